Background: an optimization exercise with open tools, aiming at small area, a short achievable clock period and few clock cycles. Do not read the settings as production practice. Only simulation tests tie the RTL to the original design; equivalence was not proved. Runs are listed by start time; runs that overlapped did not see each other's results, and the first one shown may already differ from the original design. The series may have gaps, and a smaller design here may also do less where the tests do not look. Power is estimated from default activity; no workload was simulated.

### run.sh
#!/bin/bash
# synth_recipe.tcl (not shown) runs the flow's synth.tcl, then flattens the netlist and writes it again
# the make line also repeats each setting of config.mk as NAME=value (left out here)
make -C /OpenROAD-flow-scripts/flow DESIGN_CONFIG=/design/flow/config.mk WORK_HOME=/design/flow/orfs CLKGATE_MAP_FILE= SYNTH_SCRIPT=/design/flow/synth_recipe.tcl finish
### config.mk
export PLATFORM = sky130hd
export DESIGN_NAME = riscv
export DESIGN_NICKNAME = riscv
export VERILOG_FILES = /design/flow/design.v
export SDC_FILE = /design/flow/constraint.sdc
export NUM_CORES = 8
export LEC_CHECK = 0
export CAP_MARGIN = 20
export CORE_MARGIN = 2
export CORE_UTILIZATION = 40
export SLEW_MARGIN = 20
### constraint.sdc
create_clock -name core_clock -period 12.0 [get_ports {clk}]
set_input_delay 2.4000 -clock core_clock [delete_from_list [all_inputs] [get_ports {clk}]]
set_output_delay 2.4000 -clock core_clock [all_outputs]
set_load 0.01 [all_outputs]
### design.v
module adder (input [31:0] a, b,
                output [31:0] y);
    assign y =  a + b;
endmodule  
module mux2 (input logic [31:0] d0, d1,
              input logic s,
              output logic [31:0] y);
    assign y = s ? d1: d0;
endmodule  
module mux3 (input logic [31:0] d0, d1, d2,
                 input logic [1:0] s,
                 output logic [31:0] y);
    assign y = s[1] ? d2 : (s[0] ? d1 : d0);
endmodule  
module mux4 (input logic [31:0] d0, d1, d2, d3,
             input logic [1:0] s,
             output logic [31:0] y);
    always_comb begin
        case (s)
            2'b00: y = d0;
            2'b01: y = d1;
            2'b10: y = d2;
            2'b11: y = d3;
            default: y = 32'b0;
        endcase
    end
endmodule  
module regfile (input logic clk, we3, clr,
                input logic [4:0] a1, a2, a3,
                input logic [31:0] wd3,
                output logic [31:0] rd1, rd2);
    logic [31:0] rf[31:0];
    always_ff @(posedge clk or posedge clr) begin
        if (clr) begin
            integer i;
            for (i = 0; i < 32; i=i+1)
                rf[i] <= 32'b0;
        end else if (we3) rf[a3] <= wd3;
    end
    always_comb begin
        if (we3 && (a3 == a1) && (a1 != 0)) rd1 = wd3;  
        else if (a1 == 0) rd1 = 32'b0;  
        else rd1 = rf[a1];  
        if (we3 && (a3 == a2) && (a2 != 0)) rd2 = wd3;
        else if (a2 == 0) rd2 = 32'b0;
        else rd2 = rf[a2];
    end
endmodule  
module alu (input logic [31:0] d0, d1,
            input logic [3:0] s,
            output logic [31:0] y);
    always_comb begin
        case (s)
            4'b0000: y = d0 + d1;  
            4'b0001: y = d0 - d1;  
            4'b0111: y = d0 << d1[4:0];  
            4'b0101: y = ($signed(d0) < $signed(d1)) ? 32'b1 : 32'b0;  
            4'b0110: y = (d0 < d1) ? 32'b1 : 32'b0;  
            4'b0100: y = d0 ^ d1;  
            4'b1001: y = $signed(d0) >>> d1[4:0];  
            4'b1000: y = d0 >> d1[4:0];  
            4'b0011: y = d0 | d1;  
            4'b0010: y = d0 & d1;  
            default: y = 32'b0;
        endcase
    end
endmodule  
module branch_unit (input logic [31:0] SrcAE, SrcBE,
                    input logic [2:0] funct3E,
                    output logic branchTakenE
);
    logic eqE, ltE, ltuE;
    assign eqE = (SrcAE == SrcBE);
    assign ltE = $signed(SrcAE) < $signed(SrcBE);
    assign ltuE = $unsigned(SrcAE) < $unsigned(SrcBE);
    always_comb begin
        case (funct3E)
            3'b000: branchTakenE = eqE;  
            3'b001: branchTakenE = !eqE;  
            3'b100: branchTakenE = ltE;  
            3'b101: branchTakenE = !ltE;  
            3'b110: branchTakenE = ltuE;  
            3'b111: branchTakenE = !ltuE;  
            default: branchTakenE =  1'b0;
        endcase
    end
endmodule  
module IFregister (input logic clk, en, clr,
                    input logic [31:0] d,
                    output logic [31:0] q);
    always_ff @(posedge clk or posedge clr)
        if (clr) begin
            q <= 32'b0;
        end
        else if (en) q <= d;
endmodule  
module IFIDregister (input logic clk, clr, flush, en,
                    input logic [31:0] RD_instr, PCF, PCPlus4F,
                    output logic [31:0] InstrD, PCD, PCPlus4D);
    always_ff @(posedge clk or posedge clr)
        if (clr) begin
            InstrD <= 32'b0;
            PCD <= 32'b0;
            PCPlus4D <= 32'b0;
        end
        else if (flush) begin
            InstrD <= 32'b0;
            PCD <= 32'b0;
            PCPlus4D <= 32'b0;
        end
        else if (en) begin
            InstrD <= RD_instr;
            PCD <= PCF;
            PCPlus4D <= PCPlus4F;
        end
endmodule  
module IDEXregister (input logic clk, clr, flush,
                    input logic RegWriteD,
                    input logic [2:0] ResultSrcD,
                    input logic MemWriteD,
                    input logic JumpD,
                    input logic BranchD,
                    input logic [3:0] ALUControlD,
                    input logic ALUSrcD,
                    input logic SrcAsrcD,
                    input logic [2:0] funct3D,
                    input logic jumpRegD,
                    input logic is_M,
                    output logic RegWriteE,
                    output logic [2:0] ResultSrcE,
                    output logic MemWriteE,
                    output logic JumpE,
                    output logic BranchE,
                    output logic [3:0] ALUControlE,
                    output logic ALUSrcE,
                    output logic SrcAsrcE,
                    output logic [2:0] funct3E,
                    output logic jumpRegE,
                    output logic is_ME,
                    input logic [31:0] RD1, RD2, PCD,
                    input logic [4:0] Rs1D, Rs2D, RdD,
                    input logic [31:0] ImmExtD,
                    input logic [31:0] PCPlus4D,
                    output logic [31:0] RD1E, RD2E, PCE,
                    output logic [4:0] Rs1E, Rs2E, RdE,
                    output logic [31:0] ImmExtE,
                    output logic [31:0] PCPlus4E
);
    always_ff @(posedge clk or posedge clr) begin
        if (clr) begin
            RegWriteE <= 1'b0;
            ResultSrcE <= 3'b0;
            MemWriteE <= 1'b0;
            JumpE <= 1'b0;
            BranchE <= 1'b0;
            ALUControlE <= 4'b0;
            ALUSrcE <= 1'b0;
            SrcAsrcE <= 1'b0;
            funct3E <= 3'b0;
            jumpRegE <= 1'b0;
            is_ME <= 1'b0;
            RD1E <= 32'b0; RD2E <= 32'b0; PCE <= 32'b0;
            Rs1E <= 5'b0; Rs2E <= 5'b0; RdE <= 5'b0;
            ImmExtE <= 32'b0;
            PCPlus4E <= 32'b0;
        end else if (flush) begin
            RegWriteE <= 1'b0;
            ResultSrcE <= 3'b0;
            MemWriteE <= 1'b0;
            JumpE <= 1'b0;
            BranchE <= 1'b0;
            ALUControlE <= 4'b0;
            ALUSrcE <= 1'b0;
            SrcAsrcE <= 1'b0;
            funct3E <= 3'b0;
            jumpRegE <= 1'b0;
            is_ME <= 1'b0;
            RD1E <= 32'b0; RD2E <= 32'b0; PCE <= 32'b0;
            Rs1E <= 5'b0; Rs2E <= 5'b0; RdE <= 5'b0;
            ImmExtE <= 32'b0;
            PCPlus4E <= 32'b0;
        end else begin
            RegWriteE <= RegWriteD;
            ResultSrcE <= ResultSrcD;
            MemWriteE <= MemWriteD;
            JumpE <= JumpD;
            BranchE <= BranchD;
            ALUControlE <= ALUControlD;
            ALUSrcE <= ALUSrcD;
            SrcAsrcE <= SrcAsrcD;
            funct3E <= funct3D;
            jumpRegE <= jumpRegD;
            is_ME <= is_M;
            RD1E <= RD1; RD2E <= RD2; PCE <= PCD;
            Rs1E <= Rs1D; Rs2E <= Rs2D; RdE <= RdD;
            ImmExtE <= ImmExtD;
            PCPlus4E <= PCPlus4D;
        end
    end   
endmodule
module Intemediate_register (input logic clk, clr,
                    input logic RegWriteE,
                    input logic [2:0] ResultSrcE,
                    input logic MemWriteE,
                    input logic [2:0] funct3E,
                    input logic is_ME,
                    output logic RegWrite_interm,
                    output logic [2:0] ResultSrc_interm,
                    output logic MemWrite_interm,
                    output logic [2:0] funct3_interm,
                    output logic is_M_interm,
                    input logic [31:0] ALUResultE,
                    input logic [31:0] WriteDataE,
                    input logic [4:0] RdE,
                    input logic [31:0] ImmExtE,
                    input logic [31:0] PCPlus4E,
                    input logic [31:0] SrcAE,
                    input logic [31:0] SrcBE,
                    output logic [31:0] ALUResult_interm,
                    output logic [31:0] WriteData_interm,
                    output logic [4:0] Rd_interm,
                    output logic [31:0] ImmExt_interm,
                    output logic [31:0] PCPlus4_interm,
                    output logic [31:0] SrcA_interm,
                    output logic [31:0] SrcB_interm
);
    always_ff @(posedge clk or posedge clr) begin
        if (clr) begin
            RegWrite_interm <= 1'b0;
            ResultSrc_interm <= 3'b0;
            MemWrite_interm <= 1'b0;
            funct3_interm <= 3'b0;
            is_M_interm <= 1'b0;
            ALUResult_interm <= 32'b0;
            WriteData_interm <= 32'b0;
            Rd_interm <= 5'b0;
            ImmExt_interm <= 32'b0;
            PCPlus4_interm <= 32'b0;
            SrcA_interm <= 32'b0;
            SrcB_interm <= 32'b0;
        end else begin
            RegWrite_interm <= RegWriteE;
            ResultSrc_interm <= ResultSrcE;
            MemWrite_interm <= MemWriteE;
            funct3_interm <= funct3E;
            is_M_interm <= is_ME;
            ALUResult_interm <= ALUResultE;
            WriteData_interm <= WriteDataE;
            Rd_interm <= RdE;
            ImmExt_interm <= ImmExtE;
            PCPlus4_interm <= PCPlus4E;
            SrcA_interm <= SrcAE;
            SrcB_interm <= SrcBE;
        end
    end  
endmodule
module IntermMEMregister (input logic clk, clr,  
                    input logic RegWrite_interm,
                    input logic [2:0] ResultSrc_interm,
                    input logic MemWrite_interm,
                    input logic [2:0] funct3_interm,
                    input logic is_M_interm,
                    output logic RegWriteM,
                    output logic [2:0] ResultSrcM,
                    output logic MemWriteM,
                    output logic [2:0] funct3M,
                    output logic is_MM,
                    input logic [31:0] ALUResult_interm,
                    input logic [31:0] WriteData_interm,
                    input logic [4:0] Rd_interm,
                    input logic [31:0] ImmExt_interm,
                    input logic [31:0] PCPlus4_interm,
                    input logic [63:0] mul_interm,
                    input logic [63:0] mul_s_interm,
                    input logic SrcA_b31_interm,
                    input logic [31:0] SrcB_interm,
                    output logic [31:0] ALUResultM,
                    output logic [31:0] WriteDataM,
                    output logic [4:0] RdM,
                    output logic [31:0] ImmExtM,
                    output logic [31:0] PCPlus4M,
                    output logic [63:0] mulM,
                    output logic [63:0] mul_sM,
                    output logic SrcA_b31M,
                    output logic [31:0] SrcBM
);
    always_ff @(posedge clk or posedge clr) begin
        if (clr) begin
            RegWriteM <= 1'b0;
            ResultSrcM <= 3'b0;
            MemWriteM <= 1'b0;
            funct3M <= 3'b0;
            is_MM <= 1'b0;
            ALUResultM <= 32'b0;
            WriteDataM <= 32'b0;
            RdM <= 5'b0;
            ImmExtM <= 32'b0;
            PCPlus4M <= 32'b0;
            mulM <= 64'b0;
            mul_sM <= 64'b0;
            SrcA_b31M <= 1'b0;
            SrcBM <= 32'b0;
        end else begin
            RegWriteM <= RegWrite_interm;
            ResultSrcM <= ResultSrc_interm;
            MemWriteM <= MemWrite_interm;
            funct3M <= funct3_interm;
            is_MM <= is_M_interm;
            ALUResultM <= ALUResult_interm;
            WriteDataM <= WriteData_interm;
            RdM <= Rd_interm;
            ImmExtM <= ImmExt_interm;
            PCPlus4M <= PCPlus4_interm;
            mulM <= mul_interm;
            mul_sM <= mul_s_interm;
            SrcA_b31M <= SrcA_b31_interm;
            SrcBM <= SrcB_interm;
        end
    end  
endmodule
module MEMWBregister (input logic clk, clr,  
                    input logic RegWriteM,
                    input logic [2:0] ResultSrcM,
                    output logic RegWriteW,
                    output logic [2:0] ResultSrcW,
                    input logic [31:0] ALUResultM,
                    input logic [31:0] load_data,
                    input logic [4:0] RdM,
                    input logic [31:0] ImmExtM,
                    input logic [31:0] PCPlus4M,
                    input logic [31:0] mul_resultM,
                    output logic [31:0] ALUResultW,
                    output logic [31:0] ReadDataW,
                    output logic [4:0] RdW,
                    output logic [31:0] ImmExtW,
                    output logic [31:0] PCPlus4W,
                    output logic [31:0] mul_resultW
);
    always_ff @(posedge clk or posedge clr) begin
        if (clr) begin
            RegWriteW <= 1'b0;
            ResultSrcW <= 3'b0;
            ALUResultW <= 32'b0;
            ReadDataW <= 32'b0;
            RdW <= 5'b0;
            ImmExtW <= 32'b0;
            PCPlus4W <= 32'b0;
            mul_resultW <= 32'b0;
        end else begin
            RegWriteW <= RegWriteM;
            ResultSrcW <= ResultSrcM;
            ALUResultW <= ALUResultM;
            ReadDataW <= load_data;
            RdW <= RdM;
            ImmExtW <= ImmExtM;
            PCPlus4W <= PCPlus4M;
            mul_resultW <= mul_resultM;
        end
    end   
endmodule
module extend (input logic [31:0] instr,
               input logic [2:0] immsrc,
               output logic [31:0] immext);
    always_comb
        case (immsrc)
            3'b000: immext = { {20{ instr[31] }}, instr[31:20] };
            3'b001: immext = { {20{instr[31]} }, instr[31:25], instr[11:7] };
            3'b010: immext = { {20{instr[31]} }, instr[7], instr[30:25], instr[11:8], 1'b0 };
            3'b011: immext = { {12{instr[31]}}, instr[19:12], instr[20], instr[30:21], 1'b0 };
            3'b100: immext = {instr[31:12], 12'b0};
            default: immext = 32'b0;  
        endcase
endmodule
module loadext (
    input logic [2:0] LoadTypeM,  
    input logic [31:0] RD_data,
    input logic [1:0] byteAddrM,
    output logic [31:0] load_data
);
    always_comb begin
        case (LoadTypeM)
            3'b000: case (byteAddrM)  
                2'b00: load_data = {{24{RD_data[7]}}, RD_data[7:0]};
                2'b01: load_data = {{24{RD_data[15]}}, RD_data[15:8]};
                2'b10: load_data = {{24{RD_data[23]}}, RD_data[23:16]};
                2'b11: load_data = {{24{RD_data[31]}}, RD_data[31:24]};
                default: load_data = 31'b0;
            endcase
            3'b100: case (byteAddrM)  
                2'b00: load_data = {24'b0, RD_data[7:0]};
                2'b01: load_data = {24'b0, RD_data[15:8]};
                2'b10: load_data = {24'b0, RD_data[23:16]};
                2'b11: load_data = {24'b0, RD_data[31:24]};
                default: load_data = 31'b0;
            endcase
            3'b001: if (byteAddrM[1] == 1'b0)  
                        load_data = {{16{RD_data[15]}}, RD_data[15:0]};
                    else
                        load_data = {{16{RD_data[31]}}, RD_data[31:16]};
            3'b101: if (byteAddrM[1] == 1'b0)  
                        load_data = {16'b0, RD_data[15:0]};
                    else
                        load_data = {16'b0, RD_data[31:16]};
            3'b010: load_data = RD_data;  
            default: load_data = 32'b0;  
        endcase
    end
endmodule
module multiplier (
	dataa,
	datab,
	result);
	input	[31:0]  dataa;
	input	[31:0]  datab;
	output	[63:0]  result;
	assign result = dataa * datab;
endmodule
module multiplier_s (
	dataa,
	datab,
	result);
	input	[31:0]  dataa;
	input	[31:0]  datab;
	output	[63:0]  result;
	assign result = $signed(dataa) * $signed(datab);
endmodule
module maindec (input logic [6:0] op,
                input logic [2:0] funct3,
                input logic [6:0] funct7,
                output logic [2:0] ResultSrcD,
                output logic MemWriteD,
                output logic BranchD, ALUSrcD,
                output logic RegWriteD, JumpD,
                output logic [2:0] ImmSrcD,
                output logic [1:0] ALUOp,
                output logic SrcAsrcD,
                output logic jumpRegD,
                output logic is_M);
    logic [14:0] controls;
    assign {RegWriteD, ImmSrcD, ALUSrcD, MemWriteD,
            ResultSrcD, BranchD, ALUOp, JumpD, SrcAsrcD, jumpRegD} = controls;
    always_comb begin
        is_M = 1'b0;
        case (op)
            7'b0110011: begin
                if (funct7 == 7'b0000001) begin
                    controls = 15'b1_000_0_0_100_0_00_0_1_0;  
                    is_M = 1'b1;
                end else controls = 15'b1_000_0_0_000_0_10_0_1_0;  
            end
            7'b0000011: controls = 15'b1_000_1_0_001_0_00_0_1_0;  
            7'b0100011: controls = 15'b0_001_1_1_000_0_00_0_1_0;  
            7'b0010011: controls = 15'b1_000_1_0_000_0_10_0_1_0;  
            7'b1100011: controls = 15'b0_010_0_0_000_1_01_0_1_0;  
            7'b0110111: controls = 15'b1_100_1_0_011_0_00_0_0_0;  
            7'b0010111: controls = 15'b1_100_1_0_000_0_00_0_0_0;  
            7'b1101111: controls = 15'b1_011_0_0_010_0_00_1_1_0;  
            7'b1100111: controls = 15'b1_000_0_0_010_0_00_1_1_1;  
            default: controls = 15'b0;  
        endcase
    end
endmodule
module aludec (input logic opb5,  
                input logic [2:0] funct3,  
                input logic funct7b5,  
                input logic [1:0] ALUOp,
                output logic [3:0] ALUControl
);
    logic RtypeSub;
    assign RtypeSub = funct7b5 & opb5;  
    localparam [3:0]
        ADD = 4'b0000,
        SUB = 4'b0001,
        AND = 4'b0010,
        OR = 4'b0011,
        XOR = 4'b0100,
        SLT = 4'b0101,
        SLTU = 4'b0110,
        SLL = 4'b0111,
        SRL = 4'b1000,
        SRA = 4'b1001;
    always_comb begin
            case (ALUOp)
                2'b00: ALUControl = ADD;  
                2'b01: ALUControl = SUB;  
                default: begin
                    case (funct3)
                        3'b000: ALUControl = RtypeSub ? SUB : ADD;
                        3'b001: ALUControl = SLL;
                        3'b010: ALUControl = SLT;  
                        3'b011: ALUControl = SLTU;  
                        3'b100: ALUControl = XOR;
                        3'b101: ALUControl = funct7b5
                                            ? SRA  
                                            : SRL;  
                        3'b110: ALUControl = OR;  
                        3'b111: ALUControl = AND;  
                        default: ALUControl = 4'b0;
                    endcase
                end
            endcase
        end
endmodule
module controller (input logic [6:0] op,
                   input logic [2:0] funct3,
                   input logic [6:0] funct7,
                   output logic RegWriteD,
                   output logic [2:0] ResultSrcD,
                   output logic MemWriteD,
                   output logic JumpD,
                   output logic BranchD,
                   output logic [3:0] ALUControlD,
                   output logic ALUSrcD,
                   output logic [2:0] ImmSrcD,
                   output logic SrcAsrcD,
                   output logic [2:0] funct3D,
                   output logic jumpRegD,
                   output logic is_M);
    logic [1:0] ALUOp;
    assign funct3D = funct3;
    maindec md(
        .op(op),
        .funct3(funct3),
        .funct7(funct7),
        .ResultSrcD(ResultSrcD),
        .MemWriteD(MemWriteD),
        .BranchD(BranchD),
        .ALUSrcD(ALUSrcD),
        .RegWriteD(RegWriteD),
        .JumpD(JumpD),
        .ImmSrcD(ImmSrcD),
        .ALUOp(ALUOp),
        .SrcAsrcD(SrcAsrcD),
        .jumpRegD(jumpRegD),
        .is_M(is_M)
    );
    aludec ad(
        .opb5(op[5]),
        .funct3(funct3),
        .funct7b5(funct7[5]),
        .ALUOp(ALUOp),
        .ALUControl(ALUControlD)
    );
endmodule
module hazard (input logic [4:0] Rs1D, Rs2D,
                input logic [4:0] Rs1E, Rs2E, RdE,
                input logic PCSrcE, 
                input logic LoadMulE,  
                input logic [4:0] Rd_interm,
                input logic RegWrite_interm,
                input logic Load_interm,  
                input logic [4:0] RdM,
                input logic RegWriteM,
                input logic [4:0] RdW,
                input logic RegWriteW,
                output logic StallF,
                output logic StallD, FlushD,
                output logic FlushE,
                output logic [1:0] ForwardAE, ForwardBE
);
    logic lwStall;
    always_comb begin
        if ( ( (Rs1E == Rd_interm) && RegWrite_interm ) && (Rs1E != 0) ) begin
            ForwardAE = 2'b11;
        end else if ( ( (Rs1E == RdM) && RegWriteM ) && (Rs1E != 0) ) begin
            ForwardAE = 2'b10;
        end else if ( ((Rs1E == RdW) && RegWriteW) && (Rs1E != 0) ) begin
            ForwardAE = 2'b01;
        end else begin
            ForwardAE = 2'b00;
        end
        if ( ( (Rs2E == Rd_interm) && RegWrite_interm ) && (Rs2E != 0) ) begin
            ForwardBE = 2'b11;
        end else if ( ( (Rs2E == RdM) && RegWriteM ) && (Rs2E != 0) ) begin
            ForwardBE = 2'b10;
        end else if ( ((Rs2E == RdW) && RegWriteW) && (Rs2E != 0) ) begin
            ForwardBE = 2'b01;
        end else ForwardBE = 2'b00;
    end
    assign lwStall = ~PCSrcE & (
                       ( LoadMulE & ( (Rs1D == RdE) | (Rs2D == RdE) ) ) |
                       ( Load_interm & ( (Rs1D == Rd_interm) | (Rs2D == Rd_interm) ) ) );
    assign StallF = lwStall;
    assign StallD = lwStall;
    assign FlushD = PCSrcE ? 1'b1 : 1'b0;
    assign FlushE = (lwStall | PCSrcE) ? 1'b1 : 1'b0;
endmodule
module datapath (input logic clk, clr,
                input logic RegWriteD,
                input logic [2:0] ResultSrcD,
                input logic MemWriteD,
                input logic JumpD,
                input logic BranchD,
                input logic [3:0] ALUControlD,
                input logic ALUSrcD,
                input logic [2:0] ImmSrcD,
                input logic SrcAsrcD,
                input logic [2:0] funct3D,
                input logic jumpRegD,
                input logic is_M,
                input logic StallF, StallD, FlushD, FlushE,
                input logic [1:0] ForwardAE, ForwardBE,
                input logic [31:0] RD_instr, RD_data,
                output logic [31:0] PCF,  
                output logic [31:0] ALUResultM, WriteDataM,  
                output logic MemWriteM,  
                output logic [31:0] InstrD,  
                output logic [3:0] byteEnable,  
                output logic [4:0] Rs1D, Rs2D,  
                output logic [4:0] Rs1E, Rs2E,
                output logic [4:0] RdE,  
                output logic PCSrcE, LoadMulE, RegWriteM, RegWriteW,
                output logic [4:0] Rd_interm,  
                output logic RegWrite_interm, Load_interm,
                output logic [4:0] RdM,  
                output logic [4:0] RdW  
);  
    logic [31:0] PCPlus4F, PCTargetE, PCF_new;
    logic PCSrcE_int;
    logic [31:0] PCF_int;
    assign PCSrcE = PCSrcE_int;
    assign PCF = PCF_int;
    mux2 pcmux(
        .d0(PCPlus4F),
        .d1(PCTargetE),
        .s(PCSrcE_int),
        .y(PCF_new)
    );
    IFregister ifreg(
        .clk(clk),
        .en(~StallF),
        .clr(clr),
        .d(PCF_new),
        .q(PCF_int)
    );
    adder pcplus4(
        .a(PCF_int),
        .b(32'd4),
        .y(PCPlus4F)
    );
    logic [31:0] PCD, PCPlus4D;
    logic [31:0] RD1, RD2;
    logic [31:0] ResultW;
    logic [31:0] ImmExtD;
    logic [4:0] RdD;
    logic [31:0] InstrD_int;
    assign InstrD = InstrD_int;
    logic [4:0] Rs1D_int, Rs2D_int;
    assign Rs1D = Rs1D_int;
    assign Rs2D = Rs2D_int;
    assign Rs1D_int = InstrD_int[19:15];
    assign Rs2D_int = InstrD_int[24:20];
    assign RdD = InstrD_int[11:7];
    IFIDregister ifidreg(
        .clk(clk),
        .clr(clr),
        .flush(FlushD),
        .en(~StallD),
        .RD_instr(RD_instr), .PCF(PCF_int), .PCPlus4F(PCPlus4F),
        .InstrD(InstrD_int), .PCD(PCD), .PCPlus4D(PCPlus4D)
    );
	logic RegWriteW_int;
    assign RegWriteW = RegWriteW_int;
    regfile rf(
        .clk(clk), .we3(RegWriteW_int), .clr(clr),
        .a1(Rs1D_int), .a2(Rs2D_int), .a3(RdW),
        .wd3(ResultW), .rd1(RD1), .rd2(RD2)
    );
    extend ext(
        .instr(InstrD_int),
        .immsrc(ImmSrcD),
        .immext(ImmExtD)
    );
    logic [31:0] RD1E, RD2E, PCE;
    logic [31:0] ImmExtE;
    logic [31:0] PCPlus4E;
    logic [31:0] SrcAE, SrcBE;
    logic [31:0] WriteDataE;
    logic [31:0] SrcAE_input1;
    logic [31:0] ALUResultE;
    logic RegWriteE;
    logic [2:0] ResultSrcE;
    logic MemWriteE, JumpE, BranchE;
    logic [3:0] ALUControlE;
    logic ALUSrcE;
    logic SrcAsrcE;
    logic [2:0] funct3E;
    logic branchTakenE;
    logic jumpRegE;
    logic is_ME;
    IDEXregister idexreg(
        .clk(clk), .clr(clr), .flush(FlushE),
        .RegWriteD(RegWriteD),
        .ResultSrcD(ResultSrcD),
        .MemWriteD(MemWriteD),
        .JumpD(JumpD),
        .BranchD(BranchD),
        .ALUControlD(ALUControlD),
        .ALUSrcD(ALUSrcD),
        .SrcAsrcD(SrcAsrcD),
        .funct3D(funct3D),
        .jumpRegD(jumpRegD),
        .is_M(is_M),
        .RegWriteE(RegWriteE),
        .ResultSrcE(ResultSrcE),
        .MemWriteE(MemWriteE),
        .JumpE(JumpE),
        .BranchE(BranchE),
        .ALUControlE(ALUControlE),
        .ALUSrcE(ALUSrcE),
        .SrcAsrcE(SrcAsrcE),
        .funct3E(funct3E),
        .jumpRegE(jumpRegE),
        .is_ME(is_ME),
        .RD1(RD1), .RD2(RD2), .PCD(PCD),
        .Rs1D(Rs1D_int), .Rs2D(Rs2D_int), .RdD(RdD),
        .ImmExtD(ImmExtD),
        .PCPlus4D(PCPlus4D),
        .RD1E(RD1E), .RD2E(RD2E), .PCE(PCE),
        .Rs1E(Rs1E), .Rs2E(Rs2E), .RdE(RdE),
        .ImmExtE(ImmExtE),
        .PCPlus4E(PCPlus4E)
    );
    assign PCSrcE_int = (BranchE & branchTakenE) | JumpE;
    assign LoadMulE = (ResultSrcE == 3'b001) | (ResultSrcE == 3'b100);
	logic [31:0] ALUResultM_int;
    assign ALUResultM_int = ALUResultM;
    logic [31:0] Result_interm_fwd, ResultM_fwd;
    mux4 SrcAE_input1mux(
        .d0(RD1E), .d1(ResultW), .d2(ResultM_fwd), .d3(Result_interm_fwd),  
        .s(ForwardAE),  
        .y(SrcAE_input1)  
    );
    mux2 SrcAEmux(
        .d0(PCE), .d1(SrcAE_input1),
        .s(SrcAsrcE),  
        .y(SrcAE)
    );
    mux4 WriteDataEmux(
        .d0(RD2E), .d1(ResultW), .d2(ResultM_fwd), .d3(Result_interm_fwd),
        .s(ForwardBE),
        .y(WriteDataE)
    );
    mux2 SrcBEmux(
        .d0(WriteDataE), .d1(ImmExtE),  
        .s(ALUSrcE),  
        .y(SrcBE)  
    );
    branch_unit bu(
        .SrcAE(SrcAE), .SrcBE(SrcBE),
        .funct3E(funct3E),
        .branchTakenE(branchTakenE)
    );
    logic [31:0] adder_base;
    assign adder_base = jumpRegE ? SrcAE_input1 : PCE;
    logic [31:0] PCTargetE_sum;
    adder add(
        .a(adder_base), .b(ImmExtE),  
        .y(PCTargetE_sum)  
    );
    assign PCTargetE = {PCTargetE_sum[31:1], 1'b0};  
    alu alu(
        .d0(SrcAE), .d1(SrcBE),  
        .s(ALUControlE),  
        .y(ALUResultE)  
    );
    logic [2:0] ResultSrc_interm;
    logic MemWrite_interm;
    logic [2:0] funct3_interm;
    logic is_M_interm;
    logic [31:0] ALUResult_interm;
    logic [31:0] WriteData_interm;
    logic [31:0] ImmExt_interm;
    logic [31:0] PCPlus4_interm;
    logic [31:0] SrcA_interm, SrcB_interm;
    Intemediate_register interm_reg (
        .clk(clk), .clr(clr),
        .RegWriteE(RegWriteE),
        .ResultSrcE(ResultSrcE),
        .MemWriteE(MemWriteE),
        .funct3E(funct3E),
        .is_ME(is_ME),
        .RegWrite_interm(RegWrite_interm),
        .ResultSrc_interm(ResultSrc_interm),
        .MemWrite_interm(MemWrite_interm),
        .funct3_interm(funct3_interm),
        .is_M_interm(is_M_interm),
        .ALUResultE(ALUResultE),
        .WriteDataE(WriteDataE),
        .RdE(RdE),
        .ImmExtE(ImmExtE),
        .PCPlus4E(PCPlus4E),
        .SrcAE(SrcAE),
        .SrcBE(SrcBE),
        .ALUResult_interm(ALUResult_interm),
        .WriteData_interm(WriteData_interm),
        .Rd_interm(Rd_interm),
        .ImmExt_interm(ImmExt_interm),
        .PCPlus4_interm(PCPlus4_interm),
        .SrcA_interm(SrcA_interm),
        .SrcB_interm(SrcB_interm)
    );
    assign Load_interm = (ResultSrc_interm == 3'b001);
    always_comb begin
        case (ResultSrc_interm)
            3'b010: Result_interm_fwd = PCPlus4_interm;
            3'b011: Result_interm_fwd = ImmExt_interm;
            default: Result_interm_fwd = ALUResult_interm;
        endcase
    end
    logic [31:0] WriteData_interm_lanes;
    assign WriteData_interm_lanes = WriteData_interm << {ALUResult_interm[1:0], 3'b000};
    logic [63:0] mul_interm, mul_s_interm;
    multiplier multiplier (
        .dataa(SrcA_interm),
        .datab(SrcB_interm),
        .result(mul_interm)
    );
    multiplier_s multiplier_s (
        .dataa(SrcA_interm),
        .datab(SrcB_interm),
        .result(mul_s_interm)
    );
    logic [31:0] PCPlus4M;
    logic [2:0] funct3M;
    logic RegWriteM_int;
    assign RegWriteM = RegWriteM_int;
    logic [2:0] ResultSrcM;
    logic [1:0] byteAddrM;
    assign byteAddrM = ALUResultM_int[1:0];
    logic [31:0] load_data;
    logic [31:0] ImmExtM;
    logic is_MM;
    logic [63:0] mulM, mul_sM;
    logic [31:0] mul_resultM;
    logic SrcA_b31M;
    logic [31:0] SrcBM;
    IntermMEMregister interm_memreg(
        .clk(clk), .clr(clr),
        .RegWrite_interm(RegWrite_interm),
        .ResultSrc_interm(ResultSrc_interm),
        .MemWrite_interm(MemWrite_interm),
        .funct3_interm(funct3_interm),
        .is_M_interm(is_M_interm),
        .RegWriteM(RegWriteM_int),
        .ResultSrcM(ResultSrcM),
        .MemWriteM(MemWriteM),
        .funct3M(funct3M),
        .is_MM(is_MM),
        .ALUResult_interm(ALUResult_interm),
        .WriteData_interm(WriteData_interm_lanes),
        .Rd_interm(Rd_interm),
        .ImmExt_interm(ImmExt_interm),
        .PCPlus4_interm(PCPlus4_interm),
        .mul_interm(mul_interm),
        .mul_s_interm(mul_s_interm),
        .SrcA_b31_interm(SrcA_interm[31]),
        .SrcB_interm(SrcB_interm),
        .ALUResultM(ALUResultM),  
        .WriteDataM(WriteDataM),
        .RdM(RdM),
        .ImmExtM(ImmExtM),
        .PCPlus4M(PCPlus4M),
        .mulM(mulM),
        .mul_sM(mul_sM),
        .SrcA_b31M(SrcA_b31M),
        .SrcBM(SrcBM)
    );
    always_comb begin
        byteEnable = 4'b0000;
        case (funct3M)  
            3'b000: case (byteAddrM)
                2'b00: byteEnable = 4'b0001;  
                2'b01: byteEnable = 4'b0010;  
                2'b10: byteEnable = 4'b0100;  
                2'b11: byteEnable = 4'b1000;  
                default: byteEnable = 4'b0000;
            endcase
            3'b001: byteEnable = (byteAddrM[1] == 0)  
                                    ? 4'b0011  
                                    : 4'b1100;  
            3'b010: byteEnable = 4'b1111;
            default: byteEnable = 4'b0000;
        endcase
    end
    loadext loadext(
        .LoadTypeM(funct3M),
        .RD_data(RD_data),
        .byteAddrM(byteAddrM),
        .load_data(load_data)
    );
    always_comb begin
        if (is_MM) begin
            case (funct3M)
                3'b000: mul_resultM = mulM[31:0];  
                3'b001: mul_resultM = mul_sM[63:32];  
                3'b010: mul_resultM = mulM[63:32] - (SrcA_b31M ? SrcBM : 32'b0);  
                3'b011: mul_resultM = mulM[63:32];  
                default: mul_resultM = 32'b0;
            endcase
        end else mul_resultM = 32'b0;
    end  
    logic [31:0] ALUResultW;
    logic [31:0] ReadDataW;
    logic [31:0] PCPlus4W;
    logic [31:0] ImmExtW;
    logic [2:0] ResultSrcW;
    logic [31:0] mul_resultW;
    MEMWBregister wbreg(
        .clk(clk), .clr(clr),
        .RegWriteM(RegWriteM_int),
        .ResultSrcM(ResultSrcM),
        .RegWriteW(RegWriteW_int),
        .ResultSrcW(ResultSrcW),
        .ALUResultM(ALUResultM_int),
        .load_data(load_data),
        .RdM(RdM),
        .ImmExtM(ImmExtM),
        .PCPlus4M(PCPlus4M),
        .mul_resultM(mul_resultM),
        .ALUResultW(ALUResultW),
        .ReadDataW(ReadDataW),
        .RdW(RdW),
        .ImmExtW(ImmExtW),
        .PCPlus4W(PCPlus4W),
        .mul_resultW(mul_resultW)
    );
    always_comb begin
        case (ResultSrcM)
            3'b010: ResultM_fwd = PCPlus4M;
            3'b011: ResultM_fwd = ImmExtM;
            3'b100: ResultM_fwd = mul_resultM;
            default: ResultM_fwd = ALUResultM_int;
        endcase
    end
    always_comb begin
        case (ResultSrcW)
            3'b001: ResultW = ReadDataW;
            3'b010: ResultW = PCPlus4W;
            3'b011: ResultW = ImmExtW;
            3'b100: ResultW = mul_resultW;
            default: ResultW = ALUResultW;
        endcase
    end
endmodule
module riscv (input logic clk, clr,
                        input logic [31:0] RD_instr, RD_data,
                        output logic [31:0] PCF,
                        output logic [31:0] ALUResultM, WriteDataM,
                        output logic MemWriteM,
                        output logic [3:0] byteEnable);
    logic RegWriteD;
    logic [2:0] ResultSrcD;
    logic MemWriteD;
    logic JumpD;
    logic BranchD;
    logic [3:0] ALUControlD;
    logic ALUSrcD;
    logic [2:0] ImmSrcD;
    logic SrcAsrcD;
    logic is_M;
    logic [31:0] InstrD;
    logic LoadMulE;
    logic [4:0] Rd_interm;
    logic RegWrite_interm, Load_interm;
    logic StallF;
    logic StallD, FlushD;
    logic FlushE;
    logic [1:0] ForwardAE, ForwardBE;
    logic PCSrcE;
    logic [4:0] Rs1D, Rs2D;
    logic [4:0] Rs1E, Rs2E, RdE;
    logic [4:0] RdM, RdW;
    logic RegWriteM, RegWriteW;
    logic [2:0] funct3;
    logic jumpRegD;
    logic [1:0] src1;
    controller c(
        .op(InstrD[6:0]),
        .funct3(InstrD[14:12]),
        .funct7(InstrD[31:25]),
        .RegWriteD(RegWriteD),
        .ResultSrcD(ResultSrcD),
        .MemWriteD(MemWriteD),
        .JumpD(JumpD),
        .BranchD(BranchD),
        .ALUControlD(ALUControlD),
        .ALUSrcD(ALUSrcD),
        .ImmSrcD(ImmSrcD),
        .SrcAsrcD(SrcAsrcD),
        .funct3D(funct3),
        .jumpRegD(jumpRegD),
        .is_M(is_M)
    );
    datapath dp(.clk(clk), .clr(clr),
                .RegWriteD(RegWriteD),
                .ResultSrcD(ResultSrcD),
                .MemWriteD(MemWriteD),
                .JumpD(JumpD),
                .BranchD(BranchD),
                .ALUControlD(ALUControlD),
                .ALUSrcD(ALUSrcD),
                .ImmSrcD(ImmSrcD),
                .SrcAsrcD(SrcAsrcD),
                .funct3D(funct3),
                .jumpRegD(jumpRegD),
                .is_M(is_M),
                .StallF(StallF), .StallD(StallD), .FlushD(FlushD), .FlushE(FlushE),
                .ForwardAE(ForwardAE), .ForwardBE(ForwardBE),
                .RD_instr(RD_instr), .RD_data(RD_data),
                .PCF(PCF),
                .ALUResultM(ALUResultM), .WriteDataM(WriteDataM),
				.MemWriteM(MemWriteM),
                .InstrD(InstrD),
                .byteEnable(byteEnable),
                .Rs1D(Rs1D), .Rs2D(Rs2D),
                .Rs1E(Rs1E), .Rs2E(Rs2E),
                .PCSrcE(PCSrcE), .LoadMulE(LoadMulE),
                .Rd_interm(Rd_interm), .RegWrite_interm(RegWrite_interm), .Load_interm(Load_interm),
                .RegWriteM(RegWriteM), .RegWriteW(RegWriteW),
                .RdE(RdE),
                .RdM(RdM),
                .RdW(RdW));
    hazard hu(
        .Rs1D(Rs1D), .Rs2D(Rs2D),
        .Rs1E(Rs1E), .Rs2E(Rs2E), .RdE(RdE),
        .PCSrcE(PCSrcE),
        .LoadMulE(LoadMulE),
        .Rd_interm(Rd_interm),
        .RegWrite_interm(RegWrite_interm),
        .Load_interm(Load_interm),
        .RdM(RdM),
        .RegWriteM(RegWriteM),
        .RdW(RdW),
        .RegWriteW(RegWriteW),
        .StallF(StallF),
        .StallD(StallD), .FlushD(FlushD),
        .FlushE(FlushE),
        .ForwardAE(ForwardAE), .ForwardBE(ForwardBE)
    );
endmodule
==> results of run 1 <==
## through the flow
stage / hold slack (ps) / util
2_1_floorplan: 331 / -
3_3_place_gp: 332 / 0.423
3_5_place_dp: 335 / 0.423
4_1_cts: 325 / 0.443
5_1_grt: 336 / 0.444
6_report: 314 / 0.444
## worst paths after layout
| check | from | end | slack [ps] | depth (start not counted) |
|---|---|---|---|---|
| setup / recovery | dp.interm_reg.SrcB_interm[2]$_DFF_PP0_ | dp.interm_memreg.mul_sM[59]$_DFF_PP0_ | 2450 | 28 |
| hold / removal | dp.interm_reg.funct3_interm[2]$_DFF_PP0_ | dp.interm_memreg.funct3M[2]$_DFF_PP0_ | 310 | 0 |
| setup reg to reg | dp.interm_reg.SrcB_interm[2]$_DFF_PP0_ | dp.interm_memreg.mul_sM[59]$_DFF_PP0_ | 2450 | 28 |
| hold reg to reg | dp.interm_reg.funct3_interm[2]$_DFF_PP0_ | dp.interm_memreg.funct3M[2]$_DFF_PP0_ | 310 | 0 |
| max in group asynchronous | clr | dp.rf.rf[7][18]$_DFFE_PP0P_ | 7380 | 5 |
| min in group asynchronous | clr | dp.rf.rf[12][15]$_DFFE_PP0P_ | 2190 | 3 |
## synthesized netlist by cell type (all sizes together) (123+ instances only)
| cell type | n |
|---|---|
| buf | 123 |
| mux2i | 281 |
| and2 | 412 |
| nand3 | 126 |
| a21oi | 519 |
| xnor2 | 184 |
| a21o | 132 |
| nand2 | 2379 |
| dfrtp | 1954 |
| o21ai | 1349 |
| fa | 1475 |
| nor2 | 651 |
| a221oi | 492 |
| inv | 1865 |
| a211oi | 135 |
| ha | 544 |
| clkbuf | 970 |
| a22o | 398 |
| nand4 | 192 |
## where the power goes
group	internal, W	switching, W	leakage [nW]
registers	0.00774	0.00134	26.0
logic	0.00772	0.0145	44.4
clock network	0.00416	0.00306	3.71
## kinds of logic (layout without fill, tap and decap cells)
kind of cell | after synthesis | count (layout) | share of synthesized area
xor+xnor | 289 | 289 | 0.0172
buf+inv | 2961 | 2840 | 0.0767
flops | 1954 | 1954 | 0.332
fa+ha+maj | 2019 | 2019 | 0.246
mux | 327 | 327 | 0.0238
simple gates | 4319 | 4319 | 0.131
other cells | 1 | 52 | 0.0000254
compound gates | 3792 | 3792 | 0.173
## cell usage in the layout, fill, tap and decap left out, types with 105 or more instances in the layout
cell type        instances
dfrtp_1               1937
a211oi_1               133
inv_1                 1860
ha_1                   544
nor2_1                 581
a21o_1                 131
nand3_1                116
buf_4                  384
fa_1                  1475
clkbuf_16              224
mux2i_1                279
clkdlybuf4s50_1        165
xnor2_1                183
o21ai_0               1327
xor2_1                 105
a221oi_1               490
and2_1                 411
a22o_1                 398
nand4_1                192
nand2_1               2354
a21oi_1                513
## layer usage
metal	wire (um)	up-vias	global-route usage
li1	-	52200	-
met1	264000	64300	0.481
met2	271000	8781	0.498
met3	87700	2235	0.118
met4	47600	26	0.200
met5	253	-	0
## final cells by class
type / count / area, um^2 / area share
flip-flops and latches: 1954 / 48900 / 0.301
diodes: 51 / 128 / 0.000784
clock buffers: 321 / 6490 / 0.0399
multi-input cells: 10700 / 88200 / 0.542
repair buffers: 567 / 4850 / 0.0298
inverters: 1868 / 7020 / 0.0431
well taps: 4816 / 6030 / 0.0370
clock inverters: 84 / 1100 / 0.00678
## worst max-delay path, delay by kind of cell (launching register included)
kind / cells / cell delay (ps)
adders and majority gates: 9 / 4330
AOI/OAI and AO/OA: 8 / 2300
and+or+nand+nor: 4 / 1210
xor gates and xnor gates: 1 / 130
buffers and inverters: 6 / 680
DFF: 1 / 800
==> flow_metrics.tcl, run 1 <==
set metrics [dict create \
    status "finished clean" \
    reg_top3 "dp.rf.rf (992), dp.interm_memreg.mulM (64)" \
    area_growth_pct 10.3 \
    nFillCells 35300 \
    placed_cell_area_mm2 0.155 \
    powerDensity_mw_per_mm2 236 \
    fin_setup_tns_ps 0 \
    wl_mm 670 \
    syn_area_mm2 0.147 \
    start_util 0.403 \
    ys_types 112 \
    tightest_slew_ps 1330 \
    htree_levels 4 \
    core_area_mm2 0.366 \
    port_buffers 165 \
    dieArea_mm2 0.374 \
    cts_hold_buf 0 \
    drc 0 \
    power_w 0.0385 \
    cp.required_ps 12840 \
    rsz0062_at_grt "false" \
    track_usage 0.356 \
    die_h_um 611 \
    synth_warnings 17 \
    worst_ir_drop_vdd_uv 236 \
    rows 222 \
    hpwl_mm 472 \
    largest_reg_flops 992 \
    synth_edf_count 0 \
    vias_per_cell 6.25 \
    clock_skew_ps 123 \
    synth_top_area_cell "dfrtp_1" \
    antenna_found_initial 53 \
    clockRootBuffer "clkbuf_16" \
    instances_no_fill 20400 \
    async_flop_share 1.00 \
    cts_setup_buffers 0 \
    dr_total_vias 128000 \
    place.gp.congestion 1.06 \
    die_x_um 611 \
    synthCells 15700 \
    ys_ff_latch 1954 \
    grt_pass1_vias 124000 \
    post-place-cells 19900 \
    clk_path_buf_depth 4 \
    report.final.slew_viol_count 0 \
    firstDrtPassIters 9 \
    synth_seq_area_share 0.332 \
    crit_type "flip-flop to flip-flop" \
    grt_start_max_net_pins 162 \
    drive_above_1_share 0.0685 \
    cts_tree "yes" \
    drtAntennaViolNets 0 \
    timing.final.ws_setup_ps 2450 \
    slowest_delay_ps 800 \
    avgSynthCellArea_um2 9.42 \
    cp.arrival_ps 10390 \
    hold_class "flip-flop to flip-flop" \
    max_freq_mhz 105 \
    hold_violations 0 \
    path_clk_slew_ps 60 \
    post_drt_wl_per_cell_um 32.8 \
    leakage_nw 74.0 \
    fin_crit_sh 0.796 \
    clock_latency_ps 980 \
    cap_violations 0 \
    slew_headroom 0.0883 \
    worstSetupStartpointType "flip-flop" \
    regMostFlops "dp.rf.rf" \
    cp-end-kind "flip-flop" \
    cts_buffers 222 \
    slowest_stage "dfrtp_1" \
    ys.flop_type "dfrtp_1" \
    finish.instance_area_mm2 0.163 \
    nets 17400 \
    synth_area_leaders "dfrtp_1 (33%), fa_1 (20%), nand2_1 (6.1%), inv_1 (4.7%), ha_1 (4.6%)" \
    worstPathMaxFanout 20 \
    fin_crit_ps 9550 \
    synth.top_cell.area_share 0.332 \
    postCtsResizedCells 0 \
    io_pins 167 \
    grt_pass1_wl_mm 951 \
    critPathMostFrequentCell "fa_1" \
    setup-violations-final 0 \
    drt_iter0_drc 17900 \
    dpl_worst_slack_ps 2380 \
    grt_remaining_overflow 0 \
    clock_sinks 1954 \
]
Testbench counts, summed over its fixed seeds: cycles 20,150.
==> run 2, diff against run 1 <==
==> design.v (replaced) <==
module mul_booth (input logic clk,
                  input logic [31:0] a, b,
                  input logic sa, sb,
                  output logic [63:0] p);
  wire [33:0] ax = {{2{sa & a[31]}}, a};
  wire [34:0] bx = {{3{sb & b[31]}}, b};
  wire s1;
  wire c2;
  wire s3;
  wire c4;
  wire s5;
  wire c6;
  wire s7;
  wire c8;
  wire s9;
  wire c10;
  wire s11;
  wire c12;
  wire s13;
  wire c14;
  wire s15;
  wire c16;
  wire s17;
  wire c18;
  wire s19;
  wire c20;
  wire s21;
  wire c22;
  wire s23;
  wire c24;
  wire s25;
  wire c26;
  wire s27;
  wire c28;
  wire s29;
  wire c30;
  wire s31;
  wire c32;
  wire s33;
  wire c34;
  wire s35;
  wire c36;
  wire s37;
  wire c38;
  wire s39;
  wire c40;
  wire s41;
  wire c42;
  wire s43;
  wire c44;
  wire s45;
  wire c46;
  wire s47;
  wire c48;
  wire s49;
  wire c50;
  wire s51;
  wire c52;
  wire s53;
  wire c54;
  wire s55;
  wire c56;
  wire s57;
  wire c58;
  wire s59;
  wire c60;
  wire s61;
  wire c62;
  wire s63;
  wire c64;
  wire s65;
  wire c66;
  wire s67;
  wire c68;
  wire s69;
  wire c70;
  wire s71;
  wire c72;
  wire s73;
  wire c74;
  wire s75;
  wire c76;
  wire s77;
  wire c78;
  wire s79;
  wire c80;
  wire s81;
  wire c82;
  wire s83;
  wire c84;
  wire s85;
  wire c86;
  wire s87;
  wire c88;
  wire s89;
  wire c90;
  wire s91;
  wire c92;
  wire s93;
  wire c94;
  wire s95;
  wire c96;
  wire s97;
  wire c98;
  wire s99;
  wire c100;
  wire s101;
  wire c102;
  wire s103;
  wire c104;
  wire s105;
  wire c106;
  wire s107;
  wire c108;
  wire s109;
  wire c110;
  wire s111;
  wire c112;
  wire s113;
  wire c114;
  wire s115;
  wire c116;
  wire s117;
  wire c118;
  wire s119;
  wire c120;
  wire s121;
  wire c122;
  wire s123;
  wire c124;
  wire s125;
  wire c126;
  wire s127;
  wire c128;
  wire s129;
  wire c130;
  wire s131;
  wire c132;
  wire s133;
  wire c134;
  wire s135;
  wire c136;
  wire s137;
  wire c138;
  wire s139;
  wire c140;
  wire s141;
  wire c142;
  wire s143;
  wire c144;
  wire s145;
  wire c146;
  wire s147;
  wire c148;
  wire s149;
  wire c150;
  wire s151;
  wire c152;
  wire s153;
  wire c154;
  wire s155;
  wire c156;
  wire s157;
  wire c158;
  wire s159;
  wire c160;
  wire s161;
  wire c162;
  wire s163;
  wire c164;
  wire s165;
  wire c166;
  wire s167;
  wire c168;
  wire s169;
  wire c170;
  wire s171;
  wire c172;
  wire s173;
  wire c174;
  wire s175;
  wire c176;
  wire s177;
  wire c178;
  wire s179;
  wire c180;
  wire s181;
  wire c182;
  wire s183;
  wire c184;
  wire s185;
  wire c186;
  wire s187;
  wire c188;
  wire s189;
  wire c190;
  wire s191;
  wire c192;
  wire s193;
  wire c194;
  wire s195;
  wire c196;
  wire s197;
  wire c198;
  wire s199;
  wire c200;
  wire s201;
  wire c202;
  wire s203;
  wire c204;
  wire s205;
  wire c206;
  wire s207;
  wire c208;
  wire s209;
  wire c210;
  wire s211;
  wire c212;
  wire s213;
  wire c214;
  wire s215;
  wire c216;
  wire s217;
  wire c218;
  wire s219;
  wire c220;
  wire s221;
  wire c222;
  wire s223;
  wire c224;
  wire s225;
  wire c226;
  wire s227;
  wire c228;
  wire s229;
  wire c230;
  wire s231;
  wire c232;
  wire s233;
  wire c234;
  wire s235;
  wire c236;
  wire s237;
  wire c238;
  wire s239;
  wire c240;
  wire s241;
  wire c242;
  wire s243;
  wire c244;
  wire s245;
  wire c246;
  wire s247;
  wire c248;
  wire s249;
  wire c250;
  wire s251;
  wire c252;
  wire s253;
  wire c254;
  wire s255;
  wire c256;
  wire s257;
  wire c258;
  wire s259;
  wire c260;
  wire s261;
  wire c262;
  wire s263;
  wire c264;
  wire s265;
  wire c266;
  wire s267;
  wire c268;
  wire s269;
  wire c270;
  wire s271;
  wire c272;
  wire s273;
  wire c274;
  wire s275;
  wire c276;
  wire s277;
  wire c278;
  wire s279;
  wire c280;
  wire s281;
  wire c282;
  wire s283;
  wire c284;
  wire s285;
  wire c286;
  wire s287;
  wire c288;
  wire s289;
  wire c290;
  wire s291;
  wire c292;
  wire s293;
  wire c294;
  wire s295;
  wire c296;
  wire s297;
  wire c298;
  wire s299;
  wire c300;
  wire s301;
  wire c302;
  wire s303;
  wire c304;
  wire s305;
  wire c306;
  wire s307;
  wire c308;
  wire s309;
  wire c310;
  wire s311;
  wire c312;
  wire s313;
  wire c314;
  wire s315;
  wire c316;
  wire s317;
  wire c318;
  wire s319;
  wire c320;
  wire s321;
  wire c322;
  wire s323;
  wire c324;
  wire s325;
  wire c326;
  wire s327;
  wire c328;
  wire s329;
  wire c330;
  wire s331;
  wire c332;
  wire s333;
  wire c334;
  wire s335;
  wire c336;
  wire s337;
  wire c338;
  wire s339;
  wire c340;
  wire s341;
  wire c342;
  wire s343;
  wire c344;
  wire s345;
  wire c346;
  wire s347;
  wire c348;
  wire s349;
  wire c350;
  wire s351;
  wire c352;
  wire s353;
  wire c354;
  wire s355;
  wire c356;
  wire s357;
  wire c358;
  wire s359;
  wire c360;
  wire s361;
  wire c362;
  wire s363;
  wire c364;
  wire s365;
  wire c366;
  wire s367;
  wire c368;
  wire s369;
  wire c370;
  wire s371;
  wire c372;
  wire s373;
  wire c374;
  wire s375;
  wire c376;
  wire s377;
  wire c378;
  wire s379;
  wire c380;
  wire s381;
  wire c382;
  wire s383;
  wire c384;
  wire s385;
  wire c386;
  wire s387;
  wire c388;
  wire s389;
  wire c390;
  wire s391;
  wire c392;
  wire s393;
  wire c394;
  wire s395;
  wire c396;
  wire s397;
  wire c398;
  wire s399;
  wire c400;
  wire s401;
  wire c402;
  wire s403;
  wire c404;
  wire s405;
  wire c406;
  wire s407;
  wire c408;
  wire s409;
  wire c410;
  wire s411;
  wire c412;
  wire s413;
  wire c414;
  wire s415;
  wire c416;
  wire s417;
  wire c418;
  wire s419;
  wire c420;
  wire s421;
  wire c422;
  wire s423;
  wire c424;
  wire s425;
  wire c426;
  wire s427;
  wire c428;
  wire s429;
  wire c430;
  wire s431;
  wire c432;
  wire s433;
  wire c434;
  wire s435;
  wire c436;
  wire s437;
  wire c438;
  wire s439;
  wire c440;
  wire s441;
  wire c442;
  wire s443;
  wire c444;
  wire s445;
  wire c446;
  wire s447;
  wire c448;
  wire s449;
  wire c450;
  wire s451;
  wire c452;
  wire s453;
  wire c454;
  wire s455;
  wire c456;
  wire s457;
  wire c458;
  wire s459;
  wire c460;
  wire s461;
  wire c462;
  wire s463;
  wire c464;
  wire s465;
  wire c466;
  wire s467;
  wire c468;
  wire s469;
  wire c470;
  wire s471;
  wire c472;
  wire s473;
  wire c474;
  wire s475;
  wire c476;
  wire s477;
  wire c478;
  wire s479;
  wire c480;
  wire s481;
  wire c482;
  wire s483;
  wire c484;
  wire s485;
  wire c486;
  wire s487;
  wire c488;
  wire s489;
  wire c490;
  wire s491;
  wire c492;
  wire s493;
  wire c494;
  wire s495;
  wire c496;
  wire s497;
  wire c498;
  wire s499;
  wire c500;
  wire s501;
  wire c502;
  wire s503;
  wire c504;
  wire s505;
  wire c506;
  wire s507;
  wire c508;
  wire s509;
  wire c510;
  wire s511;
  wire c512;
  wire s513;
  wire c514;
  wire s515;
  wire c516;
  wire s517;
  wire c518;
  wire s519;
  wire c520;
  wire s521;
  wire c522;
  wire s523;
  wire c524;
  wire s525;
  wire c526;
  wire s527;
  wire c528;
  wire s529;
  wire c530;
  wire s531;
  wire c532;
  wire s533;
  wire c534;
  wire s535;
  wire c536;
  wire s537;
  wire c538;
  wire s539;
  wire c540;
  wire s541;
  wire c542;
  wire s543;
  wire c544;
  wire s545;
  wire c546;
  wire s547;
  wire c548;
  wire s549;
  wire c550;
  wire s551;
  wire c552;
  wire s553;
  wire c554;
  wire s555;
  wire c556;
  wire s557;
  wire c558;
  wire s559;
  wire c560;
  wire s561;
  wire c562;
  wire s563;
  wire c564;
  wire s565;
  wire c566;
  wire s567;
  wire c568;
  wire s569;
  wire c570;
  wire s571;
  wire c572;
  wire s573;
  wire c574;
  wire s575;
  wire c576;
  wire s577;
  wire c578;
  wire s579;
  wire c580;
  wire s581;
  wire c582;
  wire s583;
  wire c584;
  wire s585;
  wire c586;
  wire s587;
  wire c588;
  wire s589;
  wire c590;
  wire s591;
  wire c592;
  wire s593;
  wire c594;
  wire s595;
  wire c596;
  wire s597;
  wire c598;
  wire s599;
  wire c600;
  wire s601;
  wire c602;
  wire s603;
  wire c604;
  wire s605;
  wire c606;
  wire s607;
  wire c608;
  wire s609;
  wire c610;
  wire s611;
  wire c612;
  wire s613;
  wire c614;
  wire s615;
  wire c616;
  wire s617;
  wire c618;
  wire s619;
  wire c620;
  wire s621;
  wire c622;
  wire s623;
  wire c624;
  wire s625;
  wire c626;
  wire s627;
  wire c628;
  wire s629;
  wire c630;
  wire s631;
  wire c632;
  wire s633;
  wire c634;
  wire s635;
  wire c636;
  wire s637;
  wire c638;
  wire s639;
  wire c640;
  wire s641;
  wire c642;
  wire s643;
  wire c644;
  wire s645;
  wire c646;
  wire s647;
  wire c648;
  wire s649;
  wire c650;
  wire s651;
  wire c652;
  wire s653;
  wire c654;
  wire s655;
  wire c656;
  wire s657;
  wire c658;
  wire s659;
  wire c660;
  wire s661;
  wire c662;
  wire s663;
  wire c664;
  wire s665;
  wire c666;
  wire s667;
  wire c668;
  wire s669;
  wire c670;
  wire s671;
  wire c672;
  wire s673;
  wire c674;
  wire s675;
  wire c676;
  wire s677;
  wire c678;
  wire s679;
  wire c680;
  wire s681;
  wire c682;
  wire s683;
  wire c684;
  wire s685;
  wire c686;
  wire s687;
  wire c688;
  wire s689;
  wire c690;
  wire s691;
  wire c692;
  wire s693;
  wire c694;
  wire s695;
  wire c696;
  wire s697;
  wire c698;
  wire s699;
  wire c700;
  wire s701;
  wire c702;
  wire s703;
  wire c704;
  wire s705;
  wire c706;
  wire s707;
  wire c708;
  wire s709;
  wire c710;
  wire s711;
  wire c712;
  wire s713;
  wire c714;
  wire s715;
  wire c716;
  wire s717;
  wire c718;
  wire s719;
  wire c720;
  wire s721;
  wire c722;
  wire s723;
  wire c724;
  wire s725;
  wire c726;
  wire s727;
  wire c728;
  wire s729;
  wire c730;
  wire s731;
  wire c732;
  wire s733;
  wire c734;
  wire s735;
  wire c736;
  wire s737;
  wire c738;
  wire s739;
  wire c740;
  wire s741;
  wire c742;
  wire s743;
  wire c744;
  wire s745;
  wire c746;
  wire s747;
  wire c748;
  wire s749;
  wire c750;
  wire s751;
  wire c752;
  wire s753;
  wire c754;
  wire s755;
  wire c756;
  wire s757;
  wire c758;
  wire s759;
  wire c760;
  wire s761;
  wire c762;
  wire s763;
  wire c764;
  wire s765;
  wire c766;
  wire s767;
  wire c768;
  wire s769;
  wire c770;
  wire s771;
  wire c772;
  wire s773;
  wire c774;
  wire s775;
  wire c776;
  wire s777;
  wire c778;
  wire s779;
  wire c780;
  wire s781;
  wire c782;
  wire s783;
  wire c784;
  wire s785;
  wire c786;
  wire s787;
  wire c788;
  wire s789;
  wire c790;
  wire s791;
  wire c792;
  wire s793;
  wire c794;
  wire s795;
  wire c796;
  wire s797;
  wire c798;
  wire s799;
  wire c800;
  wire s801;
  wire c802;
  wire s803;
  wire c804;
  wire s805;
  wire c806;
  wire s807;
  wire c808;
  wire s809;
  wire c810;
  wire s811;
  wire c812;
  wire s813;
  wire c814;
  wire s815;
  wire c816;
  wire s817;
  wire c818;
  wire s819;
  wire c820;
  wire s821;
  wire c822;
  wire s823;
  wire c824;
  wire s825;
  wire c826;
  wire s827;
  wire c828;
  wire s829;
  wire c830;
  wire s831;
  wire c832;
  wire s833;
  wire c834;
  wire s835;
  wire c836;
  wire s837;
  wire c838;
  wire s839;
  wire c840;
  wire s841;
  wire c842;
  wire s843;
  wire c844;
  wire s845;
  wire c846;
  wire s847;
  wire c848;
  wire s849;
  wire c850;
  wire s851;
  wire c852;
  wire s853;
  wire c854;
  wire s855;
  wire c856;
  wire s857;
  wire c858;
  wire s859;
  wire c860;
  wire s861;
  wire c862;
  wire s863;
  wire c864;
  wire s865;
  wire c866;
  wire s867;
  wire c868;
  wire s869;
  wire c870;
  wire s871;
  wire c872;
  wire s873;
  wire c874;
  wire s875;
  wire c876;
  wire s877;
  wire c878;
  wire s879;
  wire c880;
  wire s881;
  wire c882;
  wire s883;
  wire c884;
  wire s885;
  wire c886;
  wire s887;
  wire c888;
  wire s889;
  wire c890;
  wire s891;
  wire c892;
  wire s893;
  wire c894;
  wire s895;
  wire c896;
  wire s897;
  wire c898;
  wire s899;
  wire c900;
  wire s901;
  wire c902;
  wire s903;
  wire c904;
  wire s905;
  wire c906;
  wire s907;
  wire c908;
  wire s909;
  wire c910;
  wire s911;
  wire c912;
  wire s913;
  wire c914;
  wire s915;
  wire c916;
  wire s917;
  wire c918;
  wire s919;
  wire c920;
  wire s921;
  wire c922;
  wire s923;
  wire c924;
  wire s925;
  wire c926;
  wire s927;
  wire c928;
  wire s929;
  wire c930;
  wire s931;
  wire c932;
  wire s933;
  wire c934;
  wire s935;
  wire c936;
  wire s937;
  wire c938;
  wire s939;
  wire c940;
  wire s941;
  wire c942;
  wire s943;
  wire c944;
  wire s945;
  wire c946;
  wire s947;
  wire c948;
  wire s949;
  wire c950;
  wire s951;
  wire c952;
  wire s953;
  wire c954;
  wire s955;
  wire c956;
  wire s957;
  wire c958;
  wire s959;
  wire c960;
  wire s961;
  wire c962;
  wire s963;
  wire c964;
  wire s965;
  wire c966;
  wire s967;
  wire c968;
  wire s969;
  wire c970;
  wire s971;
  wire c972;
  wire s973;
  wire c974;
  wire s975;
  wire c976;
  wire s977;
  wire c978;
  wire s979;
  wire c980;
  wire s981;
  wire c982;
  wire s983;
  wire c984;
  wire s985;
  wire c986;
  wire s987;
  wire c988;
  wire s989;
  wire c990;
  wire s991;
  wire c992;
  wire s993;
  wire c994;
  wire s995;
  wire c996;
  wire s997;
  wire c998;
  wire s999;
  wire c1000;
  wire s1001;
  wire c1002;
  wire s1003;
  wire c1004;
  wire s1005;
  wire c1006;
  wire s1007;
  wire c1008;
  wire s1009;
  wire c1010;
  wire s1011;
  wire c1012;
  wire s1013;
  wire c1014;
  wire s1015;
  wire c1016;
  wire s1017;
  wire c1018;
  wire s1019;
  wire c1020;
  wire s1021;
  wire c1022;
  wire s1023;
  wire c1024;
  wire s1025;
  wire c1026;
  wire s1027;
  wire c1028;
  wire s1029;
  wire c1030;
  wire s1031;
  wire c1032;
  wire s1033;
  wire c1034;
  wire s1035;
  wire c1036;
  wire s1037;
  wire c1038;
  wire s1039;
  wire c1040;
  wire s1041;
  wire c1042;
  wire s1043;
  wire c1044;
  wire s1045;
  wire c1046;
  wire s1047;
  wire c1048;
  wire s1049;
  wire c1050;
  wire s1051;
  wire c1052;
  wire s1053;
  wire c1054;
  reg [241:0] q;
  wire q0 = q[0];
  wire q1 = q[1];
  wire q2 = q[2];
  wire q3 = q[3];
  wire q4 = q[4];
  wire q5 = q[5];
  wire q6 = q[6];
  wire q7 = q[7];
  wire q8 = q[8];
  wire q9 = q[9];
  wire q10 = q[10];
  wire q11 = q[11];
  wire q12 = q[12];
  wire q13 = q[13];
  wire q14 = q[14];
  wire q15 = q[15];
  wire q16 = q[16];
  wire q17 = q[17];
  wire q18 = q[18];
  wire q19 = q[19];
  wire q20 = q[20];
  wire q21 = q[21];
  wire q22 = q[22];
  wire q23 = q[23];
  wire q24 = q[24];
  wire q25 = q[25];
  wire q26 = q[26];
  wire q27 = q[27];
  wire q28 = q[28];
  wire q29 = q[29];
  wire q30 = q[30];
  wire q31 = q[31];
  wire q32 = q[32];
  wire q33 = q[33];
  wire q34 = q[34];
  wire q35 = q[35];
  wire q36 = q[36];
  wire q37 = q[37];
  wire q38 = q[38];
  wire q39 = q[39];
  wire q40 = q[40];
  wire q41 = q[41];
  wire q42 = q[42];
  wire q43 = q[43];
  wire q44 = q[44];
  wire q45 = q[45];
  wire q46 = q[46];
  wire q47 = q[47];
  wire q48 = q[48];
  wire q49 = q[49];
  wire q50 = q[50];
  wire q51 = q[51];
  wire q52 = q[52];
  wire q53 = q[53];
  wire q54 = q[54];
  wire q55 = q[55];
  wire q56 = q[56];
  wire q57 = q[57];
  wire q58 = q[58];
  wire q59 = q[59];
  wire q60 = q[60];
  wire q61 = q[61];
  wire q62 = q[62];
  wire q63 = q[63];
  wire q64 = q[64];
  wire q65 = q[65];
  wire q66 = q[66];
  wire q67 = q[67];
  wire q68 = q[68];
  wire q69 = q[69];
  wire q70 = q[70];
  wire q71 = q[71];
  wire q72 = q[72];
  wire q73 = q[73];
  wire q74 = q[74];
  wire q75 = q[75];
  wire q76 = q[76];
  wire q77 = q[77];
  wire q78 = q[78];
  wire q79 = q[79];
  wire q80 = q[80];
  wire q81 = q[81];
  wire q82 = q[82];
  wire q83 = q[83];
  wire q84 = q[84];
  wire q85 = q[85];
  wire q86 = q[86];
  wire q87 = q[87];
  wire q88 = q[88];
  wire q89 = q[89];
  wire q90 = q[90];
  wire q91 = q[91];
  wire q92 = q[92];
  wire q93 = q[93];
  wire q94 = q[94];
  wire q95 = q[95];
  wire q96 = q[96];
  wire q97 = q[97];
  wire q98 = q[98];
  wire q99 = q[99];
  wire q100 = q[100];
  wire q101 = q[101];
  wire q102 = q[102];
  wire q103 = q[103];
  wire q104 = q[104];
  wire q105 = q[105];
  wire q106 = q[106];
  wire q107 = q[107];
  wire q108 = q[108];
  wire q109 = q[109];
  wire q110 = q[110];
  wire q111 = q[111];
  wire q112 = q[112];
  wire q113 = q[113];
  wire q114 = q[114];
  wire q115 = q[115];
  wire q116 = q[116];
  wire q117 = q[117];
  wire q118 = q[118];
  wire q119 = q[119];
  wire q120 = q[120];
  wire q121 = q[121];
  wire q122 = q[122];
  wire q123 = q[123];
  wire q124 = q[124];
  wire q125 = q[125];
  wire q126 = q[126];
  wire q127 = q[127];
  wire q128 = q[128];
  wire q129 = q[129];
  wire q130 = q[130];
  wire q131 = q[131];
  wire q132 = q[132];
  wire q133 = q[133];
  wire q134 = q[134];
  wire q135 = q[135];
  wire q136 = q[136];
  wire q137 = q[137];
  wire q138 = q[138];
  wire q139 = q[139];
  wire q140 = q[140];
  wire q141 = q[141];
  wire q142 = q[142];
  wire q143 = q[143];
  wire q144 = q[144];
  wire q145 = q[145];
  wire q146 = q[146];
  wire q147 = q[147];
  wire q148 = q[148];
  wire q149 = q[149];
  wire q150 = q[150];
  wire q151 = q[151];
  wire q152 = q[152];
  wire q153 = q[153];
  wire q154 = q[154];
  wire q155 = q[155];
  wire q156 = q[156];
  wire q157 = q[157];
  wire q158 = q[158];
  wire q159 = q[159];
  wire q160 = q[160];
  wire q161 = q[161];
  wire q162 = q[162];
  wire q163 = q[163];
  wire q164 = q[164];
  wire q165 = q[165];
  wire q166 = q[166];
  wire q167 = q[167];
  wire q168 = q[168];
  wire q169 = q[169];
  wire q170 = q[170];
  wire q171 = q[171];
  wire q172 = q[172];
  wire q173 = q[173];
  wire q174 = q[174];
  wire q175 = q[175];
  wire q176 = q[176];
  wire q177 = q[177];
  wire q178 = q[178];
  wire q179 = q[179];
  wire q180 = q[180];
  wire q181 = q[181];
  wire q182 = q[182];
  wire q183 = q[183];
  wire q184 = q[184];
  wire q185 = q[185];
  wire q186 = q[186];
  wire q187 = q[187];
  wire q188 = q[188];
  wire q189 = q[189];
  wire q190 = q[190];
  wire q191 = q[191];
  wire q192 = q[192];
  wire q193 = q[193];
  wire q194 = q[194];
  wire q195 = q[195];
  wire q196 = q[196];
  wire q197 = q[197];
  wire q198 = q[198];
  wire q199 = q[199];
  wire q200 = q[200];
  wire q201 = q[201];
  wire q202 = q[202];
  wire q203 = q[203];
  wire q204 = q[204];
  wire q205 = q[205];
  wire q206 = q[206];
  wire q207 = q[207];
  wire q208 = q[208];
  wire q209 = q[209];
  wire q210 = q[210];
  wire q211 = q[211];
  wire q212 = q[212];
  wire q213 = q[213];
  wire q214 = q[214];
  wire q215 = q[215];
  wire q216 = q[216];
  wire q217 = q[217];
  wire q218 = q[218];
  wire q219 = q[219];
  wire q220 = q[220];
  wire q221 = q[221];
  wire q222 = q[222];
  wire q223 = q[223];
  wire q224 = q[224];
  wire q225 = q[225];
  wire q226 = q[226];
  wire q227 = q[227];
  wire q228 = q[228];
  wire q229 = q[229];
  wire q230 = q[230];
  wire q231 = q[231];
  wire q232 = q[232];
  wire q233 = q[233];
  wire q234 = q[234];
  wire q235 = q[235];
  wire q236 = q[236];
  wire q237 = q[237];
  wire q238 = q[238];
  wire q239 = q[239];
  wire q240 = q[240];
  wire q241 = q[241];
  wire neg0 = bx[1];
  wire one0 = bx[0] ^ 1'b0;
  wire two0 = (bx[1] & ~bx[0] & ~1'b0) | (~bx[1] & bx[0] & 1'b0);
  wire [33:0] pp0;
  assign pp0 = ({34{one0}} & ax[33:0] | {34{two0}} & {ax[32:0],1'b0}) ^ {34{neg0}};
  wire ns0 = ~pp0[33];
  wire neg1 = bx[3];
  wire one1 = bx[2] ^ bx[1];
  wire two1 = (bx[3] & ~bx[2] & ~bx[1]) | (~bx[3] & bx[2] & bx[1]);
  wire [33:0] pp1;
  assign pp1 = ({34{one1}} & ax[33:0] | {34{two1}} & {ax[32:0],1'b0}) ^ {34{neg1}};
  wire ns1 = ~pp1[33];
  wire neg2 = bx[5];
  wire one2 = bx[4] ^ bx[3];
  wire two2 = (bx[5] & ~bx[4] & ~bx[3]) | (~bx[5] & bx[4] & bx[3]);
  wire [33:0] pp2;
  assign pp2 = ({34{one2}} & ax[33:0] | {34{two2}} & {ax[32:0],1'b0}) ^ {34{neg2}};
  wire ns2 = ~pp2[33];
  wire neg3 = bx[7];
  wire one3 = bx[6] ^ bx[5];
  wire two3 = (bx[7] & ~bx[6] & ~bx[5]) | (~bx[7] & bx[6] & bx[5]);
  wire [33:0] pp3;
  assign pp3 = ({34{one3}} & ax[33:0] | {34{two3}} & {ax[32:0],1'b0}) ^ {34{neg3}};
  wire ns3 = ~pp3[33];
  wire neg4 = bx[9];
  wire one4 = bx[8] ^ bx[7];
  wire two4 = (bx[9] & ~bx[8] & ~bx[7]) | (~bx[9] & bx[8] & bx[7]);
  wire [33:0] pp4;
  assign pp4 = ({34{one4}} & ax[33:0] | {34{two4}} & {ax[32:0],1'b0}) ^ {34{neg4}};
  wire ns4 = ~pp4[33];
  wire neg5 = bx[11];
  wire one5 = bx[10] ^ bx[9];
  wire two5 = (bx[11] & ~bx[10] & ~bx[9]) | (~bx[11] & bx[10] & bx[9]);
  wire [33:0] pp5;
  assign pp5 = ({34{one5}} & ax[33:0] | {34{two5}} & {ax[32:0],1'b0}) ^ {34{neg5}};
  wire ns5 = ~pp5[33];
  wire neg6 = bx[13];
  wire one6 = bx[12] ^ bx[11];
  wire two6 = (bx[13] & ~bx[12] & ~bx[11]) | (~bx[13] & bx[12] & bx[11]);
  wire [33:0] pp6;
  assign pp6 = ({34{one6}} & ax[33:0] | {34{two6}} & {ax[32:0],1'b0}) ^ {34{neg6}};
  wire ns6 = ~pp6[33];
  wire neg7 = bx[15];
  wire one7 = bx[14] ^ bx[13];
  wire two7 = (bx[15] & ~bx[14] & ~bx[13]) | (~bx[15] & bx[14] & bx[13]);
  wire [33:0] pp7;
  assign pp7 = ({34{one7}} & ax[33:0] | {34{two7}} & {ax[32:0],1'b0}) ^ {34{neg7}};
  wire ns7 = ~pp7[33];
  wire neg8 = bx[17];
  wire one8 = bx[16] ^ bx[15];
  wire two8 = (bx[17] & ~bx[16] & ~bx[15]) | (~bx[17] & bx[16] & bx[15]);
  wire [33:0] pp8;
  assign pp8 = ({34{one8}} & ax[33:0] | {34{two8}} & {ax[32:0],1'b0}) ^ {34{neg8}};
  wire ns8 = ~pp8[33];
  wire neg9 = bx[19];
  wire one9 = bx[18] ^ bx[17];
  wire two9 = (bx[19] & ~bx[18] & ~bx[17]) | (~bx[19] & bx[18] & bx[17]);
  wire [33:0] pp9;
  assign pp9 = ({34{one9}} & ax[33:0] | {34{two9}} & {ax[32:0],1'b0}) ^ {34{neg9}};
  wire ns9 = ~pp9[33];
  wire neg10 = bx[21];
  wire one10 = bx[20] ^ bx[19];
  wire two10 = (bx[21] & ~bx[20] & ~bx[19]) | (~bx[21] & bx[20] & bx[19]);
  wire [33:0] pp10;
  assign pp10 = ({34{one10}} & ax[33:0] | {34{two10}} & {ax[32:0],1'b0}) ^ {34{neg10}};
  wire ns10 = ~pp10[33];
  wire neg11 = bx[23];
  wire one11 = bx[22] ^ bx[21];
  wire two11 = (bx[23] & ~bx[22] & ~bx[21]) | (~bx[23] & bx[22] & bx[21]);
  wire [33:0] pp11;
  assign pp11 = ({34{one11}} & ax[33:0] | {34{two11}} & {ax[32:0],1'b0}) ^ {34{neg11}};
  wire ns11 = ~pp11[33];
  wire neg12 = bx[25];
  wire one12 = bx[24] ^ bx[23];
  wire two12 = (bx[25] & ~bx[24] & ~bx[23]) | (~bx[25] & bx[24] & bx[23]);
  wire [33:0] pp12;
  assign pp12 = ({34{one12}} & ax[33:0] | {34{two12}} & {ax[32:0],1'b0}) ^ {34{neg12}};
  wire ns12 = ~pp12[33];
  wire neg13 = bx[27];
  wire one13 = bx[26] ^ bx[25];
  wire two13 = (bx[27] & ~bx[26] & ~bx[25]) | (~bx[27] & bx[26] & bx[25]);
  wire [33:0] pp13;
  assign pp13 = ({34{one13}} & ax[33:0] | {34{two13}} & {ax[32:0],1'b0}) ^ {34{neg13}};
  wire ns13 = ~pp13[33];
  wire neg14 = bx[29];
  wire one14 = bx[28] ^ bx[27];
  wire two14 = (bx[29] & ~bx[28] & ~bx[27]) | (~bx[29] & bx[28] & bx[27]);
  wire [33:0] pp14;
  assign pp14 = ({34{one14}} & ax[33:0] | {34{two14}} & {ax[32:0],1'b0}) ^ {34{neg14}};
  wire ns14 = ~pp14[33];
  wire neg15 = bx[31];
  wire one15 = bx[30] ^ bx[29];
  wire two15 = (bx[31] & ~bx[30] & ~bx[29]) | (~bx[31] & bx[30] & bx[29]);
  wire [33:0] pp15;
  assign pp15 = ({34{one15}} & ax[33:0] | {34{two15}} & {ax[32:0],1'b0}) ^ {34{neg15}};
  wire ns15 = ~pp15[33];
  wire neg16 = bx[33];
  wire one16 = bx[32] ^ bx[31];
  wire two16 = (bx[33] & ~bx[32] & ~bx[31]) | (~bx[33] & bx[32] & bx[31]);
  wire [33:0] pp16;
  assign pp16 = ({34{one16}} & ax[33:0] | {34{two16}} & {ax[32:0],1'b0}) ^ {34{neg16}};
  assign {c2,s1} = pp0[24] + pp1[22];
  assign {c4,s3} = pp0[25] + pp1[23];
  assign {c6,s5} = pp0[26] + pp1[24] + pp2[22];
  assign {c8,s7} = pp3[20] + pp4[18];
  assign {c10,s9} = pp0[27] + pp1[25] + pp2[23];
  assign {c12,s11} = pp3[21] + pp4[19];
  assign {c14,s13} = pp0[28] + pp1[26] + pp2[24];
  assign {c16,s15} = pp3[22] + pp4[20] + pp5[18];
  assign {c18,s17} = pp6[16] + pp7[14];
  assign {c20,s19} = pp0[29] + pp1[27] + pp2[25];
  assign {c22,s21} = pp3[23] + pp4[21] + pp5[19];
  assign {c24,s23} = pp6[17] + pp7[15];
  assign {c26,s25} = pp0[30] + pp1[28] + pp2[26];
  assign {c28,s27} = pp3[24] + pp4[22] + pp5[20];
  assign {c30,s29} = pp6[18] + pp7[16] + pp8[14];
  assign {c32,s31} = pp9[12] + pp10[10];
  assign {c34,s33} = pp0[31] + pp1[29] + pp2[27];
  assign {c36,s35} = pp3[25] + pp4[23] + pp5[21];
  assign {c38,s37} = pp6[19] + pp7[17] + pp8[15];
  assign {c40,s39} = pp9[13] + pp10[11];
  assign {c42,s41} = pp0[32] + pp1[30] + pp2[28];
  assign {c44,s43} = pp3[26] + pp4[24] + pp5[22];
  assign {c46,s45} = pp6[20] + pp7[18] + pp8[16];
  assign {c48,s47} = pp9[14] + pp10[12] + pp11[10];
  assign {c50,s49} = pp12[8] + pp13[6];
  assign {c52,s51} = ns0 + pp1[31] + pp2[29];
  assign {c54,s53} = pp3[27] + pp4[25] + pp5[23];
  assign {c56,s55} = pp6[21] + pp7[19] + pp8[17];
  assign {c58,s57} = pp9[15] + pp10[13] + pp11[11];
  assign {c60,s59} = pp12[9] + pp13[7] + pp14[5];
  assign {c62,s61} = pp1[32] + pp2[30] + pp3[28];
  assign {c64,s63} = pp4[26] + pp5[24] + pp6[22];
  assign {c66,s65} = pp7[20] + pp8[18] + pp9[16];
  assign {c68,s67} = pp10[14] + pp11[12] + pp12[10];
  assign {c70,s69} = pp13[8] + pp14[6];
  assign {c72,s71} = ns1 + pp2[31] + pp3[29];
  assign {c74,s73} = pp4[27] + pp5[25] + pp6[23];
  assign {c76,s75} = pp7[21] + pp8[19] + pp9[17];
  assign {c78,s77} = pp10[15] + pp11[13] + pp12[11];
  assign {c80,s79} = pp2[32] + pp3[30] + pp4[28];
  assign {c82,s81} = pp5[26] + pp6[24] + pp7[22];
  assign {c84,s83} = pp8[20] + pp9[18] + pp10[16];
  assign {c86,s85} = pp11[14] + pp12[12];
  assign {c88,s87} = ns2 + pp3[31] + pp4[29];
  assign {c90,s89} = pp5[27] + pp6[25] + pp7[23];
  assign {c92,s91} = pp8[21] + pp9[19] + pp10[17];
  assign {c94,s93} = pp3[32] + pp4[30] + pp5[28];
  assign {c96,s95} = pp6[26] + pp7[24] + pp8[22];
  assign {c98,s97} = pp9[20] + pp10[18];
  assign {c100,s99} = ns3 + pp4[31] + pp5[29];
  assign {c102,s101} = pp6[27] + pp7[25] + pp8[23];
  assign {c104,s103} = pp4[32] + pp5[30] + pp6[28];
  assign {c106,s105} = pp7[26] + pp8[24];
  assign {c108,s107} = ns4 + pp5[31] + pp6[29];
  assign {c110,s109} = pp5[32] + pp6[30];
  assign {c112,s111} = pp0[16] + pp1[14];
  assign {c114,s113} = pp0[17] + pp1[15];
  assign {c116,s115} = pp0[18] + pp1[16] + pp2[14];
  assign {c118,s117} = pp3[12] + pp4[10];
  assign {c120,s119} = pp0[19] + pp1[17] + pp2[15];
  assign {c122,s121} = pp3[13] + pp4[11];
  assign {c124,s123} = pp0[20] + pp1[18] + pp2[16];
  assign {c126,s125} = pp3[14] + pp4[12] + pp5[10];
  assign {c128,s127} = pp6[8] + pp7[6];
  assign {c130,s129} = pp0[21] + pp1[19] + pp2[17];
  assign {c132,s131} = pp3[15] + pp4[13] + pp5[11];
  assign {c134,s133} = pp6[9] + pp7[7];
  assign {c136,s135} = pp0[22] + pp1[20] + pp2[18];
  assign {c138,s137} = pp3[16] + pp4[14] + pp5[12];
  assign {c140,s139} = pp6[10] + pp7[8] + pp8[6];
  assign {c142,s141} = pp9[4] + pp10[2];
  assign {c144,s143} = pp0[23] + pp1[21] + pp2[19];
  assign {c146,s145} = pp3[17] + pp4[15] + pp5[13];
  assign {c148,s147} = pp6[11] + pp7[9] + pp8[7];
  assign {c150,s149} = pp9[5] + pp10[3];
  assign {c152,s151} = pp2[20] + pp3[18] + pp4[16];
  assign {c154,s153} = pp5[14] + pp6[12] + pp7[10];
  assign {c156,s155} = pp8[8] + pp9[6] + pp10[4];
  assign {c158,s157} = pp11[2] + pp12[0] + neg12;
  assign {c160,s159} = pp2[21] + pp3[19] + pp4[17];
  assign {c162,s161} = pp5[15] + pp6[13] + pp7[11];
  assign {c164,s163} = pp8[9] + pp9[7] + pp10[5];
  assign {c166,s165} = pp11[3] + pp12[1] + s3;
  assign {c168,s167} = pp5[16] + pp6[14] + pp7[12];
  assign {c170,s169} = pp8[10] + pp9[8] + pp10[6];
  assign {c172,s171} = pp11[4] + pp12[2] + pp13[0];
  assign {c174,s173} = neg13 + s5 + s7;
  assign {c176,s175} = pp5[17] + pp6[15] + pp7[13];
  assign {c178,s177} = pp8[11] + pp9[9] + pp10[7];
  assign {c180,s179} = pp11[5] + pp12[3] + pp13[1];
  assign {c182,s181} = s9 + s11 + c6;
  assign {c184,s183} = pp8[12] + pp9[10] + pp10[8];
  assign {c186,s185} = pp11[6] + pp12[4] + pp13[2];
  assign {c188,s187} = pp14[0] + neg14 + s13;
  assign {c190,s189} = s15 + s17 + c10;
  assign {c192,s191} = pp8[13] + pp9[11] + pp10[9];
  assign {c194,s193} = pp11[7] + pp12[5] + pp13[3];
  assign {c196,s195} = pp14[1] + s19 + s21;
  assign {c198,s197} = s23 + c14 + c16;
  assign {c200,s199} = pp11[8] + pp12[6] + pp13[4];
  assign {c202,s201} = pp14[2] + pp15[0] + neg15;
  assign {c204,s203} = s25 + s27 + s29;
  assign {c206,s205} = s31 + c20 + c22;
  assign {c208,s207} = pp11[9] + pp12[7] + pp13[5];
  assign {c210,s209} = pp14[3] + pp15[1] + s33;
  assign {c212,s211} = s35 + s37 + s39;
  assign {c214,s213} = c26 + c28 + c30;
  assign {c216,s215} = pp14[4] + pp15[2] + pp16[0];
  assign {c218,s217} = neg16 + s41 + s43;
  assign {c220,s219} = s45 + s47 + s49;
  assign {c222,s221} = c34 + c36 + c38;
  assign {c224,s223} = pp15[3] + pp16[1] + 1'b1;
  assign {c226,s225} = s51 + s53 + s55;
  assign {c228,s227} = s57 + s59 + c42;
  assign {c230,s229} = c44 + c46 + c48;
  assign {c232,s231} = pp15[4] + pp16[2] + 1'b1;
  assign {c234,s233} = s61 + s63 + s65;
  assign {c236,s235} = s67 + s69 + c52;
  assign {c238,s237} = c54 + c56 + c58;
  assign {c240,s239} = pp13[9] + pp14[7] + pp15[5];
  assign {c242,s241} = pp16[3] + s71 + s73;
  assign {c244,s243} = s75 + s77 + c62;
  assign {c246,s245} = c64 + c66 + c68;
  assign {c248,s247} = pp13[10] + pp14[8] + pp15[6];
  assign {c250,s249} = pp16[4] + 1'b1 + s79;
  assign {c252,s251} = s81 + s83 + s85;
  assign {c254,s253} = c72 + c74 + c76;
  assign {c256,s255} = pp11[15] + pp12[13] + pp13[11];
  assign {c258,s257} = pp14[9] + pp15[7] + pp16[5];
  assign {c260,s259} = s87 + s89 + s91;
  assign {c262,s261} = c80 + c82 + c84;
  assign {c264,s263} = pp11[16] + pp12[14] + pp13[12];
  assign {c266,s265} = pp14[10] + pp15[8] + pp16[6];
  assign {c268,s267} = 1'b1 + s93 + s95;
  assign {c270,s269} = s97 + c88 + c90;
  assign {c272,s271} = pp9[21] + pp10[19] + pp11[17];
  assign {c274,s273} = pp12[15] + pp13[13] + pp14[11];
  assign {c276,s275} = pp15[9] + pp16[7] + s99;
  assign {c278,s277} = s101 + c94 + c96;
  assign {c280,s279} = pp9[22] + pp10[20] + pp11[18];
  assign {c282,s281} = pp12[16] + pp13[14] + pp14[12];
  assign {c284,s283} = pp15[10] + pp16[8] + 1'b1;
  assign {c286,s285} = s103 + s105 + c100;
  assign {c288,s287} = pp7[27] + pp8[25] + pp9[23];
  assign {c290,s289} = pp10[21] + pp11[19] + pp12[17];
  assign {c292,s291} = pp13[15] + pp14[13] + pp15[11];
  assign {c294,s293} = pp16[9] + s107 + c104;
  assign {c296,s295} = pp7[28] + pp8[26] + pp9[24];
  assign {c298,s297} = pp10[22] + pp11[20] + pp12[18];
  assign {c300,s299} = pp13[16] + pp14[14] + pp15[12];
  assign {c302,s301} = pp16[10] + 1'b1 + s109;
  assign {c304,s303} = ns5 + pp6[31] + pp7[29];
  assign {c306,s305} = pp8[27] + pp9[25] + pp10[23];
  assign {c308,s307} = pp11[21] + pp12[19] + pp13[17];
  assign {c310,s309} = pp14[15] + pp15[13] + pp16[11];
  assign {c312,s311} = pp6[32] + pp7[30] + pp8[28];
  assign {c314,s313} = pp9[26] + pp10[24] + pp11[22];
  assign {c316,s315} = pp12[20] + pp13[18] + pp14[16];
  assign {c318,s317} = pp15[14] + pp16[12];
  assign {c320,s319} = ns6 + pp7[31] + pp8[29];
  assign {c322,s321} = pp9[27] + pp10[25] + pp11[23];
  assign {c324,s323} = pp12[21] + pp13[19] + pp14[17];
  assign {c326,s325} = pp7[32] + pp8[30] + pp9[28];
  assign {c328,s327} = pp10[26] + pp11[24] + pp12[22];
  assign {c330,s329} = pp13[20] + pp14[18];
  assign {c332,s331} = ns7 + pp8[31] + pp9[29];
  assign {c334,s333} = pp10[27] + pp11[25] + pp12[23];
  assign {c336,s335} = pp8[32] + pp9[30] + pp10[28];
  assign {c338,s337} = pp11[26] + pp12[24];
  assign {c340,s339} = ns8 + pp9[31] + pp10[29];
  assign {c342,s341} = pp9[32] + pp10[30];
  assign {c344,s343} = pp0[10] + pp1[8];
  assign {c346,s345} = pp0[11] + pp1[9];
  assign {c348,s347} = pp0[12] + pp1[10] + pp2[8];
  assign {c350,s349} = pp3[6] + pp4[4];
  assign {c352,s351} = pp0[13] + pp1[11] + pp2[9];
  assign {c354,s353} = pp3[7] + pp4[5];
  assign {c356,s355} = pp0[14] + pp1[12] + pp2[10];
  assign {c358,s357} = pp3[8] + pp4[6] + pp5[4];
  assign {c360,s359} = pp6[2] + pp7[0];
  assign {c362,s361} = pp0[15] + pp1[13] + pp2[11];
  assign {c364,s363} = pp3[9] + pp4[7] + pp5[5];
  assign {c366,s365} = pp6[3] + pp7[1];
  assign {c368,s367} = pp2[12] + pp3[10] + pp4[8];
  assign {c370,s369} = pp5[6] + pp6[4] + pp7[2];
  assign {c372,s371} = pp8[0] + neg8 + s111;
  assign {c374,s373} = pp2[13] + pp3[11] + pp4[9];
  assign {c376,s375} = pp5[7] + pp6[5] + pp7[3];
  assign {c378,s377} = pp8[1] + s113 + c112;
  assign {c380,s379} = pp5[8] + pp6[6] + pp7[4];
  assign {c382,s381} = pp8[2] + pp9[0] + neg9;
  assign {c384,s383} = s115 + s117 + c114;
  assign {c386,s385} = pp5[9] + pp6[7] + pp7[5];
  assign {c388,s387} = pp8[3] + pp9[1] + s119;
  assign {c390,s389} = s121 + c116 + c118;
  assign {c392,s391} = pp8[4] + pp9[2] + pp10[0];
  assign {c394,s393} = neg10 + s123 + s125;
  assign {c396,s395} = s127 + c120 + c122;
  assign {c398,s397} = pp8[5] + pp9[3] + pp10[1];
  assign {c400,s399} = s129 + s131 + s133;
  assign {c402,s401} = c124 + c126 + c128;
  assign {c404,s403} = pp11[0] + neg11 + s135;
  assign {c406,s405} = s137 + s139 + s141;
  assign {c408,s407} = c130 + c132 + c134;
  assign {c410,s409} = pp11[1] + s143 + s145;
  assign {c412,s411} = s147 + s149 + c136;
  assign {c414,s413} = c138 + c140 + c142;
  assign {c416,s415} = s1 + s151 + s153;
  assign {c418,s417} = s155 + s157 + c144;
  assign {c420,s419} = c146 + c148 + c150;
  assign {c422,s421} = c2 + s159 + s161;
  assign {c424,s423} = s163 + s165 + c152;
  assign {c426,s425} = c154 + c156 + c158;
  assign {c428,s427} = c4 + s167 + s169;
  assign {c430,s429} = s171 + s173 + c160;
  assign {c432,s431} = c162 + c164 + c166;
  assign {c434,s433} = c8 + s175 + s177;
  assign {c436,s435} = s179 + s181 + c168;
  assign {c438,s437} = c170 + c172 + c174;
  assign {c440,s439} = c12 + s183 + s185;
  assign {c442,s441} = s187 + s189 + c176;
  assign {c444,s443} = c178 + c180 + c182;
  assign {c446,s445} = c18 + s191 + s193;
  assign {c448,s447} = s195 + s197 + c184;
  assign {c450,s449} = c186 + c188 + c190;
  assign {c452,s451} = c24 + s199 + s201;
  assign {c454,s453} = s203 + s205 + c192;
  assign {c456,s455} = c194 + c196 + c198;
  assign {c458,s457} = c32 + s207 + s209;
  assign {c460,s459} = s211 + s213 + c200;
  assign {c462,s461} = c202 + c204 + c206;
  assign {c464,s463} = c40 + s215 + s217;
  assign {c466,s465} = s219 + s221 + c208;
  assign {c468,s467} = c210 + c212 + c214;
  assign {c470,s469} = c50 + s223 + s225;
  assign {c472,s471} = s227 + s229 + c216;
  assign {c474,s473} = c218 + c220 + c222;
  assign {c476,s475} = c60 + s231 + s233;
  assign {c478,s477} = s235 + s237 + c224;
  assign {c480,s479} = c226 + c228 + c230;
  assign {c482,s481} = c70 + s239 + s241;
  assign {c484,s483} = s243 + s245 + c232;
  assign {c486,s485} = c234 + c236 + c238;
  assign {c488,s487} = c78 + s247 + s249;
  assign {c490,s489} = s251 + s253 + c240;
  assign {c492,s491} = c242 + c244 + c246;
  assign {c494,s493} = c86 + s255 + s257;
  assign {c496,s495} = s259 + s261 + c248;
  assign {c498,s497} = c250 + c252 + c254;
  assign {c500,s499} = c92 + s263 + s265;
  assign {c502,s501} = s267 + s269 + c256;
  assign {c504,s503} = c258 + c260 + c262;
  assign {c506,s505} = c98 + s271 + s273;
  assign {c508,s507} = s275 + s277 + c264;
  assign {c510,s509} = c266 + c268 + c270;
  assign {c512,s511} = c102 + s279 + s281;
  assign {c514,s513} = s283 + s285 + c272;
  assign {c516,s515} = c274 + c276 + c278;
  assign {c518,s517} = c106 + s287 + s289;
  assign {c520,s519} = s291 + s293 + c280;
  assign {c522,s521} = c282 + c284 + c286;
  assign {c524,s523} = c108 + s295 + s297;
  assign {c526,s525} = s299 + s301 + c288;
  assign {c528,s527} = c290 + c292 + c294;
  assign {c530,s529} = c110 + s303 + s305;
  assign {c532,s531} = s307 + s309 + c296;
  assign {c534,s533} = c298 + c300 + c302;
  assign {c536,s535} = 1'b1 + s311 + s313;
  assign {c538,s537} = s315 + s317 + c304;
  assign {c540,s539} = c306 + c308 + c310;
  assign {c542,s541} = pp15[15] + pp16[13] + s319;
  assign {c544,s543} = s321 + s323 + c312;
  assign {c546,s545} = c314 + c316 + c318;
  assign {c548,s547} = pp15[16] + pp16[14] + 1'b1;
  assign {c550,s549} = s325 + s327 + s329;
  assign {c552,s551} = c320 + c322 + c324;
  assign {c554,s553} = pp13[21] + pp14[19] + pp15[17];
  assign {c556,s555} = pp16[15] + s331 + s333;
  assign {c558,s557} = c326 + c328 + c330;
  assign {c560,s559} = pp13[22] + pp14[20] + pp15[18];
  assign {c562,s561} = pp16[16] + 1'b1 + s335;
  assign {c564,s563} = s337 + c332 + c334;
  assign {c566,s565} = pp11[27] + pp12[25] + pp13[23];
  assign {c568,s567} = pp14[21] + pp15[19] + pp16[17];
  assign {c570,s569} = s339 + c336 + c338;
  assign {c572,s571} = pp11[28] + pp12[26] + pp13[24];
  assign {c574,s573} = pp14[22] + pp15[20] + pp16[18];
  assign {c576,s575} = 1'b1 + s341 + c340;
  assign {c578,s577} = ns9 + pp10[31] + pp11[29];
  assign {c580,s579} = pp12[27] + pp13[25] + pp14[23];
  assign {c582,s581} = pp15[21] + pp16[19] + c342;
  assign {c584,s583} = pp10[32] + pp11[30] + pp12[28];
  assign {c586,s585} = pp13[26] + pp14[24] + pp15[22];
  assign {c588,s587} = pp16[20] + 1'b1;
  assign {c590,s589} = ns10 + pp11[31] + pp12[29];
  assign {c592,s591} = pp13[27] + pp14[25] + pp15[23];
  assign {c594,s593} = pp11[32] + pp12[30] + pp13[28];
  assign {c596,s595} = pp14[26] + pp15[24];
  assign {c598,s597} = ns11 + pp12[31] + pp13[29];
  assign {c600,s599} = pp12[32] + pp13[30];
  assign {c602,s601} = pp0[6] + pp1[4];
  assign {c604,s603} = pp0[7] + pp1[5];
  assign {c606,s605} = pp0[8] + pp1[6] + pp2[4];
  assign {c608,s607} = pp3[2] + pp4[0];
  assign {c610,s609} = pp0[9] + pp1[7] + pp2[5];
  assign {c612,s611} = pp3[3] + pp4[1];
  assign {c614,s613} = pp2[6] + pp3[4] + pp4[2];
  assign {c616,s615} = pp5[0] + neg5 + s343;
  assign {c618,s617} = pp2[7] + pp3[5] + pp4[3];
  assign {c620,s619} = pp5[1] + s345 + c344;
  assign {c622,s621} = pp5[2] + pp6[0] + neg6;
  assign {c624,s623} = s347 + s349 + c346;
  assign {c626,s625} = pp5[3] + pp6[1] + s351;
  assign {c628,s627} = s353 + c348 + c350;
  assign {c630,s629} = neg7 + s355 + s357;
  assign {c632,s631} = s359 + c352 + c354;
  assign {c634,s633} = s361 + s363 + s365;
  assign {c636,s635} = c356 + c358 + c360;
  assign {c638,s637} = s367 + s369 + s371;
  assign {c640,s639} = c362 + c364 + c366;
  assign {c642,s641} = s373 + s375 + s377;
  assign {c644,s643} = c368 + c370 + c372;
  assign {c646,s645} = s379 + s381 + s383;
  assign {c648,s647} = c374 + c376 + c378;
  assign {c650,s649} = s385 + s387 + s389;
  assign {c652,s651} = c380 + c382 + c384;
  assign {c654,s653} = s391 + s393 + s395;
  assign {c656,s655} = c386 + c388 + c390;
  assign {c658,s657} = s397 + s399 + s401;
  assign {c660,s659} = c392 + c394 + c396;
  assign {c662,s661} = s403 + s405 + s407;
  assign {c664,s663} = c398 + c400 + c402;
  assign {c666,s665} = s409 + s411 + s413;
  assign {c668,s667} = c404 + c406 + c408;
  assign {c670,s669} = s415 + s417 + s419;
  assign {c672,s671} = c410 + c412 + c414;
  assign {c674,s673} = s421 + s423 + s425;
  assign {c676,s675} = c416 + c418 + c420;
  assign {c678,s677} = s427 + s429 + s431;
  assign {c680,s679} = c422 + c424 + c426;
  assign {c682,s681} = s433 + s435 + s437;
  assign {c684,s683} = c428 + c430 + c432;
  assign {c686,s685} = s439 + s441 + s443;
  assign {c688,s687} = c434 + c436 + c438;
  assign {c690,s689} = s445 + s447 + s449;
  assign {c692,s691} = c440 + c442 + c444;
  assign {c694,s693} = s451 + s453 + s455;
  assign {c696,s695} = c446 + c448 + c450;
  assign {c698,s697} = s457 + s459 + s461;
  assign {c700,s699} = c452 + c454 + c456;
  assign {c702,s701} = s463 + s465 + s467;
  assign {c704,s703} = c458 + c460 + c462;
  assign {c706,s705} = s469 + s471 + s473;
  assign {c708,s707} = c464 + c466 + c468;
  assign {c710,s709} = s475 + s477 + s479;
  assign {c712,s711} = c470 + c472 + c474;
  assign {c714,s713} = s481 + s483 + s485;
  assign {c716,s715} = c476 + c478 + c480;
  assign {c718,s717} = s487 + s489 + s491;
  assign {c720,s719} = c482 + c484 + c486;
  assign {c722,s721} = s493 + s495 + s497;
  assign {c724,s723} = c488 + c490 + c492;
  assign {c726,s725} = s499 + s501 + s503;
  assign {c728,s727} = c494 + c496 + c498;
  assign {c730,s729} = s505 + s507 + s509;
  assign {c732,s731} = c500 + c502 + c504;
  assign {c734,s733} = s511 + s513 + s515;
  assign {c736,s735} = c506 + c508 + c510;
  assign {c738,s737} = s517 + s519 + s521;
  assign {c740,s739} = c512 + c514 + c516;
  assign {c742,s741} = s523 + s525 + s527;
  assign {c744,s743} = c518 + c520 + c522;
  assign {c746,s745} = s529 + s531 + s533;
  assign {c748,s747} = c524 + c526 + c528;
  assign {c750,s749} = s535 + s537 + s539;
  assign {c752,s751} = c530 + c532 + c534;
  assign {c754,s753} = s541 + s543 + s545;
  assign {c756,s755} = c536 + c538 + c540;
  assign {c758,s757} = s547 + s549 + s551;
  assign {c760,s759} = c542 + c544 + c546;
  assign {c762,s761} = s553 + s555 + s557;
  assign {c764,s763} = c548 + c550 + c552;
  assign {c766,s765} = s559 + s561 + s563;
  assign {c768,s767} = c554 + c556 + c558;
  assign {c770,s769} = s565 + s567 + s569;
  assign {c772,s771} = c560 + c562 + c564;
  assign {c774,s773} = s571 + s573 + s575;
  assign {c776,s775} = c566 + c568 + c570;
  assign {c778,s777} = s577 + s579 + s581;
  assign {c780,s779} = c572 + c574 + c576;
  assign {c782,s781} = s583 + s585 + s587;
  assign {c784,s783} = c578 + c580 + c582;
  assign {c786,s785} = pp16[21] + s589 + s591;
  assign {c788,s787} = c584 + c586 + c588;
  assign {c790,s789} = pp16[22] + 1'b1 + s593;
  assign {c792,s791} = s595 + c590 + c592;
  assign {c794,s793} = pp14[27] + pp15[25] + pp16[23];
  assign {c796,s795} = s597 + c594 + c596;
  assign {c798,s797} = pp14[28] + pp15[26] + pp16[24];
  assign {c800,s799} = 1'b1 + s599 + c598;
  assign {c802,s801} = ns12 + pp13[31] + pp14[29];
  assign {c804,s803} = pp15[27] + pp16[25] + c600;
  assign {c806,s805} = pp13[32] + pp14[30] + pp15[28];
  assign {c808,s807} = pp16[26] + 1'b1;
  assign {c810,s809} = ns13 + pp14[31] + pp15[29];
  assign {c812,s811} = pp14[32] + pp15[30];
  assign {c814,s813} = q8 + q9;
  assign {c816,s815} = q12 + q13;
  assign {c818,s817} = q15 + q16 + q17;
  assign {c820,s819} = q19 + q20 + q21;
  assign {c822,s821} = q23 + q24 + q25;
  assign {c824,s823} = q27 + q28 + q29;
  assign {c826,s825} = q31 + q32 + q33;
  assign {c828,s827} = q35 + q36 + q37;
  assign {c830,s829} = q39 + q40 + q41;
  assign {c832,s831} = q43 + q44 + q45;
  assign {c834,s833} = q47 + q48 + q49;
  assign {c836,s835} = q51 + q52 + q53;
  assign {c838,s837} = q55 + q56 + q57;
  assign {c840,s839} = q59 + q60 + q61;
  assign {c842,s841} = q63 + q64 + q65;
  assign {c844,s843} = q67 + q68 + q69;
  assign {c846,s845} = q71 + q72 + q73;
  assign {c848,s847} = q75 + q76 + q77;
  assign {c850,s849} = q79 + q80 + q81;
  assign {c852,s851} = q83 + q84 + q85;
  assign {c854,s853} = q87 + q88 + q89;
  assign {c856,s855} = q91 + q92 + q93;
  assign {c858,s857} = q95 + q96 + q97;
  assign {c860,s859} = q99 + q100 + q101;
  assign {c862,s861} = q103 + q104 + q105;
  assign {c864,s863} = q107 + q108 + q109;
  assign {c866,s865} = q111 + q112 + q113;
  assign {c868,s867} = q115 + q116 + q117;
  assign {c870,s869} = q119 + q120 + q121;
  assign {c872,s871} = q123 + q124 + q125;
  assign {c874,s873} = q127 + q128 + q129;
  assign {c876,s875} = q131 + q132 + q133;
  assign {c878,s877} = q135 + q136 + q137;
  assign {c880,s879} = q139 + q140 + q141;
  assign {c882,s881} = q143 + q144 + q145;
  assign {c884,s883} = q147 + q148 + q149;
  assign {c886,s885} = q151 + q152 + q153;
  assign {c888,s887} = q155 + q156 + q157;
  assign {c890,s889} = q159 + q160 + q161;
  assign {c892,s891} = q163 + q164 + q165;
  assign {c894,s893} = q167 + q168 + q169;
  assign {c896,s895} = q171 + q172 + q173;
  assign {c898,s897} = q175 + q176 + q177;
  assign {c900,s899} = q179 + q180 + q181;
  assign {c902,s901} = q183 + q184 + q185;
  assign {c904,s903} = q187 + q188 + q189;
  assign {c906,s905} = q191 + q192 + q193;
  assign {c908,s907} = q195 + q196 + q197;
  assign {c910,s909} = q199 + q200 + q201;
  assign {c912,s911} = q203 + q204 + q205;
  assign {c914,s913} = q207 + q208 + q209;
  assign {c916,s915} = q211 + q212 + q213;
  assign {c918,s917} = q215 + q216 + q217;
  assign {c920,s919} = q219 + q220 + q221;
  assign {c922,s921} = q223 + q224 + q225;
  assign {c924,s923} = q227 + q228 + q229;
  assign {c926,s925} = q231 + 1'b1 + q232;
  assign {c928,s927} = q234 + q235 + q236;
  assign {c930,s929} = q238 + q239;
  assign {c932,s931} = q3 + q4;
  assign {c934,s933} = q6 + q7;
  assign {c936,s935} = q10 + q11 + s813;
  assign {c938,s937} = q14 + s815 + c814;
  assign {c940,s939} = q18 + s817 + c816;
  assign {c942,s941} = q22 + s819 + c818;
  assign {c944,s943} = q26 + s821 + c820;
  assign {c946,s945} = q30 + s823 + c822;
  assign {c948,s947} = q34 + s825 + c824;
  assign {c950,s949} = q38 + s827 + c826;
  assign {c952,s951} = q42 + s829 + c828;
  assign {c954,s953} = q46 + s831 + c830;
  assign {c956,s955} = q50 + s833 + c832;
  assign {c958,s957} = q54 + s835 + c834;
  assign {c960,s959} = q58 + s837 + c836;
  assign {c962,s961} = q62 + s839 + c838;
  assign {c964,s963} = q66 + s841 + c840;
  assign {c966,s965} = q70 + s843 + c842;
  assign {c968,s967} = q74 + s845 + c844;
  assign {c970,s969} = q78 + s847 + c846;
  assign {c972,s971} = q82 + s849 + c848;
  assign {c974,s973} = q86 + s851 + c850;
  assign {c976,s975} = q90 + s853 + c852;
  assign {c978,s977} = q94 + s855 + c854;
  assign {c980,s979} = q98 + s857 + c856;
  assign {c982,s981} = q102 + s859 + c858;
  assign {c984,s983} = q106 + s861 + c860;
  assign {c986,s985} = q110 + s863 + c862;
  assign {c988,s987} = q114 + s865 + c864;
  assign {c990,s989} = q118 + s867 + c866;
  assign {c992,s991} = q122 + s869 + c868;
  assign {c994,s993} = q126 + s871 + c870;
  assign {c996,s995} = q130 + s873 + c872;
  assign {c998,s997} = q134 + s875 + c874;
  assign {c1000,s999} = q138 + s877 + c876;
  assign {c1002,s1001} = q142 + s879 + c878;
  assign {c1004,s1003} = q146 + s881 + c880;
  assign {c1006,s1005} = q150 + s883 + c882;
  assign {c1008,s1007} = q154 + s885 + c884;
  assign {c1010,s1009} = q158 + s887 + c886;
  assign {c1012,s1011} = q162 + s889 + c888;
  assign {c1014,s1013} = q166 + s891 + c890;
  assign {c1016,s1015} = q170 + s893 + c892;
  assign {c1018,s1017} = q174 + s895 + c894;
  assign {c1020,s1019} = q178 + s897 + c896;
  assign {c1022,s1021} = q182 + s899 + c898;
  assign {c1024,s1023} = q186 + s901 + c900;
  assign {c1026,s1025} = q190 + s903 + c902;
  assign {c1028,s1027} = q194 + s905 + c904;
  assign {c1030,s1029} = q198 + s907 + c906;
  assign {c1032,s1031} = q202 + s909 + c908;
  assign {c1034,s1033} = q206 + s911 + c910;
  assign {c1036,s1035} = q210 + s913 + c912;
  assign {c1038,s1037} = q214 + s915 + c914;
  assign {c1040,s1039} = q218 + s917 + c916;
  assign {c1042,s1041} = q222 + s919 + c918;
  assign {c1044,s1043} = q226 + s921 + c920;
  assign {c1046,s1045} = q230 + s923 + c922;
  assign {c1048,s1047} = q233 + s925 + c924;
  assign {c1050,s1049} = q237 + s927 + c926;
  assign {c1052,s1051} = 1'b1 + s929 + c928;
  assign {c1054,s1053} = q240 + q241 + c930;
  always_ff @(posedge clk) begin
    q <= {pp16[31], ns15, pp16[30], pp15[32], c812, pp16[29], pp15[31], ns14, c810, s811, pp16[28], c808, c806, s809, pp16[27], c804, c802, s807, s805, c800, c798, s803, s801, c796, c794, s799, s797, c792, c790, s795, s793, c788, c786, s791, s789, c784, c782, s787, s785, c780, c778, s783, s781, c776, c774, s779, s777, c772, c770, s775, s773, c768, c766, s771, s769, c764, c762, s767, s765, c760, c758, s763, s761, c756, c754, s759, s757, c752, c750, s755, s753, c748, c746, s751, s749, c744, c742, s747, s745, c740, c738, s743, s741, c736, c734, s739, s737, c732, c730, s735, s733, c728, c726, s731, s729, c724, c722, s727, s725, c720, c718, s723, s721, c716, c714, s719, s717, c712, c710, s715, s713, c708, c706, s711, s709, c704, c702, s707, s705, c700, c698, s703, s701, c696, c694, s699, s697, c692, c690, s695, s693, c688, c686, s691, s689, c684, c682, s687, s685, c680, c678, s683, s681, c676, c674, s679, s677, c672, c670, s675, s673, c668, c666, s671, s669, c664, c662, s667, s665, c660, c658, s663, s661, c656, c654, s659, s657, c652, c650, s655, s653, c648, c646, s651, s649, c644, c642, s647, s645, c640, c638, s643, s641, c636, c634, s639, s637, c632, c630, s635, s633, c628, c626, s631, s629, c624, c622, s627, s625, c620, c618, s623, s621, c616, c614, s619, s617, c612, c610, s615, s613, c608, c606, s611, s609, c604, s607, s605, neg4, c602, s603, pp3[1], pp2[3], s601, neg3, pp3[0], pp2[2], pp2[1], pp1[3], pp0[5], neg2, pp2[0], pp1[2], pp0[4], pp1[1], pp0[3], neg1, pp1[0], pp0[2], pp0[1], neg0, pp0[0]};
  end
  wire [63:0] ra = {s1053, s1051, s1049, s1047, s1045, s1043, s1041, s1039, s1037, s1035, s1033, s1031, s1029, s1027, s1025, s1023, s1021, s1019, s1017, s1015, s1013, s1011, s1009, s1007, s1005, s1003, s1001, s999, s997, s995, s993, s991, s989, s987, s985, s983, s981, s979, s977, s975, s973, s971, s969, s967, s965, s963, s961, s959, s957, s955, s953, s951, s949, s947, s945, s943, s941, s939, s937, s935, s933, q5, q2, q0};
  wire [63:0] rb = {c1052, c1050, c1048, c1046, c1044, c1042, c1040, c1038, c1036, c1034, c1032, c1030, c1028, c1026, c1024, c1022, c1020, c1018, c1016, c1014, c1012, c1010, c1008, c1006, c1004, c1002, c1000, c998, c996, c994, c992, c990, c988, c986, c984, c982, c980, c978, c976, c974, c972, c970, c968, c966, c964, c962, c960, c958, c956, c954, c952, c950, c948, c946, c944, c942, c940, c938, c936, c934, c932, s931, 1'b0, q1};
  assign p = ra + rb;
endmodule
module riscv (input  logic        clk, clr,
              input  logic [31:0] RD_instr, RD_data,
              output logic [31:0] PCF,
              output logic [31:0] ALUResultM, WriteDataM,
              output logic        MemWriteM,
              output logic [3:0]  byteEnable);
    logic        stallD, redirD, redirE;
    logic [31:0] targetE, pcImmD;
    logic [31:1] pcF;
    assign PCF = {pcF, 1'b0};
    wire  [31:1] pcPlus4F = pcF + 31'd2;
    always_ff @(posedge clk or posedge clr)
        if (clr)          pcF <= '0;
        else if (redirE)  pcF <= targetE[31:1];
        else if (redirD)  pcF <= pcImmD[31:1];
        else if (!stallD) pcF <= pcPlus4F;
    logic        validD;
    logic [31:0] instrD;
    logic [31:1] pcD;
    always_ff @(posedge clk or posedge clr)
        if (clr)                   validD <= 1'b0;
        else if (redirE | redirD)  validD <= 1'b0;
        else if (!stallD)          validD <= 1'b1;
    always_ff @(posedge clk)
        if (!stallD) begin
            instrD <= RD_instr;
            pcD    <= pcF;
        end
    wire [4:0] op  = instrD[6:2];
    wire [2:0] f3  = instrD[14:12];
    wire [4:0] rdD = instrD[11:7];
    wire [4:0] rs1D = instrD[19:15];
    wire [4:0] rs2D = instrD[24:20];
    wire isLUI   = op == 5'b01101;
    wire isAUIPC = op == 5'b00101;
    wire isJAL   = op == 5'b11011;
    wire isJALR  = op == 5'b11001;
    wire isBr    = op == 5'b11000;
    wire isLd    = op == 5'b00000;
    wire isSt    = op == 5'b01000;
    wire isOpI   = op == 5'b00100;
    wire isOp    = op == 5'b01100;
    wire isMul   = isOp & instrD[25];
    wire isAlu   = isOpI | isOp & ~instrD[25];
    wire writesRd = isLUI | isAUIPC | isJAL | isJALR | isLd | isOpI | isOp;
    wire useRs1   = isJALR | isBr | isLd | isSt | isOpI | isOp;
    wire useRs2   = isBr | isSt | isOp;
    wire regwD    = validD & writesRd & (rdD != 5'd0);
    wire [31:0] immI = {{20{instrD[31]}}, instrD[31:20]};
    wire [31:0] immS = {{20{instrD[31]}}, instrD[31:25], instrD[11:7]};
    wire [31:0] immB = {{20{instrD[31]}}, instrD[7], instrD[30:25], instrD[11:8], 1'b0};
    wire [31:0] immJ = {{12{instrD[31]}}, instrD[19:12], instrD[20], instrD[30:21], 1'b0};
    wire [31:0] immU = {instrD[31:12], 12'b0};
    wire [31:0] immPC = isJAL ? immJ : isBr ? immB : immU;
    assign pcImmD = {pcD, 1'b0} + immPC;
    wire [31:0] cD = isLUI ? immU : (isJAL | isJALR) ? {pcF, 1'b0} : pcImmD;
    assign redirD = validD & isJAL;
    wire subD  = isOp & instrD[30] & (f3 == 3'b000) | (isAlu & f3[2:1] == 2'b01) | isBr;
    wire selAdd = isAlu & (f3 == 3'b000) | isLd | isSt;
    wire selSlt = isAlu & (f3[2:1] == 2'b01);
    wire selSh  = isAlu & (f3[1:0] == 2'b01);
    wire selXor = isAlu & (f3 == 3'b100);
    wire selOr  = isAlu & (f3 == 3'b110);
    wire selAnd = isAlu & (f3 == 3'b111);
    wire selC   = isLUI | isAUIPC | isJAL | isJALR;
    wire bImm   = isOpI | isLd | isSt | isJALR;
    logic [31:0] regs [31:1];
    logic        regwW;
    logic [4:0]  rdW;
    logic [31:0] resW;
    genvar gi;
    generate
        for (gi = 1; gi < 32; gi = gi + 1) begin : g_rf
            always_ff @(posedge clk)
                if (regwW && rdW == gi) regs[gi] <= resW;
        end
    endgenerate
    logic [31:0] rf1, rf2;
    always_comb begin
        rf1 = '0;
        rf2 = '0;
        for (int k = 1; k < 32; k++) begin
            rf1 = rf1 | ({32{rs1D == k}} & regs[k]);
            rf2 = rf2 | ({32{rs2D == k}} & regs[k]);
        end
    end
    wire [31:0] r1D = (regwW && rdW == rs1D) ? resW : rf1;
    wire [31:0] r2D = (regwW && rdW == rs2D) ? resW : rf2;
    logic        regwE, isLdE, isMulE, isStE, isBrE, isJALRE;
    logic [4:0]  rdE;
    logic [31:0] aE, bE, immE, cE;
    logic [2:0]  f3E;
    logic        fAME, fAWE, fBME, fBWE;
    logic        subE, selAddE, selSltE, selShE, selXorE, selOrE, selAndE, selCE, bImmE;
    logic        shLeftE, shArithE, saE, sbE, mulHiE;
    logic        regwM, isLdM, isMulM, mulHiM;
    logic [4:0]  rdM;
    logic [2:0]  f3M;
    wire fAM = regwE & (rdE == rs1D);
    wire fAW = regwM & (rdM == rs1D);
    wire fBM = regwE & (rdE == rs2D);
    wire fBW = regwM & (rdM == rs2D);
    assign stallD = validD & (isLdE | isMulE) & regwE &
                    ((useRs1 & (rdE == rs1D)) | (useRs2 & (rdE == rs2D)));
    wire bubble = stallD | redirE;
    always_ff @(posedge clk or posedge clr)
        if (clr) begin
            regwE <= 1'b0; isLdE <= 1'b0; isMulE <= 1'b0; isStE <= 1'b0; isBrE <= 1'b0; isJALRE <= 1'b0;
        end else if (bubble) begin
            regwE <= 1'b0; isLdE <= 1'b0; isMulE <= 1'b0; isStE <= 1'b0; isBrE <= 1'b0; isJALRE <= 1'b0;
        end else begin
            regwE   <= regwD;
            isLdE   <= validD & isLd;
            isMulE  <= validD & isMul;
            isStE   <= validD & isSt;
            isBrE   <= validD & isBr;
            isJALRE <= validD & isJALR;
        end
    always_ff @(posedge clk) begin
        rdE  <= rdD;
        aE   <= r1D;
        bE   <= r2D;
        immE <= isSt ? immS : immI;
        cE   <= cD;
        f3E  <= f3;
        fAME <= fAM; fAWE <= fAW & ~fAM;
        fBME <= fBM; fBWE <= fBW & ~fBM;
        subE <= subD;
        selAddE <= selAdd; selSltE <= selSlt; selShE <= selSh; selXorE <= selXor;
        selOrE <= selOr; selAndE <= selAnd; selCE <= selC; bImmE <= bImm;
        shLeftE  <= ~f3[2];
        shArithE <= instrD[30] & f3[2];
        saE    <= f3[1] ^ f3[0];
        sbE    <= ~f3[1] & f3[0];
        mulHiE <= f3[1] | f3[0];
    end
    wire [31:0] A   = fAME ? ALUResultM : fAWE ? resW : aE;
    wire [31:0] B   = fBME ? ALUResultM : fBWE ? resW : bE;
    wire [31:0] opB = bImmE ? immE : B;
    wire [32:0] sum = {1'b0, A} + {1'b0, opB ^ {32{subE}}} + {32'b0, subE};
    wire ltU = ~sum[32];
    wire ltS = (A[31] ^ opB[31]) ? A[31] : sum[31];
    wire eq  = A == opB;
    logic [31:0] shIn, shOut, shRes;
    always_comb
        for (int k = 0; k < 32; k++) shIn[k] = shLeftE ? A[31-k] : A[k];
    assign shOut = 32'($signed({shArithE & A[31], shIn}) >>> opB[4:0]);
    always_comb
        for (int k = 0; k < 32; k++) shRes[k] = shLeftE ? shOut[31-k] : shOut[k];
    wire slt = f3E[0] ? ltU : ltS;
    wire [31:0] resE = ({32{selAddE}} & sum[31:0])
                     | ({32{selSltE}} & {31'b0, slt})
                     | ({32{selShE}}  & shRes)
                     | ({32{selXorE}} & (A ^ opB))
                     | ({32{selOrE}}  & (A | opB))
                     | ({32{selAndE}} & (A & opB))
                     | ({32{selCE}}   & cE);
    logic taken;
    always_comb
        case (f3E[2:1])
            2'b00:   taken = eq ^ f3E[0];
            2'b10:   taken = ltS ^ f3E[0];
            2'b11:   taken = ltU ^ f3E[0];
            default: taken = 1'b0;
        endcase
    assign redirE  = isBrE & taken | isJALRE;
    assign targetE = isJALRE ? {sum[31:1], 1'b0} : cE;
    wire [63:0] prodM;
    mul_booth mul (.clk(clk), .a(A), .b(B), .sa(saE), .sb(sbE), .p(prodM));
    always_ff @(posedge clk or posedge clr)
        if (clr) begin
            MemWriteM <= 1'b0; regwM <= 1'b0; isLdM <= 1'b0; isMulM <= 1'b0;
        end else begin
            MemWriteM <= isStE; regwM <= regwE; isLdM <= isLdE; isMulM <= isMulE;
        end
    always_ff @(posedge clk) begin
        ALUResultM <= resE;
        WriteDataM <= f3E[1] ? B : f3E[0] ? {2{B[15:0]}} : {4{B[7:0]}};
        byteEnable <= f3E[1] ? 4'b1111 :
                      f3E[0] ? (sum[1] ? 4'b1100 : 4'b0011) :
                      (4'b0001 << sum[1:0]);
        rdM    <= rdE;
        f3M    <= f3E;
        mulHiM <= mulHiE;
    end
    wire [7:0]  ldByte = ALUResultM[1] ? (ALUResultM[0] ? RD_data[31:24] : RD_data[23:16])
                                       : (ALUResultM[0] ? RD_data[15:8]  : RD_data[7:0]);
    wire [15:0] ldHalf = ALUResultM[1] ? RD_data[31:16] : RD_data[15:0];
    wire [31:0] ldData = f3M[1] ? RD_data :
                         f3M[0] ? {{16{~f3M[2] & ldHalf[15]}}, ldHalf} :
                                  {{24{~f3M[2] & ldByte[7]}}, ldByte};
    wire [31:0] mulRes = mulHiM ? prodM[63:32] : prodM[31:0];
    wire [31:0] resM   = isLdM ? ldData : isMulM ? mulRes : ALUResultM;
    always_ff @(posedge clk or posedge clr)
        if (clr) regwW <= 1'b0;
        else     regwW <= regwM;
    always_ff @(posedge clk) begin
        resW <= resM;
        rdW  <= rdM;
    end
endmodule
==> run 2 against run 1 <==
Effect of this change:
- setup slack better by 2300 ps
- critical path type unchanged
- die area down 32%
- clock power down 23%
- register-to-register slack better by 2300 ps
- global-route usage up 4.5 points
- still clean
- hold slack better by 67 ps
- wire length down 20%
==> flow_metrics.tcl, run 2 <==
set metrics [dict create \
    yosysMostFrequentCell "edfxtp_1" \
    final_cell_mix "edfxtp_1 (1053), o21ai_0 (973), a21oi_1 (735)" \
    worst_ir_drop_vdd_uv 421 \
    drtAntennaViolNets 0 \
    synth.top_cell.area_share 0.315 \
    clock_skew_ps 120 \
    clock_latency_ps 960 \
    htree_levels 4 \
    dr_total_vias 99800 \
    grt_start_max_net_pins 108 \
    reg_top3 "regs (992), mul.q (242)" \
    port_buffers 163 \
    path_clk_slew_ps 60 \
    start_util 0.401 \
    worstPathMaxFanout 33 \
    cp.required_ps 12750 \
    cap_violations 0 \
    cts_setup_buffers 0 \
    ys.flop_type "edfxtp_1" \
    synth_top_area_cell "edfxtp_1" \
    largest_reg_flops 992 \
    tightest_slew_ps 1410 \
    worst-r2r-setup-slack_ps 4770 \
    synthTopCellsByCount "edfxtp_1 (1053), o21ai_0 (998), clkbuf_1 (958)" \
    nets 10600 \
    drt_iter0_drc 22500 \
    clock_sinks 1581 \
    rsz0062_at_grt "false" \
    r2r-end "mul.q[119]$_DFF_P_" \
    synth_seq_area_share 0.422 \
    postCtsResizedCells 0 \
    powerDensity_mw_per_mm2 322 \
    synth_area_leaders "edfxtp_1 (31%), dfxtp_1 (9.7%), fa_1 (9.2%), o21ai_0 (5.0%), a21oi_1 (3.7%)" \
    grt_pass1_wl_mm 729 \
    drive_above_1_share 0.0982 \
    synth_edf_count 1053 \
    worstRegToRegCells 14 \
    cts_tree "yes" \
    synth_warnings 3 \
    rows 184 \
    die_x_um 505 \
    firstDrtPassIters 22 \
    synthCells 10100 \
    async_flop_share 0.0272 \
    hold_violations 0 \
    clockRootBuffer "clkbuf_16" \
    antenna_found_initial 38 \
    holdPathStages 0 \
    place.gp.congestion 1.08 \
    utilization 0.449 \
    wl_mm 533 \
    ys_ff_latch 1581 \
    avgSynthCellArea_um2 9.91 \
    status "finished clean" \
    hold_class "flip-flop to flip-flop" \
    worstSetupStartpointType "flip-flop" \
    cp-end-kind "flip-flop" \
    cts_hold_buf 0 \
    syn_area_mm2 0.101 \
    slew_headroom 0.0536 \
    ys_types 97 \
    clk_path_buf_depth 3 \
    track_usage 0.401 \
    cts_buffers 174 \
    vias_per_cell 7.47 \
    fin_crit_sh 0.602 \
    leakage_nw 40.2 \
    max_freq_mhz 138 \
    crit_type "flip-flop to flip-flop" \
    core_area_mm2 0.251 \
    final_common_cell "edfxtp_1" \
    post_drt_wl_per_cell_um 40.0 \
    fin_setup_tns_ps 0 \
    hp-start "isStE$_DFF_PP0_" \
    report.final.slew_viol_count 0 \
    hpwl_mm 328 \
    regMostFlops "regs" \
    dieArea_mm2 0.255 \
    setup-violations-final 0 \
    cp.arrival_ps 7980 \
    area_growth_pct 12.0 \
    die_h_um 505 \
    grt_pass1_vias 93200 \
    drc 0 \
    io_pins 167 \
    fin_crit_ps 7230 \
    grt_remaining_overflow 0 \
    reg2reg_from "fBWE$_DFF_P_" \
    min_to "MemWriteM$_DFF_PP0_" \
]
run 2: changes by cell type after synthesis, sizes merged, moves of 324 or more:
| cell | delta |
|---|---|
| o21ai | -324 |
| dfrtp | -1911 |
| and2 | -382 |
| edfxtp | +1053 |
| fa | -1015 |
| nand2 | -1899 |
| inv | -1361 |
| dfxtp | +485 |
| a22oi | +420 |
run 2: worst max-delay path, cell delays in order (launching register included):
cell and delay [ps]:
dfxtp_2 310, buf_4 480, mux2i_1 410, o21a_2 640, buf_4 500, clkinv_1 710
nand2_1 1170, o21ai_0 170, o21ai_0 220, o221ai_1 200, fa_1 660, fa_1 470
fa_1 510, fa_1 500, inv_1 40
run 2: per-stage QoR:
step,cells,hold WS (ps),power (W),setup slack (ps),area [um^2]
6_report,13300,380,0.0362,4770,113000
4_1_cts,13300,386,0.0349,4800,112000
3_3_place_gp,13000,371,0.0291,4830,106000
3_5_place_dp,13000,354,0.0292,4800,106000
5_1_grt,13300,395,0.0377,4740,113000
2_1_floorplan,10100,310,0.0209,6590,101000
run 2: cell families after synthesis:
kind of cell | count (synthesis) | share of synthesized area
compound gates | 4094 | 0.273
xor+xnor | 219 | 0.0191
fa+ha+maj | 711 | 0.123
buf+inv | 1583 | 0.0598
flops | 1581 | 0.422
mux | 194 | 0.0239
other cells | 1 | 0.0000373
simple gates | 1758 | 0.0798
run 2: how the worst max path moves through the flow:
stage / slack, ps / end / depth (start not counted) / from
after detailed placement: 4800 / pcF[15]$_DFFE_PP0P_ / 18 / resW[0]$_DFF_P_
after floorplan: 6590 / pcF[15]$_DFFE_PP0P_ / 21 / fBME$_DFF_P_
after global routing: 4740 / pcF[15]$_DFFE_PP0P_ / 22 / fBWE$_DFF_P_
after CTS: 4800 / pcF[15]$_DFFE_PP0P_ / 18 / resW[0]$_DFF_P_
final: 4770 / mul.q[119]$_DFF_P_ / 14 / fBWE$_DFF_P_
after global placement: 4830 / pcF[15]$_DFFE_PP0P_ / 18 / resW[0]$_DFF_P_
run 2: report_power, final:
part	total [W]	leakage [nW]	internal, W	switching, W
clock	0.00554	2.83	0.00307	0.00247
combinational	0.0230	23.0	0.00776	0.0153
sequential	0.00764	14.4	0.00691	0.000730
run 2: cell type report:
class | count | area [um^2]
repair buffers | 554 | 4600
fillers | 23200 | 138000
clock buffers | 219 | 4680
diodes | 42 | 105
inverters | 520 | 1960
well taps | 3348 | 4190
clock inverters | 106 | 1230
multi-input cells | 6977 | 53400
flip-flops and latches | 1581 | 42400
run 2: layer usage:
metal	global-route usage	routed length, um	vias up
met5	0.00694	512	-
li1	-	-	38100
met2	0.535	204000	10600
met3	0.197	94000	3163
met1	0.488	180000	47900
met4	0.310	54500	38
Testbench counts for the RTL of run 2, summed over its fixed seeds: cycles 19,604.
==> run 3, diff against run 2 <==
--- a/design.v
+++ b/design.v
@@ -1944,7 +1944,6 @@
               output logic [3:0]  byteEnable);
-    logic        stallD, redirD, redirE;
-    logic [31:0] targetE, pcImmD;
+    logic        stallF, redirE;
+    logic [31:0] targetE;
     logic [31:1] pcF;
     assign PCF = {pcF, 1'b0};
-    wire  [31:1] pcPlus4F = pcF + 31'd2;
     always_ff @(posedge clk or posedge clr)
@@ -1952,21 +1951,9 @@
         else if (redirE)  pcF <= targetE[31:1];
-        else if (redirD)  pcF <= pcImmD[31:1];
-        else if (!stallD) pcF <= pcPlus4F;
-    logic        validD;
-    logic [31:0] instrD;
-    logic [31:1] pcD;
-    always_ff @(posedge clk or posedge clr)
-        if (clr)                   validD <= 1'b0;
-        else if (redirE | redirD)  validD <= 1'b0;
-        else if (!stallD)          validD <= 1'b1;
-    always_ff @(posedge clk)
-        if (!stallD) begin
-            instrD <= RD_instr;
-            pcD    <= pcF;
-        end
-    wire [4:0] op  = instrD[6:2];
-    wire [2:0] f3  = instrD[14:12];
-    wire [4:0] rdD = instrD[11:7];
-    wire [4:0] rs1D = instrD[19:15];
-    wire [4:0] rs2D = instrD[24:20];
+        else if (!stallF) pcF <= pcF + 31'd1 + 31'd1;
+    wire [31:0] iF   = RD_instr;
+    wire [4:0]  op   = iF[6:2];
+    wire [2:0]  f3   = iF[14:12];
+    wire [4:0]  rdF  = iF[11:7];
+    wire [4:0]  rs1F = iF[19:15];
+    wire [4:0]  rs2F = iF[24:20];
     wire isLUI   = op == 5'b01101;
@@ -1980,4 +1967,4 @@
     wire isOp    = op == 5'b01100;
-    wire isMul   = isOp & instrD[25];
-    wire isAlu   = isOpI | isOp & ~instrD[25];
+    wire isMul   = isOp & iF[25];
+    wire isAlu   = isOpI | isOp & ~iF[25];
     wire writesRd = isLUI | isAUIPC | isJAL | isJALR | isLd | isOpI | isOp;
@@ -1985,13 +1972,9 @@
     wire useRs2   = isBr | isSt | isOp;
-    wire regwD    = validD & writesRd & (rdD != 5'd0);
-    wire [31:0] immI = {{20{instrD[31]}}, instrD[31:20]};
-    wire [31:0] immS = {{20{instrD[31]}}, instrD[31:25], instrD[11:7]};
-    wire [31:0] immB = {{20{instrD[31]}}, instrD[7], instrD[30:25], instrD[11:8], 1'b0};
-    wire [31:0] immJ = {{12{instrD[31]}}, instrD[19:12], instrD[20], instrD[30:21], 1'b0};
-    wire [31:0] immU = {instrD[31:12], 12'b0};
-    wire [31:0] immPC = isJAL ? immJ : isBr ? immB : immU;
-    assign pcImmD = {pcD, 1'b0} + immPC;
-    wire [31:0] cD = isLUI ? immU : (isJAL | isJALR) ? {pcF, 1'b0} : pcImmD;
-    assign redirD = validD & isJAL;
-    wire subD  = isOp & instrD[30] & (f3 == 3'b000) | (isAlu & f3[2:1] == 2'b01) | isBr;
+    wire [31:0] immI = {{20{iF[31]}}, iF[31:20]};
+    wire [31:0] immS = {{20{iF[31]}}, iF[31:25], iF[11:7]};
+    wire [31:0] immB = {{20{iF[31]}}, iF[7], iF[30:25], iF[11:8], 1'b0};
+    wire [31:0] immJ = {{12{iF[31]}}, iF[19:12], iF[20], iF[30:21], 1'b0};
+    wire [31:0] immU = {iF[31:12], 12'b0};
+    wire [31:0] immF = (isLUI | isAUIPC) ? immU : isJAL ? immJ : isBr ? immB : isSt ? immS : immI;
+    wire subF   = isOp & iF[30] & (f3 == 3'b000) | (isAlu & f3[2:1] == 2'b01) | isBr;
     wire selAdd = isAlu & (f3 == 3'b000) | isLd | isSt;
@@ -2002,3 +1985,2 @@
     wire selAnd = isAlu & (f3 == 3'b111);
-    wire selC   = isLUI | isAUIPC | isJAL | isJALR;
     wire bImm   = isOpI | isLd | isSt | isJALR;
@@ -2007,3 +1989,6 @@
     logic [4:0]  rdW;
-    logic [31:0] resW;
+    logic [31:0] resW, resWr;
+    logic [31:1] wdec;
+    always_comb
+        for (int k = 1; k < 32; k++) wdec[k] = regwW & (rdW == k);
     genvar gi;
@@ -2012,22 +1997,22 @@
             always_ff @(posedge clk)
-                if (regwW && rdW == gi) regs[gi] <= resW;
+                if (wdec[gi]) regs[gi] <= resWr;
         end
     endgenerate
-    logic [31:0] rf1, rf2;
+    logic [31:0] r1F, r2F;
     always_comb begin
-        rf1 = '0;
-        rf2 = '0;
+        r1F = {32{regwW & (rdW == rs1F) & (rs1F != 5'd0)}} & resWr;
+        r2F = {32{regwW & (rdW == rs2F) & (rs2F != 5'd0)}} & resWr;
         for (int k = 1; k < 32; k++) begin
-            rf1 = rf1 | ({32{rs1D == k}} & regs[k]);
-            rf2 = rf2 | ({32{rs2D == k}} & regs[k]);
+            r1F = r1F | ({32{(rs1F == k) & ~wdec[k]}} & regs[k]);
+            r2F = r2F | ({32{(rs2F == k) & ~wdec[k]}} & regs[k]);
         end
     end
-    wire [31:0] r1D = (regwW && rdW == rs1D) ? resW : rf1;
-    wire [31:0] r2D = (regwW && rdW == rs2D) ? resW : rf2;
-    logic        regwE, isLdE, isMulE, isStE, isBrE, isJALRE;
+    logic        regwE, isLdE, isMulE, isStE, isBrE, isJALE, isJALRE;
     logic [4:0]  rdE;
-    logic [31:0] aE, bE, immE, cE;
+    logic [31:0] aE, bE, immE;
+    logic [31:1] pcE;
     logic [2:0]  f3E;
     logic        fAME, fAWE, fBME, fBWE;
-    logic        subE, selAddE, selSltE, selShE, selXorE, selOrE, selAndE, selCE, bImmE;
+    logic        subE, selAddE, selSltE, selShE, selXorE, selOrE, selAndE, bImmE;
+    logic        selLuiE, selAuipcE, selLinkE;
     logic        shLeftE, shArithE, saE, sbE, mulHiE;
@@ -2036,36 +2021,38 @@
     logic [2:0]  f3M;
-    wire fAM = regwE & (rdE == rs1D);
-    wire fAW = regwM & (rdM == rs1D);
-    wire fBM = regwE & (rdE == rs2D);
-    wire fBW = regwM & (rdM == rs2D);
-    assign stallD = validD & (isLdE | isMulE) & regwE &
-                    ((useRs1 & (rdE == rs1D)) | (useRs2 & (rdE == rs2D)));
-    wire bubble = stallD | redirE;
+    assign stallF = (isLdE | isMulE) & regwE &
+                    ((useRs1 & (rdE == rs1F)) | (useRs2 & (rdE == rs2F)));
+    wire bubble = stallF | redirE;
     always_ff @(posedge clk or posedge clr)
         if (clr) begin
-            regwE <= 1'b0; isLdE <= 1'b0; isMulE <= 1'b0; isStE <= 1'b0; isBrE <= 1'b0; isJALRE <= 1'b0;
+            regwE <= 1'b0; isLdE <= 1'b0; isMulE <= 1'b0; isStE <= 1'b0;
+            isBrE <= 1'b0; isJALE <= 1'b0; isJALRE <= 1'b0;
         end else if (bubble) begin
-            regwE <= 1'b0; isLdE <= 1'b0; isMulE <= 1'b0; isStE <= 1'b0; isBrE <= 1'b0; isJALRE <= 1'b0;
+            regwE <= 1'b0; isLdE <= 1'b0; isMulE <= 1'b0; isStE <= 1'b0;
+            isBrE <= 1'b0; isJALE <= 1'b0; isJALRE <= 1'b0;
         end else begin
-            regwE   <= regwD;
-            isLdE   <= validD & isLd;
-            isMulE  <= validD & isMul;
-            isStE   <= validD & isSt;
-            isBrE   <= validD & isBr;
-            isJALRE <= validD & isJALR;
+            regwE   <= writesRd & (rdF != 5'd0);
+            isLdE   <= isLd;
+            isMulE  <= isMul;
+            isStE   <= isSt;
+            isBrE   <= isBr;
+            isJALE  <= isJAL;
+            isJALRE <= isJALR;
         end
     always_ff @(posedge clk) begin
-        rdE  <= rdD;
-        aE   <= r1D;
-        bE   <= r2D;
-        immE <= isSt ? immS : immI;
-        cE   <= cD;
+        rdE  <= rdF;
+        aE   <= r1F;
+        bE   <= r2F;
+        immE <= immF;
+        pcE  <= pcF;
         f3E  <= f3;
-        fAME <= fAM; fAWE <= fAW & ~fAM;
-        fBME <= fBM; fBWE <= fBW & ~fBM;
-        subE <= subD;
+        fAME <= regwE & (rdE == rs1F);
+        fAWE <= regwM & (rdM == rs1F) & ~(regwE & (rdE == rs1F));
+        fBME <= regwE & (rdE == rs2F);
+        fBWE <= regwM & (rdM == rs2F) & ~(regwE & (rdE == rs2F));
+        subE <= subF;
         selAddE <= selAdd; selSltE <= selSlt; selShE <= selSh; selXorE <= selXor;
-        selOrE <= selOr; selAndE <= selAnd; selCE <= selC; bImmE <= bImm;
+        selOrE <= selOr; selAndE <= selAnd; bImmE <= bImm;
+        selLuiE <= isLUI; selAuipcE <= isAUIPC; selLinkE <= isJAL | isJALR;
         shLeftE  <= ~f3[2];
-        shArithE <= instrD[30] & f3[2];
+        shArithE <= iF[30] & f3[2];
         saE    <= f3[1] ^ f3[0];
@@ -2081,2 +2068,3 @@
     wire eq  = A == opB;
+    wire [31:0] pcImmE = {pcE, 1'b0} + immE;
     logic [31:0] shIn, shOut, shRes;
@@ -2088,9 +2076,11 @@
     wire slt = f3E[0] ? ltU : ltS;
-    wire [31:0] resE = ({32{selAddE}} & sum[31:0])
-                     | ({32{selSltE}} & {31'b0, slt})
-                     | ({32{selShE}}  & shRes)
-                     | ({32{selXorE}} & (A ^ opB))
-                     | ({32{selOrE}}  & (A | opB))
-                     | ({32{selAndE}} & (A & opB))
-                     | ({32{selCE}}   & cE);
+    wire [31:0] resE = ({32{selAddE}}   & sum[31:0])
+                     | ({32{selSltE}}   & {31'b0, slt})
+                     | ({32{selShE}}    & shRes)
+                     | ({32{selXorE}}   & (A ^ opB))
+                     | ({32{selOrE}}    & (A | opB))
+                     | ({32{selAndE}}   & (A & opB))
+                     | ({32{selLuiE}}   & immE)
+                     | ({32{selAuipcE}} & pcImmE)
+                     | ({32{selLinkE}}  & {pcF, 1'b0});
     logic taken;
@@ -2103,4 +2093,4 @@
         endcase
-    assign redirE  = isBrE & taken | isJALRE;
-    assign targetE = isJALRE ? {sum[31:1], 1'b0} : cE;
+    assign redirE  = isBrE & taken | isJALE | isJALRE;
+    assign targetE = isJALRE ? {sum[31:1], 1'b0} : pcImmE;
     wire [63:0] prodM;
@@ -2137,2 +2127,3 @@
         rdW  <= rdM;
+        if (regwM) resWr <= resM;
     end
==> flow/run.sh (new file) <==
#!/bin/bash
set -euo pipefail
bash standard.sh SETUP_SLACK_MARGIN=7.5 finish > standard_flow.log 2>&1
==> standard.sh (new file) <==
#!/bin/bash
# synth_recipe.tcl (not shown) runs the flow's synth.tcl, then flattens the netlist and writes it again
# the make line also repeats each setting of config.mk as NAME=value (left out here)
make -C /OpenROAD-flow-scripts/flow DESIGN_CONFIG=/design/flow/config.mk WORK_HOME=/design/flow/orfs CLKGATE_MAP_FILE= SYNTH_SCRIPT=/design/flow/synth_recipe.tcl "${@:-finish}"
--- a/config.mk
+++ b/config.mk
@@ -7,2 +7,3 @@
 export LEC_CHECK = 0
+export ABC_AREA = 1
 export CAP_MARGIN = 20
removed: run.sh
==> run 3 against run 2 <==
Effect of this change:
- still clean on timing, DRC and antenna
- final area is 2.9% higher
- core utilization is 3.9 points higher
- hold slack worse by 65 ps
- critical path type unchanged
- critical endpoint unchanged
==> flow_metrics.tcl, run 3 <==
set metrics [dict create \
    status "finished clean" \
    place.gp.congestion 1.02 \
    synthCells 10000 \
    htree_levels 4 \
    yosysMostFrequentCell "nand2_1" \
    clock_sinks 1574 \
    crit_type "flip-flop to flip-flop" \
    clk_path_buf_depth 3 \
    grt_use_met3 0.139 \
    track_usage 0.378 \
    use_met2 0.539 \
    use_met1 0.466 \
    synth_seq_area_share 0.441 \
    reg_top3 "regs (992), mul.q (242)" \
    hold_class "flip-flop to flip-flop" \
    start_util 0.401 \
    clockRootBuffer "clkbuf_16" \
    dieArea_mm2 0.242 \
    avgSynthCellArea_um2 9.48 \
    fin_crit_ps 5040 \
    ys.flop_type "edfxtp_1" \
    cp.arrival_ps 5810 \
    placed_cell_area_mm2 0.102 \
    drt_iter0_drc 14800 \
    tightest_slew_ps 1280 \
    async_flop_share 0.0273 \
    ys_ff_latch 1574 \
    grt.busiest_layer "met2" \
    antenna_found_initial 46 \
    area_growth_pct 21.8 \
    port_buffers 163 \
    report.final.slew_viol_count 0 \
    clock_latency_ps 900 \
    ys_types 71 \
    rows 179 \
    io_pins 167 \
    synth_area_leaders "edfxtp_1 (32%), dfxtp_1 (11%), fa_1 (9.7%), nand2_1 (6.1%), xor2_1 (5.7%)" \
    cts_tree "yes" \
    fin_crit_sh 0.420 \
    clock_skew_ps 108 \
    grt_start_max_net_pins 52 \
    grt_pass1_vias 84200 \
    firstDrtPassIters 13 \
    regMostFlops "regs" \
    fin_setup_tns_ps 0 \
    drc 0 \
    post_drt_wl_per_cell_um 34.5 \
    syn_area_mm2 0.0952 \
    final_cell_mix "nand2_1 (1441), inv_1 (1244), edfxtp_1 (1024)" \
    drive_above_1_share 0.156 \
    final_common_cell "nand2_1" \
    max_freq_mhz 198 \
    cts_buffers 174 \
    worstSetupStartpointType "flip-flop" \
    cap_violations 0 \
    synth_edf_count 1024 \
    cts_hold_buf 0 \
    drtAntennaViolNets 0 \
    vias_per_cell 6.43 \
    die_h_um 492 \
    synth.top_cell.area_share 0.323 \
    wl_mm 477 \
    post-place-cells 13100 \
    slew_headroom 0.139 \
    nets 11200 \
    finish.instance_area_mm2 0.116 \
    synthTopCellsByCount "nand2_1 (1538), inv_1 (1310), edfxtp_1 (1024)" \
    synth_warnings 3 \
    cp.required_ps 12770 \
    hold_violations 0 \
    hpwl_mm 302 \
    grt_pass1_wl_mm 648 \
    largest_reg_flops 992 \
    die_x_um 492 \
    instances_no_fill 13800 \
    rsz0062_at_grt "true" \
    setup-violations-final 0 \
    grt_remaining_overflow 0 \
    worstPathMaxFanout 8 \
    synth_top_area_cell "edfxtp_1" \
    dr_total_vias 88800 \
    core_area_mm2 0.237 \
    cp-end-kind "flip-flop" \
    path_clk_slew_ps 70 \
]
run 3: changes by cell type after synthesis, moves of 450 or more:
cell      previous run  this run
xor2_1              94       622
o21ai_0            998       548
nand2_1            480      1538
clkbuf_1           958       410
o22ai_1            335       812
inv_1              494      1310
run 3: worst paths after layout:
kind	slack, ps	to	depth (start not counted)	from
min in group asynchronous	1990	pcF[26]$_DFFE_PP0P_	2	clr
hold reg to reg	320	MemWriteM$_DFF_PP0_	0	isStE$_DFF_PP0_
setup reg to reg	6960	mul.q[119]$_DFF_P_	18	fBWE$_DFF_P_
hold / removal	320	MemWriteM$_DFF_PP0_	0	isStE$_DFF_PP0_
setup / recovery	6960	mul.q[119]$_DFF_P_	18	fBWE$_DFF_P_
max in group asynchronous	9310	pcF[4]$_DFFE_PP0P_	2	clr
run 3: kinds of logic after synthesis:
family	after synthesis	synth area share
AND/OR/NAND/NOR	2554	0.115
multiplexers	22	0.00231
adder cells (fa/ha/maj)	711	0.130
XOR/XNOR	663	0.0610
flip-flops	1574	0.441
AO/OA/AOI/OAI	2545	0.171
other	1	0.0000394
buffers and inverters	1963	0.0797
run 3: worst max-delay path: stages (launching register included):
cell and delay [ps]:
dfxtp_4 400, buf_12 170, clkinv_16 70, o211ai_1 900, o21ai_2 270, inv_2 160
buf_6 120, nand2_4 60, nand2_4 70, nand2_4 50, buf_12 150, buf_12 130
o22ai_4 90, xor2_1 200, fa_1 470, fa_1 550, fa_2 450, fa_2 540
inv_1 40
run 3: layer usage:
metal	wire, um	vias to the layer above	part of all wire
met5	473	-	0.00099
met4	45400	34	0.095
met3	68600	2203	0.14
met2	196000	7547	0.41
met1	167000	43000	0.35
li1	-	36000	-
run 3: what timing repair did:
item	in CTS	in global routing
cloned	53	13
setup buffers	170	110
gates resized for setup	741	348
pin swaps	87	130
setup endpoints to repair	366	248
run 3: through the flow:
stage	hold slack (ps)	utilization	setup WS, ps
global route	317	0.488	7010
finish	315	0.488	6960
CTS	306	0.477	7290
global placement	341	0.428	4940
floorplan	310	-	7550
detailed placement	341	0.428	4920
run 3: cell type report:
type / instances / area (um^2)
repair inverters: 4 / 28.8
diodes: 29 / 72.6
repair buffers: 832 / 9750
clock inverters: 114 / 1200
well taps: 3167 / 3960
inverters: 1368 / 5400
flip-flops and latches: 1574 / 42100
clock buffers: 212 / 4650
multi-input cells: 6507 / 48700
fillers: 21600 / 121000
Testbench counts for the RTL of run 3, summed over its fixed seeds: cycles 18,062.
Power of run 3 is not shown: the default activity estimate is doubtful for this run.
==> run 4, diff against run 3 <==
--- a/design.v
+++ b/design.v
@@ -1944,3 +1944,4 @@
               output logic [3:0]  byteEnable);
-    logic        stallF, redirE;
+    logic        stallF, redirE, predF;
+    logic [31:0] pcTgtF;
     logic [31:0] targetE;
@@ -1951,3 +1952,5 @@
         else if (redirE)  pcF <= targetE[31:1];
-        else if (!stallF) pcF <= pcF + 31'd1 + 31'd1;
+        else if (stallF)  pcF <= pcF;
+        else if (predF)   pcF <= pcTgtF[31:1];
+        else              pcF <= pcF + 31'd1 + 31'd1;
     wire [31:0] iF   = RD_instr;
@@ -1977,3 +1980,5 @@
     wire [31:0] immU = {iF[31:12], 12'b0};
-    wire [31:0] immF = (isLUI | isAUIPC) ? immU : isJAL ? immJ : isBr ? immB : isSt ? immS : immI;
+    assign predF  = isJAL | isBr & iF[31];
+    assign pcTgtF = {pcF, 1'b0} + (iF[3] ? immJ : immB);
+    wire [31:0] immF = (isLUI | isAUIPC) ? immU : predF ? 32'd4 : isBr ? immB : isSt ? immS : immI;
     wire subF   = isOp & iF[30] & (f3 == 3'b000) | (isAlu & f3[2:1] == 2'b01) | isBr;
@@ -2009,3 +2014,3 @@
     end
-    logic        regwE, isLdE, isMulE, isStE, isBrE, isJALE, isJALRE;
+    logic        regwE, isLdE, isMulE, isStE, isBrE, isJALRE, predE;
     logic [4:0]  rdE;
@@ -2016,3 +2021,3 @@
     logic        subE, selAddE, selSltE, selShE, selXorE, selOrE, selAndE, bImmE;
-    logic        selLuiE, selAuipcE, selLinkE;
+    logic        selLuiE, selAuipcE, selLinkE;    
     logic        shLeftE, shArithE, saE, sbE, mulHiE;
@@ -2027,6 +2032,6 @@
             regwE <= 1'b0; isLdE <= 1'b0; isMulE <= 1'b0; isStE <= 1'b0;
-            isBrE <= 1'b0; isJALE <= 1'b0; isJALRE <= 1'b0;
+            isBrE <= 1'b0; isJALRE <= 1'b0;
         end else if (bubble) begin
             regwE <= 1'b0; isLdE <= 1'b0; isMulE <= 1'b0; isStE <= 1'b0;
-            isBrE <= 1'b0; isJALE <= 1'b0; isJALRE <= 1'b0;
+            isBrE <= 1'b0; isJALRE <= 1'b0;
         end else begin
@@ -2037,3 +2042,2 @@
             isBrE   <= isBr;
-            isJALE  <= isJAL;
             isJALRE <= isJALR;
@@ -2054,3 +2058,4 @@
         selOrE <= selOr; selAndE <= selAnd; bImmE <= bImm;
-        selLuiE <= isLUI; selAuipcE <= isAUIPC; selLinkE <= isJAL | isJALR;
+        selLuiE <= isLUI; selAuipcE <= isAUIPC | isJAL; selLinkE <= isJALR;
+        predE <= iF[31];
         shLeftE  <= ~f3[2];
@@ -2093,3 +2098,3 @@
         endcase
-    assign redirE  = isBrE & taken | isJALE | isJALRE;
+    assign redirE  = isBrE & (taken ^ predE) | isJALRE;
     assign targetE = isJALRE ? {sum[31:1], 1'b0} : pcImmE;
--- a/config.mk
+++ b/config.mk
@@ -10,3 +10,3 @@
 export CORE_MARGIN = 2
-export CORE_UTILIZATION = 40
+export CORE_UTILIZATION = 65
 export SLEW_MARGIN = 20
==> run 4 against run 3 <==
Effect of this change:
- the flow now stops in 5_1_grt
- area after synthesis up 1.2%
- synthesized cell count up 2.3%
==> flow_metrics.tcl, run 4 <==
set metrics [dict create \
    synth_seq_area_share 0.436 \
    grt_start_max_net_pins 74 \
    synth_top_area_cell "edfxtp_1" \
    rows 141 \
    io_pins 167 \
    yosysMostFrequentCell "nand2_1" \
    synthTopCellsByCount "nand2_1 (1698), inv_1 (1247), edfxtp_1 (1024)" \
    status "stopped before the end" \
    stop_stage "5_1_grt" \
    post-place-cells 12000 \
    hpwl_mm 290 \
    synthCells 10300 \
    syn_area_mm2 0.0963 \
    synth_warnings 3 \
    port_buffers 163 \
    synth.top_cell.area_share 0.319 \
    clock_sinks 1574 \
    grt_remaining_overflow 11 \
    async_flop_share 0.0267 \
    firstError "[ERROR GRT-0232] Routing congestion too high. Check the congestion heatmap in the GUI." \
    synth_area_leaders "edfxtp_1 (32%), dfxtp_1 (11%), fa_1 (9.6%), nand2_1 (6.6%), xor2_1 (5.5%)" \
    die_h_um 389 \
    die_x_um 389 \
    ys.flop_type "edfxtp_1" \
    clockRootBuffer "clkbuf_16" \
    place.gp.congestion 1.07 \
    cts_buffers 165 \
    cts_hold_buf 0 \
    clk_path_buf_depth 3 \
    htree_levels 4 \
    track_usage 0.697 \
    ys_ff_latch 1574 \
    ys_types 72 \
    synth_edf_count 1024 \
    start_util 0.653 \
    avgSynthCellArea_um2 9.38 \
]
run 4: worst min path at each step:
stage,startpoint,end,slack (ps),cells after the start
after detailed placement,mulHiE$_DFF_P_,mulHiM$_DFF_P_,320,0
after floorplan,mulHiE$_DFF_P_,mulHiM$_DFF_P_,310,0
after global placement,mulHiE$_DFF_P_,mulHiM$_DFF_P_,310,0
after CTS,mulHiE$_DFF_P_,mulHiM$_DFF_P_,330,0
run 4: per-stage QoR:
step                setup WS [ps]   util  hold slack (ps)  instance area (um^2)
global placement             4920  0.685              314                101000
detailed placement           4840  0.685              316                101000
CTS                          7430  0.777              330                114000
floorplan                    7180      -              310                 96400
run 4: cell families after synthesis:
family / synth area share
other: 0.0000390
flip-flops: 0.436
multiplexers: 0.00252
buffers and inverters: 0.0754
adder cells (fa/ha/maj): 0.132
XOR/XNOR: 0.0604
AND/OR/NAND/NOR: 0.119
AO/OA/AOI/OAI: 0.175
run 4: routing by layer:
metal,overflow,GRT usage
met5,0,0.299
met4,8,0.617
met3,1,0.527
met2,2,0.861
met1,0,0.736
run 4: repair_timing:
action                                 4_1_cts
endpoints found under the hold margin        0
gates resized for setup                    892
setup endpoints to repair                  412
gates cloned                                73
pin swaps                                  154
buffers inserted                           301
Testbench counts for the RTL of run 4, summed over its fixed seeds: cycles 17,224.
## Run 5: large edit since run 4, in outline
design.v: 2135 -> 2170 lines; modules unchanged: 0
  aoi222: new, 3 lines
  aoi22: new, 3 lines
  rdmux32: new, 12 lines
  fa_cell: new, 3 lines
  ha_cell: new, 3 lines
  mul_booth: edited, 1938 -> 1938 lines, shown in part
  riscv: edited, 197 -> 208 lines
==> module aoi222 as of run 5 <==
module aoi222 (input logic a0, b0, a1, b1, a2, b2, output logic y);
    assign y = ~(a0 & b0 | a1 & b1 | a2 & b2);
endmodule
==> module aoi22 as of run 5 <==
module aoi22 (input logic a0, b0, a1, b1, output logic y);
    assign y = ~(a0 & b0 | a1 & b1);
endmodule
==> module rdmux32 as of run 5 <==
module rdmux32 (input logic [31:0] sel, d, output logic y);
    logic [10:0] n;
    genvar t;
    generate
        for (t = 0; t < 10; t = t + 1) begin : g_t
            aoi222 u (.a0(sel[3*t]), .b0(d[3*t]), .a1(sel[3*t+1]), .b1(d[3*t+1]),
                      .a2(sel[3*t+2]), .b2(d[3*t+2]), .y(n[t]));
        end
    endgenerate
    aoi22 u_last (.a0(sel[30]), .b0(d[30]), .a1(sel[31]), .b1(d[31]), .y(n[10]));
    assign y = ~(&n);
endmodule
==> module fa_cell as of run 5 <==
module fa_cell (input logic a, b, c, output logic s, co);
  assign {co, s} = a + b + c;
endmodule
==> module ha_cell as of run 5 <==
module ha_cell (input logic a, b, output logic s, co);
  assign {co, s} = a + b;
endmodule
==> module mul_booth as of run 5, first 134 of 1938 lines <==
module mul_booth (input logic clk,
                  input logic [31:0] a, b,
                  input logic sa, sb,
                  output logic [63:0] p);
  wire [33:0] ax = {{2{sa & a[31]}}, a};
  wire [34:0] bx = {{3{sb & b[31]}}, b};
  wire s1;
  wire c2;
  wire s3;
  wire c4;
  wire s5;
  wire c6;
  wire s7;
  wire c8;
  wire s9;
  wire c10;
  wire s11;
  wire c12;
  wire s13;
  wire c14;
  wire s15;
  wire c16;
  wire s17;
  wire c18;
  wire s19;
  wire c20;
  wire s21;
  wire c22;
  wire s23;
  wire c24;
  wire s25;
  wire c26;
  wire s27;
  wire c28;
  wire s29;
  wire c30;
  wire s31;
  wire c32;
  wire s33;
  wire c34;
  wire s35;
  wire c36;
  wire s37;
  wire c38;
  wire s39;
  wire c40;
  wire s41;
  wire c42;
  wire s43;
  wire c44;
  wire s45;
  wire c46;
  wire s47;
  wire c48;
  wire s49;
  wire c50;
  wire s51;
  wire c52;
  wire s53;
  wire c54;
  wire s55;
  wire c56;
  wire s57;
  wire c58;
  wire s59;
  wire c60;
  wire s61;
  wire c62;
  wire s63;
  wire c64;
  wire s65;
  wire c66;
  wire s67;
  wire c68;
  wire s69;
  wire c70;
  wire s71;
  wire c72;
  wire s73;
  wire c74;
  wire s75;
  wire c76;
  wire s77;
  wire c78;
  wire s79;
  wire c80;
  wire s81;
  wire c82;
  wire s83;
  wire c84;
  wire s85;
  wire c86;
  wire s87;
  wire c88;
  wire s89;
  wire c90;
  wire s91;
  wire c92;
  wire s93;
  wire c94;
  wire s95;
  wire c96;
  wire s97;
  wire c98;
  wire s99;
  wire c100;
  wire s101;
  wire c102;
  wire s103;
  wire c104;
  wire s105;
  wire c106;
  wire s107;
  wire c108;
  wire s109;
  wire c110;
  wire s111;
  wire c112;
  wire s113;
  wire c114;
  wire s115;
  wire c116;
  wire s117;
  wire c118;
  wire s119;
  wire c120;
  wire s121;
  wire c122;
  wire s123;
  wire c124;
  wire s125;
  wire c126;
  wire s127;
  wire c128;
==> module riscv, changes in run 5 <==
@@ -67,11 +67,22 @@
     endgenerate
-    logic [31:0] r1F, r2F;
-    always_comb begin
-        r1F = {32{regwW & (rdW == rs1F) & (rs1F != 5'd0)}} & resWr;
-        r2F = {32{regwW & (rdW == rs2F) & (rs2F != 5'd0)}} & resWr;
+    logic [31:0] sel1, sel2, r1F, r2F;
+    assign sel1[0] = regwW & (rdW == rs1F) & (rs1F != 5'd0);
+    assign sel2[0] = regwW & (rdW == rs2F) & (rs2F != 5'd0);
+    always_comb
         for (int k = 1; k < 32; k++) begin
-            r1F = r1F | ({32{(rs1F == k) & ~wdec[k]}} & regs[k]);
-            r2F = r2F | ({32{(rs2F == k) & ~wdec[k]}} & regs[k]);
-        end
-    end
+            sel1[k] = (rs1F == k) & ~wdec[k];
+            sel2[k] = (rs2F == k) & ~wdec[k];
+        end
+    genvar bi, ki;
+    generate
+        for (bi = 0; bi < 32; bi = bi + 1) begin : g_rd
+            wire [31:0] col;
+            assign col[0] = resWr[bi];
+            for (ki = 1; ki < 32; ki = ki + 1) begin : g_c
+                assign col[ki] = regs[ki][bi];
+            end
+            rdmux32 u1 (.sel(sel1), .d(col), .y(r1F[bi]));
+            rdmux32 u2 (.sel(sel2), .d(col), .y(r2F[bi]));
+        end
+    endgenerate
     logic        regwE, isLdE, isMulE, isStE, isBrE, isJALRE, predE;
==> flow/run.sh (replaced) <==
#!/bin/bash
set -euo pipefail
R=orfs/results/sky130hd/riscv/base
DU="sky130_fd_sc_hd__probe_p_8 sky130_fd_sc_hd__probec_p_8 sky130_fd_sc_hd__lpflow_bleeder_1 sky130_fd_sc_hd__lpflow_clkbufkapwr_1 sky130_fd_sc_hd__lpflow_clkbufkapwr_16 sky130_fd_sc_hd__lpflow_clkbufkapwr_2 sky130_fd_sc_hd__lpflow_clkbufkapwr_4 sky130_fd_sc_hd__lpflow_clkbufkapwr_8 sky130_fd_sc_hd__lpflow_clkinvkapwr_1 sky130_fd_sc_hd__lpflow_clkinvkapwr_16 sky130_fd_sc_hd__lpflow_clkinvkapwr_2 sky130_fd_sc_hd__lpflow_clkinvkapwr_4 sky130_fd_sc_hd__lpflow_clkinvkapwr_8 sky130_fd_sc_hd__lpflow_decapkapwr_12 sky130_fd_sc_hd__lpflow_decapkapwr_3 sky130_fd_sc_hd__lpflow_decapkapwr_4 sky130_fd_sc_hd__lpflow_decapkapwr_6 sky130_fd_sc_hd__lpflow_decapkapwr_8 sky130_fd_sc_hd__lpflow_inputiso0n_1 sky130_fd_sc_hd__lpflow_inputiso0p_1 sky130_fd_sc_hd__lpflow_inputiso1n_1 sky130_fd_sc_hd__lpflow_inputiso1p_1 sky130_fd_sc_hd__lpflow_inputisolatch_1 sky130_fd_sc_hd__lpflow_isobufsrc_1 sky130_fd_sc_hd__lpflow_isobufsrc_16 sky130_fd_sc_hd__lpflow_isobufsrc_2 sky130_fd_sc_hd__lpflow_isobufsrc_4 sky130_fd_sc_hd__lpflow_isobufsrc_8 sky130_fd_sc_hd__lpflow_isobufsrckapwr_16 sky130_fd_sc_hd__lpflow_lsbuf_lh_hl_isowell_tap_1 sky130_fd_sc_hd__lpflow_lsbuf_lh_hl_isowell_tap_2 sky130_fd_sc_hd__lpflow_lsbuf_lh_hl_isowell_tap_4 sky130_fd_sc_hd__lpflow_lsbuf_lh_isowell_4 sky130_fd_sc_hd__lpflow_lsbuf_lh_isowell_tap_1 sky130_fd_sc_hd__lpflow_lsbuf_lh_isowell_tap_2 sky130_fd_sc_hd__lpflow_lsbuf_lh_isowell_tap_4 sky130_fd_sc_hd__clkdlybuf4s* sky130_fd_sc_hd__dlygate4sd* sky130_fd_sc_hd__dlymetal6s*"

bash standard.sh synth > std_synth.log 2>&1
cp $R/1_2_yosys.v std_1_2_yosys.v
cp orfs/logs/sky130hd/riscv/base/1_2_yosys.log std_1_2_yosys.log

sed "s|SYNTH_SCRIPT=[^ ]*|SYNTH_SCRIPT=$PWD/flow/synth_split.tcl|" standard.sh > split.sh
rm -f $R/1_2_yosys.v $R/1_2_yosys.sdc $R/1_synth.odb $R/1_synth.sdc
bash split.sh synth > split_synth.log 2>&1
python3 flow/regcheck.py std_1_2_yosys.v $R/1_2_yosys.v > regcheck.log 2>&1

bash split.sh SETUP_SLACK_MARGIN=7.5 "DONT_USE_CELLS=$DU" finish > layout.log 2>&1
==> flow/regcheck.py (new file) <==
#!/usr/bin/env python3
"""regcheck.py STD.v NEW.v: exit 1 unless both netlists hold the same registers (instance names
and cell types, drive strength aside)."""
import re, sys

def regs(path):
    text = open(path).read()
    out = {}
    for typ, name in re.findall(r'^\s*(sky130_fd_sc_hd__\w+)\s+(\S+)\s*\(', text, re.M):
        base = re.sub(r'_\d+$', '', typ)
        if re.search(r'__(s?e?df|dl)', base):
            out[name] = base
    return out

a, b = regs(sys.argv[1]), regs(sys.argv[2])
bad = [n for n in set(a) | set(b) if a.get(n) != b.get(n)]
print(f"registers: standard {len(a)}, this synthesis {len(b)}, differing {len(bad)}")
for n in sorted(bad)[:20]:
    print(f"  {n}: {a.get(n)} vs {b.get(n)}")
sys.exit(1 if bad else 0)
==> flow/synth_split.tcl (new file) <==
# The standard synthesis script (synth_recipe.tcl), except that technology mapping with ABC
# runs per module: the small gate modules of blocks.sv (aoi222, aoi22, rdmux32) with ORFS's speed
# script, which maps each one to a single complex cell, and every other module with ORFS's area
# script.  Registers are mapped before ABC runs, so they are the standard synthesis's.
proc synth {args} { yosys synth -nofsm -noshare {*}$args }
proc abc {args} {
  set speed_mods {aoi222 aoi22 rdmux32}
  set base [list]
  set skip 0
  foreach a $args {
    if {$skip} { set skip 0; continue }
    if {$a eq "-script"} { set skip 1; continue }
    lappend base $a
  }
  set sd $::env(SCRIPTS_DIR)
  yosys abc -script $sd/abc_speed.script {*}$base {*}$speed_mods
  set rest [list *]
  foreach m $speed_mods { lappend rest $m %d }
  yosys abc -script $sd/abc_area.script {*}$base {*}$rest
}
source $::env(SCRIPTS_DIR)/synth.tcl
# left out here: clear keep_hierarchy, flatten, clean up, hide names made inside functions, write 1_2_yosys.v
--- a/config.mk
+++ b/config.mk
@@ -7,6 +7,6 @@
 export LEC_CHECK = 0
-export ABC_AREA = 1
 export CAP_MARGIN = 20
 export CORE_MARGIN = 2
-export CORE_UTILIZATION = 65
+export CORE_UTILIZATION = 55
 export SLEW_MARGIN = 20
+export SYNTH_HIERARCHICAL = 1
==> run 5 against run 4 <==
Effect of this change:
- now clean on timing, DRC and antenna
- area after synthesis fell by 2.5%
- synthesized cell count fell by 11%
==> flow_metrics.tcl, run 5 <==
set metrics [dict create \
    die_h_um 417 \
    drive_above_1_share 0.162 \
    vias_per_cell 7.23 \
    post_drt_wl_per_cell_um 36.8 \
    holdPathStages 0 \
    fin_setup_tns_ps 0 \
    synth_edf_count 1024 \
    start_util 0.554 \
    hpwl_mm 294 \
    place.gp.congestion 1.08 \
    regMostFlops "regs" \
    drtAntennaViolNets 0 \
    wl_mm 448 \
    clock_skew_ps 74.6 \
    clk_path_buf_depth 3 \
    synth_area_leaders "edfxtp_1 (33%), dfxtp_1 (11%), fa_1 (10%), a222oi_1 (6.8%), xor2_1 (6.0%)" \
    worstPathMaxFanout 7 \
    grt.busiest_layer "met2" \
    cp.required_ps 12680 \
    ys_types 66 \
    worst-r2r-setup-slack_ps 6950 \
    reg2reg_from "fBWE$_DFF_P_" \
    crit_type "flip-flop to flip-flop" \
    htree_levels 4 \
    area_growth_pct 17.6 \
    hold_slack_ps 350 \
    port_buffers 163 \
    cts_hold_buf 0 \
    rows 151 \
    dr_total_vias 88100 \
    synthTopCellsByCount "nand2_1 (1490), edfxtp_1 (1024), inv_1 (681)" \
    antenna_found_initial 54 \
    worstSetupStartpointType "flip-flop" \
    track_usage 0.495 \
    path_clk_slew_ps 60 \
    nets 10600 \
    tightest_slew_ps 1320 \
    grt_start_max_net_pins 58 \
    largest_reg_flops 992 \
    regArea_mm2 0.0421 \
    fin_crit_ps 5050 \
    fin_crit_sh 0.421 \
    synth_seq_area_share 0.448 \
    avgSynthCellArea_um2 10.3 \
    io_pins 167 \
    firstDrtPassIters 14 \
    nFillCells 13700 \
    grt_remaining_overflow 0 \
    hold_violations 0 \
    grt_pass1_vias 82100 \
    cts_buffers 169 \
    cap_violations 0 \
    utilization 0.651 \
    dieArea_mm2 0.174 \
    final_common_cell "nand2_1" \
    clockRootBuffer "clkbuf_16" \
    report.final.slew_viol_count 0 \
    r2r-end "mul.q[123]$_DFF_P_" \
    grt_use_met3 0.207 \
    async_flop_share 0.0266 \
    ys.flop_type "edfxtp_1" \
    timing.final.ws_setup_ps 6950 \
    clock_sinks 1578 \
    max_freq_mhz 198 \
    cp.arrival_ps 5730 \
    use_met2 0.698 \
    syn_area_mm2 0.0939 \
    cp-endpoint "mul.q[123]$_DFF_P_" \
    clock_latency_ps 880 \
    dpl_worst_slack_ps 4660 \
    multi_input_area_mm2 0.0500 \
    drt_iter0_drc 16900 \
    setup-violations-final 0 \
    die_x_um 417 \
    yosysMostFrequentCell "nand2_1" \
    synthCells 9108 \
    synth_warnings 9 \
    synth_top_area_cell "edfxtp_1" \
    status "finished clean" \
    drc 0 \
    synth.top_cell.area_share 0.327 \
    worstRegToRegCells 16 \
    slew_headroom 0.110 \
    cp-end-kind "flip-flop" \
    core_area_mm2 0.169 \
    reg_top3 "regs (992), mul.q (242)" \
    final_cell_mix "nand2_1 (1425), edfxtp_1 (1024), a222oi_1 (640)" \
    grt_pass1_wl_mm 610 \
    ys_ff_latch 1578 \
    cts_tree "yes" \
    use_met1 0.588 \
    rsz0062_at_grt "true" \
    worstSetupStartpoint "fBWE$_DFF_P_" \
    hold_class "flip-flop to flip-flop" \
]
[run 5: routing by layer]
layer  share of wire  vias to the layer above
met5          0.0010                        -
met4            0.11                       36
met3            0.15                     2514
met2            0.41                     7995
met1            0.33                    42300
li1                -                    35300
[run 5: timing repair]
item,in CTS,in global routing
pin swaps,98,185
endpoints found under the setup margin,375,245
setup buffers,241,172
gates resized for setup,574,482
gates cloned,37,22
[run 5: layout make-up]
| cell class | count | share of cell area |
|---|---|---|
| timing repair inverter | 12 | 0.000850 |
| sequential | 1578 | 0.381 |
| tap | 2218 | 0.0251 |
| inverter | 725 | 0.0291 |
| timing repair buffer | 915 | 0.0578 |
| clock inverter | 81 | 0.00838 |
| antenna | 53 | 0.00120 |
| clock buffer | 232 | 0.0432 |
| multi-input combinational | 6378 | 0.453 |
[run 5: cell families after synthesis]
kind of cell               Yosys count  synth area share
other                                1         0.0000399
AOI/OAI and AO/OA                 2220             0.173
buffers and inverters             1175            0.0503
DFF                               1578             0.448
muxes                               23           0.00245
and+or+nand+nor                   2687             0.126
xor gates and xnor gates           673            0.0628
adders and majority gates          751             0.138
[run 5: how the worst min path moves through the flow]
stage                    start                  end  slack, ps
2_1_floorplan   mulHiE$_DFF_P_       mulHiM$_DFF_P_        310
3_3_place_gp   isStE$_DFF_PP0_  MemWriteM$_DFF_PP0_        330
3_5_place_dp   isStE$_DFF_PP0_  MemWriteM$_DFF_PP0_        340
4_1_cts        isStE$_DFF_PP0_  MemWriteM$_DFF_PP0_        350
5_1_grt        isStE$_DFF_PP0_  MemWriteM$_DFF_PP0_        370
6_report       isStE$_DFF_PP0_  MemWriteM$_DFF_PP0_        350
[run 5: Yosys stat by module (local to each module, per instance)]
module | cells | flip-flops and latches | times used | area [um^2]
fa_cell | 1 | 0 | 467 | 20.0
aoi22 | 1 | 0 | 64 | 12.5
ha_cell | 1 | 0 | 44 | 12.5
aoi222 | 1 | 0 | 640 | 10.0
riscv | 4517 | 1336 | 1 | 53900
rdmux32 | 4 | 0 | 64 | 23.8
mul_booth | 3120 | 242 | 1 | 21300
[run 5: critical path, cell delays in order (launching register included)]
cell       delay [ps]
dfxtp_4           430
clkinv_8          100
o211ai_1          910
o21ai_4           170
buf_2             200
buf_12            140
buf_16            130
nand2_2            80
inv_1              70
nor2_4            130
bufinv_16         200
o22ai_2           150
xor2_1            200
fa_1              470
fa_2              590
fa_2              440
fa_1              450
[run 5: per-stage QoR]
stage	area (um^2)	cells
after floorplan	94200	9108
after global placement	97600	11300
after detailed placement	97800	11300
after CTS	107000	11900
after global routing	110000	12200
final	110000	12200
Testbench counts for the RTL of run 5, summed over its fixed seeds: cycles 17,224.
Power of run 5 is not shown: the default activity estimate is doubtful for this run.
==> run 6, diff against run 5 <==
--- a/design.v
+++ b/design.v
@@ -25,3 +25,5 @@
 module mul_booth (input logic clk,
-                  input logic [31:0] a, b,
+                  input logic [31:0] a,
+                  input logic [31:0] bm, bw, br,   
+                  input logic fm, fw,
                   input logic sa, sb,
@@ -29,3 +31,5 @@
   wire [33:0] ax = {{2{sa & a[31]}}, a};
-  wire [34:0] bx = {{3{sb & b[31]}}, b};
+  wire [34:0] bxm = {{3{sb & bm[31]}}, bm};
+  wire [34:0] bxw = {{3{sb & bw[31]}}, bw};
+  wire [34:0] bxr = {{3{sb & br[31]}}, br};
   wire s1;
@@ -1327,5 +1331,14 @@
   wire q241 = q[241];
-  wire neg0 = bx[1];
-  wire one0 = bx[0] ^ 1'b0;
-  wire two0 = (bx[1] & ~bx[0] & ~1'b0) | (~bx[1] & bx[0] & 1'b0);
+  wire neg0m = bxm[1];
+  wire one0m = bxm[0] ^ 1'b0;
+  wire two0m = (bxm[1] & ~bxm[0] & ~1'b0) | (~bxm[1] & bxm[0] & 1'b0);
+  wire neg0w = bxw[1];
+  wire one0w = bxw[0] ^ 1'b0;
+  wire two0w = (bxw[1] & ~bxw[0] & ~1'b0) | (~bxw[1] & bxw[0] & 1'b0);
+  wire neg0r = bxr[1];
+  wire one0r = bxr[0] ^ 1'b0;
+  wire two0r = (bxr[1] & ~bxr[0] & ~1'b0) | (~bxr[1] & bxr[0] & 1'b0);
+  wire neg0 = fm ? neg0m : fw ? neg0w : neg0r;
+  wire one0 = fm ? one0m : fw ? one0w : one0r;
+  wire two0 = fm ? two0m : fw ? two0w : two0r;
   wire [33:0] pp0;
@@ -1333,5 +1346,14 @@
   wire ns0 = ~pp0[33];
-  wire neg1 = bx[3];
-  wire one1 = bx[2] ^ bx[1];
-  wire two1 = (bx[3] & ~bx[2] & ~bx[1]) | (~bx[3] & bx[2] & bx[1]);
+  wire neg1m = bxm[3];
+  wire one1m = bxm[2] ^ bxm[1];
+  wire two1m = (bxm[3] & ~bxm[2] & ~bxm[1]) | (~bxm[3] & bxm[2] & bxm[1]);
+  wire neg1w = bxw[3];
+  wire one1w = bxw[2] ^ bxw[1];
+  wire two1w = (bxw[3] & ~bxw[2] & ~bxw[1]) | (~bxw[3] & bxw[2] & bxw[1]);
+  wire neg1r = bxr[3];
+  wire one1r = bxr[2] ^ bxr[1];
+  wire two1r = (bxr[3] & ~bxr[2] & ~bxr[1]) | (~bxr[3] & bxr[2] & bxr[1]);
+  wire neg1 = fm ? neg1m : fw ? neg1w : neg1r;
+  wire one1 = fm ? one1m : fw ? one1w : one1r;
+  wire two1 = fm ? two1m : fw ? two1w : two1r;
   wire [33:0] pp1;
@@ -1339,5 +1361,14 @@
   wire ns1 = ~pp1[33];
-  wire neg2 = bx[5];
-  wire one2 = bx[4] ^ bx[3];
-  wire two2 = (bx[5] & ~bx[4] & ~bx[3]) | (~bx[5] & bx[4] & bx[3]);
+  wire neg2m = bxm[5];
+  wire one2m = bxm[4] ^ bxm[3];
+  wire two2m = (bxm[5] & ~bxm[4] & ~bxm[3]) | (~bxm[5] & bxm[4] & bxm[3]);
+  wire neg2w = bxw[5];
+  wire one2w = bxw[4] ^ bxw[3];
+  wire two2w = (bxw[5] & ~bxw[4] & ~bxw[3]) | (~bxw[5] & bxw[4] & bxw[3]);
+  wire neg2r = bxr[5];
+  wire one2r = bxr[4] ^ bxr[3];
+  wire two2r = (bxr[5] & ~bxr[4] & ~bxr[3]) | (~bxr[5] & bxr[4] & bxr[3]);
+  wire neg2 = fm ? neg2m : fw ? neg2w : neg2r;
+  wire one2 = fm ? one2m : fw ? one2w : one2r;
+  wire two2 = fm ? two2m : fw ? two2w : two2r;
   wire [33:0] pp2;
@@ -1345,5 +1376,14 @@
   wire ns2 = ~pp2[33];
-  wire neg3 = bx[7];
-  wire one3 = bx[6] ^ bx[5];
-  wire two3 = (bx[7] & ~bx[6] & ~bx[5]) | (~bx[7] & bx[6] & bx[5]);
+  wire neg3m = bxm[7];
+  wire one3m = bxm[6] ^ bxm[5];
+  wire two3m = (bxm[7] & ~bxm[6] & ~bxm[5]) | (~bxm[7] & bxm[6] & bxm[5]);
+  wire neg3w = bxw[7];
+  wire one3w = bxw[6] ^ bxw[5];
+  wire two3w = (bxw[7] & ~bxw[6] & ~bxw[5]) | (~bxw[7] & bxw[6] & bxw[5]);
+  wire neg3r = bxr[7];
+  wire one3r = bxr[6] ^ bxr[5];
+  wire two3r = (bxr[7] & ~bxr[6] & ~bxr[5]) | (~bxr[7] & bxr[6] & bxr[5]);
+  wire neg3 = fm ? neg3m : fw ? neg3w : neg3r;
+  wire one3 = fm ? one3m : fw ? one3w : one3r;
+  wire two3 = fm ? two3m : fw ? two3w : two3r;
   wire [33:0] pp3;
@@ -1351,5 +1391,14 @@
   wire ns3 = ~pp3[33];
-  wire neg4 = bx[9];
-  wire one4 = bx[8] ^ bx[7];
-  wire two4 = (bx[9] & ~bx[8] & ~bx[7]) | (~bx[9] & bx[8] & bx[7]);
+  wire neg4m = bxm[9];
+  wire one4m = bxm[8] ^ bxm[7];
+  wire two4m = (bxm[9] & ~bxm[8] & ~bxm[7]) | (~bxm[9] & bxm[8] & bxm[7]);
+  wire neg4w = bxw[9];
+  wire one4w = bxw[8] ^ bxw[7];
+  wire two4w = (bxw[9] & ~bxw[8] & ~bxw[7]) | (~bxw[9] & bxw[8] & bxw[7]);
+  wire neg4r = bxr[9];
+  wire one4r = bxr[8] ^ bxr[7];
+  wire two4r = (bxr[9] & ~bxr[8] & ~bxr[7]) | (~bxr[9] & bxr[8] & bxr[7]);
+  wire neg4 = fm ? neg4m : fw ? neg4w : neg4r;
+  wire one4 = fm ? one4m : fw ? one4w : one4r;
+  wire two4 = fm ? two4m : fw ? two4w : two4r;
   wire [33:0] pp4;
@@ -1357,5 +1406,14 @@
   wire ns4 = ~pp4[33];
-  wire neg5 = bx[11];
-  wire one5 = bx[10] ^ bx[9];
-  wire two5 = (bx[11] & ~bx[10] & ~bx[9]) | (~bx[11] & bx[10] & bx[9]);
+  wire neg5m = bxm[11];
+  wire one5m = bxm[10] ^ bxm[9];
+  wire two5m = (bxm[11] & ~bxm[10] & ~bxm[9]) | (~bxm[11] & bxm[10] & bxm[9]);
+  wire neg5w = bxw[11];
+  wire one5w = bxw[10] ^ bxw[9];
+  wire two5w = (bxw[11] & ~bxw[10] & ~bxw[9]) | (~bxw[11] & bxw[10] & bxw[9]);
+  wire neg5r = bxr[11];
+  wire one5r = bxr[10] ^ bxr[9];
+  wire two5r = (bxr[11] & ~bxr[10] & ~bxr[9]) | (~bxr[11] & bxr[10] & bxr[9]);
+  wire neg5 = fm ? neg5m : fw ? neg5w : neg5r;
+  wire one5 = fm ? one5m : fw ? one5w : one5r;
+  wire two5 = fm ? two5m : fw ? two5w : two5r;
   wire [33:0] pp5;
@@ -1363,5 +1421,14 @@
   wire ns5 = ~pp5[33];
-  wire neg6 = bx[13];
-  wire one6 = bx[12] ^ bx[11];
-  wire two6 = (bx[13] & ~bx[12] & ~bx[11]) | (~bx[13] & bx[12] & bx[11]);
+  wire neg6m = bxm[13];
+  wire one6m = bxm[12] ^ bxm[11];
+  wire two6m = (bxm[13] & ~bxm[12] & ~bxm[11]) | (~bxm[13] & bxm[12] & bxm[11]);
+  wire neg6w = bxw[13];
+  wire one6w = bxw[12] ^ bxw[11];
+  wire two6w = (bxw[13] & ~bxw[12] & ~bxw[11]) | (~bxw[13] & bxw[12] & bxw[11]);
+  wire neg6r = bxr[13];
+  wire one6r = bxr[12] ^ bxr[11];
+  wire two6r = (bxr[13] & ~bxr[12] & ~bxr[11]) | (~bxr[13] & bxr[12] & bxr[11]);
+  wire neg6 = fm ? neg6m : fw ? neg6w : neg6r;
+  wire one6 = fm ? one6m : fw ? one6w : one6r;
+  wire two6 = fm ? two6m : fw ? two6w : two6r;
   wire [33:0] pp6;
@@ -1369,5 +1436,14 @@
   wire ns6 = ~pp6[33];
-  wire neg7 = bx[15];
-  wire one7 = bx[14] ^ bx[13];
-  wire two7 = (bx[15] & ~bx[14] & ~bx[13]) | (~bx[15] & bx[14] & bx[13]);
+  wire neg7m = bxm[15];
+  wire one7m = bxm[14] ^ bxm[13];
+  wire two7m = (bxm[15] & ~bxm[14] & ~bxm[13]) | (~bxm[15] & bxm[14] & bxm[13]);
+  wire neg7w = bxw[15];
+  wire one7w = bxw[14] ^ bxw[13];
+  wire two7w = (bxw[15] & ~bxw[14] & ~bxw[13]) | (~bxw[15] & bxw[14] & bxw[13]);
+  wire neg7r = bxr[15];
+  wire one7r = bxr[14] ^ bxr[13];
+  wire two7r = (bxr[15] & ~bxr[14] & ~bxr[13]) | (~bxr[15] & bxr[14] & bxr[13]);
+  wire neg7 = fm ? neg7m : fw ? neg7w : neg7r;
+  wire one7 = fm ? one7m : fw ? one7w : one7r;
+  wire two7 = fm ? two7m : fw ? two7w : two7r;
   wire [33:0] pp7;
@@ -1375,5 +1451,14 @@
   wire ns7 = ~pp7[33];
-  wire neg8 = bx[17];
-  wire one8 = bx[16] ^ bx[15];
-  wire two8 = (bx[17] & ~bx[16] & ~bx[15]) | (~bx[17] & bx[16] & bx[15]);
+  wire neg8m = bxm[17];
+  wire one8m = bxm[16] ^ bxm[15];
+  wire two8m = (bxm[17] & ~bxm[16] & ~bxm[15]) | (~bxm[17] & bxm[16] & bxm[15]);
+  wire neg8w = bxw[17];
+  wire one8w = bxw[16] ^ bxw[15];
+  wire two8w = (bxw[17] & ~bxw[16] & ~bxw[15]) | (~bxw[17] & bxw[16] & bxw[15]);
+  wire neg8r = bxr[17];
+  wire one8r = bxr[16] ^ bxr[15];
+  wire two8r = (bxr[17] & ~bxr[16] & ~bxr[15]) | (~bxr[17] & bxr[16] & bxr[15]);
+  wire neg8 = fm ? neg8m : fw ? neg8w : neg8r;
+  wire one8 = fm ? one8m : fw ? one8w : one8r;
+  wire two8 = fm ? two8m : fw ? two8w : two8r;
   wire [33:0] pp8;
@@ -1381,5 +1466,14 @@
   wire ns8 = ~pp8[33];
-  wire neg9 = bx[19];
-  wire one9 = bx[18] ^ bx[17];
-  wire two9 = (bx[19] & ~bx[18] & ~bx[17]) | (~bx[19] & bx[18] & bx[17]);
+  wire neg9m = bxm[19];
+  wire one9m = bxm[18] ^ bxm[17];
+  wire two9m = (bxm[19] & ~bxm[18] & ~bxm[17]) | (~bxm[19] & bxm[18] & bxm[17]);
+  wire neg9w = bxw[19];
+  wire one9w = bxw[18] ^ bxw[17];
+  wire two9w = (bxw[19] & ~bxw[18] & ~bxw[17]) | (~bxw[19] & bxw[18] & bxw[17]);
+  wire neg9r = bxr[19];
+  wire one9r = bxr[18] ^ bxr[17];
+  wire two9r = (bxr[19] & ~bxr[18] & ~bxr[17]) | (~bxr[19] & bxr[18] & bxr[17]);
+  wire neg9 = fm ? neg9m : fw ? neg9w : neg9r;
+  wire one9 = fm ? one9m : fw ? one9w : one9r;
+  wire two9 = fm ? two9m : fw ? two9w : two9r;
   wire [33:0] pp9;
@@ -1387,5 +1481,14 @@
   wire ns9 = ~pp9[33];
-  wire neg10 = bx[21];
-  wire one10 = bx[20] ^ bx[19];
-  wire two10 = (bx[21] & ~bx[20] & ~bx[19]) | (~bx[21] & bx[20] & bx[19]);
+  wire neg10m = bxm[21];
+  wire one10m = bxm[20] ^ bxm[19];
+  wire two10m = (bxm[21] & ~bxm[20] & ~bxm[19]) | (~bxm[21] & bxm[20] & bxm[19]);
+  wire neg10w = bxw[21];
+  wire one10w = bxw[20] ^ bxw[19];
+  wire two10w = (bxw[21] & ~bxw[20] & ~bxw[19]) | (~bxw[21] & bxw[20] & bxw[19]);
+  wire neg10r = bxr[21];
+  wire one10r = bxr[20] ^ bxr[19];
+  wire two10r = (bxr[21] & ~bxr[20] & ~bxr[19]) | (~bxr[21] & bxr[20] & bxr[19]);
+  wire neg10 = fm ? neg10m : fw ? neg10w : neg10r;
+  wire one10 = fm ? one10m : fw ? one10w : one10r;
+  wire two10 = fm ? two10m : fw ? two10w : two10r;
   wire [33:0] pp10;
@@ -1393,5 +1496,14 @@
   wire ns10 = ~pp10[33];
-  wire neg11 = bx[23];
-  wire one11 = bx[22] ^ bx[21];
-  wire two11 = (bx[23] & ~bx[22] & ~bx[21]) | (~bx[23] & bx[22] & bx[21]);
+  wire neg11m = bxm[23];
+  wire one11m = bxm[22] ^ bxm[21];
+  wire two11m = (bxm[23] & ~bxm[22] & ~bxm[21]) | (~bxm[23] & bxm[22] & bxm[21]);
+  wire neg11w = bxw[23];
+  wire one11w = bxw[22] ^ bxw[21];
+  wire two11w = (bxw[23] & ~bxw[22] & ~bxw[21]) | (~bxw[23] & bxw[22] & bxw[21]);
+  wire neg11r = bxr[23];
+  wire one11r = bxr[22] ^ bxr[21];
+  wire two11r = (bxr[23] & ~bxr[22] & ~bxr[21]) | (~bxr[23] & bxr[22] & bxr[21]);
+  wire neg11 = fm ? neg11m : fw ? neg11w : neg11r;
+  wire one11 = fm ? one11m : fw ? one11w : one11r;
+  wire two11 = fm ? two11m : fw ? two11w : two11r;
   wire [33:0] pp11;
@@ -1399,5 +1511,14 @@
   wire ns11 = ~pp11[33];
-  wire neg12 = bx[25];
-  wire one12 = bx[24] ^ bx[23];
-  wire two12 = (bx[25] & ~bx[24] & ~bx[23]) | (~bx[25] & bx[24] & bx[23]);
+  wire neg12m = bxm[25];
+  wire one12m = bxm[24] ^ bxm[23];
+  wire two12m = (bxm[25] & ~bxm[24] & ~bxm[23]) | (~bxm[25] & bxm[24] & bxm[23]);
+  wire neg12w = bxw[25];
+  wire one12w = bxw[24] ^ bxw[23];
+  wire two12w = (bxw[25] & ~bxw[24] & ~bxw[23]) | (~bxw[25] & bxw[24] & bxw[23]);
+  wire neg12r = bxr[25];
+  wire one12r = bxr[24] ^ bxr[23];
+  wire two12r = (bxr[25] & ~bxr[24] & ~bxr[23]) | (~bxr[25] & bxr[24] & bxr[23]);
+  wire neg12 = fm ? neg12m : fw ? neg12w : neg12r;
+  wire one12 = fm ? one12m : fw ? one12w : one12r;
+  wire two12 = fm ? two12m : fw ? two12w : two12r;
   wire [33:0] pp12;
@@ -1405,5 +1526,14 @@
   wire ns12 = ~pp12[33];
-  wire neg13 = bx[27];
-  wire one13 = bx[26] ^ bx[25];
-  wire two13 = (bx[27] & ~bx[26] & ~bx[25]) | (~bx[27] & bx[26] & bx[25]);
+  wire neg13m = bxm[27];
+  wire one13m = bxm[26] ^ bxm[25];
+  wire two13m = (bxm[27] & ~bxm[26] & ~bxm[25]) | (~bxm[27] & bxm[26] & bxm[25]);
+  wire neg13w = bxw[27];
+  wire one13w = bxw[26] ^ bxw[25];
+  wire two13w = (bxw[27] & ~bxw[26] & ~bxw[25]) | (~bxw[27] & bxw[26] & bxw[25]);
+  wire neg13r = bxr[27];
+  wire one13r = bxr[26] ^ bxr[25];
+  wire two13r = (bxr[27] & ~bxr[26] & ~bxr[25]) | (~bxr[27] & bxr[26] & bxr[25]);
+  wire neg13 = fm ? neg13m : fw ? neg13w : neg13r;
+  wire one13 = fm ? one13m : fw ? one13w : one13r;
+  wire two13 = fm ? two13m : fw ? two13w : two13r;
   wire [33:0] pp13;
@@ -1411,5 +1541,14 @@
   wire ns13 = ~pp13[33];
-  wire neg14 = bx[29];
-  wire one14 = bx[28] ^ bx[27];
-  wire two14 = (bx[29] & ~bx[28] & ~bx[27]) | (~bx[29] & bx[28] & bx[27]);
+  wire neg14m = bxm[29];
+  wire one14m = bxm[28] ^ bxm[27];
+  wire two14m = (bxm[29] & ~bxm[28] & ~bxm[27]) | (~bxm[29] & bxm[28] & bxm[27]);
+  wire neg14w = bxw[29];
+  wire one14w = bxw[28] ^ bxw[27];
+  wire two14w = (bxw[29] & ~bxw[28] & ~bxw[27]) | (~bxw[29] & bxw[28] & bxw[27]);
+  wire neg14r = bxr[29];
+  wire one14r = bxr[28] ^ bxr[27];
+  wire two14r = (bxr[29] & ~bxr[28] & ~bxr[27]) | (~bxr[29] & bxr[28] & bxr[27]);
+  wire neg14 = fm ? neg14m : fw ? neg14w : neg14r;
+  wire one14 = fm ? one14m : fw ? one14w : one14r;
+  wire two14 = fm ? two14m : fw ? two14w : two14r;
   wire [33:0] pp14;
@@ -1417,5 +1556,14 @@
   wire ns14 = ~pp14[33];
-  wire neg15 = bx[31];
-  wire one15 = bx[30] ^ bx[29];
-  wire two15 = (bx[31] & ~bx[30] & ~bx[29]) | (~bx[31] & bx[30] & bx[29]);
+  wire neg15m = bxm[31];
+  wire one15m = bxm[30] ^ bxm[29];
+  wire two15m = (bxm[31] & ~bxm[30] & ~bxm[29]) | (~bxm[31] & bxm[30] & bxm[29]);
+  wire neg15w = bxw[31];
+  wire one15w = bxw[30] ^ bxw[29];
+  wire two15w = (bxw[31] & ~bxw[30] & ~bxw[29]) | (~bxw[31] & bxw[30] & bxw[29]);
+  wire neg15r = bxr[31];
+  wire one15r = bxr[30] ^ bxr[29];
+  wire two15r = (bxr[31] & ~bxr[30] & ~bxr[29]) | (~bxr[31] & bxr[30] & bxr[29]);
+  wire neg15 = fm ? neg15m : fw ? neg15w : neg15r;
+  wire one15 = fm ? one15m : fw ? one15w : one15r;
+  wire two15 = fm ? two15m : fw ? two15w : two15r;
   wire [33:0] pp15;
@@ -1423,5 +1571,14 @@
   wire ns15 = ~pp15[33];
-  wire neg16 = bx[33];
-  wire one16 = bx[32] ^ bx[31];
-  wire two16 = (bx[33] & ~bx[32] & ~bx[31]) | (~bx[33] & bx[32] & bx[31]);
+  wire neg16m = bxm[33];
+  wire one16m = bxm[32] ^ bxm[31];
+  wire two16m = (bxm[33] & ~bxm[32] & ~bxm[31]) | (~bxm[33] & bxm[32] & bxm[31]);
+  wire neg16w = bxw[33];
+  wire one16w = bxw[32] ^ bxw[31];
+  wire two16w = (bxw[33] & ~bxw[32] & ~bxw[31]) | (~bxw[33] & bxw[32] & bxw[31]);
+  wire neg16r = bxr[33];
+  wire one16r = bxr[32] ^ bxr[31];
+  wire two16r = (bxr[33] & ~bxr[32] & ~bxr[31]) | (~bxr[33] & bxr[32] & bxr[31]);
+  wire neg16 = fm ? neg16m : fw ? neg16w : neg16r;
+  wire one16 = fm ? one16m : fw ? one16w : one16r;
+  wire two16 = fm ? two16m : fw ? two16w : two16r;
   wire [33:0] pp16;
@@ -1968,3 +2125,3 @@
               output logic [3:0]  byteEnable);
-    logic        stallF, redirE, predF;
+    logic        stallF, redirE, predF, takeTgtF;
     logic [31:0] pcTgtF;
@@ -1974,7 +2131,6 @@
     always_ff @(posedge clk or posedge clr)
-        if (clr)          pcF <= '0;
-        else if (redirE)  pcF <= targetE[31:1];
-        else if (stallF)  pcF <= pcF;
-        else if (predF)   pcF <= pcTgtF[31:1];
-        else              pcF <= pcF + 31'd1 + 31'd1;
+        if (clr)           pcF <= '0;
+        else if (takeTgtF) pcF <= pcTgtF[31:1];
+        else if (redirE)   pcF <= targetE[31:1];
+        else if (!stallF)  pcF <= pcF + 31'd1 + 31'd1;
     wire [31:0] iF   = RD_instr;
@@ -1997,4 +2153,4 @@
     wire writesRd = isLUI | isAUIPC | isJAL | isJALR | isLd | isOpI | isOp;
-    wire useRs1   = isJALR | isBr | isLd | isSt | isOpI | isOp;
-    wire useRs2   = isBr | isSt | isOp;
+    wire useRs1   = ~op[0] | ~op[2] & ~op[1];
+    wire useRs2   = op[3] & ~op[0];
     wire [31:0] immI = {{20{iF[31]}}, iF[31:20]};
@@ -2006,4 +2162,5 @@
     assign pcTgtF = {pcF, 1'b0} + (iF[3] ? immJ : immB);
+    assign takeTgtF = predF & ~stallF & ~redirE;
     wire [31:0] immF = (isLUI | isAUIPC) ? immU : predF ? 32'd4 : isBr ? immB : isSt ? immS : immI;
-    wire subF   = isOp & iF[30] & (f3 == 3'b000) | (isAlu & f3[2:1] == 2'b01) | isBr;
+    wire subF   = isOp & iF[30] & (f3 == 3'b000) | (isAlu & f3[2:1] == 2'b01);
     wire selAdd = isAlu & (f3 == 3'b000) | isLd | isSt;
@@ -2050,2 +2207,3 @@
     logic        regwE, isLdE, isMulE, isStE, isBrE, isJALRE, predE;
+    logic        ldmulE;    
     logic [4:0]  rdE;
@@ -2061,4 +2219,3 @@
     logic [2:0]  f3M;
-    assign stallF = (isLdE | isMulE) & regwE &
-                    ((useRs1 & (rdE == rs1F)) | (useRs2 & (rdE == rs2F)));
+    assign stallF = ldmulE & ((useRs1 & (rdE == rs1F)) | (useRs2 & (rdE == rs2F)));
     wire bubble = stallF | redirE;
@@ -2066,6 +2223,6 @@
         if (clr) begin
-            regwE <= 1'b0; isLdE <= 1'b0; isMulE <= 1'b0; isStE <= 1'b0;
+            regwE <= 1'b0; isLdE <= 1'b0; isMulE <= 1'b0; isStE <= 1'b0; ldmulE <= 1'b0;
             isBrE <= 1'b0; isJALRE <= 1'b0;
         end else if (bubble) begin
-            regwE <= 1'b0; isLdE <= 1'b0; isMulE <= 1'b0; isStE <= 1'b0;
+            regwE <= 1'b0; isLdE <= 1'b0; isMulE <= 1'b0; isStE <= 1'b0; ldmulE <= 1'b0;
             isBrE <= 1'b0; isJALRE <= 1'b0;
@@ -2073,2 +2230,3 @@
             regwE   <= writesRd & (rdF != 5'd0);
+            ldmulE  <= (isLd | isMul) & (rdF != 5'd0);
             isLdE   <= isLd;
@@ -2107,3 +2265,5 @@
     wire ltS = (A[31] ^ opB[31]) ? A[31] : sum[31];
-    wire eq  = A == opB;
+    wire brEq  = A == B;
+    wire brLtU = A < B;
+    wire brLtS = (A[31] ^ B[31]) ? A[31] : brLtU;
     wire [31:0] pcImmE = {pcE, 1'b0} + immE;
@@ -2128,5 +2288,5 @@
         case (f3E[2:1])
-            2'b00:   taken = eq ^ f3E[0];
-            2'b10:   taken = ltS ^ f3E[0];
-            2'b11:   taken = ltU ^ f3E[0];
+            2'b00:   taken = brEq ^ f3E[0];
+            2'b10:   taken = brLtS ^ f3E[0];
+            2'b11:   taken = brLtU ^ f3E[0];
             default: taken = 1'b0;
@@ -2136,3 +2296,4 @@
     wire [63:0] prodM;
-    mul_booth mul (.clk(clk), .a(A), .b(B), .sa(saE), .sb(sbE), .p(prodM));
+    mul_booth mul (.clk(clk), .a(A), .bm(ALUResultM), .bw(resW), .br(bE), .fm(fBME), .fw(fBWE),
+                   .sa(saE), .sb(sbE), .p(prodM));
     always_ff @(posedge clk or posedge clr)
--- a/config.mk
+++ b/config.mk
@@ -9,3 +9,3 @@
 export CORE_MARGIN = 2
-export CORE_UTILIZATION = 55
+export CORE_UTILIZATION = 45
 export SLEW_MARGIN = 20
==> run 6 against run 5 <==
Effect of this change:
- global-route usage down 7.5 points
- core utilization shrank 13 points
- clock skew grew 23 ps
- clock-buffer cell count down 5
- still clean
- first-iteration DRC count grew 8.6%
- highest routed layer unchanged
- hold slack improved by 4.1 ps
- final cell count is 22% higher
- critical path type is now primary input to flip-flop
- critical path depth fell by 7
- setup slack better by 430 ps
==> flow_metrics.tcl, run 6 <==
set metrics [dict create \
    synth_edf_count 1024 \
    die_x_um 479 \
    antenna_found_initial 37 \
    nFillCells 20800 \
    ys_types 71 \
    async_flop_share 0.0272 \
    clock_latency_ps 900 \
    crit_type "primary input to flip-flop" \
    io_pins 167 \
    firstDrtPassIters 14 \
    setup-violations-final 0 \
    avgSynthCellArea_um2 8.94 \
    fin_crit_ps 4630 \
    path_clk_slew_ps 60 \
    hold_slack_ps 354 \
    hpwl_mm 338 \
    ys_ff_latch 1579 \
    drive_above_1_share 0.107 \
    synth.top_cell.area_share 0.303 \
    rsz0062_at_grt "true" \
    hold_violations 0 \
    cp.arrival_ps 5430 \
    worstSetupStartpointType "primary input" \
    grt_pass1_vias 93300 \
    synth_seq_area_share 0.414 \
    final_cell_mix "nand2_1 (3295), edfxtp_1 (1024), o21ai_0 (724)" \
    timing.final.ws_setup_ps 7370 \
    wl_mm 504 \
    nets 12600 \
    grt.busiest_layer "met2" \
    reg_top3 "regs (992), mul.q (242)" \
    port_buffers 163 \
    cts_buffers 175 \
    grt_start_max_net_pins 64 \
    syn_area_mm2 0.102 \
    cp-end-kind "flip-flop" \
    worst-r2r-setup-slack_ps 7390 \
    post-place-cells 14300 \
    grt_use_met3 0.148 \
    use_met1 0.521 \
    clockRootBuffer "clkbuf_16" \
    synth_warnings 9 \
    rows 174 \
    drt_iter0_drc 18400 \
    drc 0 \
    synth_area_leaders "edfxtp_1 (30%), nand2_1 (12%), dfxtp_1 (10%), fa_1 (9.3%), a222oi_1 (6.3%)" \
    tightest_slew_ps 1340 \
    die_h_um 479 \
    drtAntennaViolNets 0 \
    regMostFlops "regs" \
    report.final.slew_viol_count 0 \
    worstPathMaxFanout 27 \
    largest_reg_flops 992 \
    instances_no_fill 14900 \
    yosysMostFrequentCell "nand2_1" \
    area_growth_pct 14.5 \
    grt_remaining_overflow 0 \
    use_met2 0.607 \
    grt_pass1_wl_mm 691 \
    dpl_worst_slack_ps 4510 \
    htree_levels 4 \
    fin_setup_tns_ps 0 \
    synthCells 11400 \
    clk_path_buf_depth 3 \
    vias_per_cell 6.74 \
    start_util 0.452 \
    synthTopCellsByCount "nand2_1 (3321), edfxtp_1 (1024), inv_1 (774)" \
    clock_sinks 1579 \
    status "finished clean" \
    final_common_cell "nand2_1" \
    post_drt_wl_per_cell_um 33.9 \
    track_usage 0.421 \
    slew_headroom 0.104 \
    dieArea_mm2 0.230 \
    dr_total_vias 100000 \
    ys.flop_type "edfxtp_1" \
    cap_violations 0 \
    cts_tree "yes" \
    cp.required_ps 12810 \
    place.gp.congestion 1.04 \
    hold_class "flip-flop to flip-flop" \
    synth_top_area_cell "edfxtp_1" \
    core_area_mm2 0.225 \
    max_freq_mhz 216 \
    fin_crit_sh 0.386 \
    clock_skew_ps 97.4 \
]
## run 6: stage by stage
stage | utilization | area (um^2)
detailed placement | 0.471 | 106000
CTS | 0.510 | 115000
finish | 0.518 | 116000
global route | 0.518 | 116000
global placement | 0.471 | 106000
floorplan | - | 102000
## run 6: metal layers
layer,vias to the layer above,routed length (um)
li1,41700,-
met1,48100,176000
met2,8323,207000
met3,2205,75000
met4,28,46700
met5,-,188
## run 6: path summary, 6_finish.rpt
| check | depth (start not counted) | endpoint | start |
|---|---|---|---|
| max reg2reg | 14 | mul.q[105]$_DFF_P_ | fAME$_DFF_P_ |
| max | 9 | bE[16]$_DFF_P_ | RD_instr[21] |
| min reg2reg | 0 | regwM$_DFF_PP0_ | regwE$_DFF_PP0_ |
| min in group asynchronous | 2 | isStE$_DFF_PP0_ | clr |
| min | 0 | regwM$_DFF_PP0_ | regwE$_DFF_PP0_ |
| max in group asynchronous | 2 | pcF[20]$_DFFE_PP0P_ | clr |
## run 6: cell type report
class / count / area (um^2) / area share
Antenna cell: 16 / 40.0 / 0.000344
Clock buffer: 227 / 4820 / 0.0415
Clock inverter: 102 / 1410 / 0.0121
Inverter: 800 / 3340 / 0.0287
Multi-Input combinational cell: 8413 / 55800 / 0.480
Sequential cell: 1579 / 42100 / 0.362
Tap cell: 2992 / 3740 / 0.0322
Timing Repair Buffer: 762 / 4940 / 0.0425
Timing Repair inverter: 6 / 51.3 / 0.000441
## run 6: logic make-up (layout without fill, tap and decap cells)
logic type | after synthesis | in the layout | share of synthesized area
xor+xnor | 236 | 236 | 0.0203
buf+inv | 1398 | 1897 | 0.0553
flops | 1579 | 1579 | 0.414
compound gates | 2470 | 2475 | 0.178
simple gates | 4866 | 4892 | 0.199
other cells | 1 | 17 | 0.0000369
mux | 26 | 26 | 0.00256
fa+ha+maj | 783 | 783 | 0.131
## run 6: worst max-delay path, stage by stage
cell and delay (ps):
buf_2 150, clkbuf_4 230, nor2_2 330, nand2_1 170, nor3_2 560, buf_4 530, a222oi_1 200, nand4_1 610
or3_1 190
## run 6: per-module statistics from Yosys (local to each module, per instance), a selection
module / copies in the design / flops+latches / area [um^2] / cells inside
riscv: 1 / 1337 / 55200 / 4745
aoi22: 64 / 0 / 12.5 / 1
mul_booth: 1 / 242 / 27800 / 5143
fa_cell: 467 / 0 / 20.0 / 1
aoi222: 640 / 0 / 10.0 / 1
rdmux32: 64 / 0 / 23.8 / 4
## run 6: what timing repair did
item / CTS / global route
gates resized for setup: 479 / 285
pin swaps: 63 / 46
buffers inserted: 140 / 100
setup endpoints to repair: 379 / 211
gates cloned: 26 / 17
hold buffers: 0 / 0
Testbench counts for the RTL of run 6, summed over its fixed seeds: cycles 17,224.
Power of run 6 is not shown: the default activity estimate is doubtful for this run.
==> run 7, diff against run 6 <==
--- a/design.v
+++ b/design.v
@@ -24,2 +24,9 @@
 endmodule
+module booth_digit (input logic [2:0] m, w, r, input logic fm, fw,
+                    output logic neg, one, two);
+  wire [2:0] t = fm ? m : fw ? w : r;
+  assign neg = t[2];
+  assign one = t[1] ^ t[0];
+  assign two = (t[2] & ~t[1] & ~t[0]) | (~t[2] & t[1] & t[0]);
+endmodule
 module mul_booth (input logic clk,
@@ -1331,14 +1338,4 @@
   wire q241 = q[241];
-  wire neg0m = bxm[1];
-  wire one0m = bxm[0] ^ 1'b0;
-  wire two0m = (bxm[1] & ~bxm[0] & ~1'b0) | (~bxm[1] & bxm[0] & 1'b0);
-  wire neg0w = bxw[1];
-  wire one0w = bxw[0] ^ 1'b0;
-  wire two0w = (bxw[1] & ~bxw[0] & ~1'b0) | (~bxw[1] & bxw[0] & 1'b0);
-  wire neg0r = bxr[1];
-  wire one0r = bxr[0] ^ 1'b0;
-  wire two0r = (bxr[1] & ~bxr[0] & ~1'b0) | (~bxr[1] & bxr[0] & 1'b0);
-  wire neg0 = fm ? neg0m : fw ? neg0w : neg0r;
-  wire one0 = fm ? one0m : fw ? one0w : one0r;
-  wire two0 = fm ? two0m : fw ? two0w : two0r;
+  wire neg0, one0, two0;
+  booth_digit u_bd0 (.m({bxm[1], bxm[0], 1'b0}), .w({bxw[1], bxw[0], 1'b0}), .r({bxr[1], bxr[0], 1'b0}), .fm(fm), .fw(fw), .neg(neg0), .one(one0), .two(two0));
   wire [33:0] pp0;
@@ -1346,14 +1343,4 @@
   wire ns0 = ~pp0[33];
-  wire neg1m = bxm[3];
-  wire one1m = bxm[2] ^ bxm[1];
-  wire two1m = (bxm[3] & ~bxm[2] & ~bxm[1]) | (~bxm[3] & bxm[2] & bxm[1]);
-  wire neg1w = bxw[3];
-  wire one1w = bxw[2] ^ bxw[1];
-  wire two1w = (bxw[3] & ~bxw[2] & ~bxw[1]) | (~bxw[3] & bxw[2] & bxw[1]);
-  wire neg1r = bxr[3];
-  wire one1r = bxr[2] ^ bxr[1];
-  wire two1r = (bxr[3] & ~bxr[2] & ~bxr[1]) | (~bxr[3] & bxr[2] & bxr[1]);
-  wire neg1 = fm ? neg1m : fw ? neg1w : neg1r;
-  wire one1 = fm ? one1m : fw ? one1w : one1r;
-  wire two1 = fm ? two1m : fw ? two1w : two1r;
+  wire neg1, one1, two1;
+  booth_digit u_bd1 (.m({bxm[3], bxm[2], bxm[1]}), .w({bxw[3], bxw[2], bxw[1]}), .r({bxr[3], bxr[2], bxr[1]}), .fm(fm), .fw(fw), .neg(neg1), .one(one1), .two(two1));
   wire [33:0] pp1;
@@ -1361,14 +1348,4 @@
   wire ns1 = ~pp1[33];
-  wire neg2m = bxm[5];
-  wire one2m = bxm[4] ^ bxm[3];
-  wire two2m = (bxm[5] & ~bxm[4] & ~bxm[3]) | (~bxm[5] & bxm[4] & bxm[3]);
-  wire neg2w = bxw[5];
-  wire one2w = bxw[4] ^ bxw[3];
-  wire two2w = (bxw[5] & ~bxw[4] & ~bxw[3]) | (~bxw[5] & bxw[4] & bxw[3]);
-  wire neg2r = bxr[5];
-  wire one2r = bxr[4] ^ bxr[3];
-  wire two2r = (bxr[5] & ~bxr[4] & ~bxr[3]) | (~bxr[5] & bxr[4] & bxr[3]);
-  wire neg2 = fm ? neg2m : fw ? neg2w : neg2r;
-  wire one2 = fm ? one2m : fw ? one2w : one2r;
-  wire two2 = fm ? two2m : fw ? two2w : two2r;
+  wire neg2, one2, two2;
+  booth_digit u_bd2 (.m({bxm[5], bxm[4], bxm[3]}), .w({bxw[5], bxw[4], bxw[3]}), .r({bxr[5], bxr[4], bxr[3]}), .fm(fm), .fw(fw), .neg(neg2), .one(one2), .two(two2));
   wire [33:0] pp2;
@@ -1376,14 +1353,4 @@
   wire ns2 = ~pp2[33];
-  wire neg3m = bxm[7];
-  wire one3m = bxm[6] ^ bxm[5];
-  wire two3m = (bxm[7] & ~bxm[6] & ~bxm[5]) | (~bxm[7] & bxm[6] & bxm[5]);
-  wire neg3w = bxw[7];
-  wire one3w = bxw[6] ^ bxw[5];
-  wire two3w = (bxw[7] & ~bxw[6] & ~bxw[5]) | (~bxw[7] & bxw[6] & bxw[5]);
-  wire neg3r = bxr[7];
-  wire one3r = bxr[6] ^ bxr[5];
-  wire two3r = (bxr[7] & ~bxr[6] & ~bxr[5]) | (~bxr[7] & bxr[6] & bxr[5]);
-  wire neg3 = fm ? neg3m : fw ? neg3w : neg3r;
-  wire one3 = fm ? one3m : fw ? one3w : one3r;
-  wire two3 = fm ? two3m : fw ? two3w : two3r;
+  wire neg3, one3, two3;
+  booth_digit u_bd3 (.m({bxm[7], bxm[6], bxm[5]}), .w({bxw[7], bxw[6], bxw[5]}), .r({bxr[7], bxr[6], bxr[5]}), .fm(fm), .fw(fw), .neg(neg3), .one(one3), .two(two3));
   wire [33:0] pp3;
@@ -1391,14 +1358,4 @@
   wire ns3 = ~pp3[33];
-  wire neg4m = bxm[9];
-  wire one4m = bxm[8] ^ bxm[7];
-  wire two4m = (bxm[9] & ~bxm[8] & ~bxm[7]) | (~bxm[9] & bxm[8] & bxm[7]);
-  wire neg4w = bxw[9];
-  wire one4w = bxw[8] ^ bxw[7];
-  wire two4w = (bxw[9] & ~bxw[8] & ~bxw[7]) | (~bxw[9] & bxw[8] & bxw[7]);
-  wire neg4r = bxr[9];
-  wire one4r = bxr[8] ^ bxr[7];
-  wire two4r = (bxr[9] & ~bxr[8] & ~bxr[7]) | (~bxr[9] & bxr[8] & bxr[7]);
-  wire neg4 = fm ? neg4m : fw ? neg4w : neg4r;
-  wire one4 = fm ? one4m : fw ? one4w : one4r;
-  wire two4 = fm ? two4m : fw ? two4w : two4r;
+  wire neg4, one4, two4;
+  booth_digit u_bd4 (.m({bxm[9], bxm[8], bxm[7]}), .w({bxw[9], bxw[8], bxw[7]}), .r({bxr[9], bxr[8], bxr[7]}), .fm(fm), .fw(fw), .neg(neg4), .one(one4), .two(two4));
   wire [33:0] pp4;
@@ -1406,14 +1363,4 @@
   wire ns4 = ~pp4[33];
-  wire neg5m = bxm[11];
-  wire one5m = bxm[10] ^ bxm[9];
-  wire two5m = (bxm[11] & ~bxm[10] & ~bxm[9]) | (~bxm[11] & bxm[10] & bxm[9]);
-  wire neg5w = bxw[11];
-  wire one5w = bxw[10] ^ bxw[9];
-  wire two5w = (bxw[11] & ~bxw[10] & ~bxw[9]) | (~bxw[11] & bxw[10] & bxw[9]);
-  wire neg5r = bxr[11];
-  wire one5r = bxr[10] ^ bxr[9];
-  wire two5r = (bxr[11] & ~bxr[10] & ~bxr[9]) | (~bxr[11] & bxr[10] & bxr[9]);
-  wire neg5 = fm ? neg5m : fw ? neg5w : neg5r;
-  wire one5 = fm ? one5m : fw ? one5w : one5r;
-  wire two5 = fm ? two5m : fw ? two5w : two5r;
+  wire neg5, one5, two5;
+  booth_digit u_bd5 (.m({bxm[11], bxm[10], bxm[9]}), .w({bxw[11], bxw[10], bxw[9]}), .r({bxr[11], bxr[10], bxr[9]}), .fm(fm), .fw(fw), .neg(neg5), .one(one5), .two(two5));
   wire [33:0] pp5;
@@ -1421,14 +1368,4 @@
   wire ns5 = ~pp5[33];
-  wire neg6m = bxm[13];
-  wire one6m = bxm[12] ^ bxm[11];
-  wire two6m = (bxm[13] & ~bxm[12] & ~bxm[11]) | (~bxm[13] & bxm[12] & bxm[11]);
-  wire neg6w = bxw[13];
-  wire one6w = bxw[12] ^ bxw[11];
-  wire two6w = (bxw[13] & ~bxw[12] & ~bxw[11]) | (~bxw[13] & bxw[12] & bxw[11]);
-  wire neg6r = bxr[13];
-  wire one6r = bxr[12] ^ bxr[11];
-  wire two6r = (bxr[13] & ~bxr[12] & ~bxr[11]) | (~bxr[13] & bxr[12] & bxr[11]);
-  wire neg6 = fm ? neg6m : fw ? neg6w : neg6r;
-  wire one6 = fm ? one6m : fw ? one6w : one6r;
-  wire two6 = fm ? two6m : fw ? two6w : two6r;
+  wire neg6, one6, two6;
+  booth_digit u_bd6 (.m({bxm[13], bxm[12], bxm[11]}), .w({bxw[13], bxw[12], bxw[11]}), .r({bxr[13], bxr[12], bxr[11]}), .fm(fm), .fw(fw), .neg(neg6), .one(one6), .two(two6));
   wire [33:0] pp6;
@@ -1436,14 +1373,4 @@
   wire ns6 = ~pp6[33];
-  wire neg7m = bxm[15];
-  wire one7m = bxm[14] ^ bxm[13];
-  wire two7m = (bxm[15] & ~bxm[14] & ~bxm[13]) | (~bxm[15] & bxm[14] & bxm[13]);
-  wire neg7w = bxw[15];
-  wire one7w = bxw[14] ^ bxw[13];
-  wire two7w = (bxw[15] & ~bxw[14] & ~bxw[13]) | (~bxw[15] & bxw[14] & bxw[13]);
-  wire neg7r = bxr[15];
-  wire one7r = bxr[14] ^ bxr[13];
-  wire two7r = (bxr[15] & ~bxr[14] & ~bxr[13]) | (~bxr[15] & bxr[14] & bxr[13]);
-  wire neg7 = fm ? neg7m : fw ? neg7w : neg7r;
-  wire one7 = fm ? one7m : fw ? one7w : one7r;
-  wire two7 = fm ? two7m : fw ? two7w : two7r;
+  wire neg7, one7, two7;
+  booth_digit u_bd7 (.m({bxm[15], bxm[14], bxm[13]}), .w({bxw[15], bxw[14], bxw[13]}), .r({bxr[15], bxr[14], bxr[13]}), .fm(fm), .fw(fw), .neg(neg7), .one(one7), .two(two7));
   wire [33:0] pp7;
@@ -1451,14 +1378,4 @@
   wire ns7 = ~pp7[33];
-  wire neg8m = bxm[17];
-  wire one8m = bxm[16] ^ bxm[15];
-  wire two8m = (bxm[17] & ~bxm[16] & ~bxm[15]) | (~bxm[17] & bxm[16] & bxm[15]);
-  wire neg8w = bxw[17];
-  wire one8w = bxw[16] ^ bxw[15];
-  wire two8w = (bxw[17] & ~bxw[16] & ~bxw[15]) | (~bxw[17] & bxw[16] & bxw[15]);
-  wire neg8r = bxr[17];
-  wire one8r = bxr[16] ^ bxr[15];
-  wire two8r = (bxr[17] & ~bxr[16] & ~bxr[15]) | (~bxr[17] & bxr[16] & bxr[15]);
-  wire neg8 = fm ? neg8m : fw ? neg8w : neg8r;
-  wire one8 = fm ? one8m : fw ? one8w : one8r;
-  wire two8 = fm ? two8m : fw ? two8w : two8r;
+  wire neg8, one8, two8;
+  booth_digit u_bd8 (.m({bxm[17], bxm[16], bxm[15]}), .w({bxw[17], bxw[16], bxw[15]}), .r({bxr[17], bxr[16], bxr[15]}), .fm(fm), .fw(fw), .neg(neg8), .one(one8), .two(two8));
   wire [33:0] pp8;
@@ -1466,14 +1383,4 @@
   wire ns8 = ~pp8[33];
-  wire neg9m = bxm[19];
-  wire one9m = bxm[18] ^ bxm[17];
-  wire two9m = (bxm[19] & ~bxm[18] & ~bxm[17]) | (~bxm[19] & bxm[18] & bxm[17]);
-  wire neg9w = bxw[19];
-  wire one9w = bxw[18] ^ bxw[17];
-  wire two9w = (bxw[19] & ~bxw[18] & ~bxw[17]) | (~bxw[19] & bxw[18] & bxw[17]);
-  wire neg9r = bxr[19];
-  wire one9r = bxr[18] ^ bxr[17];
-  wire two9r = (bxr[19] & ~bxr[18] & ~bxr[17]) | (~bxr[19] & bxr[18] & bxr[17]);
-  wire neg9 = fm ? neg9m : fw ? neg9w : neg9r;
-  wire one9 = fm ? one9m : fw ? one9w : one9r;
-  wire two9 = fm ? two9m : fw ? two9w : two9r;
+  wire neg9, one9, two9;
+  booth_digit u_bd9 (.m({bxm[19], bxm[18], bxm[17]}), .w({bxw[19], bxw[18], bxw[17]}), .r({bxr[19], bxr[18], bxr[17]}), .fm(fm), .fw(fw), .neg(neg9), .one(one9), .two(two9));
   wire [33:0] pp9;
@@ -1481,14 +1388,4 @@
   wire ns9 = ~pp9[33];
-  wire neg10m = bxm[21];
-  wire one10m = bxm[20] ^ bxm[19];
-  wire two10m = (bxm[21] & ~bxm[20] & ~bxm[19]) | (~bxm[21] & bxm[20] & bxm[19]);
-  wire neg10w = bxw[21];
-  wire one10w = bxw[20] ^ bxw[19];
-  wire two10w = (bxw[21] & ~bxw[20] & ~bxw[19]) | (~bxw[21] & bxw[20] & bxw[19]);
-  wire neg10r = bxr[21];
-  wire one10r = bxr[20] ^ bxr[19];
-  wire two10r = (bxr[21] & ~bxr[20] & ~bxr[19]) | (~bxr[21] & bxr[20] & bxr[19]);
-  wire neg10 = fm ? neg10m : fw ? neg10w : neg10r;
-  wire one10 = fm ? one10m : fw ? one10w : one10r;
-  wire two10 = fm ? two10m : fw ? two10w : two10r;
+  wire neg10, one10, two10;
+  booth_digit u_bd10 (.m({bxm[21], bxm[20], bxm[19]}), .w({bxw[21], bxw[20], bxw[19]}), .r({bxr[21], bxr[20], bxr[19]}), .fm(fm), .fw(fw), .neg(neg10), .one(one10), .two(two10));
   wire [33:0] pp10;
@@ -1496,14 +1393,4 @@
   wire ns10 = ~pp10[33];
-  wire neg11m = bxm[23];
-  wire one11m = bxm[22] ^ bxm[21];
-  wire two11m = (bxm[23] & ~bxm[22] & ~bxm[21]) | (~bxm[23] & bxm[22] & bxm[21]);
-  wire neg11w = bxw[23];
-  wire one11w = bxw[22] ^ bxw[21];
-  wire two11w = (bxw[23] & ~bxw[22] & ~bxw[21]) | (~bxw[23] & bxw[22] & bxw[21]);
-  wire neg11r = bxr[23];
-  wire one11r = bxr[22] ^ bxr[21];
-  wire two11r = (bxr[23] & ~bxr[22] & ~bxr[21]) | (~bxr[23] & bxr[22] & bxr[21]);
-  wire neg11 = fm ? neg11m : fw ? neg11w : neg11r;
-  wire one11 = fm ? one11m : fw ? one11w : one11r;
-  wire two11 = fm ? two11m : fw ? two11w : two11r;
+  wire neg11, one11, two11;
+  booth_digit u_bd11 (.m({bxm[23], bxm[22], bxm[21]}), .w({bxw[23], bxw[22], bxw[21]}), .r({bxr[23], bxr[22], bxr[21]}), .fm(fm), .fw(fw), .neg(neg11), .one(one11), .two(two11));
   wire [33:0] pp11;
@@ -1511,14 +1398,4 @@
   wire ns11 = ~pp11[33];
-  wire neg12m = bxm[25];
-  wire one12m = bxm[24] ^ bxm[23];
-  wire two12m = (bxm[25] & ~bxm[24] & ~bxm[23]) | (~bxm[25] & bxm[24] & bxm[23]);
-  wire neg12w = bxw[25];
-  wire one12w = bxw[24] ^ bxw[23];
-  wire two12w = (bxw[25] & ~bxw[24] & ~bxw[23]) | (~bxw[25] & bxw[24] & bxw[23]);
-  wire neg12r = bxr[25];
-  wire one12r = bxr[24] ^ bxr[23];
-  wire two12r = (bxr[25] & ~bxr[24] & ~bxr[23]) | (~bxr[25] & bxr[24] & bxr[23]);
-  wire neg12 = fm ? neg12m : fw ? neg12w : neg12r;
-  wire one12 = fm ? one12m : fw ? one12w : one12r;
-  wire two12 = fm ? two12m : fw ? two12w : two12r;
+  wire neg12, one12, two12;
+  booth_digit u_bd12 (.m({bxm[25], bxm[24], bxm[23]}), .w({bxw[25], bxw[24], bxw[23]}), .r({bxr[25], bxr[24], bxr[23]}), .fm(fm), .fw(fw), .neg(neg12), .one(one12), .two(two12));
   wire [33:0] pp12;
@@ -1526,14 +1403,4 @@
   wire ns12 = ~pp12[33];
-  wire neg13m = bxm[27];
-  wire one13m = bxm[26] ^ bxm[25];
-  wire two13m = (bxm[27] & ~bxm[26] & ~bxm[25]) | (~bxm[27] & bxm[26] & bxm[25]);
-  wire neg13w = bxw[27];
-  wire one13w = bxw[26] ^ bxw[25];
-  wire two13w = (bxw[27] & ~bxw[26] & ~bxw[25]) | (~bxw[27] & bxw[26] & bxw[25]);
-  wire neg13r = bxr[27];
-  wire one13r = bxr[26] ^ bxr[25];
-  wire two13r = (bxr[27] & ~bxr[26] & ~bxr[25]) | (~bxr[27] & bxr[26] & bxr[25]);
-  wire neg13 = fm ? neg13m : fw ? neg13w : neg13r;
-  wire one13 = fm ? one13m : fw ? one13w : one13r;
-  wire two13 = fm ? two13m : fw ? two13w : two13r;
+  wire neg13, one13, two13;
+  booth_digit u_bd13 (.m({bxm[27], bxm[26], bxm[25]}), .w({bxw[27], bxw[26], bxw[25]}), .r({bxr[27], bxr[26], bxr[25]}), .fm(fm), .fw(fw), .neg(neg13), .one(one13), .two(two13));
   wire [33:0] pp13;
@@ -1541,14 +1408,4 @@
   wire ns13 = ~pp13[33];
-  wire neg14m = bxm[29];
-  wire one14m = bxm[28] ^ bxm[27];
-  wire two14m = (bxm[29] & ~bxm[28] & ~bxm[27]) | (~bxm[29] & bxm[28] & bxm[27]);
-  wire neg14w = bxw[29];
-  wire one14w = bxw[28] ^ bxw[27];
-  wire two14w = (bxw[29] & ~bxw[28] & ~bxw[27]) | (~bxw[29] & bxw[28] & bxw[27]);
-  wire neg14r = bxr[29];
-  wire one14r = bxr[28] ^ bxr[27];
-  wire two14r = (bxr[29] & ~bxr[28] & ~bxr[27]) | (~bxr[29] & bxr[28] & bxr[27]);
-  wire neg14 = fm ? neg14m : fw ? neg14w : neg14r;
-  wire one14 = fm ? one14m : fw ? one14w : one14r;
-  wire two14 = fm ? two14m : fw ? two14w : two14r;
+  wire neg14, one14, two14;
+  booth_digit u_bd14 (.m({bxm[29], bxm[28], bxm[27]}), .w({bxw[29], bxw[28], bxw[27]}), .r({bxr[29], bxr[28], bxr[27]}), .fm(fm), .fw(fw), .neg(neg14), .one(one14), .two(two14));
   wire [33:0] pp14;
@@ -1556,14 +1413,4 @@
   wire ns14 = ~pp14[33];
-  wire neg15m = bxm[31];
-  wire one15m = bxm[30] ^ bxm[29];
-  wire two15m = (bxm[31] & ~bxm[30] & ~bxm[29]) | (~bxm[31] & bxm[30] & bxm[29]);
-  wire neg15w = bxw[31];
-  wire one15w = bxw[30] ^ bxw[29];
-  wire two15w = (bxw[31] & ~bxw[30] & ~bxw[29]) | (~bxw[31] & bxw[30] & bxw[29]);
-  wire neg15r = bxr[31];
-  wire one15r = bxr[30] ^ bxr[29];
-  wire two15r = (bxr[31] & ~bxr[30] & ~bxr[29]) | (~bxr[31] & bxr[30] & bxr[29]);
-  wire neg15 = fm ? neg15m : fw ? neg15w : neg15r;
-  wire one15 = fm ? one15m : fw ? one15w : one15r;
-  wire two15 = fm ? two15m : fw ? two15w : two15r;
+  wire neg15, one15, two15;
+  booth_digit u_bd15 (.m({bxm[31], bxm[30], bxm[29]}), .w({bxw[31], bxw[30], bxw[29]}), .r({bxr[31], bxr[30], bxr[29]}), .fm(fm), .fw(fw), .neg(neg15), .one(one15), .two(two15));
   wire [33:0] pp15;
@@ -1571,14 +1418,4 @@
   wire ns15 = ~pp15[33];
-  wire neg16m = bxm[33];
-  wire one16m = bxm[32] ^ bxm[31];
-  wire two16m = (bxm[33] & ~bxm[32] & ~bxm[31]) | (~bxm[33] & bxm[32] & bxm[31]);
-  wire neg16w = bxw[33];
-  wire one16w = bxw[32] ^ bxw[31];
-  wire two16w = (bxw[33] & ~bxw[32] & ~bxw[31]) | (~bxw[33] & bxw[32] & bxw[31]);
-  wire neg16r = bxr[33];
-  wire one16r = bxr[32] ^ bxr[31];
-  wire two16r = (bxr[33] & ~bxr[32] & ~bxr[31]) | (~bxr[33] & bxr[32] & bxr[31]);
-  wire neg16 = fm ? neg16m : fw ? neg16w : neg16r;
-  wire one16 = fm ? one16m : fw ? one16w : one16r;
-  wire two16 = fm ? two16m : fw ? two16w : two16r;
+  wire neg16, one16, two16;
+  booth_digit u_bd16 (.m({bxm[33], bxm[32], bxm[31]}), .w({bxw[33], bxw[32], bxw[31]}), .r({bxr[33], bxr[32], bxr[31]}), .fm(fm), .fw(fw), .neg(neg16), .one(one16), .two(two16));
   wire [33:0] pp16;
@@ -2175,3 +2012,3 @@
     logic [4:0]  rdW;
-    logic [31:0] resW, resWr;
+    logic [31:0] resW;
     logic [31:1] wdec;
@@ -2183,3 +2020,3 @@
             always_ff @(posedge clk)
-                if (wdec[gi]) regs[gi] <= resWr;
+                if (wdec[gi]) regs[gi] <= resW;
         end
@@ -2198,3 +2035,3 @@
             wire [31:0] col;
-            assign col[0] = resWr[bi];
+            assign col[0] = resW[bi];
             for (ki = 1; ki < 32; ki = ki + 1) begin : g_c
@@ -2328,3 +2165,2 @@
         rdW  <= rdM;
-        if (regwM) resWr <= resM;
     end
--- a/flow/synth_split.tcl
+++ b/flow/synth_split.tcl
@@ -1,4 +1,4 @@
 # The standard synthesis script (synth_recipe.tcl), except that technology mapping with ABC
-# runs per module: the small gate modules of blocks.sv (aoi222, aoi22, rdmux32) with ORFS's speed
-# script, which maps each one to a single complex cell, and every other module with ORFS's area
+# runs per module: the small gate modules (aoi222, aoi22, rdmux32, booth_digit) with ORFS's speed
+# script, which maps each small module to few complex cells, and every other module with ORFS's area
 # script.  Registers are mapped before ABC runs, so they are the standard synthesis's.
@@ -6,3 +6,3 @@
 proc abc {args} {
-  set speed_mods {aoi222 aoi22 rdmux32}
+  set speed_mods {aoi222 aoi22 rdmux32 booth_digit}
   set base [list]
==> run 7 against run 6 <==
Effect of this change:
- still clean on timing, DRC and antenna
- core utilization is 0.93 points higher
- fmax down 0.27%
- global-route usage is 2.3 points lower
- critical path depth increased by 7
- final area is 4.0% lower
- non-clock buffer count rose by 22
- clock-buffer cell count fell by 24
- register-to-register slack got worse by 30 ps
- setup slack worse by 13 ps
- synthesized cell count shrank 16%
- highest routed layer unchanged
==> flow_metrics.tcl, run 7 <==
set metrics [dict create \
    status "finished clean" \
    area_growth_pct 16.4 \
    worstSetupStartpointType "flip-flop" \
    largest_reg_flops 992 \
    drc 0 \
    clock_skew_ps 57.6 \
    reg2reg_from "fBWE$_DFF_P_" \
    synth_compound_area_frac 0.162 \
    yosysMostFrequentCell "nand2_1" \
    cp.depth 16 \
    async_flop_share 0.0278 \
    hold_violations 0 \
    port_buffers 163 \
    synth_top_family_by_area "compound AO/OA/AOI/OAI gates" \
    grt_remaining_overflow 0 \
    yosys.area_share.simple 0.138 \
    path_buf_inv 6 \
    hpwl_mm 313 \
    cap_violations 0 \
    final_common_cell "nand2_1" \
    antenna_found_initial 38 \
    clock_latency_ps 860 \
    die_x_um 466 \
    slowest_stage "fa_2" \
    drt_iter0_drc 14600 \
    grt_pass1_vias 82300 \
    core_area_mm2 0.212 \
    path_clk_slew_ps 60 \
    start_util 0.453 \
    synth.top_cell.area_share 0.311 \
    die_h_um 466 \
    place.gp.congestion 1.04 \
    slowest_delay_ps 580 \
    synth_edf_count 992 \
    synth_seq_area_share 0.429 \
    worstRegToRegCells 16 \
    synth_fa_ha_area_frac 0.139 \
    report.final.slew_viol_count 0 \
    synth_area_leaders "edfxtp_1 (31%), dfxtp_1 (11%), fa_1 (9.8%), a222oi_1 (6.7%), nand2_1 (6.6%)" \
    worstSetupStartpoint "fBWE$_DFF_P_" \
    regMostFlops "regs" \
    synthTopCellsByCount "nand2_1 (1698), edfxtp_1 (992), xor2_1 (713)" \
    fin_crit_sh 0.387 \
    syn_area_mm2 0.0959 \
    worstPathMaxFanout 9 \
    track_usage 0.397 \
    hp-start "mulHiE$_DFF_P_" \
    cts_tree "yes" \
    ys_ff_latch 1547 \
    rows 169 \
    final_cell_mix "nand2_1 (1686), edfxtp_1 (992), xor2_1 (672)" \
    dr_total_vias 86200 \
    clockRootBuffer "clkbuf_16" \
    cp.arrival_ps 5330 \
    firstDrtPassIters 14 \
    dieArea_mm2 0.217 \
    drtAntennaViolNets 0 \
    io_pins 167 \
    cp-end-kind "flip-flop" \
    max_freq_mhz 215 \
    crit_type "flip-flop to flip-flop" \
    crit_path_cell_trace "buf_12 -> buf_16 -> buf_12 -> mux2i_4 -> nor2_2 -> a21oi_4 -> buf_6 -> mux2i_4 -> clkinvlp_4 -> buf_6 -> o22ai_2 -> xor2_2 -> fa_1 -> fa_1 -> fa_2 -> fa_2" \
    drive_above_1_share 0.139 \
    synthXorXnorAreaFrac 0.0698 \
    r2r-end "mul.q[139]$_DFF_P_" \
    synthCells 9529 \
    cts_buffers 167 \
    setup-violations-final 0 \
    fin_setup_tns_ps 0 \
    hold_class "flip-flop to flip-flop" \
    slew_headroom 0.163 \
    reg_top3 "regs (992), mul.q (242)" \
    synthMuxAreaShare 0.0135 \
    rsz0062_at_grt "true" \
    post_drt_wl_per_cell_um 34.2 \
    grt_start_max_net_pins 57 \
    synth_warnings 9 \
    clk_path_buf_depth 3 \
    avgSynthCellArea_um2 10.1 \
    vias_per_cell 6.62 \
    ys_types 71 \
    fin_crit_ps 4640 \
    grt_pass1_wl_mm 618 \
    synth_top_area_cell "edfxtp_1" \
    finish.instance_area_mm2 0.112 \
    cp.required_ps 12690 \
    nets 10900 \
    cp_top_family "adder cells" \
    cp-endpoint "mul.q[139]$_DFF_P_" \
    placed_cell_area_mm2 0.100 \
    ys.flop_type "edfxtp_1" \
    clock_sinks 1547 \
    tightest_slew_ps 1250 \
    htree_levels 4 \
    wl_mm 446 \
    worst-r2r-setup-slack_ps 7360 \
]
## run 7: cell types whose count changed after synthesis, sizes merged, moves of 32 or more
cell and delta:
buf -59, clkbuf -83, edfxtp -32, inv -127, mux2i +63, nand2 -1615, nand3 -137, nor2 -41
o211ai -404, o21ai -379, o22ai +488, xor2 +514
## run 7: cells by family (layout without fill, tap and decap cells)
family	after synthesis	count (layout)
and+or+nand+nor	3059	3067
AOI/OAI and AO/OA	2108	2114
DFF	1547	1547
buffers and inverters	1160	1804
adders and majority gates	783	783
xor gates and xnor gates	764	764
muxes	106	106
other	2	20
## run 7: worst min-delay path by stage
stage	endpoint	cells past startpoint
6_report	mulHiM$_DFF_P_	0
3_5_place_dp	mulHiM$_DFF_P_	0
5_1_grt	mulHiM$_DFF_P_	0
2_1_floorplan	mulHiM$_DFF_P_	0
4_1_cts	mulHiM$_DFF_P_	0
3_3_place_gp	mulHiM$_DFF_P_	0
## run 7: modules after synthesis (local to each module, per instance)
module,flip-flops and latches,area [um^2],cells inside,times used
aoi22,0,12.5,1,64
aoi222,0,10.0,1,640
booth_digit,0,100,12,17
fa_cell,0,20.0,1,467
ha_cell,0,12.5,1,44
mul_booth,242,20900,3071,1
rdmux32,0,23.8,4,64
riscv,1305,54600,4783,1
## run 7: cell type report
class | instances | area [um^2]
fillers | 19200 | 100000
multi-input cells | 6838 | 53100
flip-flops and latches | 1547 | 41200
repair buffers | 784 | 5060
clock buffers | 203 | 4400
well taps | 2821 | 3530
inverters | 704 | 3090
clock inverters | 104 | 1170
repair inverters | 9 | 67.6
diodes | 16 | 40.0
## run 7: timing repair
action                     CTS  global route
hold buffers                 0             0
setup endpoints to repair  367           203
pin swaps                   79            89
cloned                      23             8
buffers inserted           191           112
gates resized for setup    625           299
## run 7: metrics by stage
stage               cells  hold WS [ps]  setup WS (ps)  utilization
floorplan            9531           310           5870            -
CTS                 12900           328           7410        0.517
global route        13000           331           7310        0.527
global placement    12400           327           4760        0.473
finish              13000           319           7360        0.527
detailed placement  12400           331           4710        0.474
## run 7: routing by layer
layer,global-route usage,routed length [um]
met1,0.514,165000
met2,0.593,191000
met3,0.116,57800
met4,0.229,31400
met5,0,128
Testbench counts for the RTL of run 7, summed over its fixed seeds: cycles 17,224.
Power of run 7 is not shown: the default activity estimate is doubtful for this run.
==> run 8, diff against run 7 <==
--- a/design.v
+++ b/design.v
@@ -2050,2 +2050,3 @@
     logic        fAME, fAWE, fBME, fBWE;
+    logic        nfAME, nfAWE;    
     logic        subE, selAddE, selSltE, selShE, selXorE, selOrE, selAndE, bImmE;
@@ -2083,2 +2084,4 @@
         fAWE <= regwM & (rdM == rs1F) & ~(regwE & (rdE == rs1F));
+        nfAME <= ~(regwE & (rdE == rs1F));
+        nfAWE <= ~(regwM & (rdM == rs1F) & ~(regwE & (rdE == rs1F)));
         fBME <= regwE & (rdE == rs2F);
@@ -2097,2 +2100,3 @@
     wire [31:0] A   = fAME ? ALUResultM : fAWE ? resW : aE;
+    wire [31:0] mulA = ~nfAME ? ALUResultM : ~nfAWE ? resW : aE;
     wire [31:0] B   = fBME ? ALUResultM : fBWE ? resW : bE;
@@ -2133,3 +2137,3 @@
     wire [63:0] prodM;
-    mul_booth mul (.clk(clk), .a(A), .bm(ALUResultM), .bw(resW), .br(bE), .fm(fBME), .fw(fBWE),
+    mul_booth mul (.clk(clk), .a(mulA), .bm(ALUResultM), .bw(resW), .br(bE), .fm(fBME), .fw(fBWE),
                    .sa(saE), .sb(sbE), .p(prodM));
==> run 8 against run 7 <==
Effect of this change:
- die area grew 0.59%
- register-to-register slack lost 170 ps
- critical path depth shrank 6
- sequential share of layout area shrank 0.59 points
- sequential cell count grew 2
- critical endpoint is now mul.q[119]$_DFF_P_
==> flow_metrics.tcl, run 8 <==
set metrics [dict create \
    synth_warnings 9 \
    min_to "mulHiM$_DFF_P_" \
    reg_top3 "regs (992), mul.q (242)" \
    dpl_worst_slack_ps 4700 \
    worst-r2r-setup-slack_ps 7190 \
    hold_class "flip-flop to flip-flop" \
    cp.required_ps 12740 \
    place.gp.congestion 1.08 \
    wl_mm 482 \
    report.final.slew_viol_count 0 \
    synth.top_cell.area_share 0.309 \
    path_clk_slew_ps 70 \
    ys_ff_latch 1549 \
    cts_buffers 170 \
    reg2reg_from "ALUResultM[14]$_DFF_P_" \
    nFillCells 19000 \
    drive_above_1_share 0.155 \
    cap_violations 0 \
    clockRootBuffer "clkbuf_16" \
    regMostFlops "regs" \
    worstRegToRegCells 10 \
    core_area_mm2 0.213 \
    async_flop_share 0.0278 \
    grt_pass1_wl_mm 656 \
    dieArea_mm2 0.218 \
    dr_total_vias 90200 \
    cp-end-kind "flip-flop" \
    clk_path_buf_depth 3 \
    port_buffers 163 \
    tightest_slew_ps 1250 \
    max_freq_mhz 208 \
    holdPathStages 0 \
    hold_violations 0 \
    placed_cell_area_mm2 0.101 \
    nets 11000 \
    start_util 0.454 \
    die_h_um 467 \
    die_x_um 467 \
    regArea_mm2 0.0412 \
    hp-start "mulHiE$_DFF_P_" \
    ys_types 70 \
    timing.final.ws_setup_ps 7190 \
    drt_iter0_drc 16700 \
    vias_per_cell 6.87 \
    worstSetupStartpointType "flip-flop" \
    final_common_cell "nand2_1" \
    antenna_found_initial 46 \
    clock_sinks 1549 \
    track_usage 0.427 \
    final_cell_mix "nand2_1 (1643), edfxtp_1 (992), xor2_1 (654)" \
    avgSynthCellArea_um2 10.0 \
    cp.arrival_ps 5550 \
    hpwl_mm 329 \
    fin_setup_tns_ps 0 \
    grt_pass1_vias 84800 \
    firstDrtPassIters 12 \
    rows 169 \
    largest_reg_flops 992 \
    yosysMostFrequentCell "nand2_1" \
    crit_type "flip-flop to flip-flop" \
    synth_area_leaders "edfxtp_1 (31%), dfxtp_1 (11%), fa_1 (9.8%), a222oi_1 (6.6%), nand2_1 (6.5%)" \
    clock_latency_ps 880 \
    io_pins 167 \
    rsz0062_at_grt "true" \
    post_drt_wl_per_cell_um 36.7 \
    drc 0 \
    r2r-end "mul.q[119]$_DFF_P_" \
    area_growth_pct 17.8 \
    synthTopCellsByCount "nand2_1 (1661), edfxtp_1 (992), xor2_1 (707)" \
    setup-violations-final 0 \
    synth_top_area_cell "edfxtp_1" \
    syn_area_mm2 0.0965 \
    drtAntennaViolNets 0 \
    synth_edf_count 992 \
    multi_input_area_mm2 0.0543 \
    fin_crit_ps 4810 \
    ys.flop_type "edfxtp_1" \
    status "finished clean" \
    fin_crit_sh 0.401 \
    slew_headroom 0.167 \
    grt_start_max_net_pins 93 \
    htree_levels 4 \
    synthCells 9620 \
    grt_remaining_overflow 0 \
    synth_seq_area_share 0.427 \
    worstPathMaxFanout 22 \
    cts_tree "yes" \
    clock_skew_ps 58.3 \
    finish.instance_area_mm2 0.114 \
]
## run 8: how the worst max path moves through the flow
stage                                       from                  to  slack [ps]  cells after the start
final                     ALUResultM[14]$_DFF_P_  mul.q[119]$_DFF_P_        7190                     10
after global routing                fBWE$_DFF_P_  mul.q[123]$_DFF_P_        7210                     16
after CTS                          nfAME$_DFF_P_  mul.q[119]$_DFF_P_        7320                     11
after detailed placement            fBME$_DFF_P_  mul.q[131]$_DFF_P_        4700                     13
after global placement              fBME$_DFF_P_  mul.q[119]$_DFF_P_        4770                     14
after floorplan                     RD_instr[21]       bE[0]$_DFF_P_        5840                      8
## run 8: kinds of logic after synthesis
| kind of cell | synth area share |
|---|---|
| simple gates | 0.137 |
| fa+ha+maj | 0.138 |
| other cells | 0.0000779 |
| buf+inv | 0.0489 |
| flops | 0.427 |
| mux | 0.0136 |
| compound gates | 0.166 |
| xor+xnor | 0.0700 |
## run 8: metal layers
metal	global-route usage	wire (um)
met2	0.603	195000
met3	0.133	68200
met5	0	138
met4	0.265	39400
met1	0.569	179000
## run 8: cell type report
class	count	area share
diodes	23	0.000506
clock buffers	229	0.0411
clock inverters	87	0.00940
inverters	735	0.0277
multi-input cells	6885	0.478
flip-flops and latches	1549	0.363
well taps	2821	0.0311
repair buffers	795	0.0493
repair inverters	2	0.000132
## run 8: stage by stage
| step | std cells | hold slack [ps] | util |
|---|---|---|---|
| global route | 13100 | 350 | 0.535 |
| finish | 13100 | 341 | 0.535 |
| CTS | 13000 | 341 | 0.524 |
| floorplan | 9622 | 310 | - |
| global placement | 12500 | 321 | 0.476 |
| detailed placement | 12500 | 325 | 0.477 |
## run 8: repair_timing
| action | in CTS | in global routing |
|---|---|---|
| resized for setup | 751 | 375 |
| setup endpoints to repair | 361 | 221 |
| hold buffers | 0 | 0 |
| cloned | 26 | 8 |
| pin swaps | 113 | 117 |
| buffers inserted | 182 | 90 |
## run 8: modules after synthesis (local to each module, per instance), a selection
module	times used	cells inside	flip-flops and latches
riscv	1	4874	1307
mul_booth	1	3071	242
booth_digit	17	12	0
rdmux32	64	4	0
fa_cell	467	1	0
aoi22	64	1	0
ha_cell	44	1	0
## run 8: critical path: stages, from the launching register on
cell	delay, ps
dfxtp_1	790
nor2_1	160
a31oi_2	430
clkinv_2	370
buf_4	380
o22ai_4	250
xor2_2	100
fa_1	590
fa_1	470
fa_2	590
fa_2	470
Testbench counts for the RTL of run 8, summed over its fixed seeds: cycles 17,224.
Power of run 8 is not shown: the default activity estimate is doubtful for this run.
==> run 9, diff against run 8 <==
--- a/flow/run.sh
+++ b/flow/run.sh
@@ -14,2 +14,2 @@
 
-bash split.sh SETUP_SLACK_MARGIN=7.5 "DONT_USE_CELLS=$DU" finish > layout.log 2>&1
+bash split.sh SETUP_SLACK_MARGIN=7.8 "DONT_USE_CELLS=$DU" finish > layout.log 2>&1
==> run 9 against run 8 <==
Effect of this change:
- global-route usage is 0.71 points lower
- setup slack gained 56 ps
- sequential cell count stayed put
- clock skew increased by 12 ps
- register-to-register slack gained 60 ps
- synthesized cell count did not move
- fmax increased by 1.2%
- core utilization is 1.0 points higher
- wire length is 0.35% lower
- hold slack better by 5.3 ps
- first-iteration DRC count rose by 5.3%
- sequential share of layout area down 0.66 points
- critical path type unchanged
==> flow_metrics.tcl, run 9 <==
set metrics [dict create \
    rsz0062_at_grt "true" \
    report.final.slew_viol_count 0 \
    post-place-cells 12500 \
    critPathMostFrequentCell "fa_2" \
    grt_pass1_wl_mm 649 \
    cts_buffers 166 \
    area_growth_pct 20.1 \
    wl_met1_mm 171 \
    clk_path_buf_depth 3 \
    cts_hold_buf 0 \
    async_flop_share 0.0278 \
    tightest_slew_ps 1340 \
    drc 0 \
    grt_start_max_net_pins 64 \
    max_freq_mhz 210 \
    fin_crit_ps 4760 \
    die_x_um 467 \
    regMostFlops "regs" \
    start_util 0.454 \
    fin_crit_sh 0.396 \
    fin_setup_tns_ps 0 \
    crit_path_cell_trace "buf_12 -> buf_2 -> buf_6 -> buf_16 -> mux2_4 -> mux2i_4 -> buf_6 -> xor2_4 -> buf_8 -> clkinvlp_4 -> buf_12 -> buf_8 -> clkbuf_2 -> o22ai_4 -> xor2_2 -> fa_2 -> fa_2 -> fa_2 -> fa_2" \
    syn_area_mm2 0.0965 \
    slew_headroom 0.106 \
    wl_mm 480 \
    cp-end-kind "flip-flop" \
    nFillCells 18500 \
    post_drt_wl_per_cell_um 36.3 \
    wl_met3_mm 73.3 \
    regArea_mm2 0.0413 \
    synth_area_leaders "edfxtp_1 (31%), dfxtp_1 (11%), fa_1 (9.8%), a222oi_1 (6.6%), nand2_1 (6.5%)" \
    drtAntennaViolNets 0 \
    htree_levels 4 \
    ys_ff_latch 1549 \
    r2r-end "mul.q[107]$_DFF_P_" \
    dr_total_vias 91000 \
    multi_input_area_mm2 0.0557 \
    yosysMostFrequentCell "nand2_1" \
    status "finished clean" \
    maxUsedRoutingLayer "met5" \
    min_to "MemWriteM$_DFF_PP0_" \
    worstSetupStartpointType "flip-flop" \
    instances_no_fill 13200 \
    antenna_found_initial 58 \
    worstSetupStartpoint "fBWE$_DFF_P_" \
    avgSynthCellArea_um2 10.0 \
    synthTopCellsByCount "nand2_1 (1661), edfxtp_1 (992), xor2_1 (707)" \
    synth_edf_count 992 \
    cp.arrival_ps 5530 \
    final_common_cell "nand2_1" \
    ys_types 70 \
    largest_reg_flops 992 \
    cts_tree "yes" \
    path_clk_slew_ps 80 \
    clock_skew_ps 70.7 \
    rows 169 \
    hold_slack_ps 347 \
    setup-violations-final 0 \
    hpwl_mm 328 \
    hold_class "flip-flop to flip-flop" \
    clock_latency_ps 870 \
    ys.flop_type "edfxtp_1" \
    synth_warnings 9 \
    place.gp.congestion 1.15 \
    synth_seq_area_share 0.427 \
    met2_length_mm 194 \
    final_cell_mix "nand2_1 (1610), edfxtp_1 (992), a222oi_1 (640)" \
    cap_violations 0 \
    slowest_stage "fa_2" \
    reg_top3 "regs (992), mul.q (242)" \
    dieArea_mm2 0.218 \
    worstPathMaxFanout 8 \
    clockRootBuffer "clkbuf_16" \
    synth_top_area_cell "edfxtp_1" \
    worst-r2r-setup-slack_ps 7240 \
    port_buffers 163 \
    crit_type "flip-flop to flip-flop" \
    die_h_um 467 \
    clock_sinks 1549 \
    holdPathStages 0 \
    drt_iter0_drc 17600 \
    track_usage 0.420 \
    grt_remaining_overflow 0 \
    core_area_mm2 0.213 \
    firstDrtPassIters 13 \
    cp.required_ps 12770 \
    hold_violations 0 \
    drive_above_1_share 0.189 \
    synthCells 9620 \
    nets 11100 \
    worstRegToRegCells 19 \
    vias_per_cell 6.88 \
    io_pins 167 \
    slowest_delay_ps 550 \
    grt_pass1_vias 83900 \
    synth.top_cell.area_share 0.309 \
    hp-start "isStE$_DFF_PP0_" \
    reg2reg_from "fBWE$_DFF_P_" \
]
==> run 9: per-module statistics from Yosys, one instance, submodules excluded <==
module,flops+latches,times used
mul_booth,242,1
riscv,1307,1
ha_cell,0,44
rdmux32,0,64
booth_digit,0,17
fa_cell,0,467
aoi222,0,640
aoi22,0,64
==> run 9: timing repair <==
item,4_1_cts,5_1_grt
buffers inserted,201,150
resized for setup,867,665
pin swaps,117,182
endpoints found under the setup margin,397,252
gates cloned,30,22
==> run 9: metrics by stage <==
stage	cell area [um^2]	util	setup WS [ps]
4_1_cts	112000	0.527	7440
3_5_place_dp	102000	0.479	4180
3_3_place_gp	102000	0.479	4210
5_1_grt	116000	0.545	7180
6_report	116000	0.545	7240
2_1_floorplan	97800	-	5840
==> run 9: cell families after synthesis <==
logic type | synth area share
simple gates | 0.137
compound gates | 0.166
flops | 0.427
buf+inv | 0.0489
fa+ha+maj | 0.138
xor+xnor | 0.0700
mux | 0.0136
other cells | 0.0000779
==> run 9: area by class of cell <==
class,count,share of cell area
antenna,18,0.000389
clock buffer,239,0.0407
clock inverter,69,0.00895
inverter,735,0.0269
multi-input combinational,6899,0.481
sequential,1549,0.356
tap,2821,0.0305
timing repair buffer,881,0.0549
timing repair inverter,7,0.000572
==> run 9: worst max-delay path by stage <==
stage / end / slack, ps
2_1_floorplan: bE[0]$_DFF_P_ / 5840
3_3_place_gp: pcF[31]$_DFFE_PP0P_ / 4210
3_5_place_dp: pcF[18]$_DFFE_PP0P_ / 4180
4_1_cts: mul.q[103]$_DFF_P_ / 7440
5_1_grt: mul.q[219]$_DFF_P_ / 7180
6_report: mul.q[107]$_DFF_P_ / 7240
==> run 9: worst max-delay path, delay by kind of cell, from the launching register on <==
family	cells	cell delay (ps)
fa+ha+maj	4	1980
xor+xnor	2	320
mux	2	480
buf+inv	10	1330
compound gates	1	160
flops	1	360
==> run 9: per-layer routing <==
layer | vias up | track usage
met5 | - | 0
met4 | 46 | 0.269
met3 | 1818 | 0.141
met2 | 7951 | 0.595
met1 | 44400 | 0.549
li1 | 36800 | -
Power of run 9 is not shown: the default activity estimate is doubtful for this run.
==> run 10, diff against run 9 <==
--- a/design.v
+++ b/design.v
@@ -2050,3 +2050,2 @@
     logic        fAME, fAWE, fBME, fBWE;
-    logic        nfAME, nfAWE;    
     logic        subE, selAddE, selSltE, selShE, selXorE, selOrE, selAndE, bImmE;
@@ -2084,4 +2083,2 @@
         fAWE <= regwM & (rdM == rs1F) & ~(regwE & (rdE == rs1F));
-        nfAME <= ~(regwE & (rdE == rs1F));
-        nfAWE <= ~(regwM & (rdM == rs1F) & ~(regwE & (rdE == rs1F)));
         fBME <= regwE & (rdE == rs2F);
@@ -2100,3 +2097,2 @@
     wire [31:0] A   = fAME ? ALUResultM : fAWE ? resW : aE;
-    wire [31:0] mulA = ~nfAME ? ALUResultM : ~nfAWE ? resW : aE;
     wire [31:0] B   = fBME ? ALUResultM : fBWE ? resW : bE;
@@ -2137,3 +2133,3 @@
     wire [63:0] prodM;
-    mul_booth mul (.clk(clk), .a(mulA), .bm(ALUResultM), .bw(resW), .br(bE), .fm(fBME), .fw(fBWE),
+    mul_booth mul (.clk(clk), .a(A), .bm(ALUResultM), .bw(resW), .br(bE), .fm(fBME), .fw(fBWE),
                    .sa(saE), .sb(sbE), .p(prodM));
--- a/flow/run.sh
+++ b/flow/run.sh
@@ -14,2 +14,2 @@
 
-bash split.sh SETUP_SLACK_MARGIN=7.8 "DONT_USE_CELLS=$DU" finish > layout.log 2>&1
+bash split.sh SETUP_SLACK_MARGIN=7.2 "DONT_USE_CELLS=$DU" finish > layout.log 2>&1
==> run 10 against run 9 <==
Effect of this change:
- clock-buffer cell count shrank 29
- final cell count fell by 2.9%
- clock skew grew 9.6 ps
- sequential cell count shrank 2
- hold slack better by 7.0 ps
- highest routed layer unchanged
==> flow_metrics.tcl, run 10 <==
set metrics [dict create \
    area_growth_pct 13.3 \
    synth.top_cell.area_share 0.311 \
    port_buffers 163 \
    vias_per_cell 6.63 \
    final_cell_mix "nand2_1 (1689), edfxtp_1 (992), xor2_1 (690)" \
    regArea_mm2 0.0411 \
    r2r-end "mul.q[139]$_DFF_P_" \
    clockRootBuffer "clkbuf_16" \
    hpwl_mm 294 \
    reg2reg_from "ALUResultM[5]$_DFF_P_" \
    crit_type "primary input to flip-flop" \
    cp-end-kind "flip-flop" \
    die_x_um 466 \
    holdPathStages 0 \
    core_area_mm2 0.212 \
    rsz0062_at_grt "true" \
    fin_crit_ps 4920 \
    grt_pass1_vias 81000 \
    hold_class "flip-flop to flip-flop" \
    crit_path_cell_trace "buf_1 -> inv_1 -> nor2_1 -> nand2_1 -> nor3_4 -> buf_6 -> a222oi_1 -> nand4_1 -> or3_1" \
    async_flop_share 0.0278 \
    nets 10700 \
    clock_latency_ps 900 \
    ys_types 71 \
    synthTopCellsByCount "nand2_1 (1698), edfxtp_1 (992), xor2_1 (713)" \
    cts_tree "yes" \
    clock_sinks 1547 \
    start_util 0.453 \
    fin_setup_tns_ps 0 \
    final_common_cell "nand2_1" \
    fin_crit_sh 0.410 \
    syn_area_mm2 0.0959 \
    slew_headroom 0.0709 \
    clock_skew_ps 80.3 \
    cts_hold_buf 0 \
    max_freq_mhz 203 \
    regMostFlops "regs" \
    synth_edf_count 992 \
    cap_violations 0 \
    report.final.slew_viol_count 0 \
    slowest_stage "nor3_4" \
    worstSetupStartpointType "primary input" \
    drc 0 \
    tightest_slew_ps 1380 \
    drive_above_1_share 0.112 \
    setup-violations-final 0 \
    hold_violations 0 \
    antenna_found_initial 27 \
    worstPathMaxFanout 26 \
    avgSynthCellArea_um2 10.1 \
    yosysMostFrequentCell "nand2_1" \
    slowest_delay_ps 610 \
    synth_warnings 9 \
    place.gp.congestion 1.07 \
    hp-start "mulHiE$_DFF_P_" \
    dieArea_mm2 0.217 \
    status "finished clean" \
    synth_seq_area_share 0.429 \
    drtAntennaViolNets 0 \
    drt_iter0_drc 14800 \
    post_drt_wl_per_cell_um 32.7 \
    use_met1 0.466 \
    min_to "mulHiM$_DFF_P_" \
    synth_top_area_cell "edfxtp_1" \
    io_pins 167 \
    ys.flop_type "edfxtp_1" \
    htree_levels 4 \
    cp.arrival_ps 5700 \
    synthCells 9529 \
    grt_pass1_wl_mm 585 \
    wl_mm 419 \
    grt_remaining_overflow 0 \
    clk_path_buf_depth 3 \
    cts_buffers 165 \
    reg_top3 "regs (992), mul.q (242)" \
    path_clk_slew_ps 70 \
    grt_use_met3 0.134 \
    grt.busiest_layer "met2" \
    rows 169 \
    worst-r2r-setup-slack_ps 7090 \
    use_met2 0.553 \
    multi_input_area_mm2 0.0520 \
    firstDrtPassIters 13 \
    nFillCells 19200 \
    dr_total_vias 85100 \
    grt_start_max_net_pins 57 \
    die_h_um 466 \
    synth_area_leaders "edfxtp_1 (31%), dfxtp_1 (11%), fa_1 (9.8%), a222oi_1 (6.7%), nand2_1 (6.6%)" \
    track_usage 0.374 \
    worstRegToRegCells 11 \
    largest_reg_flops 992 \
    cp.required_ps 12780 \
    ys_ff_latch 1547 \
]
-- run 10: changes by cell type in the layout (fill, tap and decap cells not counted), moves of 55 or more --
cell / before / now
o22ai_1: 404 / 559
fa_1: 333 / 467
o22ai_2: 108 / 1
buf_6: 132 / 38
buf_1: 340 / 285
nand2_1: 1610 / 1689
buf_4: 130 / 64
fa_2: 137 / 3
-- run 10: repair_timing --
action / 4_1_cts / 5_1_grt
pin swaps: 20 / 27
buffers inserted: 83 / 74
resized for setup: 303 / 204
gates cloned: 10 / 5
endpoints found under the setup margin: 340 / 189
-- run 10: kinds of logic (layout without fill, tap and decap cells) --
logic type / after synthesis / count (layout) / synth area share
xor+xnor: 764 / 764 / 0.0698
flops: 1547 / 1547 / 0.429
other cells: 2 / 12 / 0.0000783
fa+ha+maj: 783 / 783 / 0.139
simple gates: 3059 / 3064 / 0.138
compound gates: 2108 / 2112 / 0.162
mux: 106 / 106 / 0.0135
buf+inv: 1160 / 1627 / 0.0487
-- run 10: area by class of cell --
class | instances | area share
multi-input combinational | 6833 | 0.479
inverter | 704 | 0.0274
antenna | 8 | 0.000184
clock inverter | 95 | 0.00954
tap | 2821 | 0.0325
clock buffer | 210 | 0.0410
sequential | 1547 | 0.379
timing repair buffer | 614 | 0.0316
timing repair inverter | 4 | 0.000253
-- run 10: worst max-delay path: cells and delay by family --
| family | cells | cell delay (ps) |
|---|---|---|
| compound gates | 1 | 180 |
| simple gates | 5 | 1990 |
| buf+inv | 3 | 1080 |
-- run 10: through the flow --
| step | instance area (um^2) | hold slack (ps) | utilization | setup slack (ps) | std cells |
|---|---|---|---|---|---|
| final | 109000 | 354 | 0.513 | 7080 | 12800 |
| after global routing | 109000 | 355 | 0.513 | 7160 | 12800 |
| after CTS | 107000 | 348 | 0.506 | 7090 | 12700 |
| after detailed placement | 100000 | 333 | 0.473 | 4790 | 12300 |
| after global placement | 100000 | 317 | 0.473 | 4810 | 12300 |
| after floorplan | 96000 | 310 | - | 5870 | 9531 |
-- run 10: per-module statistics from Yosys (local to each module, per instance) --
| module | times used | cell area [um^2] | flops+latches | cells inside |
|---|---|---|---|---|
| rdmux32 | 64 | 23.8 | 0 | 4 |
| booth_digit | 17 | 100 | 0 | 12 |
| aoi222 | 640 | 10.0 | 0 | 1 |
| fa_cell | 467 | 20.0 | 0 | 1 |
| mul_booth | 1 | 20900 | 242 | 3071 |
| riscv | 1 | 54600 | 1305 | 4783 |
| aoi22 | 64 | 12.5 | 0 | 1 |
| ha_cell | 44 | 12.5 | 0 | 1 |
-- run 10: worst max path at each step --
| stage | depth (start not counted) | endpoint | startpoint | slack [ps] |
|---|---|---|---|---|
| 2_1_floorplan | 8 | bE[0]$_DFF_P_ | RD_instr[21] | 5870 |
| 3_3_place_gp | 24 | pcF[18]$_DFFE_PP0P_ | fBME$_DFF_P_ | 4810 |
| 3_5_place_dp | 24 | pcF[12]$_DFFE_PP0P_ | fBME$_DFF_P_ | 4790 |
| 4_1_cts | 23 | pcF[18]$_DFFE_PP0P_ | fBWE$_DFF_P_ | 7090 |
| 5_1_grt | 16 | mul.q[131]$_DFF_P_ | fBWE$_DFF_P_ | 7160 |
| 6_report | 9 | aE[25]$_DFF_P_ | RD_instr[15] | 7080 |
-- run 10: layer usage --
metal,routed length [um],part of all wire
met2,177000,0.42
met3,59700,0.14
met4,32300,0.077
met5,147,0.00035
met1,150000,0.36
Testbench counts for the RTL of run 10, summed over its fixed seeds: cycles 17,224.
Power of run 10 is not shown: the default activity estimate is doubtful for this run.
==> run 11, diff against run 10 <==
--- a/flow/run.sh
+++ b/flow/run.sh
@@ -14,2 +14,2 @@
 
-bash split.sh SETUP_SLACK_MARGIN=7.2 "DONT_USE_CELLS=$DU" finish > layout.log 2>&1
+bash split.sh SETUP_SLACK_MARGIN=6.9 "DONT_USE_CELLS=$DU" finish > layout.log 2>&1
==> run 11 against run 10 <==
Effect of this change:
- still clean
- core utilization down 0.34 points
- non-clock buffer count down 62
- fmax shrank 5.3%
- area after synthesis is the same
- register-to-register slack got worse by 240 ps
- sequential cell count unchanged
- first-iteration DRC count increased by 4.7%
- setup slack worse by 270 ps
- clock-buffer cell count increased by 5
- sequential share of layout area grew 0.26 points
- wire length increased by 2.0%
- critical path type unchanged
- critical endpoint is now bE[31]$_DFF_P_
==> flow_metrics.tcl, run 11 <==
set metrics [dict create \
    port_buffers 163 \
    slew_headroom 0.144 \
    synth_compound_area_frac 0.162 \
    synth.top_cell.area_share 0.311 \
    ys_types 71 \
    area_growth_pct 12.5 \
    drc 0 \
    drt_iter0_drc 15500 \
    synth_fa_ha_area_frac 0.139 \
    met2_length_mm 182 \
    synthTopCellsByCount "nand2_1 (1698), edfxtp_1 (992), xor2_1 (713)" \
    die_x_um 466 \
    rows 169 \
    worstSetupStartpointType "primary input" \
    setup-violations-final 0 \
    max_freq_mhz 193 \
    grt_pass1_wl_mm 596 \
    path_clk_slew_ps 60 \
    clockRootBuffer "clkbuf_16" \
    nets 10700 \
    synth_area_leaders "edfxtp_1 (31%), dfxtp_1 (11%), fa_1 (9.8%), a222oi_1 (6.7%), nand2_1 (6.6%)" \
    async_flop_share 0.0278 \
    synthMuxAreaShare 0.0135 \
    crit_path_cell_trace "buf_1 -> inv_6 -> nor2_4 -> nand2_1 -> nor3_4 -> buf_2 -> a222oi_1 -> nand4_1 -> or3_1" \
    antenna_found_initial 45 \
    firstDrtPassIters 15 \
    utilization 0.509 \
    report.final.slew_viol_count 0 \
    hold_class "flip-flop to flip-flop" \
    hpwl_mm 300 \
    tightest_slew_ps 1280 \
    avgSynthCellArea_um2 10.1 \
    worstPathMaxFanout 21 \
    synthXorXnorAreaFrac 0.0698 \
    vias_per_cell 6.72 \
    dieArea_mm2 0.217 \
    slowest_stage "nor3_4" \
    synth_edf_count 992 \
    cts_buffers 167 \
    drive_above_1_share 0.102 \
    cts_hold_buf 0 \
    path_buf_inv 3 \
    place.gp.congestion 1.07 \
    drtAntennaViolNets 0 \
    reg_top3 "regs (992), mul.q (242)" \
    track_usage 0.382 \
    regMostFlops "regs" \
    fin_setup_tns_ps 0 \
    clk_path_buf_depth 3 \
    crit_type "primary input to flip-flop" \
    worst-r2r-setup-slack_ps 6850 \
    grt_remaining_overflow 0 \
    htree_levels 4 \
    synthCells 9529 \
    cp_top_family "simple AND/OR/NAND/NOR gates" \
    synth_top_area_cell "edfxtp_1" \
    cts_tree "yes" \
    ys.flop_type "edfxtp_1" \
    wl_met1_mm 155 \
    final_common_cell "nand2_1" \
    cp.required_ps 12720 \
    clock_skew_ps 103 \
    clock_sinks 1547 \
    maxUsedRoutingLayer "met5" \
    status "finished clean" \
    wl_met3_mm 59.5 \
    hold_violations 0 \
    final_cell_mix "nand2_1 (1692), edfxtp_1 (992), xor2_1 (700)" \
    instances_no_fill 12800 \
    core_area_mm2 0.212 \
    wl_mm 427 \
    post-place-cells 12300 \
    largest_reg_flops 992 \
    fin_crit_ps 5190 \
    cap_violations 0 \
    syn_area_mm2 0.0959 \
    start_util 0.453 \
    synth_seq_area_share 0.429 \
    die_h_um 466 \
    cp-end-kind "flip-flop" \
    yosys.area_share.simple 0.138 \
    dr_total_vias 86000 \
    synth_warnings 9 \
    rsz0062_at_grt "true" \
    grt_start_max_net_pins 61 \
    post_drt_wl_per_cell_um 33.4 \
    slowest_delay_ps 830 \
    yosysMostFrequentCell "nand2_1" \
    ys_ff_latch 1547 \
    fin_crit_sh 0.433 \
    clock_latency_ps 900 \
    hold_slack_ps 352 \
    synth_top_family_by_area "compound AO/OA/AOI/OAI gates" \
    io_pins 167 \
    grt_pass1_vias 81400 \
    cp.arrival_ps 5910 \
]
-- run 11: cell counts after synthesis --
Identical to the previous run, type by type.
-- run 11: area by class of cell --
type | count | area [um^2]
fill | 19200 | 104000
multi-input combinational | 6830 | 51600
tap | 2821 | 3530
timing repair inverter | 5 | 32.5
inverter | 704 | 2870
clock inverter | 96 | 1310
clock buffer | 215 | 4510
timing repair buffer | 552 | 2840
sequential | 1547 | 41200
antenna | 19 | 47.5
-- run 11: through the flow --
step | area (um^2) | setup WS, ps
2_1_floorplan | 96000 | 5870
3_3_place_gp | 100000 | 4550
6_report | 108000 | 6810
3_5_place_dp | 100000 | 4710
5_1_grt | 108000 | 6780
4_1_cts | 107000 | 6840
-- run 11: worst paths after layout --
kind | from | to | depth (start not counted)
worst max register to register | fAWE$_DFF_P_ | mul.q[147]$_DFF_P_ | 14
worst min register to register | isLdE$_DFF_PP0_ | isLdM$_DFF_PP0_ | 0
worst min-delay path | isLdE$_DFF_PP0_ | isLdM$_DFF_PP0_ | 0
min in group asynchronous | clr | isMulE$_DFF_PP0_ | 2
max in group asynchronous | clr | pcF[28]$_DFFE_PP0P_ | 3
worst max-delay path | RD_instr[21] | bE[31]$_DFF_P_ | 9
-- run 11: per-module statistics from Yosys (local to each module, per instance) --
module | cell area [um^2] | flip-flops and latches
riscv | 54600 | 1305
mul_booth | 20900 | 242
aoi22 | 12.5 | 0
fa_cell | 20.0 | 0
ha_cell | 12.5 | 0
aoi222 | 10.0 | 0
booth_digit | 100 | 0
rdmux32 | 23.8 | 0
-- run 11: worst reg2reg max path, delay by kind of cell, from the launching register on --
| kind | cells | cell delay [ps] |
|---|---|---|
| AOI/OAI and AO/OA | 2 | 500 |
| adders and majority gates | 4 | 2110 |
| DFF | 1 | 340 |
| buffers and inverters | 4 | 960 |
| xor gates and xnor gates | 1 | 480 |
| and+or+nand+nor | 3 | 550 |
-- run 11: timing repair --
item / 4_1_cts / 5_1_grt
gates resized for setup: 203 / 127
endpoints found under the hold margin: 0 / 0
buffers inserted: 43 / 52
setup endpoints to repair: 322 / 186
pin swaps: 13 / 6
gates cloned: 6 / 7
-- run 11: logic make-up (layout without fill, tap and decap cells) --
group                    count (synthesis)  after routing
AND/OR/NAND/NOR                       3059           3062
AO/OA/AOI/OAI                         2108           2111
flip-flops                            1547           1547
buffers and inverters                 1160           1572
adder cells (fa/ha/maj)                783            783
XOR/XNOR                               764            764
multiplexers                           106            106
other                                    2             23
-- run 11: layer usage --
layer,vias up,global-route usage
met1,42000,0.486
met3,1377,0.125
met2,6798,0.570
li1,35700,-
met5,-,0
met4,20,0.219
Power of run 11 is not shown: the default activity estimate is doubtful for this run.
==> run 12, diff against run 11 <==
--- a/flow/run.sh
+++ b/flow/run.sh
@@ -14,2 +14,2 @@
 
-bash split.sh SETUP_SLACK_MARGIN=6.9 "DONT_USE_CELLS=$DU" finish > layout.log 2>&1
+bash split.sh SETUP_SLACK_MARGIN=7.5 "DONT_USE_CELLS=$DU" finish > layout.log 2>&1
--- a/config.mk
+++ b/config.mk
@@ -12 +12,2 @@
 export SYNTH_HIERARCHICAL = 1
+export TNS_END_PERCENT = 20
==> run 12 against run 11 <==
Effect of this change:
- still clean
- wire length rose by 1.2%
- via count up 0.47%
- synthesized cell count did not move
- register-to-register slack better by 490 ps
- first-iteration DRC count is 4.4% lower
- core utilization up 0.87 points
- final cell count rose by 0.91%
- critical endpoint is now resW[24]$_DFF_P_
==> flow_metrics.tcl, run 12 <==
set metrics [dict create \
    worstPathMaxFanout 4 \
    tightest_slew_ps 1350 \
    synthXorXnorAreaFrac 0.0698 \
    cts_hold_buf 0 \
    synthMuxAreaShare 0.0135 \
    port_buffers 163 \
    core_area_mm2 0.212 \
    avgSynthCellArea_um2 10.1 \
    vias_per_cell 6.69 \
    ys_types 71 \
    fin_crit_sh 0.388 \
    cp.depth 15 \
    clk_path_buf_depth 3 \
    track_usage 0.386 \
    grt_start_max_net_pins 85 \
    nets 10800 \
    die_h_um 466 \
    dieArea_mm2 0.217 \
    synthTopCellsByCount "nand2_1 (1698), edfxtp_1 (992), xor2_1 (713)" \
    synthCells 9529 \
    post_drt_wl_per_cell_um 33.5 \
    cts_tree "yes" \
    async_flop_share 0.0278 \
    syn_area_mm2 0.0959 \
    clockRootBuffer "clkbuf_16" \
    clock_sinks 1547 \
    drive_above_1_share 0.124 \
    cts_buffers 162 \
    cp-endpoint "resW[24]$_DFF_P_" \
    final_cell_mix "nand2_1 (1688), edfxtp_1 (992), xor2_1 (690)" \
    fin_crit_ps 4660 \
    dr_total_vias 86400 \
    io_pins 167 \
    cp-end-kind "flip-flop" \
    r2r-end "resW[24]$_DFF_P_" \
    reg_top3 "regs (992), mul.q (242)" \
    area_growth_pct 14.4 \
    post-place-cells 12400 \
    start_util 0.453 \
    critPathMostFrequentCell "nand2_1" \
    synth_warnings 9 \
    final_common_cell "nand2_1" \
    ys_ff_latch 1547 \
    wl_mm 433 \
    path_clk_slew_ps 70 \
    grt_pass1_vias 81800 \
    ys.flop_type "edfxtp_1" \
    cp_top_family "compound AO/OA/AOI/OAI gates" \
    instances_no_fill 12900 \
    synth_compound_area_frac 0.162 \
    hpwl_mm 302 \
    hold_violations 0 \
    clock_skew_ps 84.5 \
    drtAntennaViolNets 0 \
    utilization 0.518 \
    worstRegToRegCells 15 \
    regMostFlops "regs" \
    hold_slack_ps 316 \
    firstDrtPassIters 17 \
    rsz0062_at_grt "true" \
    slowest_stage "o21ai_0" \
    place.gp.congestion 1.06 \
    drt_iter0_drc 14800 \
    synth_fa_ha_area_frac 0.139 \
    yosys.area_share.simple 0.138 \
    cp.required_ps 12660 \
    largest_reg_flops 992 \
    rows 169 \
    cp.arrival_ps 5330 \
    slew_headroom 0.0920 \
    synth_edf_count 992 \
    htree_levels 4 \
    synth_area_leaders "edfxtp_1 (31%), dfxtp_1 (11%), fa_1 (9.8%), a222oi_1 (6.7%), nand2_1 (6.6%)" \
    hold_class "flip-flop to flip-flop" \
    crit_type "flip-flop to flip-flop" \
    drc 0 \
    setup-violations-final 0 \
    worst-r2r-setup-slack_ps 7340 \
    slowest_delay_ps 1020 \
    status "finished clean" \
    synth.top_cell.area_share 0.311 \
    fin_setup_tns_ps 0 \
    synth_seq_area_share 0.429 \
    max_freq_mhz 215 \
    worstSetupStartpointType "flip-flop" \
    reg2reg_from "mul.q[59]$_DFF_P_" \
    cap_violations 0 \
    synth_top_family_by_area "compound AO/OA/AOI/OAI gates" \
    synth_top_area_cell "edfxtp_1" \
    crit_path_cell_trace "fa_1 -> fa_1 -> ha_1 -> nand2_1 -> nand2_1 -> nand2_1 -> nand2_1 -> a21oi_1 -> nand3_2 -> nand2_1 -> nand3_1 -> nand2_1 -> nand2_1 -> o21ai_0 -> a22oi_1" \
    report.final.slew_viol_count 0 \
    die_x_um 466 \
    antenna_found_initial 37 \
    clock_latency_ps 890 \
    path_buf_inv 0 \
    grt_remaining_overflow 0 \
    yosysMostFrequentCell "nand2_1" \
    worstSetupStartpoint "mul.q[59]$_DFF_P_" \
    grt_pass1_wl_mm 603 \
]
-- run 12: cell families (layout without fill, tap and decap cells) --
| family | after synthesis | after routing |
|---|---|---|
| muxes | 106 | 106 |
| adders and majority gates | 783 | 783 |
| buffers and inverters | 1160 | 1688 |
| AOI/OAI and AO/OA | 2108 | 2114 |
| xor gates and xnor gates | 764 | 764 |
| other | 2 | 14 |
| and+or+nand+nor | 3059 | 3069 |
| DFF | 1547 | 1547 |
-- run 12: metal layers --
layer | global-route usage | wire length [um] | vias to the layer above
li1 | - | - | 36000
met1 | 0.486 | 155000 | 42000
met2 | 0.575 | 185000 | 6871
met3 | 0.130 | 60000 | 1443
met4 | 0.230 | 31800 | 38
met5 | 0 | 429 | -
-- run 12: layout make-up --
type                    count  area (um^2)
inverters                 704         3020
well taps                2821         3530
diodes                     10         25.0
multi-input cells        6840        52300
flip-flops and latches   1547        41200
clock buffers             216         4410
repair buffers            686         4400
fillers                 19200       102000
clock inverters            80          852
repair inverters            2         15.0
-- run 12: worst min-delay path by stage --
stage                           startpoint             endpoint  slack, ps  cells after the start
after floorplan             mulHiE$_DFF_P_       mulHiM$_DFF_P_        310                      0
after global placement     isLdE$_DFF_PP0_      isLdM$_DFF_PP0_        330                      0
after detailed placement   isStE$_DFF_PP0_  MemWriteM$_DFF_PP0_        340                      0
after CTS                 isMulE$_DFF_PP0_     isMulM$_DFF_PP0_        320                      0
after global routing      isMulE$_DFF_PP0_     isMulM$_DFF_PP0_        320                      0
final                     isMulE$_DFF_PP0_     isMulM$_DFF_PP0_        320                      0
-- run 12: what timing repair did --
action,4_1_cts,5_1_grt
buffers inserted,140,68
cloned,19,9
endpoints found under the hold margin,0,0
pin swaps,47,39
setup endpoints to repair,355,225
gates resized for setup,483,215
-- run 12: through the flow --
step                      instance area, um^2  setup slack [ps]
after floorplan                         96000              5870
after global placement                 100000              4940
after detailed placement               100000              4870
after CTS                              108000              7450
after global routing                   110000              7310
final                                  110000              7340
-- run 12: worst reg2reg max path: stages, from the launching register on --
cell and delay [ps]:
dfxtp_1 320, fa_1 560, fa_1 470, ha_1 450, nand2_1 110, nand2_1 150, nand2_1 110, nand2_1 70
a21oi_1 340, nand3_2 240, nand2_1 140, nand3_1 80, nand2_1 70, nand2_1 50, o21ai_0 1020, a22oi_1 280
-- run 12: modules after synthesis, one instance, submodules excluded --
| module | area [um^2] | times used | flip-flops and latches |
|---|---|---|---|
| booth_digit | 100 | 17 | 0 |
| riscv | 54600 | 1 | 1305 |
| aoi222 | 10.0 | 640 | 0 |
| rdmux32 | 23.8 | 64 | 0 |
| fa_cell | 20.0 | 467 | 0 |
| aoi22 | 12.5 | 64 | 0 |
| ha_cell | 12.5 | 44 | 0 |
| mul_booth | 20900 | 1 | 242 |
Power of run 12 is not shown: the default activity estimate is doubtful for this run.
==> run 13, diff against run 12 <==
--- a/config.mk
+++ b/config.mk
@@ -9,5 +9,4 @@
 export CORE_MARGIN = 2
-export CORE_UTILIZATION = 45
+export CORE_UTILIZATION = 38
 export SLEW_MARGIN = 20
 export SYNTH_HIERARCHICAL = 1
-export TNS_END_PERCENT = 20
==> run 13 against run 12 <==
Effect of this change:
- critical path type unchanged
- largest cell class unchanged
- first-iteration DRC count is 10% higher
- final area grew 3.3%
- sequential share of layout area decreased by 1.2 points
- die area up 18%
- still clean on timing, DRC and antenna
==> flow_metrics.tcl, run 13 <==
set metrics [dict create \
    instances_no_fill 13600 \
    dr_total_vias 88700 \
    drive_above_1_share 0.148 \
    tightest_slew_ps 1290 \
    ys.flop_type "edfxtp_1" \
    largest_reg_flops 992 \
    nets 10900 \
    grt_pass1_wl_mm 624 \
    wl_mm 456 \
    clock_sinks 1547 \
    hold_violations 0 \
    drt_iter0_drc 16300 \
    hpwl_mm 305 \
    ys_ff_latch 1547 \
    yosysMostFrequentCell "nand2_1" \
    status "finished clean" \
    cp.required_ps 12690 \
    synthCells 9529 \
    slew_headroom 0.140 \
    cts_buffers 173 \
    cap_violations 0 \
    final_common_cell "nand2_1" \
    clock_latency_ps 900 \
    fin_crit_ps 4700 \
    drtAntennaViolNets 0 \
    worstSetupStartpointType "flip-flop" \
    firstDrtPassIters 14 \
    hold_slack_ps 357 \
    port_buffers 163 \
    cts_hold_buf 0 \
    start_util 0.382 \
    post-place-cells 12900 \
    grt_remaining_overflow 0 \
    synth_top_area_cell "edfxtp_1" \
    path_clk_slew_ps 70 \
    async_flop_share 0.0278 \
    clock_skew_ps 102 \
    synth_edf_count 992 \
    reg_top3 "regs (992), mul.q (242)" \
    htree_levels 4 \
    avgSynthCellArea_um2 10.1 \
    rsz0062_at_grt "true" \
    synthTopCellsByCount "nand2_1 (1698), edfxtp_1 (992), xor2_1 (713)" \
    rows 184 \
    dieArea_mm2 0.256 \
    track_usage 0.338 \
    grt_pass1_vias 83800 \
    place.gp.congestion 1.09 \
    synth_warnings 9 \
    synth_seq_area_share 0.429 \
    fin_setup_tns_ps 0 \
    synth_area_leaders "edfxtp_1 (31%), dfxtp_1 (11%), fa_1 (9.8%), a222oi_1 (6.7%), nand2_1 (6.6%)" \
    final_cell_mix "nand2_1 (1678), edfxtp_1 (992), xor2_1 (667)" \
    area_growth_pct 18.2 \
    hold_class "flip-flop to flip-flop" \
    clockRootBuffer "clkbuf_16" \
    crit_type "flip-flop to flip-flop" \
    report.final.slew_viol_count 0 \
    fin_crit_sh 0.391 \
    die_h_um 506 \
    worstPathMaxFanout 27 \
    max_freq_mhz 213 \
    nFillCells 23300 \
    cp.arrival_ps 5390 \
    die_x_um 506 \
    setup-violations-final 0 \
    utilization 0.451 \
    drc 0 \
    ys_types 71 \
    syn_area_mm2 0.0959 \
    grt_start_max_net_pins 89 \
    cts_tree "yes" \
    core_area_mm2 0.251 \
    antenna_found_initial 45 \
    synth.top_cell.area_share 0.311 \
    post_drt_wl_per_cell_um 33.7 \
    cp-end-kind "flip-flop" \
    vias_per_cell 6.55 \
    io_pins 167 \
    regMostFlops "regs" \
    clk_path_buf_depth 3 \
]
run 13: cell counts after synthesis:
Identical to the previous run, type by type.
run 13: per-module statistics from Yosys, one instance, submodules excluded:
module / flops+latches / cells inside
aoi22: 0 / 1
rdmux32: 0 / 4
riscv: 1305 / 4783
fa_cell: 0 / 1
ha_cell: 0 / 1
aoi222: 0 / 1
mul_booth: 242 / 3071
booth_digit: 0 / 12
run 13: worst max-delay path: stages, from the launching register on:
cell	delay, ps
dfrtp_1	390
nand2_1	470
buf_2	490
nor2_4	770
nor3_2	270
buf_2	540
a222oi_1	520
nand4_1	440
or3_4	570
run 13: repair_timing:
action | in CTS | in global routing
resized for setup | 644 | 389
setup buffers | 192 | 113
setup endpoints to repair | 351 | 193
pin swaps | 89 | 89
hold endpoints to repair | 0 | 0
cloned | 25 | 15
run 13: cell families after synthesis:
logic type               share of synthesized area
XOR/XNOR                                    0.0698
AND/OR/NAND/NOR                              0.138
AO/OA/AOI/OAI                                0.162
other                                    0.0000783
flip-flops                                   0.429
adder cells (fa/ha/maj)                      0.139
multiplexers                                0.0135
buffers and inverters                       0.0487
run 13: path summary, 6_finish.rpt:
path	startpoint	to	slack [ps]	cells past startpoint
min in group asynchronous	clr	MemWriteM$_DFF_PP0_	1630	2
max reg2reg	regwW$_DFF_PP0_	aE[17]$_DFF_P_	7300	8
min reg2reg	isMulE$_DFF_PP0_	isMulM$_DFF_PP0_	360	0
max	regwW$_DFF_PP0_	aE[17]$_DFF_P_	7300	8
min	isMulE$_DFF_PP0_	isMulM$_DFF_PP0_	360	0
max in group asynchronous	clr	pcF[21]$_DFFE_PP0P_	9830	2
run 13: final cells by class:
type	count	area [um^2]	area share
timing repair buffer	761	5300	0.0468
clock buffer	218	4670	0.0412
antenna	15	37.5	0.000331
tap	3348	4190	0.0370
inverter	704	3230	0.0285
multi-input combinational	6837	53300	0.470
timing repair inverter	14	125	0.00110
clock inverter	107	1340	0.0118
sequential	1547	41200	0.363
run 13: metrics by stage:
step,cell area [um^2],setup WS (ps)
finish,113000,7300
global route,113000,7300
CTS,111000,7380
detailed placement,101000,4550
global placement,101000,4600
floorplan,96100,5870
run 13: per-layer routing:
| metal | routed length (um) | track usage |
|---|---|---|
| met5 | 319 | 0 |
| met4 | 39500 | 0.222 |
| met3 | 62600 | 0.101 |
| met2 | 193000 | 0.504 |
| met1 | 161000 | 0.425 |
Power of run 13 is not shown: the default activity estimate is doubtful for this run.
==> run 14, diff against run 13 <==
--- a/config.mk
+++ b/config.mk
@@ -9,4 +9,4 @@
 export CORE_MARGIN = 2
-export CORE_UTILIZATION = 38
-export SLEW_MARGIN = 20
+export CORE_UTILIZATION = 45
+export SLEW_MARGIN = 60
 export SYNTH_HIERARCHICAL = 1
==> run 14 against run 13 <==
Effect of this change:
- sequential cell count is the same
- fmax shrank 0.23%
- die area decreased by 15%
- core utilization rose by 8.4 points
- area after synthesis unchanged
- synthesized cell count stayed put
- sequential share of layout area about the same
- clock-buffer cell count fell by 6
- highest routed layer unchanged
- critical path type unchanged
- global-route usage up 5.5 points
- via count fell by 2.0%
- clock skew is 14 ps lower
- wire length shrank 2.5%
==> flow_metrics.tcl, run 14 <==
set metrics [dict create \
    grt_pass1_wl_mm 613 \
    drt_iter0_drc 14500 \
    path_clk_slew_ps 70 \
    synth_area_leaders "edfxtp_1 (31%), dfxtp_1 (11%), fa_1 (9.8%), a222oi_1 (6.7%), nand2_1 (6.6%)" \
    synth_edf_count 992 \
    status "finished clean" \
    rows 169 \
    worstRegToRegCells 13 \
    core_area_mm2 0.212 \
    grt_remaining_overflow 0 \
    cp.required_ps 12720 \
    dieArea_mm2 0.217 \
    track_usage 0.394 \
    reg_top3 "regs (992), mul.q (242)" \
    fin_crit_sh 0.392 \
    multi_input_area_mm2 0.0534 \
    async_flop_share 0.0278 \
    hold_class "flip-flop to flip-flop" \
    tightest_slew_ps 926 \
    report.final.slew_viol_count 0 \
    final_common_cell "nand2_1" \
    place.gp.congestion 1.04 \
    port_buffers 163 \
    synth.top_cell.area_share 0.311 \
    synth_seq_area_share 0.429 \
    clk_path_buf_depth 3 \
    synth_warnings 9 \
    die_x_um 466 \
    avgSynthCellArea_um2 10.1 \
    ys_types 71 \
    firstDrtPassIters 17 \
    io_pins 167 \
    wl_mm 445 \
    cts_buffers 168 \
    placed_cell_area_mm2 0.103 \
    post_drt_wl_per_cell_um 34.0 \
    grt_start_max_net_pins 57 \
    cp.arrival_ps 5420 \
    cp-end-kind "flip-flop" \
    ys.flop_type "edfxtp_1" \
    worstSetupStartpointType "flip-flop" \
    final_cell_mix "nand2_1 (1684), edfxtp_1 (992), xor2_1 (660)" \
    vias_per_cell 6.66 \
    area_growth_pct 18.2 \
    drtAntennaViolNets 0 \
    largest_reg_flops 992 \
    antenna_found_initial 32 \
    max_freq_mhz 212 \
    clock_sinks 1547 \
    fin_setup_tns_ps 0 \
    drc 0 \
    yosysMostFrequentCell "nand2_1" \
    fin_crit_ps 4710 \
    holdPathStages 0 \
    synthTopCellsByCount "nand2_1 (1698), edfxtp_1 (992), xor2_1 (713)" \
    regArea_mm2 0.0412 \
    clockRootBuffer "clkbuf_16" \
    syn_area_mm2 0.0959 \
    dr_total_vias 87000 \
    cap_violations 0 \
    hpwl_mm 319 \
    synthCells 9529 \
    regMostFlops "regs" \
    drive_above_1_share 0.160 \
    clock_skew_ps 88.6 \
    ys_ff_latch 1547 \
    cts_hold_buf 0 \
    nFillCells 18800 \
    rsz0062_at_grt "true" \
    slew_headroom 0.382 \
    worstPathMaxFanout 6 \
    finish.instance_area_mm2 0.113 \
    start_util 0.453 \
    htree_levels 4 \
    synth_top_area_cell "edfxtp_1" \
    cts_tree "yes" \
    clock_latency_ps 900 \
    grt_pass1_vias 82500 \
    nets 10900 \
    setup-violations-final 0 \
    crit_type "flip-flop to flip-flop" \
    hold_violations 0 \
    die_h_um 466 \
]
## run 14: cell counts after synthesis
No cell type changed its count.
## run 14: repair_timing
action / CTS / global route
pin swaps: 56 / 143
endpoints found under the setup margin: 281 / 164
gates cloned: 11 / 15
setup buffers: 102 / 149
gates resized for setup: 316 / 366
## run 14: area by class of cell
type / instances / area share
diodes: 16 / 0.000353
clock inverters: 91 / 0.00995
clock buffers: 212 / 0.0402
repair inverters: 7 / 0.000397
flip-flops and latches: 1547 / 0.363
well taps: 2821 / 0.0311
repair buffers: 839 / 0.0552
inverters: 704 / 0.0278
multi-input cells: 6829 / 0.472
## run 14: per-module statistics from Yosys, one instance, submodules excluded
module | times used | area, um^2
rdmux32 | 64 | 23.8
riscv | 1 | 54600
aoi22 | 64 | 12.5
booth_digit | 17 | 100
fa_cell | 467 | 20.0
ha_cell | 44 | 12.5
aoi222 | 640 | 10.0
mul_booth | 1 | 20900
## run 14: cells by family after synthesis
kind of cell,after synthesis,share of synthesized area
buffers and inverters,1160,0.0487
XOR/XNOR,764,0.0698
multiplexers,106,0.0135
AO/OA/AOI/OAI,2108,0.162
other,2,0.0000783
AND/OR/NAND/NOR,3059,0.138
flip-flops,1547,0.429
adder cells (fa/ha/maj),783,0.139
## run 14: critical path, stage by stage, from the launching register on
cell	delay, ps
dfxtp_4	420
buf_8	130
clkbuf_16	150
clkbuf_16	170
mux2_1	360
mux2i_4	190
buf_6	140
xor2_4	100
o21ai_2	450
xor2_1	400
fa_1	530
fa_1	530
fa_2	610
fa_1	410
## run 14: metrics by stage
| stage | hold slack [ps] | setup slack, ps | std cells | util |
|---|---|---|---|---|
| 2_1_floorplan | 310 | 5870 | 9531 | - |
| 3_3_place_gp | 327 | 4760 | 12400 | 0.473 |
| 3_5_place_dp | 336 | 6010 | 12500 | 0.485 |
| 4_1_cts | 340 | 7420 | 12900 | 0.522 |
| 5_1_grt | 343 | 7330 | 13100 | 0.535 |
| 6_report | 338 | 7290 | 13100 | 0.535 |
## run 14: metal layers
layer	vias to the layer above	global-route usage	part of all wire
met5	-	0	0.00048
met4	16	0.214	0.069
met3	1399	0.116	0.13
met2	6513	0.597	0.43
met1	42800	0.505	0.37
li1	36300	-	-
## run 14: path summary, 6_finish.rpt
| path | start | endpoint | slack (ps) |
|---|---|---|---|
| min in group asynchronous | clr | isMulM$_DFF_PP0_ | 1550 |
| worst min-delay path | isMulE$_DFF_PP0_ | isMulM$_DFF_PP0_ | 340 |
| worst max register to register | fBWE$_DFF_P_ | mul.q[139]$_DFF_P_ | 7290 |
| worst max-delay path | fBWE$_DFF_P_ | mul.q[139]$_DFF_P_ | 7290 |
| worst min register to register | isMulE$_DFF_PP0_ | isMulM$_DFF_PP0_ | 340 |
| max in group asynchronous | clr | pcF[20]$_DFFE_PP0P_ | 10090 |
Power of run 14 is not shown: the default activity estimate is doubtful for this run.
==> run 15, diff against run 14 <==
--- a/config.mk
+++ b/config.mk
@@ -10,3 +10,4 @@
 export CORE_UTILIZATION = 45
-export SLEW_MARGIN = 60
+export CTS_BUF_LIST = sky130_fd_sc_hd__clkbuf_4 sky130_fd_sc_hd__clkbuf_8 sky130_fd_sc_hd__clkbuf_16
+export SLEW_MARGIN = 20
 export SYNTH_HIERARCHICAL = 1
==> run 15 against run 14 <==
Effect of this change:
- sequential share of layout area up 0.66 points
- final area down 1.8%
- via count down 0.70%
- synthesized cell count unchanged
- first-iteration DRC count down 0.50%
- final cell count down 0.63%
- die area unchanged
- core utilization down 0.97 points
- critical path type unchanged
- clock skew down 30 ps
==> flow_metrics.tcl, run 15 <==
set metrics [dict create \
    start_util 0.453 \
    regMostFlops "regs" \
    port_buffers 163 \
    clock_sinks 1547 \
    grt_start_max_net_pins 57 \
    synth.top_cell.area_share 0.311 \
    synthMuxAreaShare 0.0135 \
    use_met2 0.598 \
    max_freq_mhz 215 \
    avgSynthCellArea_um2 10.1 \
    async_flop_share 0.0278 \
    ys_types 71 \
    htree_levels 4 \
    dieArea_mm2 0.217 \
    wl_mm 446 \
    die_x_um 466 \
    reg_top3 "regs (992), mul.q (242)" \
    critPathMostFrequentCell "nand2_1" \
    nFillCells 19200 \
    track_usage 0.397 \
    cp.arrival_ps 5080 \
    synthTopCellsByCount "nand2_1 (1698), edfxtp_1 (992), xor2_1 (713)" \
    dr_total_vias 86400 \
    synth_warnings 9 \
    place.gp.congestion 1.04 \
    cts_buffers 167 \
    area_growth_pct 16.1 \
    cp.required_ps 12430 \
    cp_top_family "simple AND/OR/NAND/NOR gates" \
    path_buf_inv 6 \
    drc 0 \
    worstPathMaxFanout 32 \
    rsz0062_at_grt "true" \
    yosys.area_share.simple 0.138 \
    synth_compound_area_frac 0.162 \
    fin_setup_tns_ps 0 \
    nets 10900 \
    drtAntennaViolNets 0 \
    drive_above_1_share 0.141 \
    ys_ff_latch 1547 \
    core_area_mm2 0.212 \
    cp-end-kind "flip-flop" \
    synth_edf_count 992 \
    path_clk_slew_ps 60 \
    report.final.slew_viol_count 0 \
    hold_violations 0 \
    synth_top_family_by_area "compound AO/OA/AOI/OAI gates" \
    synthXorXnorAreaFrac 0.0698 \
    cts_hold_buf 0 \
    status "finished clean" \
    tightest_slew_ps 1260 \
    fin_crit_sh 0.387 \
    io_pins 167 \
    synth_top_area_cell "edfxtp_1" \
    final_cell_mix "nand2_1 (1685), edfxtp_1 (992), xor2_1 (672)" \
    setup-violations-final 0 \
    synth_area_leaders "edfxtp_1 (31%), dfxtp_1 (11%), fa_1 (9.8%), a222oi_1 (6.7%), nand2_1 (6.6%)" \
    clock_skew_ps 58.4 \
    synth_seq_area_share 0.429 \
    slowest_stage "nand3_1" \
    cap_violations 0 \
    cts_tree "yes" \
    grt_remaining_overflow 0 \
    ys.flop_type "edfxtp_1" \
    yosysMostFrequentCell "nand2_1" \
    vias_per_cell 6.65 \
    antenna_found_initial 38 \
    clk_path_buf_depth 3 \
    rows 169 \
    hold_class "flip-flop to flip-flop" \
    grt_pass1_vias 82200 \
    synthCells 9529 \
    hpwl_mm 313 \
    grt_pass1_wl_mm 617 \
    worstSetupStartpointType "flip-flop" \
    grt_use_met3 0.107 \
    synth_fa_ha_area_frac 0.139 \
    largest_reg_flops 992 \
    die_h_um 466 \
    firstDrtPassIters 13 \
    slew_headroom 0.161 \
    final_common_cell "nand2_1" \
    clockRootBuffer "clkbuf_16" \
    drt_iter0_drc 14400 \
    crit_path_cell_trace "buf_12 -> buf_6 -> clkinv_8 -> nand2_1 -> nand3_2 -> o21ai_4 -> nand2_1 -> o21ai_4 -> buf_12 -> buf_2 -> inv_1 -> nand2_1 -> o21ai_0 -> a21oi_1 -> nand2_1 -> nand3_1 -> nand3_1" \
    use_met1 0.519 \
    post_drt_wl_per_cell_um 34.3 \
    syn_area_mm2 0.0959 \
    clock_latency_ps 870 \
    crit_type "flip-flop to flip-flop" \
    slowest_delay_ps 670 \
    fin_crit_ps 4650 \
    grt.busiest_layer "met2" \
]
[run 15: logic make-up (layout without fill, tap and decap cells)]
logic type | after synthesis | count (layout)
muxes | 106 | 106
xor gates and xnor gates | 764 | 764
DFF | 1547 | 1547
other | 2 | 24
adders and majority gates | 783 | 783
AOI/OAI and AO/OA | 2108 | 2114
buffers and inverters | 1160 | 1758
and+or+nand+nor | 3059 | 3067
[run 15: metal layers]
layer | part of all wire | vias to the layer above
met1 | 0.37 | 42400
li1 | - | 36100
met5 | 0.00018 | -
met4 | 0.069 | 12
met2 | 0.43 | 6488
met3 | 0.13 | 1371
[run 15: repair_timing]
action	4_1_cts	5_1_grt
buffers inserted	154	101
gates resized for setup	587	334
pin swaps	73	84
endpoints found under the setup margin	367	183
cloned	22	10
[run 15: final timing paths]
| path | startpoint | end | slack [ps] | cells after the start |
|---|---|---|---|---|
| max in group asynchronous | clr | pcF[31]$_DFFE_PP0P_ | 9990 | 3 |
| worst min-delay path | mulHiE$_DFF_P_ | mulHiM$_DFF_P_ | 350 | 0 |
| min in group asynchronous | clr | regwM$_DFF_PP0_ | 1500 | 2 |
| worst max-delay path | fBWE$_DFF_P_ | ALUResultM[1]$_DFF_P_ | 7350 | 17 |
| worst min register to register | mulHiE$_DFF_P_ | mulHiM$_DFF_P_ | 350 | 0 |
| worst max register to register | fBWE$_DFF_P_ | ALUResultM[1]$_DFF_P_ | 7350 | 17 |
[run 15: through the flow]
stage / instances / hold slack, ps / cell area, um^2 / setup slack [ps] / utilization
floorplan: 9531 / 310 / 96100 / 5870 / -
CTS: 12800 / 328 / 109000 / 7410 / 0.515
global route: 13000 / 348 / 111000 / 7290 / 0.525
finish: 13000 / 346 / 111000 / 7350 / 0.525
global placement: 12400 / 327 / 100000 / 4760 / 0.473
detailed placement: 12400 / 331 / 100000 / 4710 / 0.474
[run 15: layout make-up]
type | count | area [um^2] | share of cell area
inverters | 704 | 3080 | 0.0277
multi-input cells | 6838 | 53000 | 0.476
flip-flops and latches | 1547 | 41200 | 0.370
repair inverters | 8 | 53.8 | 0.000483
well taps | 2821 | 3530 | 0.0317
clock inverters | 104 | 1170 | 0.0105
diodes | 20 | 50.0 | 0.000450
clock buffers | 203 | 4510 | 0.0405
repair buffers | 739 | 4730 | 0.0425
[run 15: per-module statistics from Yosys (local to each module, per instance)]
module | times used | cell area, um^2 | cells
riscv | 1 | 54600 | 4783
mul_booth | 1 | 20900 | 3071
booth_digit | 17 | 100 | 12
rdmux32 | 64 | 23.8 | 4
fa_cell | 467 | 20.0 | 1
aoi22 | 64 | 12.5 | 1
ha_cell | 44 | 12.5 | 1
aoi222 | 640 | 10.0 | 1
Power of run 15 is not shown: the default activity estimate is doubtful for this run.
==> run 16, diff against run 15 <==
--- a/design.v
+++ b/design.v
@@ -1978,14 +1978,16 @@
     wire [4:0]  rs2F = iF[24:20];
-    wire isLUI   = op == 5'b01101;
-    wire isAUIPC = op == 5'b00101;
-    wire isJAL   = op == 5'b11011;
-    wire isJALR  = op == 5'b11001;
-    wire isBr    = op == 5'b11000;
-    wire isLd    = op == 5'b00000;
-    wire isSt    = op == 5'b01000;
-    wire isOpI   = op == 5'b00100;
-    wire isOp    = op == 5'b01100;
+    wire isAluC  = op[2] & ~op[0];
+    wire isUpper = op[2] & op[0];
+    wire isLUI   = isUpper & op[3];
+    wire isAUIPC = isUpper & ~op[3];
+    wire isJAL   = op[4] & op[1];
+    wire isJALR  = op[4] & op[0] & ~op[1];
+    wire isBr    = op[4] & ~op[0];
+    wire isLd    = ~op[4] & ~op[3] & ~op[2];
+    wire isSt    = ~op[4] & op[3] & ~op[2];
+    wire isOpI   = isAluC & ~op[3];
+    wire isOp    = isAluC & op[3];
     wire isMul   = isOp & iF[25];
-    wire isAlu   = isOpI | isOp & ~iF[25];
-    wire writesRd = isLUI | isAUIPC | isJAL | isJALR | isLd | isOpI | isOp;
+    wire isAlu   = isAluC & ~(op[3] & iF[25]);
+    wire writesRd = ~isBr & ~isSt;
     wire useRs1   = ~op[0] | ~op[2] & ~op[1];
@@ -2001,3 +2003,3 @@
     wire [31:0] immF = (isLUI | isAUIPC) ? immU : predF ? 32'd4 : isBr ? immB : isSt ? immS : immI;
-    wire subF   = isOp & iF[30] & (f3 == 3'b000) | (isAlu & f3[2:1] == 2'b01);
+    wire subF   = isAluC & (op[3] & iF[30] & (f3 == 3'b000) | f3[2:1] == 2'b01);
     wire selAdd = isAlu & (f3 == 3'b000) | isLd | isSt;
--- a/config.mk
+++ b/config.mk
@@ -10,3 +10,2 @@
 export CORE_UTILIZATION = 45
-export CTS_BUF_LIST = sky130_fd_sc_hd__clkbuf_4 sky130_fd_sc_hd__clkbuf_8 sky130_fd_sc_hd__clkbuf_16
 export SLEW_MARGIN = 20
==> run 16 against run 15 <==
Effect of this change:
- setup slack lost 87 ps
- die area hardly changed
- register-to-register slack lost 90 ps
- sequential share of layout area down 0.10 points
- global-route usage increased by 0.58 points
- hold slack improved by 1.3 ps
- final area increased by 0.31%
- clock-buffer cell count is 24 higher
- area after synthesis about the same
- first-iteration DRC count rose by 11%
- critical endpoint is now mul.q[123]$_DFF_P_
- largest cell class unchanged
- highest routed layer unchanged
==> flow_metrics.tcl, run 16 <==
set metrics [dict create \
    rsz0062_at_grt "true" \
    synth_area_leaders "edfxtp_1 (31%), dfxtp_1 (11%), fa_1 (9.8%), a222oi_1 (6.7%), xor2_1 (6.5%)" \
    nets 10900 \
    synthTopCellsByCount "nand2_1 (1646), edfxtp_1 (992), xor2_1 (712)" \
    path_buf_inv 5 \
    cp-end-kind "flip-flop" \
    dr_total_vias 88200 \
    ys_ff_latch 1547 \
    cts_tree "yes" \
    finish.instance_area_mm2 0.112 \
    tightest_slew_ps 1330 \
    placed_cell_area_mm2 0.100 \
    worstPathMaxFanout 11 \
    status "finished clean" \
    drt_iter0_drc 16000 \
    grt_pass1_vias 83100 \
    area_growth_pct 16.4 \
    io_pins 167 \
    slowest_stage "fa_2" \
    fin_crit_sh 0.395 \
    worst-r2r-setup-slack_ps 7270 \
    clockRootBuffer "clkbuf_16" \
    nFillCells 18900 \
    clk_path_buf_depth 3 \
    fin_crit_ps 4730 \
    yosysMostFrequentCell "nand2_1" \
    clock_latency_ps 880 \
    track_usage 0.403 \
    vias_per_cell 6.78 \
    core_area_mm2 0.212 \
    crit_type "flip-flop to flip-flop" \
    grt_start_max_net_pins 65 \
    cp.required_ps 12750 \
    drive_above_1_share 0.144 \
    clock_sinks 1547 \
    wl_mm 453 \
    post_drt_wl_per_cell_um 34.8 \
    report.final.slew_viol_count 0 \
    hold_violations 0 \
    max_freq_mhz 211 \
    avgSynthCellArea_um2 10.1 \
    cp.arrival_ps 5480 \
    synthCells 9515 \
    drtAntennaViolNets 0 \
    cp_top_family "adder cells" \
    final_common_cell "nand2_1" \
    cts_hold_buf 0 \
    holdPathStages 0 \
    start_util 0.452 \
    synth_top_area_cell "edfxtp_1" \
    cp.depth 12 \
    grt_remaining_overflow 0 \
    crit_path_cell_trace "buf_12 -> buf_16 -> buf_1 -> mux2i_1 -> o21ai_4 -> buf_1 -> buf_2 -> xor2_1 -> fa_1 -> fa_2 -> fa_1 -> fa_2" \
    firstDrtPassIters 14 \
    synth.top_cell.area_share 0.311 \
    slew_headroom 0.106 \
    cap_violations 0 \
    final_cell_mix "nand2_1 (1621), edfxtp_1 (992), xor2_1 (669)" \
    antenna_found_initial 50 \
    reg_top3 "regs (992), mul.q (242)" \
    die_h_um 466 \
    ys_types 66 \
    rows 169 \
    syn_area_mm2 0.0959 \
    drc 0 \
    worstRegToRegCells 12 \
    cts_buffers 166 \
    path_clk_slew_ps 60 \
    clock_skew_ps 82.1 \
    slowest_delay_ps 630 \
    port_buffers 163 \
    hpwl_mm 314 \
    synth_warnings 9 \
    htree_levels 4 \
    hold_class "flip-flop to flip-flop" \
    largest_reg_flops 992 \
    grt_pass1_wl_mm 624 \
    dieArea_mm2 0.217 \
    worstSetupStartpointType "flip-flop" \
    fin_setup_tns_ps 0 \
    setup-violations-final 0 \
    regMostFlops "regs" \
    place.gp.congestion 1.04 \
    async_flop_share 0.0278 \
    die_x_um 466 \
    synth_edf_count 992 \
    synth_seq_area_share 0.429 \
    ys.flop_type "edfxtp_1" \
]
## run 16: cell count changes in the layout (fill, tap and decap cells not counted), sizes merged, moves of 11 or more
cell,change
a21oi,-17
a31oi,+11
clkbuf,+25
clkinvlp,-16
diode,+14
inv,+14
nand2,-46
nand3,+32
o21ai,-12
## run 16: per-layer routing
metal,global-route usage,routed length (um),up-vias
met1,0.500,158000,43000
met2,0.603,193000,7189
met4,0.257,37500,34
met3,0.132,63800,1690
met5,0.00395,340,-
li1,-,-,36200
## run 16: area by class of cell
cell class | instances | area (um^2) | area share
Timing Repair inverter | 8 | 61.3 | 0.000549
Inverter | 718 | 3140 | 0.0281
Antenna cell | 34 | 85.1 | 0.000762
Timing Repair Buffer | 737 | 4730 | 0.0424
Clock inverter | 78 | 1070 | 0.00959
Sequential cell | 1547 | 41200 | 0.369
Multi-Input combinational cell | 6827 | 53300 | 0.477
Tap cell | 2821 | 3530 | 0.0316
Clock buffer | 227 | 4560 | 0.0409
## run 16: path summary, 6_finish.rpt
path                                        to              from
min in group asynchronous      regwM$_DFF_PP0_               clr
min reg2reg                   isMulM$_DFF_PP0_  isMulE$_DFF_PP0_
min                           isMulM$_DFF_PP0_  isMulE$_DFF_PP0_
max                         mul.q[123]$_DFF_P_      fBWE$_DFF_P_
max reg2reg                 mul.q[123]$_DFF_P_      fBWE$_DFF_P_
max in group asynchronous  pcF[25]$_DFFE_PP0P_               clr
## run 16: cell families after synthesis
kind of cell             synth area share
multiplexers                       0.0138
AND/OR/NAND/NOR                     0.140
buffers and inverters              0.0476
other                           0.0000783
AO/OA/AOI/OAI                       0.161
adder cells (fa/ha/maj)             0.139
flip-flops                          0.429
XOR/XNOR                           0.0699
## run 16: stage by stage
stage / hold WS, ps / setup slack (ps) / instances / utilization
after floorplan: 310 / 5840 / 9517 / -
after global placement: 340 / 4790 / 12300 / 0.474
after detailed placement: 335 / 4810 / 12300 / 0.474
after CTS: 348 / 7390 / 12800 / 0.514
after global routing: 361 / 7240 / 13000 / 0.527
final: 348 / 7270 / 13000 / 0.527
## run 16: what timing repair did
item	4_1_cts	5_1_grt
pin swaps	67	131
buffers inserted	130	139
cloned	28	14
setup endpoints to repair	357	184
resized for setup	605	419
endpoints found under the hold margin	0	0
## run 16: per-module statistics from Yosys, one instance, submodules excluded
| module | cell area (um^2) | copies in the design | flip-flops and latches | cells inside |
|---|---|---|---|---|
| aoi222 | 10.0 | 640 | 0 | 1 |
| mul_booth | 21000 | 1 | 242 | 3071 |
| ha_cell | 12.5 | 44 | 0 | 1 |
| rdmux32 | 23.8 | 64 | 0 | 4 |
| riscv | 54600 | 1 | 1305 | 4769 |
| aoi22 | 12.5 | 64 | 0 | 1 |
| fa_cell | 20.0 | 467 | 0 | 1 |
| booth_digit | 100 | 17 | 0 | 12 |
## run 16: worst reg2reg max path: cells and delay by family (launching register included)
family          cells  cell delay (ps)
flops               1              390
xor+xnor            1              610
compound gates      1              240
buf+inv             5             1030
fa+ha+maj           4             2240
mux                 1              120
Testbench counts for the RTL of run 16, summed over its fixed seeds: cycles 17,224.
Power of run 16 is not shown: the default activity estimate is doubtful for this run.
==> run 17, diff against run 16 <==
--- a/config.mk
+++ b/config.mk
@@ -9,3 +9,3 @@
 export CORE_MARGIN = 2
-export CORE_UTILIZATION = 45
+export CORE_UTILIZATION = 50
 export SLEW_MARGIN = 20
==> run 17 against run 16 <==
Effect of this change:
- wire length grew 0.93%
- critical path type unchanged
- area after synthesis is the same
- sequential cell count is the same
- clock skew grew 20 ps
- clock-buffer cell count shrank 7
- critical path depth is the same
- via count grew 0.21%
- core utilization grew 5.8 points
- register-to-register slack gained 30 ps
- final area shrank 0.27%
- global-route usage grew 4.6 points
- sequential share of layout area grew 0.10 points
==> flow_metrics.tcl, run 17 <==
set metrics [dict create \
    dr_total_vias 88300 \
    synth_warnings 9 \
    hpwl_mm 315 \
    hold_class "flip-flop to flip-flop" \
    grt_pass1_wl_mm 624 \
    clockRootBuffer "clkbuf_16" \
    core_area_mm2 0.190 \
    post_drt_wl_per_cell_um 36.1 \
    report.final.slew_viol_count 0 \
    grt_remaining_overflow 0 \
    clock_sinks 1547 \
    synth_top_area_cell "edfxtp_1" \
    largest_reg_flops 992 \
    async_flop_share 0.0278 \
    antenna_found_initial 39 \
    cp.required_ps 12700 \
    rows 160 \
    yosys.area_share.simple 0.140 \
    worstSetupStartpointType "flip-flop" \
    fin_crit_ps 4700 \
    track_usage 0.449 \
    drc 0 \
    rsz0062_at_grt "true" \
    multi_input_area_mm2 0.0531 \
    synth_seq_area_share 0.429 \
    reg_top3 "regs (992), mul.q (242)" \
    max_freq_mhz 213 \
    io_pins 167 \
    die_x_um 442 \
    synth_area_leaders "edfxtp_1 (31%), dfxtp_1 (11%), fa_1 (9.8%), a222oi_1 (6.7%), xor2_1 (6.5%)" \
    cp.arrival_ps 5410 \
    cts_tree "yes" \
    drtAntennaViolNets 0 \
    holdPathStages 0 \
    regArea_mm2 0.0412 \
    worst-r2r-setup-slack_ps 7300 \
    fin_setup_tns_ps 0 \
    hp-start "isMulE$_DFF_PP0_" \
    ys_ff_latch 1547 \
    setup-violations-final 0 \
    area_growth_pct 16.1 \
    timing.final.ws_setup_ps 7300 \
    clock_latency_ps 900 \
    port_buffers 163 \
    clock_skew_ps 102 \
    nFillCells 16300 \
    dpl_worst_slack_ps 4910 \
    clk_path_buf_depth 3 \
    ys_types 66 \
    regMostFlops "regs" \
    wl_mm 457 \
    htree_levels 4 \
    utilization 0.585 \
    synth_top_family_by_area "compound AO/OA/AOI/OAI gates" \
    syn_area_mm2 0.0959 \
    hold_slack_ps 353 \
    synth_edf_count 992 \
    cap_violations 0 \
    firstDrtPassIters 13 \
    synthMuxAreaShare 0.0138 \
    tightest_slew_ps 1410 \
    crit_type "flip-flop to flip-flop" \
    avgSynthCellArea_um2 10.1 \
    hold_violations 0 \
    r2r-end "mul.q[123]$_DFF_P_" \
    worstRegToRegCells 12 \
    grt_start_max_net_pins 52 \
    place.gp.congestion 1.02 \
    final_common_cell "nand2_1" \
    grt_pass1_vias 83800 \
    nets 10800 \
    status "finished clean" \
    final_cell_mix "nand2_1 (1635), edfxtp_1 (992), xor2_1 (673)" \
    cp-end-kind "flip-flop" \
    worstPathMaxFanout 34 \
    fin_crit_sh 0.392 \
    synthTopCellsByCount "nand2_1 (1646), edfxtp_1 (992), xor2_1 (712)" \
    drt_iter0_drc 16400 \
    min_to "isMulM$_DFF_PP0_" \
    synth_compound_area_frac 0.161 \
    cts_hold_buf 0 \
    reg2reg_from "resW[28]$_DFF_P_" \
    slew_headroom 0.0626 \
    die_h_um 442 \
    cts_buffers 166 \
    start_util 0.504 \
    vias_per_cell 6.98 \
    synthCells 9515 \
    dieArea_mm2 0.195 \
    synthXorXnorAreaFrac 0.0699 \
    synth_fa_ha_area_frac 0.139 \
    synth.top_cell.area_share 0.311 \
    drive_above_1_share 0.142 \
    path_clk_slew_ps 60 \
    yosysMostFrequentCell "nand2_1" \
    ys.flop_type "edfxtp_1" \
]
[run 17: worst max-delay path: stages (launching register included)]
cell and delay [ps]:
dfxtp_1 450, buf_8 250, mux2i_1 310, nor2_1 130
a21oi_4 320, mux2i_2 360, clkinvlp_4 280, o22ai_4 250
xor2_2 170, fa_1 460, fa_1 530, fa_2 600
fa_2 420
[run 17: layer usage]
layer	wire (um)	track usage	vias up	share of wire
met5	276	0.0112	-	0.00060
met4	40400	0.327	20	0.088
met3	62400	0.150	1790	0.14
met2	193000	0.660	7276	0.42
met1	161000	0.551	43100	0.35
li1	-	-	36200	-
[run 17: kinds of logic (layout without fill, tap and decap cells)]
group | after synthesis | count (layout)
and+or+nand+nor | 3044 | 3057
AOI/OAI and AO/OA | 2098 | 2100
DFF | 1547 | 1547
buffers and inverters | 1167 | 1764
adders and majority gates | 783 | 783
xor gates and xnor gates | 765 | 765
muxes | 109 | 109
other | 2 | 29
[run 17: cell type report]
cell class | instances | share of cell area
Inverter | 718 | 0.0281
Timing Repair Buffer | 726 | 0.0457
Clock inverter | 89 | 0.00878
Clock buffer | 220 | 0.0411
Sequential cell | 1547 | 0.370
Timing Repair inverter | 11 | 0.000742
Multi-Input combinational cell | 6818 | 0.477
Tap cell | 2511 | 0.0282
Antenna cell | 25 | 0.000562
[run 17: per-stage QoR]
step | instance area (um^2) | instances
2_1_floorplan | 96000 | 9517
3_3_place_gp | 100000 | 12000
3_5_place_dp | 100000 | 12000
4_1_cts | 109000 | 12500
5_1_grt | 111000 | 12700
6_report | 111000 | 12700
[run 17: per-module statistics from Yosys (local to each module, per instance)]
module,flip-flops and latches,times used,area (um^2)
rdmux32,0,64,23.8
ha_cell,0,44,12.5
aoi222,0,640,10.0
booth_digit,0,17,100
mul_booth,242,1,21000
riscv,1305,1,54600
aoi22,0,64,12.5
fa_cell,0,467,20.0
[run 17: worst max path at each step]
stage                                 from  slack, ps  cells past startpoint                   to
after floorplan               RD_instr[21]       5840                      8        bE[0]$_DFF_P_
after global placement        fBME$_DFF_P_       4960                     20   pcF[3]$_DFFE_PP0P_
after detailed placement      fBME$_DFF_P_       4910                     20  pcF[19]$_DFFE_PP0P_
after CTS                     fBWE$_DFF_P_       7430                     28  pcF[20]$_DFFE_PP0P_
after global routing          fBWE$_DFF_P_       7260                     17   mul.q[131]$_DFF_P_
final                     resW[28]$_DFF_P_       7300                     12   mul.q[123]$_DFF_P_
[run 17: what timing repair did]
item	4_1_cts	5_1_grt
endpoints found under the setup margin	352	220
pin swaps	60	142
resized for setup	526	477
gates cloned	22	17
buffers inserted	141	122
Power of run 17 is not shown: the default activity estimate is doubtful for this run.
==> run 18, diff against run 17 <==
--- a/design.v
+++ b/design.v
@@ -1978,16 +1978,14 @@
     wire [4:0]  rs2F = iF[24:20];
-    wire isAluC  = op[2] & ~op[0];
-    wire isUpper = op[2] & op[0];
-    wire isLUI   = isUpper & op[3];
-    wire isAUIPC = isUpper & ~op[3];
-    wire isJAL   = op[4] & op[1];
-    wire isJALR  = op[4] & op[0] & ~op[1];
-    wire isBr    = op[4] & ~op[0];
-    wire isLd    = ~op[4] & ~op[3] & ~op[2];
-    wire isSt    = ~op[4] & op[3] & ~op[2];
-    wire isOpI   = isAluC & ~op[3];
-    wire isOp    = isAluC & op[3];
+    wire isLUI   = op == 5'b01101;
+    wire isAUIPC = op == 5'b00101;
+    wire isJAL   = op == 5'b11011;
+    wire isJALR  = op == 5'b11001;
+    wire isBr    = op == 5'b11000;
+    wire isLd    = op == 5'b00000;
+    wire isSt    = op == 5'b01000;
+    wire isOpI   = op == 5'b00100;
+    wire isOp    = op == 5'b01100;
     wire isMul   = isOp & iF[25];
-    wire isAlu   = isAluC & ~(op[3] & iF[25]);
-    wire writesRd = ~isBr & ~isSt;
+    wire isAlu   = isOpI | isOp & ~iF[25];
+    wire writesRd = isLUI | isAUIPC | isJAL | isJALR | isLd | isOpI | isOp;
     wire useRs1   = ~op[0] | ~op[2] & ~op[1];
@@ -2003,3 +2001,3 @@
     wire [31:0] immF = (isLUI | isAUIPC) ? immU : predF ? 32'd4 : isBr ? immB : isSt ? immS : immI;
-    wire subF   = isAluC & (op[3] & iF[30] & (f3 == 3'b000) | f3[2:1] == 2'b01);
+    wire subF   = isOp & iF[30] & (f3 == 3'b000) | (isAlu & f3[2:1] == 2'b01);
     wire selAdd = isAlu & (f3 == 3'b000) | isLd | isSt;
==> flow/run.sh (replaced) <==
#!/bin/bash
set -euo pipefail
R=orfs/results/sky130hd/riscv/base
DU="sky130_fd_sc_hd__probe_p_8 sky130_fd_sc_hd__probec_p_8 sky130_fd_sc_hd__lpflow_bleeder_1 sky130_fd_sc_hd__lpflow_clkbufkapwr_1 sky130_fd_sc_hd__lpflow_clkbufkapwr_16 sky130_fd_sc_hd__lpflow_clkbufkapwr_2 sky130_fd_sc_hd__lpflow_clkbufkapwr_4 sky130_fd_sc_hd__lpflow_clkbufkapwr_8 sky130_fd_sc_hd__lpflow_clkinvkapwr_1 sky130_fd_sc_hd__lpflow_clkinvkapwr_16 sky130_fd_sc_hd__lpflow_clkinvkapwr_2 sky130_fd_sc_hd__lpflow_clkinvkapwr_4 sky130_fd_sc_hd__lpflow_clkinvkapwr_8 sky130_fd_sc_hd__lpflow_decapkapwr_12 sky130_fd_sc_hd__lpflow_decapkapwr_3 sky130_fd_sc_hd__lpflow_decapkapwr_4 sky130_fd_sc_hd__lpflow_decapkapwr_6 sky130_fd_sc_hd__lpflow_decapkapwr_8 sky130_fd_sc_hd__lpflow_inputiso0n_1 sky130_fd_sc_hd__lpflow_inputiso0p_1 sky130_fd_sc_hd__lpflow_inputiso1n_1 sky130_fd_sc_hd__lpflow_inputiso1p_1 sky130_fd_sc_hd__lpflow_inputisolatch_1 sky130_fd_sc_hd__lpflow_isobufsrc_1 sky130_fd_sc_hd__lpflow_isobufsrc_16 sky130_fd_sc_hd__lpflow_isobufsrc_2 sky130_fd_sc_hd__lpflow_isobufsrc_4 sky130_fd_sc_hd__lpflow_isobufsrc_8 sky130_fd_sc_hd__lpflow_isobufsrckapwr_16 sky130_fd_sc_hd__lpflow_lsbuf_lh_hl_isowell_tap_1 sky130_fd_sc_hd__lpflow_lsbuf_lh_hl_isowell_tap_2 sky130_fd_sc_hd__lpflow_lsbuf_lh_hl_isowell_tap_4 sky130_fd_sc_hd__lpflow_lsbuf_lh_isowell_4 sky130_fd_sc_hd__lpflow_lsbuf_lh_isowell_tap_1 sky130_fd_sc_hd__lpflow_lsbuf_lh_isowell_tap_2 sky130_fd_sc_hd__lpflow_lsbuf_lh_isowell_tap_4 sky130_fd_sc_hd__clkdlybuf4s* sky130_fd_sc_hd__dlygate4sd* sky130_fd_sc_hd__dlymetal6s* sky130_fd_sc_hd__a2111oi_0 sky130_fd_sc_hd__a21boi_0 sky130_fd_sc_hd__and2_0 sky130_fd_sc_hd__einvn_0 sky130_fd_sc_hd__o21ai_0 sky130_fd_sc_hd__o311ai_0 sky130_fd_sc_hd__or2_0"

bash standard.sh synth > std_synth.log 2>&1
cp $R/1_2_yosys.v std_1_2_yosys.v
cp orfs/logs/sky130hd/riscv/base/1_2_yosys.log std_1_2_yosys.log

sed "s|SYNTH_SCRIPT=[^ ]*|SYNTH_SCRIPT=$PWD/flow/synth_split.tcl|" standard.sh > split.sh
rm -f $R/1_2_yosys.v $R/1_2_yosys.sdc $R/1_synth.odb $R/1_synth.sdc
bash split.sh "DONT_USE_CELLS=$DU" synth > split_synth.log 2>&1
python3 flow/regcheck.py std_1_2_yosys.v $R/1_2_yosys.v > regcheck.log 2>&1

bash split.sh SETUP_SLACK_MARGIN=7.5 "DONT_USE_CELLS=$DU" finish > layout.log 2>&1
--- a/config.mk
+++ b/config.mk
@@ -9,3 +9,3 @@
 export CORE_MARGIN = 2
-export CORE_UTILIZATION = 50
+export CORE_UTILIZATION = 45
 export SLEW_MARGIN = 20
==> run 18 against run 17 <==
Effect of this change:
- critical path type unchanged
- final area increased by 0.27%
- clock-buffer cell count decreased by 8
- setup slack got worse by 410 ps
- final cell count is 2.6% higher
- via count fell by 1.0%
- die area rose by 11%
- clock skew shrank 7.8 ps
- fmax fell by 8.0%
- global-route usage decreased by 5.3 points
- synthesized cell count did not move
- non-clock buffer count grew 30
- still clean on timing, DRC and antenna
==> flow_metrics.tcl, run 18 <==
set metrics [dict create \
    synth_edf_count 992 \
    ys_types 67 \
    ys.flop_type "edfxtp_1" \
    worstSetupStartpointType "flip-flop" \
    post_drt_wl_per_cell_um 34.3 \
    grt_pass1_wl_mm 614 \
    synth_warnings 9 \
    synth_area_leaders "edfxtp_1 (31%), dfxtp_1 (11%), fa_1 (9.8%), a222oi_1 (6.7%), nand2_1 (6.7%)" \
    worstPathMaxFanout 7 \
    fin_setup_tns_ps 0 \
    rsz0062_at_grt "true" \
    rows 169 \
    port_buffers 163 \
    slew_headroom 0.162 \
    report.final.slew_viol_count 0 \
    max_freq_mhz 196 \
    clk_path_buf_depth 3 \
    drive_above_1_share 0.145 \
    clock_skew_ps 94.2 \
    reg_top3 "regs (992), mul.q (242)" \
    clock_sinks 1547 \
    cp-end-kind "flip-flop" \
    core_area_mm2 0.212 \
    synthTopCellsByCount "nand2_1 (1700), edfxtp_1 (992), xor2_1 (713)" \
    dieArea_mm2 0.217 \
    tightest_slew_ps 1260 \
    worstRegToRegCells 14 \
    fin_crit_sh 0.426 \
    start_util 0.452 \
    path_clk_slew_ps 60 \
    firstDrtPassIters 13 \
    io_pins 167 \
    grt_remaining_overflow 0 \
    synth.top_cell.area_share 0.311 \
    hold_violations 0 \
    antenna_found_initial 33 \
    crit_type "flip-flop to flip-flop" \
    grt_start_max_net_pins 91 \
    drt_iter0_drc 16300 \
    syn_area_mm2 0.0958 \
    ys_ff_latch 1547 \
    synth_seq_area_share 0.429 \
    drtAntennaViolNets 0 \
    holdPathStages 0 \
    grt_pass1_vias 82500 \
    avgSynthCellArea_um2 10.1 \
    nets 10900 \
    cts_tree "yes" \
    largest_reg_flops 992 \
    cap_violations 0 \
    cp.arrival_ps 5850 \
    vias_per_cell 6.73 \
    dpl_worst_slack_ps 5030 \
    hpwl_mm 308 \
    drc 0 \
    hold_class "flip-flop to flip-flop" \
    die_x_um 465 \
    area_growth_pct 16.5 \
    fin_crit_ps 5110 \
    final_cell_mix "nand2_1 (1679), edfxtp_1 (992), xor2_1 (674)" \
    setup-violations-final 0 \
    die_h_um 465 \
    track_usage 0.396 \
    wl_mm 446 \
    yosysMostFrequentCell "nand2_1" \
    regMostFlops "regs" \
    synth_top_area_cell "edfxtp_1" \
    cts_buffers 164 \
    place.gp.congestion 1.04 \
    status "finished clean" \
    cp.required_ps 12740 \
    htree_levels 4 \
    hold_slack_ps 304 \
    dr_total_vias 87500 \
    clock_latency_ps 880 \
    timing.final.ws_setup_ps 6890 \
    final_common_cell "nand2_1" \
    synthCells 9515 \
    async_flop_share 0.0278 \
    clockRootBuffer "clkbuf_16" \
]
run 18: cell types whose count changed in the layout (fill, tap and decap cells not counted), sizes merged, moves of 19 or more:
cell and change:
buf +46, inv -19, clkinvlp -19, nand2 +50, nand3 -37, clkbuf -21
run 18: cells by family after synthesis:
logic type / Yosys count / synth area share
muxes: 110 / 0.0139
xor gates and xnor gates: 767 / 0.0701
adders and majority gates: 783 / 0.139
other: 2 / 0.0000784
buffers and inverters: 1152 / 0.0479
DFF: 1547 / 0.429
AOI/OAI and AO/OA: 2100 / 0.162
and+or+nand+nor: 3054 / 0.138
run 18: final timing paths:
| check | to | start | slack, ps |
|---|---|---|---|
| setup / recovery | mul.q[131]$_DFF_P_ | fBWE$_DFF_P_ | 6890 |
| hold / removal | isLdM$_DFF_PP0_ | isLdE$_DFF_PP0_ | 300 |
| setup reg to reg | mul.q[131]$_DFF_P_ | fBWE$_DFF_P_ | 6890 |
| hold reg to reg | isLdM$_DFF_PP0_ | isLdE$_DFF_PP0_ | 300 |
| max in group asynchronous | pcF[28]$_DFFE_PP0P_ | clr | 9800 |
| min in group asynchronous | isMulM$_DFF_PP0_ | clr | 1660 |
run 18: metrics by stage:
| stage | instances | instance area [um^2] | utilization |
|---|---|---|---|
| floorplan | 9517 | 96000 | - |
| detailed placement | 12300 | 100000 | 0.473 |
| global route | 13000 | 112000 | 0.527 |
| global placement | 12300 | 100000 | 0.473 |
| CTS | 12800 | 109000 | 0.515 |
| finish | 13000 | 112000 | 0.527 |
run 18: area by class of cell:
class	count	area, um^2
Fill cell	18800	100000
Multi-Input combinational cell	6844	53300
Sequential cell	1547	41200
Timing Repair Buffer	756	4880
Clock buffer	212	4510
Tap cell	2821	3530
Inverter	696	3050
Clock inverter	90	1030
Timing Repair inverter	8	56.3
Antenna cell	18	45.0
run 18: layer usage:
layer  share of wire  up-vias  GRT usage
li1                -    36200          -
met5         0.00050        -          0
met1            0.36    42500      0.506
met2            0.42     7058      0.584
met4           0.087       34      0.261
met3            0.14     1679      0.112
run 18: modules after synthesis (local to each module, per instance):
module       flops+latches  cells  copies in the design  area [um^2]
aoi22                    0      1                    64         12.5
riscv                 1305   4769                     1        54500
fa_cell                  0      1                   467         20.0
mul_booth              242   3071                     1        20900
booth_digit              0     12                    17          100
rdmux32                  0      4                    64         23.8
aoi222                   0      1                   640         10.0
ha_cell                  0      1                    44         12.5
run 18: worst max-delay path: stages (launching register included):
cell	delay (ps)
dfxtp_4	490
buf_6	170
buf_16	130
buf_4	120
mux2i_4	250
o21ai_4	90
or2_1	240
mux2i_1	220
buf_2	170
o21ai_1	70
xor2_1	780
fa_1	580
fa_1	620
fa_1	480
fa_2	570
run 18: repair_timing:
action | in CTS | in global routing
gates cloned | 30 | 14
endpoints found under the setup margin | 360 | 172
setup buffers | 179 | 131
pin swaps | 81 | 121
hold buffers | 0 | 0
gates resized for setup | 598 | 373
Testbench counts for the RTL of run 18, summed over its fixed seeds: cycles 17,224.
Power of run 18 is not shown: the default activity estimate is doubtful for this run.
==> run 19, diff against run 18 <==
--- a/design.v
+++ b/design.v
@@ -1978,14 +1978,16 @@
     wire [4:0]  rs2F = iF[24:20];
-    wire isLUI   = op == 5'b01101;
-    wire isAUIPC = op == 5'b00101;
-    wire isJAL   = op == 5'b11011;
-    wire isJALR  = op == 5'b11001;
-    wire isBr    = op == 5'b11000;
-    wire isLd    = op == 5'b00000;
-    wire isSt    = op == 5'b01000;
-    wire isOpI   = op == 5'b00100;
-    wire isOp    = op == 5'b01100;
+    wire isAluC  = op[2] & ~op[0];
+    wire isUpper = op[2] & op[0];
+    wire isLUI   = isUpper & op[3];
+    wire isAUIPC = isUpper & ~op[3];
+    wire isJAL   = op[4] & op[1];
+    wire isJALR  = op[4] & op[0] & ~op[1];
+    wire isBr    = op[4] & ~op[0];
+    wire isLd    = ~op[4] & ~op[3] & ~op[2];
+    wire isSt    = ~op[4] & op[3] & ~op[2];
+    wire isOpI   = isAluC & ~op[3];
+    wire isOp    = isAluC & op[3];
     wire isMul   = isOp & iF[25];
-    wire isAlu   = isOpI | isOp & ~iF[25];
-    wire writesRd = isLUI | isAUIPC | isJAL | isJALR | isLd | isOpI | isOp;
+    wire isAlu   = isAluC & ~(op[3] & iF[25]);
+    wire writesRd = ~isBr & ~isSt;
     wire useRs1   = ~op[0] | ~op[2] & ~op[1];
@@ -2001,3 +2003,3 @@
     wire [31:0] immF = (isLUI | isAUIPC) ? immU : predF ? 32'd4 : isBr ? immB : isSt ? immS : immI;
-    wire subF   = isOp & iF[30] & (f3 == 3'b000) | (isAlu & f3[2:1] == 2'b01);
+    wire subF   = isAluC & (op[3] & iF[30] & (f3 == 3'b000) | f3[2:1] == 2'b01);
     wire selAdd = isAlu & (f3 == 3'b000) | isLd | isSt;
==> run 19 against run 18 <==
Effect of this change:
- register-to-register slack better by 490 ps
- via count is 0.24% higher
- sequential cell count stayed put
- synthesized cell count is 0.16% higher
- fmax is 10% higher
- global-route usage is 0.38 points higher
- setup slack better by 480 ps
- critical endpoint is now aE[23]$_DFF_P_
- clock-buffer cell count is 12 higher
- still clean
- sequential share of layout area is 0.31 points higher
==> flow_metrics.tcl, run 19 <==
set metrics [dict create \
    ys.flop_type "edfxtp_1" \
    track_usage 0.399 \
    holdPathStages 0 \
    vias_per_cell 6.78 \
    rows 169 \
    grt_start_max_net_pins 92 \
    post_drt_wl_per_cell_um 34.7 \
    drc 0 \
    core_area_mm2 0.212 \
    maxUsedRoutingLayer "met5" \
    regMostFlops "regs" \
    die_x_um 466 \
    wl_met3_mm 63.4 \
    synth_seq_area_share 0.429 \
    fin_crit_ps 4630 \
    cts_tree "yes" \
    start_util 0.452 \
    async_flop_share 0.0278 \
    worstPathMaxFanout 16 \
    clock_latency_ps 910 \
    synthCells 9530 \
    hpwl_mm 308 \
    grt_pass1_vias 82900 \
    antenna_found_initial 40 \
    slowest_delay_ps 710 \
    cap_violations 0 \
    synth_area_leaders "edfxtp_1 (31%), dfxtp_1 (11%), fa_1 (9.8%), a222oi_1 (6.7%), xor2_1 (6.5%)" \
    reg_top3 "regs (992), mul.q (242)" \
    drt_iter0_drc 16500 \
    hold_violations 0 \
    wl_met1_mm 159 \
    ys_types 63 \
    io_pins 167 \
    dieArea_mm2 0.217 \
    crit_path_cell_trace "buf_1 -> inv_2 -> nor2_1 -> nand2_1 -> nor3_2 -> buf_2 -> a222oi_1 -> nand4_1 -> or3_1" \
    cp_top_family "simple AND/OR/NAND/NOR gates" \
    clk_path_buf_depth 3 \
    clock_sinks 1547 \
    synth_warnings 9 \
    hold_class "flip-flop to flip-flop" \
    tightest_slew_ps 1330 \
    syn_area_mm2 0.0959 \
    status "finished clean" \
    wl_mm 449 \
    report.final.slew_viol_count 0 \
    setup-violations-final 0 \
    nFillCells 18900 \
    cts_hold_buf 0 \
    nets 10800 \
    fin_crit_sh 0.386 \
    slew_headroom 0.117 \
    met2_length_mm 189 \
    port_buffers 163 \
    drive_above_1_share 0.138 \
    avgSynthCellArea_um2 10.1 \
    clock_skew_ps 118 \
    cts_buffers 164 \
    largest_reg_flops 992 \
    final_common_cell "nand2_1" \
    worstRegToRegCells 11 \
    synth.top_cell.area_share 0.310 \
    slowest_stage "nor3_2" \
    fin_setup_tns_ps 0 \
    ys_ff_latch 1547 \
    htree_levels 4 \
    dr_total_vias 87700 \
    path_buf_inv 3 \
    path_clk_slew_ps 70 \
    cp.required_ps 12750 \
    area_growth_pct 15.4 \
    drtAntennaViolNets 0 \
    rsz0062_at_grt "true" \
    synth_edf_count 992 \
    max_freq_mhz 216 \
    yosysMostFrequentCell "nand2_1" \
    grt_pass1_wl_mm 619 \
    synth_top_area_cell "edfxtp_1" \
    synthTopCellsByCount "nand2_1 (1660), edfxtp_1 (992), xor2_1 (713)" \
    place.gp.congestion 1.09 \
    cp-end-kind "flip-flop" \
    clockRootBuffer "clkbuf_16" \
    final_cell_mix "nand2_1 (1648), edfxtp_1 (992), xor2_1 (678)" \
    cp.depth 9 \
    crit_type "primary input to flip-flop" \
    worstSetupStartpointType "primary input" \
    die_h_um 466 \
    grt_remaining_overflow 0 \
    firstDrtPassIters 14 \
    cp.arrival_ps 5380 \
]
[run 19: cell types whose count changed after synthesis, sizes merged, moves of 7 or more]
cell    previous run  this run
nor4              12        19
clkbuf           302       322
nor2             415       401
a31oi              7        19
buf              154       130
o21ai            409       402
nand2           1721      1682
nand3            501       536
or2               31        41
a21oi            274       263
inv              656       676
[run 19: cells by family (layout without fill, tap and decap cells)]
| kind of cell | after synthesis | count (layout) | share of synthesized area |
|---|---|---|---|
| compound gates | 2098 | 2103 | 0.161 |
| xor+xnor | 765 | 765 | 0.0698 |
| fa+ha+maj | 783 | 783 | 0.139 |
| buf+inv | 1168 | 1696 | 0.0478 |
| flops | 1547 | 1547 | 0.429 |
| mux | 109 | 109 | 0.0138 |
| other cells | 2 | 26 | 0.0000783 |
| simple gates | 3058 | 3070 | 0.140 |
[run 19: worst reg2reg max path: cells and delay by family, from the launching register on]
kind / cells / cell delay (ps)
flip-flops: 1 / 990
adder cells (fa/ha/maj): 4 / 2110
AO/OA/AOI/OAI: 1 / 210
AND/OR/NAND/NOR: 1 / 310
multiplexers: 2 / 430
XOR/XNOR: 1 / 120
buffers and inverters: 2 / 280
[run 19: final timing paths]
check	to	start	slack, ps
worst max-delay path	aE[23]$_DFF_P_	RD_instr[15]	7370
worst max register to register	mul.q[147]$_DFF_P_	ALUResultM[5]$_DFF_P_	7380
max in group asynchronous	pcF[30]$_DFFE_PP0P_	clr	10030
worst min-delay path	isLdM$_DFF_PP0_	isLdE$_DFF_PP0_	350
min in group asynchronous	isLdE$_DFF_PP0_	clr	1440
worst min register to register	isLdM$_DFF_PP0_	isLdE$_DFF_PP0_	350
[run 19: metrics by stage]
step	instance area (um^2)	std cells	hold WS, ps	worst slack [ps]	util
CTS	109000	12800	349	7450	0.514
finish	111000	12900	350	7370	0.522
global placement	100000	12300	334	4750	0.473
global route	111000	12900	358	7340	0.522
floorplan	96100	9532	310	5860	-
detailed placement	100000	12300	335	4750	0.474
[run 19: routing by layer]
metal | GRT usage | vias to the layer above
li1 | - | 36100
met1 | 0.504 | 42800
met2 | 0.586 | 7174
met3 | 0.128 | 1545
met4 | 0.265 | 24
met5 | 0.000659 | -
[run 19: layout make-up]
type / instances / area (um^2) / share of cell area
well taps: 2821 / 3530 / 0.0319
clock buffers: 224 / 4630 / 0.0418
clock inverters: 79 / 1020 / 0.00921
inverters: 716 / 3090 / 0.0279
flip-flops and latches: 1547 / 41200 / 0.372
repair buffers: 670 / 4270 / 0.0385
multi-input cells: 6834 / 52800 / 0.477
repair inverters: 7 / 47.5 / 0.000430
diodes: 22 / 55.1 / 0.000497
[run 19: what timing repair did]
| action | in CTS | in global routing |
|---|---|---|
| endpoints found under the setup margin | 355 | 220 |
| pin swaps | 74 | 62 |
| setup buffers | 151 | 73 |
| gates resized for setup | 563 | 274 |
| gates cloned | 21 | 9 |
[run 19: modules after synthesis (local to each module, per instance), a selection]
| module | times used | flip-flops and latches | cells inside |
|---|---|---|---|
| aoi222 | 640 | 0 | 1 |
| mul_booth | 1 | 242 | 3071 |
| ha_cell | 44 | 0 | 1 |
| fa_cell | 467 | 0 | 1 |
| rdmux32 | 64 | 0 | 4 |
| booth_digit | 17 | 0 | 12 |
| aoi22 | 64 | 0 | 1 |
Testbench counts for the RTL of run 19, summed over its fixed seeds: cycles 17,224.
Power of run 19 is not shown: the default activity estimate is doubtful for this run.
==> run 20, diff against run 19 <==
--- a/design.v
+++ b/design.v
@@ -31,2 +31,5 @@
 endmodule
+module add64 (input logic [63:0] a, b, output logic [63:0] y);
+  assign y = a + b;
+endmodule
 module mul_booth (input logic clk,
@@ -1095,3 +1098,3 @@
   wire c1054;
-  reg [241:0] q;
+  reg [338:0] q;
   wire q0 = q[0];
@@ -1338,2 +1341,99 @@
   wire q241 = q[241];
+  wire q242 = q[242];
+  wire q243 = q[243];
+  wire q244 = q[244];
+  wire q245 = q[245];
+  wire q246 = q[246];
+  wire q247 = q[247];
+  wire q248 = q[248];
+  wire q249 = q[249];
+  wire q250 = q[250];
+  wire q251 = q[251];
+  wire q252 = q[252];
+  wire q253 = q[253];
+  wire q254 = q[254];
+  wire q255 = q[255];
+  wire q256 = q[256];
+  wire q257 = q[257];
+  wire q258 = q[258];
+  wire q259 = q[259];
+  wire q260 = q[260];
+  wire q261 = q[261];
+  wire q262 = q[262];
+  wire q263 = q[263];
+  wire q264 = q[264];
+  wire q265 = q[265];
+  wire q266 = q[266];
+  wire q267 = q[267];
+  wire q268 = q[268];
+  wire q269 = q[269];
+  wire q270 = q[270];
+  wire q271 = q[271];
+  wire q272 = q[272];
+  wire q273 = q[273];
+  wire q274 = q[274];
+  wire q275 = q[275];
+  wire q276 = q[276];
+  wire q277 = q[277];
+  wire q278 = q[278];
+  wire q279 = q[279];
+  wire q280 = q[280];
+  wire q281 = q[281];
+  wire q282 = q[282];
+  wire q283 = q[283];
+  wire q284 = q[284];
+  wire q285 = q[285];
+  wire q286 = q[286];
+  wire q287 = q[287];
+  wire q288 = q[288];
+  wire q289 = q[289];
+  wire q290 = q[290];
+  wire q291 = q[291];
+  wire q292 = q[292];
+  wire q293 = q[293];
+  wire q294 = q[294];
+  wire q295 = q[295];
+  wire q296 = q[296];
+  wire q297 = q[297];
+  wire q298 = q[298];
+  wire q299 = q[299];
+  wire q300 = q[300];
+  wire q301 = q[301];
+  wire q302 = q[302];
+  wire q303 = q[303];
+  wire q304 = q[304];
+  wire q305 = q[305];
+  wire q306 = q[306];
+  wire q307 = q[307];
+  wire q308 = q[308];
+  wire q309 = q[309];
+  wire q310 = q[310];
+  wire q311 = q[311];
+  wire q312 = q[312];
+  wire q313 = q[313];
+  wire q314 = q[314];
+  wire q315 = q[315];
+  wire q316 = q[316];
+  wire q317 = q[317];
+  wire q318 = q[318];
+  wire q319 = q[319];
+  wire q320 = q[320];
+  wire q321 = q[321];
+  wire q322 = q[322];
+  wire q323 = q[323];
+  wire q324 = q[324];
+  wire q325 = q[325];
+  wire q326 = q[326];
+  wire q327 = q[327];
+  wire q328 = q[328];
+  wire q329 = q[329];
+  wire q330 = q[330];
+  wire q331 = q[331];
+  wire q332 = q[332];
+  wire q333 = q[333];
+  wire q334 = q[334];
+  wire q335 = q[335];
+  wire q336 = q[336];
+  wire q337 = q[337];
+  wire q338 = q[338];
   wire neg0, one0, two0;
@@ -1722,167 +1822,167 @@
   ha_cell u_s599 (.a(pp12[32]), .b(pp13[30]), .s(s599), .co(c600));
-  ha_cell u_s601 (.a(pp0[6]), .b(pp1[4]), .s(s601), .co(c602));
-  ha_cell u_s603 (.a(pp0[7]), .b(pp1[5]), .s(s603), .co(c604));
-  fa_cell u_s605 (.a(pp0[8]), .b(pp1[6]), .c(pp2[4]), .s(s605), .co(c606));
-  ha_cell u_s607 (.a(pp3[2]), .b(pp4[0]), .s(s607), .co(c608));
-  fa_cell u_s609 (.a(pp0[9]), .b(pp1[7]), .c(pp2[5]), .s(s609), .co(c610));
-  ha_cell u_s611 (.a(pp3[3]), .b(pp4[1]), .s(s611), .co(c612));
-  fa_cell u_s613 (.a(pp2[6]), .b(pp3[4]), .c(pp4[2]), .s(s613), .co(c614));
-  fa_cell u_s615 (.a(pp5[0]), .b(neg5), .c(s343), .s(s615), .co(c616));
-  fa_cell u_s617 (.a(pp2[7]), .b(pp3[5]), .c(pp4[3]), .s(s617), .co(c618));
-  fa_cell u_s619 (.a(pp5[1]), .b(s345), .c(c344), .s(s619), .co(c620));
-  fa_cell u_s621 (.a(pp5[2]), .b(pp6[0]), .c(neg6), .s(s621), .co(c622));
-  fa_cell u_s623 (.a(s347), .b(s349), .c(c346), .s(s623), .co(c624));
-  fa_cell u_s625 (.a(pp5[3]), .b(pp6[1]), .c(s351), .s(s625), .co(c626));
-  fa_cell u_s627 (.a(s353), .b(c348), .c(c350), .s(s627), .co(c628));
-  fa_cell u_s629 (.a(neg7), .b(s355), .c(s357), .s(s629), .co(c630));
-  fa_cell u_s631 (.a(s359), .b(c352), .c(c354), .s(s631), .co(c632));
-  fa_cell u_s633 (.a(s361), .b(s363), .c(s365), .s(s633), .co(c634));
-  fa_cell u_s635 (.a(c356), .b(c358), .c(c360), .s(s635), .co(c636));
-  fa_cell u_s637 (.a(s367), .b(s369), .c(s371), .s(s637), .co(c638));
-  fa_cell u_s639 (.a(c362), .b(c364), .c(c366), .s(s639), .co(c640));
-  fa_cell u_s641 (.a(s373), .b(s375), .c(s377), .s(s641), .co(c642));
-  fa_cell u_s643 (.a(c368), .b(c370), .c(c372), .s(s643), .co(c644));
-  fa_cell u_s645 (.a(s379), .b(s381), .c(s383), .s(s645), .co(c646));
-  fa_cell u_s647 (.a(c374), .b(c376), .c(c378), .s(s647), .co(c648));
-  fa_cell u_s649 (.a(s385), .b(s387), .c(s389), .s(s649), .co(c650));
-  fa_cell u_s651 (.a(c380), .b(c382), .c(c384), .s(s651), .co(c652));
-  fa_cell u_s653 (.a(s391), .b(s393), .c(s395), .s(s653), .co(c654));
-  fa_cell u_s655 (.a(c386), .b(c388), .c(c390), .s(s655), .co(c656));
-  fa_cell u_s657 (.a(s397), .b(s399), .c(s401), .s(s657), .co(c658));
-  fa_cell u_s659 (.a(c392), .b(c394), .c(c396), .s(s659), .co(c660));
-  fa_cell u_s661 (.a(s403), .b(s405), .c(s407), .s(s661), .co(c662));
-  fa_cell u_s663 (.a(c398), .b(c400), .c(c402), .s(s663), .co(c664));
-  fa_cell u_s665 (.a(s409), .b(s411), .c(s413), .s(s665), .co(c666));
-  fa_cell u_s667 (.a(c404), .b(c406), .c(c408), .s(s667), .co(c668));
-  fa_cell u_s669 (.a(s415), .b(s417), .c(s419), .s(s669), .co(c670));
-  fa_cell u_s671 (.a(c410), .b(c412), .c(c414), .s(s671), .co(c672));
-  fa_cell u_s673 (.a(s421), .b(s423), .c(s425), .s(s673), .co(c674));
-  fa_cell u_s675 (.a(c416), .b(c418), .c(c420), .s(s675), .co(c676));
-  fa_cell u_s677 (.a(s427), .b(s429), .c(s431), .s(s677), .co(c678));
-  fa_cell u_s679 (.a(c422), .b(c424), .c(c426), .s(s679), .co(c680));
-  fa_cell u_s681 (.a(s433), .b(s435), .c(s437), .s(s681), .co(c682));
-  fa_cell u_s683 (.a(c428), .b(c430), .c(c432), .s(s683), .co(c684));
-  fa_cell u_s685 (.a(s439), .b(s441), .c(s443), .s(s685), .co(c686));
-  fa_cell u_s687 (.a(c434), .b(c436), .c(c438), .s(s687), .co(c688));
-  fa_cell u_s689 (.a(s445), .b(s447), .c(s449), .s(s689), .co(c690));
-  fa_cell u_s691 (.a(c440), .b(c442), .c(c444), .s(s691), .co(c692));
-  fa_cell u_s693 (.a(s451), .b(s453), .c(s455), .s(s693), .co(c694));
-  fa_cell u_s695 (.a(c446), .b(c448), .c(c450), .s(s695), .co(c696));
-  fa_cell u_s697 (.a(s457), .b(s459), .c(s461), .s(s697), .co(c698));
-  fa_cell u_s699 (.a(c452), .b(c454), .c(c456), .s(s699), .co(c700));
-  fa_cell u_s701 (.a(s463), .b(s465), .c(s467), .s(s701), .co(c702));
-  fa_cell u_s703 (.a(c458), .b(c460), .c(c462), .s(s703), .co(c704));
-  fa_cell u_s705 (.a(s469), .b(s471), .c(s473), .s(s705), .co(c706));
-  fa_cell u_s707 (.a(c464), .b(c466), .c(c468), .s(s707), .co(c708));
-  fa_cell u_s709 (.a(s475), .b(s477), .c(s479), .s(s709), .co(c710));
-  fa_cell u_s711 (.a(c470), .b(c472), .c(c474), .s(s711), .co(c712));
-  fa_cell u_s713 (.a(s481), .b(s483), .c(s485), .s(s713), .co(c714));
-  fa_cell u_s715 (.a(c476), .b(c478), .c(c480), .s(s715), .co(c716));
-  fa_cell u_s717 (.a(s487), .b(s489), .c(s491), .s(s717), .co(c718));
-  fa_cell u_s719 (.a(c482), .b(c484), .c(c486), .s(s719), .co(c720));
-  fa_cell u_s721 (.a(s493), .b(s495), .c(s497), .s(s721), .co(c722));
-  fa_cell u_s723 (.a(c488), .b(c490), .c(c492), .s(s723), .co(c724));
-  fa_cell u_s725 (.a(s499), .b(s501), .c(s503), .s(s725), .co(c726));
-  fa_cell u_s727 (.a(c494), .b(c496), .c(c498), .s(s727), .co(c728));
-  fa_cell u_s729 (.a(s505), .b(s507), .c(s509), .s(s729), .co(c730));
-  fa_cell u_s731 (.a(c500), .b(c502), .c(c504), .s(s731), .co(c732));
-  fa_cell u_s733 (.a(s511), .b(s513), .c(s515), .s(s733), .co(c734));
-  fa_cell u_s735 (.a(c506), .b(c508), .c(c510), .s(s735), .co(c736));
-  fa_cell u_s737 (.a(s517), .b(s519), .c(s521), .s(s737), .co(c738));
-  fa_cell u_s739 (.a(c512), .b(c514), .c(c516), .s(s739), .co(c740));
-  fa_cell u_s741 (.a(s523), .b(s525), .c(s527), .s(s741), .co(c742));
-  fa_cell u_s743 (.a(c518), .b(c520), .c(c522), .s(s743), .co(c744));
-  fa_cell u_s745 (.a(s529), .b(s531), .c(s533), .s(s745), .co(c746));
-  fa_cell u_s747 (.a(c524), .b(c526), .c(c528), .s(s747), .co(c748));
-  fa_cell u_s749 (.a(s535), .b(s537), .c(s539), .s(s749), .co(c750));
-  fa_cell u_s751 (.a(c530), .b(c532), .c(c534), .s(s751), .co(c752));
-  fa_cell u_s753 (.a(s541), .b(s543), .c(s545), .s(s753), .co(c754));
-  fa_cell u_s755 (.a(c536), .b(c538), .c(c540), .s(s755), .co(c756));
-  fa_cell u_s757 (.a(s547), .b(s549), .c(s551), .s(s757), .co(c758));
-  fa_cell u_s759 (.a(c542), .b(c544), .c(c546), .s(s759), .co(c760));
-  fa_cell u_s761 (.a(s553), .b(s555), .c(s557), .s(s761), .co(c762));
-  fa_cell u_s763 (.a(c548), .b(c550), .c(c552), .s(s763), .co(c764));
-  fa_cell u_s765 (.a(s559), .b(s561), .c(s563), .s(s765), .co(c766));
-  fa_cell u_s767 (.a(c554), .b(c556), .c(c558), .s(s767), .co(c768));
-  fa_cell u_s769 (.a(s565), .b(s567), .c(s569), .s(s769), .co(c770));
-  fa_cell u_s771 (.a(c560), .b(c562), .c(c564), .s(s771), .co(c772));
-  fa_cell u_s773 (.a(s571), .b(s573), .c(s575), .s(s773), .co(c774));
-  fa_cell u_s775 (.a(c566), .b(c568), .c(c570), .s(s775), .co(c776));
-  fa_cell u_s777 (.a(s577), .b(s579), .c(s581), .s(s777), .co(c778));
-  fa_cell u_s779 (.a(c572), .b(c574), .c(c576), .s(s779), .co(c780));
-  fa_cell u_s781 (.a(s583), .b(s585), .c(s587), .s(s781), .co(c782));
-  fa_cell u_s783 (.a(c578), .b(c580), .c(c582), .s(s783), .co(c784));
-  fa_cell u_s785 (.a(pp16[21]), .b(s589), .c(s591), .s(s785), .co(c786));
-  fa_cell u_s787 (.a(c584), .b(c586), .c(c588), .s(s787), .co(c788));
-  assign {c790,s789} = pp16[22] + 1'b1 + s593;
-  fa_cell u_s791 (.a(s595), .b(c590), .c(c592), .s(s791), .co(c792));
-  fa_cell u_s793 (.a(pp14[27]), .b(pp15[25]), .c(pp16[23]), .s(s793), .co(c794));
-  fa_cell u_s795 (.a(s597), .b(c594), .c(c596), .s(s795), .co(c796));
-  fa_cell u_s797 (.a(pp14[28]), .b(pp15[26]), .c(pp16[24]), .s(s797), .co(c798));
-  assign {c800,s799} = 1'b1 + s599 + c598;
-  fa_cell u_s801 (.a(ns12), .b(pp13[31]), .c(pp14[29]), .s(s801), .co(c802));
-  fa_cell u_s803 (.a(pp15[27]), .b(pp16[25]), .c(c600), .s(s803), .co(c804));
-  fa_cell u_s805 (.a(pp13[32]), .b(pp14[30]), .c(pp15[28]), .s(s805), .co(c806));
-  assign {c808,s807} = pp16[26] + 1'b1;
-  fa_cell u_s809 (.a(ns13), .b(pp14[31]), .c(pp15[29]), .s(s809), .co(c810));
-  ha_cell u_s811 (.a(pp14[32]), .b(pp15[30]), .s(s811), .co(c812));
+  ha_cell u_s601 (.a(q15), .b(q16), .s(s601), .co(c602));
+  ha_cell u_s603 (.a(q20), .b(q21), .s(s603), .co(c604));
+  fa_cell u_s605 (.a(q24), .b(q25), .c(q26), .s(s605), .co(c606));
+  ha_cell u_s607 (.a(q27), .b(q28), .s(s607), .co(c608));
+  fa_cell u_s609 (.a(q30), .b(q31), .c(q32), .s(s609), .co(c610));
+  ha_cell u_s611 (.a(q33), .b(q34), .s(s611), .co(c612));
+  fa_cell u_s613 (.a(q35), .b(q36), .c(q37), .s(s613), .co(c614));
+  fa_cell u_s615 (.a(q38), .b(q39), .c(q40), .s(s615), .co(c616));
+  fa_cell u_s617 (.a(q41), .b(q42), .c(q43), .s(s617), .co(c618));
+  fa_cell u_s619 (.a(q44), .b(q45), .c(q46), .s(s619), .co(c620));
+  fa_cell u_s621 (.a(q47), .b(q48), .c(q49), .s(s621), .co(c622));
+  fa_cell u_s623 (.a(q50), .b(q51), .c(q52), .s(s623), .co(c624));
+  fa_cell u_s625 (.a(q53), .b(q54), .c(q55), .s(s625), .co(c626));
+  fa_cell u_s627 (.a(q56), .b(q57), .c(q58), .s(s627), .co(c628));
+  fa_cell u_s629 (.a(q59), .b(q60), .c(q61), .s(s629), .co(c630));
+  fa_cell u_s631 (.a(q62), .b(q63), .c(q64), .s(s631), .co(c632));
+  fa_cell u_s633 (.a(q65), .b(q66), .c(q67), .s(s633), .co(c634));
+  fa_cell u_s635 (.a(q68), .b(q69), .c(q70), .s(s635), .co(c636));
+  fa_cell u_s637 (.a(q71), .b(q72), .c(q73), .s(s637), .co(c638));
+  fa_cell u_s639 (.a(q74), .b(q75), .c(q76), .s(s639), .co(c640));
+  fa_cell u_s641 (.a(q77), .b(q78), .c(q79), .s(s641), .co(c642));
+  fa_cell u_s643 (.a(q80), .b(q81), .c(q82), .s(s643), .co(c644));
+  fa_cell u_s645 (.a(q83), .b(q84), .c(q85), .s(s645), .co(c646));
+  fa_cell u_s647 (.a(q86), .b(q87), .c(q88), .s(s647), .co(c648));
+  fa_cell u_s649 (.a(q89), .b(q90), .c(q91), .s(s649), .co(c650));
+  fa_cell u_s651 (.a(q92), .b(q93), .c(q94), .s(s651), .co(c652));
+  fa_cell u_s653 (.a(q95), .b(q96), .c(q97), .s(s653), .co(c654));
+  fa_cell u_s655 (.a(q98), .b(q99), .c(q100), .s(s655), .co(c656));
+  fa_cell u_s657 (.a(q101), .b(q102), .c(q103), .s(s657), .co(c658));
+  fa_cell u_s659 (.a(q104), .b(q105), .c(q106), .s(s659), .co(c660));
+  fa_cell u_s661 (.a(q107), .b(q108), .c(q109), .s(s661), .co(c662));
+  fa_cell u_s663 (.a(q110), .b(q111), .c(q112), .s(s663), .co(c664));
+  fa_cell u_s665 (.a(q113), .b(q114), .c(q115), .s(s665), .co(c666));
+  fa_cell u_s667 (.a(q116), .b(q117), .c(q118), .s(s667), .co(c668));
+  fa_cell u_s669 (.a(q119), .b(q120), .c(q121), .s(s669), .co(c670));
+  fa_cell u_s671 (.a(q122), .b(q123), .c(q124), .s(s671), .co(c672));
+  fa_cell u_s673 (.a(q125), .b(q126), .c(q127), .s(s673), .co(c674));
+  fa_cell u_s675 (.a(q128), .b(q129), .c(q130), .s(s675), .co(c676));
+  fa_cell u_s677 (.a(q131), .b(q132), .c(q133), .s(s677), .co(c678));
+  fa_cell u_s679 (.a(q134), .b(q135), .c(q136), .s(s679), .co(c680));
+  fa_cell u_s681 (.a(q137), .b(q138), .c(q139), .s(s681), .co(c682));
+  fa_cell u_s683 (.a(q140), .b(q141), .c(q142), .s(s683), .co(c684));
+  fa_cell u_s685 (.a(q143), .b(q144), .c(q145), .s(s685), .co(c686));
+  fa_cell u_s687 (.a(q146), .b(q147), .c(q148), .s(s687), .co(c688));
+  fa_cell u_s689 (.a(q149), .b(q150), .c(q151), .s(s689), .co(c690));
+  fa_cell u_s691 (.a(q152), .b(q153), .c(q154), .s(s691), .co(c692));
+  fa_cell u_s693 (.a(q155), .b(q156), .c(q157), .s(s693), .co(c694));
+  fa_cell u_s695 (.a(q158), .b(q159), .c(q160), .s(s695), .co(c696));
+  fa_cell u_s697 (.a(q161), .b(q162), .c(q163), .s(s697), .co(c698));
+  fa_cell u_s699 (.a(q164), .b(q165), .c(q166), .s(s699), .co(c700));
+  fa_cell u_s701 (.a(q167), .b(q168), .c(q169), .s(s701), .co(c702));
+  fa_cell u_s703 (.a(q170), .b(q171), .c(q172), .s(s703), .co(c704));
+  fa_cell u_s705 (.a(q173), .b(q174), .c(q175), .s(s705), .co(c706));
+  fa_cell u_s707 (.a(q176), .b(q177), .c(q178), .s(s707), .co(c708));
+  fa_cell u_s709 (.a(q179), .b(q180), .c(q181), .s(s709), .co(c710));
+  fa_cell u_s711 (.a(q182), .b(q183), .c(q184), .s(s711), .co(c712));
+  fa_cell u_s713 (.a(q185), .b(q186), .c(q187), .s(s713), .co(c714));
+  fa_cell u_s715 (.a(q188), .b(q189), .c(q190), .s(s715), .co(c716));
+  fa_cell u_s717 (.a(q191), .b(q192), .c(q193), .s(s717), .co(c718));
+  fa_cell u_s719 (.a(q194), .b(q195), .c(q196), .s(s719), .co(c720));
+  fa_cell u_s721 (.a(q197), .b(q198), .c(q199), .s(s721), .co(c722));
+  fa_cell u_s723 (.a(q200), .b(q201), .c(q202), .s(s723), .co(c724));
+  fa_cell u_s725 (.a(q203), .b(q204), .c(q205), .s(s725), .co(c726));
+  fa_cell u_s727 (.a(q206), .b(q207), .c(q208), .s(s727), .co(c728));
+  fa_cell u_s729 (.a(q209), .b(q210), .c(q211), .s(s729), .co(c730));
+  fa_cell u_s731 (.a(q212), .b(q213), .c(q214), .s(s731), .co(c732));
+  fa_cell u_s733 (.a(q215), .b(q216), .c(q217), .s(s733), .co(c734));
+  fa_cell u_s735 (.a(q218), .b(q219), .c(q220), .s(s735), .co(c736));
+  fa_cell u_s737 (.a(q221), .b(q222), .c(q223), .s(s737), .co(c738));
+  fa_cell u_s739 (.a(q224), .b(q225), .c(q226), .s(s739), .co(c740));
+  fa_cell u_s741 (.a(q227), .b(q228), .c(q229), .s(s741), .co(c742));
+  fa_cell u_s743 (.a(q230), .b(q231), .c(q232), .s(s743), .co(c744));
+  fa_cell u_s745 (.a(q233), .b(q234), .c(q235), .s(s745), .co(c746));
+  fa_cell u_s747 (.a(q236), .b(q237), .c(q238), .s(s747), .co(c748));
+  fa_cell u_s749 (.a(q239), .b(q240), .c(q241), .s(s749), .co(c750));
+  fa_cell u_s751 (.a(q242), .b(q243), .c(q244), .s(s751), .co(c752));
+  fa_cell u_s753 (.a(q245), .b(q246), .c(q247), .s(s753), .co(c754));
+  fa_cell u_s755 (.a(q248), .b(q249), .c(q250), .s(s755), .co(c756));
+  fa_cell u_s757 (.a(q251), .b(q252), .c(q253), .s(s757), .co(c758));
+  fa_cell u_s759 (.a(q254), .b(q255), .c(q256), .s(s759), .co(c760));
+  fa_cell u_s761 (.a(q257), .b(q258), .c(q259), .s(s761), .co(c762));
+  fa_cell u_s763 (.a(q260), .b(q261), .c(q262), .s(s763), .co(c764));
+  fa_cell u_s765 (.a(q263), .b(q264), .c(q265), .s(s765), .co(c766));
+  fa_cell u_s767 (.a(q266), .b(q267), .c(q268), .s(s767), .co(c768));
+  fa_cell u_s769 (.a(q269), .b(q270), .c(q271), .s(s769), .co(c770));
+  fa_cell u_s771 (.a(q272), .b(q273), .c(q274), .s(s771), .co(c772));
+  fa_cell u_s773 (.a(q275), .b(q276), .c(q277), .s(s773), .co(c774));
+  fa_cell u_s775 (.a(q278), .b(q279), .c(q280), .s(s775), .co(c776));
+  fa_cell u_s777 (.a(q281), .b(q282), .c(q283), .s(s777), .co(c778));
+  fa_cell u_s779 (.a(q284), .b(q285), .c(q286), .s(s779), .co(c780));
+  fa_cell u_s781 (.a(q287), .b(q288), .c(q289), .s(s781), .co(c782));
+  fa_cell u_s783 (.a(q290), .b(q291), .c(q292), .s(s783), .co(c784));
+  fa_cell u_s785 (.a(q293), .b(q294), .c(q295), .s(s785), .co(c786));
+  fa_cell u_s787 (.a(q296), .b(q297), .c(q298), .s(s787), .co(c788));
+  assign {c790,s789} = q299 + 1'b1 + q300;
+  fa_cell u_s791 (.a(q301), .b(q302), .c(q303), .s(s791), .co(c792));
+  fa_cell u_s793 (.a(q304), .b(q305), .c(q306), .s(s793), .co(c794));
+  fa_cell u_s795 (.a(q307), .b(q308), .c(q309), .s(s795), .co(c796));
+  fa_cell u_s797 (.a(q310), .b(q311), .c(q312), .s(s797), .co(c798));
+  assign {c800,s799} = 1'b1 + q313 + q314;
+  fa_cell u_s801 (.a(q315), .b(q316), .c(q317), .s(s801), .co(c802));
+  fa_cell u_s803 (.a(q318), .b(q319), .c(q320), .s(s803), .co(c804));
+  fa_cell u_s805 (.a(q321), .b(q322), .c(q323), .s(s805), .co(c806));
+  assign {c808,s807} = q324 + 1'b1;
+  fa_cell u_s809 (.a(q325), .b(q326), .c(q327), .s(s809), .co(c810));
+  ha_cell u_s811 (.a(q329), .b(q330), .s(s811), .co(c812));
   ha_cell u_s813 (.a(q8), .b(q9), .s(s813), .co(c814));
   ha_cell u_s815 (.a(q12), .b(q13), .s(s815), .co(c816));
-  fa_cell u_s817 (.a(q15), .b(q16), .c(q17), .s(s817), .co(c818));
-  fa_cell u_s819 (.a(q19), .b(q20), .c(q21), .s(s819), .co(c820));
-  fa_cell u_s821 (.a(q23), .b(q24), .c(q25), .s(s821), .co(c822));
-  fa_cell u_s823 (.a(q27), .b(q28), .c(q29), .s(s823), .co(c824));
-  fa_cell u_s825 (.a(q31), .b(q32), .c(q33), .s(s825), .co(c826));
-  fa_cell u_s827 (.a(q35), .b(q36), .c(q37), .s(s827), .co(c828));
-  fa_cell u_s829 (.a(q39), .b(q40), .c(q41), .s(s829), .co(c830));
-  fa_cell u_s831 (.a(q43), .b(q44), .c(q45), .s(s831), .co(c832));
-  fa_cell u_s833 (.a(q47), .b(q48), .c(q49), .s(s833), .co(c834));
-  fa_cell u_s835 (.a(q51), .b(q52), .c(q53), .s(s835), .co(c836));
-  fa_cell u_s837 (.a(q55), .b(q56), .c(q57), .s(s837), .co(c838));
-  fa_cell u_s839 (.a(q59), .b(q60), .c(q61), .s(s839), .co(c840));
-  fa_cell u_s841 (.a(q63), .b(q64), .c(q65), .s(s841), .co(c842));
-  fa_cell u_s843 (.a(q67), .b(q68), .c(q69), .s(s843), .co(c844));
-  fa_cell u_s845 (.a(q71), .b(q72), .c(q73), .s(s845), .co(c846));
-  fa_cell u_s847 (.a(q75), .b(q76), .c(q77), .s(s847), .co(c848));
-  fa_cell u_s849 (.a(q79), .b(q80), .c(q81), .s(s849), .co(c850));
-  fa_cell u_s851 (.a(q83), .b(q84), .c(q85), .s(s851), .co(c852));
-  fa_cell u_s853 (.a(q87), .b(q88), .c(q89), .s(s853), .co(c854));
-  fa_cell u_s855 (.a(q91), .b(q92), .c(q93), .s(s855), .co(c856));
-  fa_cell u_s857 (.a(q95), .b(q96), .c(q97), .s(s857), .co(c858));
-  fa_cell u_s859 (.a(q99), .b(q100), .c(q101), .s(s859), .co(c860));
-  fa_cell u_s861 (.a(q103), .b(q104), .c(q105), .s(s861), .co(c862));
-  fa_cell u_s863 (.a(q107), .b(q108), .c(q109), .s(s863), .co(c864));
-  fa_cell u_s865 (.a(q111), .b(q112), .c(q113), .s(s865), .co(c866));
-  fa_cell u_s867 (.a(q115), .b(q116), .c(q117), .s(s867), .co(c868));
-  fa_cell u_s869 (.a(q119), .b(q120), .c(q121), .s(s869), .co(c870));
-  fa_cell u_s871 (.a(q123), .b(q124), .c(q125), .s(s871), .co(c872));
-  fa_cell u_s873 (.a(q127), .b(q128), .c(q129), .s(s873), .co(c874));
-  fa_cell u_s875 (.a(q131), .b(q132), .c(q133), .s(s875), .co(c876));
-  fa_cell u_s877 (.a(q135), .b(q136), .c(q137), .s(s877), .co(c878));
-  fa_cell u_s879 (.a(q139), .b(q140), .c(q141), .s(s879), .co(c880));
-  fa_cell u_s881 (.a(q143), .b(q144), .c(q145), .s(s881), .co(c882));
-  fa_cell u_s883 (.a(q147), .b(q148), .c(q149), .s(s883), .co(c884));
-  fa_cell u_s885 (.a(q151), .b(q152), .c(q153), .s(s885), .co(c886));
-  fa_cell u_s887 (.a(q155), .b(q156), .c(q157), .s(s887), .co(c888));
-  fa_cell u_s889 (.a(q159), .b(q160), .c(q161), .s(s889), .co(c890));
-  fa_cell u_s891 (.a(q163), .b(q164), .c(q165), .s(s891), .co(c892));
-  fa_cell u_s893 (.a(q167), .b(q168), .c(q169), .s(s893), .co(c894));
-  fa_cell u_s895 (.a(q171), .b(q172), .c(q173), .s(s895), .co(c896));
-  fa_cell u_s897 (.a(q175), .b(q176), .c(q177), .s(s897), .co(c898));
-  fa_cell u_s899 (.a(q179), .b(q180), .c(q181), .s(s899), .co(c900));
-  fa_cell u_s901 (.a(q183), .b(q184), .c(q185), .s(s901), .co(c902));
-  fa_cell u_s903 (.a(q187), .b(q188), .c(q189), .s(s903), .co(c904));
-  fa_cell u_s905 (.a(q191), .b(q192), .c(q193), .s(s905), .co(c906));
-  fa_cell u_s907 (.a(q195), .b(q196), .c(q197), .s(s907), .co(c908));
-  fa_cell u_s909 (.a(q199), .b(q200), .c(q201), .s(s909), .co(c910));
-  fa_cell u_s911 (.a(q203), .b(q204), .c(q205), .s(s911), .co(c912));
-  fa_cell u_s913 (.a(q207), .b(q208), .c(q209), .s(s913), .co(c914));
-  fa_cell u_s915 (.a(q211), .b(q212), .c(q213), .s(s915), .co(c916));
-  fa_cell u_s917 (.a(q215), .b(q216), .c(q217), .s(s917), .co(c918));
-  fa_cell u_s919 (.a(q219), .b(q220), .c(q221), .s(s919), .co(c920));
-  fa_cell u_s921 (.a(q223), .b(q224), .c(q225), .s(s921), .co(c922));
-  fa_cell u_s923 (.a(q227), .b(q228), .c(q229), .s(s923), .co(c924));
-  assign {c926,s925} = q231 + 1'b1 + q232;
-  fa_cell u_s927 (.a(q234), .b(q235), .c(q236), .s(s927), .co(c928));
-  ha_cell u_s929 (.a(q238), .b(q239), .s(s929), .co(c930));
+  fa_cell u_s817 (.a(q17), .b(q18), .c(q19), .s(s817), .co(c818));
+  fa_cell u_s819 (.a(q22), .b(q23), .c(s603), .s(s819), .co(c820));
+  fa_cell u_s821 (.a(q29), .b(s605), .c(s607), .s(s821), .co(c822));
+  fa_cell u_s823 (.a(s609), .b(s611), .c(c606), .s(s823), .co(c824));
+  fa_cell u_s825 (.a(s613), .b(s615), .c(c610), .s(s825), .co(c826));
+  fa_cell u_s827 (.a(s617), .b(s619), .c(c614), .s(s827), .co(c828));
+  fa_cell u_s829 (.a(s621), .b(s623), .c(c618), .s(s829), .co(c830));
+  fa_cell u_s831 (.a(s625), .b(s627), .c(c622), .s(s831), .co(c832));
+  fa_cell u_s833 (.a(s629), .b(s631), .c(c626), .s(s833), .co(c834));
+  fa_cell u_s835 (.a(s633), .b(s635), .c(c630), .s(s835), .co(c836));
+  fa_cell u_s837 (.a(s637), .b(s639), .c(c634), .s(s837), .co(c838));
+  fa_cell u_s839 (.a(s641), .b(s643), .c(c638), .s(s839), .co(c840));
+  fa_cell u_s841 (.a(s645), .b(s647), .c(c642), .s(s841), .co(c842));
+  fa_cell u_s843 (.a(s649), .b(s651), .c(c646), .s(s843), .co(c844));
+  fa_cell u_s845 (.a(s653), .b(s655), .c(c650), .s(s845), .co(c846));
+  fa_cell u_s847 (.a(s657), .b(s659), .c(c654), .s(s847), .co(c848));
+  fa_cell u_s849 (.a(s661), .b(s663), .c(c658), .s(s849), .co(c850));
+  fa_cell u_s851 (.a(s665), .b(s667), .c(c662), .s(s851), .co(c852));
+  fa_cell u_s853 (.a(s669), .b(s671), .c(c666), .s(s853), .co(c854));
+  fa_cell u_s855 (.a(s673), .b(s675), .c(c670), .s(s855), .co(c856));
+  fa_cell u_s857 (.a(s677), .b(s679), .c(c674), .s(s857), .co(c858));
+  fa_cell u_s859 (.a(s681), .b(s683), .c(c678), .s(s859), .co(c860));
+  fa_cell u_s861 (.a(s685), .b(s687), .c(c682), .s(s861), .co(c862));
+  fa_cell u_s863 (.a(s689), .b(s691), .c(c686), .s(s863), .co(c864));
+  fa_cell u_s865 (.a(s693), .b(s695), .c(c690), .s(s865), .co(c866));
+  fa_cell u_s867 (.a(s697), .b(s699), .c(c694), .s(s867), .co(c868));
+  fa_cell u_s869 (.a(s701), .b(s703), .c(c698), .s(s869), .co(c870));
+  fa_cell u_s871 (.a(s705), .b(s707), .c(c702), .s(s871), .co(c872));
+  fa_cell u_s873 (.a(s709), .b(s711), .c(c706), .s(s873), .co(c874));
+  fa_cell u_s875 (.a(s713), .b(s715), .c(c710), .s(s875), .co(c876));
+  fa_cell u_s877 (.a(s717), .b(s719), .c(c714), .s(s877), .co(c878));
+  fa_cell u_s879 (.a(s721), .b(s723), .c(c718), .s(s879), .co(c880));
+  fa_cell u_s881 (.a(s725), .b(s727), .c(c722), .s(s881), .co(c882));
+  fa_cell u_s883 (.a(s729), .b(s731), .c(c726), .s(s883), .co(c884));
+  fa_cell u_s885 (.a(s733), .b(s735), .c(c730), .s(s885), .co(c886));
+  fa_cell u_s887 (.a(s737), .b(s739), .c(c734), .s(s887), .co(c888));
+  fa_cell u_s889 (.a(s741), .b(s743), .c(c738), .s(s889), .co(c890));
+  fa_cell u_s891 (.a(s745), .b(s747), .c(c742), .s(s891), .co(c892));
+  fa_cell u_s893 (.a(s749), .b(s751), .c(c746), .s(s893), .co(c894));
+  fa_cell u_s895 (.a(s753), .b(s755), .c(c750), .s(s895), .co(c896));
+  fa_cell u_s897 (.a(s757), .b(s759), .c(c754), .s(s897), .co(c898));
+  fa_cell u_s899 (.a(s761), .b(s763), .c(c758), .s(s899), .co(c900));
+  fa_cell u_s901 (.a(s765), .b(s767), .c(c762), .s(s901), .co(c902));
+  fa_cell u_s903 (.a(s769), .b(s771), .c(c766), .s(s903), .co(c904));
+  fa_cell u_s905 (.a(s773), .b(s775), .c(c770), .s(s905), .co(c906));
+  fa_cell u_s907 (.a(s777), .b(s779), .c(c774), .s(s907), .co(c908));
+  fa_cell u_s909 (.a(s781), .b(s783), .c(c778), .s(s909), .co(c910));
+  fa_cell u_s911 (.a(s785), .b(s787), .c(c782), .s(s911), .co(c912));
+  fa_cell u_s913 (.a(s789), .b(s791), .c(c786), .s(s913), .co(c914));
+  fa_cell u_s915 (.a(s793), .b(s795), .c(c790), .s(s915), .co(c916));
+  fa_cell u_s917 (.a(s797), .b(s799), .c(c794), .s(s917), .co(c918));
+  fa_cell u_s919 (.a(s801), .b(s803), .c(c798), .s(s919), .co(c920));
+  fa_cell u_s921 (.a(s805), .b(s807), .c(c802), .s(s921), .co(c922));
+  fa_cell u_s923 (.a(q328), .b(s809), .c(c806), .s(s923), .co(c924));
+  assign {c926,s925} = q331 + 1'b1 + s811;
+  fa_cell u_s927 (.a(q332), .b(q333), .c(q334), .s(s927), .co(c928));
+  ha_cell u_s929 (.a(q335), .b(q336), .s(s929), .co(c930));
   ha_cell u_s931 (.a(q3), .b(q4), .s(s931), .co(c932));
@@ -1891,62 +1991,62 @@
   fa_cell u_s937 (.a(q14), .b(s815), .c(c814), .s(s937), .co(c938));
-  fa_cell u_s939 (.a(q18), .b(s817), .c(c816), .s(s939), .co(c940));
-  fa_cell u_s941 (.a(q22), .b(s819), .c(c818), .s(s941), .co(c942));
-  fa_cell u_s943 (.a(q26), .b(s821), .c(c820), .s(s943), .co(c944));
-  fa_cell u_s945 (.a(q30), .b(s823), .c(c822), .s(s945), .co(c946));
-  fa_cell u_s947 (.a(q34), .b(s825), .c(c824), .s(s947), .co(c948));
-  fa_cell u_s949 (.a(q38), .b(s827), .c(c826), .s(s949), .co(c950));
-  fa_cell u_s951 (.a(q42), .b(s829), .c(c828), .s(s951), .co(c952));
-  fa_cell u_s953 (.a(q46), .b(s831), .c(c830), .s(s953), .co(c954));
-  fa_cell u_s955 (.a(q50), .b(s833), .c(c832), .s(s955), .co(c956));
-  fa_cell u_s957 (.a(q54), .b(s835), .c(c834), .s(s957), .co(c958));
-  fa_cell u_s959 (.a(q58), .b(s837), .c(c836), .s(s959), .co(c960));
-  fa_cell u_s961 (.a(q62), .b(s839), .c(c838), .s(s961), .co(c962));
-  fa_cell u_s963 (.a(q66), .b(s841), .c(c840), .s(s963), .co(c964));
-  fa_cell u_s965 (.a(q70), .b(s843), .c(c842), .s(s965), .co(c966));
-  fa_cell u_s967 (.a(q74), .b(s845), .c(c844), .s(s967), .co(c968));
-  fa_cell u_s969 (.a(q78), .b(s847), .c(c846), .s(s969), .co(c970));
-  fa_cell u_s971 (.a(q82), .b(s849), .c(c848), .s(s971), .co(c972));
-  fa_cell u_s973 (.a(q86), .b(s851), .c(c850), .s(s973), .co(c974));
-  fa_cell u_s975 (.a(q90), .b(s853), .c(c852), .s(s975), .co(c976));
-  fa_cell u_s977 (.a(q94), .b(s855), .c(c854), .s(s977), .co(c978));
-  fa_cell u_s979 (.a(q98), .b(s857), .c(c856), .s(s979), .co(c980));
-  fa_cell u_s981 (.a(q102), .b(s859), .c(c858), .s(s981), .co(c982));
-  fa_cell u_s983 (.a(q106), .b(s861), .c(c860), .s(s983), .co(c984));
-  fa_cell u_s985 (.a(q110), .b(s863), .c(c862), .s(s985), .co(c986));
-  fa_cell u_s987 (.a(q114), .b(s865), .c(c864), .s(s987), .co(c988));
-  fa_cell u_s989 (.a(q118), .b(s867), .c(c866), .s(s989), .co(c990));
-  fa_cell u_s991 (.a(q122), .b(s869), .c(c868), .s(s991), .co(c992));
-  fa_cell u_s993 (.a(q126), .b(s871), .c(c870), .s(s993), .co(c994));
-  fa_cell u_s995 (.a(q130), .b(s873), .c(c872), .s(s995), .co(c996));
-  fa_cell u_s997 (.a(q134), .b(s875), .c(c874), .s(s997), .co(c998));
-  fa_cell u_s999 (.a(q138), .b(s877), .c(c876), .s(s999), .co(c1000));
-  fa_cell u_s1001 (.a(q142), .b(s879), .c(c878), .s(s1001), .co(c1002));
-  fa_cell u_s1003 (.a(q146), .b(s881), .c(c880), .s(s1003), .co(c1004));
-  fa_cell u_s1005 (.a(q150), .b(s883), .c(c882), .s(s1005), .co(c1006));
-  fa_cell u_s1007 (.a(q154), .b(s885), .c(c884), .s(s1007), .co(c1008));
-  fa_cell u_s1009 (.a(q158), .b(s887), .c(c886), .s(s1009), .co(c1010));
-  fa_cell u_s1011 (.a(q162), .b(s889), .c(c888), .s(s1011), .co(c1012));
-  fa_cell u_s1013 (.a(q166), .b(s891), .c(c890), .s(s1013), .co(c1014));
-  fa_cell u_s1015 (.a(q170), .b(s893), .c(c892), .s(s1015), .co(c1016));
-  fa_cell u_s1017 (.a(q174), .b(s895), .c(c894), .s(s1017), .co(c1018));
-  fa_cell u_s1019 (.a(q178), .b(s897), .c(c896), .s(s1019), .co(c1020));
-  fa_cell u_s1021 (.a(q182), .b(s899), .c(c898), .s(s1021), .co(c1022));
-  fa_cell u_s1023 (.a(q186), .b(s901), .c(c900), .s(s1023), .co(c1024));
-  fa_cell u_s1025 (.a(q190), .b(s903), .c(c902), .s(s1025), .co(c1026));
-  fa_cell u_s1027 (.a(q194), .b(s905), .c(c904), .s(s1027), .co(c1028));
-  fa_cell u_s1029 (.a(q198), .b(s907), .c(c906), .s(s1029), .co(c1030));
-  fa_cell u_s1031 (.a(q202), .b(s909), .c(c908), .s(s1031), .co(c1032));
-  fa_cell u_s1033 (.a(q206), .b(s911), .c(c910), .s(s1033), .co(c1034));
-  fa_cell u_s1035 (.a(q210), .b(s913), .c(c912), .s(s1035), .co(c1036));
-  fa_cell u_s1037 (.a(q214), .b(s915), .c(c914), .s(s1037), .co(c1038));
-  fa_cell u_s1039 (.a(q218), .b(s917), .c(c916), .s(s1039), .co(c1040));
-  fa_cell u_s1041 (.a(q222), .b(s919), .c(c918), .s(s1041), .co(c1042));
-  fa_cell u_s1043 (.a(q226), .b(s921), .c(c920), .s(s1043), .co(c1044));
-  fa_cell u_s1045 (.a(q230), .b(s923), .c(c922), .s(s1045), .co(c1046));
-  fa_cell u_s1047 (.a(q233), .b(s925), .c(c924), .s(s1047), .co(c1048));
-  fa_cell u_s1049 (.a(q237), .b(s927), .c(c926), .s(s1049), .co(c1050));
+  fa_cell u_s939 (.a(s601), .b(s817), .c(c816), .s(s939), .co(c940));
+  fa_cell u_s941 (.a(c602), .b(s819), .c(c818), .s(s941), .co(c942));
+  fa_cell u_s943 (.a(c604), .b(s821), .c(c820), .s(s943), .co(c944));
+  fa_cell u_s945 (.a(c608), .b(s823), .c(c822), .s(s945), .co(c946));
+  fa_cell u_s947 (.a(c612), .b(s825), .c(c824), .s(s947), .co(c948));
+  fa_cell u_s949 (.a(c616), .b(s827), .c(c826), .s(s949), .co(c950));
+  fa_cell u_s951 (.a(c620), .b(s829), .c(c828), .s(s951), .co(c952));
+  fa_cell u_s953 (.a(c624), .b(s831), .c(c830), .s(s953), .co(c954));
+  fa_cell u_s955 (.a(c628), .b(s833), .c(c832), .s(s955), .co(c956));
+  fa_cell u_s957 (.a(c632), .b(s835), .c(c834), .s(s957), .co(c958));
+  fa_cell u_s959 (.a(c636), .b(s837), .c(c836), .s(s959), .co(c960));
+  fa_cell u_s961 (.a(c640), .b(s839), .c(c838), .s(s961), .co(c962));
+  fa_cell u_s963 (.a(c644), .b(s841), .c(c840), .s(s963), .co(c964));
+  fa_cell u_s965 (.a(c648), .b(s843), .c(c842), .s(s965), .co(c966));
+  fa_cell u_s967 (.a(c652), .b(s845), .c(c844), .s(s967), .co(c968));
+  fa_cell u_s969 (.a(c656), .b(s847), .c(c846), .s(s969), .co(c970));
+  fa_cell u_s971 (.a(c660), .b(s849), .c(c848), .s(s971), .co(c972));
+  fa_cell u_s973 (.a(c664), .b(s851), .c(c850), .s(s973), .co(c974));
+  fa_cell u_s975 (.a(c668), .b(s853), .c(c852), .s(s975), .co(c976));
+  fa_cell u_s977 (.a(c672), .b(s855), .c(c854), .s(s977), .co(c978));
+  fa_cell u_s979 (.a(c676), .b(s857), .c(c856), .s(s979), .co(c980));
+  fa_cell u_s981 (.a(c680), .b(s859), .c(c858), .s(s981), .co(c982));
+  fa_cell u_s983 (.a(c684), .b(s861), .c(c860), .s(s983), .co(c984));
+  fa_cell u_s985 (.a(c688), .b(s863), .c(c862), .s(s985), .co(c986));
+  fa_cell u_s987 (.a(c692), .b(s865), .c(c864), .s(s987), .co(c988));
+  fa_cell u_s989 (.a(c696), .b(s867), .c(c866), .s(s989), .co(c990));
+  fa_cell u_s991 (.a(c700), .b(s869), .c(c868), .s(s991), .co(c992));
+  fa_cell u_s993 (.a(c704), .b(s871), .c(c870), .s(s993), .co(c994));
+  fa_cell u_s995 (.a(c708), .b(s873), .c(c872), .s(s995), .co(c996));
+  fa_cell u_s997 (.a(c712), .b(s875), .c(c874), .s(s997), .co(c998));
+  fa_cell u_s999 (.a(c716), .b(s877), .c(c876), .s(s999), .co(c1000));
+  fa_cell u_s1001 (.a(c720), .b(s879), .c(c878), .s(s1001), .co(c1002));
+  fa_cell u_s1003 (.a(c724), .b(s881), .c(c880), .s(s1003), .co(c1004));
+  fa_cell u_s1005 (.a(c728), .b(s883), .c(c882), .s(s1005), .co(c1006));
+  fa_cell u_s1007 (.a(c732), .b(s885), .c(c884), .s(s1007), .co(c1008));
+  fa_cell u_s1009 (.a(c736), .b(s887), .c(c886), .s(s1009), .co(c1010));
+  fa_cell u_s1011 (.a(c740), .b(s889), .c(c888), .s(s1011), .co(c1012));
+  fa_cell u_s1013 (.a(c744), .b(s891), .c(c890), .s(s1013), .co(c1014));
+  fa_cell u_s1015 (.a(c748), .b(s893), .c(c892), .s(s1015), .co(c1016));
+  fa_cell u_s1017 (.a(c752), .b(s895), .c(c894), .s(s1017), .co(c1018));
+  fa_cell u_s1019 (.a(c756), .b(s897), .c(c896), .s(s1019), .co(c1020));
+  fa_cell u_s1021 (.a(c760), .b(s899), .c(c898), .s(s1021), .co(c1022));
+  fa_cell u_s1023 (.a(c764), .b(s901), .c(c900), .s(s1023), .co(c1024));
+  fa_cell u_s1025 (.a(c768), .b(s903), .c(c902), .s(s1025), .co(c1026));
+  fa_cell u_s1027 (.a(c772), .b(s905), .c(c904), .s(s1027), .co(c1028));
+  fa_cell u_s1029 (.a(c776), .b(s907), .c(c906), .s(s1029), .co(c1030));
+  fa_cell u_s1031 (.a(c780), .b(s909), .c(c908), .s(s1031), .co(c1032));
+  fa_cell u_s1033 (.a(c784), .b(s911), .c(c910), .s(s1033), .co(c1034));
+  fa_cell u_s1035 (.a(c788), .b(s913), .c(c912), .s(s1035), .co(c1036));
+  fa_cell u_s1037 (.a(c792), .b(s915), .c(c914), .s(s1037), .co(c1038));
+  fa_cell u_s1039 (.a(c796), .b(s917), .c(c916), .s(s1039), .co(c1040));
+  fa_cell u_s1041 (.a(c800), .b(s919), .c(c918), .s(s1041), .co(c1042));
+  fa_cell u_s1043 (.a(c804), .b(s921), .c(c920), .s(s1043), .co(c1044));
+  fa_cell u_s1045 (.a(c808), .b(s923), .c(c922), .s(s1045), .co(c1046));
+  fa_cell u_s1047 (.a(c810), .b(s925), .c(c924), .s(s1047), .co(c1048));
+  fa_cell u_s1049 (.a(c812), .b(s927), .c(c926), .s(s1049), .co(c1050));
   assign {c1052,s1051} = 1'b1 + s929 + c928;
-  fa_cell u_s1053 (.a(q240), .b(q241), .c(c930), .s(s1053), .co(c1054));
+  fa_cell u_s1053 (.a(q337), .b(q338), .c(c930), .s(s1053), .co(c1054));
   always_ff @(posedge clk) begin
-    q <= {pp16[31], ns15, pp16[30], pp15[32], c812, pp16[29], pp15[31], ns14, c810, s811, pp16[28], c808, c806, s809, pp16[27], c804, c802, s807, s805, c800, c798, s803, s801, c796, c794, s799, s797, c792, c790, s795, s793, c788, c786, s791, s789, c784, c782, s787, s785, c780, c778, s783, s781, c776, c774, s779, s777, c772, c770, s775, s773, c768, c766, s771, s769, c764, c762, s767, s765, c760, c758, s763, s761, c756, c754, s759, s757, c752, c750, s755, s753, c748, c746, s751, s749, c744, c742, s747, s745, c740, c738, s743, s741, c736, c734, s739, s737, c732, c730, s735, s733, c728, c726, s731, s729, c724, c722, s727, s725, c720, c718, s723, s721, c716, c714, s719, s717, c712, c710, s715, s713, c708, c706, s711, s709, c704, c702, s707, s705, c700, c698, s703, s701, c696, c694, s699, s697, c692, c690, s695, s693, c688, c686, s691, s689, c684, c682, s687, s685, c680, c678, s683, s681, c676, c674, s679, s677, c672, c670, s675, s673, c668, c666, s671, s669, c664, c662, s667, s665, c660, c658, s663, s661, c656, c654, s659, s657, c652, c650, s655, s653, c648, c646, s651, s649, c644, c642, s647, s645, c640, c638, s643, s641, c636, c634, s639, s637, c632, c630, s635, s633, c628, c626, s631, s629, c624, c622, s627, s625, c620, c618, s623, s621, c616, c614, s619, s617, c612, c610, s615, s613, c608, c606, s611, s609, c604, s607, s605, neg4, c602, s603, pp3[1], pp2[3], s601, neg3, pp3[0], pp2[2], pp2[1], pp1[3], pp0[5], neg2, pp2[0], pp1[2], pp0[4], pp1[1], pp0[3], neg1, pp1[0], pp0[2], pp0[1], neg0, pp0[0]};
+    q <= {pp16[31], ns15, pp16[30], pp15[32], pp16[29], pp15[31], ns14, pp16[28], pp15[30], pp14[32], pp16[27], pp15[29], pp14[31], ns13, pp16[26], pp15[28], pp14[30], pp13[32], c600, pp16[25], pp15[27], pp14[29], pp13[31], ns12, c598, s599, pp16[24], pp15[26], pp14[28], c596, c594, s597, pp16[23], pp15[25], pp14[27], c592, c590, s595, s593, pp16[22], c588, c586, c584, s591, s589, pp16[21], c582, c580, c578, s587, s585, s583, c576, c574, c572, s581, s579, s577, c570, c568, c566, s575, s573, s571, c564, c562, c560, s569, s567, s565, c558, c556, c554, s563, s561, s559, c552, c550, c548, s557, s555, s553, c546, c544, c542, s551, s549, s547, c540, c538, c536, s545, s543, s541, c534, c532, c530, s539, s537, s535, c528, c526, c524, s533, s531, s529, c522, c520, c518, s527, s525, s523, c516, c514, c512, s521, s519, s517, c510, c508, c506, s515, s513, s511, c504, c502, c500, s509, s507, s505, c498, c496, c494, s503, s501, s499, c492, c490, c488, s497, s495, s493, c486, c484, c482, s491, s489, s487, c480, c478, c476, s485, s483, s481, c474, c472, c470, s479, s477, s475, c468, c466, c464, s473, s471, s469, c462, c460, c458, s467, s465, s463, c456, c454, c452, s461, s459, s457, c450, c448, c446, s455, s453, s451, c444, c442, c440, s449, s447, s445, c438, c436, c434, s443, s441, s439, c432, c430, c428, s437, s435, s433, c426, c424, c422, s431, s429, s427, c420, c418, c416, s425, s423, s421, c414, c412, c410, s419, s417, s415, c408, c406, c404, s413, s411, s409, c402, c400, c398, s407, s405, s403, c396, c394, c392, s401, s399, s397, c390, c388, c386, s395, s393, s391, c384, c382, c380, s389, s387, s385, c378, c376, c374, s383, s381, s379, c372, c370, c368, s377, s375, s373, c366, c364, c362, s371, s369, s367, c360, c358, c356, s365, s363, s361, c354, c352, s359, s357, s355, neg7, c350, c348, s353, s351, pp6[1], pp5[3], c346, s349, s347, neg6, pp6[0], pp5[2], c344, s345, pp5[1], pp4[3], pp3[5], pp2[7], s343, neg5, pp5[0], pp4[2], pp3[4], pp2[6], pp4[1], pp3[3], pp2[5], pp1[7], pp0[9], neg4, pp4[0], pp3[2], pp2[4], pp1[6], pp0[8], pp3[1], pp2[3], pp1[5], pp0[7], neg3, pp3[0], pp2[2], pp1[4], pp0[6], pp2[1], pp1[3], pp0[5], neg2, pp2[0], pp1[2], pp0[4], pp1[1], pp0[3], neg1, pp1[0], pp0[2], pp0[1], neg0, pp0[0]};
   end
@@ -1954,3 +2054,3 @@
   wire [63:0] rb = {c1052, c1050, c1048, c1046, c1044, c1042, c1040, c1038, c1036, c1034, c1032, c1030, c1028, c1026, c1024, c1022, c1020, c1018, c1016, c1014, c1012, c1010, c1008, c1006, c1004, c1002, c1000, c998, c996, c994, c992, c990, c988, c986, c984, c982, c980, c978, c976, c974, c972, c970, c968, c966, c964, c962, c960, c958, c956, c954, c952, c950, c948, c946, c944, c942, c940, c938, c936, c934, c932, s931, 1'b0, q1};
-  assign p = ra + rb;
+  add64 u_cpa (.a(ra), .b(rb), .y(p));
 endmodule
--- a/flow/synth_split.tcl
+++ b/flow/synth_split.tcl
@@ -1,3 +1,4 @@
 # The standard synthesis script (synth_recipe.tcl), except that technology mapping with ABC
-# runs per module: the small gate modules (aoi222, aoi22, rdmux32, booth_digit) with ORFS's speed
+# runs per module: the small gate modules (aoi222, aoi22, rdmux32, booth_digit) and the
+# multiplier's final adder (add64) with ORFS's speed
 # script, which maps each small module to few complex cells, and every other module with ORFS's area
@@ -6,3 +7,3 @@
 proc abc {args} {
-  set speed_mods {aoi222 aoi22 rdmux32 booth_digit}
+  set speed_mods {aoi222 aoi22 rdmux32 booth_digit add64}
   set base [list]
==> run 20 against run 19 <==
Effect of this change:
- still clean
- setup slack got worse by 350 ps
- critical path type is now flip-flop to flip-flop
- die area grew 5.9%
- critical path depth is 8 higher
- final area is 6.3% higher
- clock skew is 5.1 ps lower
- global-route usage increased by 1.1 points
==> flow_metrics.tcl, run 20 <==
set metrics [dict create \
    clock_sinks 1644 \
    fin_crit_sh 0.416 \
    yosysMostFrequentCell "nand2_1" \
    hold_class "flip-flop to flip-flop" \
    cp_top_family "adder cells" \
    io_pins 167 \
    cts_tree "yes" \
    drt_iter0_drc 17900 \
    grt.busiest_layer "met2" \
    dieArea_mm2 0.230 \
    synthXorXnorAreaFrac 0.0203 \
    synth_warnings 9 \
    nets 12400 \
    die_h_um 479 \
    avgSynthCellArea_um2 9.03 \
    crit_type "flip-flop to flip-flop" \
    post_drt_wl_per_cell_um 33.0 \
    wl_mm 488 \
    async_flop_share 0.0262 \
    clock_skew_ps 113 \
    yosys.area_share.simple 0.237 \
    area_growth_pct 15.7 \
    vias_per_cell 6.63 \
    cp-end-kind "flip-flop" \
    synth_fa_ha_area_frac 0.131 \
    dpl_worst_slack_ps 4390 \
    synth_area_leaders "edfxtp_1 (29%), nand2_1 (14%), dfxtp_1 (12%), fa_1 (9.3%), a222oi_1 (6.3%)" \
    ys_types 85 \
    grt_use_met3 0.117 \
    grt_pass1_wl_mm 676 \
    drtAntennaViolNets 0 \
    cts_buffers 179 \
    antenna_found_initial 38 \
    use_met2 0.608 \
    tightest_slew_ps 1270 \
    cp.arrival_ps 5630 \
    rows 174 \
    start_util 0.453 \
    placed_cell_area_mm2 0.106 \
    path_clk_slew_ps 60 \
    synth.top_cell.area_share 0.293 \
    core_area_mm2 0.225 \
    fin_setup_tns_ps 0 \
    ys_ff_latch 1644 \
    hpwl_mm 326 \
    synth_edf_count 992 \
    drc 0 \
    fin_crit_ps 4990 \
    worstSetupStartpointType "flip-flop" \
    status "finished clean" \
    clockRootBuffer "clkbuf_16" \
    synth_seq_area_share 0.423 \
    reg_top3 "regs (992), mul.q (339)" \
    synthMuxAreaShare 0.0130 \
    crit_path_cell_trace "fa_1 -> fa_1 -> fa_2 -> ha_4 -> buf_4 -> a211oi_4 -> nand2_1 -> nor2_4 -> a21oi_4 -> a41o_4 -> o31a_4 -> buf_6 -> a21boi_4 -> buf_6 -> xnor2_2 -> o21ai_2 -> a22oi_1" \
    clk_path_buf_depth 3 \
    grt_start_max_net_pins 78 \
    regMostFlops "regs" \
    slowest_stage "fa_1" \
    port_buffers 163 \
    cts_hold_buf 0 \
    synth_top_family_by_area "simple AND/OR/NAND/NOR gates" \
    synth_top_area_cell "edfxtp_1" \
    setup-violations-final 0 \
    finish.instance_area_mm2 0.118 \
    grt_remaining_overflow 0 \
    synthCells 11300 \
    htree_levels 4 \
    clock_latency_ps 930 \
    use_met1 0.516 \
    cp.required_ps 12640 \
    slowest_delay_ps 600 \
    timing.final.ws_setup_ps 7010 \
    synth_compound_area_frac 0.130 \
    hold_violations 0 \
    path_buf_inv 3 \
    drive_above_1_share 0.126 \
    synthTopCellsByCount "nand2_1 (3889), nand3_1 (1055), edfxtp_1 (992)" \
    firstDrtPassIters 13 \
    die_x_um 479 \
    place.gp.congestion 1.01 \
    report.final.slew_viol_count 0 \
    worstPathMaxFanout 4 \
    syn_area_mm2 0.102 \
    final_common_cell "nand2_1" \
    utilization 0.524 \
    final_cell_mix "nand2_1 (3861), nand3_1 (1040), edfxtp_1 (992)" \
    cap_violations 0 \
    ys.flop_type "edfxtp_1" \
    largest_reg_flops 992 \
    max_freq_mhz 201 \
    grt_pass1_vias 92200 \
    rsz0062_at_grt "true" \
    track_usage 0.410 \
    dr_total_vias 97900 \
    slew_headroom 0.154 \
]
==> run 20: changes by cell type after synthesis, sizes merged, moves of 90 or more <==
cell and delta:
nor2 -90, dfxtp +97, nand2 +2214, clkbuf -191, inv -271, buf +345, nand3 +526, o22ai -543
xor2 -548
==> run 20: metal layers <==
layer	part of all wire	vias to the layer above
met1	0.35	47200
li1	-	41100
met4	0.085	18
met5	0.00045	-
met2	0.42	7878
met3	0.14	1817
==> run 20: cell families after synthesis <==
group | count (synthesis)
fa+ha+maj | 784
simple gates | 5749
buf+inv | 1018
compound gates | 1718
mux | 109
flops | 1644
other cells | 2
xor+xnor | 236
==> run 20: cell type report <==
cell class                 count  area (um^2)
tap                         2992         3740
multi-input combinational   8639        58700
timing repair buffer         721         4410
sequential                  1644        43100
inverter                     412         1730
fill                       20400       107000
clock inverter                94         1070
clock buffer                 244         4920
antenna                       22         55.1
==> run 20: through the flow <==
step | hold WS, ps | cells
after floorplan | 310 | 11300
after global placement | 344 | 14100
after detailed placement | 341 | 14100
after CTS | 349 | 14700
after global routing | 369 | 14800
final | 345 | 14800
==> run 20: timing repair <==
| item | in CTS | in global routing |
|---|---|---|
| pin swaps | 196 | 135 |
| cloned | 37 | 6 |
| buffers inserted | 161 | 89 |
| gates resized for setup | 609 | 267 |
| setup endpoints to repair | 422 | 201 |
==> run 20: path summary, 6_finish.rpt <==
| path | startpoint | to | slack (ps) | depth (start not counted) |
|---|---|---|---|---|
| hold / removal | isMulE$_DFF_PP0_ | isMulM$_DFF_PP0_ | 340 | 0 |
| min in group asynchronous | clr | MemWriteM$_DFF_PP0_ | 1640 | 2 |
| setup reg to reg | mul.q[42]$_DFF_P_ | resW[18]$_DFF_P_ | 7010 | 17 |
| setup / recovery | mul.q[42]$_DFF_P_ | resW[18]$_DFF_P_ | 7010 | 17 |
| hold reg to reg | isMulE$_DFF_PP0_ | isMulM$_DFF_PP0_ | 340 | 0 |
| max in group asynchronous | clr | pcF[28]$_DFFE_PP0P_ | 9830 | 2 |
==> run 20: per-module statistics from Yosys (local to each module, per instance), a selection <==
module	cell area, um^2	flip-flops and latches	cells inside	copies in the design
rdmux32	23.8	0	4	64
mul_booth	22800	339	4221	1
aoi222	10.0	0	1	640
riscv	54600	1305	4784	1
add64	3920	0	580	1
ha_cell	12.5	0	1	44
booth_digit	100	0	12	17
fa_cell	20.0	0	1	467
Testbench counts for the RTL of run 20, summed over its fixed seeds: cycles 17,224.
Power of run 20 is not shown: default switching activity piles up to over one toggle a cycle in this logic, so the estimate is an artifact.
==> run 21, diff against run 20 <==
==> design.v: back to that of run 16 <==
--- a/flow/synth_split.tcl
+++ b/flow/synth_split.tcl
@@ -1,4 +1,3 @@
 # The standard synthesis script (synth_recipe.tcl), except that technology mapping with ABC
-# runs per module: the small gate modules (aoi222, aoi22, rdmux32, booth_digit) and the
-# multiplier's final adder (add64) with ORFS's speed
+# runs per module: the small gate modules (aoi222, aoi22, rdmux32, booth_digit) with ORFS's speed
 # script, which maps each small module to few complex cells, and every other module with ORFS's area
@@ -7,3 +6,3 @@
 proc abc {args} {
-  set speed_mods {aoi222 aoi22 rdmux32 booth_digit add64}
+  set speed_mods {aoi222 aoi22 rdmux32 booth_digit}
   set base [list]
--- a/config.mk
+++ b/config.mk
@@ -12 +12,2 @@
 export SYNTH_HIERARCHICAL = 1
+export TNS_END_PERCENT = 30
==> run 21 against run 20 <==
Effect of this change:
- highest routed layer unchanged
- clock skew decreased by 26 ps
- area after synthesis decreased by 5.7%
- clock-buffer cell count decreased by 27
- die area decreased by 5.6%
- hold slack improved by 4.0 ps
- via count decreased by 11%
- core utilization about the same
- register-to-register slack improved by 260 ps
- setup slack improved by 210 ps
==> flow_metrics.tcl, run 21 <==
set metrics [dict create \
    status "finished clean" \
    synth_edf_count 992 \
    final_common_cell "nand2_1" \
    post_drt_wl_per_cell_um 34.5 \
    placed_cell_area_mm2 0.100 \
    wl_met3_mm 64.4 \
    reg_top3 "regs (992), mul.q (242)" \
    max_freq_mhz 209 \
    worstRegToRegCells 9 \
    clock_latency_ps 890 \
    avgSynthCellArea_um2 10.1 \
    crit_type "primary input to flip-flop" \
    track_usage 0.395 \
    syn_area_mm2 0.0959 \
    htree_levels 4 \
    largest_reg_flops 992 \
    yosysMostFrequentCell "nand2_1" \
    synth.top_cell.area_share 0.310 \
    hold_class "flip-flop to flip-flop" \
    drc 0 \
    grt_pass1_wl_mm 613 \
    start_util 0.452 \
    final_cell_mix "nand2_1 (1638), edfxtp_1 (992), xor2_1 (682)" \
    grt_remaining_overflow 0 \
    clockRootBuffer "clkbuf_16" \
    synthCells 9530 \
    synth_top_area_cell "edfxtp_1" \
    cp.required_ps 12680 \
    fin_crit_sh 0.398 \
    cts_buffers 162 \
    drt_iter0_drc 15800 \
    drive_above_1_share 0.139 \
    cts_hold_buf 0 \
    io_pins 167 \
    report.final.slew_viol_count 0 \
    cts_tree "yes" \
    synth_warnings 9 \
    hold_violations 0 \
    wl_mm 447 \
    holdPathStages 0 \
    hpwl_mm 308 \
    worst-r2r-setup-slack_ps 7270 \
    rsz0062_at_grt "true" \
    synth_area_leaders "edfxtp_1 (31%), dfxtp_1 (11%), fa_1 (9.8%), a222oi_1 (6.7%), xor2_1 (6.5%)" \
    ys_ff_latch 1547 \
    async_flop_share 0.0278 \
    clock_sinks 1547 \
    finish.instance_area_mm2 0.111 \
    worstSetupStartpointType "primary input" \
    core_area_mm2 0.212 \
    fin_crit_ps 4780 \
    hp-start "isMulE$_DFF_PP0_" \
    regMostFlops "regs" \
    instances_no_fill 13000 \
    cp.arrival_ps 5460 \
    ys.flop_type "edfxtp_1" \
    antenna_found_initial 32 \
    die_h_um 466 \
    post-place-cells 12300 \
    wl_met1_mm 157 \
    dieArea_mm2 0.217 \
    tightest_slew_ps 1250 \
    ys_types 63 \
    reg2reg_from "ALUResultM[3]$_DFF_P_" \
    maxUsedRoutingLayer "met5" \
    cap_violations 0 \
    r2r-end "mul.q[83]$_DFF_P_" \
    place.gp.congestion 1.09 \
    area_growth_pct 15.9 \
    worstPathMaxFanout 32 \
    rows 169 \
    firstDrtPassIters 13 \
    met2_length_mm 188 \
    fin_setup_tns_ps 0 \
    drtAntennaViolNets 0 \
    clock_skew_ps 86.8 \
    vias_per_cell 6.73 \
    clk_path_buf_depth 3 \
    min_to "isMulM$_DFF_PP0_" \
    nets 10800 \
    slew_headroom 0.165 \
    grt_pass1_vias 81700 \
    path_clk_slew_ps 60 \
    synthTopCellsByCount "nand2_1 (1660), edfxtp_1 (992), xor2_1 (713)" \
    grt_start_max_net_pins 64 \
    cp-end-kind "flip-flop" \
    port_buffers 163 \
    dr_total_vias 87200 \
    setup-violations-final 0 \
    synth_seq_area_share 0.429 \
    die_x_um 466 \
]
[run 21: per-module statistics from Yosys, one instance, submodules excluded]
module | cells inside | copies in the design
mul_booth | 3071 | 1
riscv | 4784 | 1
booth_digit | 12 | 17
aoi222 | 1 | 640
rdmux32 | 4 | 64
aoi22 | 1 | 64
ha_cell | 1 | 44
fa_cell | 1 | 467
[run 21: cell type report]
type                       count  area [um^2]
timing repair buffer         717         4630
sequential                  1547        41200
multi-input combinational   6842        53000
fill                       18800       101000
inverter                     716         3130
antenna                       18         45.0
tap                         2821         3530
clock buffer                 217         4480
clock inverter                81         1090
timing repair inverter         6         52.6
[run 21: worst max path at each step]
stage | startpoint | depth (start not counted) | end | slack, ps
after floorplan | RD_instr[21] | 8 | bE[0]$_DFF_P_ | 5860
after global placement | fAWE$_DFF_P_ | 22 | pcF[3]$_DFFE_PP0P_ | 4790
after detailed placement | fAME$_DFF_P_ | 24 | pcF[8]$_DFFE_PP0P_ | 4800
after CTS | regwW$_DFF_PP0_ | 8 | bE[12]$_DFF_P_ | 7310
after global routing | fBWE$_DFF_P_ | 19 | mul.q[135]$_DFF_P_ | 7260
final | RD_instr[19] | 7 | aE[15]$_DFF_P_ | 7220
[run 21: critical path: stages]
cell,delay [ps]
clkbuf_2,360
buf_4,340
nor3_2,70
buf_2,480
a222oi_1,420
nand4_1,730
or3_1,620
[run 21: metrics by stage]
step | utilization | hold slack (ps) | setup slack (ps)
after global placement | 0.472 | 338 | 4790
after floorplan | - | 310 | 5860
after detailed placement | 0.474 | 336 | 4800
after CTS | 0.513 | 349 | 7310
final | 0.524 | 349 | 7220
after global routing | 0.524 | 368 | 7260
[run 21: layer usage]
layer  global-route usage  vias to the layer above
li1                     -                    36200
met5                    0                        -
met1                0.497                    42400
met4                0.263                       18
met2                0.581                     7154
met3                0.126                     1508
[run 21: cells by family after synthesis]
kind of cell             Yosys count  share of synthesized area
AND/OR/NAND/NOR                 3058                      0.140
AO/OA/AOI/OAI                   2098                      0.161
flip-flops                      1547                      0.429
buffers and inverters           1168                     0.0478
adder cells (fa/ha/maj)          783                      0.139
XOR/XNOR                         765                     0.0698
multiplexers                     109                     0.0138
other                              2                  0.0000783
[run 21: repair_timing]
action / in CTS / in global routing
setup endpoints to repair: 352 / 240
resized for setup: 519 / 390
cloned: 22 / 17
pin swaps: 52 / 97
setup buffers: 134 / 131
Testbench counts for the RTL of run 21, summed over its fixed seeds: cycles 17,224.
Power of run 21 is not shown: the default activity estimate is doubtful for this run.
==> run 22, diff against run 21 <==
--- a/design.v
+++ b/design.v
@@ -18,2 +18,8 @@
 endmodule
+module rdsel (input logic [4:0] rs, input logic regw, input logic [4:0] rd,
+              input logic [31:1] wdec, output logic [31:0] sel);
+    assign sel[0] = regw & (rd == rs) & (rs != 5'd0);
+    always_comb
+        for (int k = 1; k < 32; k++) sel[k] = (rs == k) & ~wdec[k];
+endmodule
 module fa_cell (input logic a, b, c, output logic s, co);
@@ -1978,16 +1984,14 @@
     wire [4:0]  rs2F = iF[24:20];
-    wire isAluC  = op[2] & ~op[0];
-    wire isUpper = op[2] & op[0];
-    wire isLUI   = isUpper & op[3];
-    wire isAUIPC = isUpper & ~op[3];
-    wire isJAL   = op[4] & op[1];
-    wire isJALR  = op[4] & op[0] & ~op[1];
-    wire isBr    = op[4] & ~op[0];
-    wire isLd    = ~op[4] & ~op[3] & ~op[2];
-    wire isSt    = ~op[4] & op[3] & ~op[2];
-    wire isOpI   = isAluC & ~op[3];
-    wire isOp    = isAluC & op[3];
+    wire isLUI   = op == 5'b01101;
+    wire isAUIPC = op == 5'b00101;
+    wire isJAL   = op == 5'b11011;
+    wire isJALR  = op == 5'b11001;
+    wire isBr    = op == 5'b11000;
+    wire isLd    = op == 5'b00000;
+    wire isSt    = op == 5'b01000;
+    wire isOpI   = op == 5'b00100;
+    wire isOp    = op == 5'b01100;
     wire isMul   = isOp & iF[25];
-    wire isAlu   = isAluC & ~(op[3] & iF[25]);
-    wire writesRd = ~isBr & ~isSt;
+    wire isAlu   = isOpI | isOp & ~iF[25];
+    wire writesRd = isLUI | isAUIPC | isJAL | isJALR | isLd | isOpI | isOp;
     wire useRs1   = ~op[0] | ~op[2] & ~op[1];
@@ -2003,3 +2007,3 @@
     wire [31:0] immF = (isLUI | isAUIPC) ? immU : predF ? 32'd4 : isBr ? immB : isSt ? immS : immI;
-    wire subF   = isAluC & (op[3] & iF[30] & (f3 == 3'b000) | f3[2:1] == 2'b01);
+    wire subF   = isOp & iF[30] & (f3 == 3'b000) | (isAlu & f3[2:1] == 2'b01);
     wire selAdd = isAlu & (f3 == 3'b000) | isLd | isSt;
@@ -2025,10 +2029,7 @@
     endgenerate
-    logic [31:0] sel1, sel2, r1F, r2F;
-    assign sel1[0] = regwW & (rdW == rs1F) & (rs1F != 5'd0);
-    assign sel2[0] = regwW & (rdW == rs2F) & (rs2F != 5'd0);
-    always_comb
-        for (int k = 1; k < 32; k++) begin
-            sel1[k] = (rs1F == k) & ~wdec[k];
-            sel2[k] = (rs2F == k) & ~wdec[k];
-        end
+    logic [31:0] sel1lo, sel1hi, sel2lo, sel2hi, r1F, r2F;
+    rdsel u_s1lo (.rs(rs1F), .regw(regwW), .rd(rdW), .wdec(wdec), .sel(sel1lo));
+    rdsel u_s1hi (.rs(rs1F), .regw(regwW), .rd(rdW), .wdec(wdec), .sel(sel1hi));
+    rdsel u_s2lo (.rs(rs2F), .regw(regwW), .rd(rdW), .wdec(wdec), .sel(sel2lo));
+    rdsel u_s2hi (.rs(rs2F), .regw(regwW), .rd(rdW), .wdec(wdec), .sel(sel2hi));
     genvar bi, ki;
@@ -2041,4 +2042,4 @@
             end
-            rdmux32 u1 (.sel(sel1), .d(col), .y(r1F[bi]));
-            rdmux32 u2 (.sel(sel2), .d(col), .y(r2F[bi]));
+            rdmux32 u1 (.sel(bi < 16 ? sel1lo : sel1hi), .d(col), .y(r1F[bi]));
+            rdmux32 u2 (.sel(bi < 16 ? sel2lo : sel2hi), .d(col), .y(r2F[bi]));
         end
==> flow/run.sh (replaced) <==
#!/bin/bash
set -euo pipefail
R=orfs/results/sky130hd/riscv/base
DU="sky130_fd_sc_hd__probe_p_8 sky130_fd_sc_hd__probec_p_8 sky130_fd_sc_hd__lpflow_bleeder_1 sky130_fd_sc_hd__lpflow_clkbufkapwr_1 sky130_fd_sc_hd__lpflow_clkbufkapwr_16 sky130_fd_sc_hd__lpflow_clkbufkapwr_2 sky130_fd_sc_hd__lpflow_clkbufkapwr_4 sky130_fd_sc_hd__lpflow_clkbufkapwr_8 sky130_fd_sc_hd__lpflow_clkinvkapwr_1 sky130_fd_sc_hd__lpflow_clkinvkapwr_16 sky130_fd_sc_hd__lpflow_clkinvkapwr_2 sky130_fd_sc_hd__lpflow_clkinvkapwr_4 sky130_fd_sc_hd__lpflow_clkinvkapwr_8 sky130_fd_sc_hd__lpflow_decapkapwr_12 sky130_fd_sc_hd__lpflow_decapkapwr_3 sky130_fd_sc_hd__lpflow_decapkapwr_4 sky130_fd_sc_hd__lpflow_decapkapwr_6 sky130_fd_sc_hd__lpflow_decapkapwr_8 sky130_fd_sc_hd__lpflow_inputiso0n_1 sky130_fd_sc_hd__lpflow_inputiso0p_1 sky130_fd_sc_hd__lpflow_inputiso1n_1 sky130_fd_sc_hd__lpflow_inputiso1p_1 sky130_fd_sc_hd__lpflow_inputisolatch_1 sky130_fd_sc_hd__lpflow_isobufsrc_1 sky130_fd_sc_hd__lpflow_isobufsrc_16 sky130_fd_sc_hd__lpflow_isobufsrc_2 sky130_fd_sc_hd__lpflow_isobufsrc_4 sky130_fd_sc_hd__lpflow_isobufsrc_8 sky130_fd_sc_hd__lpflow_isobufsrckapwr_16 sky130_fd_sc_hd__lpflow_lsbuf_lh_hl_isowell_tap_1 sky130_fd_sc_hd__lpflow_lsbuf_lh_hl_isowell_tap_2 sky130_fd_sc_hd__lpflow_lsbuf_lh_hl_isowell_tap_4 sky130_fd_sc_hd__lpflow_lsbuf_lh_isowell_4 sky130_fd_sc_hd__lpflow_lsbuf_lh_isowell_tap_1 sky130_fd_sc_hd__lpflow_lsbuf_lh_isowell_tap_2 sky130_fd_sc_hd__lpflow_lsbuf_lh_isowell_tap_4 sky130_fd_sc_hd__clkdlybuf4s* sky130_fd_sc_hd__dlygate4sd* sky130_fd_sc_hd__dlymetal6s*"

bash standard.sh synth > std_synth.log 2>&1
cp $R/1_2_yosys.v std_1_2_yosys.v
cp orfs/logs/sky130hd/riscv/base/1_2_yosys.log std_1_2_yosys.log

sed "s|SYNTH_SCRIPT=[^ ]*|SYNTH_SCRIPT=$PWD/flow/synth_split.tcl|" standard.sh > split.sh
rm -f $R/1_2_yosys.v $R/1_2_yosys.sdc $R/1_synth.odb $R/1_synth.sdc
bash split.sh synth > split_synth.log 2>&1
python3 flow/regcheck.py std_1_2_yosys.v $R/1_2_yosys.v > regcheck.log 2>&1

bash split.sh SETUP_SLACK_MARGIN=7.5 "DONT_USE_CELLS=$DU" finish > layout.log 2>&1
--- a/flow/synth_split.tcl
+++ b/flow/synth_split.tcl
@@ -1,3 +1,3 @@
 # The standard synthesis script (synth_recipe.tcl), except that technology mapping with ABC
-# runs per module: the small gate modules (aoi222, aoi22, rdmux32, booth_digit) with ORFS's speed
+# runs per module: the small gate modules (aoi222, aoi22, rdmux32, booth_digit, rdsel) with ORFS's speed
 # script, which maps each small module to few complex cells, and every other module with ORFS's area
@@ -6,3 +6,3 @@
 proc abc {args} {
-  set speed_mods {aoi222 aoi22 rdmux32 booth_digit}
+  set speed_mods {aoi222 aoi22 rdmux32 booth_digit rdsel}
   set base [list]
--- a/config.mk
+++ b/config.mk
@@ -12,2 +12 @@
 export SYNTH_HIERARCHICAL = 1
-export TNS_END_PERCENT = 30
==> run 22 against run 21 <==
Effect of this change:
- die area grew 0.95%
- clock skew shrank 16 ps
- wire length grew 4.5%
- the layout now fails its checks (capacitance limit, slew limit)
- non-clock buffer count grew 87
- largest cell class unchanged
- first-iteration DRC count grew 4.8%
- core utilization grew 0.63 points
==> flow_metrics.tcl, run 22 <==
set metrics [dict create \
    drt_iter0_drc 16600 \
    clock_skew_ps 71.1 \
    ys_types 73 \
    path_clk_slew_ps 60 \
    cp.arrival_ps 6110 \
    async_flop_share 0.0278 \
    die_x_um 468 \
    reg_top3 "regs (992), mul.q (242)" \
    port_buffers 163 \
    antenna_found_initial 48 \
    largest_reg_flops 992 \
    core_area_mm2 0.214 \
    syn_area_mm2 0.0969 \
    track_usage 0.411 \
    synth_warnings 10 \
    grt_pass1_wl_mm 637 \
    drive_above_1_share 0.148 \
    clock_latency_ps 890 \
    synth_edf_count 992 \
    grt_start_max_net_pins 48 \
    final_common_cell "nand2_1" \
    slew_headroom -0.203 \
    tightest_slew_ps 1790 \
    rsz0062_at_grt "true" \
    yosysMostFrequentCell "nand2_1" \
    clockRootBuffer "clkbuf_16" \
    report.final.slew_viol_count 2 \
    cts_tree "yes" \
    hold_class "flip-flop to flip-flop" \
    status "failed layout checks" \
    grt_pass1_vias 83400 \
    firstDrtPassIters 13 \
    nets 11000 \
    ys.flop_type "edfxtp_1" \
    grt_remaining_overflow 0 \
    area_growth_pct 17.3 \
    hold_slack_ps 348 \
    synth.top_cell.area_share 0.308 \
    drc 0 \
    final_cell_mix "nand2_1 (1611), edfxtp_1 (992), xor2_1 (682)" \
    setup-violations-final 0 \
    post_drt_wl_per_cell_um 35.4 \
    start_util 0.452 \
    fin_setup_tns_ps 0 \
    synthTopCellsByCount "nand2_1 (1633), edfxtp_1 (992), xor2_1 (725)" \
    reg2reg_from "fBWE$_DFF_P_" \
    synth_top_area_cell "edfxtp_1" \
    regMostFlops "regs" \
    avgSynthCellArea_um2 10.0 \
    io_pins 167 \
    hold_violations 0 \
    die_h_um 468 \
    crit_type "flip-flop to flip-flop" \
    wl_mm 467 \
    hp-start "isMulE$_DFF_PP0_" \
    nFillCells 19100 \
    worstSetupStartpointType "flip-flop" \
    fin_crit_sh 0.446 \
    instances_no_fill 13200 \
    dieArea_mm2 0.219 \
    worstSetupStartpoint "fBWE$_DFF_P_" \
    cp.required_ps 12760 \
    synthCells 9651 \
    worstPathMaxFanout 14 \
    rows 170 \
    max_freq_mhz 187 \
    place.gp.congestion 1.01 \
    synth_area_leaders "edfxtp_1 (31%), dfxtp_1 (11%), fa_1 (9.7%), a222oi_1 (6.6%), xor2_1 (6.6%)" \
    cap_violations 1 \
    clk_path_buf_depth 3 \
    failed_checks "capacitance limit, slew limit" \
    vias_per_cell 6.75 \
    htree_levels 4 \
    synth_seq_area_share 0.424 \
    ys_ff_latch 1547 \
    cp-end-kind "flip-flop" \
    hpwl_mm 321 \
    dr_total_vias 89000 \
    clock_sinks 1547 \
    fin_crit_ps 5350 \
    drtAntennaViolNets 0 \
    post-place-cells 12500 \
    cts_buffers 171 \
]
run 22: changes by cell type in the layout (fill, tap and decap cells not counted), sizes merged, moves of 9 or more:
cell      before   now
clkinv        95    84
nor4          19    10
a21oi        263   291
clkbuf       258   301
clkinvlp      24    34
nor3         106   171
nand2       1684  1653
xor2         713   725
or2           41    28
inv          664   708
buf          673   732
run 22: worst paths after layout:
| check | to | slack, ps | depth (start not counted) |
|---|---|---|---|
| min in group asynchronous | MemWriteM$_DFF_PP0_ | 1620 | 2 |
| max in group asynchronous | isMulM$_DFF_PP0_ | 9770 | 2 |
| hold reg to reg | isMulM$_DFF_PP0_ | 350 | 0 |
| setup reg to reg | mul.q[163]$_DFF_P_ | 6650 | 12 |
| hold / removal | isMulM$_DFF_PP0_ | 350 | 0 |
| setup / recovery | mul.q[163]$_DFF_P_ | 6650 | 12 |
run 22: cells by family after synthesis:
kind of cell               after synthesis  share of synthesized area
and+or+nand+nor                       3117                      0.144
buffers and inverters                 1206                     0.0495
adders and majority gates              783                      0.138
other                                    2                  0.0000775
muxes                                  108                     0.0136
DFF                                   1547                      0.424
AOI/OAI and AO/OA                     2107                      0.160
xor gates and xnor gates               781                     0.0706
run 22: layout make-up:
| cell class | count | area (um^2) | area share |
|---|---|---|---|
| sequential | 1547 | 41200 | 0.362 |
| inverter | 749 | 3410 | 0.0300 |
| antenna | 18 | 45.0 | 0.000396 |
| clock inverter | 83 | 1090 | 0.00959 |
| timing repair inverter | 17 | 125 | 0.00110 |
| timing repair buffer | 804 | 5030 | 0.0443 |
| clock buffer | 230 | 4670 | 0.0411 |
| multi-input combinational | 6910 | 54500 | 0.480 |
| tap | 2838 | 3550 | 0.0313 |
run 22: Yosys stat by module, one instance, submodules excluded:
module | cell area [um^2] | cells inside | times used | flip-flops and latches
aoi222 | 10.0 | 1 | 640 | 0
mul_booth | 20900 | 3071 | 1 | 242
riscv | 53900 | 4665 | 1 | 1305
ha_cell | 12.5 | 1 | 44 | 0
booth_digit | 100 | 12 | 17 | 0
rdmux32 | 23.8 | 4 | 64 | 0
aoi22 | 12.5 | 1 | 64 | 0
fa_cell | 20.0 | 1 | 467 | 0
rdsel | 412 | 60 | 4 | 0
run 22: timing repair:
item | 4_1_cts | 5_1_grt
setup endpoints to repair | 353 | 231
pin swaps | 48 | 118
buffers inserted | 168 | 171
resized for setup | 577 | 459
gates cloned | 21 | 15
hold buffers | 0 | 0
run 22: stage by stage:
stage | instance area (um^2) | setup WS [ps] | utilization
2_1_floorplan | 97000 | 7210 | -
3_3_place_gp | 102000 | 5270 | 0.475
3_5_place_dp | 102000 | 5180 | 0.475
4_1_cts | 111000 | 7380 | 0.517
5_1_grt | 114000 | 6780 | 0.530
6_report | 114000 | 6650 | 0.530
run 22: layer usage:
layer	GRT usage	wire length (um)	up-vias
li1	-	-	36700
met1	0.536	172000	43500
met2	0.602	195000	7056
met3	0.131	64900	1688
met4	0.233	35300	20
met5	0	138	-
run 22: worst max-delay path: stages, from the launching register on:
cell,delay [ps]
dfxtp_4,390
buf_12,150
buf_16,160
mux2_1,360
mux2i_4,250
or2_1,180
mux2i_4,80
buf_2,200
o21ai_0,1370
xor2_2,430
fa_1,710
fa_1,460
fa_1,500
Testbench counts for the RTL of run 22, summed over its fixed seeds: cycles 17,224.
Power of run 22 is not shown: the default activity estimate is doubtful for this run.

separate check: timing with driven ports:
The results above use ideal ports. As a check the final layouts listed here were re-extracted and re-timed, cells and wires unchanged.
Step 1 (the two cells are an assumption about what drives the block):
set clk [get_ports {clk}]
set_driving_cell -lib_cell sky130_fd_sc_hd__clkbuf_16 $clk
set_driving_cell -lib_cell sky130_fd_sc_hd__buf_2 [delete_from_list [all_inputs] $clk]
Step 2 also shifts input and output timing later by t, the mid clock arrival at the registers, as if the neighbouring blocks saw the same clock.
Three values: ideal, step 1, step 2; two values: the first two.
| run | shift t [ns] | setup slack, ns | worst setup path at the end | latest minus earliest clock arrival (ns) |
|---|---|---|---|---|
| run 1 | 1.028 | 2.451 / 2.451 / 2.451 | register to register | 0.125 / 0.124 |
| run 2 | 1.005 | 4.771 / 4.771 / 4.771 | register to register | 0.138 / 0.138 |
| run 3 | 0.943 | 6.957 / 6.957 / 6.440 | input to register | 0.108 / 0.109 |
| run 5 | 0.938 | 6.946 / 6.946 / 6.231 | input to register | 0.082 / 0.081 |
| run 6 | 0.950 | 7.371 / 7.392 / 6.497 | input to register | 0.104 / 0.104 |
| run 7 | 0.924 | 7.359 / 7.293 / 6.369 | input to register | 0.060 / 0.061 |
| run 8 | 0.942 | 7.187 / 7.187 / 6.481 | input to register | 0.059 / 0.060 |
| run 9 | 0.929 | 7.243 / 7.243 / 6.651 | input to register | 0.080 / 0.079 |
| run 10 | 0.952 | 7.080 / 7.077 / 6.125 | input to register | 0.080 / 0.080 |
| run 11 | 0.948 | 6.807 / 6.746 / 5.799 | input to register | 0.112 / 0.111 |
| run 12 | 0.933 | 7.340 / 7.340 / 6.444 | input to register | 0.089 / 0.090 |
| run 13 | 0.942 | 7.302 / 7.302 / 6.462 | input to register | 0.106 / 0.106 |
| run 14 | 0.960 | 7.291 / 7.291 / 6.519 | input to register | 0.094 / 0.094 |
| run 15 | 0.929 | 7.353 / 7.353 / 6.442 | input to register | 0.058 / 0.058 |
| run 16 | 0.932 | 7.266 / 7.266 / 6.432 | input to register | 0.083 / 0.083 |
| run 17 | 0.947 | 7.299 / 7.299 / 6.395 | input to register | 0.104 / 0.104 |
| run 18 | 0.935 | 6.893 / 6.893 / 6.479 | input to register | 0.097 / 0.097 |
| run 19 | 0.953 | 7.368 / 7.375 / 6.491 | input to register | 0.123 / 0.123 |
| run 20 | 0.963 | 7.013 / 7.013 / 6.442 | input to register | 0.119 / 0.120 |
| run 21 | 0.928 | 7.222 / 7.266 / 6.361 | input to register | 0.097 / 0.096 |
| run 22 | 0.962 | 6.646 / 6.646 / 6.504 | input to register | 0.077 / 0.078 |
The setup slack of run 11, which loses most, moves by -0.061 ns with the drivers and by -1.008 ns with both steps.
